This is an optimization exercise on Yosys and OpenROAD, whose aim is a short achievable clock period and few clock cycles, not a production implementation.
Where RTL was checked, it was by simulation tests only, not by an equivalence proof against the original.
Runs are listed by start time; runs that overlapped did not see each other's results, and the first one shown may already differ from the original design.
The series may have gaps, and a smaller design here may also do less where the tests do not look.
Function not checked in runs 3, 4, 6 and 12: the RTL went through the layout flow alone.
Power and IR drop assume default switching activity.

**run.sh**
```bash
#!/bin/bash
# synth_recipe.tcl (not shown) runs the flow's synth.tcl, then flattens the netlist and writes it again
# the make line also repeats each setting of config.mk as NAME=value (left out here)
make -C /OpenROAD-flow-scripts/flow DESIGN_CONFIG=/design/flow/config.mk WORK_HOME=/design/flow/orfs CLKGATE_MAP_FILE= SYNTH_SCRIPT=/design/flow/synth_recipe.tcl finish
```
**config.mk**
```make
export PLATFORM = sky130hd
export DESIGN_NAME = my_cpu
export DESIGN_NICKNAME = my_cpu
export VERILOG_FILES = /design/flow/design.v
export SDC_FILE = /design/flow/constraint.sdc
export NUM_CORES = 4
export LEC_CHECK = 0
export CAP_MARGIN = 20
export CORE_MARGIN = 2
export CORE_UTILIZATION = 40
export SLEW_MARGIN = 20
```
**constraint.sdc**
```tcl
create_clock -name core_clock -period 5.0 [get_ports {clk}]
set_input_delay 1.0000 -clock core_clock [delete_from_list [all_inputs] [get_ports {clk}]]
set_output_delay 1.0000 -clock core_clock [all_outputs]
set_load 0.01 [all_outputs]
```
**design.v**
```verilog
module flopr # (parameter WIDTH = 8)
(input clk, reset,load,
input [WIDTH-1:0] d,
output [WIDTH-1:0] q);
reg [WIDTH-1:0] data;
assign q = data;
always @ (posedge clk)
begin
if(reset)
	data <= 0;
else if(load)
	data <= d;
end
endmodule 
module mux2 # (parameter WIDTH = 8)
(input [WIDTH-1:0] d0, d1, input s,
output [WIDTH-1:0] y);
assign y = s ? d1 : d0;
endmodule
module acc_mux #(parameter N = 8)
(input [N-1:0]d0,d1,d2,d3,
input [1:0] sel,
output reg [N-1:0] out);
always@(*)
	begin 
		case(sel)
		2'b00: out <= d0;
		2'b01: out <= d1;
		2'b10: out <= d2;
		2'b11: out <= d3;
		default: out <= d0;
		endcase
	end
endmodule
module jump_mux #(parameter N = 6)
(input[N-1:0] d0,d1,d2,d3,
input [1:0] sel,
output reg [N-1:0] out);
always@(*)
 begin
	case(sel)
	2'b00: out <= d0;
	2'b01: out <= d1;
	2'b10: out <= d2;
	2'b11: out <= d3;
	default: out <= d1;
	endcase
 end
endmodule 
module pcplus(input[5:0] d,
output [5:0] q);
assign q = d + 6'd1; 
endmodule
module relplus(input[5:0] a,b,
output[5:0] OUT);
assign OUT =  a + {3'b000,b[2:0]};
endmodule 
module relminus(input[5:0]a,b,
output[5:0] OUT);
assign OUT =  a - {3'b000,b[2:0]};
endmodule 
module alu (a,b,sel, out);
    input [7:0] a,b;
    input [2:0] sel; 
    output reg [7:0] out;
    always @ (*) 
    begin 
        case(sel) 
         3'b000: out = a; 
			3'b001: out = a & b; 	
         3'b010: out = a | b;  
			3'b011: out = ~a;    
         3'b100: out = a + b;
			3'b101: out = a - b;
			3'b110: out = a + 8'd1;
			3'b111: out = a - 8'd1;
			default: out = a;  
        endcase
    end
endmodule
module shifter(a,sel,out);
	input [7:0] a;
	input [1:0] sel;
	output reg [7:0] out;
	always@(*)
	begin
		case(sel)
		2'b00:out = a;
		2'b01:out = a << 1;
		2'b10:out = a >> 1;
		2'b11:out = {a[0],a[7:1]};
		default: out = a;
	endcase
	end
endmodule 
module regfile(input[7:0] D,input[2:0] address ,input we,clock,reset,
output [7:0] out);
reg [7:0] register [7:0];
integer i;
always@(posedge clock)
begin
	if(reset)
	begin
		for(i = 0; i < 8; i = i + 1)
			register[i] <= 8'd0;
	end
	else if(we)
	begin
		register[address] <= D; 
	end
end
assign out = register[address];
endmodule 
module datapath(input clk,reset,
				input [7:0] readdata,
				input IRload,
				input [1:0] Jmpmuxsel,
				input PCload,
				input MemInst,
				input MRload,
				input [1:0] Asel,
				input Aload,
				input RFwr,
				input [2:0] ALUsel,
				input [1:0] Shiftsel,
				input outen,
				input [7:0] IN,
				output [7:0] accout,
				output [7:0]OUT,
				output [7:0] INSTR,
				output [5:0] address 
				);				
wire [7:0] result,rfout;
wire [7:0] aluout;
wire [7:0] amux_out; 
wire [5:0] MAout;
wire [5:0] PCout,pos_sign,neg_sign,PCplusone;
wire [5:0] JMPmuxOut; 
flopr #(8) IR (clk,reset,IRload,readdata,INSTR);
flopr #(6) MA (clk,reset,MRload,readdata[5:0],MAout);
flopr #(6) PC(clk,reset,PCload,JMPmuxOut,PCout);
relplus pos(PCout,INSTR[5:0],pos_sign);
relminus min(PCout,INSTR[5:0],neg_sign);
pcplus pcplusone(PCout,PCplusone);
jump_mux #(6) JMPmux(PCplusone,readdata[5:0],neg_sign,pos_sign,Jmpmuxsel,JMPmuxOut);
mux2 #(6) MemMux(PCout,MAout,MemInst,address);
acc_mux #(8) accmux4(result,rfout,IN,readdata,Asel,amux_out);
flopr #(8) accumlator(clk,reset,Aload,amux_out,accout);
regfile RF(accout,INSTR[2:0],RFwr,clk,reset,rfout);
alu ALU(accout,rfout,ALUsel,aluout);
shifter shiftReg(aluout,Shiftsel,result);
flopr #(8) OUTREG(clk,reset,outen,accout,OUT);
endmodule
module controller(input clk,reset,
			     input [7:0] instr,
				  input [7:0] A,
				  output MemWr,
				  output [1:0] JMPmux,Shiftsel,Asel,
				  output IRload,MRload,PCload,MemInst,Aload,RFwr,OutEn,
				  output [2:0] ALUsel,
				  output halted
				  );
wire [5:0] present;
reg [5:0] next;
reg [5:0] next_c;
reg [16:0] bits;
localparam FETCH = 6'd0,
		   DECODE = 6'd1,
			NOP = 6'd2,
		   LDA = 6'd3,
		   STA = 6'd4,
		   LDM = 6'd5,
		   STM = 6'd6,
		   LDI = 6'd7,
		   AND = 6'd8,
		   OR = 6'd9,
		   ADD = 6'd10,
		   SUB = 6'd11,
		   NOT = 6'd12,
		   INC = 6'd13,
		   DEC = 6'd14,
		   SHFL = 6'd15,
		   SHFR = 6'd16,
		   ROTR = 6'd17,
		   IN = 6'd18,
		   OUT = 6'd19,
		   HALT = 6'd20,
		   JMP = 6'd21,
		   JMPR = 6'd22,
		   JZ = 6'd23,
		   JZR = 6'd24,
		   JNZ = 6'd25,
		   JNZR = 6'd26,
		   JP = 6'd27,
		   JPR = 6'd28,
		   LDMC2 = 6'd29,
		   STMC2 = 6'd30;
assign present = reset ? 6'd0 : next;
always@(posedge clk)
begin
	if(reset)
		next <= 6'd0;
	else
		next <= next_c;
end
always@(*)
begin
			bits = 17'd0;
			next_c = 6'd0;
			case(present)
				FETCH:
					begin					
						bits = 17'b10001000000000000;
						next_c = DECODE;
					end
				DECODE:
				begin
						bits = 17'd0;
					if(instr == 8'b0000_0000)
						next_c = NOP;
					else if(instr[7:4] == 4'b0001)
						next_c = LDA;
					else if(instr[7:4] == 4'b0010)
						next_c = STA;
					else if(instr[7:4] == 4'b0011)
						next_c = LDM;
					else if(instr[7:4] == 4'b0100)
						next_c = STM;
					else if(instr[7:4] == 4'b0101)
						next_c = LDI;
					else if(instr[7:4] == 4'b1010)
						next_c = AND;
					else if(instr[7:4] == 4'b1011)
						next_c = OR;
					else if(instr[7:4] == 4'b1100)
						next_c = ADD;
					else if(instr[7:4] == 4'b1101)
						next_c = SUB;
					else if(instr == 8'b1110_0000)
						next_c = NOT;
					else if(instr == 8'b1110_0001)
						next_c = INC;
					else if(instr == 8'b1110_0010)
						next_c = DEC;
					else if(instr == 8'b1110_0011)
						next_c = SHFL;
					else if(instr == 8'b1110_0100)
						next_c = SHFR;
					else if(instr == 8'b1110_0101)
						next_c = ROTR;
					else if(instr == 8'b1111_0000)
						next_c = IN;
					else if(instr == 8'b1111_0001)
						next_c = OUT;
					else if(instr == 8'b1111_0010)
						next_c = HALT;
					else if(instr[7:4] == 4'b0110)
					begin
						if(instr[3:0] == 4'd0)
							next_c = JMP;
						else
							next_c = JMPR;
					end
					else if(instr[7:4] == 4'b0111)
					begin
						if(instr[3:0] == 4'd0)
							next_c = JZ;
						else
							next_c = JZR;
					end
					else if(instr[7:4] == 4'b1000)
					begin
						if(instr[3:0] == 4'd0)
							next_c = JNZ;
						else 
							next_c = JNZR;
					end					
					else if(instr[7:4] == 4'b1001)
					begin
						if(instr[3:0]== 4'd0)	
							next_c = JP;
						else	
							next_c = JPR;
					end
					else 
						next_c = FETCH;
				end
				NOP:
					begin
						bits = 17'b00000000000000000;
						next_c = FETCH;
					end
				LDA:
					begin
						bits = 17'b00000000110000000;
						next_c = FETCH;
					end
				STA:
					begin
						bits = 17'b00000000001000000;
						next_c = FETCH;
					end
				LDM:
					begin
						bits = 17'b01001000000000000;
						next_c = LDMC2;
					end
				STM:
					begin 
						bits = 17'b01001000000000000;
						next_c = STMC2;
					end
				LDI:
					begin
						bits = 17'b00001001110000000;
						next_c = FETCH;
					end
				AND:
					begin
						bits = 17'b00000000010001000;
						next_c = FETCH;
					end
				OR:
					begin
						bits = 17'b00000000010010000;
						next_c = FETCH;
					end
				ADD:
					begin
						bits = 17'b00000000010100000;
						next_c = FETCH;
					end
				SUB:
					begin
						bits = 17'b00000000010101000;
						next_c = FETCH;
					end
				NOT:
					begin
						bits = 17'b00000000010011000;
						next_c = FETCH;
					end
				INC:
					begin
						bits = 17'b00000000010110000;
						next_c = FETCH;
					end
				DEC:
					begin
						bits = 17'b00000000010111000;
						next_c = FETCH;
					end
				SHFL:
					begin
						bits = 17'b00000000010000010;
						next_c = FETCH;
					end
				SHFR:
					begin
						bits = 17'b00000000010000100;
						next_c = FETCH;
					end
				ROTR:
					begin
						bits = 17'b00000000010000110;
						next_c = FETCH;
					end
				IN:
					begin
						bits = 17'b00000001010000000;
						next_c = FETCH;
					end
				OUT:
					begin
						bits = 17'b00000000000000001;
						next_c = FETCH;
					end
				HALT:
					begin
						bits = 17'd0;
						next_c = HALT;
					end
				LDMC2:
					begin
						bits = 17'b00000101110000000;
						next_c = FETCH;
					end
				STMC2:
					begin
						bits = 17'b00000110000000000;
						next_c = FETCH;
					end
				JMP:
					begin
						bits = 17'b00011000000000000;
						next_c = FETCH;
					end
				JMPR:
					begin
						if(instr[3:0] == 4'd0)
							bits = 17'd0;
						else
						begin
							if(instr[3] == 1'd0) 
								bits = 17'b00111000000000000;
							else 
								bits = 17'b00101000000000000;
						end
					next_c = FETCH;
					end
				JZ:
					begin
						if(A == 8'b0)
							bits = 17'b00011000000000000;
						else  
							bits = 17'b00001000000000000;
						next_c = FETCH;
					end
				JZR:
					begin
						if(A == 8'b0 && instr[3:0]!= 4'd0)
							begin
								if(instr[3] == 1'd0) 
									bits = 17'b00111000000000000;
								else 
									bits = 17'b00101000000000000;
							end
						else 
							bits =17'd0;
						next_c = FETCH;
					end
				JNZ:
					begin
						if(A != 8'b0)
							bits = 17'b00011000000000000;
						else
							bits = 17'b00001000000000000;
						next_c = FETCH;
					end
				JNZR:
					begin
						if(A!=8'b0 && instr[3:0] != 4'd0)
							begin
								if(instr[3] == 1'd0) 
									bits = 17'b00111000000000000;
								else 
									bits = 17'b00101000000000000;
							end
						else  
							bits = 17'd0;
						next_c = FETCH;
					end
				JP:
					begin
						if(A[7] == 1'd0 && A !=8'd0 ) 
							bits = 17'b00011000000000000;
						else  
							bits = 17'b00001000000000000;
						next_c = FETCH;
					end
				JPR:
					begin
						if(A[7] == 1'd0 && instr[3:0] != 4'd0)
							begin
								if(instr[3] == 1'd0) 
									bits = 17'b00111000000000000;
								else 
									bits = 17'b00101000000000000;
							end
						else  
							bits = 17'd0;
					next_c = FETCH;
					end
			default:
				begin
					bits = 17'd0;
					next_c = FETCH;
				end
			endcase
end
assign IRload = bits[16];
assign MRload = bits[15];
assign JMPmux = bits[14:13];
assign PCload = bits[12];
assign MemInst = bits[11];
assign MemWr = bits[10];
assign Asel = bits[9:8];
assign Aload = bits [7];
assign RFwr = bits [6];
assign ALUsel = bits [5:3];
assign Shiftsel = bits [2:1];
assign OutEn = bits[0];
assign halted = (present == HALT);	
endmodule 
module my_cpu(input clk,reset,
output[5:0] address,
output memWr,
output[7:0] writedata,
input [7:0] readdata,IN,
output [7:0] OUT,
output halted
);
wire IRload,PCload,MRload,RFwr,OutEn,Aload;
wire MemInst;
wire [1:0] Jmpmuxsel,Shiftsel;
wire [1:0] Asel;
wire [2:0] ALUsel;
wire [7:0] instr;
controller fsm(clk,reset,instr,writedata,memWr,Jmpmuxsel,Shiftsel,Asel,IRload,MRload,PCload,
MemInst,Aload,RFwr,OutEn,ALUsel,halted);
datapath DP(clk,reset,readdata,IRload,Jmpmuxsel,PCload,MemInst,MRload,
Asel,Aload,RFwr,ALUsel,Shiftsel,OutEn,IN,writedata,OUT,instr,address);
endmodule
```
==> results of run 1 <==
[where the power goes]
| group | internal, uW | total [uW] | switching [uW] | leakage (uW) |
|---|---|---|---|---|
| Combinational | 360 | 837 | 476 | 0.00163 |
| Clock | 392 | 737 | 345 | 0.000145 |
| Sequential | 992 | 1100 | 111 | 0.00102 |
[registers in the layout, indices dropped and copies added (netlist names), named ones only]
register            count
DP.OUTREG.data          8
DP.IR.data              8
DP.MA.data              6
DP.RF.register         64
DP.accumlator.data      8
fsm.next                5
DP.PC.data              6
[cell families (layout without fill, tap and decap cells)]
kind of cell    after synthesis  in the layout  synth area share, %
flops                       108            108                 40.7
buf+inv                      68             93                 4.04
xor+xnor                     14             14                 1.78
fa+ha+maj                    21             21                 4.04
compound gates              156            156                 15.4
simple gates                271            271                 20.8
mux                          66             66                 13.2
[cells in the final DEF, fill, tap and decap left out, drive strengths merged, types with 7 or more instances in the layout]
master,instances
mux2,16
o211ai,8
mux4,16
or2,13
buf,15
nand2b,10
nand3,11
mux2i,34
edfxtp,64
a21oi,26
ha,19
clkbuf,9
xnor2,9
a211oi,9
dfxtp,44
clkdlybuf4s50,40
nor2,80
nor4,7
or3,8
o21ai,37
inv,24
a22oi,7
and2,50
nand2,34
o22ai,11
nor3,27
[per-layer routing]
| metal | vias up | track usage [%] | wire [um] |
|---|---|---|---|
| met5 | - | 0 | 0 |
| met4 | 0 | 7.58 | 457 |
| met3 | 34 | 4.00 | 1420 |
| met2 | 260 | 37.6 | 9610 |
| met1 | 2753 | 31.8 | 8840 |
| li1 | 2668 | - | - |
[path summary, 6_finish.rpt]
path                                   endpoint  slack (ps)
max reg2reg  DP.accumlator.data[4]$_SDFFE_PP0P_         670
min reg2reg          DP.MA.data[1]$_SDFFE_PP0P_         490
max          DP.accumlator.data[4]$_SDFFE_PP0P_         670
min                  DP.MA.data[1]$_SDFFE_PP0P_         490
[stage by stage]
step	utilization, %	instances	cell area, um2	total power, uW	hold slack (ps)
final	46.6	949	7780	2680	490
after global routing	46.6	949	7780	2820	513
after CTS	46.6	949	7780	2680	496
after global placement	44.8	934	7480	1930	471
after floorplan	-	704	6880	1710	450
after detailed placement	44.8	934	7480	1940	478
[critical path: cells and delay by family (launching register included)]
kind / cells / cell delay [ps]
fa+ha+maj: 2 / 690
compound gates: 8 / 1390
mux: 2 / 950
simple gates: 4 / 440
buf+inv: 1 / 100
flops: 1 / 620
[final cells by class]
| type | instances | share of cell area [%] |
|---|---|---|
| Clock buffer | 9 | 2.89 |
| Clock inverter | 6 | 0.917 |
| Inverter | 23 | 1.11 |
| Multi-Input combinational cell | 528 | 49.0 |
| Sequential cell | 108 | 36.0 |
| Tap cell | 220 | 3.54 |
| Timing Repair Buffer | 55 | 6.56 |
==> run summary, run 1 <==
Status: timing/DRC/antenna clean
WHS Path Cells: 2
Initial antenna violation count: 0
First-pass DRT Iterations: 5
CP max stage delay: 620 ps
Setup TNS: 0 ps
Largest net degree at the start of global routing: 52
Tmin final: 4330 ps
VDD IR max: 0.206 mV
Area of the multi-input gates: 3810 um2
Final net count: 764
Mapped Area: 6880 um2
# DRC: 0
P per Cell Area: 344 nW/um2
Cell accounting for the most synthesized area: edfxtp_1
Die ar.: 18300 um2
Final Max Slew Viols: 0
Clk Latency, worst-skew pair: 370 ps
CTS buffer count: 9
# setup viols final: 0
Startpoint Class: flop
Register bit count reported by yosys: 108
Remaining antenna violation count: 0
Diodes inserted: 0
HP Start: DP.MA.data[1]$_SDFFE_PP0P_
Vias in the first global route: 5517
FP Rows: 47
FILL cells: 1606
Top cells by area, synth: edfxtp_1 (28%), dfxtp_1 (13%), mux2i_1 (4.8%)
Ys async rst share: 0%
Gr usage total: 23.2%
Num Clock Sinks: 108
Area grow syn2layout: 13.0%
I/O pins: 42
Hold crit path type: reg2reg
Die Wd: 135 um
Area share of the largest cell type after synthesis: 27.9%
Initial Util: 41.2%
Library cells used by synthesis: 78
Die H: 135 um
Clock Skews: 11.6 ps
HPWL Detailed: 14800 um
Synth Instances: 704
CP endpoint kind: flop
Global-route wire length before repair: 32100 um
Final WL: 20300 um
Slowest stage cell, crit path: dfxtp_1
Max cap viols: 0
Most frequent cells after synthesis: nor2_1 (80), edfxtp_1 (64), and2_1 (50)
Layout cells sized above 1: 11.7%
Largest fanout on the critical path: 8
Drt initial violations: 595
Routed vias: 5715
Worst path arrival time: 4550 ps
Hold-fix buffers at CTS: 0
Worst-path clk slew: 70 ps
Worst path cell trace: mux4_1 -> mux2_2 -> inv_1 -> ha_1 -> o21ai_0 -> nand2_1 -> o31ai_1 -> nand2_1 -> o21a_1 -> fa_1 -> nand2b_1 -> a21oi_1 -> a211oi_1 -> a2111oi_2 -> nor2_1 -> a211oi_1 -> a221oi_1
Clock root buffer: clkbuf_16
Reg2Reg Depth: 17
Period utilisation layout: 86.6%
Port Buffers: 41
Drt wl/cell: 21.4 um
Max Freq: 231 MHz
Number of synthesized flops with an enable pin: 64
Ys Warns: 8
Final setup margin: 671 ps
CTS tree: done
H-tree Lvls: 3
Dpl ws: 671 ps
Post-CTS setup buffers: 0
Register area share after synthesis: 40.7%
Setup CP Type: reg2reg
# resized after CTS: 0
Placer Congestion: 0.887
CORE AREA: 16700 um2
DR vias/cell: 6.02
Worst slew pin tran: 1200 ps
Syn Area/Cell: 9.78 um2
Unrepaired setup endpoints after global routing: false
Leakage power: 0.00279 uW
Req. time, crit path: 5220 ps
Longest Clk Path Bufs: 2
Post-synth top flop: edfxtp_1
Grt ovf: 0
Hold Fails Final Rpt: 0
Most numerous cell in the Yosys netlist: nor2_1
Slew Limit Headroom: 19.5%
Register cell area after layout: 2800 um2
Testbench counts, summed over its fixed seeds: cycles 129,957.
==> run 2, diff against run 1 <==
--- a/design.v
+++ b/design.v
@@ -500,14 +500,140 @@
 output [7:0] OUT,
 output halted
 );
-wire IRload,PCload,MRload,RFwr,OutEn,Aload;
-wire MemInst;
-wire [1:0] Jmpmuxsel,Shiftsel;
-wire [1:0] Asel;
-wire [2:0] ALUsel;
-wire [7:0] instr;
-controller fsm(clk,reset,instr,writedata,memWr,Jmpmuxsel,Shiftsel,Asel,IRload,MRload,PCload,
-MemInst,Aload,RFwr,OutEn,ALUsel,halted);
-datapath DP(clk,reset,readdata,IRload,Jmpmuxsel,PCload,MemInst,MRload,
-Asel,Aload,RFwr,ALUsel,Shiftsel,OutEn,IN,writedata,OUT,instr,address);
+reg oper;            
+reg data;            
+reg [1:0] kind;      
+reg [5:0] addr;      
+reg [5:0] ret;       
+reg [7:0] A, OUTr;
+reg [7:0] R [0:7];
+reg wr, hlt;
+assign address = addr;
+assign memWr = wr;
+assign writedata = A;
+assign OUT = OUTr;
+assign halted = hlt;
+wire [7:0] d = readdata;
+wire [3:0] hi = d[7:4];
+wire [3:0] lo = d[3:0];
+wire fetch = !oper && !data;
+wire [7:0] r_val [0:7];
+wire [7:0] r_and [0:7];
+wire [7:0] r_or  [0:7];
+wire [7:0] r_add [0:7];
+wire [7:0] r_sub [0:7];
+genvar gi;
+generate for (gi = 0; gi < 8; gi = gi + 1) begin : pre
+	assign r_val[gi] = R[gi];
+	assign r_and[gi] = A & R[gi];
+	assign r_or[gi]  = A | R[gi];
+	assign r_add[gi] = A + R[gi];
+	assign r_sub[gi] = A - R[gi];
+end endgenerate
+wire [7:0] u_not  = ~A;
+wire [7:0] u_inc  = A + 8'd1;
+wire [7:0] u_dec  = A - 8'd1;
+wire [7:0] u_shl  = {A[6:0], 1'b0};
+wire [7:0] u_shr  = {1'b0, A[7:1]};
+wire [7:0] u_rotr = {A[0], A[7:1]};
+wire [7:0] rs;
+generate for (gi = 0; gi < 8; gi = gi + 1) begin : rsel
+	assign rs[gi] = (d[2:0] == gi);
+end endgenerate
+wire op_lda = hi == 4'h1;
+wire op_sta = hi == 4'h2;
+wire op_and = hi == 4'hA;
+wire op_or  = hi == 4'hB;
+wire op_add = hi == 4'hC;
+wire op_sub = hi == 4'hD;
+wire op_not = d == 8'hE0;
+wire op_inc = d == 8'hE1;
+wire op_dec = d == 8'hE2;
+wire op_shl = d == 8'hE3;
+wire op_shr = d == 8'hE4;
+wire op_rot = d == 8'hE5;
+wire op_in  = d == 8'hF0;
+wire op_out = d == 8'hF1;
+wire op_hlt = d == 8'hF2;
+reg [7:0] sel_val, sel_and, sel_or, sel_add, sel_sub;
+integer i;
+always @(*) begin
+	sel_val = 8'd0; sel_and = 8'd0; sel_or = 8'd0; sel_add = 8'd0; sel_sub = 8'd0;
+	for (i = 0; i < 8; i = i + 1) begin
+		sel_val = sel_val | ({8{rs[i]}} & r_val[i]);
+		sel_and = sel_and | ({8{rs[i]}} & r_and[i]);
+		sel_or  = sel_or  | ({8{rs[i]}} & r_or[i]);
+		sel_add = sel_add | ({8{rs[i]}} & r_add[i]);
+		sel_sub = sel_sub | ({8{rs[i]}} & r_sub[i]);
+	end
+end
+wire a_alu = op_lda | op_and | op_or | op_add | op_sub | op_not | op_inc |
+             op_dec | op_shl | op_shr | op_rot | op_in;
+wire [7:0] a_fetch = ({8{op_lda}} & sel_val) | ({8{op_and}} & sel_and) |
+                     ({8{op_or}}  & sel_or)  | ({8{op_add}} & sel_add) |
+                     ({8{op_sub}} & sel_sub) | ({8{op_not}} & u_not) |
+                     ({8{op_inc}} & u_inc)   | ({8{op_dec}} & u_dec) |
+                     ({8{op_shl}} & u_shl)   | ({8{op_shr}} & u_shr) |
+                     ({8{op_rot}} & u_rotr)  | ({8{op_in}}  & IN);
+wire z = (A == 8'd0);
+wire n = A[7];
+wire is_jmp = (hi[3:2] == 2'b01 && hi[1:0] == 2'b10) || (hi[3:2] == 2'b01 && hi[1:0] == 2'b11) ||
+              (hi == 4'h8) || (hi == 4'h9);
+wire cond = (hi == 4'h6) | ((hi == 4'h7) & z) | ((hi == 4'h8) & !z) | ((hi == 4'h9) & !n);
+wire is_abs = is_jmp && lo == 4'd0;
+wire is_rel = is_jmp && lo != 4'd0;
+wire abs_take = is_abs && cond && !(hi == 4'h9 && z);
+wire abs_skip = is_abs && !abs_take;
+wire rel_take = is_rel && cond;
+wire two_byte = (hi == 4'h3) || (hi == 4'h4) || (hi == 4'h5) || abs_take;
+wire [5:0] a_p1 = addr + 6'd1;
+wire [5:0] a_p2 = addr + 6'd2;
+wire [5:0] a_rel [0:15];
+generate for (gi = 0; gi < 16; gi = gi + 1) begin : rel
+	if (gi < 8)
+		assign a_rel[gi] = addr + 6'd1 + gi;
+	else
+		assign a_rel[gi] = addr + 6'd1 - (gi - 8);
+end endgenerate
+reg [5:0] rel_addr;
+always @(*) begin
+	rel_addr = 6'd0;
+	for (i = 0; i < 16; i = i + 1)
+		rel_addr = rel_addr | ({6{lo == i}} & a_rel[i]);
+end
+always @(posedge clk) begin
+	if (reset) begin
+		oper <= 1'b0; data <= 1'b0; kind <= 2'd0;
+		addr <= 6'd0; ret <= 6'd0;
+		A <= 8'd0; OUTr <= 8'd0;
+		for (i = 0; i < 8; i = i + 1) R[i] <= 8'd0;
+		wr <= 1'b0; hlt <= 1'b0;
+	end else if (!hlt) begin
+		if (fetch) begin
+			if (a_alu) A <= a_fetch;
+			if (op_sta) R[d[2:0]] <= A;
+			if (op_out) OUTr <= A;
+			if (op_hlt) hlt <= 1'b1;
+			oper <= two_byte;
+			kind <= (hi == 4'h5) ? 2'd0 : (hi == 4'h3) ? 2'd2 : (hi == 4'h4) ? 2'd3 : 2'd1;
+			if (abs_skip) addr <= a_p2;
+			else if (rel_take) addr <= rel_addr;
+			else addr <= a_p1;
+		end else if (oper) begin
+			oper <= 1'b0;
+			ret <= a_p1;
+			case (kind)
+			2'd0: begin A <= d; addr <= a_p1; end
+			2'd1: addr <= d[5:0];
+			2'd2: begin addr <= d[5:0]; data <= 1'b1; end
+			2'd3: begin addr <= d[5:0]; data <= 1'b1; wr <= 1'b1; end
+			endcase
+		end else begin
+			data <= 1'b0;
+			wr <= 1'b0;
+			addr <= ret;
+			if (kind == 2'd2) A <= d;
+		end
+	end
+end
 endmodule
==> run 2 against run 1 <==
  * Worst setup slack improved by 490 ps
  * Total power rose by 31%
  * Via count rose to 2.5 times the previous value
  * Utilization fell by 2.3 points
  * Cell area rose by 96%
  * Critical path type unchanged
  * Sequential cell count fell by 10
  * Sequential power fell by 14%
  * Non-clock buffer count rose by 65
  * Worst hold slack improved by 15 ps
  * Register-to-register slack improved by 490 ps
  * Clock-buffer cell count did not move
==> run summary, run 2 <==
Synth Instances: 1757 (was 704)
Post-synth top flop: edfxtp_1 (unchanged)
Worst slew pin tran: 1050 ps (was 1200 ps)
Reg2Reg Depth: 10 (was 17)
Final WL: 66300 um (was 20300 um)
CORE AREA: 34500 um2 (was 16700 um2)
HPWL Detailed: 50400 um (was 14800 um)
Number of synthesized flops with an enable pin: 64 (unchanged)
Placer Congestion: 1.01 (was 0.887)
Status: timing/DRC/antenna clean (unchanged)
Largest fanout on the critical path: 11 (was 8)
Register with the most flip-flops: R (was DP.RF.register)
Cell accounting for the most synthesized area: ha_1 (was edfxtp_1)
Ys async rst share: 0% (unchanged)
WHS Path Cells: 2 (unchanged)
Die Wd: 191 um (was 135 um)
Die ar.: 36500 um2 (was 18300 um2)
Period utilisation layout: 76.9% (was 86.6%)
Routed vias: 14500 (was 5715)
Mapped Area: 14000 um2 (was 6880 um2)
CP Capture Point: A[7]$_SDFFE_PP0P_ (was DP.accumlator.data[4]$_SDFFE_PP0P_)
Register bit count reported by yosys: 98 (was 108)
Library cells used by synthesis: 82 (was 78)
Slew Limit Headroom: 28.1% (was 19.5%)
Req. time, crit path: 5270 ps (was 5220 ps)
Fin util: 44.3% (was 46.6%)
DR vias/cell: 6.57 (was 6.02)
Hold Fails Final Rpt: 0 (unchanged)
Commonest cells after routing, fill and taps aside: ha_1 (201), inv_1 (122), nor2_1 (122) (was nor2_1 (79), edfxtp_1 (64), and2_1 (50))
Gr usage total: 36.5% (was 23.2%)
Leakage power: 0.00584 uW (was 0.00279 uW)
Max reg flops: 64 (unchanged)
Diodes inserted: 0 (unchanged)
VDD IR max: 0.196 mV (was 0.206 mV)
Max cap viols: 0 (unchanged)
Clk Latency, worst-skew pair: 400 ps (was 370 ps)
Global-route wire length before repair: 95700 um (was 32100 um)
P per Cell Area: 229 nW/um2 (was 344 nW/um2)
Unrepaired setup endpoints after global routing: false (unchanged)
Commonest non-fill, non-tap cell in the layout: ha_1 (was nor2_1)
Initial antenna violation count: 0 (unchanged)
FP Rows: 68 (was 47)
Max Freq: 260 MHz (was 231 MHz)
Remaining antenna violation count: 0 (unchanged)
I/O pins: 42 (unchanged)
Setup crit start: A[1]$_SDFFE_PP0P_
Most frequent cells after synthesis: ha_1 (201), nor2_1 (123), inv_1 (122) (was nor2_1 (80), edfxtp_1 (64), and2_1 (50))
Vias in the first global route: 13500 (was 5517)
Layout cells sized above 1: 7.76% (was 11.7%)
Hold crit path type: reg2reg (unchanged)
Most numerous cell in the Yosys netlist: ha_1 (was nor2_1)
CP endpoint kind: flop (unchanged)
CTS tree: done (unchanged)
Register area share after synthesis: 18.6% (was 40.7%)
Syn Area/Cell: 7.96 um2 (was 9.78 um2)
Die H: 191 um (was 135 um)
# resized after CTS: 0 (unchanged)
Longest Clk Path Bufs: 2 (unchanged)
Final net count: 1983 (was 764)
Top cells by area, synth: ha_1 (18%), edfxtp_1 (14%), dfxtp_1 (4.9%) (was edfxtp_1 (28%), dfxtp_1 (13%), mux2i_1 (4.8%))
Largest regs: R: 64 flops, A: 8 flops, OUTr: 8 flops
Grt ovf: 0 (unchanged)
Setup CP Type: reg2reg (unchanged)
R2R setup slack: 1160 ps (was 670 ps)
Worst reg2reg startpoint: A[1]$_SDFFE_PP0P_
Worst-path clk slew: 90 ps (was 70 ps)
Final Max Slew Viols: 0 (unchanged)
Port Buffers: 41 (unchanged)
First-pass DRT Iterations: 7 (was 5)
Pwr Total: 3490 uW (was 2680 uW)
Hold-fix buffers at CTS: 0 (unchanged)
Worst path arrival time: 4110 ps (was 4550 ps)
Setup TNS: 0 ps (unchanged)
Clock root buffer: clkbuf_16 (unchanged)
Post-CTS setup buffers: 0 (unchanged)
FILL cells: 3493 (was 1606)
Drt initial violations: 1939 (was 595)
H-tree Lvls: 3 (unchanged)
# setup viols final: 0 (unchanged)
Area share of the largest cell type after synthesis: 18.0% (was 27.9%)
Reg2reg end: A[7]$_SDFFE_PP0P_ (was DP.accumlator.data[4]$_SDFFE_PP0P_)
Ys Warns: 1 (was 8)
Area grow syn2layout: 9.20% (was 13.0%)
Drt wl/cell: 30.0 um (was 21.4 um)
Tmin final: 3840 ps (was 4330 ps)
Clock Skews: 13.4 ps (was 11.6 ps)
Num Clock Sinks: 98 (was 108)
CTS buffer count: 9 (unchanged)
# DRC: 0 (unchanged)
Initial Util: 40.6% (was 41.2%)
Startpoint Class: flop (unchanged)
Largest net degree at the start of global routing: 52 (unchanged)
## run 2: cells by family (layout without fill, tap and decap cells)
kind of cell	Yosys count	after routing	share of synthesized area, %
compound gates	542	542	26.1
fa+ha+maj	217	217	20.3
xor+xnor	94	94	6.05
simple gates	488	488	17.7
flops	98	98	18.6
mux	48	48	3.68
buf+inv	270	266	7.66
## run 2: critical path, cell delays in order (launching register included)
cell and delay, ps:
dfxtp_2 330, inv_1 400, ha_1 350, a21oi_1 350
o221ai_1 440, o41ai_1 610, mux2i_1 260, nand4_1 100
or3_1 350, a2111oi_0 390, a21oi_1 120
## run 2: how the worst min path moves through the flow
stage | end | slack [ps] | start
floorplan | ret[0]$_SDFFE_PP0P_ | 450 | ret[0]$_SDFFE_PP0P_
global placement | wr$_SDFFE_PP0P_ | 470 | wr$_SDFFE_PP0P_
detailed placement | ret[3]$_SDFFE_PP0P_ | 500 | ret[3]$_SDFFE_PP0P_
CTS | ret[3]$_SDFFE_PP0P_ | 510 | ret[3]$_SDFFE_PP0P_
global route | OUTr[7]$_SDFFE_PP0P_ | 530 | OUTr[7]$_SDFFE_PP0P_
finish | ret[3]$_SDFFE_PP0P_ | 500 | ret[3]$_SDFFE_PP0P_
## run 2: final cells by class
class	instances	area [um2]	share of cell area, %
clock buffers	9	225	1.47
clock inverters	7	60.1	0.393
inverters	130	488	3.19
multi-input cells	1389	10300	67.7
flip-flops and latches	98	2600	17.0
well taps	455	569	3.73
repair buffers	120	988	6.47
## run 2: per-layer routing
| layer | global-route usage (%) | vias to the layer above | part of all wire [%] |
|---|---|---|---|
| met4 | 20.9 | 0 | 6.1 |
| li1 | - | 6477 | - |
| met1 | 49.8 | 6999 | 42 |
| met5 | 0 | - | 0 |
| met3 | 4.11 | 172 | 8.1 |
| met2 | 55.5 | 863 | 44 |
## run 2: through the flow
step | std cells | hold slack (ps) | cell area (um2) | setup slack, ps
floorplan | 1757 | 455 | 14000 | 701
global placement | 2192 | 474 | 15000 | 1080
detailed placement | 2192 | 498 | 15000 | 1090
CTS | 2208 | 508 | 15300 | 1180
global route | 2208 | 532 | 15300 | 871
finish | 2208 | 504 | 15300 | 1160
## run 2: where the power goes
part           internal (uW)  switching (uW)  leakage (uW)
logic                    640            1130       0.00476
registers                897            52.2      0.000939
clock network            349             425      0.000138
total                   1890            1610       0.00584
Testbench counts for the RTL of run 2, summed over its fixed seeds: cycles 54,795.
==> run 3, diff against run 2 <==
--- a/design.v
+++ b/design.v
@@ -508,6 +508,12 @@
 reg [7:0] A, OUTr;
 reg [7:0] R [0:7];
 reg wr, hlt;
+reg [5:0] lastpc;    
+reg       c_v [0:1];
+reg [5:0] c_tag [0:1];
+reg [5:0] c_qa [0:1];
+reg [7:0] c_d [0:1];
+reg       c_lru;     
 assign address = addr;
 assign memWr = wr;
 assign writedata = A;
@@ -601,6 +607,11 @@
 	for (i = 0; i < 16; i = i + 1)
 		rel_addr = rel_addr | ({6{lo == i}} & a_rel[i]);
 end
+wire hit0 = c_v[0] && c_tag[0] == addr;
+wire hit1 = c_v[1] && c_tag[1] == addr;
+wire chit = hit0 | hit1;
+wire [7:0] cdat = hit0 ? c_d[0] : c_d[1];
+wire use_c = chit && two_byte;
 always @(posedge clk) begin
 	if (reset) begin
 		oper <= 1'b0; data <= 1'b0; kind <= 2'd0;
@@ -608,20 +619,37 @@
 		A <= 8'd0; OUTr <= 8'd0;
 		for (i = 0; i < 8; i = i + 1) R[i] <= 8'd0;
 		wr <= 1'b0; hlt <= 1'b0;
+		lastpc <= 6'd0; c_lru <= 1'b0;
+		for (i = 0; i < 2; i = i + 1) begin
+			c_v[i] <= 1'b0; c_tag[i] <= 6'd0; c_qa[i] <= 6'd0; c_d[i] <= 8'd0;
+		end
 	end else if (!hlt) begin
 		if (fetch) begin
 			if (a_alu) A <= a_fetch;
 			if (op_sta) R[d[2:0]] <= A;
 			if (op_out) OUTr <= A;
 			if (op_hlt) hlt <= 1'b1;
-			oper <= two_byte;
+			lastpc <= addr;
 			kind <= (hi == 4'h5) ? 2'd0 : (hi == 4'h3) ? 2'd2 : (hi == 4'h4) ? 2'd3 : 2'd1;
-			if (abs_skip) addr <= a_p2;
-			else if (rel_take) addr <= rel_addr;
-			else addr <= a_p1;
+			ret <= a_p2;
+			if (use_c) begin
+				c_lru <= hit0;
+				oper <= 1'b0;
+				if (hi == 4'h5) begin A <= cdat; addr <= a_p2; end
+				else if (hi == 4'h3) begin addr <= cdat[5:0]; data <= 1'b1; end
+				else if (hi == 4'h4) begin addr <= cdat[5:0]; data <= 1'b1; wr <= 1'b1; end
+				else addr <= cdat[5:0];
+			end else begin
+				oper <= two_byte;
+				if (abs_skip) addr <= a_p2;
+				else if (rel_take) addr <= rel_addr;
+				else addr <= a_p1;
+			end
 		end else if (oper) begin
 			oper <= 1'b0;
 			ret <= a_p1;
+			c_v[c_lru] <= 1'b1; c_tag[c_lru] <= lastpc; c_qa[c_lru] <= addr; c_d[c_lru] <= d;
+			c_lru <= !c_lru;
 			case (kind)
 			2'd0: begin A <= d; addr <= a_p1; end
 			2'd1: addr <= d[5:0];
@@ -631,6 +659,10 @@
 		end else begin
 			data <= 1'b0;
 			wr <= 1'b0;
+			if (wr) begin
+				for (i = 0; i < 2; i = i + 1)
+					if (c_qa[i] == addr) c_v[i] <= 1'b0;
+			end
 			addr <= ret;
 			if (kind == 2'd2) A <= d;
 		end
--- a/config.mk
+++ b/config.mk
@@ -8,4 +8,5 @@
 export CAP_MARGIN = 20
 export CORE_MARGIN = 2
 export CORE_UTILIZATION = 40
+export SETUP_SLACK_MARGIN = 3.0
 export SLEW_MARGIN = 20
==> run 3 against run 2 <==
  * Still clean
  * Synthesized cell count rose by 14%
  * Sequential share of layout area up 0.098 points
  * Critical path depth shrank 1
  * First-iteration DRC count grew 26%
  * Non-clock buffer count increased by 234
  * Via count is 27% higher
  * Combinational power is 98% higher
  * Critical endpoint is now A[0]$_SDFFE_PP0P_
==> run summary, run 3 <==
# setup viols final: 0 (unchanged)
Most numerous cell in the Yosys netlist: ha_1 (unchanged)
CTS tree: done (unchanged)
Grt ovf: 0 (unchanged)
Drt initial violations: 2450 (was 1939)
Ys async rst share: 0% (unchanged)
Port Buffers: 41 (unchanged)
Layout cells sized above 1: 35.3% (was 7.76%)
Most frequent cells after synthesis: ha_1 (200), clkbuf_1 (124), nor2_1 (124) (was ha_1 (201), nor2_1 (123), inv_1 (122))
Slew Limit Headroom: 25.2% (was 28.1%)
Mux share of post-synthesis cell area: 4.00% (was 3.68%)
Hold Fails Final Rpt: 0 (unchanged)
FP Rows: 74 (was 68)
Period utilisation layout: 61.0% (was 76.9%)
Library cells used by synthesis: 87 (was 82)
Simple-gate portion of the synthesized area: 19.3% (was 17.7%)
Pint: 3630 uW (was 1890 uW)
Initial antenna violation count: 1 (was 0)
Register area share after synthesis: 23.9% (was 18.6%)
Longest Clk Path Bufs: 2 (unchanged)
Final Max Slew Viols: 0 (unchanged)
Tmin final: 3050 ps (was 3840 ps)
Area grow syn2layout: 41.9% (was 9.20%)
Routed vias: 18500 (was 14500)
First-pass DRT Iterations: 7 (unchanged)
Startpoint Class: input pin (was flop)
Clock Skews: 15.5 ps (was 13.4 ps)
FILL cells: 3626 (was 3493)
Worst slew pin tran: 1120 ps (was 1050 ps)
Cell accounting for the most synthesized area: edfxtp_1 (was ha_1)
Register with the most flip-flops: R (unchanged)
# DRC: 0 (unchanged)
Sequential Power Share: 22.9% (was 27.2%)
Final WL: 88500 um (was 66300 um)
Syn Area/Cell: 8.34 um2 (was 7.96 um2)
Global-route wire length before repair: 124000 um (was 95700 um)
Unrepaired setup endpoints after global routing: true (was false)
Final net count: 2440 (was 1983)
Die ar.: 43300 um2 (was 36500 um2)
Gr usage total: 39.1% (was 36.5%)
Mapped Area: 16700 um2 (was 14000 um2)
Setup CP Type: in2reg (was reg2reg)
Layout Cells excl Fill: 2753 (was 2208)
Largest regs: R: 64 flops, c_d: 16 flops (was R: 64 flops, A: 8 flops, OUTr: 8 flops)
Hold-fix buffers at CTS: 0 (unchanged)
Clk Latency, worst-skew pair: 510 ps (was 400 ps)
H-tree Lvls: 4 (was 3)
P per Cell Area: 269 nW/um2 (was 229 nW/um2)
Max Freq: 328 MHz (was 260 MHz)
Largest fanout on the critical path: 24 (was 11)
Drt wl/cell: 32.1 um (was 30.0 um)
Post-synth top flop: edfxtp_1 (unchanged)
Setup TNS: 0 ps (unchanged)
Num Clock Sinks: 147 (was 98)
Remaining antenna violation count: 0 (unchanged)
Max cap viols: 0 (unchanged)
VDD IR max: 0.207 mV (was 0.196 mV)
Area share of the largest cell type after synthesis: 18.8% (was 18.0%)
CTS buffer count: 17 (was 9)
Synth Instances: 1998 (was 1757)
Max reg flops: 64 (unchanged)
Number of synthesized flops with an enable pin: 104 (was 64)
CP endpoint kind: flop (unchanged)
Status: timing/DRC/antenna clean (unchanged)
Die Wd: 208 um (was 191 um)
Combinational Power Share: 55.3% (was 50.7%)
Worst path arrival time: 3420 ps (was 4110 ps)
Req. time, crit path: 5370 ps (was 5270 ps)
Leakage power: 0.00926 uW (was 0.00584 uW)
Top cells by area, synth: edfxtp_1 (19%), ha_1 (15%), dfxtp_1 (5.2%) (was ha_1 (18%), edfxtp_1 (14%), dfxtp_1 (4.9%))
Psw: 2720 uW (was 1610 uW)
CORE AREA: 40900 um2 (was 34500 um2)
Worst-path clk slew: 70 ps (was 90 ps)
Largest net degree at the start of global routing: 39 (was 52)
I/O pins: 42 (unchanged)
Commonest cells after routing, fill and taps aside: buf_4 (199), ha_1 (147), nor2_1 (109) (was ha_1 (201), inv_1 (122), nor2_1 (122))
Synth Area in Compound Gates: 22.9% (was 26.1%)
Commonest non-fill, non-tap cell in the layout: buf_4 (was ha_1)
HPWL Detailed: 57200 um (was 50400 um)
Vias in the first global route: 17400 (was 13500)
Initial Util: 40.7% (was 40.6%)
Placer Congestion: 1.08 (was 1.01)
Clock root buffer: clkbuf_16 (unchanged)
Hold crit path type: reg2reg (unchanged)
Die H: 208 um (was 191 um)
DR vias/cell: 6.70 (was 6.57)
Post-Synth XOR/XNOR Area: 6.05% (about the same)
Ys Warns: 1 (unchanged)
Dpl cells: 2479 (was 2192)
Register bit count reported by yosys: 147 (was 98)
Clock power share: 21.8% (was 22.2%)
Sw frac: 42.9% (was 46.0%)
Post-Synth Adder-Cell Area: 16.9% (was 20.3%)
Largest family of logic cells by synthesized area: compound AO/OA/AOI/OAI gates (unchanged)
## run 3: cell count changes after synthesis, sizes merged, moves of 12 or more
cell and delta:
and2 +40, clkbuf +32, edfxtp +40, mux2i +13, nand2 +35, nand4 +12
o22ai -15
## run 3: what timing repair did
action,CTS,global route
cloned,17,5
gates resized for setup,514,171
endpoints found under the setup margin,266,219
pin swaps,108,88
buffers inserted,151,67
## run 3: critical path, cell delays in order
cell	delay, ps
buf_16	120
buf_12	180
inv_2	560
o211ai_1	190
a222oi_1	800
or3_1	260
o2111ai_1	120
o21ai_1	100
a221oi_1	80
## run 3: metal layers
layer	vias up	share of wire [%]	global-route usage [%]
met2	1295	44	59.8
met5	-	0	0
met4	0	8.1	25.8
met3	358	11	8.62
met1	8990	38	49.6
li1	7813	-	-
## run 3: power groups by stage
| stage | combinational, uW | clock [uW] | sequential (uW) |
|---|---|---|---|
| finish | 3510 | 1380 | 1450 |
| global route | 3630 | 1440 | 1460 |
| CTS | 3080 | 1400 | 1450 |
| detailed placement | 2330 | 0 | 1520 |
| global placement | 2350 | 0 | 1520 |
| floorplan | 1640 | 0 | 1480 |
## run 3: layout make-up
type                       instances  area (um2)  area share, %
antenna                            2        5.00         0.0212
tap                              532         666           2.82
inverter                         121         524           2.22
clock buffer                      19         433           1.83
timing repair buffer             354        3950           16.7
clock inverter                    13         148          0.625
sequential                       147        4050           17.1
multi-input combinational       1565       13900           58.6
## run 3: final timing paths
path                                             start                endpoint  slack, ps  cells after the start
worst max-delay path                       readdata[0]       A[0]$_SDFFE_PP0P_       1950                      9
worst max register to register       A[0]$_SDFFE_PP0P_       A[0]$_SDFFE_PP0P_       1970                     12
worst min register to register  lastpc[3]$_SDFFE_PP0P_  lastpc[3]$_SDFFE_PP0P_        470                      2
worst min-delay path            lastpc[3]$_SDFFE_PP0P_  lastpc[3]$_SDFFE_PP0P_        470                      2
## run 3: logic make-up after synthesis
kind of cell	after synthesis
XOR/XNOR	115
buffers and inverters	292
adder cells (fa/ha/maj)	216
AO/OA/AOI/OAI	552
multiplexers	62
AND/OR/NAND/NOR	614
flip-flops	147
## run 3: through the flow
step	hold slack [ps]	worst slack, ps	power (uW)	utilization, %	cell area, um2
CTS	470	2000	5920	54.2	22200
global route	492	1950	6530	57.7	23600
floorplan	440	2080	3120	-	18000
global placement	449	607	3870	44.6	18300
detailed placement	460	554	3860	44.6	18300
finish	467	1950	6350	57.7	23600
==> run 4, diff against run 3 <==
--- a/config.mk
+++ b/config.mk
@@ -5,6 +5,7 @@
 export SDC_FILE = /design/flow/constraint.sdc
 export NUM_CORES = 4
 export LEC_CHECK = 0
+export ABC_CLOCK_PERIOD_IN_PS = 2000
 export CAP_MARGIN = 20
 export CORE_MARGIN = 2
 export CORE_UTILIZATION = 40
==> run 4 against run 3 <==
  * Still clean on timing, DRC and antenna
  * First-iteration DRC count did not move
  * Combinational power barely moved
  * Critical path depth did not move
  * Area after synthesis did not move
  * Final cell count did not move
  * Fmax did not move
  * Clock power barely moved
  * Register-to-register slack barely moved
  * Worst hold slack did not move
  * Worst setup slack did not move
  * Non-clock buffer count did not move
  * Synthesized cell count did not move
  * Critical path type unchanged
  * Largest cell class unchanged
==> run summary, run 4 <==
Most frequent cells after synthesis: ha_1 (200), clkbuf_1 (124), nor2_1 (124) (unchanged)
H-tree Lvls: 4 (unchanged)
First-pass DRT Iterations: 7 (unchanged)
CP max stage delay: 800 ps (about the same)
Max cap viols: 0 (unchanged)
Syn Area/Cell: 8.34 um2 (unchanged)
Hold Fails Final Rpt: 0 (unchanged)
Final net count: 2440 (unchanged)
Hold_ws: 467 ps (unchanged)
Startpoint Class: input pin (unchanged)
Setup TNS: 0 ps (unchanged)
Register bit count reported by yosys: 147 (unchanged)
Most numerous cell in the Yosys netlist: ha_1 (unchanged)
Placer Congestion: 1.08 (unchanged)
Library cells used by synthesis: 87 (unchanged)
Pint: 3630 uW (unchanged)
Clock root buffer: clkbuf_16 (unchanged)
Top delay family on crit path: compound AO/OA/AOI/OAI gates (unchanged)
HP Start: lastpc[3]$_SDFFE_PP0P_ (unchanged)
Synth Instances: 1998 (unchanged)
Num Clock Sinks: 147 (unchanged)
Post-Synth Adder-Cell Area: 16.9% (unchanged)
Sw frac: 42.9% (unchanged)
Final WL: 88500 um (unchanged)
Final Max Slew Viols: 0 (unchanged)
Vias in the first global route: 17400 (unchanged)
DR vias/cell: 6.70 (unchanged)
Setup CP Type: in2reg (unchanged)
Longest Clk Path Bufs: 2 (unchanged)
Cell accounting for the most synthesized area: edfxtp_1 (unchanged)
Worst slew pin tran: 1120 ps (unchanged)
Sequential Power Share: 22.9% (about the same)
Largest family of logic cells by synthesized area: compound AO/OA/AOI/OAI gates (unchanged)
CP Depth: 9 (unchanged)
P per Cell Area: 269 nW/um2 (unchanged)
Post-Synth XOR/XNOR Area: 6.05% (unchanged)
Layout cells sized above 1: 35.3% (unchanged)
Simple-gate portion of the synthesized area: 19.3% (unchanged)
Drt wl/cell: 32.1 um (unchanged)
Slew Limit Headroom: 25.2% (unchanged)
Routed vias: 18500 (unchanged)
Leakage power: 0.00926 uW (unchanged)
Die Wd: 208 um (unchanged)
Gr usage total: 39.1% (unchanged)
Max Freq: 328 MHz (unchanged)
WHS Path Cells: 2 (unchanged)
Mapped Area: 16700 um2 (unchanged)
Unrepaired setup endpoints after global routing: true (unchanged)
Register area share after synthesis: 23.9% (unchanged)
Worst Path Buf+Inv: 3 (unchanged)
Hold crit path type: reg2reg (unchanged)
Area grow syn2layout: 41.9% (unchanged)
# DRC: 0 (unchanged)
Commonest cells after routing, fill and taps aside: buf_4 (199), ha_1 (147), nor2_1 (109) (unchanged)
Status: timing/DRC/antenna clean (unchanged)
Synth Area in Compound Gates: 22.9% (unchanged)
Combinational Power Share: 55.3% (about the same)
Clock Skews: 15.5 ps (unchanged)
Remaining antenna violation count: 0 (unchanged)
R2R setup slack: 1970 ps (about the same)
Global-route wire length before repair: 124000 um (unchanged)
Clk Latency, worst-skew pair: 510 ps (about the same)
Grt ovf: 0 (unchanged)
CTS tree: done (unchanged)
Area share of the largest cell type after synthesis: 18.8% (unchanged)
Die H: 208 um (unchanged)
CTS buffer count: 17 (unchanged)
Largest regs: R: 64 flops, c_d: 16 flops (unchanged)
Commonest non-fill, non-tap cell in the layout: buf_4 (unchanged)
Drt initial violations: 2450 (unchanged)
Mux share of post-synthesis cell area: 4.00% (unchanged)
Register with the most flip-flops: R (unchanged)
Slowest stage cell, crit path: a222oi_1 (unchanged)
Worst Hold End: lastpc[3]$_SDFFE_PP0P_ (unchanged)
CP endpoint kind: flop (unchanged)
Psw: 2720 uW (unchanged)
I/O pins: 42 (unchanged)
Clock power share: 21.8% (about the same)
Worst path cell trace: buf_16 -> buf_12 -> inv_2 -> o211ai_1 -> a222oi_1 -> or3_1 -> o2111ai_1 -> o21ai_1 -> a221oi_1 (unchanged)
Port Buffers: 41 (unchanged)
VDD IR max: 0.207 mV (unchanged)
FP Rows: 74 (unchanged)
Tmin final: 3050 ps (unchanged)
Reg2Reg Depth: 12 (unchanged)
Reg2reg end: A[0]$_SDFFE_PP0P_ (unchanged)
Number of synthesized flops with an enable pin: 104 (unchanged)
Largest net degree at the start of global routing: 39 (unchanged)
Largest fanout on the critical path: 24 (unchanged)
Ys async rst share: 0% (unchanged)
Worst reg2reg startpoint: A[0]$_SDFFE_PP0P_ (unchanged)
Post-synth top flop: edfxtp_1 (unchanged)
Period utilisation layout: 61.0% (unchanged)
Die ar.: 43300 um2 (unchanged)
Max reg flops: 64 (unchanged)
Hold-fix buffers at CTS: 0 (unchanged)
HPWL Detailed: 57200 um (unchanged)
Worst path arrival time: 3420 ps (about the same)
Initial Util: 40.7% (unchanged)
Worst-path clk slew: 70 ps (about the same)
CORE AREA: 40900 um2 (unchanged)
Top cells by area, synth: edfxtp_1 (19%), ha_1 (15%), dfxtp_1 (5.2%) (unchanged)
# setup viols final: 0 (unchanged)
Ys Warns: 1 (unchanged)
Initial antenna violation count: 1 (unchanged)
Req. time, crit path: 5370 ps (about the same)
-- run 4: cell counts in the layout (fill, tap and decap cells not counted) --
Identical to the previous run, type by type.
-- run 4: power groups by stage --
stage          clock network [uW]  registers, uW  logic [uW]
2_1_floorplan                   0           1480        1640
3_3_place_gp                    0           1520        2350
3_5_place_dp                    0           1520        2330
4_1_cts                      1400           1450        3080
5_1_grt                      1440           1460        3630
6_report                     1380           1450        3510
-- run 4: final cells by class --
cell class / count / area (um2)
flip-flops and latches: 147 / 4050
repair buffers: 354 / 3950
clock buffers: 19 / 433
clock inverters: 13 / 148
well taps: 532 / 666
inverters: 121 / 524
multi-input cells: 1565 / 13900
diodes: 2 / 5.00
fillers: 3626 / 17300
-- run 4: worst max path at each step --
stage / slack, ps / to / startpoint
6_report: 1950 / A[0]$_SDFFE_PP0P_ / readdata[0]
5_1_grt: 1950 / A[6]$_SDFFE_PP0P_ / A[0]$_SDFFE_PP0P_
4_1_cts: 2000 / A[6]$_SDFFE_PP0P_ / R[1][0]$_SDFFCE_PN0P_
3_5_place_dp: 550 / addr[4]$_SDFFE_PP0N_ / readdata[7]
3_3_place_gp: 610 / addr[4]$_SDFFE_PP0N_ / readdata[7]
2_1_floorplan: 2080 / A[7]$_SDFFE_PP0P_ / A[1]$_SDFFE_PP0P_
-- run 4: tightest hold or removal path, delay by kind of cell, from the launching register on --
kind	cells	cell delay, ps
flip-flops	1	310
AND/OR/NAND/NOR	1	50
AO/OA/AOI/OAI	1	60
-- run 4: metal layers --
metal  share of wire, %  global-route usage [%]
met2                 44                    59.8
met4                8.1                    25.8
met3                 11                    8.62
met1                 38                    49.6
met5                  0                       0
-- run 4: metrics by stage --
stage | setup WS (ps) | util (%) | instance area, um2 | power [uW] | std cells
after floorplan | 2080 | - | 18000 | 3120 | 1998
after global placement | 607 | 44.6 | 18300 | 3870 | 2479
after detailed placement | 554 | 44.6 | 18300 | 3860 | 2479
after CTS | 2000 | 54.2 | 22200 | 5920 | 2679
after global routing | 1950 | 57.7 | 23600 | 6530 | 2751
final | 1950 | 57.7 | 23600 | 6350 | 2753
-- run 4: cells by family after synthesis --
kind of cell	count (synthesis)
compound gates	552
xor+xnor	115
fa+ha+maj	216
buf+inv	292
flops	147
mux	62
simple gates	614
-- run 4: repair_timing --
action	4_1_cts	5_1_grt
gates cloned	17	5
pin swaps	108	88
setup buffers	151	67
gates resized for setup	514	171
hold endpoints to repair	0	0
setup endpoints to repair	266	219
==> run 5, diff against run 4 <==
--- a/design.v
+++ b/design.v
@@ -500,20 +500,29 @@
 output [7:0] OUT,
 output halted
 );
-reg oper;            
-reg data;            
-reg [1:0] kind;      
+integer i;
+genvar gi;
+reg m_o;             
+reg m_d;             
+reg k_ldi, k_ldm, k_stm, k_jmp, k_jcc;    
 reg [5:0] addr;      
 reg [5:0] ret;       
-reg [7:0] A, OUTr;
-reg [7:0] R [0:7];
+reg [5:0] alt;       
+reg [5:0] ipc;       
 reg wr, hlt;
-reg [5:0] lastpc;    
+reg [7:0] A, B, OUTr, opnd;
+reg [7:0] R [0:7];
+reg x_b, x_and, x_or, x_add, x_sub, x_not, x_inc, x_dec, x_shl, x_shr, x_rot, x_in, x_opnd;
+reg x_awe;           
+reg x_out;
+reg [7:0] x_sta;
+reg bv, bpred;       
+reg [4:0] bc;        
 reg       c_v [0:1];
 reg [5:0] c_tag [0:1];
 reg [5:0] c_qa [0:1];
 reg [7:0] c_d [0:1];
-reg       c_lru;     
+reg       c_lru;
 assign address = addr;
 assign memWr = wr;
 assign writedata = A;
@@ -522,32 +531,33 @@
 wire [7:0] d = readdata;
 wire [3:0] hi = d[7:4];
 wire [3:0] lo = d[3:0];
-wire fetch = !oper && !data;
-wire [7:0] r_val [0:7];
-wire [7:0] r_and [0:7];
-wire [7:0] r_or  [0:7];
-wire [7:0] r_add [0:7];
-wire [7:0] r_sub [0:7];
-genvar gi;
-generate for (gi = 0; gi < 8; gi = gi + 1) begin : pre
-	assign r_val[gi] = R[gi];
-	assign r_and[gi] = A & R[gi];
-	assign r_or[gi]  = A | R[gi];
-	assign r_add[gi] = A + R[gi];
-	assign r_sub[gi] = A - R[gi];
-end endgenerate
-wire [7:0] u_not  = ~A;
-wire [7:0] u_inc  = A + 8'd1;
-wire [7:0] u_dec  = A - 8'd1;
-wire [7:0] u_shl  = {A[6:0], 1'b0};
-wire [7:0] u_shr  = {1'b0, A[7:1]};
-wire [7:0] u_rotr = {A[0], A[7:1]};
-wire [7:0] rs;
-generate for (gi = 0; gi < 8; gi = gi + 1) begin : rsel
-	assign rs[gi] = (d[2:0] == gi);
-end endgenerate
+wire z = (A == 8'd0);
+wire n = A[7];
+function cond_of(input [4:0] c, input zf, input nf);
+	cond_of = c[0] | (c[1] & zf) | (c[2] & !zf) | (c[3] & !nf & !zf) | (c[4] & !nf);
+endfunction
+wire misp = bv && (cond_of(bc, z, n) != bpred);
+wire fv = !m_o && !m_d && !misp;           
+wire [7:0] r_add = A + B;
+wire [7:0] r_sub = A - B;
+wire [7:0] r_inc = A + 8'd1;
+wire [7:0] r_dec = A - 8'd1;
+wire ld_d = (m_o & k_ldi) | (m_d & k_ldm);
+wire [7:0] a_next = ({8{x_b}}   & B)       | ({8{x_and}} & (A & B)) |
+                    ({8{x_or}}  & (A | B)) | ({8{x_add}} & r_add)   |
+                    ({8{x_sub}} & r_sub)   | ({8{x_not}} & ~A)      |
+                    ({8{x_inc}} & r_inc)   | ({8{x_dec}} & r_dec)   |
+                    ({8{x_shl}} & {A[6:0], 1'b0}) |
+                    ({8{x_shr}} & {1'b0, A[7:1]}) |
+                    ({8{x_rot}} & {A[0], A[7:1]}) |
+                    ({8{x_in}}  & IN)      | ({8{x_opnd}} & opnd)    |
+                    ({8{ld_d}}  & d);
+wire a_we = x_awe | ld_d;
 wire op_lda = hi == 4'h1;
 wire op_sta = hi == 4'h2;
+wire op_ldm = hi == 4'h3;
+wire op_stm = hi == 4'h4;
+wire op_ldi = hi == 4'h5;
 wire op_and = hi == 4'hA;
 wire op_or  = hi == 4'hB;
 wire op_add = hi == 4'hC;
@@ -561,37 +571,16 @@
 wire op_in  = d == 8'hF0;
 wire op_out = d == 8'hF1;
 wire op_hlt = d == 8'hF2;
-reg [7:0] sel_val, sel_and, sel_or, sel_add, sel_sub;
-integer i;
-always @(*) begin
-	sel_val = 8'd0; sel_and = 8'd0; sel_or = 8'd0; sel_add = 8'd0; sel_sub = 8'd0;
-	for (i = 0; i < 8; i = i + 1) begin
-		sel_val = sel_val | ({8{rs[i]}} & r_val[i]);
-		sel_and = sel_and | ({8{rs[i]}} & r_and[i]);
-		sel_or  = sel_or  | ({8{rs[i]}} & r_or[i]);
-		sel_add = sel_add | ({8{rs[i]}} & r_add[i]);
-		sel_sub = sel_sub | ({8{rs[i]}} & r_sub[i]);
-	end
-end
-wire a_alu = op_lda | op_and | op_or | op_add | op_sub | op_not | op_inc |
-             op_dec | op_shl | op_shr | op_rot | op_in;
-wire [7:0] a_fetch = ({8{op_lda}} & sel_val) | ({8{op_and}} & sel_and) |
-                     ({8{op_or}}  & sel_or)  | ({8{op_add}} & sel_add) |
-                     ({8{op_sub}} & sel_sub) | ({8{op_not}} & u_not) |
-                     ({8{op_inc}} & u_inc)   | ({8{op_dec}} & u_dec) |
-                     ({8{op_shl}} & u_shl)   | ({8{op_shr}} & u_shr) |
-                     ({8{op_rot}} & u_rotr)  | ({8{op_in}}  & IN);
-wire z = (A == 8'd0);
-wire n = A[7];
-wire is_jmp = (hi[3:2] == 2'b01 && hi[1:0] == 2'b10) || (hi[3:2] == 2'b01 && hi[1:0] == 2'b11) ||
-              (hi == 4'h8) || (hi == 4'h9);
-wire cond = (hi == 4'h6) | ((hi == 4'h7) & z) | ((hi == 4'h8) & !z) | ((hi == 4'h9) & !n);
-wire is_abs = is_jmp && lo == 4'd0;
-wire is_rel = is_jmp && lo != 4'd0;
-wire abs_take = is_abs && cond && !(hi == 4'h9 && z);
-wire abs_skip = is_abs && !abs_take;
-wire rel_take = is_rel && cond;
-wire two_byte = (hi == 4'h3) || (hi == 4'h4) || (hi == 4'h5) || abs_take;
+wire op_br  = hi[3:2] == 2'b01 && hi[1] == 1'b1 || hi[3:1] == 3'b100;    
+wire op_abs = op_br && lo == 4'd0;
+wire op_rel = op_br && lo != 4'd0;
+wire [4:0] f_bc = {(hi == 4'h9) & op_rel, (hi == 4'h9) & op_abs, hi == 4'h8, hi == 4'h7, hi == 4'h6};
+wire cond_now = cond_of(f_bc, z, n);
+wire stable = !x_awe || hi == 4'h6;
+wire hit0 = c_v[0] && c_tag[0] == addr;
+wire hit1 = c_v[1] && c_tag[1] == addr;
+wire chit = hit0 | hit1;
+wire [7:0] cdat = hit0 ? c_d[0] : c_d[1];
 wire [5:0] a_p1 = addr + 6'd1;
 wire [5:0] a_p2 = addr + 6'd2;
 wire [5:0] a_rel [0:15];
@@ -601,70 +590,111 @@
 	else
 		assign a_rel[gi] = addr + 6'd1 - (gi - 8);
 end endgenerate
-reg [5:0] rel_addr;
-always @(*) begin
-	rel_addr = 6'd0;
-	for (i = 0; i < 16; i = i + 1)
-		rel_addr = rel_addr | ({6{lo == i}} & a_rel[i]);
-end
-wire hit0 = c_v[0] && c_tag[0] == addr;
-wire hit1 = c_v[1] && c_tag[1] == addr;
-wire chit = hit0 | hit1;
-wire [7:0] cdat = hit0 ? c_d[0] : c_d[1];
-wire use_c = chit && two_byte;
+wire [5:0] rel_addr = a_rel[lo];
+wire [7:0] r_eff [0:7];
+generate for (gi = 0; gi < 8; gi = gi + 1) begin : reff
+	assign r_eff[gi] = x_sta[gi] ? A : R[gi];
+end endgenerate
 always @(posedge clk) begin
 	if (reset) begin
-		oper <= 1'b0; data <= 1'b0; kind <= 2'd0;
-		addr <= 6'd0; ret <= 6'd0;
-		A <= 8'd0; OUTr <= 8'd0;
-		for (i = 0; i < 8; i = i + 1) R[i] <= 8'd0;
+		m_o <= 1'b0; m_d <= 1'b0;
+		k_ldi <= 1'b0; k_ldm <= 1'b0; k_stm <= 1'b0; k_jmp <= 1'b0; k_jcc <= 1'b0;
+		addr <= 6'd0; ret <= 6'd0; alt <= 6'd0; ipc <= 6'd0;
 		wr <= 1'b0; hlt <= 1'b0;
-		lastpc <= 6'd0; c_lru <= 1'b0;
+		A <= 8'd0; B <= 8'd0; OUTr <= 8'd0; opnd <= 8'd0;
+		for (i = 0; i < 8; i = i + 1) R[i] <= 8'd0;
+		x_b <= 1'b0; x_and <= 1'b0; x_or <= 1'b0; x_add <= 1'b0; x_sub <= 1'b0;
+		x_not <= 1'b0; x_inc <= 1'b0; x_dec <= 1'b0; x_shl <= 1'b0; x_shr <= 1'b0;
+		x_rot <= 1'b0; x_in <= 1'b0; x_opnd <= 1'b0; x_awe <= 1'b0; x_out <= 1'b0;
+		x_sta <= 8'd0; bv <= 1'b0; bpred <= 1'b0; bc <= 5'd0;
+		c_lru <= 1'b0;
 		for (i = 0; i < 2; i = i + 1) begin
 			c_v[i] <= 1'b0; c_tag[i] <= 6'd0; c_qa[i] <= 6'd0; c_d[i] <= 8'd0;
 		end
 	end else if (!hlt) begin
-		if (fetch) begin
-			if (a_alu) A <= a_fetch;
-			if (op_sta) R[d[2:0]] <= A;
-			if (op_out) OUTr <= A;
-			if (op_hlt) hlt <= 1'b1;
-			lastpc <= addr;
-			kind <= (hi == 4'h5) ? 2'd0 : (hi == 4'h3) ? 2'd2 : (hi == 4'h4) ? 2'd3 : 2'd1;
-			ret <= a_p2;
-			if (use_c) begin
-				c_lru <= hit0;
-				oper <= 1'b0;
-				if (hi == 4'h5) begin A <= cdat; addr <= a_p2; end
-				else if (hi == 4'h3) begin addr <= cdat[5:0]; data <= 1'b1; end
-				else if (hi == 4'h4) begin addr <= cdat[5:0]; data <= 1'b1; wr <= 1'b1; end
-				else addr <= cdat[5:0];
-			end else begin
-				oper <= two_byte;
-				if (abs_skip) addr <= a_p2;
-				else if (rel_take) addr <= rel_addr;
-				else addr <= a_p1;
-			end
-		end else if (oper) begin
-			oper <= 1'b0;
-			ret <= a_p1;
-			c_v[c_lru] <= 1'b1; c_tag[c_lru] <= lastpc; c_qa[c_lru] <= addr; c_d[c_lru] <= d;
+		if (a_we) A <= a_next;
+		for (i = 0; i < 8; i = i + 1)
+			if (x_sta[i]) R[i] <= A;
+		if (x_out) OUTr <= A;
+		B <= r_eff[d[2:0]];
+		x_b <= 1'b0; x_and <= 1'b0; x_or <= 1'b0; x_add <= 1'b0; x_sub <= 1'b0;
+		x_not <= 1'b0; x_inc <= 1'b0; x_dec <= 1'b0; x_shl <= 1'b0; x_shr <= 1'b0;
+		x_rot <= 1'b0; x_in <= 1'b0; x_opnd <= 1'b0; x_awe <= 1'b0; x_out <= 1'b0;
+		x_sta <= 8'd0; bv <= 1'b0;
+		m_o <= 1'b0; m_d <= 1'b0; wr <= 1'b0;
+		k_ldi <= op_ldi; k_ldm <= op_ldm; k_stm <= op_stm; k_jmp <= 1'b0; k_jcc <= 1'b0;
+		bc <= f_bc;
+		opnd <= cdat;
+		ret <= a_p2;
+		ipc <= addr;
+		if (m_o) begin
+			k_ldi <= k_ldi; k_ldm <= k_ldm; k_stm <= k_stm; bc <= bc;
+			ret <= ret; ipc <= ipc;
+			c_v[c_lru] <= 1'b1; c_tag[c_lru] <= ipc; c_qa[c_lru] <= addr; c_d[c_lru] <= d;
 			c_lru <= !c_lru;
-			case (kind)
-			2'd0: begin A <= d; addr <= a_p1; end
-			2'd1: addr <= d[5:0];
-			2'd2: begin addr <= d[5:0]; data <= 1'b1; end
-			2'd3: begin addr <= d[5:0]; data <= 1'b1; wr <= 1'b1; end
-			endcase
-		end else begin
-			data <= 1'b0;
-			wr <= 1'b0;
+			if (k_ldi) addr <= ret;
+			else if (k_jcc) addr <= cond_of(bc, z, n) ? d[5:0] : ret;
+			else addr <= d[5:0];
+			if (k_ldm | k_stm) m_d <= 1'b1;
+			if (k_stm) wr <= 1'b1;
+		end else if (m_d) begin
+			addr <= ret;
 			if (wr) begin
 				for (i = 0; i < 2; i = i + 1)
 					if (c_qa[i] == addr) c_v[i] <= 1'b0;
 			end
-			addr <= ret;
-			if (kind == 2'd2) A <= d;
+		end else if (misp) begin
+			addr <= alt;
+		end else begin
+			if (op_hlt) hlt <= 1'b1;
+			x_b   <= op_lda; x_and <= op_and; x_or  <= op_or;
+			x_add <= op_add; x_sub <= op_sub; x_not <= op_not;
+			x_inc <= op_inc; x_dec <= op_dec; x_shl <= op_shl;
+			x_shr <= op_shr; x_rot <= op_rot; x_in  <= op_in;
+			x_out <= op_out;
+			x_awe <= op_lda | op_and | op_or | op_add | op_sub | op_not | op_inc |
+			         op_dec | op_shl | op_shr | op_rot | op_in | (op_ldi & chit);
+			for (i = 0; i < 8; i = i + 1)
+				x_sta[i] <= op_sta && d[2:0] == i;
+			addr <= a_p1;
+			if (op_ldi) begin
+				if (chit) begin x_opnd <= 1'b1; addr <= a_p2; c_lru <= hit0; end
+				else m_o <= 1'b1;
+			end
+			if (op_ldm | op_stm) begin
+				if (chit) begin
+					m_d <= 1'b1; addr <= cdat[5:0]; c_lru <= hit0;
+					if (op_stm) wr <= 1'b1;
+				end else m_o <= 1'b1;
+			end
+			if (op_abs) begin
+				if (stable) begin
+					if (cond_now) begin
+						if (chit) begin addr <= cdat[5:0]; c_lru <= hit0; end
+						else begin m_o <= 1'b1; k_jmp <= 1'b1; end
+					end else
+						addr <= a_p2;
+				end else begin
+					if (chit) begin
+						addr <= cdat[5:0]; c_lru <= hit0;
+						bv <= 1'b1; bpred <= 1'b1; alt <= a_p2;
+					end else begin
+						m_o <= 1'b1; k_jcc <= 1'b1;
+					end
+				end
+			end
+			if (op_rel) begin
+				if (stable) begin
+					if (cond_now) addr <= rel_addr;
+				end else begin
+					bv <= 1'b1;
+					if (hi != 4'h7) begin
+						bpred <= 1'b1; addr <= rel_addr; alt <= a_p1;
+					end else begin
+						bpred <= 1'b0; alt <= rel_addr;
+					end
+				end
+			end
 		end
 	end
 end
==> config.mk (replaced) <==
export PLATFORM = sky130hd
export DESIGN_NAME = my_cpu
export DESIGN_NICKNAME = my_cpu
export VERILOG_FILES = /design/flow/design.v
export SDC_FILE = /design/flow/constraint.sdc
export NUM_CORES = 4
export LEC_CHECK = 0
export CAP_MARGIN = 20
export CORE_MARGIN = 2
export CORE_UTILIZATION = 55
export PLACE_DENSITY = 0.7
export SETUP_SLACK_MARGIN = 3.5
export SLEW_MARGIN = 20
==> run 5 against run 4 <==
  * Via count decreased by 27%
  * Critical path type is now reg2reg
  * Worst setup slack gained 160 ps
  * Utilization is 23 points higher
  * Fmax is 5.5% higher
  * Clock-buffer cell count decreased by 2
  * Total power decreased by 29%
  * First-iteration DRC count down 7.7%
  * Register-to-register slack improved by 140 ps
  * Still clean
  * Sequential share of layout area is 8.6 points higher
  * Critical path depth is 3 higher
==> run summary, run 5 <==
Largest regs: R: 64 flops, c_d: 16 flops (unchanged)
Clock power share: 33.1% (was 21.8%)
Largest fanout on the critical path: 4 (was 24)
Worst path arrival time: 3210 ps (was 3420 ps)
Final WL: 51400 um (was 88500 um)
Die Wd: 152 um (was 208 um)
Clock Skews: 12.6 ps (was 15.5 ps)
Final Max Slew Viols: 0 (unchanged)
Die H: 152 um (was 208 um)
Top cells by area, synth: dfxtp_1 (27%), edfxtp_1 (10%), nor2_1 (7.2%) (was edfxtp_1 (19%), ha_1 (15%), dfxtp_1 (5.2%))
Sequential Power Share: 38.8% (was 22.9%)
Sw frac: 34.4% (was 42.9%)
Max cap viols: 0 (unchanged)
Library cells used by synthesis: 85 (was 87)
Unrepaired setup endpoints after global routing: true (unchanged)
H-tree Lvls: 4 (unchanged)
Register bit count reported by yosys: 200 (was 147)
Routed vias: 13500 (was 18500)
P per Cell Area: 260 nW/um2 (was 269 nW/um2)
Synth Instances: 1474 (was 1998)
Num Clock Sinks: 200 (was 147)
Layout Cells excl Fill: 1951 (was 2753)
Ys async rst share: 0% (unchanged)
Initial antenna violation count: 0 (was 1)
Syn Area/Cell: 8.18 um2 (was 8.34 um2)
First-pass DRT Iterations: 10 (was 7)
Layout cells sized above 1: 36.8% (was 35.3%)
Cell accounting for the most synthesized area: dfxtp_1 (was edfxtp_1)
Tmin final: 2890 ps (was 3050 ps)
Final net count: 1717 (was 2440)
Max reg flops: 64 (unchanged)
Drt wl/cell: 26.3 um (was 32.1 um)
Post-synth top flop: dfxtp_1 (was edfxtp_1)
Drt initial violations: 2262 (was 2450)
Mapped Area: 12100 um2 (was 16700 um2)
Psw: 1560 uW (was 2720 uW)
Commonest non-fill, non-tap cell in the layout: nor2_1 (was buf_4)
Dpl ws: 667 ps (was 554 ps)
Clk Latency, worst-skew pair: 470 ps (was 510 ps)
Register with the most flip-flops: R (unchanged)
Remaining antenna violation count: 0 (unchanged)
Pint: 2970 uW (was 3630 uW)
CTS tree: done (unchanged)
Longest Clk Path Bufs: 2 (unchanged)
HPWL Detailed: 25500 um (was 57200 um)
Ys Warns: 2 (was 1)
Number of synthesized flops with an enable pin: 40 (was 104)
Largest net degree at the start of global routing: 106 (was 39)
Register area share after synthesis: 36.5% (was 23.9%)
Area grow syn2layout: 44.5% (was 41.9%)
Worst-path clk slew: 90 ps (was 70 ps)
Commonest cells after routing, fill and taps aside: nor2_1 (207), buf_4 (145), dfxtp_1 (132) (was buf_4 (199), ha_1 (147), nor2_1 (109))
Diodes inserted: 0 (was 2)
Hold Fails Final Rpt: 0 (unchanged)
Slew Limit Headroom: 44.5% (was 25.2%)
Global-route wire length before repair: 69800 um (was 124000 um)
Setup TNS: 0 ps (unchanged)
Placer Congestion: 0.994 (was 1.08)
Startpoint Class: flop (was input pin)
CTS buffer count: 17 (unchanged)
Setup CP Type: reg2reg (was in2reg)
Gr usage total: 38.3% (was 39.1%)
Leakage power: 0.00652 uW (was 0.00926 uW)
Hold crit path type: reg2reg (unchanged)
Period utilisation layout: 57.8% (was 61.0%)
Most frequent cells after synthesis: nor2_1 (231), dfxtp_1 (160), a21oi_1 (144) (was ha_1 (200), clkbuf_1 (124), nor2_1 (124))
CORE AREA: 21700 um2 (was 40900 um2)
Area share of the largest cell type after synthesis: 26.6% (was 18.8%)
Worst slew pin tran: 832 ps (was 1120 ps)
Vias in the first global route: 11900 (was 17400)
# setup viols final: 0 (unchanged)
Clock root buffer: clkbuf_16 (unchanged)
Dpl cells: 1688 (was 2479)
Port Buffers: 41 (unchanged)
# DRC: 0 (unchanged)
Status: timing/DRC/antenna clean (unchanged)
Combinational Power Share: 28.2% (was 55.3%)
DR vias/cell: 6.92 (was 6.70)
Final setup margin: 2110 ps (was 1950 ps)
I/O pins: 42 (unchanged)
VDD IR max: 0.188 mV (was 0.207 mV)
Initial Util: 55.6% (was 40.7%)
Hold-fix buffers at CTS: 0 (unchanged)
Max Freq: 346 MHz (was 328 MHz)
CP endpoint kind: flop (unchanged)
Die ar.: 23100 um2 (was 43300 um2)
Most numerous cell in the Yosys netlist: nor2_1 (was ha_1)
Grt ovf: 0 (unchanged)
Pwr Total: 4520 uW (was 6350 uW)
Fin util: 80.4% (was 57.7%)
FP Rows: 54 (was 74)
Req. time, crit path: 5320 ps (was 5370 ps)
==> run 5: cell types whose count changed after synthesis, sizes merged, moves of 24 or more <==
| cell | change |
|---|---|
| nor3 | -76 |
| dfxtp | +117 |
| o22ai | -33 |
| a21oi | +42 |
| o21ai | -24 |
| inv | -82 |
| ha | -163 |
| nor2 | +106 |
| edfxtp | -64 |
| xnor2 | -27 |
==> run 5: power groups by stage <==
stage | clock network (uW) | logic, uW | registers, uW
6_report | 1500 | 1270 | 1750
4_1_cts | 1480 | 1060 | 1750
3_3_place_gp | 0 | 712 | 1810
3_5_place_dp | 0 | 718 | 1820
2_1_floorplan | 0 | 598 | 1760
5_1_grt | 1550 | 1310 | 1760
==> run 5: kinds of logic (layout without fill, tap and decap cells) <==
group	Yosys count	count (layout)	share of synthesized area, %
buf+inv	172	359	5.64
simple gates	521	529	20.5
xor+xnor	67	67	4.87
fa+ha+maj	41	41	4.50
compound gates	393	395	21.3
flops	200	200	36.5
mux	80	80	6.70
==> run 5: final timing paths <==
| path | depth (start not counted) | startpoint | endpoint | slack (ps) |
|---|---|---|---|---|
| hold / removal | 2 | ret[2]$_SDFFE_PP0P_ | ret[2]$_SDFFE_PP0P_ | 460 |
| setup reg to reg | 12 | addr[1]$_SDFFE_PP0N_ | alt[4]$_SDFFE_PP0P_ | 2110 |
| hold reg to reg | 2 | ret[2]$_SDFFE_PP0P_ | ret[2]$_SDFFE_PP0P_ | 460 |
| setup / recovery | 12 | addr[1]$_SDFFE_PP0N_ | alt[4]$_SDFFE_PP0P_ | 2110 |
==> run 5: repair_timing <==
action                     4_1_cts  5_1_grt
resized for setup              452      138
pin swaps                       95       87
buffers inserted               140       67
setup endpoints to repair      264      238
cloned                          18        6
==> run 5: critical path: stages (launching register included) <==
cell	delay [ps]
dfxtp_4	400
ha_2	210
nand3_1	130
xor2_2	340
inv_2	130
ha_1	330
xnor2_1	280
o22ai_2	150
a221oi_2	230
buf_4	200
a21oi_2	60
o22ai_1	150
a311oi_1	130
==> run 5: cell type report <==
cell class	count	area, um2
Timing Repair inverter	1	8.76
Multi-Input combinational cell	1112	8600
Timing Repair Buffer	285	3140
Inverter	41	241
Fill cell	1276	4260
Clock inverter	15	193
Clock buffer	17	425
Sequential cell	200	4480
Tap cell	280	350
==> run 5: layer usage <==
metal | part of all wire [%] | GRT usage, % | up-vias
met4 | 6.3 | 14.2 | 0
met1 | 37 | 55.2 | 6322
met2 | 42 | 55.3 | 1195
met3 | 15 | 9.93 | 347
met5 | 0 | 0 | -
li1 | - | - | 5645
==> run 5: stage by stage <==
step / hold WS (ps) / instance area (um2)
after global routing: 493 / 17400
after CTS: 459 / 16200
after detailed placement: 446 / 12900
final: 460 / 17400
after floorplan: 429 / 13000
after global placement: 440 / 12900
Testbench counts for the RTL of run 5, summed over its fixed seeds: cycles 51,525.
==> run 6, diff against run 5 <==
--- a/design.v
+++ b/design.v
@@ -505,17 +505,20 @@
 reg m_o;             
 reg m_d;             
 reg k_ldi, k_ldm, k_stm, k_jmp, k_jcc;    
+reg ld_d;            
 reg [5:0] addr;      
+reg [5:0] addr_o;    
 reg [5:0] ret;       
 reg [5:0] alt;       
 reg [5:0] ipc;       
 reg wr, hlt;
-reg [7:0] A, B, OUTr, opnd;
+reg [7:0] A, WD, B, OUTr, opnd;    
 reg [7:0] R [0:7];
+reg xv;
 reg x_b, x_and, x_or, x_add, x_sub, x_not, x_inc, x_dec, x_shl, x_shr, x_rot, x_in, x_opnd;
 reg x_awe;           
-reg x_out;
-reg [7:0] x_sta;
+reg x_out, x_sta;
+reg [2:0] x_r;       
 reg bv, bpred;       
 reg [4:0] bc;        
 reg       c_v [0:1];
@@ -523,36 +526,37 @@
 reg [5:0] c_qa [0:1];
 reg [7:0] c_d [0:1];
 reg       c_lru;
-assign address = addr;
+assign address = addr_o;
 assign memWr = wr;
-assign writedata = A;
+assign writedata = WD;
 assign OUT = OUTr;
 assign halted = hlt;
 wire [7:0] d = readdata;
 wire [3:0] hi = d[7:4];
 wire [3:0] lo = d[3:0];
+wire mf = !m_o && !m_d;      
 wire z = (A == 8'd0);
 wire n = A[7];
 function cond_of(input [4:0] c, input zf, input nf);
 	cond_of = c[0] | (c[1] & zf) | (c[2] & !zf) | (c[3] & !nf & !zf) | (c[4] & !nf);
 endfunction
 wire misp = bv && (cond_of(bc, z, n) != bpred);
-wire fv = !m_o && !m_d && !misp;           
+wire fv = mf && !misp;       
 wire [7:0] r_add = A + B;
 wire [7:0] r_sub = A - B;
 wire [7:0] r_inc = A + 8'd1;
 wire [7:0] r_dec = A - 8'd1;
-wire ld_d = (m_o & k_ldi) | (m_d & k_ldm);
-wire [7:0] a_next = ({8{x_b}}   & B)       | ({8{x_and}} & (A & B)) |
-                    ({8{x_or}}  & (A | B)) | ({8{x_add}} & r_add)   |
-                    ({8{x_sub}} & r_sub)   | ({8{x_not}} & ~A)      |
-                    ({8{x_inc}} & r_inc)   | ({8{x_dec}} & r_dec)   |
-                    ({8{x_shl}} & {A[6:0], 1'b0}) |
-                    ({8{x_shr}} & {1'b0, A[7:1]}) |
-                    ({8{x_rot}} & {A[0], A[7:1]}) |
-                    ({8{x_in}}  & IN)      | ({8{x_opnd}} & opnd)    |
-                    ({8{ld_d}}  & d);
-wire a_we = x_awe | ld_d;
+wire [7:0] a_res = ({8{x_b}}   & B)       | ({8{x_and}} & (A & B)) |
+                   ({8{x_or}}  & (A | B)) | ({8{x_add}} & r_add)   |
+                   ({8{x_sub}} & r_sub)   | ({8{x_not}} & ~A)      |
+                   ({8{x_inc}} & r_inc)   | ({8{x_dec}} & r_dec)   |
+                   ({8{x_shl}} & {A[6:0], 1'b0}) |
+                   ({8{x_shr}} & {1'b0, A[7:1]}) |
+                   ({8{x_rot}} & {A[0], A[7:1]}) |
+                   ({8{x_in}}  & IN)      | ({8{x_opnd}} & opnd);
+wire a_we = ((x_awe & xv) | ld_d) & !hlt;
+wire [7:0] a_next = ld_d ? d : a_res;
+wire st_we = x_sta & xv & !hlt;
 wire op_lda = hi == 4'h1;
 wire op_sta = hi == 4'h2;
 wire op_ldm = hi == 4'h3;
@@ -572,11 +576,17 @@
 wire op_out = d == 8'hF1;
 wire op_hlt = d == 8'hF2;
 wire op_br  = hi[3:2] == 2'b01 && hi[1] == 1'b1 || hi[3:1] == 3'b100;    
-wire op_abs = op_br && lo == 4'd0;
-wire op_rel = op_br && lo != 4'd0;
-wire [4:0] f_bc = {(hi == 4'h9) & op_rel, (hi == 4'h9) & op_abs, hi == 4'h8, hi == 4'h7, hi == 4'h6};
-wire cond_now = cond_of(f_bc, z, n);
-wire stable = !x_awe || hi == 4'h6;
+wire lo0 = lo == 4'd0;
+wire op_abs = op_br && lo0;
+wire op_rel = op_br && !lo0;
+wire [4:0] f_bc = {(hi == 4'h9) & !lo0, (hi == 4'h9) & lo0, hi == 4'h8, hi == 4'h7, hi == 4'h6};
+wire stable = !x_awe;        
+wire [3:0] c_abs = {!n && !z, !z, z, 1'b1};
+wire [3:0] c_rel = {!n, !z, z, 1'b1};
+wire [3:0] p_rel = 4'b1011;                  
+wire [3:0] t_rel = stable ? c_rel : p_rel;   
+wire [3:0] r_abs = {stable, stable, stable, 1'b1};   
+wire [1:0] row = hi[1:0] ^ 2'b10;            
 wire hit0 = c_v[0] && c_tag[0] == addr;
 wire hit1 = c_v[1] && c_tag[1] == addr;
 wire chit = hit0 | hit1;
@@ -591,110 +601,90 @@
 		assign a_rel[gi] = addr + 6'd1 - (gi - 8);
 end endgenerate
 wire [5:0] rel_addr = a_rel[lo];
-wire [7:0] r_eff [0:7];
-generate for (gi = 0; gi < 8; gi = gi + 1) begin : reff
-	assign r_eff[gi] = x_sta[gi] ? A : R[gi];
+wire [5:0] c_p1 = chit ? cdat[5:0] : a_p1;
+wire [5:0] abs_nx [0:3];
+generate for (gi = 0; gi < 4; gi = gi + 1) begin : absn
+	assign abs_nx[gi] = (r_abs[gi] && !c_abs[gi]) ? a_p2 : c_p1;
 end endgenerate
+reg [5:0] f_next;    
+always @(*) begin
+	case (hi)
+	4'h3, 4'h4: f_next = c_p1;
+	4'h5: f_next = chit ? a_p2 : a_p1;
+	4'h6, 4'h7, 4'h8, 4'h9:
+		if (lo0) f_next = abs_nx[row];
+		else f_next = t_rel[row] ? rel_addr : a_p1;
+	default: f_next = a_p1;
+	endcase
+end
+wire [5:0] o_next = k_ldi ? ret : (k_jcc && !cond_of(bc, z, n)) ? ret : d[5:0];
+wire [5:0] addr_next = m_o ? o_next : m_d ? ret : misp ? alt : f_next;
 always @(posedge clk) begin
 	if (reset) begin
-		m_o <= 1'b0; m_d <= 1'b0;
+		m_o <= 1'b0; m_d <= 1'b0; ld_d <= 1'b0;
 		k_ldi <= 1'b0; k_ldm <= 1'b0; k_stm <= 1'b0; k_jmp <= 1'b0; k_jcc <= 1'b0;
-		addr <= 6'd0; ret <= 6'd0; alt <= 6'd0; ipc <= 6'd0;
+		addr <= 6'd0; addr_o <= 6'd0;
 		wr <= 1'b0; hlt <= 1'b0;
-		A <= 8'd0; B <= 8'd0; OUTr <= 8'd0; opnd <= 8'd0;
+		A <= 8'd0; WD <= 8'd0; OUTr <= 8'd0;
 		for (i = 0; i < 8; i = i + 1) R[i] <= 8'd0;
+		xv <= 1'b0;
 		x_b <= 1'b0; x_and <= 1'b0; x_or <= 1'b0; x_add <= 1'b0; x_sub <= 1'b0;
 		x_not <= 1'b0; x_inc <= 1'b0; x_dec <= 1'b0; x_shl <= 1'b0; x_shr <= 1'b0;
 		x_rot <= 1'b0; x_in <= 1'b0; x_opnd <= 1'b0; x_awe <= 1'b0; x_out <= 1'b0;
-		x_sta <= 8'd0; bv <= 1'b0; bpred <= 1'b0; bc <= 5'd0;
+		x_sta <= 1'b0; bv <= 1'b0;
 		c_lru <= 1'b0;
-		for (i = 0; i < 2; i = i + 1) begin
-			c_v[i] <= 1'b0; c_tag[i] <= 6'd0; c_qa[i] <= 6'd0; c_d[i] <= 8'd0;
-		end
-	end else if (!hlt) begin
+		for (i = 0; i < 2; i = i + 1) c_v[i] <= 1'b0;
+	end else begin
 		if (a_we) A <= a_next;
-		for (i = 0; i < 8; i = i + 1)
-			if (x_sta[i]) R[i] <= A;
-		if (x_out) OUTr <= A;
-		B <= r_eff[d[2:0]];
-		x_b <= 1'b0; x_and <= 1'b0; x_or <= 1'b0; x_add <= 1'b0; x_sub <= 1'b0;
-		x_not <= 1'b0; x_inc <= 1'b0; x_dec <= 1'b0; x_shl <= 1'b0; x_shr <= 1'b0;
-		x_rot <= 1'b0; x_in <= 1'b0; x_opnd <= 1'b0; x_awe <= 1'b0; x_out <= 1'b0;
-		x_sta <= 8'd0; bv <= 1'b0;
-		m_o <= 1'b0; m_d <= 1'b0; wr <= 1'b0;
-		k_ldi <= op_ldi; k_ldm <= op_ldm; k_stm <= op_stm; k_jmp <= 1'b0; k_jcc <= 1'b0;
-		bc <= f_bc;
+		WD <= a_we ? a_next : A;
+		if (st_we) R[x_r] <= A;
+		if (x_out && xv && !hlt) OUTr <= A;
+		addr <= addr_next;
+		addr_o <= addr_next;
+		xv <= !misp;
+		x_b   <= mf & op_lda; x_and <= mf & op_and; x_or  <= mf & op_or;
+		x_add <= mf & op_add; x_sub <= mf & op_sub; x_not <= mf & op_not;
+		x_inc <= mf & op_inc; x_dec <= mf & op_dec; x_shl <= mf & op_shl;
+		x_shr <= mf & op_shr; x_rot <= mf & op_rot; x_in  <= mf & op_in;
+		x_out <= mf & op_out; x_sta <= mf & op_sta;
+		x_opnd <= mf & op_ldi & chit;
+		x_awe <= mf & (op_lda | op_and | op_or | op_add | op_sub | op_not | op_inc |
+		         op_dec | op_shl | op_shr | op_rot | op_in | (op_ldi & chit));
+		x_r <= d[2:0];
+		B <= (st_we && x_r == d[2:0]) ? A : R[d[2:0]];
 		opnd <= cdat;
-		ret <= a_p2;
-		ipc <= addr;
+		if (fv && op_hlt) hlt <= 1'b1;
 		if (m_o) begin
-			k_ldi <= k_ldi; k_ldm <= k_ldm; k_stm <= k_stm; bc <= bc;
-			ret <= ret; ipc <= ipc;
 			c_v[c_lru] <= 1'b1; c_tag[c_lru] <= ipc; c_qa[c_lru] <= addr; c_d[c_lru] <= d;
 			c_lru <= !c_lru;
-			if (k_ldi) addr <= ret;
-			else if (k_jcc) addr <= cond_of(bc, z, n) ? d[5:0] : ret;
-			else addr <= d[5:0];
-			if (k_ldm | k_stm) m_d <= 1'b1;
-			if (k_stm) wr <= 1'b1;
+			m_o <= 1'b0;
+			m_d <= k_ldm | k_stm;
+			ld_d <= k_ldm;
+			wr <= k_stm & !hlt;
+			bv <= 1'b0;
 		end else if (m_d) begin
-			addr <= ret;
+			m_d <= 1'b0;
+			ld_d <= 1'b0;
+			wr <= 1'b0;
+			bv <= 1'b0;
 			if (wr) begin
 				for (i = 0; i < 2; i = i + 1)
 					if (c_qa[i] == addr) c_v[i] <= 1'b0;
 			end
-		end else if (misp) begin
-			addr <= alt;
 		end else begin
-			if (op_hlt) hlt <= 1'b1;
-			x_b   <= op_lda; x_and <= op_and; x_or  <= op_or;
-			x_add <= op_add; x_sub <= op_sub; x_not <= op_not;
-			x_inc <= op_inc; x_dec <= op_dec; x_shl <= op_shl;
-			x_shr <= op_shr; x_rot <= op_rot; x_in  <= op_in;
-			x_out <= op_out;
-			x_awe <= op_lda | op_and | op_or | op_add | op_sub | op_not | op_inc |
-			         op_dec | op_shl | op_shr | op_rot | op_in | (op_ldi & chit);
-			for (i = 0; i < 8; i = i + 1)
-				x_sta[i] <= op_sta && d[2:0] == i;
-			addr <= a_p1;
-			if (op_ldi) begin
-				if (chit) begin x_opnd <= 1'b1; addr <= a_p2; c_lru <= hit0; end
-				else m_o <= 1'b1;
-			end
-			if (op_ldm | op_stm) begin
-				if (chit) begin
-					m_d <= 1'b1; addr <= cdat[5:0]; c_lru <= hit0;
-					if (op_stm) wr <= 1'b1;
-				end else m_o <= 1'b1;
-			end
-			if (op_abs) begin
-				if (stable) begin
-					if (cond_now) begin
-						if (chit) begin addr <= cdat[5:0]; c_lru <= hit0; end
-						else begin m_o <= 1'b1; k_jmp <= 1'b1; end
-					end else
-						addr <= a_p2;
-				end else begin
-					if (chit) begin
-						addr <= cdat[5:0]; c_lru <= hit0;
-						bv <= 1'b1; bpred <= 1'b1; alt <= a_p2;
-					end else begin
-						m_o <= 1'b1; k_jcc <= 1'b1;
-					end
-				end
-			end
-			if (op_rel) begin
-				if (stable) begin
-					if (cond_now) addr <= rel_addr;
-				end else begin
-					bv <= 1'b1;
-					if (hi != 4'h7) begin
-						bpred <= 1'b1; addr <= rel_addr; alt <= a_p1;
-					end else begin
-						bpred <= 1'b0; alt <= rel_addr;
-					end
-				end
-			end
+			k_ldi <= op_ldi; k_ldm <= op_ldm; k_stm <= op_stm;
+			k_jmp <= op_abs; k_jcc <= op_abs && !r_abs[row];
+			bc <= f_bc;
+			ret <= a_p2;
+			ipc <= addr;
+			m_o <= fv & !chit & (op_ldi | op_ldm | op_stm | (op_abs & c_abs[row] | op_abs & !r_abs[row]));
+			m_d <= fv & chit & (op_ldm | op_stm);
+			ld_d <= fv & ((chit & op_ldm) | (!chit & op_ldi));
+			wr <= fv & chit & op_stm & !hlt;
+			bv <= fv & op_br & (lo0 ? (chit & !r_abs[row]) : (row != 2'd0 && !stable));
+			bpred <= lo0 | t_rel[row];
+			alt <= lo0 ? a_p2 : t_rel[row] ? a_p1 : rel_addr;
+			if ((op_ldi | op_ldm | op_stm | op_abs) & chit & fv) c_lru <= hit0;
 		end
 	end
 end
--- a/config.mk
+++ b/config.mk
@@ -7,7 +7,6 @@
 export LEC_CHECK = 0
 export CAP_MARGIN = 20
 export CORE_MARGIN = 2
-export CORE_UTILIZATION = 55
-export PLACE_DENSITY = 0.7
-export SETUP_SLACK_MARGIN = 3.5
+export CORE_UTILIZATION = 40
+export SETUP_SLACK_MARGIN = 3.0
 export SLEW_MARGIN = 20
==> run 6 against run 5 <==
  * Total power decreased by 6.1%
  * Worst setup slack improved by 33 ps
  * Critical path depth unchanged
  * Clock-buffer cell count increased by 2
  * Highest routed layer unchanged
==> run summary, run 6 <==
Longest Clk Path Bufs: 2 (unchanged)
Post-Synth XOR/XNOR Area: 4.40% (was 4.87%)
Cell accounting for the most synthesized area: edfxtp_1 (was dfxtp_1)
Mux share of post-synthesis cell area: 6.32% (was 6.70%)
Register bit count reported by yosys: 198 (was 200)
Sw frac: 29.1% (was 34.4%)
Commonest non-fill, non-tap cell in the layout: buf_4 (was nor2_1)
Commonest cells after routing, fill and taps aside: buf_4 (159), edfxtp_1 (146), nor2_1 (71) (was nor2_1 (207), buf_4 (145), dfxtp_1 (132))
Synth Instances: 1039 (was 1474)
Tmin final: 2860 ps (was 2890 ps)
DR vias/cell: 6.07 (was 6.92)
Register with the most flip-flops: R (unchanged)
Layout cells sized above 1: 44.5% (was 36.8%)
Status: timing/DRC/antenna clean (unchanged)
Most frequent cells after synthesis: edfxtp_1 (146), nor2_1 (87), a21oi_1 (77) (was nor2_1 (231), dfxtp_1 (160), a21oi_1 (144))
Hold crit path type: reg2reg (unchanged)
Worst slew pin tran: 744 ps (was 832 ps)
Drt wl/cell: 23.2 um (was 26.3 um)
Number of synthesized flops with an enable pin: 146 (was 40)
FP Rows: 60 (was 54)
Library cells used by synthesis: 83 (was 85)
Worst-path clk slew: 90 ps (about the same)
Area share of the largest cell type after synthesis: 40.0% (was 26.6%)
I/O pins: 42 (unchanged)
Clock root buffer: clkbuf_16 (unchanged)
CTS buffer count: 17 (unchanged)
CORE AREA: 27000 um2 (was 21700 um2)
Final WL: 37400 um (was 51400 um)
Drt initial violations: 1023 (was 2262)
Period utilisation layout: 57.2% (was 57.8%)
Setup CP Type: in2reg (was reg2reg)
Vias in the first global route: 9355 (was 11900)
Ys async rst share: 0% (unchanged)
Simple-gate portion of the synthesized area: 14.6% (was 20.5%)
Area grow syn2layout: 43.5% (was 44.5%)
Remaining antenna violation count: 0 (unchanged)
Most numerous cell in the Yosys netlist: edfxtp_1 (was nor2_1)
Die Wd: 170 um (was 152 um)
CP endpoint kind: flop (unchanged)
Slew Limit Headroom: 50.2% (was 44.5%)
Largest fanout on the critical path: 4 (unchanged)
CTS tree: done (unchanged)
Mapped Area: 11000 um2 (was 12100 um2)
Clock Skews: 18.4 ps (was 12.6 ps)
Req. time, crit path: 5200 ps (was 5320 ps)
Synth Area in Compound Gates: 15.6% (was 21.3%)
Hold Fails Final Rpt: 0 (unchanged)
Largest regs: R: 64 flops, c_d: 16 flops (unchanged)
Leakage power: 0.00577 uW (was 0.00652 uW)
Gr usage total: 26.0% (was 38.3%)
Hold_ws: 452 ps (was 460 ps)
Initial antenna violation count: 0 (unchanged)
# setup viols final: 0 (unchanged)
HPWL Detailed: 21800 um (was 25500 um)
Clock power share: 33.6% (was 33.1%)
Clk Latency, worst-skew pair: 450 ps (was 470 ps)
Final Max Slew Viols: 0 (unchanged)
Psw: 1240 uW (was 1560 uW)
Post-Synth Adder-Cell Area: 4.95% (was 4.50%)
Die H: 170 um (was 152 um)
Placer Congestion: 0.898 (was 0.994)
Die ar.: 28700 um2 (was 23100 um2)
VDD IR max: 0.225 mV (was 0.188 mV)
Worst path arrival time: 3060 ps (was 3210 ps)
Combinational Power Share: 22.1% (was 28.2%)
Syn Area/Cell: 10.5 um2 (was 8.18 um2)
Unrepaired setup endpoints after global routing: true (unchanged)
Routed vias: 9773 (was 13500)
# DRC: 0 (unchanged)
Pwr Total: 4250 uW (was 4520 uW)
Largest family of logic cells by synthesized area: compound AO/OA/AOI/OAI gates (unchanged)
Diodes inserted: 0 (unchanged)
Largest net degree at the start of global routing: 33 (was 106)
Ys Warns: 1 (was 2)
Startpoint Class: input pin (was flop)
Max Freq: 350 MHz (was 346 MHz)
Hold-fix buffers at CTS: 0 (unchanged)
Post-synth top flop: edfxtp_1 (was dfxtp_1)
Port Buffers: 41 (unchanged)
Global-route wire length before repair: 56500 um (was 69800 um)
Num Clock Sinks: 198 (was 200)
Sequential Power Share: 44.3% (was 38.8%)
Grt ovf: 0 (unchanged)
First-pass DRT Iterations: 5 (was 10)
Max cap viols: 0 (unchanged)
Final net count: 1315 (was 1717)
Max reg flops: 64 (unchanged)
Initial Util: 40.7% (was 55.6%)
H-tree Lvls: 4 (unchanged)
Top cells by area, synth: edfxtp_1 (40%), dfxtp_1 (9.5%), ha_1 (4.2%) (was dfxtp_1 (27%), edfxtp_1 (10%), nor2_1 (7.2%))
Setup TNS: 0 ps (unchanged)
P per Cell Area: 270 nW/um2 (was 260 nW/um2)
Pint: 3010 uW (was 2970 uW)
Register area share after synthesis: 49.5% (was 36.5%)
[run 6: logic make-up after synthesis]
| group | after synthesis |
|---|---|
| AO/OA/AOI/OAI | 253 |
| XOR/XNOR | 55 |
| adder cells (fa/ha/maj) | 41 |
| flip-flops | 198 |
| multiplexers | 47 |
| AND/OR/NAND/NOR | 322 |
| buffers and inverters | 123 |
[run 6: path summary, 6_finish.rpt]
check	from	end	slack, ps	cells past startpoint
max	readdata[1]	alt[5]$_DFFE_PP_	2140	12
min	ipc[5]$_DFFE_PP_	c_tag[1][5]$_DFFE_PP_	450	0
max reg2reg	addr[2]$_SDFF_PP0_	alt[5]$_DFFE_PP_	2160	14
min reg2reg	ipc[5]$_DFFE_PP_	c_tag[1][5]$_DFFE_PP_	450	0
[run 6: critical path: stages]
cell and delay, ps:
buf_12 80, nor2b_4 170, and2_4 180, ha_4 200, nor2b_1 120, o21a_1 210
or4b_1 480, a21oi_1 150, o31a_1 190, nor3_2 60, a21oi_1 120, o21ai_1 70
[run 6: cell type report]
class / count / area (um2)
Multi-Input combinational cell: 722 / 6340
Clock inverter: 13 / 155
Sequential cell: 198 / 5490
Clock buffer: 19 / 443
Timing Repair inverter: 1 / 7.51
Timing Repair Buffer: 273 / 2650
Tap cell: 341 / 427
Fill cell: 2125 / 11200
Inverter: 43 / 220
[run 6: what timing repair did]
| action | 4_1_cts | 5_1_grt |
|---|---|---|
| endpoints found under the setup margin | 255 | 130 |
| setup buffers | 159 | 49 |
| resized for setup | 321 | 113 |
| endpoints found under the hold margin | 0 | 0 |
| pin swaps | 69 | 50 |
| gates cloned | 7 | 1 |
[run 6: power by group through the flow]
stage	clock (uW)	combinational [uW]	sequential, uW
after floorplan	0	448	1900
after global placement	0	574	1930
after detailed placement	0	577	1940
after CTS	1440	820	1880
after global routing	1500	994	1890
final	1430	938	1880
[run 6: routing by layer]
layer | global-route usage, % | wire (um) | up-vias
met5 | 0 | 0 | -
met4 | 9.18 | 1300 | 0
met3 | 4.01 | 2760 | 101
met2 | 42.0 | 17700 | 526
met1 | 35.8 | 15700 | 4791
li1 | - | - | 4355
[run 6: through the flow]
stage	util, %	worst slack, ps	area, um2	std cells
2_1_floorplan	-	1830	11800	1039
3_3_place_gp	44.9	946	12100	1362
3_5_place_dp	44.9	854	12100	1362
4_1_cts	55.5	2140	15000	1560
5_1_grt	58.4	2030	15700	1610
6_report	58.4	2140	15700	1610
==> run 7, diff against run 6 <==
==> design.v: back to that of run 5 <==
==> run 7 against run 6 <==
  * Critical endpoint is now addr[1]$_SDFFE_PP0N_
  * Still clean on timing, DRC and antenna
  * Largest power group unchanged
  * Critical path depth is 4 lower
  * Worst setup slack improved by 83 ps
  * Register-to-register slack better by 170 ps
  * Final cell count up 27%
==> run summary, run 7 <==
Port Buffers: 41 (unchanged)
Cell accounting for the most synthesized area: dfxtp_1 (was edfxtp_1)
CTS buffer count: 17 (unchanged)
Library cells used by synthesis: 85 (was 83)
Drt initial violations: 1393 (was 1023)
Commonest non-fill, non-tap cell in the layout: nor2_1 (was buf_4)
Syn Area/Cell: 8.18 um2 (was 10.5 um2)
Register with the most flip-flops: R (unchanged)
Worst slew pin tran: 680 ps (was 744 ps)
Clk Latency, worst-skew pair: 450 ps (about the same)
Worst path arrival time: 3090 ps (was 3060 ps)
Hold-fix buffers at CTS: 0 (unchanged)
Final Max Slew Viols: 0 (unchanged)
Max Freq: 360 MHz (was 350 MHz)
Clock root buffer: clkbuf_16 (unchanged)
Area of the multi-input gates: 8380 um2 (was 6340 um2)
Layout cells sized above 1: 34.1% (was 44.5%)
Period utilisation layout: 55.5% (was 57.2%)
Top cells by area, synth: dfxtp_1 (27%), edfxtp_1 (10%), nor2_1 (7.2%) (was edfxtp_1 (40%), dfxtp_1 (9.5%), ha_1 (4.2%))
Register cell area after layout: 4470 um2 (was 5490 um2)
HP Start: R[7][2]$_SDFFE_PP0N_ (was ipc[5]$_DFFE_PP_)
H-tree Lvls: 4 (unchanged)
VDD IR max: 0.230 mV (was 0.225 mV)
Tmin final: 2780 ps (was 2860 ps)
FP Rows: 63 (was 60)
Startpoint Class: input pin (unchanged)
Final setup margin: 2220 ps (was 2140 ps)
Largest fanout on the critical path: 7 (was 4)
Most frequent cells after synthesis: nor2_1 (231), dfxtp_1 (160), a21oi_1 (144) (was edfxtp_1 (146), nor2_1 (87), a21oi_1 (77))
Area share of the largest cell type after synthesis: 26.6% (was 40.0%)
Setup CP Type: in2reg (unchanged)
Die H: 178 um (was 170 um)
Pwr Total: 4420 uW (was 4250 uW)
Dpl ws: 575 ps (was 854 ps)
Cell Area, Placed: 12900 um2 (was 12100 um2)
Worst-path clk slew: 70 ps (was 90 ps)
Hold Fails Final Rpt: 0 (unchanged)
CP endpoint kind: flop (unchanged)
Global-route wire length before repair: 68100 um (was 56500 um)
Post-synth top flop: dfxtp_1 (was edfxtp_1)
DR vias/cell: 5.98 (was 6.07)
Drt wl/cell: 22.4 um (was 23.2 um)
Worst reg2reg startpoint: addr[1]$_SDFFE_PP0N_ (was addr[2]$_SDFF_PP0_)
Hold crit path type: reg2reg (unchanged)
Final WL: 45700 um (was 37400 um)
Unrepaired setup endpoints after global routing: true (unchanged)
Routed vias: 12200 (was 9773)
Commonest cells after routing, fill and taps aside: nor2_1 (213), buf_4 (166), dfxtp_1 (137) (was buf_4 (159), edfxtp_1 (146), nor2_1 (71))
Initial antenna violation count: 0 (unchanged)
Clock Skews: 14.7 ps (was 18.4 ps)
Most numerous cell in the Yosys netlist: nor2_1 (was edfxtp_1)
CORE AREA: 29600 um2 (was 27000 um2)
# DRC: 0 (unchanged)
Synth Instances: 1474 (was 1039)
Largest regs: R: 64 flops, c_d: 16 flops (unchanged)
Die Wd: 178 um (was 170 um)
Max cap viols: 0 (unchanged)
Initial Util: 40.7% (about the same)
Largest net degree at the start of global routing: 105 (was 33)
Area grow syn2layout: 40.0% (was 43.5%)
Mapped Area: 12100 um2 (was 11000 um2)
Grt ovf: 0 (unchanged)
Number of synthesized flops with an enable pin: 40 (was 146)
First-pass DRT Iterations: 8 (was 5)
Setup crit start: readdata[2] (was readdata[1])
Leakage power: 0.00629 uW (was 0.00577 uW)
Register bit count reported by yosys: 200 (was 198)
Status: timing/DRC/antenna clean (unchanged)
CTS tree: done (unchanged)
Max reg flops: 64 (unchanged)
Register area share after synthesis: 36.5% (was 49.5%)
Final net count: 1698 (was 1315)
Ys Warns: 2 (was 1)
Placer Congestion: 0.935 (was 0.898)
Die ar.: 31600 um2 (was 28700 um2)
Req. time, crit path: 5320 ps (was 5200 ps)
Ys async rst share: 0% (unchanged)
Remaining antenna violation count: 0 (unchanged)
Num Clock Sinks: 200 (was 198)
Slew Limit Headroom: 54.7% (was 50.2%)
Setup TNS: 0 ps (unchanged)
Post-route cell area: 16900 um2 (was 15700 um2)
P per Cell Area: 262 nW/um2 (was 270 nW/um2)
Hold_ws: 455 ps (was 452 ps)
Vias in the first global route: 11400 (was 9355)
FILL cells: 2612 (was 2125)
Longest Clk Path Bufs: 2 (unchanged)
I/O pins: 42 (unchanged)
Gr usage total: 28.3% (was 26.0%)
Diodes inserted: 0 (unchanged)
HPWL Detailed: 27100 um (was 21800 um)
# setup viols final: 0 (unchanged)
run 7: cell types whose count changed after synthesis, moves of 22 or more:
| cell | previous run | this run |
|---|---|---|
| nor2_1 | 87 | 231 |
| dfxtp_1 | 52 | 160 |
| edfxtp_1 | 146 | 40 |
| a21oi_1 | 77 | 144 |
| mux2i_1 | 18 | 74 |
| clkbuf_1 | 61 | 103 |
| nand2_1 | 54 | 93 |
| nor3_1 | 72 | 33 |
| and2_1 | 3 | 41 |
| o22ai_1 | 7 | 29 |
run 7: power breakdown:
group,internal [uW],switching [uW],total [uW]
clock,763,703,1470
combinational,568,648,1220
sequential,1690,53.5,1740
total,3020,1410,4420
run 7: worst max-delay path: stages:
cell       delay, ps
buf_12           120
or4_4            590
o221ai_4         230
a311oi_4         220
a211oi_4         500
buf_4            210
a2111oi_4         40
o21bai_1         180
run 7: what timing repair did:
| item | CTS | global route |
|---|---|---|
| pin swaps | 74 | 84 |
| cloned | 9 | 2 |
| endpoints found under the setup margin | 250 | 161 |
| resized for setup | 411 | 130 |
| setup buffers | 131 | 65 |
run 7: cell families after synthesis:
group                    after synthesis  synth area share, %
buffers and inverters                172                 5.64
AO/OA/AOI/OAI                        393                 21.3
multiplexers                          80                 6.70
XOR/XNOR                              67                 4.87
flip-flops                           200                 36.5
adder cells (fa/ha/maj)               41                 4.50
AND/OR/NAND/NOR                      521                 20.5
run 7: metal layers:
| layer | up-vias | wire [um] | global-route usage, % |
|---|---|---|---|
| met1 | 5865 | 20200 | 39.5 |
| met2 | 651 | 19800 | 42.5 |
| met3 | 120 | 4090 | 6.58 |
| met5 | - | 0 | 0 |
| met4 | 0 | 1550 | 10.3 |
| li1 | 5583 | - | - |
run 7: path summary, 6_finish.rpt:
kind | cells past startpoint | slack, ps | end
worst max register to register | 12 | 2330 | alt[4]$_SDFFE_PP0P_
worst max-delay path | 8 | 2220 | addr[1]$_SDFFE_PP0N_
worst min-delay path | 2 | 450 | R[7][2]$_SDFFE_PP0N_
worst min register to register | 2 | 450 | R[7][2]$_SDFFE_PP0N_
run 7: area by class of cell:
class	count	area share, %
clock buffer	20	2.83
sequential	200	26.5
inverter	41	1.20
clock inverter	12	0.786
tap	390	2.89
multi-input combinational	1105	49.6
timing repair buffer	274	16.2
run 7: per-stage QoR:
step	util [%]	cells
3_3_place_gp	43.5	1803
3_5_place_dp	43.5	1803
6_report	57.0	2042
2_1_floorplan	-	1474
4_1_cts	53.2	1975
5_1_grt	57.0	2042
Testbench counts for the RTL of run 7, summed over its fixed seeds: cycles 51,525.
==> run 8, diff against run 7 <==
--- a/design.v
+++ b/design.v
@@ -17,6 +17,17 @@
 output [WIDTH-1:0] y);
 assign y = s ? d1 : d0;
 endmodule
+module aomux #(parameter N = 2, parameter W = 8)
+(input [N-1:0] sel,
+input [N*W-1:0] v,
+output reg [W-1:0] y);
+integer k;
+always @(*) begin
+	y = {W{1'b0}};
+	for (k = 0; k < N; k = k + 1)
+		y = y | ({W{sel[k]}} & v[k*W +: W]);
+end
+endmodule
 module acc_mux #(parameter N = 8)
 (input [N-1:0]d0,d1,d2,d3,
 input [1:0] sel,
@@ -59,24 +70,117 @@
 output[5:0] OUT);
 assign OUT =  a - {3'b000,b[2:0]};
 endmodule 
-module alu (a,b,sel, out);
-    input [7:0] a,b;
-    input [2:0] sel; 
-    output reg [7:0] out;
-    always @ (*) 
-    begin 
-        case(sel) 
-         3'b000: out = a; 
-			3'b001: out = a & b; 	
-         3'b010: out = a | b;  
-			3'b011: out = ~a;    
-         3'b100: out = a + b;
-			3'b101: out = a - b;
-			3'b110: out = a + 8'd1;
-			3'b111: out = a - 8'd1;
-			default: out = a;  
-        endcase
-    end
+module pg8(input [7:0] a, b, output [7:0] p, g);
+assign p = a ^ b;
+assign g = a & b;
+endmodule
+module cla8(input [7:0] p, g, input cin, output [8:1] c);
+wire [7:0] g0 = {g[7:1], g[0] | (p[0] & cin)};
+wire [7:0] G1, P1, G2, P2, G3;
+assign G1[0] = g0[0];                 assign P1[0] = p[0];
+assign G1[1] = g0[1] | p[1] & g0[0];  assign P1[1] = p[1] & p[0];
+assign G1[2] = g0[2];                 assign P1[2] = p[2];
+assign G1[3] = g0[3] | p[3] & g0[2];  assign P1[3] = p[3] & p[2];
+assign G1[4] = g0[4];                 assign P1[4] = p[4];
+assign G1[5] = g0[5] | p[5] & g0[4];  assign P1[5] = p[5] & p[4];
+assign G1[6] = g0[6];                 assign P1[6] = p[6];
+assign G1[7] = g0[7] | p[7] & g0[6];  assign P1[7] = p[7] & p[6];
+assign G2[1:0] = G1[1:0];             assign P2[1:0] = P1[1:0];
+assign G2[2] = G1[2] | P1[2] & G1[1]; assign P2[2] = P1[2] & P1[1];
+assign G2[3] = G1[3] | P1[3] & G1[1]; assign P2[3] = P1[3] & P1[1];
+assign G2[5:4] = G1[5:4];             assign P2[5:4] = P1[5:4];
+assign G2[6] = G1[6] | P1[6] & G1[5]; assign P2[6] = P1[6] & P1[5];
+assign G2[7] = G1[7] | P1[7] & G1[5]; assign P2[7] = P1[7] & P1[5];
+assign G3[3:0] = G2[3:0];
+assign G3[4] = G2[4] | P2[4] & G2[3];
+assign G3[5] = G2[5] | P2[5] & G2[3];
+assign G3[6] = G2[6] | P2[6] & G2[3];
+assign G3[7] = G2[7] | P2[7] & G2[3];
+assign c = G3;
+endmodule
+module xor8(input [7:0] a, b, output [7:0] y);
+assign y = a ^ b;
+endmodule
+module add8(input [7:0] a, b, input cin, output [7:0] s);
+wire [7:0] p, g;
+wire [8:1] c;
+pg8 upg (a, b, p, g);
+cla8 ucl (p, g, cin, c);
+xor8 usm (p, {c[7:1], cin}, s);
+endmodule
+module addz8(input [7:0] a, b, input cin, output z);
+wire [7:0] p = a ^ b;
+wire [7:0] k = a | b;
+assign z = (p == {k[6:0], cin});
+endmodule
+module andpre6(input [5:0] x, output [5:1] c);
+assign c[1] = x[0];
+assign c[2] = x[0] & x[1];
+assign c[3] = x[0] & x[1] & x[2];
+assign c[4] = (x[0] & x[1]) & (x[2] & x[3]);
+assign c[5] = (x[0] & x[1]) & (x[2] & x[3]) & x[4];
+endmodule
+module xor6(input [5:0] a, b, output [5:0] y);
+assign y = a ^ b;
+endmodule
+module inc6(input [5:0] x, output [5:0] y);
+wire [5:1] c;
+andpre6 uc (x, c);
+xor6 ux (x, {c, 1'b1}, y);
+endmodule
+module inc6b(input [5:0] x, output [5:0] y);
+wire [5:0] h;
+inc6 ui ({1'b0, x[5:1]}, h);
+assign y = {h[4:0], x[0]};
+endmodule
+module cla8n(input [7:0] p, g, output [7:1] c);
+wire [7:0] G1, P1, G2, P2;
+assign G1[0] = g[0];                  assign P1[0] = p[0];
+assign G1[1] = g[1] | p[1] & g[0];    assign P1[1] = p[1] & p[0];
+assign G1[2] = g[2];                  assign P1[2] = p[2];
+assign G1[3] = g[3] | p[3] & g[2];    assign P1[3] = p[3] & p[2];
+assign G1[4] = g[4];                  assign P1[4] = p[4];
+assign G1[5] = g[5] | p[5] & g[4];    assign P1[5] = p[5] & p[4];
+assign G1[6] = g[6];                  assign P1[6] = p[6];
+assign G2[1:0] = G1[1:0];
+assign G2[2] = G1[2] | P1[2] & G1[1];
+assign G2[3] = G1[3] | P1[3] & G1[1];
+assign G2[5:4] = G1[5:4];
+assign G2[6] = G1[6] | P1[6] & G1[5];
+assign c[4:1] = G2[3:0];
+assign c[5] = G2[4] | P1[4] & G2[3];
+assign c[6] = G2[5] | (P1[5] & P1[4]) & G2[3];
+assign c[7] = G2[6] | (P1[6] & P1[5]) & G2[3];
+endmodule
+module add8n(input [7:0] a, b, output [7:0] s);
+wire [7:0] p, g;
+wire [7:1] c;
+pg8 upg (a, b, p, g);
+cla8n ucl (p, g, c);
+xor8 usm (p, {c, 1'b0}, s);
+endmodule
+module andpre8(input [7:0] x, output [7:1] c);
+wire a01 = x[0] & x[1];
+wire a23 = x[2] & x[3];
+wire a45 = x[4] & x[5];
+wire a03 = a01 & a23;
+assign c[1] = x[0];
+assign c[2] = a01;
+assign c[3] = a01 & x[2];
+assign c[4] = a03;
+assign c[5] = a03 & x[4];
+assign c[6] = a03 & a45;
+assign c[7] = a03 & a45 & x[6];
+endmodule
+module inc8(input [7:0] x, output [7:0] y);
+wire [7:1] c;
+andpre8 uc (x, c);
+xor8 ux (x, {c, 1'b1}, y);
+endmodule
+module amux_late(input [7:0] early, input [3:0] sel, input [7:0] v0, v1, v2, v3,
+output [7:0] y);
+assign y = early | ({8{sel[0]}} & v0) | ({8{sel[1]}} & v1) |
+                   ({8{sel[2]}} & v2) | ({8{sel[3]}} & v3);
 endmodule
 module shifter(a,sel,out);
 	input [7:0] a;
@@ -500,202 +604,262 @@
 output [7:0] OUT,
 output halted
 );
+localparam NE = 4;       
 integer i;
 genvar gi;
+reg mf;              
 reg m_o;             
 reg m_d;             
-reg k_ldi, k_ldm, k_stm, k_jmp, k_jcc;    
-reg [5:0] addr;      
-reg [5:0] ret;       
-reg [5:0] alt;       
-reg [5:0] ipc;       
+reg ld_d;            
 reg wr, hlt;
-reg [7:0] A, B, OUTr, opnd;
+reg [5:0] addr;      
+reg [7:0] A, WD, OUTr;
+reg zf, nf;          
 reg [7:0] R [0:7];
+reg xv;              
 reg x_b, x_and, x_or, x_add, x_sub, x_not, x_inc, x_dec, x_shl, x_shr, x_rot, x_in, x_opnd;
-reg x_awe;           
-reg x_out;
-reg [7:0] x_sta;
-reg bv, bpred;       
+reg x_awe, x_out, x_sta;
+reg [2:0] mq;        
+reg rfill;           
+reg [2:0] x_r;
+reg [7:0] B, opnd;
+reg k_ldi, k_ldm, k_stm, k_abs;    
 reg [4:0] bc;        
-reg       c_v [0:1];
-reg [5:0] c_tag [0:1];
-reg [5:0] c_qa [0:1];
-reg [7:0] c_d [0:1];
-reg       c_lru;
+reg brel;            
+reg [5:0] alt;       
+reg [5:0] ret;       
+reg [5:0] ipc;       
+reg [5:0] rf_tag, rf_tgt;
+reg [4:0] rf_bc;
+reg          e_v [0:NE-1];
+reg [5:0]    e_tag [0:NE-1];
+reg [5:0]    e_qa [0:NE-1];
+reg [4:0]    e_kind [0:NE-1];    
+reg [4:0]    e_bc [0:NE-1];
+reg [7:0]    e_tgt [0:NE-1];
+reg [1:0]    e_ptr;              
 assign address = addr;
 assign memWr = wr;
-assign writedata = A;
+assign writedata = WD;
 assign OUT = OUTr;
 assign halted = hlt;
 wire [7:0] d = readdata;
 wire [3:0] hi = d[7:4];
 wire [3:0] lo = d[3:0];
-wire z = (A == 8'd0);
-wire n = A[7];
+wire [15:0] hiv, lov;
+generate for (gi = 0; gi < 16; gi = gi + 1) begin : nib
+	assign hiv[gi] = hi == gi;
+	assign lov[gi] = lo == gi;
+end endgenerate
 function cond_of(input [4:0] c, input zf, input nf);
 	cond_of = c[0] | (c[1] & zf) | (c[2] & !zf) | (c[3] & !nf & !zf) | (c[4] & !nf);
 endfunction
-wire misp = bv && (cond_of(bc, z, n) != bpred);
-wire fv = !m_o && !m_d && !misp;           
-wire [7:0] r_add = A + B;
-wire [7:0] r_sub = A - B;
-wire [7:0] r_inc = A + 8'd1;
-wire [7:0] r_dec = A - 8'd1;
-wire ld_d = (m_o & k_ldi) | (m_d & k_ldm);
-wire [7:0] a_next = ({8{x_b}}   & B)       | ({8{x_and}} & (A & B)) |
-                    ({8{x_or}}  & (A | B)) | ({8{x_add}} & r_add)   |
-                    ({8{x_sub}} & r_sub)   | ({8{x_not}} & ~A)      |
-                    ({8{x_inc}} & r_inc)   | ({8{x_dec}} & r_dec)   |
-                    ({8{x_shl}} & {A[6:0], 1'b0}) |
-                    ({8{x_shr}} & {1'b0, A[7:1]}) |
-                    ({8{x_rot}} & {A[0], A[7:1]}) |
-                    ({8{x_in}}  & IN)      | ({8{x_opnd}} & opnd)    |
-                    ({8{ld_d}}  & d);
-wire a_we = x_awe | ld_d;
-wire op_lda = hi == 4'h1;
-wire op_sta = hi == 4'h2;
-wire op_ldm = hi == 4'h3;
-wire op_stm = hi == 4'h4;
-wire op_ldi = hi == 4'h5;
-wire op_and = hi == 4'hA;
-wire op_or  = hi == 4'hB;
-wire op_add = hi == 4'hC;
-wire op_sub = hi == 4'hD;
-wire op_not = d == 8'hE0;
-wire op_inc = d == 8'hE1;
-wire op_dec = d == 8'hE2;
-wire op_shl = d == 8'hE3;
-wire op_shr = d == 8'hE4;
-wire op_rot = d == 8'hE5;
-wire op_in  = d == 8'hF0;
-wire op_out = d == 8'hF1;
-wire op_hlt = d == 8'hF2;
-wire op_br  = hi[3:2] == 2'b01 && hi[1] == 1'b1 || hi[3:1] == 3'b100;    
-wire op_abs = op_br && lo == 4'd0;
-wire op_rel = op_br && lo != 4'd0;
-wire [4:0] f_bc = {(hi == 4'h9) & op_rel, (hi == 4'h9) & op_abs, hi == 4'h8, hi == 4'h7, hi == 4'h6};
-wire cond_now = cond_of(f_bc, z, n);
-wire stable = !x_awe || hi == 4'h6;
-wire hit0 = c_v[0] && c_tag[0] == addr;
-wire hit1 = c_v[1] && c_tag[1] == addr;
-wire chit = hit0 | hit1;
-wire [7:0] cdat = hit0 ? c_d[0] : c_d[1];
-wire [5:0] a_p1 = addr + 6'd1;
-wire [5:0] a_p2 = addr + 6'd2;
-wire [5:0] a_rel [0:15];
-generate for (gi = 0; gi < 16; gi = gi + 1) begin : rel
+function [2:0] cond3(input [4:0] c);
+	cond3 = {cond_of(c, 1'b0, 1'b1), cond_of(c, 1'b0, 1'b0), cond_of(c, 1'b1, 1'b0)};
+endfunction
+wire z = zf;
+wire n = nf;
+wire misp = z ? mq[0] : n ? mq[2] : mq[1];
+wire bcond = cond_of(bc, z, n);
+wire fv = mf && !misp;       
+wire ok = xv & !hlt & !reset;
+wire ldv = ld_d & !hlt & !reset;
+wire a_we = (x_awe & ok) | ldv;
+wire hold = !a_we & !reset;
+wire [7:0] r_add, r_subn, r_inc, r_decn;
+add8n uadd (A, B, r_add);
+add8n usub (~A, B, r_subn);
+inc8 uinc (A, r_inc);
+inc8 udec (~A, r_decn);
+wire [3:0] l_sel4 = {x_dec & ok, x_inc & ok, x_sub & ok, x_add & ok};
+wire [10:0] a_sel = {hold, ldv,
+                     x_opnd & ok, x_in & ok, x_rot & ok, x_shr & ok, x_shl & ok,
+                     x_not & ok, x_or & ok, x_and & ok, x_b & ok};
+wire [11*8-1:0] a_val = {A, d,
+                         opnd, IN, {A[0], A[7:1]}, {1'b0, A[7:1]}, {A[6:0], 1'b0},
+                         ~A, A | B, A & B, B};
+wire [7:0] a_early, w_early, a_next, wd_next;
+aomux #(11, 8) amx (a_sel, a_val, a_early);
+aomux #(11, 8) wmx (a_sel, a_val, w_early);
+amux_late aml (a_early, l_sel4, r_add, ~r_subn, r_inc, ~r_decn, a_next);
+amux_late wml (w_early, l_sel4, r_add, ~r_subn, r_inc, ~r_decn, wd_next);
+wire [10:0] n7_val;
+generate for (gi = 0; gi < 11; gi = gi + 1) begin : nv
+	assign n7_val[gi] = a_val[gi*8 + 7];
+end endgenerate
+wire n_early, nf_next;
+aomux #(11, 1) nmx7 (a_sel, n7_val, n_early);
+aomux #(5, 1) nml ({l_sel4, 1'b1}, {~r_decn[7], r_inc[7], ~r_subn[7], r_add[7], n_early}, nf_next);
+wire z_add;
+addz8 uzadd (A, B, 1'b0, z_add);
+wire [15:0] z_val = {1'b1, zf, d == 8'd0,
+                     opnd == 8'd0, IN == 8'd0, zf, A[7:1] == 7'd0, A[6:0] == 7'd0,
+                     A == 8'hff, (A | B) == 8'd0, (A & B) == 8'd0, B == 8'd0,
+                     A == 8'd1, A == 8'hff, A == B, z_add};
+wire [15:0] z_sel = {reset, a_sel, x_dec & ok, x_inc & ok, x_sub & ok, x_add & ok};
+wire zf_next;
+aomux #(16, 1) zmx (z_sel, z_val, zf_next);
+wire st_we = x_sta & ok;
+wire op_lda = hiv[1];
+wire op_sta = hiv[2];
+wire op_ldm = hiv[3];
+wire op_stm = hiv[4];
+wire op_ldi = hiv[5];
+wire op_and = hiv[10];
+wire op_or  = hiv[11];
+wire op_add = hiv[12];
+wire op_sub = hiv[13];
+wire op_not = hiv[14] & lov[0];
+wire op_inc = hiv[14] & lov[1];
+wire op_dec = hiv[14] & lov[2];
+wire op_shl = hiv[14] & lov[3];
+wire op_shr = hiv[14] & lov[4];
+wire op_rot = hiv[14] & lov[5];
+wire op_in  = hiv[15] & lov[0];
+wire op_out = hiv[15] & lov[1];
+wire op_hlt = hiv[15] & lov[2];
+wire op_br  = |hiv[9:6];
+wire lo0 = lov[0];
+wire op_abs = op_br & lo0;
+wire op_rel = op_br & !lo0;
+wire op_two = op_ldi | op_ldm | op_stm | op_abs;
+wire [4:0] f_bc = {hiv[9] & !lo0, hiv[9] & lo0, hiv[8], hiv[7], hiv[6]};
+wire [5:0] a_p1, a_p2;
+inc6 uap1 (addr, a_p1);
+inc6b uap2 (addr, a_p2);
+wire stable = !x_awe;        
+wire [NE-1:0] hv, e_takek, e_ldik, e_memk, e_ldmk, e_stmk;
+wire [NE*3-1:0] e_mqk;
+wire [NE*6-1:0] e_nxk, e_altk;
+wire [NE*8-1:0] e_tgtk;
+generate for (gi = 0; gi < NE; gi = gi + 1) begin : look
+	wire br = e_kind[gi][3] | e_kind[gi][4];
+	wire known = stable | e_bc[gi][0];
+	wire pred = e_kind[gi][3] | !e_bc[gi][1];      
+	wire take = known ? cond_of(e_bc[gi], z, n) : pred;
+	wire [5:0] fall = e_kind[gi][4] ? a_p1 : a_p2;
+	assign hv[gi] = e_v[gi] && e_tag[gi] == addr;
+	assign e_mqk[gi*3 +: 3] = {3{br & !known}} & (cond3(e_bc[gi]) ^ {3{pred}});
+	assign e_takek[gi] = take;
+	assign e_ldik[gi] = e_kind[gi][0];
+	assign e_ldmk[gi] = e_kind[gi][1];
+	assign e_stmk[gi] = e_kind[gi][2];
+	assign e_memk[gi] = e_kind[gi][1] | e_kind[gi][2];
+	assign e_nxk[gi*6 +: 6] = (e_kind[gi][0] | (br & !take)) ? fall : e_tgt[gi][5:0];
+	assign e_altk[gi*6 +: 6] = take ? fall : e_tgt[gi][5:0];
+	assign e_tgtk[gi*8 +: 8] = e_tgt[gi];
+end endgenerate
+wire hit = |hv;
+wire h_ldi = |(hv & e_ldik);
+wire h_ldm = |(hv & e_ldmk);
+wire h_stm = |(hv & e_stmk);
+wire h_mem = |(hv & e_memk);
+wire [7:0] ht;
+aomux #(NE, 8) htm (hv, e_tgtk, ht);
+wire [2:0] h_mq;
+aomux #(NE, 3) hmq (hv, e_mqk, h_mq);
+wire [15*6-1:0] a_rel;
+generate for (gi = 1; gi < 16; gi = gi + 1) begin : rel
+	wire [7:0] sum;
 	if (gi < 8)
-		assign a_rel[gi] = addr + 6'd1 + gi;
+		add8 ur ({2'b00, addr}, 8'd1 + gi, 1'b0, sum);
 	else
-		assign a_rel[gi] = addr + 6'd1 - (gi - 8);
-end endgenerate
-wire [5:0] rel_addr = a_rel[lo];
-wire [7:0] r_eff [0:7];
-generate for (gi = 0; gi < 8; gi = gi + 1) begin : reff
-	assign r_eff[gi] = x_sta[gi] ? A : R[gi];
+		add8 ur ({2'b00, addr}, 8'd1 - (gi - 8), 1'b0, sum);
+	assign a_rel[(gi-1)*6 +: 6] = sum[5:0];
 end endgenerate
+wire [5:0] rtgt;
+aomux #(15, 6) rmx (lov[15:1], a_rel, rtgt);
+wire o_ret = k_ldi | (k_abs & !bcond);
+wire [NE+4-1:0] n_sel = {m_o & o_ret, m_o & !o_ret, m_d, mf & !hit, {NE{mf}} & hv};
+wire [(NE+4)*6-1:0] n_val = {ret, d[5:0], ret, a_p1, e_nxk};
+wire [5:0] addr_pre;
+aomux #(NE+4, 6) nmx (n_sel, n_val, addr_pre);
+wire [5:0] addr_next = misp ? alt : addr_pre;
+wire [NE:0] l_sel = {!hit, hv};
+wire [(NE+1)*6-1:0] l_val = {rtgt, e_altk};
+wire [5:0] alt_next;
+aomux #(NE+1, 6) lmx (l_sel, l_val, alt_next);
+wire match = st_we && x_r == lo[2:0];
+wire [9*8-1:0] b_val = {WD, R[7], R[6], R[5], R[4], R[3], R[2], R[1], R[0]};
+wire [7:0] b_next;
+aomux #(9, 8) bmx ({match, ~{8{match}} & (lov[15:8] | lov[7:0])}, b_val, b_next);
+wire fill = m_o | rfill;
+wire [5:0] f_tag = m_o ? ipc : rf_tag;
+wire [5:0] f_qa;
+inc6 uqa (f_tag, f_qa);
+wire [4:0] f_kind = m_o ? {1'b0, k_abs, k_stm, k_ldm, k_ldi} : 5'b10000;
+wire [4:0] f_bcv = m_o ? bc : rf_bc;
+wire [7:0] f_tgt = m_o ? d : {2'b00, rf_tgt};
 always @(posedge clk) begin
 	if (reset) begin
-		m_o <= 1'b0; m_d <= 1'b0;
-		k_ldi <= 1'b0; k_ldm <= 1'b0; k_stm <= 1'b0; k_jmp <= 1'b0; k_jcc <= 1'b0;
-		addr <= 6'd0; ret <= 6'd0; alt <= 6'd0; ipc <= 6'd0;
+		mf <= 1'b1; m_o <= 1'b0; m_d <= 1'b0; ld_d <= 1'b0;
 		wr <= 1'b0; hlt <= 1'b0;
-		A <= 8'd0; B <= 8'd0; OUTr <= 8'd0; opnd <= 8'd0;
+		addr <= 6'd0;
+		OUTr <= 8'd0;
 		for (i = 0; i < 8; i = i + 1) R[i] <= 8'd0;
+		xv <= 1'b0;
 		x_b <= 1'b0; x_and <= 1'b0; x_or <= 1'b0; x_add <= 1'b0; x_sub <= 1'b0;
 		x_not <= 1'b0; x_inc <= 1'b0; x_dec <= 1'b0; x_shl <= 1'b0; x_shr <= 1'b0;
 		x_rot <= 1'b0; x_in <= 1'b0; x_opnd <= 1'b0; x_awe <= 1'b0; x_out <= 1'b0;
-		x_sta <= 8'd0; bv <= 1'b0; bpred <= 1'b0; bc <= 5'd0;
-		c_lru <= 1'b0;
-		for (i = 0; i < 2; i = i + 1) begin
-			c_v[i] <= 1'b0; c_tag[i] <= 6'd0; c_qa[i] <= 6'd0; c_d[i] <= 8'd0;
+		x_sta <= 1'b0; mq <= 3'd0; rfill <= 1'b0;
+		e_ptr <= 2'd0;
+		for (i = 0; i < NE; i = i + 1) e_v[i] <= 1'b0;
+	end else begin
+		if (st_we) R[x_r] <= WD;
+		if (x_out && ok) OUTr <= WD;
+		addr <= addr_next;
+		if (fv && op_hlt) hlt <= 1'b1;
+		xv <= !misp;
+		x_b   <= mf & op_lda; x_and <= mf & op_and; x_or  <= mf & op_or;
+		x_add <= mf & op_add; x_sub <= mf & op_sub; x_not <= mf & op_not;
+		x_inc <= mf & op_inc; x_dec <= mf & op_dec; x_shl <= mf & op_shl;
+		x_shr <= mf & op_shr; x_rot <= mf & op_rot; x_in  <= mf & op_in;
+		x_out <= mf & op_out; x_sta <= mf & op_sta;
+		x_opnd <= mf & h_ldi;
+		x_awe <= mf & (op_lda | op_and | op_or | op_add | op_sub | op_not | op_inc |
+		         op_dec | op_shl | op_shr | op_rot | op_in | h_ldi);
+		mf <= !((fv & ((op_two & !hit) | h_mem)) | (m_o & (k_ldm | k_stm)));
+		m_o <= fv & op_two & !hit;
+		m_d <= (fv & h_mem) | (m_o & (k_ldm | k_stm));
+		ld_d <= (fv & ((op_ldi & !hit) | h_ldm)) | (m_o & k_ldm);
+		wr <= ((fv & h_stm) | (m_o & k_stm)) & !hlt;
+		mq <= {3{fv}} & (hit ? h_mq : {3{op_rel}} & cond3(f_bc));
+		rfill <= misp & brel;
+		if (fill) begin
+			e_v[e_ptr] <= 1'b1;
+			e_ptr <= e_ptr + 2'd1;
 		end
-	end else if (!hlt) begin
-		if (a_we) A <= a_next;
-		for (i = 0; i < 8; i = i + 1)
-			if (x_sta[i]) R[i] <= A;
-		if (x_out) OUTr <= A;
-		B <= r_eff[d[2:0]];
-		x_b <= 1'b0; x_and <= 1'b0; x_or <= 1'b0; x_add <= 1'b0; x_sub <= 1'b0;
-		x_not <= 1'b0; x_inc <= 1'b0; x_dec <= 1'b0; x_shl <= 1'b0; x_shr <= 1'b0;
-		x_rot <= 1'b0; x_in <= 1'b0; x_opnd <= 1'b0; x_awe <= 1'b0; x_out <= 1'b0;
-		x_sta <= 8'd0; bv <= 1'b0;
-		m_o <= 1'b0; m_d <= 1'b0; wr <= 1'b0;
-		k_ldi <= op_ldi; k_ldm <= op_ldm; k_stm <= op_stm; k_jmp <= 1'b0; k_jcc <= 1'b0;
+		if (m_d && wr) begin
+			for (i = 0; i < NE; i = i + 1)
+				if (e_tag[i] == addr || e_qa[i] == addr) e_v[i] <= 1'b0;
+		end
+	end
+end
+always @(posedge clk) begin
+	A <= a_next;
+	WD <= wd_next;
+	zf <= zf_next;
+	nf <= nf_next;
+	x_r <= d[2:0];
+	B <= b_next;
+	opnd <= ht;
+	alt <= alt_next;
+	brel <= !hit;
+	rf_tag <= ipc;
+	rf_tgt <= alt;
+	rf_bc <= bc;
+	if (fill) begin
+		e_tag[e_ptr] <= f_tag;
+		e_qa[e_ptr] <= f_qa;
+		e_kind[e_ptr] <= f_kind;
+		e_bc[e_ptr] <= f_bcv;
+		e_tgt[e_ptr] <= f_tgt;
+	end
+	if (mf) begin
+		k_ldi <= op_ldi; k_ldm <= op_ldm; k_stm <= op_stm; k_abs <= op_abs;
 		bc <= f_bc;
-		opnd <= cdat;
 		ret <= a_p2;
 		ipc <= addr;
-		if (m_o) begin
-			k_ldi <= k_ldi; k_ldm <= k_ldm; k_stm <= k_stm; bc <= bc;
-			ret <= ret; ipc <= ipc;
-			c_v[c_lru] <= 1'b1; c_tag[c_lru] <= ipc; c_qa[c_lru] <= addr; c_d[c_lru] <= d;
-			c_lru <= !c_lru;
-			if (k_ldi) addr <= ret;
-			else if (k_jcc) addr <= cond_of(bc, z, n) ? d[5:0] : ret;
-			else addr <= d[5:0];
-			if (k_ldm | k_stm) m_d <= 1'b1;
-			if (k_stm) wr <= 1'b1;
-		end else if (m_d) begin
-			addr <= ret;
-			if (wr) begin
-				for (i = 0; i < 2; i = i + 1)
-					if (c_qa[i] == addr) c_v[i] <= 1'b0;
-			end
-		end else if (misp) begin
-			addr <= alt;
-		end else begin
-			if (op_hlt) hlt <= 1'b1;
-			x_b   <= op_lda; x_and <= op_and; x_or  <= op_or;
-			x_add <= op_add; x_sub <= op_sub; x_not <= op_not;
-			x_inc <= op_inc; x_dec <= op_dec; x_shl <= op_shl;
-			x_shr <= op_shr; x_rot <= op_rot; x_in  <= op_in;
-			x_out <= op_out;
-			x_awe <= op_lda | op_and | op_or | op_add | op_sub | op_not | op_inc |
-			         op_dec | op_shl | op_shr | op_rot | op_in | (op_ldi & chit);
-			for (i = 0; i < 8; i = i + 1)
-				x_sta[i] <= op_sta && d[2:0] == i;
-			addr <= a_p1;
-			if (op_ldi) begin
-				if (chit) begin x_opnd <= 1'b1; addr <= a_p2; c_lru <= hit0; end
-				else m_o <= 1'b1;
-			end
-			if (op_ldm | op_stm) begin
-				if (chit) begin
-					m_d <= 1'b1; addr <= cdat[5:0]; c_lru <= hit0;
-					if (op_stm) wr <= 1'b1;
-				end else m_o <= 1'b1;
-			end
-			if (op_abs) begin
-				if (stable) begin
-					if (cond_now) begin
-						if (chit) begin addr <= cdat[5:0]; c_lru <= hit0; end
-						else begin m_o <= 1'b1; k_jmp <= 1'b1; end
-					end else
-						addr <= a_p2;
-				end else begin
-					if (chit) begin
-						addr <= cdat[5:0]; c_lru <= hit0;
-						bv <= 1'b1; bpred <= 1'b1; alt <= a_p2;
-					end else begin
-						m_o <= 1'b1; k_jcc <= 1'b1;
-					end
-				end
-			end
-			if (op_rel) begin
-				if (stable) begin
-					if (cond_now) addr <= rel_addr;
-				end else begin
-					bv <= 1'b1;
-					if (hi != 4'h7) begin
-						bpred <= 1'b1; addr <= rel_addr; alt <= a_p1;
-					end else begin
-						bpred <= 1'b0; alt <= rel_addr;
-					end
-				end
-			end
-		end
 	end
 end
 endmodule
--- a/config.mk
+++ b/config.mk
@@ -10,3 +10,4 @@
 export CORE_UTILIZATION = 40
 export SETUP_SLACK_MARGIN = 3.0
 export SLEW_MARGIN = 20
+export SYNTH_HIERARCHICAL = 1
==> run 8 against run 7 <==
  * Worst hold slack worse by 99 ps
  * First-iteration DRC count is 27% higher
  * Highest routed layer is now met5
  * Register-to-register slack better by 30 ps
  * Sequential power is 76% higher
  * Sequential cell count is 113 higher
  * Clock-buffer cell count is 25 higher
  * Worst setup slack better by 140 ps
  * Die area is 65% higher
  * Final cell count is 44% higher
  * Critical path depth is 4 higher
  * Critical endpoint is now addr[1]$_SDFF_PP0_
  * Still clean on timing, DRC and antenna
==> run summary, run 8 <==
Reg2Reg Depth: 12 (unchanged)
Worst-path clk slew: 70 ps (about the same)
HP Start: alt[3]$_DFF_P_ (was R[7][2]$_SDFFE_PP0N_)
Clock power share: 32.2% (was 33.1%)
HPWL Detailed: 43900 um (was 27100 um)
Unrepaired setup endpoints after global routing: true (unchanged)
Area grow syn2layout: 34.5% (was 40.0%)
Sw frac: 31.0% (was 31.8%)
H-tree Lvls: 2 (was 4)
Final WL: 71100 um (was 45700 um)
Layout cells sized above 1: 35.5% (was 34.1%)
First-pass DRT Iterations: 7 (was 8)
Mapped Area: 20200 um2 (was 12100 um2)
Final setup margin: 2360 ps (was 2220 ps)
Placer Congestion: 0.943 (was 0.935)
Register with the most flip-flops: R (unchanged)
Die Wd: 228 um (was 178 um)
Remaining antenna violation count: 0 (unchanged)
Max cap viols: 0 (unchanged)
Reg2reg end: addr[1]$_SDFF_PP0_ (was alt[4]$_SDFFE_PP0P_)
WHS Path Cells: 0 (was 2)
Pint: 5470 uW (was 3020 uW)
DR vias/cell: 5.82 (was 5.98)
Tmin final: 2640 ps (was 2780 ps)
Ys Warns: 17 (was 2)
Worst path arrival time: 3030 ps (was 3090 ps)
Num Clock Sinks: 313 (was 200)
Startpoint Class: flop (was input pin)
Port Buffers: 41 (unchanged)
Period utilisation layout: 52.8% (was 55.5%)
Largest net degree at the start of global routing: 40 (was 105)
VDD IR max: 0.299 mV (was 0.230 mV)
Leakage power: 0.0116 uW (was 0.00629 uW)
Combinational Power Share: 29.1% (was 27.5%)
FILL cells: 4294 (was 2612)
# setup viols final: 0 (unchanged)
Longest Clk Path Bufs: 3 (was 2)
# DRC: 0 (unchanged)
Clk Latency, worst-skew pair: 530 ps (was 450 ps)
R2R setup slack: 2360 ps (was 2330 ps)
Clock Skews: 15.1 ps (was 14.7 ps)
Final net count: 2394 (was 1698)
Die H: 228 um (was 178 um)
P per Cell Area: 292 nW/um2 (was 262 nW/um2)
Fin util: 54.2% (was 57.0%)
Gr usage total: 26.5% (was 28.3%)
Commonest cells after routing, fill and taps aside: edfxtp_1 (205), xor2_1 (157), buf_4 (152) (was nor2_1 (213), buf_4 (166), dfxtp_1 (137))
Routed vias: 17100 (was 12200)
Pwr Total: 7920 uW (was 4420 uW)
Setup TNS: 0 ps (unchanged)
Vias in the first global route: 17200 (was 11400)
Slew Limit Headroom: 46.3% (was 54.7%)
Hold Fails Final Rpt: 0 (unchanged)
Req. time, crit path: 5390 ps (was 5320 ps)
Clock root buffer: clkbuf_16 (unchanged)
Layout Cells excl Fill: 2939 (was 2042)
Largest fanout on the critical path: 6 (was 7)
Worst slew pin tran: 806 ps (was 680 ps)
Commonest non-fill, non-tap cell in the layout: edfxtp_1 (was nor2_1)
Status: timing/DRC/antenna clean (unchanged)
Syn Area/Cell: 10.9 um2 (was 8.18 um2)
CTS tree: done (unchanged)
CORE AREA: 50000 um2 (was 29600 um2)
Die ar.: 52200 um2 (was 31600 um2)
Worst reg2reg startpoint: addr[0]$_SDFF_PP0_ (was addr[1]$_SDFFE_PP0N_)
Worst Hold End: rf_tgt[3]$_DFF_P_ (was R[7][2]$_SDFFE_PP0N_)
Psw: 2460 uW (was 1410 uW)
Largest regs: R: 64 flops, e_tgt: 32 flops (was R: 64 flops, c_d: 16 flops)
Initial Util: 40.3% (was 40.7%)
Grt ovf: 0 (unchanged)
FP Rows: 82 (was 63)
I/O pins: 42 (unchanged)
Synth Instances: 1855 (was 1474)
Max reg flops: 64 (unchanged)
CTS buffer count: 34 (was 17)
Final Max Slew Viols: 0 (unchanged)
Dpl cells: 2640 (was 1803)
Initial antenna violation count: 1 (was 0)
Global-route wire length before repair: 106000 um (was 68100 um)
Drt initial violations: 1772 (was 1393)
Hold crit path type: reg2reg (unchanged)
Diodes inserted: 0 (unchanged)
Sequential Power Share: 38.7% (was 39.4%)
Setup CP Type: reg2reg (was in2reg)
Drt wl/cell: 24.2 um (was 22.4 um)
Max Freq: 379 MHz (was 360 MHz)
Dpl ws: 1050 ps (was 575 ps)
CP endpoint kind: flop (unchanged)
[run 8: area by class of cell]
cell class | instances | area, um2 | area share, %
sequential | 313 | 8440 | 31.1
clock inverter | 15 | 156 | 0.577
inverter | 77 | 329 | 1.21
multi-input combinational | 1524 | 13300 | 49.0
timing repair buffer | 293 | 3130 | 11.5
tap | 672 | 841 | 3.10
clock buffer | 45 | 943 | 3.48
[run 8: how the worst max path moves through the flow]
| stage | start | slack [ps] | end |
|---|---|---|---|
| after floorplan | readdata[2] | 2300 | B[0]$_DFF_P_ |
| final | addr[0]$_SDFF_PP0_ | 2360 | addr[1]$_SDFF_PP0_ |
| after global routing | addr[0]$_SDFF_PP0_ | 2220 | alt[4]$_DFF_P_ |
| after global placement | readdata[1] | 1180 | alt[5]$_DFF_P_ |
| after detailed placement | readdata[1] | 1050 | alt[5]$_DFF_P_ |
| after CTS | addr[0]$_SDFF_PP0_ | 2380 | alt[4]$_DFF_P_ |
[run 8: metal layers]
layer / routed length (um) / global-route usage, % / part of all wire, %
met3: 5160 / 3.80 / 7.3
met1: 28500 / 33.9 / 40
met5: 13 / 0 / 0.018
met4: 3310 / 12.1 / 4.7
met2: 34100 / 44.4 / 48
[run 8: power groups by stage]
stage          Clock (uW)  Sequential [uW]  Combinational [uW]
2_1_floorplan           0             3100                1200
3_3_place_gp            0             3220                1520
3_5_place_dp            0             3220                1550
4_1_cts              2560             3060                2180
5_1_grt              2670             3070                2480
6_report             2550             3060                2310
[run 8: through the flow]
stage | instance area [um2] | hold WS, ps
floorplan | 21200 | 330
global placement | 22000 | 347
detailed placement | 22000 | 351
CTS | 26400 | 360
global route | 27100 | 375
finish | 27100 | 356
[run 8: worst max-delay path, stage by stage, from the launching register on]
cell     delay [ps]
dfxtp_4         430
buf_8           140
buf_12          120
inv_8            30
a221o_1         410
nor4_4          390
buf_12          160
nor4_4           40
and2_4          200
a22oi_2         160
nand4_1         110
mux2i_1         210
nor2_1           90
[run 8: timing repair]
item	CTS	global route
gates cloned	14	3
setup endpoints to repair	352	242
setup buffers	184	38
pin swaps	147	102
gates resized for setup	484	77
hold buffers	0	0
Testbench counts for the RTL of run 8, summed over its fixed seeds: cycles 52,069.
==> run 9, diff against run 8 <==
--- a/design.v
+++ b/design.v
@@ -613,15 +613,16 @@
 reg ld_d;            
 reg wr, hlt;
 reg [5:0] addr;      
+reg [5:0] addr_o;    
 reg [7:0] A, WD, OUTr;
 reg zf, nf;          
 reg [7:0] R [0:7];
 reg xv;              
 reg x_b, x_and, x_or, x_add, x_sub, x_not, x_inc, x_dec, x_shl, x_shr, x_rot, x_in, x_opnd;
-reg x_awe, x_out, x_sta;
+reg x_awe, x_out;
+reg [7:0] x_stv;     
 reg [2:0] mq;        
 reg rfill;           
-reg [2:0] x_r;
 reg [7:0] B, opnd;
 reg k_ldi, k_ldm, k_stm, k_abs;    
 reg [4:0] bc;        
@@ -629,16 +630,23 @@
 reg [5:0] alt;       
 reg [5:0] ret;       
 reg [5:0] ipc;       
-reg [5:0] rf_tag, rf_tgt;
+reg [5:0] rf_tag, rf_tgt, rf_tm1, rf_tm2, rf_qa;
+reg [5:0] ipcm1, ipcm2;    
+reg [5:0] ipc1;      
+reg [3:0] x_lo;      
 reg [4:0] rf_bc;
 reg          e_v [0:NE-1];
 reg [5:0]    e_tag [0:NE-1];
 reg [5:0]    e_qa [0:NE-1];
 reg [4:0]    e_kind [0:NE-1];    
 reg [4:0]    e_bc [0:NE-1];
+reg [NE-1:0] hv;                 
 reg [7:0]    e_tgt [0:NE-1];
-reg [1:0]    e_ptr;              
-assign address = addr;
+reg [5:0]    e_tm1 [0:NE-1];     
+reg [5:0]    e_tm2 [0:NE-1];     
+reg [2:0]    e_c3 [0:NE-1];      
+reg [NE-1:0] e_ptr;              
+assign address = addr_o;
 assign memWr = wr;
 assign writedata = WD;
 assign OUT = OUTr;
@@ -699,7 +707,6 @@
 wire [15:0] z_sel = {reset, a_sel, x_dec & ok, x_inc & ok, x_sub & ok, x_add & ok};
 wire zf_next;
 aomux #(16, 1) zmx (z_sel, z_val, zf_next);
-wire st_we = x_sta & ok;
 wire op_lda = hiv[1];
 wire op_sta = hiv[2];
 wire op_ldm = hiv[3];
@@ -728,7 +735,7 @@
 inc6 uap1 (addr, a_p1);
 inc6b uap2 (addr, a_p2);
 wire stable = !x_awe;        
-wire [NE-1:0] hv, e_takek, e_ldik, e_memk, e_ldmk, e_stmk;
+wire [NE-1:0] e_usef, e_relk, e_takek, e_ldik, e_memk, e_ldmk, e_stmk;
 wire [NE*3-1:0] e_mqk;
 wire [NE*6-1:0] e_nxk, e_altk;
 wire [NE*8-1:0] e_tgtk;
@@ -736,10 +743,12 @@
 	wire br = e_kind[gi][3] | e_kind[gi][4];
 	wire known = stable | e_bc[gi][0];
 	wire pred = e_kind[gi][3] | !e_bc[gi][1];      
-	wire take = known ? cond_of(e_bc[gi], z, n) : pred;
+	wire csel = z ? e_c3[gi][0] : n ? e_c3[gi][2] : e_c3[gi][1];
+	wire take = known ? csel : pred;
 	wire [5:0] fall = e_kind[gi][4] ? a_p1 : a_p2;
-	assign hv[gi] = e_v[gi] && e_tag[gi] == addr;
-	assign e_mqk[gi*3 +: 3] = {3{br & !known}} & (cond3(e_bc[gi]) ^ {3{pred}});
+	assign e_usef[gi] = e_kind[gi][0] | (br & !take);
+	assign e_relk[gi] = e_kind[gi][4];
+	assign e_mqk[gi*3 +: 3] = {3{br & !known}} & (e_c3[gi] ^ {3{pred}});
 	assign e_takek[gi] = take;
 	assign e_ldik[gi] = e_kind[gi][0];
 	assign e_ldmk[gi] = e_kind[gi][1];
@@ -758,63 +767,92 @@
 aomux #(NE, 8) htm (hv, e_tgtk, ht);
 wire [2:0] h_mq;
 aomux #(NE, 3) hmq (hv, e_mqk, h_mq);
-wire [15*6-1:0] a_rel;
-generate for (gi = 1; gi < 16; gi = gi + 1) begin : rel
-	wire [7:0] sum;
-	if (gi < 8)
-		add8 ur ({2'b00, addr}, 8'd1 + gi, 1'b0, sum);
-	else
-		add8 ur ({2'b00, addr}, 8'd1 - (gi - 8), 1'b0, sum);
-	assign a_rel[(gi-1)*6 +: 6] = sum[5:0];
-end endgenerate
-wire [5:0] rtgt;
-aomux #(15, 6) rmx (lov[15:1], a_rel, rtgt);
 wire o_ret = k_ldi | (k_abs & !bcond);
 wire [NE+4-1:0] n_sel = {m_o & o_ret, m_o & !o_ret, m_d, mf & !hit, {NE{mf}} & hv};
 wire [(NE+4)*6-1:0] n_val = {ret, d[5:0], ret, a_p1, e_nxk};
 wire [5:0] addr_pre;
 aomux #(NE+4, 6) nmx (n_sel, n_val, addr_pre);
-wire [5:0] addr_next = misp ? alt : addr_pre;
-wire [NE:0] l_sel = {!hit, hv};
-wire [(NE+1)*6-1:0] l_val = {rtgt, e_altk};
+wire [7:0] rt_p, rt_m;
+add8 urtp ({2'b00, ipc1}, {5'd0, x_lo[2:0]}, 1'b0, rt_p);
+add8 urtm ({2'b00, ipc1}, ~{5'd0, x_lo[2:0]}, 1'b1, rt_m);
+wire [5:0] redir = !brel ? alt : x_lo[3] ? rt_m[5:0] : rt_p[5:0];
+wire [5:0] addr_next = misp ? redir : addr_pre;
+wire [5:0] addr_pre_o;
+aomux #(NE+4, 6) nmxo (n_sel, n_val, addr_pre_o);
+wire [5:0] addr_o_next = misp ? redir : addr_pre_o;
+wire [NE-1:0] l_sel = hv;
 wire [5:0] alt_next;
-aomux #(NE+1, 6) lmx (l_sel, l_val, alt_next);
-wire match = st_we && x_r == lo[2:0];
-wire [9*8-1:0] b_val = {WD, R[7], R[6], R[5], R[4], R[3], R[2], R[1], R[0]};
+aomux #(NE, 6) lmx (l_sel, e_altk, alt_next);
+wire [8*8-1:0] b_val;
+generate for (gi = 0; gi < 8; gi = gi + 1) begin : bv
+	assign b_val[gi*8 +: 8] = (x_stv[gi] & ok) ? WD : R[gi];
+end endgenerate
 wire [7:0] b_next;
-aomux #(9, 8) bmx ({match, ~{8{match}} & (lov[15:8] | lov[7:0])}, b_val, b_next);
+aomux #(8, 8) bmx (lov[15:8] | lov[7:0], b_val, b_next);
 wire fill = m_o | rfill;
 wire [5:0] f_tag = m_o ? ipc : rf_tag;
-wire [5:0] f_qa;
-inc6 uqa (f_tag, f_qa);
+wire [5:0] f_qa = m_o ? ipc1 : rf_qa;
+wire [5:0] f_tm1 = m_o ? ipcm1 : rf_tm1;
+wire [5:0] f_tm2 = m_o ? ipcm2 : rf_tm2;
 wire [4:0] f_kind = m_o ? {1'b0, k_abs, k_stm, k_ldm, k_ldi} : 5'b10000;
 wire [4:0] f_bcv = m_o ? bc : rf_bc;
 wire [7:0] f_tgt = m_o ? d : {2'b00, rf_tgt};
+wire eqf_ret = m_o ? ret == ipc : ret == rf_tag;
+wire eqf_d = m_o ? d[5:0] == ipc : d[5:0] == rf_tag;
+wire eqf_p1 = m_o ? addr == ipcm1 : addr == rf_tm1;
+wire eqf_p2 = m_o ? addr == ipcm2 : addr == rf_tm2;
+wire [NE-1:0] eqf_tgt;
+generate for (gi = 0; gi < NE; gi = gi + 1) begin : eqf
+	assign eqf_tgt[gi] = m_o ? e_tgt[gi][5:0] == ipc : e_tgt[gi][5:0] == rf_tag;
+end endgenerate
+wire [NE-1:0] hv_next;
+generate for (gi = 0; gi < NE; gi = gi + 1) begin : hvn
+	wire fs = fill & e_ptr[gi];
+	wire inv = m_d && wr && (e_tag[gi] == addr || e_qa[gi] == addr);
+	wire vv = fs | (e_v[gi] & !inv);
+	wire eq_ret = fs ? eqf_ret : ret == e_tag[gi];
+	wire eq_d = fs ? eqf_d : d[5:0] == e_tag[gi];
+	wire eq_p1 = fs ? eqf_p1 : addr == e_tm1[gi];
+	wire eq_p2 = fs ? eqf_p2 : addr == e_tm2[gi];
+	wire [NE-1:0] eq_nx;
+	genvar gk;
+	for (gk = 0; gk < NE; gk = gk + 1) begin : nx
+		wire eq_t = fs ? eqf_tgt[gk] : e_tgt[gk][5:0] == e_tag[gi];
+		assign eq_nx[gk] = e_usef[gk] ? (e_relk[gk] ? eq_p1 : eq_p2) : eq_t;
+	end
+	wire [NE+3:0] mv = {eq_ret, eq_d, eq_ret, eq_p1, eq_nx};
+	assign hv_next[gi] = vv & !misp & |(n_sel & mv);
+end endgenerate
 always @(posedge clk) begin
 	if (reset) begin
 		mf <= 1'b1; m_o <= 1'b0; m_d <= 1'b0; ld_d <= 1'b0;
 		wr <= 1'b0; hlt <= 1'b0;
 		addr <= 6'd0;
+		addr_o <= 6'd0;
 		OUTr <= 8'd0;
 		for (i = 0; i < 8; i = i + 1) R[i] <= 8'd0;
 		xv <= 1'b0;
 		x_b <= 1'b0; x_and <= 1'b0; x_or <= 1'b0; x_add <= 1'b0; x_sub <= 1'b0;
 		x_not <= 1'b0; x_inc <= 1'b0; x_dec <= 1'b0; x_shl <= 1'b0; x_shr <= 1'b0;
 		x_rot <= 1'b0; x_in <= 1'b0; x_opnd <= 1'b0; x_awe <= 1'b0; x_out <= 1'b0;
-		x_sta <= 1'b0; mq <= 3'd0; rfill <= 1'b0;
-		e_ptr <= 2'd0;
+		x_stv <= 8'd0; mq <= 3'd0; rfill <= 1'b0; hv <= {NE{1'b0}};
+		e_ptr <= {{NE-1{1'b0}}, 1'b1};
 		for (i = 0; i < NE; i = i + 1) e_v[i] <= 1'b0;
 	end else begin
-		if (st_we) R[x_r] <= WD;
+		for (i = 0; i < 8; i = i + 1)
+			if (x_stv[i] & ok) R[i] <= WD;
 		if (x_out && ok) OUTr <= WD;
 		addr <= addr_next;
+		addr_o <= addr_o_next;
 		if (fv && op_hlt) hlt <= 1'b1;
 		xv <= !misp;
 		x_b   <= mf & op_lda; x_and <= mf & op_and; x_or  <= mf & op_or;
 		x_add <= mf & op_add; x_sub <= mf & op_sub; x_not <= mf & op_not;
 		x_inc <= mf & op_inc; x_dec <= mf & op_dec; x_shl <= mf & op_shl;
 		x_shr <= mf & op_shr; x_rot <= mf & op_rot; x_in  <= mf & op_in;
-		x_out <= mf & op_out; x_sta <= mf & op_sta;
+		x_out <= mf & op_out;
+		for (i = 0; i < 8; i = i + 1) x_stv[i] <= mf & op_sta & (d[2:0] == i);
+		hv <= hv_next;
 		x_opnd <= mf & h_ldi;
 		x_awe <= mf & (op_lda | op_and | op_or | op_add | op_sub | op_not | op_inc |
 		         op_dec | op_shl | op_shr | op_rot | op_in | h_ldi);
@@ -826,8 +864,9 @@
 		mq <= {3{fv}} & (hit ? h_mq : {3{op_rel}} & cond3(f_bc));
 		rfill <= misp & brel;
 		if (fill) begin
-			e_v[e_ptr] <= 1'b1;
-			e_ptr <= e_ptr + 2'd1;
+			for (i = 0; i < NE; i = i + 1)
+				if (e_ptr[i]) e_v[i] <= 1'b1;
+			e_ptr <= {e_ptr[NE-2:0], e_ptr[NE-1]};
 		end
 		if (m_d && wr) begin
 			for (i = 0; i < NE; i = i + 1)
@@ -840,26 +879,36 @@
 	WD <= wd_next;
 	zf <= zf_next;
 	nf <= nf_next;
-	x_r <= d[2:0];
 	B <= b_next;
 	opnd <= ht;
 	alt <= alt_next;
 	brel <= !hit;
 	rf_tag <= ipc;
-	rf_tgt <= alt;
+	rf_tgt <= redir;
+	rf_tm1 <= ipcm1;
+	rf_qa <= ipc1;
+	rf_tm2 <= ipcm2;
 	rf_bc <= bc;
-	if (fill) begin
-		e_tag[e_ptr] <= f_tag;
-		e_qa[e_ptr] <= f_qa;
-		e_kind[e_ptr] <= f_kind;
-		e_bc[e_ptr] <= f_bcv;
-		e_tgt[e_ptr] <= f_tgt;
-	end
+	for (i = 0; i < NE; i = i + 1)
+		if (fill && e_ptr[i]) begin
+			e_tag[i] <= f_tag;
+			e_qa[i] <= f_qa;
+			e_tm1[i] <= f_tm1;
+			e_tm2[i] <= f_tm2;
+			e_kind[i] <= f_kind;
+			e_bc[i] <= f_bcv;
+			e_c3[i] <= cond3(f_bcv);
+			e_tgt[i] <= f_tgt;
+		end
 	if (mf) begin
 		k_ldi <= op_ldi; k_ldm <= op_ldm; k_stm <= op_stm; k_abs <= op_abs;
 		bc <= f_bc;
 		ret <= a_p2;
 		ipc <= addr;
+		ipc1 <= a_p1;
+		ipcm1 <= addr - 6'd1;
+		ipcm2 <= addr - 6'd2;
+		x_lo <= d[3:0];
 	end
 end
 endmodule
==> run 9 against run 8 <==
  * Still clean on timing, DRC and antenna
  * Utilization decreased by 2.9 points
  * Clock-buffer cell count up 18
  * Die area increased by 18%
==> run summary, run 9 <==
Die Wd: 248 um (was 228 um)
Global-route wire length before repair: 121000 um (was 106000 um)
WHS Path Cells: 0 (unchanged)
Clk Latency, worst-skew pair: 600 ps (was 530 ps)
Vias in the first global route: 18900 (was 17200)
Initial antenna violation count: 0 (was 1)
Leakage power: 0.0118 uW (was 0.0116 uW)
Initial Util: 40.4% (was 40.3%)
I/O pins: 42 (unchanged)
VDD IR max: 0.343 mV (was 0.299 mV)
Period utilisation layout: 50.3% (was 52.8%)
Grt ovf: 0 (unchanged)
Worst slew pin tran: 870 ps (was 806 ps)
P per Cell Area: 335 nW/um2 (was 292 nW/um2)
Clock Skews: 27.2 ps (was 15.1 ps)
HPWL Detailed: 53100 um (was 43900 um)
Register cell area after layout: 10400 um2 (was 8440 um2)
Ys Warns: 26 (was 17)
Commonest non-fill, non-tap cell in the layout: edfxtp_1 (unchanged)
CTS buffer count: 47 (was 34)
Die ar.: 61500 um2 (was 52200 um2)
Largest regs: R: 64 flops, e_tgt: 32 flops (unchanged)
Port Buffers: 41 (unchanged)
Drt wl/cell: 25.3 um (was 24.2 um)
Setup TNS: 0 ps (unchanged)
Tmin final: 2520 ps (was 2640 ps)
# DRC: 0 (unchanged)
Final setup margin: 2480 ps (was 2360 ps)
Cell Area, Placed: 25000 um2 (was 22000 um2)
DR vias/cell: 6.02 (was 5.82)
CP endpoint kind: flop (unchanged)
Routed vias: 19500 (was 17100)
H-tree Lvls: 2 (unchanged)
Hold_ws: 361 ps (was 356 ps)
Hold Fails Final Rpt: 0 (unchanged)
Final net count: 2495 (was 2394)
Area of the multi-input gates: 14200 um2 (was 13300 um2)
Req. time, crit path: 5510 ps (was 5390 ps)
Mapped Area: 23800 um2 (was 20200 um2)
Clock root buffer: clkbuf_16 (unchanged)
Syn Area/Cell: 10.4 um2 (was 10.9 um2)
Worst-path clk slew: 60 ps (was 70 ps)
Area grow syn2layout: 27.0% (was 34.5%)
Largest net degree at the start of global routing: 72 (was 40)
CTS tree: done (unchanged)
FILL cells: 5178 (was 4294)
CORE AREA: 58900 um2 (was 50000 um2)
Remaining antenna violation count: 0 (unchanged)
Register with the most flip-flops: R (unchanged)
Largest fanout on the critical path: 6 (unchanged)
FP Rows: 89 (was 82)
Diodes inserted: 0 (unchanged)
Drt initial violations: 1905 (was 1772)
Max cap viols: 0 (unchanged)
Commonest cells after routing, fill and taps aside: edfxtp_1 (206), xor2_1 (166), xnor2_1 (159) (was edfxtp_1 (205), xor2_1 (157), buf_4 (152))
Slew Limit Headroom: 42.0% (was 46.3%)
Unrepaired setup endpoints after global routing: true (unchanged)
Post-route cell area: 30200 um2 (was 27100 um2)
Synth Instances: 2286 (was 1855)
Setup CP Type: reg2reg (unchanged)
Layout cells sized above 1: 34.0% (was 35.5%)
Reg2Reg Depth: 9 (was 12)
Final Max Slew Viols: 0 (unchanged)
Startpoint Class: flop (unchanged)
# setup viols final: 0 (unchanged)
Placer Congestion: 0.981 (was 0.943)
Hold crit path type: reg2reg (unchanged)
Status: timing/DRC/antenna clean (unchanged)
Num Clock Sinks: 411 (was 313)
Max Freq: 397 MHz (was 379 MHz)
Longest Clk Path Bufs: 3 (unchanged)
First-pass DRT Iterations: 9 (was 7)
Gr usage total: 26.2% (was 26.5%)
Worst path arrival time: 3020 ps (was 3030 ps)
Die H: 248 um (was 228 um)
Dpl ws: 1350 ps (was 1050 ps)
Final WL: 82000 um (was 71100 um)
Fin util: 51.3% (was 54.2%)
Max reg flops: 64 (unchanged)
## run 9: changes by cell type in the layout (fill, tap and decap cells not counted), moves of 21 or more
cell     previous run  this run
nor4_1              7        32
dfxtp_1            67       152
conb_1            150        26
nand4_1            32        66
a22oi_2            26        54
a21o_1             55        28
ha_1              108        43
buf_6              77        56
xnor2_1            25       159
nand2_1            74       101
mux2_4              6        41
## run 9: routing by layer
layer  share of wire [%]  vias to the layer above  global-route usage, %
li1                    -                     8618                      -
met1                  41                     9676                   33.7
met2                  47                      918                   43.1
met3                 6.8                      262                   4.08
met4                 5.1                        0                   12.8
met5                   0                        -                      0
## run 9: worst paths after layout
path	slack, ps	endpoint	start
setup reg to reg	2480	hv[2]$_SDFF_PP0_	m_o$_SDFF_PP0_
hold / removal	360	rf_tm1[0]$_DFF_P_	ipcm1[0]$_DFFE_PP_
setup / recovery	2480	hv[2]$_SDFF_PP0_	m_o$_SDFF_PP0_
hold reg to reg	360	rf_tm1[0]$_DFF_P_	ipcm1[0]$_DFFE_PP_
## run 9: where the power goes
| part | internal, uW | total [uW] | switching [uW] | leakage (uW) |
|---|---|---|---|---|
| Clock | 2180 | 3630 | 1450 | 0.000799 |
| Combinational | 1120 | 2360 | 1240 | 0.00733 |
| Sequential | 3890 | 4130 | 244 | 0.00364 |
| Total | 7200 | 10100 | 2930 | 0.0118 |
## run 9: critical path, stage by stage, from the launching register on
cell and delay [ps]:
dfxtp_4 410, buf_12 170, mux2_4 330, xor2_2 160, nor4_4 400, a31oi_4 180
mux2i_1 170, nor2_1 70, o221a_1 280, a221oi_2 250
## run 9: layout make-up
| cell class | instances | area share, % |
|---|---|---|
| tap | 773 | 3.20 |
| clock inverter | 25 | 1.01 |
| timing repair buffer | 248 | 8.44 |
| multi-input combinational | 1617 | 46.9 |
| clock buffer | 63 | 4.39 |
| inverter | 97 | 1.51 |
| timing repair inverter | 1 | 0.0248 |
| sequential | 411 | 34.5 |
## run 9: through the flow
step | power [uW] | std cells
global route | 10500 | 3235
finish | 10100 | 3235
global placement | 5810 | 2965
CTS | 9980 | 3177
detailed placement | 5850 | 2965
floorplan | 5360 | 2304
## run 9: what timing repair did
action | in CTS | in global routing
pin swaps | 74 | 93
cloned | 7 | 2
resized for setup | 447 | 172
buffers inserted | 117 | 56
hold buffers | 0 | 0
setup endpoints to repair | 467 | 117
Testbench counts for the RTL of run 9, summed over its fixed seeds: cycles 52,069.
==> run 10, diff against run 9 <==
--- a/design.v
+++ b/design.v
@@ -633,7 +633,8 @@
 reg [5:0] rf_tag, rf_tgt, rf_tm1, rf_tm2, rf_qa;
 reg [5:0] ipcm1, ipcm2;    
 reg [5:0] ipc1;      
-reg [3:0] x_lo;      
+reg [15*6-1:0] rtc;  
+reg [15:1] x_lov;    
 reg [4:0] rf_bc;
 reg          e_v [0:NE-1];
 reg [5:0]    e_tag [0:NE-1];
@@ -772,10 +773,18 @@
 wire [(NE+4)*6-1:0] n_val = {ret, d[5:0], ret, a_p1, e_nxk};
 wire [5:0] addr_pre;
 aomux #(NE+4, 6) nmx (n_sel, n_val, addr_pre);
-wire [7:0] rt_p, rt_m;
-add8 urtp ({2'b00, ipc1}, {5'd0, x_lo[2:0]}, 1'b0, rt_p);
-add8 urtm ({2'b00, ipc1}, ~{5'd0, x_lo[2:0]}, 1'b1, rt_m);
-wire [5:0] redir = !brel ? alt : x_lo[3] ? rt_m[5:0] : rt_p[5:0];
+wire [15*6-1:0] a_rel;
+generate for (gi = 1; gi < 16; gi = gi + 1) begin : rel
+	wire [7:0] sum;
+	if (gi < 8)
+		add8 ur ({2'b00, addr}, 8'd1 + gi, 1'b0, sum);
+	else
+		add8 ur ({2'b00, addr}, 8'd1 - (gi - 8), 1'b0, sum);
+	assign a_rel[(gi-1)*6 +: 6] = sum[5:0];
+end endgenerate
+wire [5:0] rt_sel;
+aomux #(15, 6) rmx (x_lov, rtc, rt_sel);
+wire [5:0] redir = brel ? rt_sel : alt;
 wire [5:0] addr_next = misp ? redir : addr_pre;
 wire [5:0] addr_pre_o;
 aomux #(NE+4, 6) nmxo (n_sel, n_val, addr_pre_o);
@@ -797,31 +806,18 @@
 wire [4:0] f_kind = m_o ? {1'b0, k_abs, k_stm, k_ldm, k_ldi} : 5'b10000;
 wire [4:0] f_bcv = m_o ? bc : rf_bc;
 wire [7:0] f_tgt = m_o ? d : {2'b00, rf_tgt};
-wire eqf_ret = m_o ? ret == ipc : ret == rf_tag;
-wire eqf_d = m_o ? d[5:0] == ipc : d[5:0] == rf_tag;
-wire eqf_p1 = m_o ? addr == ipcm1 : addr == rf_tm1;
-wire eqf_p2 = m_o ? addr == ipcm2 : addr == rf_tm2;
-wire [NE-1:0] eqf_tgt;
-generate for (gi = 0; gi < NE; gi = gi + 1) begin : eqf
-	assign eqf_tgt[gi] = m_o ? e_tgt[gi][5:0] == ipc : e_tgt[gi][5:0] == rf_tag;
-end endgenerate
 wire [NE-1:0] hv_next;
 generate for (gi = 0; gi < NE; gi = gi + 1) begin : hvn
-	wire fs = fill & e_ptr[gi];
-	wire inv = m_d && wr && (e_tag[gi] == addr || e_qa[gi] == addr);
-	wire vv = fs | (e_v[gi] & !inv);
-	wire eq_ret = fs ? eqf_ret : ret == e_tag[gi];
-	wire eq_d = fs ? eqf_d : d[5:0] == e_tag[gi];
-	wire eq_p1 = fs ? eqf_p1 : addr == e_tm1[gi];
-	wire eq_p2 = fs ? eqf_p2 : addr == e_tm2[gi];
+	wire fs = rfill & e_ptr[gi];
+	wire eq_p1 = addr == e_tm1[gi];
+	wire eq_p2 = addr == e_tm2[gi];
 	wire [NE-1:0] eq_nx;
 	genvar gk;
 	for (gk = 0; gk < NE; gk = gk + 1) begin : nx
-		wire eq_t = fs ? eqf_tgt[gk] : e_tgt[gk][5:0] == e_tag[gi];
+		wire eq_t = e_tgt[gk][5:0] == e_tag[gi];
 		assign eq_nx[gk] = e_usef[gk] ? (e_relk[gk] ? eq_p1 : eq_p2) : eq_t;
 	end
-	wire [NE+3:0] mv = {eq_ret, eq_d, eq_ret, eq_p1, eq_nx};
-	assign hv_next[gi] = vv & !misp & |(n_sel & mv);
+	assign hv_next[gi] = e_v[gi] & !fs & mf & !misp & ((!hit & eq_p1) | |(hv & eq_nx));
 end endgenerate
 always @(posedge clk) begin
 	if (reset) begin
@@ -885,6 +881,8 @@
 	brel <= !hit;
 	rf_tag <= ipc;
 	rf_tgt <= redir;
+	rtc <= a_rel;
+	x_lov <= lov[15:1];
 	rf_tm1 <= ipcm1;
 	rf_qa <= ipc1;
 	rf_tm2 <= ipcm2;
@@ -908,7 +906,6 @@
 		ipc1 <= a_p1;
 		ipcm1 <= addr - 6'd1;
 		ipcm2 <= addr - 6'd2;
-		x_lo <= d[3:0];
 	end
 end
 endmodule
==> run 10 against run 9 <==
  * Sequential share of layout area grew 3.4 points
  * Via count up 8.5%
  * Final cell count rose by 12%
  * Routed wire length grew 5.8%
  * Clock power grew 17%
  * Non-clock buffer count fell by 73
  * First-iteration DRC count is 10% higher
  * Critical path type unchanged
==> run summary, run 10 <==
CTS tree: done (unchanged)
Startpoint Class: flop (unchanged)
First-pass DRT Iterations: 7 (was 9)
Hold-fix buffers at CTS: 0 (unchanged)
FILL cells: 5922 (was 5178)
Setup crit start: nf$_DFF_P_ (was m_o$_SDFF_PP0_)
Max Freq: 413 MHz (was 397 MHz)
Commonest cells after routing, fill and taps aside: dfxtp_1 (260), xor2_1 (209), edfxtp_1 (202) (was edfxtp_1 (206), xor2_1 (166), xnor2_1 (159))
Reg2reg end: addr_o[2]$_SDFF_PP0_ (was hv[2]$_SDFF_PP0_)
Worst-path clk slew: 60 ps (about the same)
Met2 Usage GRT: 40.7% (was 43.1%)
Gr usage total: 24.2% (was 26.2%)
Clock Skews: 37.0 ps (was 27.2 ps)
H-tree Lvls: 2 (unchanged)
Drt wl/cell: 23.8 um (was 25.3 um)
Largest net degree at the start of global routing: 68 (was 72)
Period utilisation layout: 48.4% (was 50.3%)
Syn Area/Cell: 10.8 um2 (was 10.4 um2)
Worst slew pin tran: 824 ps (was 870 ps)
Post-route cell area: 32700 um2 (was 30200 um2)
Final Max Slew Viols: 0 (unchanged)
FP Rows: 95 (was 89)
Final WL: 86700 um (was 82000 um)
Clock root buffer: clkbuf_16 (unchanged)
GR peak layer: met2 (unchanged)
CP endpoint kind: flop (unchanged)
Hold_ws: 365 ps (was 361 ps)
Initial Util: 40.4% (about the same)
VDD IR max: 0.262 mV (was 0.343 mV)
Die H: 264 um (was 248 um)
Leakage power: 0.0135 uW (was 0.0118 uW)
CP max stage delay: 410 ps (about the same)
Status: timing/DRC/antenna clean (unchanged)
Req. time, crit path: 5480 ps (was 5510 ps)
Largest regs: rtc: 90 flops, R: 64 flops, e_tgt: 32 flops (was R: 64 flops, e_tgt: 32 flops)
Setup TNS: 0 ps (unchanged)
Setup CP Type: reg2reg (unchanged)
Worst reg2reg startpoint: nf$_DFF_P_ (was m_o$_SDFF_PP0_)
Reg2Reg Depth: 9 (unchanged)
Tmin final: 2420 ps (was 2520 ps)
Commonest non-fill, non-tap cell in the layout: dfxtp_1 (was edfxtp_1)
Largest fanout on the critical path: 7 (was 6)
R2R setup slack: 2580 ps (was 2480 ps)
Num Clock Sinks: 512 (was 411)
Placer Congestion: 0.963 (was 0.981)
Max reg flops: 90 (was 64)
Routed vias: 21100 (was 19500)
Final net count: 2870 (was 2495)
Met1 Usage GRT: 31.5% (was 33.7%)
Port Buffers: 41 (unchanged)
P per Cell Area: 355 nW/um2 (was 335 nW/um2)
Mapped Area: 27100 um2 (was 23800 um2)
Ys Warns: 27 (was 26)
GR met3 Demand/Resource: 4.10% (was 4.08%)
Slew Limit Headroom: 45.0% (was 42.0%)
Max cap viols: 0 (unchanged)
Vias in the first global route: 21200 (was 18900)
Die ar.: 69900 um2 (was 61500 um2)
Grt ovf: 0 (unchanged)
Cell Area, Placed: 28600 um2 (was 25000 um2)
Slowest stage cell, crit path: dfxtp_4 (unchanged)
Unrepaired setup endpoints after global routing: true (unchanged)
Drt initial violations: 2098 (was 1905)
Worst Hold End: rf_tm2[2]$_DFF_P_ (was rf_tm1[0]$_DFF_P_)
Initial antenna violation count: 3 (was 0)
Worst path cell trace: buf_4 -> mux2_4 -> o211ai_1 -> a31o_4 -> buf_12 -> a21oi_2 -> a22oi_1 -> nand4_1 -> o21a_1 (was buf_12 -> mux2_4 -> xor2_2 -> nor4_4 -> a31oi_4 -> mux2i_1 -> nor2_1 -> o221a_1 -> a221oi_2)
Longest Clk Path Bufs: 3 (unchanged)
# setup viols final: 0 (unchanged)
Final setup margin: 2580 ps (was 2480 ps)
Synth Instances: 2509 (was 2286)
HP Start: ipcm2[2]$_DFFE_PP_ (was ipcm1[0]$_DFFE_PP_)
Remaining antenna violation count: 0 (unchanged)
Die Wd: 264 um (was 248 um)
Worst path arrival time: 2900 ps (was 3020 ps)
Hold Fails Final Rpt: 0 (unchanged)
I/O pins: 42 (unchanged)
Global-route wire length before repair: 129000 um (was 121000 um)
HPWL Detailed: 55200 um (was 53100 um)
DR vias/cell: 5.81 (was 6.02)
Register with the most flip-flops: rtc (was R)
CORE AREA: 67200 um2 (was 58900 um2)
# DRC: 0 (unchanged)
Clk Latency, worst-skew pair: 630 ps (was 600 ps)
Area grow syn2layout: 20.5% (was 27.0%)
Hold crit path type: reg2reg (unchanged)
WHS Path Cells: 0 (unchanged)
CTS buffer count: 55 (was 47)
Dpl ws: 1620 ps (was 1350 ps)
Layout cells sized above 1: 23.5% (was 34.0%)
[run 10: repair_timing]
| item | in CTS | in global routing |
|---|---|---|
| resized for setup | 320 | 80 |
| setup endpoints to repair | 300 | 125 |
| buffers inserted | 95 | 14 |
| cloned | 8 | 2 |
| pin swaps | 46 | 35 |
| endpoints found under the hold margin | 0 | 0 |
[run 10: final cells by class]
cell class | instances | area [um2] | share of cell area, %
repair buffers | 175 | 1840 | 5.62
clock buffers | 82 | 1690 | 5.15
well taps | 873 | 1090 | 3.34
diodes | 1 | 2.50 | 0.00765
clock inverters | 18 | 224 | 0.685
multi-input cells | 1895 | 15100 | 46.2
inverters | 81 | 344 | 1.05
flip-flops and latches | 512 | 12400 | 37.9
[run 10: worst max path at each step]
stage	slack, ps	end
after CTS	2690	addr_o[3]$_SDFF_PP0_
after detailed placement	1620	nf$_DFF_P_
after global routing	2590	addr_o[3]$_SDFF_PP0_
after floorplan	2510	A[6]$_DFF_P_
after global placement	1570	nf$_DFF_P_
final	2580	addr_o[2]$_SDFF_PP0_
[run 10: routing by layer]
layer  vias up  part of all wire, %
li1       9533                    -
met1     10500                   42
met2       911                   48
met3       219                  7.1
met4         4                  3.3
met5         -                0.025
[run 10: worst max-delay path, delay by kind of cell (launching register included)]
kind                   cells  cell delay [ps]
AO/OA/AOI/OAI              5             1150
flip-flops                 1              410
multiplexers               1              280
buffers and inverters      2              270
AND/OR/NAND/NOR            1              150
[run 10: power by group]
group          internal (uW)  switching, uW  total (uW)  leakage [uW]
clock                   2540           1720        4260      0.000937
sequential              4950            269        5210       0.00448
combinational            931           1200        2130       0.00805
[run 10: stage by stage]
stage | utilization (%) | power (uW) | std cells
3_5_place_dp | 42.6 | 7050 | 3417
5_1_grt | 48.7 | 12000 | 3636
6_report | 48.7 | 11600 | 3637
3_3_place_gp | 42.6 | 6980 | 3417
4_1_cts | 47.9 | 11500 | 3620
2_1_floorplan | - | 6510 | 2650
Testbench counts for the RTL of run 10, summed over its fixed seeds: cycles 52,180.
==> run 11, diff against run 10 <==
--- a/design.v
+++ b/design.v
@@ -177,10 +177,10 @@
 andpre8 uc (x, c);
 xor8 ux (x, {c, 1'b1}, y);
 endmodule
-module amux_late(input [7:0] early, input [3:0] sel, input [7:0] v0, v1, v2, v3,
+module amux_late(input clr, input [7:0] early, input [3:0] sel, input [7:0] v0, v1, v2, v3,
 output [7:0] y);
-assign y = early | ({8{sel[0]}} & v0) | ({8{sel[1]}} & v1) |
-                   ({8{sel[2]}} & v2) | ({8{sel[3]}} & v3);
+assign y = {8{!clr}} & (early | ({8{sel[0]}} & v0) | ({8{sel[1]}} & v1) |
+                                ({8{sel[2]}} & v2) | ({8{sel[3]}} & v3));
 endmodule
 module shifter(a,sel,out);
 	input [7:0] a;
@@ -647,6 +647,8 @@
 reg [5:0]    e_tm2 [0:NE-1];     
 reg [2:0]    e_c3 [0:NE-1];      
 reg [NE-1:0] e_ptr;              
+reg [NE-1:0] e_pd;               
+reg [NE-1:0] hvp;                
 assign address = addr_o;
 assign memWr = wr;
 assign writedata = WD;
@@ -671,10 +673,10 @@
 wire misp = z ? mq[0] : n ? mq[2] : mq[1];
 wire bcond = cond_of(bc, z, n);
 wire fv = mf && !misp;       
-wire ok = xv & !hlt & !reset;
-wire ldv = ld_d & !hlt & !reset;
+wire ok = xv & !hlt;
+wire ldv = ld_d & !hlt;
 wire a_we = (x_awe & ok) | ldv;
-wire hold = !a_we & !reset;
+wire hold = !a_we;
 wire [7:0] r_add, r_subn, r_inc, r_decn;
 add8n uadd (A, B, r_add);
 add8n usub (~A, B, r_subn);
@@ -690,24 +692,26 @@
 wire [7:0] a_early, w_early, a_next, wd_next;
 aomux #(11, 8) amx (a_sel, a_val, a_early);
 aomux #(11, 8) wmx (a_sel, a_val, w_early);
-amux_late aml (a_early, l_sel4, r_add, ~r_subn, r_inc, ~r_decn, a_next);
-amux_late wml (w_early, l_sel4, r_add, ~r_subn, r_inc, ~r_decn, wd_next);
+amux_late aml (reset, a_early, l_sel4, r_add, ~r_subn, r_inc, ~r_decn, a_next);
+amux_late wml (reset, w_early, l_sel4, r_add, ~r_subn, r_inc, ~r_decn, wd_next);
 wire [10:0] n7_val;
 generate for (gi = 0; gi < 11; gi = gi + 1) begin : nv
 	assign n7_val[gi] = a_val[gi*8 + 7];
 end endgenerate
-wire n_early, nf_next;
+wire n_early, nf_pre;
 aomux #(11, 1) nmx7 (a_sel, n7_val, n_early);
-aomux #(5, 1) nml ({l_sel4, 1'b1}, {~r_decn[7], r_inc[7], ~r_subn[7], r_add[7], n_early}, nf_next);
+aomux #(5, 1) nml ({l_sel4, 1'b1}, {~r_decn[7], r_inc[7], ~r_subn[7], r_add[7], n_early}, nf_pre);
+wire nf_next = !reset & nf_pre;
 wire z_add;
 addz8 uzadd (A, B, 1'b0, z_add);
-wire [15:0] z_val = {1'b1, zf, d == 8'd0,
+wire [14:0] z_val = {zf, d == 8'd0,
                      opnd == 8'd0, IN == 8'd0, zf, A[7:1] == 7'd0, A[6:0] == 7'd0,
                      A == 8'hff, (A | B) == 8'd0, (A & B) == 8'd0, B == 8'd0,
                      A == 8'd1, A == 8'hff, A == B, z_add};
-wire [15:0] z_sel = {reset, a_sel, x_dec & ok, x_inc & ok, x_sub & ok, x_add & ok};
-wire zf_next;
-aomux #(16, 1) zmx (z_sel, z_val, zf_next);
+wire [14:0] z_sel = {a_sel, x_dec & ok, x_inc & ok, x_sub & ok, x_add & ok};
+wire zf_pre;
+aomux #(15, 1) zmx (z_sel, z_val, zf_pre);
+wire zf_next = reset | zf_pre;
 wire op_lda = hiv[1];
 wire op_sta = hiv[2];
 wire op_ldm = hiv[3];
@@ -735,27 +739,25 @@
 wire [5:0] a_p1, a_p2;
 inc6 uap1 (addr, a_p1);
 inc6b uap2 (addr, a_p2);
-wire stable = !x_awe;        
 wire [NE-1:0] e_usef, e_relk, e_takek, e_ldik, e_memk, e_ldmk, e_stmk;
 wire [NE*3-1:0] e_mqk;
-wire [NE*6-1:0] e_nxk, e_altk;
+wire [NE*6-1:0] e_nx1, e_nx0, e_altk;
 wire [NE*8-1:0] e_tgtk;
 generate for (gi = 0; gi < NE; gi = gi + 1) begin : look
 	wire br = e_kind[gi][3] | e_kind[gi][4];
-	wire known = stable | e_bc[gi][0];
-	wire pred = e_kind[gi][3] | !e_bc[gi][1];      
-	wire csel = z ? e_c3[gi][0] : n ? e_c3[gi][2] : e_c3[gi][1];
-	wire take = known ? csel : pred;
+	wire pred = e_pd[gi];
+	wire take = pred;
 	wire [5:0] fall = e_kind[gi][4] ? a_p1 : a_p2;
 	assign e_usef[gi] = e_kind[gi][0] | (br & !take);
 	assign e_relk[gi] = e_kind[gi][4];
-	assign e_mqk[gi*3 +: 3] = {3{br & !known}} & (e_c3[gi] ^ {3{pred}});
+	assign e_mqk[gi*3 +: 3] = {3{br}} & (e_c3[gi] ^ {3{pred}});
 	assign e_takek[gi] = take;
 	assign e_ldik[gi] = e_kind[gi][0];
 	assign e_ldmk[gi] = e_kind[gi][1];
 	assign e_stmk[gi] = e_kind[gi][2];
 	assign e_memk[gi] = e_kind[gi][1] | e_kind[gi][2];
-	assign e_nxk[gi*6 +: 6] = (e_kind[gi][0] | (br & !take)) ? fall : e_tgt[gi][5:0];
+	assign e_nx1[gi*6 +: 6] = e_kind[gi][0] ? fall : e_tgt[gi][5:0];
+	assign e_nx0[gi*6 +: 6] = (e_kind[gi][0] | br) ? fall : e_tgt[gi][5:0];
 	assign e_altk[gi*6 +: 6] = take ? fall : e_tgt[gi][5:0];
 	assign e_tgtk[gi*8 +: 8] = e_tgt[gi];
 end endgenerate
@@ -769,10 +771,10 @@
 wire [2:0] h_mq;
 aomux #(NE, 3) hmq (hv, e_mqk, h_mq);
 wire o_ret = k_ldi | (k_abs & !bcond);
-wire [NE+4-1:0] n_sel = {m_o & o_ret, m_o & !o_ret, m_d, mf & !hit, {NE{mf}} & hv};
-wire [(NE+4)*6-1:0] n_val = {ret, d[5:0], ret, a_p1, e_nxk};
-wire [5:0] addr_pre;
-aomux #(NE+4, 6) nmx (n_sel, n_val, addr_pre);
+wire [5:0] h_nx1, h_nx0;
+aomux #(NE, 6) hn1 (hv, e_nx1, h_nx1);
+aomux #(NE, 6) hn0 (hv, e_nx0, h_nx0);
+wire h_take = |(hv & e_takek);
 wire [15*6-1:0] a_rel;
 generate for (gi = 1; gi < 16; gi = gi + 1) begin : rel
 	wire [7:0] sum;
@@ -785,10 +787,13 @@
 wire [5:0] rt_sel;
 aomux #(15, 6) rmx (x_lov, rtc, rt_sel);
 wire [5:0] redir = brel ? rt_sel : alt;
-wire [5:0] addr_next = misp ? redir : addr_pre;
-wire [5:0] addr_pre_o;
-aomux #(NE+4, 6) nmxo (n_sel, n_val, addr_pre_o);
-wire [5:0] addr_o_next = misp ? redir : addr_pre_o;
+wire go = !reset & !misp;      
+wire [5:0] n_sel = {misp & !reset, (m_d | (m_o & o_ret)) & go, m_o & !o_ret & go,
+                    mf & !hit & go, mf & hit & h_take & go, mf & hit & !h_take & go};
+wire [6*6-1:0] n_val = {redir, ret, d[5:0], a_p1, h_nx1, h_nx0};
+wire [5:0] addr_next, addr_o_next;
+aomux #(6, 6) nmx (n_sel, n_val, addr_next);
+aomux #(6, 6) nmxo (n_sel, n_val, addr_o_next);
 wire [NE-1:0] l_sel = hv;
 wire [5:0] alt_next;
 aomux #(NE, 6) lmx (l_sel, e_altk, alt_next);
@@ -817,29 +822,25 @@
 		wire eq_t = e_tgt[gk][5:0] == e_tag[gi];
 		assign eq_nx[gk] = e_usef[gk] ? (e_relk[gk] ? eq_p1 : eq_p2) : eq_t;
 	end
-	assign hv_next[gi] = e_v[gi] & !fs & mf & !misp & ((!hit & eq_p1) | |(hv & eq_nx));
+	assign hv_next[gi] = e_v[gi] & !fs & mf & go & ((!hit & eq_p1) | |(hv & eq_nx));
 end endgenerate
 always @(posedge clk) begin
 	if (reset) begin
 		mf <= 1'b1; m_o <= 1'b0; m_d <= 1'b0; ld_d <= 1'b0;
 		wr <= 1'b0; hlt <= 1'b0;
-		addr <= 6'd0;
-		addr_o <= 6'd0;
 		OUTr <= 8'd0;
 		for (i = 0; i < 8; i = i + 1) R[i] <= 8'd0;
 		xv <= 1'b0;
 		x_b <= 1'b0; x_and <= 1'b0; x_or <= 1'b0; x_add <= 1'b0; x_sub <= 1'b0;
 		x_not <= 1'b0; x_inc <= 1'b0; x_dec <= 1'b0; x_shl <= 1'b0; x_shr <= 1'b0;
 		x_rot <= 1'b0; x_in <= 1'b0; x_opnd <= 1'b0; x_awe <= 1'b0; x_out <= 1'b0;
-		x_stv <= 8'd0; mq <= 3'd0; rfill <= 1'b0; hv <= {NE{1'b0}};
+		x_stv <= 8'd0; mq <= 3'd0; rfill <= 1'b0;
 		e_ptr <= {{NE-1{1'b0}}, 1'b1};
 		for (i = 0; i < NE; i = i + 1) e_v[i] <= 1'b0;
 	end else begin
 		for (i = 0; i < 8; i = i + 1)
 			if (x_stv[i] & ok) R[i] <= WD;
 		if (x_out && ok) OUTr <= WD;
-		addr <= addr_next;
-		addr_o <= addr_o_next;
 		if (fv && op_hlt) hlt <= 1'b1;
 		xv <= !misp;
 		x_b   <= mf & op_lda; x_and <= mf & op_and; x_or  <= mf & op_or;
@@ -848,7 +849,6 @@
 		x_shr <= mf & op_shr; x_rot <= mf & op_rot; x_in  <= mf & op_in;
 		x_out <= mf & op_out;
 		for (i = 0; i < 8; i = i + 1) x_stv[i] <= mf & op_sta & (d[2:0] == i);
-		hv <= hv_next;
 		x_opnd <= mf & h_ldi;
 		x_awe <= mf & (op_lda | op_and | op_or | op_add | op_sub | op_not | op_inc |
 		         op_dec | op_shl | op_shr | op_rot | op_in | h_ldi);
@@ -859,6 +859,7 @@
 		wr <= ((fv & h_stm) | (m_o & k_stm)) & !hlt;
 		mq <= {3{fv}} & (hit ? h_mq : {3{op_rel}} & cond3(f_bc));
 		rfill <= misp & brel;
+		hvp <= hv & {NE{mf}};
 		if (fill) begin
 			for (i = 0; i < NE; i = i + 1)
 				if (e_ptr[i]) e_v[i] <= 1'b1;
@@ -871,6 +872,9 @@
 	end
 end
 always @(posedge clk) begin
+	addr <= addr_next;
+	addr_o <= addr_o_next;
+	hv <= hv_next;
 	A <= a_next;
 	WD <= wd_next;
 	zf <= zf_next;
@@ -887,6 +891,7 @@
 	rf_qa <= ipc1;
 	rf_tm2 <= ipcm2;
 	rf_bc <= bc;
+	if (misp & !brel) e_pd <= e_pd ^ hvp;
 	for (i = 0; i < NE; i = i + 1)
 		if (fill && e_ptr[i]) begin
 			e_tag[i] <= f_tag;
@@ -896,6 +901,7 @@
 			e_kind[i] <= f_kind;
 			e_bc[i] <= f_bcv;
 			e_c3[i] <= cond3(f_bcv);
+			e_pd[i] <= !m_o | bcond;
 			e_tgt[i] <= f_tgt;
 		end
 	if (mf) begin
==> run 11 against run 10 <==
  * Clock skew fell by 9.3 ps
  * Sequential power hardly changed
  * Area after synthesis up 1.8%
  * Via count is 5.5% higher
  * Critical path depth unchanged
  * Worst hold slack improved by 3.9 ps
  * Highest routed layer is now met4
  * First-iteration DRC count up 12%
  * Clock-buffer cell count is 6 lower
  * Register-to-register slack improved by 250 ps
==> run summary, run 11 <==
FILL cells: 5969 (was 5922)
Register with the most flip-flops: rtc (unchanged)
Drt wl/cell: 23.9 um (was 23.8 um)
Hold-fix buffers at CTS: 0 (unchanged)
Placer Congestion: 0.927 (was 0.963)
Initial Util: 40.4% (about the same)
Mapped Area: 27600 um2 (was 27100 um2)
Met1 Usage GRT: 32.8% (was 31.5%)
Unrepaired setup endpoints after global routing: true (unchanged)
Diodes inserted: 0 (was 1)
Syn Area/Cell: 10.6 um2 (was 10.8 um2)
I/O pins: 42 (unchanged)
Area of the multi-input gates: 16000 um2 (was 15100 um2)
Status: timing/DRC/antenna clean (unchanged)
Final WL: 92200 um (was 86700 um)
Hold Fails Final Rpt: 0 (unchanged)
Grt ovf: 0 (unchanged)
GR met3 Demand/Resource: 2.94% (was 4.10%)
Clk Latency, worst-skew pair: 620 ps (was 630 ps)
HPWL Detailed: 56400 um (was 55200 um)
Clock root buffer: clkbuf_16 (unchanged)
Cell Area, Placed: 29000 um2 (was 28600 um2)
Largest fanout on the critical path: 8 (was 7)
Dpl ws: 1740 ps (was 1620 ps)
Post-route cell area: 34900 um2 (was 32700 um2)
Largest net degree at the start of global routing: 73 (was 68)
Max cap viols: 0 (unchanged)
Worst path arrival time: 2660 ps (was 2900 ps)
Gr usage total: 24.9% (was 24.2%)
Startpoint Class: flop (unchanged)
Max Freq: 461 MHz (was 413 MHz)
Ys Warns: 27 (unchanged)
Die H: 267 um (was 264 um)
CP endpoint kind: flop (unchanged)
VDD IR max: 0.267 mV (was 0.262 mV)
CORE AREA: 68500 um2 (was 67200 um2)
# DRC: 0 (unchanged)
Req. time, crit path: 5490 ps (was 5480 ps)
Clock Skews: 27.6 ps (was 37.0 ps)
Top delay family on crit path: compound AO/OA/AOI/OAI gates (unchanged)
GR peak layer: met2 (unchanged)
Longest Clk Path Bufs: 3 (unchanged)
Final Max Slew Viols: 0 (unchanged)
Synth Instances: 2618 (was 2509)
Worst Path Buf+Inv: 2 (unchanged)
H-tree Lvls: 2 (unchanged)
Max reg flops: 90 (unchanged)
Commonest non-fill, non-tap cell in the layout: dfxtp_1 (unchanged)
Pwr Total: 11800 uW (was 11600 uW)
Final setup margin: 2830 ps (was 2580 ps)
First-pass DRT Iterations: 9 (was 7)
Worst path cell trace: nor2b_4 -> buf_16 -> and2_4 -> buf_4 -> a22o_1 -> a221oi_1 -> nand3_1 -> a21oi_2 -> a21oi_1 (was buf_4 -> mux2_4 -> o211ai_1 -> a31o_4 -> buf_12 -> a21oi_2 -> a22oi_1 -> nand4_1 -> o21a_1)
Area grow syn2layout: 26.4% (was 20.5%)
Worst-path clk slew: 60 ps (about the same)
Tmin final: 2170 ps (was 2420 ps)
Leakage power: 0.0145 uW (was 0.0135 uW)
Slew Limit Headroom: 50.5% (was 45.0%)
Largest regs: rtc: 90 flops, R: 64 flops, e_tgt: 32 flops (unchanged)
Met2 Usage GRT: 40.9% (was 40.7%)
Fin util: 51.0% (was 48.7%)
Setup TNS: 0 ps (unchanged)
CP max stage delay: 410 ps (about the same)
Setup CP Type: reg2reg (unchanged)
Die ar.: 71200 um2 (was 69900 um2)
FP Rows: 96 (was 95)
Final net count: 3077 (was 2870)
Drt initial violations: 2340 (was 2098)
Routed vias: 22300 (was 21100)
Die Wd: 267 um (was 264 um)
Layout cells sized above 1: 28.3% (was 23.5%)
Period utilisation layout: 43.4% (was 48.4%)
Port Buffers: 41 (unchanged)
Initial antenna violation count: 0 (was 3)
Remaining antenna violation count: 0 (unchanged)
Hold crit path type: reg2reg (unchanged)
# setup viols final: 0 (unchanged)
CTS tree: done (unchanged)
DR vias/cell: 5.78 (was 5.81)
Worst slew pin tran: 742 ps (was 824 ps)
Num Clock Sinks: 512 (unchanged)
Vias in the first global route: 21800 (was 21200)
Register cell area after layout: 12400 um2 (about the same)
Slowest stage cell, crit path: dfxtp_4 (unchanged)
Commonest cells after routing, fill and taps aside: dfxtp_1 (256), xor2_1 (209), edfxtp_1 (202) (was dfxtp_1 (260), xor2_1 (209), edfxtp_1 (202))
Global-route wire length before repair: 135000 um (was 129000 um)
CTS buffer count: 54 (was 55)
P per Cell Area: 338 nW/um2 (was 355 nW/um2)
run 11: path summary, 6_finish.rpt:
kind	slack, ps	startpoint	depth (start not counted)	endpoint
worst max-delay path	2830	hlt$_SDFFE_PP0P_	9	A[4]$_DFF_P_
worst min-delay path	370	ipc[2]$_DFFE_PP_	0	rf_tag[2]$_DFF_P_
worst min register to register	370	ipc[2]$_DFFE_PP_	0	rf_tag[2]$_DFF_P_
worst max register to register	2830	hlt$_SDFFE_PP0P_	9	A[4]$_DFF_P_
run 11: per-layer routing:
layer | share of wire (%) | up-vias | wire length [um]
li1 | - | 10000 | -
met1 | 42 | 10900 | 38400
met2 | 47 | 1048 | 43000
met3 | 6.9 | 255 | 6350
met4 | 4.8 | 0 | 4400
met5 | 0 | - | 0
run 11: report_power, final:
| group | total, uW | internal [uW] | switching (uW) |
|---|---|---|---|
| logic | 2430 | 1120 | 1310 |
| registers | 5200 | 4950 | 254 |
| clock network | 4190 | 2450 | 1730 |
run 11: worst reg2reg max path, stage by stage (launching register included):
cell	delay (ps)
dfxtp_4	410
nor2b_4	90
buf_16	140
and2_4	180
buf_4	150
a22o_1	200
a221oi_1	290
nand3_1	290
a21oi_2	220
a21oi_1	80
run 11: layout make-up:
cell class	count	share of cell area [%]
Clock inverter	26	0.677
Timing Repair Buffer	300	8.95
Multi-Input combinational cell	1979	45.8
Clock buffer	76	4.70
Tap cell	882	3.16
Sequential cell	512	35.6
Inverter	80	1.09
run 11: repair_timing:
| action | in CTS | in global routing |
|---|---|---|
| hold endpoints to repair | 0 | 0 |
| gates resized for setup | 381 | 181 |
| endpoints found under the setup margin | 298 | 95 |
| setup buffers | 151 | 71 |
| gates cloned | 9 | 6 |
| pin swaps | 52 | 117 |
run 11: metrics by stage:
step           hold WS [ps]  std cells
5_1_grt                 381       3855
4_1_cts                 372       3778
3_5_place_dp            352       3516
6_report                369       3855
3_3_place_gp            350       3515
2_1_floorplan           342       2758
Testbench counts for the RTL of run 11, summed over its fixed seeds: cycles 52,909.
==> run 12, diff against run 11 <==
--- a/design.v
+++ b/design.v
@@ -177,10 +177,11 @@
 andpre8 uc (x, c);
 xor8 ux (x, {c, 1'b1}, y);
 endmodule
-module amux_late(input clr, input [7:0] early, input [3:0] sel, input [7:0] v0, v1, v2, v3,
-output [7:0] y);
+module amux_late(input clr, input [7:0] early, input [5:0] sel,
+input [7:0] v0, v1, v2, v3, v4, v5, output [7:0] y);
 assign y = {8{!clr}} & (early | ({8{sel[0]}} & v0) | ({8{sel[1]}} & v1) |
-                                ({8{sel[2]}} & v2) | ({8{sel[3]}} & v3));
+                                ({8{sel[2]}} & v2) | ({8{sel[3]}} & v3) |
+                                ({8{sel[4]}} & v4) | ({8{sel[5]}} & v5));
 endmodule
 module shifter(a,sel,out);
 	input [7:0] a;
@@ -682,35 +683,34 @@
 add8n usub (~A, B, r_subn);
 inc8 uinc (A, r_inc);
 inc8 udec (~A, r_decn);
-wire [3:0] l_sel4 = {x_dec & ok, x_inc & ok, x_sub & ok, x_add & ok};
-wire [10:0] a_sel = {hold, ldv,
-                     x_opnd & ok, x_in & ok, x_rot & ok, x_shr & ok, x_shl & ok,
-                     x_not & ok, x_or & ok, x_and & ok, x_b & ok};
-wire [11*8-1:0] a_val = {A, d,
-                         opnd, IN, {A[0], A[7:1]}, {1'b0, A[7:1]}, {A[6:0], 1'b0},
-                         ~A, A | B, A & B, B};
+wire [5:0] l_sel = {x_in & ok, ldv, x_dec & ok, x_inc & ok, x_sub & ok, x_add & ok};
+wire [9:0] a_sel = {hold,
+                    x_opnd & ok, x_rot & ok, x_shr & ok, x_shl & ok,
+                    x_not & ok, x_or & ok, x_and & ok, x_b & ok, 1'b0};
+wire [10*8-1:0] a_val = {A,
+                         opnd, {A[0], A[7:1]}, {1'b0, A[7:1]}, {A[6:0], 1'b0},
+                         ~A, A | B, A & B, B, 8'd0};
 wire [7:0] a_early, w_early, a_next, wd_next;
-aomux #(11, 8) amx (a_sel, a_val, a_early);
-aomux #(11, 8) wmx (a_sel, a_val, w_early);
-amux_late aml (reset, a_early, l_sel4, r_add, ~r_subn, r_inc, ~r_decn, a_next);
-amux_late wml (reset, w_early, l_sel4, r_add, ~r_subn, r_inc, ~r_decn, wd_next);
-wire [10:0] n7_val;
-generate for (gi = 0; gi < 11; gi = gi + 1) begin : nv
+aomux #(10, 8) amx (a_sel, a_val, a_early);
+aomux #(10, 8) wmx (a_sel, a_val, w_early);
+amux_late aml (reset, a_early, l_sel, r_add, ~r_subn, r_inc, ~r_decn, d, IN, a_next);
+amux_late wml (reset, w_early, l_sel, r_add, ~r_subn, r_inc, ~r_decn, d, IN, wd_next);
+wire [9:0] n7_val;
+generate for (gi = 0; gi < 10; gi = gi + 1) begin : nv
 	assign n7_val[gi] = a_val[gi*8 + 7];
 end endgenerate
 wire n_early, nf_pre;
-aomux #(11, 1) nmx7 (a_sel, n7_val, n_early);
-aomux #(5, 1) nml ({l_sel4, 1'b1}, {~r_decn[7], r_inc[7], ~r_subn[7], r_add[7], n_early}, nf_pre);
+aomux #(10, 1) nmx7 (a_sel, n7_val, n_early);
+aomux #(7, 1) nml ({l_sel, 1'b1}, {IN[7], d[7], ~r_decn[7], r_inc[7], ~r_subn[7], r_add[7], n_early}, nf_pre);
 wire nf_next = !reset & nf_pre;
 wire z_add;
 addz8 uzadd (A, B, 1'b0, z_add);
-wire [14:0] z_val = {zf, d == 8'd0,
-                     opnd == 8'd0, IN == 8'd0, zf, A[7:1] == 7'd0, A[6:0] == 7'd0,
-                     A == 8'hff, (A | B) == 8'd0, (A & B) == 8'd0, B == 8'd0,
-                     A == 8'd1, A == 8'hff, A == B, z_add};
-wire [14:0] z_sel = {a_sel, x_dec & ok, x_inc & ok, x_sub & ok, x_add & ok};
-wire zf_pre;
-aomux #(15, 1) zmx (z_sel, z_val, zf_pre);
+wire [9:0] z_val = {zf,
+                    opnd == 8'd0, zf, A[7:1] == 7'd0, A[6:0] == 7'd0,
+                    A == 8'hff, (A | B) == 8'd0, (A & B) == 8'd0, B == 8'd0, 1'b0};
+wire z_early, zf_pre;
+aomux #(10, 1) zmx (a_sel, z_val, z_early);
+aomux #(7, 1) zml ({l_sel, 1'b1}, {IN == 8'd0, d == 8'd0, A == 8'd1, A == 8'hff, A == B, z_add, z_early}, zf_pre);
 wire zf_next = reset | zf_pre;
 wire op_lda = hiv[1];
 wire op_sta = hiv[2];
@@ -794,9 +794,8 @@
 wire [5:0] addr_next, addr_o_next;
 aomux #(6, 6) nmx (n_sel, n_val, addr_next);
 aomux #(6, 6) nmxo (n_sel, n_val, addr_o_next);
-wire [NE-1:0] l_sel = hv;
 wire [5:0] alt_next;
-aomux #(NE, 6) lmx (l_sel, e_altk, alt_next);
+aomux #(NE, 6) lmx (hv, e_altk, alt_next);
 wire [8*8-1:0] b_val;
 generate for (gi = 0; gi < 8; gi = gi + 1) begin : bv
 	assign b_val[gi*8 +: 8] = (x_stv[gi] & ok) ? WD : R[gi];
==> run 12 against run 11 <==
  * Register-to-register slack got worse by 110 ps
  * Via count increased by 0.68%
  * Clock-buffer cell count increased by 3
  * Fmax decreased by 4.8%
  * First-iteration DRC count decreased by 9.3%
  * Clock skew increased by 10 ps
  * Non-clock buffer count decreased by 2
==> run summary, run 12 <==
Status: timing/DRC/antenna clean (unchanged)
CORE AREA: 68700 um2 (was 68500 um2)
CTS tree: done (unchanged)
Largest regs: rtc: 90 flops, R: 64 flops, e_tgt: 32 flops (unchanged)
Setup CP Type: reg2reg (unchanged)
H-tree Lvls: 2 (unchanged)
FILL cells: 6169 (was 5969)
Routed vias: 22400 (was 22300)
Grt ovf: 0 (unchanged)
Die Wd: 268 um (was 267 um)
Cell Area, Placed: 29300 um2 (was 29000 um2)
Global-route wire length before repair: 135000 um (about the same)
Unrepaired setup endpoints after global routing: true (unchanged)
Clock Skews: 37.9 ps (was 27.6 ps)
Worst Path Buf+Inv: 1 (was 2)
Placer Congestion: 0.948 (was 0.927)
Hold crit path type: reg2reg (unchanged)
Final net count: 3112 (was 3077)
Largest net degree at the start of global routing: 74 (was 73)
Slew Limit Headroom: 41.0% (was 50.5%)
Hold-fix buffers at CTS: 0 (unchanged)
Mapped Area: 27800 um2 (was 27600 um2)
Max Freq: 439 MHz (was 461 MHz)
Synth Instances: 2635 (was 2618)
Drt initial violations: 2122 (was 2340)
Top cell by count, worst path: nor2b_4
Final WL: 92400 um (was 92200 um)
Clock root buffer: clkbuf_16 (unchanged)
VDD IR max: 0.297 mV (was 0.267 mV)
Largest fanout on the critical path: 11 (was 8)
Startpoint Class: flop (unchanged)
Dpl ws: 1720 ps (was 1740 ps)
Initial Util: 40.4% (about the same)
Reg2Reg Depth: 9 (unchanged)
P per Cell Area: 347 nW/um2 (was 338 nW/um2)
Layout Cells excl Fill: 3939 (was 3855)
Syn Area/Cell: 10.5 um2 (was 10.6 um2)
Leakage power: 0.0143 uW (was 0.0145 uW)
Ys Warns: 26 (was 27)
Post-route cell area: 34700 um2 (was 34900 um2)
HPWL Detailed: 58200 um (was 56400 um)
Register with the most flip-flops: rtc (unchanged)
Worst path arrival time: 2750 ps (was 2660 ps)
Tmin final: 2280 ps (was 2170 ps)
DR vias/cell: 5.70 (was 5.78)
WHS Path Cells: 0 (unchanged)
Fin util: 50.5% (was 51.0%)
Setup TNS: 0 ps (unchanged)
First-pass DRT Iterations: 7 (was 9)
Die ar.: 71600 um2 (was 71200 um2)
Period utilisation layout: 45.6% (was 43.4%)
Drt wl/cell: 23.5 um (was 23.9 um)
CTS buffer count: 54 (unchanged)
I/O pins: 42 (unchanged)
Gr usage total: 25.0% (was 24.9%)
Initial antenna violation count: 2 (was 0)
Layout cells sized above 1: 27.1% (was 28.3%)
Longest Clk Path Bufs: 3 (unchanged)
Commonest non-fill, non-tap cell in the layout: dfxtp_1 (unchanged)
Worst slew pin tran: 884 ps (was 742 ps)
Commonest cells after routing, fill and taps aside: dfxtp_1 (256), edfxtp_1 (202), a22oi_1 (201) (was dfxtp_1 (256), xor2_1 (209), edfxtp_1 (202))
Final setup margin: 2720 ps (was 2830 ps)
Worst-path clk slew: 70 ps (was 60 ps)
Die H: 268 um (was 267 um)
Worst path cell trace: nor2b_4 -> buf_12 -> a21oi_4 -> a22o_1 -> a221oi_2 -> nand4_1 -> a222oi_1 -> nand3_2 -> nor2b_4 (was nor2b_4 -> buf_16 -> and2_4 -> buf_4 -> a22o_1 -> a221oi_1 -> nand3_1 -> a21oi_2 -> a21oi_1)
Req. time, crit path: 5470 ps (was 5490 ps)
Final Max Slew Viols: 0 (unchanged)
CP max stage delay: 440 ps (was 410 ps)
Top delay family on crit path: compound AO/OA/AOI/OAI gates (unchanged)
Clk Latency, worst-skew pair: 630 ps (was 620 ps)
Area grow syn2layout: 25.0% (was 26.4%)
Slowest stage cell, crit path: a222oi_1 (was dfxtp_4)
Max reg flops: 90 (unchanged)
Hold Fails Final Rpt: 0 (unchanged)
FP Rows: 96 (unchanged)
Dpl cells: 3607 (was 3516)
CP Depth: 9 (unchanged)
# setup viols final: 0 (unchanged)
Port Buffers: 41 (unchanged)
# DRC: 0 (unchanged)
Remaining antenna violation count: 0 (unchanged)
Max cap viols: 0 (unchanged)
Num Clock Sinks: 512 (unchanged)
Vias in the first global route: 21800 (about the same)
CP endpoint kind: flop (unchanged)
## run 12: repair_timing
action                                  in CTS  in global routing
cloned                                       5                  6
setup buffers                              113                106
gates resized for setup                    349                162
endpoints found under the setup margin     175                 98
pin swaps                                   59                113
## run 12: worst reg2reg max path, stage by stage, from the launching register on
cell and delay [ps]:
dfxtp_4 370, nor2b_4 220, buf_12 170, a21oi_4 80
a22o_1 210, a221oi_2 170, nand4_1 140, a222oi_1 440
nand3_2 170, nor2b_4 170
## run 12: final cells by class
cell class	count	area, um2	share of cell area, %
well taps	931	1160	3.35
diodes	1	2.50	0.00721
multi-input cells	2019	16000	46.0
repair buffers	298	2930	8.45
flip-flops and latches	512	12400	35.8
clock inverters	22	209	0.602
inverters	77	343	0.987
clock buffers	79	1650	4.76
## run 12: path summary, 6_finish.rpt
path / start / end / slack [ps]
worst min register to register: ipc[5]$_DFFE_PP_ / rf_tag[5]$_DFF_P_ / 360
worst max-delay path: hlt$_SDFFE_PP0P_ / nf$_DFF_P_ / 2720
worst min-delay path: ipc[5]$_DFFE_PP_ / rf_tag[5]$_DFF_P_ / 360
worst max register to register: hlt$_SDFFE_PP0P_ / nf$_DFF_P_ / 2720
## run 12: layer usage
layer	share of wire (%)	up-vias	global-route usage [%]
met5	0.014	-	0
met4	4.5	2	9.75
met3	7.7	255	3.81
met2	46	1043	41.2
met1	42	11000	33.0
li1	-	10100	-
## run 12: per-stage QoR
step | power (uW) | hold WS (ps)
after floorplan | 6670 | 342
after global placement | 7200 | 350
after detailed placement | 7260 | 353
after CTS | 11700 | 364
after global routing | 12500 | 371
final | 12000 | 358
## run 12: report_power, final
part	switching (uW)	internal (uW)	leakage (uW)
Combinational	1430	1200	0.00892
Clock	1740	2450	0.000911
Sequential	254	4970	0.00448
==> run 13, diff against run 12 <==
==> design.v: back to that of run 11 <==
--- a/config.mk
+++ b/config.mk
@@ -7,7 +7,7 @@
 export LEC_CHECK = 0
 export CAP_MARGIN = 20
 export CORE_MARGIN = 2
-export CORE_UTILIZATION = 40
+export CORE_UTILIZATION = 55
 export SETUP_SLACK_MARGIN = 3.0
 export SLEW_MARGIN = 20
 export SYNTH_HIERARCHICAL = 1
==> run 13 against run 12 <==
  * Still clean
  * Clock power decreased by 5%
  * Clock skew decreased by 16 ps
  * Via count decreased by 0.31%
==> run summary, run 13 <==
Status: timing/DRC/antenna clean (unchanged)
Placer Congestion: 0.916 (was 0.948)
Setup crit start: hlt$_SDFFE_PP0P_ (unchanged)
Initial antenna violation count: 1 (was 2)
Worst slew pin tran: 937 ps (was 884 ps)
CP Capture Point: halted (was nf$_DFF_P_)
Worst-path clk slew: 60 ps (was 70 ps)
Unrepaired setup endpoints after global routing: true (unchanged)
Mapped Area: 27600 um2 (was 27800 um2)
First-pass DRT Iterations: 8 (was 7)
Global-route wire length before repair: 129000 um (was 135000 um)
Largest net degree at the start of global routing: 73 (was 74)
Worst reg2reg startpoint: addr[1]$_DFF_P_ (was hlt$_SDFFE_PP0P_)
Drt wl/cell: 24.8 um (was 23.5 um)
Final WL: 89600 um (was 92400 um)
Commonest non-fill, non-tap cell in the layout: dfxtp_1 (unchanged)
Largest fanout on the critical path: 5 (was 11)
Setup CP Type: reg2out (was reg2reg)
Largest regs: rtc: 90 flops, R: 64 flops, e_tgt: 32 flops (unchanged)
Initial Util: 55.4% (was 40.4%)
VDD IR max: 0.379 mV (was 0.297 mV)
Max Freq: 463 MHz (was 439 MHz)
Slowest stage cell, crit path: dfxtp_4 (was a222oi_1)
Reg2reg end: addr[5]$_DFF_P_ (was nf$_DFF_P_)
# DRC: 0 (unchanged)
Setup TNS: 0 ps (unchanged)
Remaining antenna violation count: 0 (unchanged)
CP max stage delay: 420 ps (was 440 ps)
FILL cells: 3924 (was 6169)
Hold_ws: 366 ps (was 358 ps)
Num Clock Sinks: 512 (unchanged)
Area grow syn2layout: 22.8% (was 25.0%)
Startpoint Class: flop (unchanged)
Layout cells sized above 1: 26.1% (was 27.1%)
Die Wd: 228 um (was 268 um)
Syn Area/Cell: 10.6 um2 (was 10.5 um2)
Drt initial violations: 2738 (was 2122)
# setup viols final: 0 (unchanged)
Worst path arrival time: 1160 ps (was 2750 ps)
Slew Limit Headroom: 37.5% (was 41.0%)
Top delay family on crit path: flip-flops (was compound AO/OA/AOI/OAI gates)
Hold Fails Final Rpt: 0 (unchanged)
R2R setup slack: 2850 ps (was 2720 ps)
Grt ovf: 0 (unchanged)
Max reg flops: 90 (unchanged)
Longest Clk Path Bufs: 3 (unchanged)
Port Buffers: 41 (unchanged)
Period utilisation layout: 43.2% (was 45.6%)
Synth Instances: 2618 (was 2635)
CORE AREA: 49900 um2 (was 68700 um2)
Req. time, crit path: 4000 ps (was 5470 ps)
Final net count: 3042 (was 3112)
FP Rows: 82 (was 96)
CTS buffer count: 54 (unchanged)
Leakage power: 0.0142 uW (was 0.0143 uW)
DR vias/cell: 6.20 (was 5.70)
Die H: 228 um (was 268 um)
Final Max Slew Viols: 0 (unchanged)
Commonest cells after routing, fill and taps aside: dfxtp_1 (252), xor2_1 (210), edfxtp_1 (202) (was dfxtp_1 (256), edfxtp_1 (202), a22oi_1 (201))
Max cap viols: 0 (unchanged)
Die ar.: 52000 um2 (was 71600 um2)
Hold crit path type: reg2reg (unchanged)
H-tree Lvls: 2 (unchanged)
HPWL Detailed: 55300 um (was 58200 um)
Worst path cell trace: buf_6 (was nor2b_4 -> buf_12 -> a21oi_4 -> a22o_1 -> a221oi_2 -> nand4_1 -> a222oi_1 -> nand3_2 -> nor2b_4)
Fin util: 68.0% (was 50.5%)
Clock root buffer: clkbuf_16 (unchanged)
Tmin final: 2160 ps (was 2280 ps)
Reg2Reg Depth: 10 (was 9)
I/O pins: 42 (unchanged)
Clk Latency, worst-skew pair: 620 ps (was 630 ps)
Register with the most flip-flops: rtc (unchanged)
CP endpoint kind: output pin (was flop)
Gr usage total: 32.2% (was 25.0%)
Clock Skews: 21.4 ps (was 37.9 ps)
CP Depth: 1 (was 9)
Routed vias: 22400 (about the same)
P per Cell Area: 340 nW/um2 (was 347 nW/um2)
Ys Warns: 27 (was 26)
CTS tree: done (unchanged)
Worst Path Buf+Inv: 1 (unchanged)
Vias in the first global route: 21100 (was 21800)
[run 13: area by class of cell]
type	instances	area, um2	share of cell area [%]
Sequential cell	512	12400	36.6
Clock buffer	87	1670	4.92
Clock inverter	14	110	0.325
Antenna cell	1	2.50	0.00738
Multi-Input combinational cell	1983	15800	46.6
Timing Repair Buffer	261	2700	7.96
Inverter	80	374	1.10
Tap cell	672	841	2.48
[run 13: worst min path at each step]
stage	from	endpoint	slack (ps)	depth (start not counted)
6_report	ipc1[3]$_DFFE_PP_	rf_qa[3]$_DFF_P_	370	0
5_1_grt	ipc1[4]$_DFFE_PP_	rf_qa[4]$_DFF_P_	370	0
4_1_cts	ipc[5]$_DFFE_PP_	rf_tag[5]$_DFF_P_	370	0
3_5_place_dp	ipc[5]$_DFFE_PP_	rf_tag[5]$_DFF_P_	350	0
3_3_place_gp	ipc1[0]$_DFFE_PP_	rf_qa[0]$_DFF_P_	350	0
2_1_floorplan	ipc1[0]$_DFFE_PP_	rf_qa[0]$_DFF_P_	340	0
[run 13: worst register-to-register path, cell delays in order, from the launching register on]
cell and delay [ps]:
dfxtp_4 410, buf_12 130, and4_4 260, and2_4 200, xor2_4 110, mux2i_2 240
a21oi_2 90, a22oi_1 210, nand2_1 120, a22oi_1 150, nand3_1 100
[run 13: report_power, final]
group	total [uW]	internal [uW]	switching [uW]
clock network	4000	2330	1670
logic	2360	1060	1310
registers	5180	4950	233
total	11500	8340	3210
[run 13: routing by layer]
| layer | global-route usage [%] | share of wire [%] |
|---|---|---|
| met1 | 45.1 | 43 |
| met2 | 51.3 | 45 |
| met3 | 5.13 | 8.7 |
| met4 | 9.84 | 3.5 |
| met5 | 0 | 0 |
[run 13: per-stage QoR]
| step | cell area, um2 | worst slack [ps] | power, uW | instances |
|---|---|---|---|---|
| 2_1_floorplan | 28300 | 2840 | 6510 | 2758 |
| 3_3_place_gp | 28700 | 1720 | 6970 | 3312 |
| 3_5_place_dp | 28700 | 1640 | 7040 | 3312 |
| 4_1_cts | 32300 | 2830 | 11300 | 3527 |
| 5_1_grt | 33900 | 2740 | 12000 | 3609 |
| 6_report | 33900 | 2840 | 11500 | 3610 |
[run 13: repair_timing]
action,CTS,global route
buffers inserted,109,67
gates resized for setup,338,192
pin swaps,49,117
hold buffers,0,0
setup endpoints to repair,252,120
cloned,5,15
Testbench counts for the RTL of run 13, summed over its fixed seeds: cycles 52,909.
==> run 14, diff against run 13 <==
--- a/design.v
+++ b/design.v
@@ -617,7 +617,6 @@
 reg [7:0] A, WD, OUTr;
 reg zf, nf;          
 reg [7:0] R [0:7];
-reg xv;              
 reg x_b, x_and, x_or, x_add, x_sub, x_not, x_inc, x_dec, x_shl, x_shr, x_rot, x_in, x_opnd;
 reg x_awe, x_out;
 reg [7:0] x_stv;     
@@ -673,19 +672,19 @@
 wire misp = z ? mq[0] : n ? mq[2] : mq[1];
 wire bcond = cond_of(bc, z, n);
 wire fv = mf && !misp;       
-wire ok = xv & !hlt;
-wire ldv = ld_d & !hlt;
-wire a_we = (x_awe & ok) | ldv;
+wire fx = fv && !hlt;        
+wire ldv = ld_d;
+wire a_we = (x_awe) | ldv;
 wire hold = !a_we;
 wire [7:0] r_add, r_subn, r_inc, r_decn;
 add8n uadd (A, B, r_add);
 add8n usub (~A, B, r_subn);
 inc8 uinc (A, r_inc);
 inc8 udec (~A, r_decn);
-wire [3:0] l_sel4 = {x_dec & ok, x_inc & ok, x_sub & ok, x_add & ok};
+wire [3:0] l_sel4 = {x_dec, x_inc, x_sub, x_add};
 wire [10:0] a_sel = {hold, ldv,
-                     x_opnd & ok, x_in & ok, x_rot & ok, x_shr & ok, x_shl & ok,
-                     x_not & ok, x_or & ok, x_and & ok, x_b & ok};
+                     x_opnd, x_in, x_rot, x_shr, x_shl,
+                     x_not, x_or, x_and, x_b};
 wire [11*8-1:0] a_val = {A, d,
                          opnd, IN, {A[0], A[7:1]}, {1'b0, A[7:1]}, {A[6:0], 1'b0},
                          ~A, A | B, A & B, B};
@@ -708,7 +707,7 @@
                      opnd == 8'd0, IN == 8'd0, zf, A[7:1] == 7'd0, A[6:0] == 7'd0,
                      A == 8'hff, (A | B) == 8'd0, (A & B) == 8'd0, B == 8'd0,
                      A == 8'd1, A == 8'hff, A == B, z_add};
-wire [14:0] z_sel = {a_sel, x_dec & ok, x_inc & ok, x_sub & ok, x_add & ok};
+wire [14:0] z_sel = {a_sel, x_dec, x_inc, x_sub, x_add};
 wire zf_pre;
 aomux #(15, 1) zmx (z_sel, z_val, zf_pre);
 wire zf_next = reset | zf_pre;
@@ -799,7 +798,7 @@
 aomux #(NE, 6) lmx (l_sel, e_altk, alt_next);
 wire [8*8-1:0] b_val;
 generate for (gi = 0; gi < 8; gi = gi + 1) begin : bv
-	assign b_val[gi*8 +: 8] = (x_stv[gi] & ok) ? WD : R[gi];
+	assign b_val[gi*8 +: 8] = (x_stv[gi]) ? WD : R[gi];
 end endgenerate
 wire [7:0] b_next;
 aomux #(8, 8) bmx (lov[15:8] | lov[7:0], b_val, b_next);
@@ -830,7 +829,6 @@
 		wr <= 1'b0; hlt <= 1'b0;
 		OUTr <= 8'd0;
 		for (i = 0; i < 8; i = i + 1) R[i] <= 8'd0;
-		xv <= 1'b0;
 		x_b <= 1'b0; x_and <= 1'b0; x_or <= 1'b0; x_add <= 1'b0; x_sub <= 1'b0;
 		x_not <= 1'b0; x_inc <= 1'b0; x_dec <= 1'b0; x_shl <= 1'b0; x_shr <= 1'b0;
 		x_rot <= 1'b0; x_in <= 1'b0; x_opnd <= 1'b0; x_awe <= 1'b0; x_out <= 1'b0;
@@ -839,23 +837,22 @@
 		for (i = 0; i < NE; i = i + 1) e_v[i] <= 1'b0;
 	end else begin
 		for (i = 0; i < 8; i = i + 1)
-			if (x_stv[i] & ok) R[i] <= WD;
-		if (x_out && ok) OUTr <= WD;
+			if (x_stv[i]) R[i] <= WD;
+		if (x_out) OUTr <= WD;
 		if (fv && op_hlt) hlt <= 1'b1;
-		xv <= !misp;
-		x_b   <= mf & op_lda; x_and <= mf & op_and; x_or  <= mf & op_or;
-		x_add <= mf & op_add; x_sub <= mf & op_sub; x_not <= mf & op_not;
-		x_inc <= mf & op_inc; x_dec <= mf & op_dec; x_shl <= mf & op_shl;
-		x_shr <= mf & op_shr; x_rot <= mf & op_rot; x_in  <= mf & op_in;
-		x_out <= mf & op_out;
-		for (i = 0; i < 8; i = i + 1) x_stv[i] <= mf & op_sta & (d[2:0] == i);
-		x_opnd <= mf & h_ldi;
-		x_awe <= mf & (op_lda | op_and | op_or | op_add | op_sub | op_not | op_inc |
+		x_b   <= fx & op_lda; x_and <= fx & op_and; x_or  <= fx & op_or;
+		x_add <= fx & op_add; x_sub <= fx & op_sub; x_not <= fx & op_not;
+		x_inc <= fx & op_inc; x_dec <= fx & op_dec; x_shl <= fx & op_shl;
+		x_shr <= fx & op_shr; x_rot <= fx & op_rot; x_in  <= fx & op_in;
+		x_out <= fx & op_out;
+		for (i = 0; i < 8; i = i + 1) x_stv[i] <= fx & op_sta & (d[2:0] == i);
+		x_opnd <= fx & h_ldi;
+		x_awe <= fx & (op_lda | op_and | op_or | op_add | op_sub | op_not | op_inc |
 		         op_dec | op_shl | op_shr | op_rot | op_in | h_ldi);
 		mf <= !((fv & ((op_two & !hit) | h_mem)) | (m_o & (k_ldm | k_stm)));
 		m_o <= fv & op_two & !hit;
 		m_d <= (fv & h_mem) | (m_o & (k_ldm | k_stm));
-		ld_d <= (fv & ((op_ldi & !hit) | h_ldm)) | (m_o & k_ldm);
+		ld_d <= ((fv & ((op_ldi & !hit) | h_ldm)) | (m_o & k_ldm)) & !hlt;
 		wr <= ((fv & h_stm) | (m_o & k_stm)) & !hlt;
 		mq <= {3{fv}} & (hit ? h_mq : {3{op_rel}} & cond3(f_bc));
 		rfill <= misp & brel;
--- a/config.mk
+++ b/config.mk
@@ -7,7 +7,7 @@
 export LEC_CHECK = 0
 export CAP_MARGIN = 20
 export CORE_MARGIN = 2
-export CORE_UTILIZATION = 55
+export CORE_UTILIZATION = 40
 export SETUP_SLACK_MARGIN = 3.0
 export SLEW_MARGIN = 20
 export SYNTH_HIERARCHICAL = 1
==> run 14 against run 13 <==
  * Sequential power is essentially flat
  * Combinational power up 8%
  * Clock power down 5.8%
  * Critical path type is now reg2reg
==> run summary, run 14 <==
Status: timing/DRC/antenna clean (unchanged)
Startpoint Class: flop (unchanged)
R2R setup slack: 2850 ps (about the same)
Post-route cell area: 34000 um2 (was 33900 um2)
Max Freq: 466 MHz (was 463 MHz)
Commonest cells after routing, fill and taps aside: dfxtp_1 (259), edfxtp_1 (202), xor2_1 (189) (was dfxtp_1 (252), xor2_1 (210), edfxtp_1 (202))
Worst reg2reg startpoint: x_lov[7]$_DFF_P_ (was addr[1]$_DFF_P_)
Period utilisation layout: 42.9% (was 43.2%)
Die ar.: 70500 um2 (was 52000 um2)
CTS buffer count: 52 (was 54)
Vias in the first global route: 21200 (was 21100)
Syn Area/Cell: 10.6 um2 (about the same)
Placer Congestion: 0.942 (was 0.916)
Clk Latency, worst-skew pair: 610 ps (was 620 ps)
Largest regs: rtc: 90 flops, R: 64 flops, e_tgt: 32 flops (unchanged)
Mapped Area: 27400 um2 (was 27600 um2)
# setup viols final: 0 (unchanged)
Hold Fails Final Rpt: 0 (unchanged)
Port Buffers: 41 (unchanged)
Max cap viols: 0 (unchanged)
Remaining antenna violation count: 0 (unchanged)
Initial Util: 40.6% (was 55.4%)
HPWL Detailed: 54900 um (was 55300 um)
H-tree Lvls: 2 (unchanged)
Num Clock Sinks: 511 (was 512)
Largest fanout on the critical path: 6 (was 5)
Req. time, crit path: 5470 ps (was 4000 ps)
Cell Area, Placed: 28700 um2 (about the same)
CTS tree: done (unchanged)
Hold crit path type: reg2reg (unchanged)
Final Max Slew Viols: 0 (unchanged)
Diodes inserted: 0 (was 1)
Hold_ws: 361 ps (was 366 ps)
Setup TNS: 0 ps (unchanged)
Drt initial violations: 2114 (was 2738)
Global-route wire length before repair: 130000 um (was 129000 um)
Die Wd: 266 um (was 228 um)
CORE AREA: 67400 um2 (was 49900 um2)
DR vias/cell: 5.72 (was 6.20)
Pwr Total: 11500 uW (about the same)
Worst path arrival time: 2610 ps (was 1160 ps)
Dpl ws: 1620 ps (was 1640 ps)
FILL cells: 5872 (was 3924)
First-pass DRT Iterations: 8 (unchanged)
Clock Skews: 22.5 ps (was 21.4 ps)
Register with the most flip-flops: rtc (unchanged)
Worst slew pin tran: 796 ps (was 937 ps)
Ys Warns: 27 (unchanged)
Final WL: 87500 um (was 89600 um)
Setup CP Type: reg2reg (was reg2out)
Tmin final: 2150 ps (was 2160 ps)
Initial antenna violation count: 2 (was 1)
Drt wl/cell: 23.2 um (was 24.8 um)
Area grow syn2layout: 24.1% (was 22.8%)
Reg2Reg Depth: 6 (was 10)
Grt ovf: 0 (unchanged)
Routed vias: 21600 (was 22400)
Final net count: 3004 (was 3042)
Leakage power: 0.0138 uW (was 0.0142 uW)
Setup crit start: x_lov[7]$_DFF_P_ (was hlt$_SDFFE_PP0P_)
Gr usage total: 24.2% (was 32.2%)
Unrepaired setup endpoints after global routing: true (unchanged)
Final setup margin: 2850 ps (was 2840 ps)
FP Rows: 95 (was 82)
I/O pins: 42 (unchanged)
Slew Limit Headroom: 46.9% (was 37.5%)
Largest net degree at the start of global routing: 72 (was 73)
P per Cell Area: 339 nW/um2 (was 340 nW/um2)
Layout cells sized above 1: 25.8% (was 26.1%)
Worst-path clk slew: 60 ps (about the same)
CP Capture Point: addr[4]$_DFF_P_ (was halted)
Synth Instances: 2575 (was 2618)
Hold-fix buffers at CTS: 0 (unchanged)
VDD IR max: 0.238 mV (was 0.379 mV)
Die H: 266 um (was 228 um)
Reg2reg end: addr[4]$_DFF_P_ (was addr[5]$_DFF_P_)
CP endpoint kind: flop (was output pin)
Commonest non-fill, non-tap cell in the layout: dfxtp_1 (unchanged)
# DRC: 0 (unchanged)
Max reg flops: 90 (unchanged)
Longest Clk Path Bufs: 3 (unchanged)
Clock root buffer: clkbuf_16 (unchanged)
==> run 14: layout make-up <==
type / count / area (um2) / area share [%]
flip-flops and latches: 511 / 12400 / 36.5
repair buffers: 259 / 2690 / 7.91
well taps: 873 / 1090 / 3.22
clock inverters: 21 / 193 / 0.567
multi-input cells: 1949 / 15800 / 46.5
clock buffers: 74 / 1450 / 4.26
inverters: 81 / 362 / 1.06
==> run 14: worst max-delay path, cell delays in order, from the launching register on <==
cell	delay (ps)
dfxtp_1	450
a22o_1	320
a221oi_1	260
nand4_1	280
mux2_2	390
a22oi_1	170
nand3_1	130
==> run 14: per-stage QoR <==
stage | util [%] | cells
4_1_cts | 48.6 | 3705
3_3_place_gp | 42.6 | 3473
2_1_floorplan | - | 2715
5_1_grt | 50.4 | 3768
3_5_place_dp | 42.6 | 3473
6_report | 50.4 | 3768
==> run 14: what timing repair did <==
action / 4_1_cts / 5_1_grt
cloned: 7 / 3
endpoints found under the setup margin: 268 / 135
resized for setup: 392 / 138
pin swaps: 88 / 123
buffers inserted: 130 / 60
==> run 14: how the worst min path moves through the flow <==
stage | start | end | slack, ps | cells past startpoint
after global placement | ipc[1]$_DFFE_PP_ | rf_tag[1]$_DFF_P_ | 350 | 0
after detailed placement | ipcm1[5]$_DFFE_PP_ | rf_tm1[5]$_DFF_P_ | 350 | 0
after global routing | ipc[1]$_DFFE_PP_ | rf_tag[1]$_DFF_P_ | 380 | 0
final | ipc[1]$_DFFE_PP_ | rf_tag[1]$_DFF_P_ | 360 | 0
after CTS | ipc[1]$_DFFE_PP_ | rf_tag[1]$_DFF_P_ | 360 | 0
after floorplan | ipc1[0]$_DFFE_PP_ | rf_qa[0]$_DFF_P_ | 340 | 0
==> run 14: metal layers <==
metal  track usage [%]  wire length [um]
met1              32.5             37500
met2              39.3             40600
met3              3.17              5870
met4              9.94              3520
met5                 0                 8
==> run 14: power breakdown <==
part	leakage, uW	total [uW]	switching (uW)	internal (uW)
Combinational	0.00857	2540	1340	1200
Clock	0.000800	3770	1640	2130
Sequential	0.00448	5190	248	4940
Total	0.0138	11500	3230	8260
Testbench counts for the RTL of run 14, summed over its fixed seeds: cycles 52,909.
==> run 15, diff against run 14 <==
--- a/design.v
+++ b/design.v
@@ -177,10 +177,11 @@
 andpre8 uc (x, c);
 xor8 ux (x, {c, 1'b1}, y);
 endmodule
-module amux_late(input clr, input [7:0] early, input [3:0] sel, input [7:0] v0, v1, v2, v3,
-output [7:0] y);
+module amux_late(input clr, input [7:0] early, input [5:0] sel,
+input [7:0] v0, v1, v2, v3, v4, v5, output [7:0] y);
 assign y = {8{!clr}} & (early | ({8{sel[0]}} & v0) | ({8{sel[1]}} & v1) |
-                                ({8{sel[2]}} & v2) | ({8{sel[3]}} & v3));
+                                ({8{sel[2]}} & v2) | ({8{sel[3]}} & v3) |
+                                ({8{sel[4]}} & v4) | ({8{sel[5]}} & v5));
 endmodule
 module shifter(a,sel,out);
 	input [7:0] a;
@@ -617,6 +618,7 @@
 reg [7:0] A, WD, OUTr;
 reg zf, nf;          
 reg [7:0] R [0:7];
+reg x_binc, x_bdec;  
 reg x_b, x_and, x_or, x_add, x_sub, x_not, x_inc, x_dec, x_shl, x_shr, x_rot, x_in, x_opnd;
 reg x_awe, x_out;
 reg [7:0] x_stv;     
@@ -629,8 +631,14 @@
 reg [5:0] alt;       
 reg [5:0] ret;       
 reg [5:0] ipc;       
-reg [5:0] rf_tag, rf_tgt, rf_tm1, rf_tm2, rf_qa;
-reg [5:0] ipcm1, ipcm2;    
+reg [5:0] rf_tag, rf_tgt, rf_tm1, rf_qa, rf_qa2;
+reg [5:0] ipcm1;     
+reg pfill;
+reg [6:0] pf_kind;
+reg [4:0] pf_bc;
+reg pf_pd;
+reg [7:0] pf_tgt;
+reg [5:0] pf_tag, pf_tm1, pf_fall, pf_qa, pf_qa2;
 reg [5:0] ipc1;      
 reg [15*6-1:0] rtc;  
 reg [15:1] x_lov;    
@@ -638,12 +646,13 @@
 reg          e_v [0:NE-1];
 reg [5:0]    e_tag [0:NE-1];
 reg [5:0]    e_qa [0:NE-1];
-reg [4:0]    e_kind [0:NE-1];    
+reg [6:0]    e_kind [0:NE-1];    
+reg [5:0]    e_qa2 [0:NE-1];     
+reg [5:0]    e_fall [0:NE-1];    
 reg [4:0]    e_bc [0:NE-1];
 reg [NE-1:0] hv;                 
 reg [7:0]    e_tgt [0:NE-1];
 reg [5:0]    e_tm1 [0:NE-1];     
-reg [5:0]    e_tm2 [0:NE-1];     
 reg [2:0]    e_c3 [0:NE-1];      
 reg [NE-1:0] e_ptr;              
 reg [NE-1:0] e_pd;               
@@ -676,12 +685,14 @@
 wire ldv = ld_d;
 wire a_we = (x_awe) | ldv;
 wire hold = !a_we;
-wire [7:0] r_add, r_subn, r_inc, r_decn;
+wire [7:0] r_add, r_subn, r_inc, r_decn, r_binc, r_bdecn;
 add8n uadd (A, B, r_add);
 add8n usub (~A, B, r_subn);
 inc8 uinc (A, r_inc);
 inc8 udec (~A, r_decn);
-wire [3:0] l_sel4 = {x_dec, x_inc, x_sub, x_add};
+inc8 ubinc (B, r_binc);
+inc8 ubdec (~B, r_bdecn);
+wire [5:0] l_sel4 = {x_bdec, x_binc, x_dec, x_inc, x_sub, x_add};
 wire [10:0] a_sel = {hold, ldv,
                      x_opnd, x_in, x_rot, x_shr, x_shl,
                      x_not, x_or, x_and, x_b};
@@ -691,25 +702,25 @@
 wire [7:0] a_early, w_early, a_next, wd_next;
 aomux #(11, 8) amx (a_sel, a_val, a_early);
 aomux #(11, 8) wmx (a_sel, a_val, w_early);
-amux_late aml (reset, a_early, l_sel4, r_add, ~r_subn, r_inc, ~r_decn, a_next);
-amux_late wml (reset, w_early, l_sel4, r_add, ~r_subn, r_inc, ~r_decn, wd_next);
+amux_late aml (reset, a_early, l_sel4, r_add, ~r_subn, r_inc, ~r_decn, r_binc, ~r_bdecn, a_next);
+amux_late wml (reset, w_early, l_sel4, r_add, ~r_subn, r_inc, ~r_decn, r_binc, ~r_bdecn, wd_next);
 wire [10:0] n7_val;
 generate for (gi = 0; gi < 11; gi = gi + 1) begin : nv
 	assign n7_val[gi] = a_val[gi*8 + 7];
 end endgenerate
 wire n_early, nf_pre;
 aomux #(11, 1) nmx7 (a_sel, n7_val, n_early);
-aomux #(5, 1) nml ({l_sel4, 1'b1}, {~r_decn[7], r_inc[7], ~r_subn[7], r_add[7], n_early}, nf_pre);
+aomux #(7, 1) nml ({l_sel4, 1'b1}, {~r_bdecn[7], r_binc[7], ~r_decn[7], r_inc[7], ~r_subn[7], r_add[7], n_early}, nf_pre);
 wire nf_next = !reset & nf_pre;
 wire z_add;
 addz8 uzadd (A, B, 1'b0, z_add);
-wire [14:0] z_val = {zf, d == 8'd0,
+wire [16:0] z_val = {B == 8'd1, B == 8'hff, zf, d == 8'd0,
                      opnd == 8'd0, IN == 8'd0, zf, A[7:1] == 7'd0, A[6:0] == 7'd0,
                      A == 8'hff, (A | B) == 8'd0, (A & B) == 8'd0, B == 8'd0,
                      A == 8'd1, A == 8'hff, A == B, z_add};
-wire [14:0] z_sel = {a_sel, x_dec, x_inc, x_sub, x_add};
+wire [16:0] z_sel = {x_bdec, x_binc, a_sel, x_dec, x_inc, x_sub, x_add};
 wire zf_pre;
-aomux #(15, 1) zmx (z_sel, z_val, zf_pre);
+aomux #(17, 1) zmx (z_sel, z_val, zf_pre);
 wire zf_next = reset | zf_pre;
 wire op_lda = hiv[1];
 wire op_sta = hiv[2];
@@ -738,25 +749,33 @@
 wire [5:0] a_p1, a_p2;
 inc6 uap1 (addr, a_p1);
 inc6b uap2 (addr, a_p2);
-wire [NE-1:0] e_usef, e_relk, e_takek, e_ldik, e_memk, e_ldmk, e_stmk;
+wire [NE-1:0] e_usef, e_relk, e_pbk, e_takek, e_ldik, e_memk, e_ldmk, e_stmk, e_pak, e_pik;
+wire [NE*5-1:0] e_bck;
 wire [NE*3-1:0] e_mqk;
+wire [NE-1:0] e_mqk_any;    
 wire [NE*6-1:0] e_nx1, e_nx0, e_altk;
 wire [NE*8-1:0] e_tgtk;
 generate for (gi = 0; gi < NE; gi = gi + 1) begin : look
-	wire br = e_kind[gi][3] | e_kind[gi][4];
+	wire br = e_kind[gi][3] | e_kind[gi][4] | e_kind[gi][5];
+	wire sk = e_kind[gi][0] | e_kind[gi][6];      
 	wire pred = e_pd[gi];
 	wire take = pred;
-	wire [5:0] fall = e_kind[gi][4] ? a_p1 : a_p2;
-	assign e_usef[gi] = e_kind[gi][0] | (br & !take);
+	wire [5:0] fall = e_fall[gi];
+	assign e_usef[gi] = sk | (br & !take);
 	assign e_relk[gi] = e_kind[gi][4];
+	assign e_pbk[gi] = e_kind[gi][5];
+	assign e_pak[gi] = e_kind[gi][6];
+	assign e_pik[gi] = e_kind[gi][6] & e_tgt[gi][0];
+	assign e_bck[gi*5 +: 5] = e_bc[gi];
 	assign e_mqk[gi*3 +: 3] = {3{br}} & (e_c3[gi] ^ {3{pred}});
 	assign e_takek[gi] = take;
+	assign e_mqk_any[gi] = br;
 	assign e_ldik[gi] = e_kind[gi][0];
 	assign e_ldmk[gi] = e_kind[gi][1];
 	assign e_stmk[gi] = e_kind[gi][2];
 	assign e_memk[gi] = e_kind[gi][1] | e_kind[gi][2];
-	assign e_nx1[gi*6 +: 6] = e_kind[gi][0] ? fall : e_tgt[gi][5:0];
-	assign e_nx0[gi*6 +: 6] = (e_kind[gi][0] | br) ? fall : e_tgt[gi][5:0];
+	assign e_nx1[gi*6 +: 6] = sk ? fall : e_tgt[gi][5:0];
+	assign e_nx0[gi*6 +: 6] = (sk | br) ? fall : e_tgt[gi][5:0];
 	assign e_altk[gi*6 +: 6] = take ? fall : e_tgt[gi][5:0];
 	assign e_tgtk[gi*8 +: 8] = e_tgt[gi];
 end endgenerate
@@ -765,6 +784,12 @@
 wire h_ldm = |(hv & e_ldmk);
 wire h_stm = |(hv & e_stmk);
 wire h_mem = |(hv & e_memk);
+wire h_pa = |(hv & e_pak);
+wire h_pinc = |(hv & e_pik);
+wire h_abs = |(hv & ~e_relk & ~e_pbk & e_mqk_any);
+wire [4:0] h_bc;
+aomux #(NE, 5) hbc (hv, e_bck, h_bc);
+wire h_pd = |(hv & e_pd);
 wire [7:0] ht;
 aomux #(NE, 8) htm (hv, e_tgtk, ht);
 wire [2:0] h_mq;
@@ -802,24 +827,29 @@
 end endgenerate
 wire [7:0] b_next;
 aomux #(8, 8) bmx (lov[15:8] | lov[7:0], b_val, b_next);
-wire fill = m_o | rfill;
-wire [5:0] f_tag = m_o ? ipc : rf_tag;
-wire [5:0] f_qa = m_o ? ipc1 : rf_qa;
-wire [5:0] f_tm1 = m_o ? ipcm1 : rf_tm1;
-wire [5:0] f_tm2 = m_o ? ipcm2 : rf_tm2;
-wire [4:0] f_kind = m_o ? {1'b0, k_abs, k_stm, k_ldm, k_ldi} : 5'b10000;
-wire [4:0] f_bcv = m_o ? bc : rf_bc;
-wire [7:0] f_tgt = m_o ? d : {2'b00, rf_tgt};
+wire fill = m_o | rfill | pfill;
+wire [5:0] f_tag = m_o ? ipc : rfill ? rf_tag : pf_tag;
+wire [5:0] f_qa = m_o ? ipc1 : rfill ? rf_qa : pf_qa;
+wire [5:0] f_qa2 = m_o ? ret : rfill ? rf_qa2 : pf_qa2;
+wire [5:0] f_tm1 = m_o ? ipcm1 : rfill ? rf_tm1 : pf_tm1;
+wire [5:0] f_fall = m_o ? ret : rfill ? rf_qa : pf_fall;
+wire [6:0] f_kind = m_o ? {3'b000, k_abs, k_stm, k_ldm, k_ldi} : rfill ? 7'b0010000 : pf_kind;
+wire [4:0] f_bcv = m_o ? bc : rfill ? rf_bc : pf_bc;
+wire [7:0] f_tgt = m_o ? d : rfill ? {2'b00, rf_tgt} : pf_tgt;
+wire f_pd = m_o ? bcond : rfill | pf_pd;
+wire seq = ipc1 == addr;
+wire pb_see = fx & seq & (|x_stv) & h_abs;
+wire pa_see = fx & seq & x_b & (op_inc | op_dec);
 wire [NE-1:0] hv_next;
 generate for (gi = 0; gi < NE; gi = gi + 1) begin : hvn
-	wire fs = rfill & e_ptr[gi];
+	wire fs = (rfill | pfill) & e_ptr[gi];
 	wire eq_p1 = addr == e_tm1[gi];
-	wire eq_p2 = addr == e_tm2[gi];
 	wire [NE-1:0] eq_nx;
 	genvar gk;
 	for (gk = 0; gk < NE; gk = gk + 1) begin : nx
 		wire eq_t = e_tgt[gk][5:0] == e_tag[gi];
-		assign eq_nx[gk] = e_usef[gk] ? (e_relk[gk] ? eq_p1 : eq_p2) : eq_t;
+		wire eq_f = e_fall[gk] == e_tag[gi];
+		assign eq_nx[gk] = e_usef[gk] ? eq_f : eq_t;
 	end
 	assign hv_next[gi] = e_v[gi] & !fs & mf & go & ((!hit & eq_p1) | |(hv & eq_nx));
 end endgenerate
@@ -832,7 +862,8 @@
 		x_b <= 1'b0; x_and <= 1'b0; x_or <= 1'b0; x_add <= 1'b0; x_sub <= 1'b0;
 		x_not <= 1'b0; x_inc <= 1'b0; x_dec <= 1'b0; x_shl <= 1'b0; x_shr <= 1'b0;
 		x_rot <= 1'b0; x_in <= 1'b0; x_opnd <= 1'b0; x_awe <= 1'b0; x_out <= 1'b0;
-		x_stv <= 8'd0; mq <= 3'd0; rfill <= 1'b0;
+		x_stv <= 8'd0; mq <= 3'd0; rfill <= 1'b0; pfill <= 1'b0;
+		x_binc <= 1'b0; x_bdec <= 1'b0;
 		e_ptr <= {{NE-1{1'b0}}, 1'b1};
 		for (i = 0; i < NE; i = i + 1) e_v[i] <= 1'b0;
 	end else begin
@@ -840,7 +871,8 @@
 			if (x_stv[i]) R[i] <= WD;
 		if (x_out) OUTr <= WD;
 		if (fv && op_hlt) hlt <= 1'b1;
-		x_b   <= fx & op_lda; x_and <= fx & op_and; x_or  <= fx & op_or;
+		x_b   <= fx & op_lda & !h_pa;
+		x_binc <= fx & h_pa & h_pinc; x_bdec <= fx & h_pa & !h_pinc; x_and <= fx & op_and; x_or  <= fx & op_or;
 		x_add <= fx & op_add; x_sub <= fx & op_sub; x_not <= fx & op_not;
 		x_inc <= fx & op_inc; x_dec <= fx & op_dec; x_shl <= fx & op_shl;
 		x_shr <= fx & op_shr; x_rot <= fx & op_rot; x_in  <= fx & op_in;
@@ -856,6 +888,7 @@
 		wr <= ((fv & h_stm) | (m_o & k_stm)) & !hlt;
 		mq <= {3{fv}} & (hit ? h_mq : {3{op_rel}} & cond3(f_bc));
 		rfill <= misp & brel;
+		pfill <= pb_see | pa_see;
 		hvp <= hv & {NE{mf}};
 		if (fill) begin
 			for (i = 0; i < NE; i = i + 1)
@@ -864,7 +897,7 @@
 		end
 		if (m_d && wr) begin
 			for (i = 0; i < NE; i = i + 1)
-				if (e_tag[i] == addr || e_qa[i] == addr) e_v[i] <= 1'b0;
+				if (e_tag[i] == addr || e_qa[i] == addr || e_qa2[i] == addr) e_v[i] <= 1'b0;
 		end
 	end
 end
@@ -886,19 +919,29 @@
 	x_lov <= lov[15:1];
 	rf_tm1 <= ipcm1;
 	rf_qa <= ipc1;
-	rf_tm2 <= ipcm2;
 	rf_bc <= bc;
 	if (misp & !brel) e_pd <= e_pd ^ hvp;
+	rf_qa2 <= ret;
+	pf_tag <= ipc;
+	pf_tm1 <= ipcm1;
+	pf_fall <= pb_see ? a_p2 : a_p1;
+	pf_qa <= ipc1;
+	pf_qa2 <= a_p1;
+	pf_kind <= pb_see ? 7'b0100000 : 7'b1000000;
+	pf_bc <= h_bc;
+	pf_pd <= h_pd;
+	pf_tgt <= pb_see ? ht : {7'd0, op_inc};
 	for (i = 0; i < NE; i = i + 1)
 		if (fill && e_ptr[i]) begin
 			e_tag[i] <= f_tag;
 			e_qa[i] <= f_qa;
 			e_tm1[i] <= f_tm1;
-			e_tm2[i] <= f_tm2;
+			e_fall[i] <= f_fall;
+			e_qa2[i] <= f_qa2;
 			e_kind[i] <= f_kind;
 			e_bc[i] <= f_bcv;
 			e_c3[i] <= cond3(f_bcv);
-			e_pd[i] <= !m_o | bcond;
+			e_pd[i] <= f_pd;
 			e_tgt[i] <= f_tgt;
 		end
 	if (mf) begin
@@ -908,7 +951,6 @@
 		ipc <= addr;
 		ipc1 <= a_p1;
 		ipcm1 <= addr - 6'd1;
-		ipcm2 <= addr - 6'd2;
 	end
 end
 endmodule
==> run 15 against run 14 <==
  * Die area grew 17%
  * Area after synthesis grew 17%
  * Still clean
  * Non-clock buffer count grew 53
  * Clock power grew 32%
  * Critical path type unchanged
  * Worst setup slack lost 310 ps
  * Synthesized cell count grew 20%
  * Clock-buffer cell count grew 25
==> run summary, run 15 <==
Status: timing/DRC/antenna clean (unchanged)
Clk Latency, worst-skew pair: 610 ps (about the same)
Largest fanout on the critical path: 8 (was 6)
Final net count: 3558 (was 3004)
Setup CP Type: reg2reg (unchanged)
Leakage power: 0.0162 uW (was 0.0138 uW)
Post-route cell area: 39300 um2 (was 34000 um2)
Register cell area after layout: 14600 um2 (was 12400 um2)
CP endpoint kind: flop (unchanged)
Ys Warns: 29 (was 27)
DR vias/cell: 5.83 (was 5.72)
Drt initial violations: 2986 (was 2114)
Synth Instances: 3092 (was 2575)
Worst-path clk slew: 70 ps (was 60 ps)
Num Clock Sinks: 594 (was 511)
Remaining antenna violation count: 0 (unchanged)
Vias in the first global route: 24700 (was 21200)
Commonest cells after routing, fill and taps aside: dfxtp_1 (285), xor2_1 (278), edfxtp_1 (253) (was dfxtp_1 (259), edfxtp_1 (202), xor2_1 (189))
Final WL: 108000 um (was 87500 um)
H-tree Lvls: 3 (was 2)
VDD IR max: 0.242 mV (was 0.238 mV)
Max cap viols: 0 (unchanged)
P per Cell Area: 324 nW/um2 (was 339 nW/um2)
Area grow syn2layout: 22.3% (was 24.1%)
Port Buffers: 41 (unchanged)
Period utilisation layout: 49.2% (was 42.9%)
Commonest non-fill, non-tap cell in the layout: dfxtp_1 (unchanged)
Initial Util: 40.5% (was 40.6%)
Worst slew pin tran: 1070 ps (was 796 ps)
Hold_ws: 365 ps (was 361 ps)
CTS tree: done (unchanged)
Die Wd: 287 um (was 266 um)
Global-route wire length before repair: 158000 um (was 130000 um)
Syn Area/Cell: 10.4 um2 (was 10.6 um2)
Hold-fix buffers at CTS: 0 (unchanged)
Startpoint Class: flop (unchanged)
Area of the multi-input gates: 17700 um2 (was 15800 um2)
Slew Limit Headroom: 28.0% (was 46.9%)
Gr usage total: 25.4% (was 24.2%)
Layout cells sized above 1: 24.1% (was 25.8%)
Die H: 287 um (was 266 um)
Largest net degree at the start of global routing: 73 (was 72)
Grt ovf: 0 (unchanged)
Fin util: 49.6% (was 50.4%)
FP Rows: 103 (was 95)
I/O pins: 42 (unchanged)
Clock root buffer: clkbuf_16 (unchanged)
First-pass DRT Iterations: 15 (was 8)
R2R setup slack: 2540 ps (was 2850 ps)
# setup viols final: 0 (unchanged)
Drt wl/cell: 23.9 um (was 23.2 um)
Max reg flops: 90 (unchanged)
CTS buffer count: 67 (was 52)
CORE AREA: 79300 um2 (was 67400 um2)
Worst path arrival time: 2990 ps (was 2610 ps)
Die ar.: 82600 um2 (was 70500 um2)
FILL cells: 7201 (was 5872)
Max Freq: 406 MHz (was 466 MHz)
Largest regs: rtc: 90 flops, R: 64 flops, e_tgt: 32 flops (unchanged)
# DRC: 0 (unchanged)
Routed vias: 26300 (was 21600)
Unrepaired setup endpoints after global routing: true (unchanged)
Clock Skews: 19.6 ps (was 22.5 ps)
Mapped Area: 32100 um2 (was 27400 um2)
Hold crit path type: reg2reg (unchanged)
Cell Area, Placed: 33800 um2 (was 28700 um2)
Hold Fails Final Rpt: 0 (unchanged)
Initial antenna violation count: 5 (was 2)
Final Max Slew Viols: 0 (unchanged)
Register with the most flip-flops: rtc (unchanged)
Longest Clk Path Bufs: 3 (unchanged)
Setup TNS: 0 ps (unchanged)
Tmin final: 2460 ps (was 2150 ps)
HPWL Detailed: 67700 um (was 54900 um)
Placer Congestion: 1.01 (was 0.942)
Req. time, crit path: 5530 ps (was 5470 ps)
-- run 15: per-stage QoR --
| step | instances | power (uW) | worst slack [ps] |
|---|---|---|---|
| finish | 4514 | 12700 | 2540 |
| detailed placement | 4141 | 7650 | 1680 |
| CTS | 4456 | 12700 | 2670 |
| global placement | 4141 | 7630 | 1740 |
| floorplan | 3232 | 7150 | 2890 |
| global route | 4513 | 13200 | 2450 |
-- run 15: final cells by class --
| class | count | area share, % |
|---|---|---|
| multi-input cells | 2313 | 45.2 |
| well taps | 1050 | 3.34 |
| diodes | 1 | 0.00637 |
| clock inverters | 23 | 0.586 |
| inverters | 115 | 1.27 |
| clock buffers | 99 | 5.12 |
| repair inverters | 7 | 0.134 |
| repair buffers | 312 | 7.26 |
| flip-flops and latches | 594 | 37.1 |
-- run 15: worst max-delay path: stages (launching register included) --
cell	delay, ps
edfxtp_1	510
nor2_4	280
buf_4	220
nor2_1	60
o21ai_0	220
nand4_1	160
or4_4	570
o311a_1	150
a31oi_1	200
-- run 15: repair_timing --
item | 4_1_cts | 5_1_grt
cloned | 10 | 3
pin swaps | 77 | 63
setup endpoints to repair | 394 | 125
resized for setup | 381 | 81
setup buffers | 183 | 54
-- run 15: routing by layer --
metal  global-route usage (%)  wire length [um]  vias up
met1                     34.0             44800    12700
met3                     5.65              9680      334
met5                        0                54        -
met4                     10.2              5090        8
met2                     39.7             48100     1333
li1                         -                 -    11900
-- run 15: worst paths after layout --
check                              start                end  cells after the start
setup / recovery  e_kind[2][6]$_DFFE_PP_      hv[2]$_DFF_P_                      8
setup reg to reg  e_kind[2][6]$_DFFE_PP_      hv[2]$_DFF_P_                      8
hold / removal        ipcm1[3]$_DFFE_PP_  rf_tm1[3]$_DFF_P_                      0
hold reg to reg       ipcm1[3]$_DFFE_PP_  rf_tm1[3]$_DFF_P_                      0
-- run 15: where the power goes --
group | total, uW | switching (uW) | internal [uW] | leakage [uW]
registers | 5900 | 256 | 5650 | 0.00519
clock network | 4990 | 2030 | 2960 | 0.00110
logic | 1820 | 1050 | 773 | 0.00993
Testbench counts for the RTL of run 15, summed over its fixed seeds: cycles 48,490.
==> run 16, diff against run 15 <==
--- a/design.v
+++ b/design.v
@@ -625,6 +625,7 @@
 reg [2:0] mq;        
 reg rfill;           
 reg [7:0] B, opnd;
+reg [7:0] INr;       
 reg k_ldi, k_ldm, k_stm, k_abs;    
 reg [4:0] bc;        
 reg brel;            
@@ -649,6 +650,7 @@
 reg [6:0]    e_kind [0:NE-1];    
 reg [5:0]    e_qa2 [0:NE-1];     
 reg [5:0]    e_fall [0:NE-1];    
+reg [NE-1:0] e_br;               
 reg [4:0]    e_bc [0:NE-1];
 reg [NE-1:0] hv;                 
 reg [7:0]    e_tgt [0:NE-1];
@@ -697,7 +699,7 @@
                      x_opnd, x_in, x_rot, x_shr, x_shl,
                      x_not, x_or, x_and, x_b};
 wire [11*8-1:0] a_val = {A, d,
-                         opnd, IN, {A[0], A[7:1]}, {1'b0, A[7:1]}, {A[6:0], 1'b0},
+                         opnd, INr, {A[0], A[7:1]}, {1'b0, A[7:1]}, {A[6:0], 1'b0},
                          ~A, A | B, A & B, B};
 wire [7:0] a_early, w_early, a_next, wd_next;
 aomux #(11, 8) amx (a_sel, a_val, a_early);
@@ -715,7 +717,7 @@
 wire z_add;
 addz8 uzadd (A, B, 1'b0, z_add);
 wire [16:0] z_val = {B == 8'd1, B == 8'hff, zf, d == 8'd0,
-                     opnd == 8'd0, IN == 8'd0, zf, A[7:1] == 7'd0, A[6:0] == 7'd0,
+                     opnd == 8'd0, INr == 8'd0, zf, A[7:1] == 7'd0, A[6:0] == 7'd0,
                      A == 8'hff, (A | B) == 8'd0, (A & B) == 8'd0, B == 8'd0,
                      A == 8'd1, A == 8'hff, A == B, z_add};
 wire [16:0] z_sel = {x_bdec, x_binc, a_sel, x_dec, x_inc, x_sub, x_add};
@@ -756,7 +758,7 @@
 wire [NE*6-1:0] e_nx1, e_nx0, e_altk;
 wire [NE*8-1:0] e_tgtk;
 generate for (gi = 0; gi < NE; gi = gi + 1) begin : look
-	wire br = e_kind[gi][3] | e_kind[gi][4] | e_kind[gi][5];
+	wire br = e_br[gi];
 	wire sk = e_kind[gi][0] | e_kind[gi][6];      
 	wire pred = e_pd[gi];
 	wire take = pred;
@@ -910,6 +912,7 @@
 	zf <= zf_next;
 	nf <= nf_next;
 	B <= b_next;
+	INr <= IN;
 	opnd <= ht;
 	alt <= alt_next;
 	brel <= !hit;
@@ -937,6 +940,7 @@
 			e_qa[i] <= f_qa;
 			e_tm1[i] <= f_tm1;
 			e_fall[i] <= f_fall;
+			e_br[i] <= f_kind[3] | f_kind[4] | f_kind[5];
 			e_qa2[i] <= f_qa2;
 			e_kind[i] <= f_kind;
 			e_bc[i] <= f_bcv;
==> run 16 against run 15 <==
  * Still clean
  * Sequential cell count grew 8
  * Utilization shrank 0.098 points
  * Global-route usage down 1.7 points
  * Via count shrank 8.9%
  * Clock skew increased by 14 ps
  * Final cell count decreased by 6.9%
  * Routed wire length down 8.5%
  * Highest routed layer unchanged
==> run summary, run 16 <==
Status: timing/DRC/antenna clean (unchanged)
Die ar.: 80200 um2 (was 82600 um2)
Dpl cells: 3887 (was 4141)
Worst Path Buf+Inv: 4 (was 1)
H-tree Lvls: 3 (unchanged)
Vias in the first global route: 23400 (was 24700)
Tmin final: 2390 ps (was 2460 ps)
Final Max Slew Viols: 0 (unchanged)
Top cell by count, worst path: buf_4
Top delay family on crit path: buffers and inverters (was simple AND/OR/NAND/NOR gates)
Drt wl/cell: 23.5 um (was 23.9 um)
Register cell area after layout: 14800 um2 (was 14600 um2)
FILL cells: 6884 (was 7201)
Clock power share: 40.2% (was 39.2%)
Largest fanout on the critical path: 4 (was 8)
Setup TNS: 0 ps (unchanged)
Pint: 9710 uW (was 9380 uW)
Period utilisation layout: 47.9% (was 49.2%)
Largest net degree at the start of global routing: 72 (was 73)
Max cap viols: 0 (unchanged)
WL met2: 45500 um (was 48100 um)
Area of the multi-input gates: 16900 um2 (was 17700 um2)
Reg2reg end: addr_o[5]$_DFF_P_ (was hv[2]$_DFF_P_)
Layout Cells excl Fill: 4201 (was 4514)
Final setup margin: 2610 ps (was 2540 ps)
Hold crit path type: reg2reg (unchanged)
Grt ovf: 0 (unchanged)
CP Capture Point: addr_o[5]$_DFF_P_ (was hv[2]$_DFF_P_)
CP max stage delay: 470 ps (was 570 ps)
Highest metal used: met5 (unchanged)
Startpoint Class: flop (unchanged)
Worst slew pin tran: 913 ps (was 1070 ps)
R2R setup slack: 2610 ps (was 2540 ps)
Placer Congestion: 0.927 (was 1.01)
Ys Warns: 29 (unchanged)
Max reg flops: 90 (unchanged)
Longest Clk Path Bufs: 3 (unchanged)
Final net count: 3253 (was 3558)
CORE AREA: 77300 um2 (was 79300 um2)
Routed vias: 24000 (was 26300)
Syn Area/Cell: 11.1 um2 (was 10.4 um2)
Remaining antenna violation count: 0 (unchanged)
Mapped Area: 31200 um2 (was 32100 um2)
Synth Instances: 2815 (was 3092)
Slew Limit Headroom: 39.1% (was 28.0%)
Area grow syn2layout: 22.7% (was 22.3%)
CP Depth: 10 (was 8)
Max Freq: 418 MHz (was 406 MHz)
CTS tree: done (unchanged)
Setup crit start: e_kind[0][0]$_DFFE_PP_ (was e_kind[2][6]$_DFFE_PP_)
Cell Area, Placed: 32900 um2 (was 33800 um2)
Wire length on met3: 6840 um (was 9680 um)
Commonest non-fill, non-tap cell in the layout: dfxtp_1 (unchanged)
I/O pins: 42 (unchanged)
Die H: 283 um (was 287 um)
Port Buffers: 41 (unchanged)
Gr usage total: 23.7% (was 25.4%)
Clock root buffer: clkbuf_16 (unchanged)
Die Wd: 283 um (was 287 um)
Largest regs: rtc: 90 flops, R: 64 flops, e_tgt: 32 flops (unchanged)
Layout cells sized above 1: 26.4% (was 24.1%)
Initial antenna violation count: 2 (was 5)
Initial Util: 40.3% (was 40.5%)
Worst reg2reg startpoint: e_kind[0][0]$_DFFE_PP_ (was e_kind[2][6]$_DFFE_PP_)
Commonest cells after routing, fill and taps aside: dfxtp_1 (288), xor2_1 (266), edfxtp_1 (253) (was dfxtp_1 (285), xor2_1 (278), edfxtp_1 (253))
Num Clock Sinks: 602 (was 594)
CP endpoint kind: flop (unchanged)
Post-route cell area: 38300 um2 (was 39300 um2)
Worst path arrival time: 2850 ps (was 2990 ps)
Unrepaired setup endpoints after global routing: true (unchanged)
CTS buffer count: 67 (unchanged)
FP Rows: 102 (was 103)
Hold Fails Final Rpt: 0 (unchanged)
Slowest stage cell, crit path: edfxtp_1 (was or4_4)
Setup CP Type: reg2reg (unchanged)
DR vias/cell: 5.71 (was 5.83)
# DRC: 0 (unchanged)
Final WL: 98600 um (was 108000 um)
Post-Route M1 WL: 43100 um (was 44800 um)
# setup viols final: 0 (unchanged)
VDD IR max: 0.241 mV (was 0.242 mV)
Leakage power: 0.0157 uW (was 0.0162 uW)
Combinational Power Share: 14.3% (about the same)
Sw frac: 26.1% (was 26.2%)
Register with the most flip-flops: rtc (unchanged)
Drt initial violations: 2316 (was 2986)
First-pass DRT Iterations: 8 (was 15)
Worst path cell trace: buf_4 -> buf_6 -> buf_4 -> or2_4 -> buf_4 -> mux2_2 -> a22oi_2 -> nand2_2 -> a22oi_2 -> nand3_2 (was nor2_4 -> buf_4 -> nor2_1 -> o21ai_0 -> nand4_1 -> or4_4 -> o311a_1 -> a31oi_1)
Global-route wire length before repair: 147000 um (was 158000 um)
HPWL Detailed: 63700 um (was 67700 um)
Worst-path clk slew: 60 ps (was 70 ps)
Psw: 3430 uW (was 3330 uW)
Req. time, crit path: 5460 ps (was 5530 ps)
Clock Skews: 33.4 ps (was 19.6 ps)
Reg2Reg Depth: 10 (was 8)
P per Cell Area: 344 nW/um2 (was 324 nW/um2)
Dpl ws: 1690 ps (was 1680 ps)
Sequential Power Share: 45.5% (was 46.4%)
Clk Latency, worst-skew pair: 620 ps (was 610 ps)
run 16: changes by cell type in the layout (fill, tap and decap cells not counted), sizes merged, moves of 11 or more:
cell | previous run | this run
buf | 294 | 228
nand2 | 170 | 116
nor2b | 55 | 23
o21ai | 99 | 68
mux2 | 121 | 146
a21oi | 68 | 47
nor3 | 51 | 33
nor2 | 120 | 105
xor2 | 283 | 271
o211ai | 15 | 4
run 16: area by class of cell:
cell class	count	area share, %
inverters	107	1.21
clock inverters	29	0.952
clock buffers	94	5.27
repair inverters	2	0.0393
diodes	2	0.0131
well taps	1040	3.40
multi-input cells	2079	44.2
flip-flops and latches	602	38.6
repair buffers	246	6.30
run 16: worst min path at each step:
stage	cells past startpoint	slack (ps)	start	endpoint
after detailed placement	0	350	ipcm1[1]$_DFFE_PP_	rf_tm1[1]$_DFF_P_
after floorplan	0	340	ipc[0]$_DFFE_PP_	rf_tag[0]$_DFF_P_
after global routing	0	370	ipc[0]$_DFFE_PP_	rf_tag[0]$_DFF_P_
final	0	360	ipc[3]$_DFFE_PP_	rf_tag[3]$_DFF_P_
after CTS	0	360	ipc[3]$_DFFE_PP_	rf_tag[3]$_DFF_P_
after global placement	0	350	ipcm1[1]$_DFFE_PP_	rf_tm1[1]$_DFF_P_
run 16: through the flow:
step	power, uW	hold WS (ps)	util (%)
floorplan	7210	342	-
global placement	7680	350	42.5
detailed placement	7740	354	42.5
CTS	13100	356	47.9
global route	13600	369	49.5
finish	13100	363	49.5
run 16: repair_timing:
item                                    CTS  global route
endpoints found under the setup margin  506           201
resized for setup                       338           145
buffers inserted                        101            80
pin swaps                                51            82
hold endpoints to repair                  0             0
hold buffers                              0             0
cloned                                    7             1
run 16: routing by layer:
metal | global-route usage (%) | vias up
met5 | 0 | -
li1 | - | 10900
met4 | 8.31 | 2
met3 | 3.68 | 207
met1 | 32.3 | 11900
met2 | 38.1 | 974
run 16: power by group through the flow:
stage / Clock [uW] / Combinational (uW) / Sequential (uW)
2_1_floorplan: 0 / 1220 / 5990
3_3_place_gp: 0 / 1570 / 6110
3_5_place_dp: 0 / 1620 / 6120
4_1_cts: 5370 / 1800 / 5980
5_1_grt: 5560 / 2060 / 6030
6_report: 5280 / 1880 / 5990
Testbench counts for the RTL of run 16, summed over its fixed seeds: cycles 48,490.
==> run 17, diff against run 16 <==
--- a/design.v
+++ b/design.v
@@ -621,6 +621,7 @@
 reg x_binc, x_bdec;  
 reg x_b, x_and, x_or, x_add, x_sub, x_not, x_inc, x_dec, x_shl, x_shr, x_rot, x_in, x_opnd;
 reg x_awe, x_out;
+reg x_one;           
 reg [7:0] x_stv;     
 reg [2:0] mq;        
 reg rfill;           
@@ -635,7 +636,7 @@
 reg [5:0] rf_tag, rf_tgt, rf_tm1, rf_qa, rf_qa2;
 reg [5:0] ipcm1;     
 reg pfill;
-reg [6:0] pf_kind;
+reg [7:0] pf_kind;
 reg [4:0] pf_bc;
 reg pf_pd;
 reg [7:0] pf_tgt;
@@ -647,7 +648,7 @@
 reg          e_v [0:NE-1];
 reg [5:0]    e_tag [0:NE-1];
 reg [5:0]    e_qa [0:NE-1];
-reg [6:0]    e_kind [0:NE-1];    
+reg [7:0]    e_kind [0:NE-1];    
 reg [5:0]    e_qa2 [0:NE-1];     
 reg [5:0]    e_fall [0:NE-1];    
 reg [NE-1:0] e_br;               
@@ -759,7 +760,7 @@
 wire [NE*8-1:0] e_tgtk;
 generate for (gi = 0; gi < NE; gi = gi + 1) begin : look
 	wire br = e_br[gi];
-	wire sk = e_kind[gi][0] | e_kind[gi][6];      
+	wire sk = e_kind[gi][0] | e_kind[gi][6] | e_kind[gi][7];    
 	wire pred = e_pd[gi];
 	wire take = pred;
 	wire [5:0] fall = e_fall[gi];
@@ -789,6 +790,7 @@
 wire h_pa = |(hv & e_pak);
 wire h_pinc = |(hv & e_pik);
 wire h_abs = |(hv & ~e_relk & ~e_pbk & e_mqk_any);
+wire h_rel = |(hv & e_relk);
 wire [4:0] h_bc;
 aomux #(NE, 5) hbc (hv, e_bck, h_bc);
 wire h_pd = |(hv & e_pd);
@@ -835,13 +837,17 @@
 wire [5:0] f_qa2 = m_o ? ret : rfill ? rf_qa2 : pf_qa2;
 wire [5:0] f_tm1 = m_o ? ipcm1 : rfill ? rf_tm1 : pf_tm1;
 wire [5:0] f_fall = m_o ? ret : rfill ? rf_qa : pf_fall;
-wire [6:0] f_kind = m_o ? {3'b000, k_abs, k_stm, k_ldm, k_ldi} : rfill ? 7'b0010000 : pf_kind;
+wire [7:0] f_kind = m_o ? {4'b0000, k_abs, k_stm, k_ldm, k_ldi} : rfill ? 8'b00010000 : pf_kind;
 wire [4:0] f_bcv = m_o ? bc : rfill ? rf_bc : pf_bc;
 wire [7:0] f_tgt = m_o ? d : rfill ? {2'b00, rf_tgt} : pf_tgt;
 wire f_pd = m_o ? bcond : rfill | pf_pd;
 wire seq = ipc1 == addr;
-wire pb_see = fx & seq & (|x_stv) & h_abs;
+wire pb_see = fx & seq & (|x_stv) & (h_abs | h_rel);
 wire pa_see = fx & seq & x_b & (op_inc | op_dec);
+wire op_nop = hiv[0] | (hiv[14] & (lo[3] | (lo[2] & lo[1]))) | (hiv[15] & (lo[3] | lo[2] | (lo[1] & lo[0])));
+wire op_one = hiv[0] | hiv[1] | hiv[2] | (hi[3] & hi[1]) | (hiv[12] | hiv[13]) |
+              (hiv[14] & !op_nop) | (hiv[15] & !op_hlt & !op_nop) | op_nop;
+wire ps_see = fx & seq & x_one & op_nop;
 wire [NE-1:0] hv_next;
 generate for (gi = 0; gi < NE; gi = gi + 1) begin : hvn
 	wire fs = (rfill | pfill) & e_ptr[gi];
@@ -865,7 +871,7 @@
 		x_not <= 1'b0; x_inc <= 1'b0; x_dec <= 1'b0; x_shl <= 1'b0; x_shr <= 1'b0;
 		x_rot <= 1'b0; x_in <= 1'b0; x_opnd <= 1'b0; x_awe <= 1'b0; x_out <= 1'b0;
 		x_stv <= 8'd0; mq <= 3'd0; rfill <= 1'b0; pfill <= 1'b0;
-		x_binc <= 1'b0; x_bdec <= 1'b0;
+		x_binc <= 1'b0; x_bdec <= 1'b0; x_one <= 1'b0;
 		e_ptr <= {{NE-1{1'b0}}, 1'b1};
 		for (i = 0; i < NE; i = i + 1) e_v[i] <= 1'b0;
 	end else begin
@@ -890,7 +896,8 @@
 		wr <= ((fv & h_stm) | (m_o & k_stm)) & !hlt;
 		mq <= {3{fv}} & (hit ? h_mq : {3{op_rel}} & cond3(f_bc));
 		rfill <= misp & brel;
-		pfill <= pb_see | pa_see;
+		pfill <= pb_see | pa_see | ps_see;
+		x_one <= fx & !hit & op_one & !op_hlt;
 		hvp <= hv & {NE{mf}};
 		if (fill) begin
 			for (i = 0; i < NE; i = i + 1)
@@ -927,13 +934,13 @@
 	rf_qa2 <= ret;
 	pf_tag <= ipc;
 	pf_tm1 <= ipcm1;
-	pf_fall <= pb_see ? a_p2 : a_p1;
+	pf_fall <= h_abs ? a_p2 : a_p1;
 	pf_qa <= ipc1;
 	pf_qa2 <= a_p1;
-	pf_kind <= pb_see ? 7'b0100000 : 7'b1000000;
+	pf_kind <= (h_abs | h_rel) ? 8'b00100000 : (op_inc | op_dec) ? 8'b01000000 : 8'b10000000;
 	pf_bc <= h_bc;
 	pf_pd <= h_pd;
-	pf_tgt <= pb_see ? ht : {7'd0, op_inc};
+	pf_tgt <= (h_abs | h_rel) ? ht : {7'd0, op_inc};
 	for (i = 0; i < NE; i = i + 1)
 		if (fill && e_ptr[i]) begin
 			e_tag[i] <= f_tag;
==> run 17 against run 16 <==
  * Area after synthesis is essentially flat
  * Clock skew shrank 6.5 ps
  * Largest power group unchanged
  * Via count shrank 0.21%
  * Non-clock buffer count shrank 6
  * Clock power shrank 2%
  * Clock-buffer cell count shrank 2
  * Sequential share of layout area grew 0.41 points
  * Worst hold slack gained 3.6 ps
  * Cell area is essentially flat
  * Combinational power is essentially flat
  * Critical path depth shrank 2
==> run summary, run 17 <==
Status: timing/DRC/antenna clean (unchanged)
Setup crit start: e_pd[0]$_DFFE_PP_ (was e_kind[0][0]$_DFFE_PP_)
Initial Util: 40.3% (about the same)
Routed vias: 23900 (was 24000)
Final WL: 99100 um (was 98600 um)
Hold crit path type: reg2reg (unchanged)
Final net count: 3272 (was 3253)
Setup TNS: 0 ps (unchanged)
Leakage power: 0.0156 uW (was 0.0157 uW)
Worst reg2reg startpoint: e_pd[0]$_DFFE_PP_ (was e_kind[0][0]$_DFFE_PP_)
Layout cells sized above 1: 25.3% (was 26.4%)
Ys Warns: 29 (unchanged)
# DRC: 0 (unchanged)
Longest Clk Path Bufs: 3 (unchanged)
Synth Instances: 2837 (was 2815)
Register with the most flip-flops: rtc (unchanged)
Dpl cells: 3923 (was 3887)
Max cap viols: 0 (unchanged)
H-tree Lvls: 3 (unchanged)
Clock root buffer: clkbuf_16 (unchanged)
Tmin final: 2510 ps (was 2390 ps)
Die H: 283 um (about the same)
CP endpoint kind: flop (unchanged)
VDD IR max: 0.222 mV (was 0.241 mV)
Global-route wire length before repair: 147000 um (about the same)
Num Clock Sinks: 608 (was 602)
Worst slew pin tran: 953 ps (was 913 ps)
Mapped Area: 31100 um2 (was 31200 um2)
Worst path arrival time: 3020 ps (was 2850 ps)
Drt initial violations: 2578 (was 2316)
Setup CP Type: reg2reg (unchanged)
Clock Skews: 26.9 ps (was 33.4 ps)
Vias in the first global route: 23400 (about the same)
First-pass DRT Iterations: 9 (was 8)
Placer Congestion: 0.950 (was 0.927)
P per Cell Area: 343 nW/um2 (was 344 nW/um2)
# setup viols final: 0 (unchanged)
CP max stage delay: 530 ps (was 470 ps)
Max reg flops: 90 (unchanged)
Grt ovf: 0 (unchanged)
Final Max Slew Viols: 0 (unchanged)
Unrepaired setup endpoints after global routing: true (unchanged)
Slowest stage cell, crit path: or4_4 (was edfxtp_1)
Commonest non-fill, non-tap cell in the layout: dfxtp_1 (unchanged)
Die ar.: 80100 um2 (was 80200 um2)
CORE AREA: 77200 um2 (was 77300 um2)
Largest fanout on the critical path: 7 (was 4)
Pwr Total: 13100 uW (about the same)
Startpoint Class: flop (unchanged)
Worst-path clk slew: 60 ps (about the same)
Commonest cells after routing, fill and taps aside: dfxtp_1 (295), xor2_1 (264), edfxtp_1 (257) (was dfxtp_1 (288), xor2_1 (266), edfxtp_1 (253))
Req. time, crit path: 5510 ps (was 5460 ps)
Clk Latency, worst-skew pair: 610 ps (was 620 ps)
Post-route cell area: 38200 um2 (was 38300 um2)
DR vias/cell: 5.67 (was 5.71)
Die Wd: 283 um (about the same)
CTS tree: done (unchanged)
Period utilisation layout: 50.2% (was 47.9%)
Largest regs: rtc: 90 flops, R: 64 flops, e_tgt: 32 flops (unchanged)
Max Freq: 399 MHz (was 418 MHz)
Layout Cells excl Fill: 4220 (was 4201)
Port Buffers: 41 (unchanged)
Hold Fails Final Rpt: 0 (unchanged)
Largest net degree at the start of global routing: 74 (was 72)
FP Rows: 102 (unchanged)
Syn Area/Cell: 11.0 um2 (was 11.1 um2)
Initial antenna violation count: 5 (was 2)
Worst path cell trace: and2b_4 -> o21ai_4 -> buf_6 -> and3_4 -> or4_4 -> nor4_4 -> a41oi_2 -> a311oi_2 (was buf_4 -> buf_6 -> buf_4 -> or2_4 -> buf_4 -> mux2_2 -> a22oi_2 -> nand2_2 -> a22oi_2 -> nand3_2)
Gr usage total: 23.7% (about the same)
Slew Limit Headroom: 35.8% (was 39.1%)
Hold_ws: 367 ps (was 363 ps)
Remaining antenna violation count: 0 (unchanged)
Cell Area, Placed: 33000 um2 (was 32900 um2)
Area grow syn2layout: 22.8% (was 22.7%)
HP Start: ipcm1[0]$_DFFE_PP_ (was ipc[3]$_DFFE_PP_)
CTS buffer count: 66 (was 67)
HPWL Detailed: 64600 um (was 63700 um)
Drt wl/cell: 23.5 um (about the same)
I/O pins: 42 (unchanged)
## run 17: changes by cell type in the layout (fill, tap and decap cells not counted), sizes merged, moves of 5 or more
cell,delta
nor2b,+13
nand2b,-9
nor3,+6
nand2,+15
a21oi,+10
nor4,+16
o21ai,-5
nand4,-14
xnor2,-6
## run 17: layout make-up
cell class	instances	area, um2
fill	6757	39000
multi-input combinational	2098	16800
sequential	608	14900
timing repair buffer	240	2380
clock buffer	92	1950
tap	1040	1300
inverter	106	463
clock inverter	27	370
timing repair inverter	4	27.5
antenna	5	12.5
## run 17: worst paths after layout
| check | depth (start not counted) | slack [ps] | endpoint |
|---|---|---|---|
| setup / recovery | 8 | 2490 | hv[2]$_DFF_P_ |
| hold / removal | 0 | 370 | rf_tm1[0]$_DFF_P_ |
| setup reg to reg | 8 | 2490 | hv[2]$_DFF_P_ |
| hold reg to reg | 0 | 370 | rf_tm1[0]$_DFF_P_ |
## run 17: what timing repair did
action / in CTS / in global routing
setup buffers: 114 / 51
cloned: 4 / 4
pin swaps: 85 / 51
resized for setup: 390 / 88
endpoints found under the setup margin: 418 / 99
hold buffers: 0 / 0
## run 17: power breakdown
group	total [uW]	switching, uW	internal, uW
clock	5160	2050	3110
sequential	6060	286	5780
combinational	1880	1080	805
total	13100	3410	9690
## run 17: worst max-delay path: cells and delay by family, from the launching register on
kind,cells,cell delay [ps]
AOI/OAI and AO/OA,3,450
buffers and inverters,1,140
DFF,1,480
and+or+nand+nor,4,1340
## run 17: metal layers
layer | wire, um | global-route usage (%)
met1 | 43100 | 31.9
met5 | 9 | 0
met2 | 46700 | 38.8
met4 | 3330 | 9.10
met3 | 6060 | 3.12
## run 17: per-stage QoR
| step | setup WS [ps] | utilization (%) |
|---|---|---|
| after floorplan | 2710 | - |
| after global placement | 1520 | 42.7 |
| after detailed placement | 1490 | 42.7 |
| after CTS | 2440 | 48.4 |
| after global routing | 2460 | 49.5 |
| final | 2490 | 49.5 |
Testbench counts for the RTL of run 17, summed over its fixed seeds: cycles 47,734.
==> run 18, diff against run 17 <==
--- a/design.v
+++ b/design.v
@@ -177,11 +177,12 @@
 andpre8 uc (x, c);
 xor8 ux (x, {c, 1'b1}, y);
 endmodule
-module amux_late(input clr, input [7:0] early, input [5:0] sel,
-input [7:0] v0, v1, v2, v3, v4, v5, output [7:0] y);
+module amux_late(input clr, input [7:0] early, input [6:0] sel,
+input [7:0] v0, v1, v2, v3, v4, v5, v6, output [7:0] y);
 assign y = {8{!clr}} & (early | ({8{sel[0]}} & v0) | ({8{sel[1]}} & v1) |
                                 ({8{sel[2]}} & v2) | ({8{sel[3]}} & v3) |
-                                ({8{sel[4]}} & v4) | ({8{sel[5]}} & v5));
+                                ({8{sel[4]}} & v4) | ({8{sel[5]}} & v5) |
+                                ({8{sel[6]}} & v6));
 endmodule
 module shifter(a,sel,out);
 	input [7:0] a;
@@ -659,6 +660,8 @@
 reg [2:0]    e_c3 [0:NE-1];      
 reg [NE-1:0] e_ptr;              
 reg [NE-1:0] e_pd;               
+reg [NE-1:0] e_sk;               
+reg [NE-1:0] e_uf;               
 reg [NE-1:0] hvp;                
 assign address = addr_o;
 assign memWr = wr;
@@ -695,35 +698,34 @@
 inc8 udec (~A, r_decn);
 inc8 ubinc (B, r_binc);
 inc8 ubdec (~B, r_bdecn);
-wire [5:0] l_sel4 = {x_bdec, x_binc, x_dec, x_inc, x_sub, x_add};
-wire [10:0] a_sel = {hold, ldv,
-                     x_opnd, x_in, x_rot, x_shr, x_shl,
-                     x_not, x_or, x_and, x_b};
-wire [11*8-1:0] a_val = {A, d,
+wire [6:0] l_sel = {ldv, x_bdec, x_binc, x_dec, x_inc, x_sub, x_add};
+wire [9:0] a_sel = {hold,
+                    x_opnd, x_in, x_rot, x_shr, x_shl,
+                    x_not, x_or, x_and, x_b};
+wire [10*8-1:0] a_val = {A,
                          opnd, INr, {A[0], A[7:1]}, {1'b0, A[7:1]}, {A[6:0], 1'b0},
                          ~A, A | B, A & B, B};
 wire [7:0] a_early, w_early, a_next, wd_next;
-aomux #(11, 8) amx (a_sel, a_val, a_early);
-aomux #(11, 8) wmx (a_sel, a_val, w_early);
-amux_late aml (reset, a_early, l_sel4, r_add, ~r_subn, r_inc, ~r_decn, r_binc, ~r_bdecn, a_next);
-amux_late wml (reset, w_early, l_sel4, r_add, ~r_subn, r_inc, ~r_decn, r_binc, ~r_bdecn, wd_next);
-wire [10:0] n7_val;
-generate for (gi = 0; gi < 11; gi = gi + 1) begin : nv
+aomux #(10, 8) amx (a_sel, a_val, a_early);
+aomux #(10, 8) wmx (a_sel, a_val, w_early);
+amux_late aml (reset, a_early, l_sel, r_add, ~r_subn, r_inc, ~r_decn, r_binc, ~r_bdecn, d, a_next);
+amux_late wml (reset, w_early, l_sel, r_add, ~r_subn, r_inc, ~r_decn, r_binc, ~r_bdecn, d, wd_next);
+wire [9:0] n7_val;
+generate for (gi = 0; gi < 10; gi = gi + 1) begin : nv
 	assign n7_val[gi] = a_val[gi*8 + 7];
 end endgenerate
 wire n_early, nf_pre;
-aomux #(11, 1) nmx7 (a_sel, n7_val, n_early);
-aomux #(7, 1) nml ({l_sel4, 1'b1}, {~r_bdecn[7], r_binc[7], ~r_decn[7], r_inc[7], ~r_subn[7], r_add[7], n_early}, nf_pre);
+aomux #(10, 1) nmx7 (a_sel, n7_val, n_early);
+aomux #(8, 1) nml ({l_sel, 1'b1}, {d[7], ~r_bdecn[7], r_binc[7], ~r_decn[7], r_inc[7], ~r_subn[7], r_add[7], n_early}, nf_pre);
 wire nf_next = !reset & nf_pre;
 wire z_add;
 addz8 uzadd (A, B, 1'b0, z_add);
-wire [16:0] z_val = {B == 8'd1, B == 8'hff, zf, d == 8'd0,
-                     opnd == 8'd0, INr == 8'd0, zf, A[7:1] == 7'd0, A[6:0] == 7'd0,
-                     A == 8'hff, (A | B) == 8'd0, (A & B) == 8'd0, B == 8'd0,
-                     A == 8'd1, A == 8'hff, A == B, z_add};
-wire [16:0] z_sel = {x_bdec, x_binc, a_sel, x_dec, x_inc, x_sub, x_add};
-wire zf_pre;
-aomux #(17, 1) zmx (z_sel, z_val, zf_pre);
+wire [9:0] z_val = {zf,
+                    opnd == 8'd0, INr == 8'd0, zf, A[7:1] == 7'd0, A[6:0] == 7'd0,
+                    A == 8'hff, (A | B) == 8'd0, (A & B) == 8'd0, B == 8'd0};
+wire z_early, zf_pre;
+aomux #(10, 1) zmx (a_sel, z_val, z_early);
+aomux #(8, 1) zml ({l_sel, 1'b1}, {d == 8'd0, B == 8'd1, B == 8'hff, A == 8'd1, A == 8'hff, A == B, z_add, z_early}, zf_pre);
 wire zf_next = reset | zf_pre;
 wire op_lda = hiv[1];
 wire op_sta = hiv[2];
@@ -760,11 +762,11 @@
 wire [NE*8-1:0] e_tgtk;
 generate for (gi = 0; gi < NE; gi = gi + 1) begin : look
 	wire br = e_br[gi];
-	wire sk = e_kind[gi][0] | e_kind[gi][6] | e_kind[gi][7];    
+	wire sk = e_sk[gi];
 	wire pred = e_pd[gi];
 	wire take = pred;
 	wire [5:0] fall = e_fall[gi];
-	assign e_usef[gi] = sk | (br & !take);
+	assign e_usef[gi] = e_uf[gi];    
 	assign e_relk[gi] = e_kind[gi][4];
 	assign e_pbk[gi] = e_kind[gi][5];
 	assign e_pak[gi] = e_kind[gi][6];
@@ -822,9 +824,8 @@
 wire [5:0] addr_next, addr_o_next;
 aomux #(6, 6) nmx (n_sel, n_val, addr_next);
 aomux #(6, 6) nmxo (n_sel, n_val, addr_o_next);
-wire [NE-1:0] l_sel = hv;
 wire [5:0] alt_next;
-aomux #(NE, 6) lmx (l_sel, e_altk, alt_next);
+aomux #(NE, 6) lmx (hv, e_altk, alt_next);
 wire [8*8-1:0] b_val;
 generate for (gi = 0; gi < 8; gi = gi + 1) begin : bv
 	assign b_val[gi*8 +: 8] = (x_stv[gi]) ? WD : R[gi];
@@ -930,7 +931,10 @@
 	rf_tm1 <= ipcm1;
 	rf_qa <= ipc1;
 	rf_bc <= bc;
-	if (misp & !brel) e_pd <= e_pd ^ hvp;
+	if (misp & !brel) begin
+		e_pd <= e_pd ^ hvp;
+		e_uf <= e_uf ^ (hvp & e_br);
+	end
 	rf_qa2 <= ret;
 	pf_tag <= ipc;
 	pf_tm1 <= ipcm1;
@@ -953,6 +957,8 @@
 			e_bc[i] <= f_bcv;
 			e_c3[i] <= cond3(f_bcv);
 			e_pd[i] <= f_pd;
+			e_sk[i] <= f_kind[0] | f_kind[6] | f_kind[7];
+			e_uf[i] <= f_kind[0] | f_kind[6] | f_kind[7] | ((f_kind[3] | f_kind[4] | f_kind[5]) & !f_pd);
 			e_tgt[i] <= f_tgt;
 		end
 	if (mf) begin
==> run 18 against run 17 <==
  * Sequential share of layout area increased by 0.91 points
  * Largest power group unchanged
  * Global-route usage decreased by 1.0 points
  * Critical endpoint is now hv[1]$_DFF_P_
  * Still clean on timing, DRC and antenna
  * Combinational power about the same
  * Routed wire length decreased by 5.0%
==> run summary, run 18 <==
FP Rows: 102 (unchanged)
Drt initial violations: 2215 (was 2578)
Initial antenna violation count: 1 (was 5)
Register with the most flip-flops: rtc (unchanged)
Hold-fix buffers at CTS: 0 (unchanged)
Clk Latency, worst-skew pair: 610 ps (about the same)
Worst slew pin tran: 1070 ps (was 953 ps)
Commonest cells after routing, fill and taps aside: dfxtp_1 (286), xor2_1 (280), edfxtp_1 (261) (was dfxtp_1 (295), xor2_1 (264), edfxtp_1 (257))
P per Cell Area: 346 nW/um2 (was 343 nW/um2)
Clock root buffer: clkbuf_16 (unchanged)
Largest net degree at the start of global routing: 74 (unchanged)
Longest Clk Path Bufs: 3 (unchanged)
Drt wl/cell: 22.9 um (was 23.5 um)
Commonest non-fill, non-tap cell in the layout: dfxtp_1 (unchanged)
Setup TNS: 0 ps (unchanged)
CP max stage delay: 490 ps (was 530 ps)
Slowest stage cell, crit path: nor4_1 (was or4_4)
Max Freq: 472 MHz (was 399 MHz)
Setup CP Type: reg2reg (unchanged)
Tmin final: 2120 ps (was 2510 ps)
Hold_ws: 365 ps (was 367 ps)
Unrepaired setup endpoints after global routing: true (unchanged)
HPWL Detailed: 61400 um (was 64600 um)
Routed vias: 23000 (was 23900)
Req. time, crit path: 5520 ps (was 5510 ps)
Initial Util: 40.3% (about the same)
Die H: 283 um (about the same)
Mapped Area: 31100 um2 (about the same)
Die Wd: 283 um (about the same)
Placer Congestion: 0.917 (was 0.950)
Max cap viols: 0 (unchanged)
Final WL: 94200 um (was 99100 um)
Final net count: 3165 (was 3272)
Vias in the first global route: 22600 (was 23400)
Max reg flops: 90 (unchanged)
Largest fanout on the critical path: 5 (was 7)
Hold crit path type: reg2reg (unchanged)
CORE AREA: 77200 um2 (unchanged)
First-pass DRT Iterations: 5 (was 9)
Top cell by count, worst path: buf_12
Period utilisation layout: 42.4% (was 50.2%)
Synth Instances: 2732 (was 2837)
Fin util: 48.9% (was 49.5%)
Largest regs: rtc: 90 flops, R: 64 flops, e_tgt: 32 flops (unchanged)
Gr usage total: 22.7% (was 23.7%)
Worst-path clk slew: 60 ps (about the same)
# DRC: 0 (unchanged)
Global-route wire length before repair: 141000 um (was 147000 um)
Grt ovf: 0 (unchanged)
CTS buffer count: 68 (was 66)
VDD IR max: 0.256 mV (was 0.222 mV)
DR vias/cell: 5.58 (was 5.67)
Startpoint Class: flop (unchanged)
Hold Fails Final Rpt: 0 (unchanged)
I/O pins: 42 (unchanged)
Status: timing/DRC/antenna clean (unchanged)
Layout cells sized above 1: 25.7% (was 25.3%)
H-tree Lvls: 3 (unchanged)
Syn Area/Cell: 11.4 um2 (was 11.0 um2)
CTS tree: done (unchanged)
Worst path arrival time: 2640 ps (was 3020 ps)
Slew Limit Headroom: 28.4% (was 35.8%)
Worst path cell trace: buf_12 -> buf_12 -> mux2i_4 -> xor2_1 -> nand4_1 -> nor4_1 -> nor4_2 -> nor2_1 (was and2b_4 -> o21ai_4 -> buf_6 -> and3_4 -> or4_4 -> nor4_4 -> a41oi_2 -> a311oi_2)
Area grow syn2layout: 21.2% (was 22.8%)
Clock Skews: 24.4 ps (was 26.9 ps)
Remaining antenna violation count: 0 (unchanged)
Port Buffers: 41 (unchanged)
Final Max Slew Viols: 0 (unchanged)
Num Clock Sinks: 612 (was 608)
Die ar.: 80100 um2 (about the same)
# setup viols final: 0 (unchanged)
Ys Warns: 28 (was 29)
CP endpoint kind: flop (unchanged)
Leakage power: 0.0153 uW (was 0.0156 uW)
==> run 18: final timing paths <==
kind         slack (ps)  cells after the start                end              start
max reg2reg        2880                      8      hv[1]$_DFF_P_  e_uf[3]$_DFFE_PP_
max                2880                      8      hv[1]$_DFF_P_  e_uf[3]$_DFFE_PP_
min reg2reg         360                      0  rf_tag[1]$_DFF_P_   ipc[1]$_DFFE_PP_
min                 360                      0  rf_tag[1]$_DFF_P_   ipc[1]$_DFFE_PP_
==> run 18: per-layer routing <==
metal  up-vias  track usage (%)  routed length (um)
met3       155             3.00                5590
met4         0             7.27                2350
met2       814             36.7               43800
li1      10500                -                   -
met1     11500             31.4               42500
met5         -                0                   0
==> run 18: worst max-delay path: cells and delay by family, from the launching register on <==
kind                      cells  cell delay, ps
xor gates and xnor gates      1             180
buffers and inverters         2             310
DFF                           1             410
muxes                         1             250
and+or+nand+nor               4             880
==> run 18: per-stage QoR <==
stage	setup WS (ps)	cells	instance area [um2]	power (uW)
detailed placement	1710	3818	32800	7860
CTS	2820	4053	36800	13100
global placement	1760	3818	32800	7800
floorplan	2750	2873	31900	7330
finish	2880	4114	37700	13100
global route	2830	4113	37700	13600
==> run 18: report_power, final <==
part,total (uW),switching [uW],internal (uW)
clock network,5070,2050,3030
logic,1880,1080,806
registers,6100,282,5810
total,13100,3410,9650
==> run 18: cell type report <==
type	instances	area, um2
Antenna cell	2	5.00
Clock buffer	96	1900
Clock inverter	29	358
Fill cell	6906	39500
Inverter	81	363
Multi-Input combinational cell	2018	16400
Sequential cell	612	15100
Tap cell	1040	1300
Timing Repair Buffer	228	2310
Timing Repair inverter	8	60.1
==> run 18: what timing repair did <==
item	4_1_cts	5_1_grt
gates resized for setup	316	98
gates cloned	9	3
endpoints found under the setup margin	446	99
hold endpoints to repair	0	0
setup buffers	101	56
pin swaps	34	36
Testbench counts for the RTL of run 18, summed over its fixed seeds: cycles 47,734.
==> run 19, diff against run 18 <==
--- a/design.v
+++ b/design.v
@@ -662,6 +662,8 @@
 reg [NE-1:0] e_pd;               
 reg [NE-1:0] e_sk;               
 reg [NE-1:0] e_uf;               
+reg [5:0]    e_nxp [0:NE-1];     
+reg [5:0]    e_alp [0:NE-1];     
 reg [NE-1:0] hvp;                
 assign address = addr_o;
 assign memWr = wr;
@@ -758,7 +760,7 @@
 wire [NE*5-1:0] e_bck;
 wire [NE*3-1:0] e_mqk;
 wire [NE-1:0] e_mqk_any;    
-wire [NE*6-1:0] e_nx1, e_nx0, e_altk;
+wire [NE*6-1:0] e_nxk, e_altk;
 wire [NE*8-1:0] e_tgtk;
 generate for (gi = 0; gi < NE; gi = gi + 1) begin : look
 	wire br = e_br[gi];
@@ -779,9 +781,8 @@
 	assign e_ldmk[gi] = e_kind[gi][1];
 	assign e_stmk[gi] = e_kind[gi][2];
 	assign e_memk[gi] = e_kind[gi][1] | e_kind[gi][2];
-	assign e_nx1[gi*6 +: 6] = sk ? fall : e_tgt[gi][5:0];
-	assign e_nx0[gi*6 +: 6] = (sk | br) ? fall : e_tgt[gi][5:0];
-	assign e_altk[gi*6 +: 6] = take ? fall : e_tgt[gi][5:0];
+	assign e_nxk[gi*6 +: 6] = e_nxp[gi];
+	assign e_altk[gi*6 +: 6] = e_alp[gi];
 	assign e_tgtk[gi*8 +: 8] = e_tgt[gi];
 end endgenerate
 wire hit = |hv;
@@ -801,10 +802,8 @@
 wire [2:0] h_mq;
 aomux #(NE, 3) hmq (hv, e_mqk, h_mq);
 wire o_ret = k_ldi | (k_abs & !bcond);
-wire [5:0] h_nx1, h_nx0;
-aomux #(NE, 6) hn1 (hv, e_nx1, h_nx1);
-aomux #(NE, 6) hn0 (hv, e_nx0, h_nx0);
-wire h_take = |(hv & e_takek);
+wire [5:0] h_nx;
+aomux #(NE, 6) hnx (hv, e_nxk, h_nx);
 wire [15*6-1:0] a_rel;
 generate for (gi = 1; gi < 16; gi = gi + 1) begin : rel
 	wire [7:0] sum;
@@ -818,12 +817,12 @@
 aomux #(15, 6) rmx (x_lov, rtc, rt_sel);
 wire [5:0] redir = brel ? rt_sel : alt;
 wire go = !reset & !misp;      
-wire [5:0] n_sel = {misp & !reset, (m_d | (m_o & o_ret)) & go, m_o & !o_ret & go,
-                    mf & !hit & go, mf & hit & h_take & go, mf & hit & !h_take & go};
-wire [6*6-1:0] n_val = {redir, ret, d[5:0], a_p1, h_nx1, h_nx0};
+wire [4:0] n_sel = {misp & !reset, (m_d | (m_o & o_ret)) & go, m_o & !o_ret & go,
+                    mf & !hit & go, mf & hit & go};
+wire [5*6-1:0] n_val = {redir, ret, d[5:0], a_p1, h_nx};
 wire [5:0] addr_next, addr_o_next;
-aomux #(6, 6) nmx (n_sel, n_val, addr_next);
-aomux #(6, 6) nmxo (n_sel, n_val, addr_o_next);
+aomux #(5, 6) nmx (n_sel, n_val, addr_next);
+aomux #(5, 6) nmxo (n_sel, n_val, addr_o_next);
 wire [5:0] alt_next;
 aomux #(NE, 6) lmx (hv, e_altk, alt_next);
 wire [8*8-1:0] b_val;
@@ -842,6 +841,7 @@
 wire [4:0] f_bcv = m_o ? bc : rfill ? rf_bc : pf_bc;
 wire [7:0] f_tgt = m_o ? d : rfill ? {2'b00, rf_tgt} : pf_tgt;
 wire f_pd = m_o ? bcond : rfill | pf_pd;
+wire f_uf = f_kind[0] | f_kind[6] | f_kind[7] | ((f_kind[3] | f_kind[4] | f_kind[5]) & !f_pd);
 wire seq = ipc1 == addr;
 wire pb_see = fx & seq & (|x_stv) & (h_abs | h_rel);
 wire pa_see = fx & seq & x_b & (op_inc | op_dec);
@@ -856,9 +856,7 @@
 	wire [NE-1:0] eq_nx;
 	genvar gk;
 	for (gk = 0; gk < NE; gk = gk + 1) begin : nx
-		wire eq_t = e_tgt[gk][5:0] == e_tag[gi];
-		wire eq_f = e_fall[gk] == e_tag[gi];
-		assign eq_nx[gk] = e_usef[gk] ? eq_f : eq_t;
+		assign eq_nx[gk] = e_nxp[gk] == e_tag[gi];
 	end
 	assign hv_next[gi] = e_v[gi] & !fs & mf & go & ((!hit & eq_p1) | |(hv & eq_nx));
 end endgenerate
@@ -934,6 +932,11 @@
 	if (misp & !brel) begin
 		e_pd <= e_pd ^ hvp;
 		e_uf <= e_uf ^ (hvp & e_br);
+		for (i = 0; i < NE; i = i + 1)
+			if (hvp[i] & e_br[i]) begin
+				e_nxp[i] <= e_alp[i];
+				e_alp[i] <= e_nxp[i];
+			end
 	end
 	rf_qa2 <= ret;
 	pf_tag <= ipc;
@@ -958,7 +961,9 @@
 			e_c3[i] <= cond3(f_bcv);
 			e_pd[i] <= f_pd;
 			e_sk[i] <= f_kind[0] | f_kind[6] | f_kind[7];
-			e_uf[i] <= f_kind[0] | f_kind[6] | f_kind[7] | ((f_kind[3] | f_kind[4] | f_kind[5]) & !f_pd);
+			e_uf[i] <= f_uf;
+			e_nxp[i] <= f_uf ? f_fall : f_tgt[5:0];
+			e_alp[i] <= f_uf ? f_tgt[5:0] : f_fall;
 			e_tgt[i] <= f_tgt;
 		end
 	if (mf) begin
==> run 19 against run 18 <==
  * First-iteration DRC count grew 4.4%
  * Fmax shrank 5.4%
  * Sequential power grew 2%
  * Clock skew shrank 1.4 ps
  * Register-to-register slack lost 120 ps
  * Die area shrank 0.58%
  * Worst hold slack gained 0.90 ps
  * Global-route usage grew 0.12 points
  * Cell area shrank 2.2%
  * Critical endpoint is now WD[5]$_DFF_P_
==> run summary, run 19 <==
Synth Instances: 2744 (was 2732)
Status: timing/DRC/antenna clean (unchanged)
Hold_ws: 366 ps (was 365 ps)
# DRC: 0 (unchanged)
Hold crit path type: reg2reg (unchanged)
Final net count: 3114 (was 3165)
Post-Route M1 WL: 39500 um (was 42500 um)
Die ar.: 79600 um2 (was 80100 um2)
H-tree Lvls: 3 (unchanged)
Diodes inserted: 0 (was 2)
Period utilisation layout: 44.9% (was 42.4%)
R2R setup slack: 2760 ps (was 2880 ps)
Unrepaired setup endpoints after global routing: true (unchanged)
FILL cells: 6931 (was 6906)
Largest net degree at the start of global routing: 77 (was 74)
Max Freq: 446 MHz (was 472 MHz)
VDD IR max: 0.242 mV (was 0.256 mV)
Die Wd: 282 um (was 283 um)
Drt initial violations: 2312 (was 2215)
Req. time, crit path: 5450 ps (was 5520 ps)
Port Buffers: 41 (unchanged)
Commonest non-fill, non-tap cell in the layout: dfxtp_1 (unchanged)
CP endpoint kind: flop (unchanged)
Leakage power: 0.0149 uW (was 0.0153 uW)
Slew Limit Headroom: 27.5% (was 28.4%)
Largest fanout on the critical path: 5 (unchanged)
Initial Util: 40.2% (was 40.3%)
Setup CP Type: reg2reg (unchanged)
CTS buffer count: 69 (was 68)
Die H: 282 um (was 283 um)
Num Clock Sinks: 628 (was 612)
Combinational Power Share: 13.7% (was 14.4%)
Clk Latency, worst-skew pair: 610 ps (about the same)
Top cell by count, worst path: buf_4 (was buf_12)
Max reg flops: 90 (unchanged)
Register cell area after layout: 15500 um2 (was 15100 um2)
Layout cells sized above 1: 21.1% (was 25.7%)
Worst-path clk slew: 60 ps (about the same)
Ys Warns: 30 (was 28)
Worst slew pin tran: 1090 ps (was 1070 ps)
Clock Skews: 23.0 ps (was 24.4 ps)
Wire length on met3: 6540 um (was 5590 um)
WL met2: 43700 um (was 43800 um)
Clock root buffer: clkbuf_16 (unchanged)
I/O pins: 42 (unchanged)
Placer Congestion: 0.914 (was 0.917)
Commonest cells after routing, fill and taps aside: dfxtp_1 (293), edfxtp_1 (277), xor2_1 (254) (was dfxtp_1 (286), xor2_1 (280), edfxtp_1 (261))
Gr usage total: 22.8% (was 22.7%)
Startpoint Class: flop (unchanged)
Final Max Slew Viols: 0 (unchanged)
Area of the multi-input gates: 15400 um2 (was 16400 um2)
CORE AREA: 77100 um2 (was 77200 um2)
Largest regs: rtc: 90 flops, R: 64 flops, e_tgt: 32 flops (unchanged)
Drt wl/cell: 22.8 um (was 22.9 um)
Final WL: 92500 um (was 94200 um)
Setup TNS: 0 ps (unchanged)
Pint: 9790 uW (was 9650 uW)
FP Rows: 102 (unchanged)
Psw: 3410 uW (about the same)
Clock power share: 39.4% (was 38.9%)
Slowest stage cell, crit path: a41oi_1 (was nor4_1)
Register with the most flip-flops: rtc (unchanged)
Global-route wire length before repair: 138000 um (was 141000 um)
Highest metal used: met5 (was met4)
P per Cell Area: 358 nW/um2 (was 346 nW/um2)
Initial antenna violation count: 1 (unchanged)
CTS tree: done (unchanged)
Vias in the first global route: 22400 (was 22600)
HPWL Detailed: 59700 um (was 61400 um)
Worst path cell trace: clkinv_8 -> ha_4 -> a21o_1 -> nand4_1 -> nand3_2 -> buf_4 -> buf_4 -> xor2_1 -> inv_1 -> a21oi_1 -> a41oi_1 (was buf_12 -> buf_12 -> mux2i_4 -> xor2_1 -> nand4_1 -> nor4_1 -> nor4_2 -> nor2_1)
CP max stage delay: 430 ps (was 490 ps)
Syn Area/Cell: 11.3 um2 (was 11.4 um2)
Routed vias: 22900 (was 23000)
Longest Clk Path Bufs: 3 (unchanged)
Tmin final: 2240 ps (was 2120 ps)
Mapped Area: 31000 um2 (was 31100 um2)
Worst path arrival time: 2690 ps (was 2640 ps)
# setup viols final: 0 (unchanged)
DR vias/cell: 5.63 (was 5.58)
Grt ovf: 0 (unchanged)
Sw frac: 25.9% (was 26.1%)
First-pass DRT Iterations: 8 (was 5)
Remaining antenna violation count: 0 (unchanged)
Hold-fix buffers at CTS: 0 (unchanged)
Area grow syn2layout: 19.1% (was 21.2%)
Hold Fails Final Rpt: 0 (unchanged)
Max cap viols: 0 (unchanged)
Sequential Power Share: 47.0% (was 46.7%)
## run 19: critical path: cells and delay by family (launching register included)
kind            cells  cell delay (ps)
compound gates      3              730
buf+inv             4              430
xor+xnor            1              150
simple gates        2              230
flops               1              410
fa+ha+maj           1              150
## run 19: power groups by stage
| stage | Sequential (uW) | Clock [uW] | Combinational [uW] |
|---|---|---|---|
| 2_1_floorplan | 6180 | 0 | 1160 |
| 3_3_place_gp | 6350 | 0 | 1470 |
| 3_5_place_dp | 6360 | 0 | 1520 |
| 4_1_cts | 6210 | 5290 | 1730 |
| 5_1_grt | 6240 | 5490 | 1960 |
| 6_report | 6200 | 5200 | 1800 |
## run 19: final cells by class
cell class                 count  share of cell area (%)
clock buffer                 104                    5.65
clock inverter                21                   0.685
inverter                      78                   0.903
multi-input combinational   1988                    41.7
sequential                   628                    42.1
tap                         1040                    3.53
timing repair buffer         201                    5.47
## run 19: metal layers
metal,vias up,GRT usage [%]
li1,10400,-
met5,-,0
met3,167,3.67
met2,893,37.9
met4,2,8.21
met1,11400,30.1
## run 19: metrics by stage
stage / instance area, um2 / utilization [%] / power [uW] / std cells / setup WS [ps]
after detailed placement: 32500 / 42.2 / 7890 / 3803 / 1570
after floorplan: 31600 / - / 7340 / 2885 / 2930
after global placement: 32500 / 42.2 / 7820 / 3803 / 1650
final: 36900 / 47.8 / 13200 / 4060 / 2760
after CTS: 36200 / 47.0 / 13200 / 4006 / 2780
after global routing: 36900 / 47.8 / 13700 / 4060 / 2670
## run 19: timing repair
action	4_1_cts	5_1_grt
endpoints found under the setup margin	599	239
setup buffers	75	52
cloned	3	2
pin swaps	34	25
resized for setup	331	53
## run 19: path summary, 6_finish.rpt
| check | from | to | depth (start not counted) |
|---|---|---|---|
| setup / recovery | A[0]$_DFF_P_ | WD[5]$_DFF_P_ | 11 |
| hold / removal | ipc[0]$_DFFE_PP_ | pf_tag[0]$_DFF_P_ | 0 |
| setup reg to reg | A[0]$_DFF_P_ | WD[5]$_DFF_P_ | 11 |
| hold reg to reg | ipc[0]$_DFFE_PP_ | pf_tag[0]$_DFF_P_ | 0 |
Testbench counts for the RTL of run 19, summed over its fixed seeds: cycles 47,734.
==> run 20, diff against run 19 <==
--- a/design.v
+++ b/design.v
@@ -184,6 +184,13 @@
                                 ({8{sel[4]}} & v4) | ({8{sel[5]}} & v5) |
                                 ({8{sel[6]}} & v6));
 endmodule
+module amux_late_nc(input [7:0] early, input [6:0] sel,
+input [7:0] v0, v1, v2, v3, v4, v5, v6, output [7:0] y);
+assign y = early | ({8{sel[0]}} & v0) | ({8{sel[1]}} & v1) |
+                   ({8{sel[2]}} & v2) | ({8{sel[3]}} & v3) |
+                   ({8{sel[4]}} & v4) | ({8{sel[5]}} & v5) |
+                   ({8{sel[6]}} & v6);
+endmodule
 module shifter(a,sel,out);
 	input [7:0] a;
 	input [1:0] sel;
@@ -708,27 +715,30 @@
                          opnd, INr, {A[0], A[7:1]}, {1'b0, A[7:1]}, {A[6:0], 1'b0},
                          ~A, A | B, A & B, B};
 wire [7:0] a_early, w_early, a_next, wd_next;
-aomux #(10, 8) amx (a_sel, a_val, a_early);
-aomux #(10, 8) wmx (a_sel, a_val, w_early);
-amux_late aml (reset, a_early, l_sel, r_add, ~r_subn, r_inc, ~r_decn, r_binc, ~r_bdecn, d, a_next);
-amux_late wml (reset, w_early, l_sel, r_add, ~r_subn, r_inc, ~r_decn, r_binc, ~r_bdecn, d, wd_next);
+wire nr = !reset;
+wire [9:0] a_selg = a_sel & {10{nr}};
+wire [6:0] l_selg = l_sel & {7{nr}};
+aomux #(10, 8) amx (a_selg, a_val, a_early);
+aomux #(10, 8) wmx (a_selg, a_val, w_early);
+amux_late_nc aml (a_early, l_selg, r_add, ~r_subn, r_inc, ~r_decn, r_binc, ~r_bdecn, d, a_next);
+amux_late_nc wml (w_early, l_selg, r_add, ~r_subn, r_inc, ~r_decn, r_binc, ~r_bdecn, d, wd_next);
 wire [9:0] n7_val;
 generate for (gi = 0; gi < 10; gi = gi + 1) begin : nv
 	assign n7_val[gi] = a_val[gi*8 + 7];
 end endgenerate
 wire n_early, nf_pre;
-aomux #(10, 1) nmx7 (a_sel, n7_val, n_early);
-aomux #(8, 1) nml ({l_sel, 1'b1}, {d[7], ~r_bdecn[7], r_binc[7], ~r_decn[7], r_inc[7], ~r_subn[7], r_add[7], n_early}, nf_pre);
-wire nf_next = !reset & nf_pre;
+aomux #(10, 1) nmx7 (a_selg, n7_val, n_early);
+aomux #(8, 1) nml ({l_selg, nr}, {d[7], ~r_bdecn[7], r_binc[7], ~r_decn[7], r_inc[7], ~r_subn[7], r_add[7], n_early}, nf_pre);
+wire nf_next = nf_pre;
 wire z_add;
 addz8 uzadd (A, B, 1'b0, z_add);
 wire [9:0] z_val = {zf,
                     opnd == 8'd0, INr == 8'd0, zf, A[7:1] == 7'd0, A[6:0] == 7'd0,
                     A == 8'hff, (A | B) == 8'd0, (A & B) == 8'd0, B == 8'd0};
 wire z_early, zf_pre;
-aomux #(10, 1) zmx (a_sel, z_val, z_early);
-aomux #(8, 1) zml ({l_sel, 1'b1}, {d == 8'd0, B == 8'd1, B == 8'hff, A == 8'd1, A == 8'hff, A == B, z_add, z_early}, zf_pre);
-wire zf_next = reset | zf_pre;
+aomux #(10, 1) zmx (a_selg, z_val, z_early);
+aomux #(9, 1) zml ({reset, l_selg, nr}, {1'b1, d == 8'd0, B == 8'd1, B == 8'hff, A == 8'd1, A == 8'hff, A == B, z_add, z_early}, zf_pre);
+wire zf_next = zf_pre;
 wire op_lda = hiv[1];
 wire op_sta = hiv[2];
 wire op_ldm = hiv[3];
==> run 20 against run 19 <==
  * Final cell count increased by 1.2%
  * Non-clock buffer count is 28 higher
  * Via count grew 0.70%
  * Sequential power barely moved
  * Synthesized cell count up 0.87%
  * Critical path type unchanged
==> run summary, run 20 <==
DR vias/cell: 5.61 (was 5.63)
Hold Fails Final Rpt: 0 (unchanged)
Drt initial violations: 2238 (was 2312)
I/O pins: 42 (unchanged)
Slew Limit Headroom: 49.0% (was 27.5%)
Wire length on met3: 6130 um (was 6540 um)
Final net count: 3161 (was 3114)
Final Max Slew Viols: 0 (unchanged)
Req. time, crit path: 5460 ps (was 5450 ps)
Clock Skews: 20.0 ps (was 23.0 ps)
Register with the most flip-flops: rtc (unchanged)
Grt ovf: 0 (unchanged)
Leakage power: 0.0154 uW (was 0.0149 uW)
Dpl cells: 3832 (was 3803)
FILL cells: 6828 (was 6931)
Largest net degree at the start of global routing: 79 (was 77)
Unrepaired setup endpoints after global routing: true (unchanged)
WL met2: 43200 um (was 43700 um)
Global-route wire length before repair: 136000 um (was 138000 um)
Startpoint Class: flop (unchanged)
Ys Warns: 31 (was 30)
Register cell area after layout: 15500 um2 (about the same)
Layout Cells excl Fill: 4107 (was 4060)
Mapped Area: 31100 um2 (was 31000 um2)
CP endpoint kind: flop (unchanged)
CORE AREA: 77200 um2 (was 77100 um2)
Diodes inserted: 0 (unchanged)
Initial Util: 40.3% (was 40.2%)
Period utilisation layout: 42.9% (was 44.9%)
Hold-fix buffers at CTS: 0 (unchanged)
Setup CP Type: reg2reg (unchanged)
Largest fanout on the critical path: 3 (was 5)
Max reg flops: 90 (unchanged)
Remaining antenna violation count: 0 (unchanged)
Port Buffers: 41 (unchanged)
Max Freq: 467 MHz (was 446 MHz)
Worst-path clk slew: 60 ps (about the same)
Die H: 283 um (was 282 um)
HPWL Detailed: 58700 um (was 59700 um)
VDD IR max: 0.244 mV (was 0.242 mV)
Die Wd: 283 um (was 282 um)
Area grow syn2layout: 20.9% (was 19.1%)
Layout cells sized above 1: 23.8% (was 21.1%)
Clock root buffer: clkbuf_16 (unchanged)
Die ar.: 80100 um2 (was 79600 um2)
# setup viols final: 0 (unchanged)
Vias in the first global route: 22200 (was 22400)
P per Cell Area: 355 nW/um2 (was 358 nW/um2)
Worst slew pin tran: 761 ps (was 1090 ps)
Final WL: 92300 um (was 92500 um)
Clk Latency, worst-skew pair: 610 ps (about the same)
Worst path arrival time: 2610 ps (was 2690 ps)
Post-Route M1 WL: 39800 um (was 39500 um)
# DRC: 0 (unchanged)
Tmin final: 2140 ps (was 2240 ps)
Fin util: 48.8% (was 47.8%)
Highest metal used: met5 (unchanged)
Hold crit path type: reg2reg (unchanged)
Syn Area/Cell: 11.2 um2 (was 11.3 um2)
Num Clock Sinks: 628 (unchanged)
CTS buffer count: 70 (was 69)
Routed vias: 23000 (was 22900)
Largest regs: rtc: 90 flops, R: 64 flops, e_tgt: 32 flops (unchanged)
First-pass DRT Iterations: 6 (was 8)
Commonest non-fill, non-tap cell in the layout: dfxtp_1 (unchanged)
Synth Instances: 2768 (was 2744)
Initial antenna violation count: 1 (unchanged)
H-tree Lvls: 3 (unchanged)
Area of the multi-input gates: 15800 um2 (was 15400 um2)
FP Rows: 102 (unchanged)
Status: timing/DRC/antenna clean (unchanged)
Placer Congestion: 0.891 (was 0.914)
Longest Clk Path Bufs: 3 (unchanged)
Max cap viols: 0 (unchanged)
Setup TNS: 0 ps (unchanged)
Drt wl/cell: 22.5 um (was 22.8 um)
Commonest cells after routing, fill and taps aside: dfxtp_1 (292), edfxtp_1 (277), xor2_1 (266) (was dfxtp_1 (293), edfxtp_1 (277), xor2_1 (254))
CTS tree: done (unchanged)
Gr usage total: 21.8% (was 22.8%)
==> run 20: area by class of cell <==
cell class | count | share of cell area, %
clock inverter | 28 | 0.827
clock buffer | 98 | 5.54
tap | 1040 | 3.46
inverter | 79 | 0.857
timing repair buffer | 229 | 6.23
sequential | 628 | 41.3
multi-input combinational | 2005 | 41.8
==> run 20: report_power, final <==
group | internal [uW] | total, uW | switching [uW]
Sequential | 5910 | 6190 | 277
Clock | 3190 | 5320 | 2130
Combinational | 800 | 1850 | 1050
==> run 20: what timing repair did <==
item                       CTS  global route
pin swaps                   42            48
hold endpoints to repair     0             0
gates resized for setup    351           120
setup endpoints to repair  566           280
gates cloned                 1             7
buffers inserted            75            66
==> run 20: through the flow <==
stage / setup WS, ps / hold WS [ps] / cell area, um2 / total power (uW)
floorplan: 2700 / 342 / 31900 / 7360
detailed placement: 1450 / 352 / 32800 / 7880
finish: 2860 / 362 / 37700 / 13400
global route: 2810 / 362 / 37700 / 13900
global placement: 1510 / 349 / 32800 / 7820
CTS: 2860 / 362 / 36500 / 13300
==> run 20: per-layer routing <==
metal  GRT usage [%]  up-vias
li1                -    10500
met2            35.6      947
met4            8.23        2
met3            3.05      182
met5               0        -
met1            29.4    11400
==> run 20: worst max-delay path, cell delays in order (launching register included) <==
cell	delay [ps]
dfxtp_4	370
ha_4	240
a21o_1	190
nand4_1	110
nand3_2	110
a31o_1	230
xor2_2	170
a22o_1	240
a221oi_2	190
nand3_1	150
==> run 20: path summary, 6_finish.rpt <==
check | start | to | slack [ps] | cells after the start
worst max-delay path | B[1]$_DFF_P_ | WD[7]$_DFF_P_ | 2860 | 9
worst min-delay path | ipcm1[0]$_DFFE_PP_ | pf_tm1[0]$_DFF_P_ | 360 | 0
worst max register to register | B[1]$_DFF_P_ | WD[7]$_DFF_P_ | 2860 | 9
worst min register to register | ipcm1[0]$_DFFE_PP_ | pf_tm1[0]$_DFF_P_ | 360 | 0
Testbench counts for the RTL of run 20, summed over its fixed seeds: cycles 47,734.

what the ideal ports hide:
In the flow no input, the clock included, has a driving cell. The finished layouts below were timed again as built, in two steps. Step 1 sets driving cells, clkbuf_16 on the clock port and buf_2 on the other inputs (assumed; they add their load-dependent delay and slew). Step 2 moves the port delays by t, midway between the first and last clock arrival at a register: inputs arrive t later, outputs are due t later. That takes back most of the time a late clock gives input paths. Three values: no drivers, after step 1, after step 2; two values: the first two.
run	t, ns	setup slack, ns	slew at the worst register clock pin (ns)	worst data-port slew with drivers (ns)	cell pins on the clock port's net
run 1	0.402	0.671 / 0.671 / 0.671	0.08 / 0.08	0.04	1
run 2	0.447	1.156 / 1.156 / 1.013	0.09 / 0.09	0.03	1
run 3	0.555	1.949 / 1.933 / 1.378	0.08 / 0.08	0.18	1
run 4	0.555	1.949 / 1.933 / 1.378	0.08 / 0.08	0.18	1
run 5	0.508	2.108 / 2.108 / 1.604	0.09 / 0.09	0.18	1
run 6	0.488	2.141 / 2.123 / 1.635	0.09 / 0.09	0.11	1
run 7	0.498	2.224 / 2.180 / 1.682	0.09 / 0.09	0.17	1
run 8	0.583	2.359 / 2.359 / 2.028	0.07 / 0.07	0.12	1
run 9	0.643	2.484 / 2.484 / 2.145	0.07 / 0.07	0.05	1
run 10	0.683	2.581 / 2.581 / 2.290	0.07 / 0.07	0.11	1
run 11	0.667	2.830 / 2.787 / 2.291	0.07 / 0.07	0.07	1
run 12	0.671	2.720 / 2.720 / 2.295	0.07 / 0.07	0.13	1
run 13	0.669	2.842 / 2.779 / 2.292	0.07 / 0.07	0.05	1
run 14	0.661	2.854 / 2.804 / 2.326	0.07 / 0.07	0.06	1
run 15	0.662	2.540 / 2.540 / 2.121	0.07 / 0.07	0.11	1
run 16	0.664	2.606 / 2.606 / 2.174	0.07 / 0.07	0.09	1
run 17	0.664	2.491 / 2.491 / 2.202	0.07 / 0.07	0.10	1
run 18	0.657	2.880 / 2.824 / 2.425	0.06 / 0.06	0.08	1
run 19	0.659	2.757 / 2.757 / 2.365	0.06 / 0.06	0.07	1
run 20	0.667	2.857 / 2.818 / 2.362	0.06 / 0.06	0.06	1
After both steps setup and hold are still met in every run listed.
